From an optimization exercise on the open Yosys and OpenROAD flow, aimed at small area and a short achievable clock period; shortcuts taken in it are not production practice. Where RTL was checked, it was by simulation tests only, not by an equivalence proof against the original. Runs are listed by start time; runs that overlapped did not see each other's results, and the first one shown may already differ from the original design. Some runs may be left out. An edit can pass the tests and still lose a function that they never use. No functional check of the RTL was part of runs 2, 3, 7, 11 and 12. No driver is modelled on the clock port, so clocking that relies on it looks cheaper here than on a real chip.

$ cat config.mk
export PLATFORM = sky130hd
export DESIGN_NAME = alu_top
export DESIGN_NICKNAME = alu_top
export VERILOG_FILES = /design/flow/design.v
export SDC_FILE = /design/flow/constraint.sdc
export NUM_CORES = 4
export LEC_CHECK = 0
export CAP_MARGIN = 20
export CORE_MARGIN = 2
export CORE_UTILIZATION = 30
export PLACE_DENSITY = 0.5
export SLEW_MARGIN = 20
$ cat constraint.sdc
create_clock -name core_clock -period 7.0 [get_ports {clk}]
set_input_delay 1.4000 -clock core_clock [delete_from_list [all_inputs] [get_ports {clk}]]
set_output_delay 1.4000 -clock core_clock [all_outputs]
set_load 0.01 [all_outputs]
$ cat design.v
module alu_top (clk, A, B, sel, Cin, Y, Zero);
	input clk;
	input [31:0] A, B;
	input [3:0] sel;
	input Cin;
	output [31:0] Y;
	output Zero;
	reg [31:0] a_q, b_q;
	reg [3:0]  sel_q;
	reg        cin_q;
	reg [31:0] y_q;
	reg        zero_q;
	wire [31:0] y_d;
	wire        zero_d;
	ALU u_alu (.A(a_q), .B(b_q), .sel(sel_q), .Cin(cin_q), .Y(y_d), .Zero(zero_d));
	always @(posedge clk) begin
		a_q    <= A;
		b_q    <= B;
		sel_q  <= sel;
		cin_q  <= Cin;
		y_q    <= y_d;
		zero_q <= zero_d;
	end
	assign Y    = y_q;
	assign Zero = zero_q;
endmodule

module ALU (A, B, sel, Cin, Y, Zero);
	input [32 - 1 : 0] A, B;
	input [3 : 0] sel;
	input Cin;
	output reg[32 - 1 : 0] Y;
	output reg Zero;
	wire out_add,out_or,out_not,out_xor,out_xnor,out_nor;
	wire[32-1:0] out_dec;
	wire[5-1:0]  out_arb;
	AND  a1(.a(A[0]),.b(B[0]),.c(out_add));
	OR   a2(.a(A[0]),.b(B[0]),.c(out_or));
	NOT  a3(.a(A[0]),.b(out_not));
	XOR  a4(.a(A[0]),.b(B[0]),.c(out_xor));
	XNOR a5(.a(A[0]),.b(B[0]),.c(out_xnor));
	NOR  a6(.a(A[0]),.b(B[0]),.c(out_nor));
	Decoder a7(.a(A[5-1:0]),.b(out_dec[32-1:0]));
	Arbiter a8(.r(A[5-1:0]),.g(out_arb[5-1:0]));
	always@(*)begin
		case(sel)
			4'b0000:begin
				Y = {31'b0,out_add};
				if(out_add == 0)
					Zero = 1;
				else
					Zero = 0;
			end
			4'b0001:begin
				Y = {31'b0,out_or};
				if(out_or == 0)
					Zero = 1;
				else
					Zero = 0;
			end
			4'b0010:begin
				Y = {31'b0,out_not};
                if(out_not == 0)
                    Zero = 1;
                else
                    Zero = 0;
			end
			4'b0011:begin
				Y = {31'b0,out_xor};
                if(out_xor == 0)
                    Zero = 1;
                else
                    Zero = 0;
			end
			4'b0100:begin
				Y = {31'b0,out_xnor};
                if(out_xnor == 0)
                    Zero = 1;
                else
                    Zero = 0;
			end
			4'b0101:begin
				Y = {31'b0,out_nor};
                if(out_nor == 0)
                    Zero = 1;
                else
                    Zero = 0;
			end
			4'b0110:begin
				Y = A + B + Cin;
				if(Y == 0)
					Zero = 1;
				else
					Zero = 0;
			end
			4'b0111:begin
				Y = A - B;
				if(Y == 0)
					Zero = 1;
				else
					Zero = 0;
			end
			4'b1000:begin
				if(A > B)
					Y = A - B;
				else
					Y = B - A;
				if(Y == 0)
					Zero = 1;
				else
					Zero = 0;
			end
			4'b1001:begin
				Y = A[15:0]*B[15:0];
				if(Y == 0)
					Zero = 1;
				else
					Zero = 0;
			end
			4'b1010:begin
				Y = A << 1'b1;
				if(Y == 0)
					Zero = 1;
				else
					Zero = 0;
			end
			4'b1011:begin
				Y = $signed(A) <<< 1'b1;
				if(Y == 0)
					Zero = 1;
				else
					Zero = 0;
			end
			4'b1100:begin
				Y = A >> 1'b1;
				if(Y == 0)
					Zero = 1;
				else
					Zero = 0;
			end
			4'b1101:begin
				Y = $signed(A) >>> 1'b1;
				if(Y == 0)
					Zero = 1;
				else
					Zero = 0;
			end
			4'b1110:begin
				Y = out_dec;
				Zero = 1'b0;
			end
			4'b1111:begin
				Y = out_arb;
				Zero = 1'b0;
			end
		endcase
	end
endmodule 
module Arbiter(r, g);  
	input [5 - 1 : 0] r;
	output[5 - 1 : 0] g;
	reg [5 - 1 : 0] g;
	always@(*)begin
		casex(r)
			5'b00000: g = 5'b00000; 
			5'bxxxx1: g = 5'b00001; 
			5'bxxx10: g = 5'b00010; 
			5'bxx100: g = 5'b00100; 
			5'bx1000: g = 5'b01000;  
			5'b10000: g = 5'b10000; 
			 default: g = 5'hx;
		endcase
	end
endmodule
module Decoder(a, b);  
	input [5 - 1 : 0] a;
	output[32- 1 : 0] b;
	wire[32 - 1 : 0]b = 1 << a;
endmodule
module AND (a, b, c);
	input  a, b;
	output c;
	wire and1;
	nand nand_to_and1(and1,a,b);
	nand nand_to_and2(c,and1,and1);
endmodule
module OR (a, b, c);
	input  a, b;
	output c;
	wire or1,or2;
	nand nand_to_or1(or1,a,a);
	nand nand_to_or2(or2,b,b);
	nand nand_to_or3(c,or1,or2);
endmodule
module NOT (a, b);
	input  a;
	output b;
	nand nand_to_not(b,a,a);
endmodule
module NOR (a, b, c);
	input  a, b;
	output c;
	wire nor1,nor2,nor3;
	nand nand_to_nor1(nor1,a,a);
	nand nand_to_nor2(nor2,b,b);
	nand nand_to_nor3(nor3,nor1,nor2);
	nand nand_to_nor4(c,nor3,nor3);
endmodule
module XNOR (a, b, c);
	input  a, b;
	output c;
	wire xnor1,xnor2,xnor3,xnor4;
	nand nand_to_xnor1(xnor1,a,b);
	nand nand_to_xnor2(xnor2,xnor1,a);
	nand nand_to_xnor3(xnor3,xnor1,b);
	nand nand_to_xnor4(xnor4,xnor3,xnor2);
	nand nand_to_xnor5(c,xnor4,xnor4);
endmodule
module XOR (a, b, c);
	input  a, b;
	output c;
	wire xor1,xor2,xor3;
	nand nand_to_xor1(xor1,a,b);
	nand nand_to_xor2(xor2,xor1,a);
	nand nand_to_xor3(xor3,xor1,b);
	nand nand_to_xor4(c,xor3,xor2);
endmodule
$ cat run.sh
#!/bin/bash
# synth_recipe.tcl (not shown) runs the flow's synth.tcl, then flattens the netlist and writes it again
# the make line also repeats each setting of config.mk as NAME=value (left out here)
make -C /OpenROAD-flow-scripts/flow DESIGN_CONFIG=/design/flow/config.mk WORK_HOME=/design/flow/orfs CLKGATE_MAP_FILE= SYNTH_SCRIPT=/design/flow/synth_recipe.tcl finish
==> results of run 1 <==
## sequential cells by signal (all words and copies together), names as in the netlist
register,cells
y_q,32
b_q,32
cin_q,1
sel_q,4
zero_q,1
a_q,32
## layout make-up
type	instances	share of cell area, %
Multi-Input combinational cell	1850	68.4
Sequential cell	102	9.33
Inverter	339	5.78
Timing Repair Buffer	258	10.2
Antenna cell	2	0.0226
Clock inverter	7	0.470
Clock buffer	9	1.02
Tap cell	846	4.79
## worst min path at each step
stage / startpoint / to / slack, ns / cells after the start
6_report: sel_q[1]$_DFF_P_ / y_q[0]$_DFF_P_ / 0.73 / 3
2_1_floorplan: a_q[7]$_DFF_P_ / y_q[6]$_DFF_P_ / 0.57 / 2
3_3_place_gp: sel_q[1]$_DFF_P_ / y_q[0]$_DFF_P_ / 0.69 / 3
3_5_place_dp: sel_q[1]$_DFF_P_ / y_q[0]$_DFF_P_ / 0.69 / 3
4_1_cts: sel_q[1]$_DFF_P_ / y_q[0]$_DFF_P_ / 0.73 / 3
5_1_grt: sel_q[1]$_DFF_P_ / y_q[0]$_DFF_P_ / 0.75 / 3
## cell families (layout without fill, tap and decap cells)
kind of cell / Yosys count / after routing / share of synthesized area [%]
xor gates and xnor gates: 104 / 104 / 4.82
muxes: 21 / 21 / 1.13
and+or+nand+nor: 741 / 741 / 18.5
other: 0 / 2 / 0
buffers and inverters: 468 / 613 / 9.76
adders and majority gates: 397 / 397 / 34.1
AOI/OAI and AO/OA: 587 / 587 / 20.9
DFF: 102 / 102 / 10.8
## Yosys cell counts (9+ instances only)
cell and count:
mux2i_1 18, o21bai_1 16, nor2_1 236, nand2_1 243
o21ai_0 101, o2111ai_1 11, a211oi_1 17, o21a_1 18
a21o_1 35, xnor2_1 81, nor4_1 22, a22oi_1 12
fa_1 198, clkbuf_1 86, nand4_1 27, dfxtp_1 102
nand2b_1 16, buf_2 15, a221oi_1 13, a221o_1 12
ha_1 199, a21oi_1 163, and2_1 10, a311oi_1 9
xor2_1 23, and3_1 15, o211ai_1 21, inv_1 329
or3_1 17, buf_1 16, nor2b_1 19, o221ai_1 12
or2_2 9, a31oi_1 22, nand3_1 39, nor3_1 41
a222oi_1 20, o31ai_1 16
## worst max-delay path, delay by kind of cell, from the launching register on
kind | cells | cell delay (ns)
adder cells (fa/ha/maj) | 7 | 3.19
buffers and inverters | 8 | 1.02
AND/OR/NAND/NOR | 6 | 0.99
AO/OA/AOI/OAI | 5 | 0.92
flip-flops | 1 | 0.41
XOR/XNOR | 1 | 0.17
## per-layer routing
metal	GRT usage, %	wire (um)	vias up
met4	7.65	2580	6
met2	41.0	37600	884
met3	4.75	6870	144
li1	-	-	8540
met5	0	40	-
met1	37.9	38800	9502
## per-stage QoR
| stage | setup slack [ns] | setup TNS [ns] | utilization, % |
|---|---|---|---|
| floorplan | 0.574 | 0 | - |
| finish | 0.225 | 0 | 35.2 |
| global route | -0.0770 | -0.0770 | 35.2 |
| CTS | 0.0722 | 0 | 34.9 |
| detailed placement | -0.0825 | -0.0825 | 34.4 |
| global placement | -0.00779 | -0.00779 | 34.4 |
## timing repair
item                       CTS  global route
buffers inserted             0             6
gates cloned                 0             0
setup endpoints to repair    1             7
resized for setup            2            33
pin swaps                    0             3
==> reports/metrics.yaml, run 1 <==
synthDominantCellAreaShare_pct: 21.0
clock-root-buffer: "clkbuf_16"
dr_total_vias: 19100
netlist_instances: 2420
clk_path_buf_depth: 2
drtIter0Drc: 2349
synth_area_leaders: "fa_1, ha_1, dfxtp_1, inv_1, nand2_1"
fin_crit_sh_pct: 96.8
nNetsFinal: 3027
final_cells: 3413
synth-seq-area-share_pct: 10.8
path_class: "reg2reg"
netlist_area_um2: 18900
hold-worst-slack_ns: 0.727
synthToLayoutAreaGrowth_pct: 16.8
syn_area_per_cell_um2: 7.82
crit_required_ns: 7.34
finalCriticalPeriod_ns: 6.78
cp.arrival_ns: 7.11
multi_input_area_um2: 15100
postRouteAntennaNets: 0
async_reset_ff_share_pct: 0
layout_common_cells: "inv_1, nand2_1, nor2_1"
drv_slew: 0
slowest_delay_ns: 0.52
post-route-drc-count: 0
final_common_cell: "inv_1"
status: "no timing/DRC/antenna violations"
seq_area_um2: 2060
slew_headroom_pct: 27.6
startpoint_type: "flop"
cts_tree: "done"
worstSetupStartpoint: "a_q[10]$_DFF_P_"
wl_per_cell_um: 25.2
globalplace.congestion: 0.972
grt_max_degree: 32
drive_gt1_share_pct: 9.32
synth_edf_count: 0
grt_pass1_vias: 19000
clkSlewWorstSetupHoldPaths_ns: 0.08
start_util_pct: 30.2
die_height_um: 255
rows: 92
reg2reg_depth: 27
cts_hold_buf: 0
cpMostUsedCell: "fa_1"
synth_top_area_cell: "fa_1"
clock_sinks: 102
crit_slowest_cell: "fa_1"
ys_seq_elements: 102
path_max_fanout: 6
grt_usage_pct: 26.6
viasPerCell: 5.59
final_area_um2: 22100
synth.distinct_cells: 91
yosysWarnings: 3
cts_buffers: 9
r2r_setup_slack_ns: 0.22
grt.overflow.total: 0
placed_cells: 3389
max_freq_mhz: 148
grt_first_pass_wirelength_um: 127000
cp-endpoint: "zero_q$_DFF_P_"
coreArea_um2: 62700
dp_hpwl_um: 71300
drt_first_pass_iters: 8
ioPinCount: 103
htreeDepth: 3
hp-class: "reg2reg"
clk_latency_ns: 0.42
drt_wl_total_um: 85900
r2r_start: "a_q[10]$_DFF_P_"
end_kind: "flop"
die_w_um: 255
hold_viol_final: 0
placed_area_um2: 21600
fin_worst_skew_ns: 0.0277
antenna_found_initial: 4
cap_violations: 0
die-area_um2: 65100
nFillCells: 6611
worstMarginPinSlew_ns: 1.08
setup_violations: 0
io_buffer_count: 102
synth_flop_cell: "dfxtp_1"
rr_endpoint: "zero_q$_DFF_P_"
Power of run 1 is not shown: the default activity estimate is doubtful for this run.
==> run 2: changes to the inputs <==
==> design.v (replaced) <==
module alu_top (clk, A, B, sel, Cin, Y, Zero);
	input clk;
	input [31:0] A, B;
	input [3:0] sel;
	input Cin;
	output [31:0] Y;
	output Zero;
	reg [31:0] a_q, b_q;
	reg [3:0]  sel_q;
	reg        cin_q;
	reg [31:0] y_q;
	reg        zero_q;
	wire [31:0] y_d;
	wire        zero_d;
	ALU u_alu (.A(a_q), .B(b_q), .sel(sel_q), .Cin(cin_q), .Y(y_d), .Zero(zero_d));
	always @(posedge clk) begin
		a_q    <= A;
		b_q    <= B;
		sel_q  <= sel;
		cin_q  <= Cin;
		y_q    <= y_d;
		zero_q <= zero_d;
	end
	assign Y    = y_q;
	assign Zero = zero_q;
endmodule

module ALU (A, B, sel, Cin, Y, Zero);
	input [31:0] A, B;
	input [3:0] sel;
	input Cin;
	output reg [31:0] Y;
	output Zero;
	wire is6 = (sel == 4'd6);
	wire is7 = (sel == 4'd7);
	wire is8 = (sel == 4'd8);
	wire sub = is7 | is8;
	wire [15:0] Am = A[15:0];
	wire one1 = B[0] ^ 1'b0;
	wire two2 = (B[1] & ~B[0] & ~1'b0) | (~B[1] & B[0] & 1'b0);
	wire neg3 = B[1];
	wire pp4 = ((one1 & Am[0])) ^ neg3;
	wire pp5 = ((one1 & Am[1]) | (two2 & Am[0])) ^ neg3;
	wire pp6 = ((one1 & Am[2]) | (two2 & Am[1])) ^ neg3;
	wire pp7 = ((one1 & Am[3]) | (two2 & Am[2])) ^ neg3;
	wire pp8 = ((one1 & Am[4]) | (two2 & Am[3])) ^ neg3;
	wire pp9 = ((one1 & Am[5]) | (two2 & Am[4])) ^ neg3;
	wire pp10 = ((one1 & Am[6]) | (two2 & Am[5])) ^ neg3;
	wire pp11 = ((one1 & Am[7]) | (two2 & Am[6])) ^ neg3;
	wire pp12 = ((one1 & Am[8]) | (two2 & Am[7])) ^ neg3;
	wire pp13 = ((one1 & Am[9]) | (two2 & Am[8])) ^ neg3;
	wire pp14 = ((one1 & Am[10]) | (two2 & Am[9])) ^ neg3;
	wire pp15 = ((one1 & Am[11]) | (two2 & Am[10])) ^ neg3;
	wire pp16 = ((one1 & Am[12]) | (two2 & Am[11])) ^ neg3;
	wire pp17 = ((one1 & Am[13]) | (two2 & Am[12])) ^ neg3;
	wire pp18 = ((one1 & Am[14]) | (two2 & Am[13])) ^ neg3;
	wire pp19 = ((one1 & Am[15]) | (two2 & Am[14])) ^ neg3;
	wire pp20 = ((two2 & Am[15])) ^ neg3;
	wire sn21 = ~neg3;
	wire one22 = B[2] ^ B[1];
	wire two23 = (B[3] & ~B[2] & ~B[1]) | (~B[3] & B[2] & B[1]);
	wire neg24 = B[3];
	wire pp25 = ((one22 & Am[0])) ^ neg24;
	wire pp26 = ((one22 & Am[1]) | (two23 & Am[0])) ^ neg24;
	wire pp27 = ((one22 & Am[2]) | (two23 & Am[1])) ^ neg24;
	wire pp28 = ((one22 & Am[3]) | (two23 & Am[2])) ^ neg24;
	wire pp29 = ((one22 & Am[4]) | (two23 & Am[3])) ^ neg24;
	wire pp30 = ((one22 & Am[5]) | (two23 & Am[4])) ^ neg24;
	wire pp31 = ((one22 & Am[6]) | (two23 & Am[5])) ^ neg24;
	wire pp32 = ((one22 & Am[7]) | (two23 & Am[6])) ^ neg24;
	wire pp33 = ((one22 & Am[8]) | (two23 & Am[7])) ^ neg24;
	wire pp34 = ((one22 & Am[9]) | (two23 & Am[8])) ^ neg24;
	wire pp35 = ((one22 & Am[10]) | (two23 & Am[9])) ^ neg24;
	wire pp36 = ((one22 & Am[11]) | (two23 & Am[10])) ^ neg24;
	wire pp37 = ((one22 & Am[12]) | (two23 & Am[11])) ^ neg24;
	wire pp38 = ((one22 & Am[13]) | (two23 & Am[12])) ^ neg24;
	wire pp39 = ((one22 & Am[14]) | (two23 & Am[13])) ^ neg24;
	wire pp40 = ((one22 & Am[15]) | (two23 & Am[14])) ^ neg24;
	wire pp41 = ((two23 & Am[15])) ^ neg24;
	wire sn42 = ~neg24;
	wire one43 = B[4] ^ B[3];
	wire two44 = (B[5] & ~B[4] & ~B[3]) | (~B[5] & B[4] & B[3]);
	wire neg45 = B[5];
	wire pp46 = ((one43 & Am[0])) ^ neg45;
	wire pp47 = ((one43 & Am[1]) | (two44 & Am[0])) ^ neg45;
	wire pp48 = ((one43 & Am[2]) | (two44 & Am[1])) ^ neg45;
	wire pp49 = ((one43 & Am[3]) | (two44 & Am[2])) ^ neg45;
	wire pp50 = ((one43 & Am[4]) | (two44 & Am[3])) ^ neg45;
	wire pp51 = ((one43 & Am[5]) | (two44 & Am[4])) ^ neg45;
	wire pp52 = ((one43 & Am[6]) | (two44 & Am[5])) ^ neg45;
	wire pp53 = ((one43 & Am[7]) | (two44 & Am[6])) ^ neg45;
	wire pp54 = ((one43 & Am[8]) | (two44 & Am[7])) ^ neg45;
	wire pp55 = ((one43 & Am[9]) | (two44 & Am[8])) ^ neg45;
	wire pp56 = ((one43 & Am[10]) | (two44 & Am[9])) ^ neg45;
	wire pp57 = ((one43 & Am[11]) | (two44 & Am[10])) ^ neg45;
	wire pp58 = ((one43 & Am[12]) | (two44 & Am[11])) ^ neg45;
	wire pp59 = ((one43 & Am[13]) | (two44 & Am[12])) ^ neg45;
	wire pp60 = ((one43 & Am[14]) | (two44 & Am[13])) ^ neg45;
	wire pp61 = ((one43 & Am[15]) | (two44 & Am[14])) ^ neg45;
	wire pp62 = ((two44 & Am[15])) ^ neg45;
	wire sn63 = ~neg45;
	wire one64 = B[6] ^ B[5];
	wire two65 = (B[7] & ~B[6] & ~B[5]) | (~B[7] & B[6] & B[5]);
	wire neg66 = B[7];
	wire pp67 = ((one64 & Am[0])) ^ neg66;
	wire pp68 = ((one64 & Am[1]) | (two65 & Am[0])) ^ neg66;
	wire pp69 = ((one64 & Am[2]) | (two65 & Am[1])) ^ neg66;
	wire pp70 = ((one64 & Am[3]) | (two65 & Am[2])) ^ neg66;
	wire pp71 = ((one64 & Am[4]) | (two65 & Am[3])) ^ neg66;
	wire pp72 = ((one64 & Am[5]) | (two65 & Am[4])) ^ neg66;
	wire pp73 = ((one64 & Am[6]) | (two65 & Am[5])) ^ neg66;
	wire pp74 = ((one64 & Am[7]) | (two65 & Am[6])) ^ neg66;
	wire pp75 = ((one64 & Am[8]) | (two65 & Am[7])) ^ neg66;
	wire pp76 = ((one64 & Am[9]) | (two65 & Am[8])) ^ neg66;
	wire pp77 = ((one64 & Am[10]) | (two65 & Am[9])) ^ neg66;
	wire pp78 = ((one64 & Am[11]) | (two65 & Am[10])) ^ neg66;
	wire pp79 = ((one64 & Am[12]) | (two65 & Am[11])) ^ neg66;
	wire pp80 = ((one64 & Am[13]) | (two65 & Am[12])) ^ neg66;
	wire pp81 = ((one64 & Am[14]) | (two65 & Am[13])) ^ neg66;
	wire pp82 = ((one64 & Am[15]) | (two65 & Am[14])) ^ neg66;
	wire pp83 = ((two65 & Am[15])) ^ neg66;
	wire sn84 = ~neg66;
	wire one85 = B[8] ^ B[7];
	wire two86 = (B[9] & ~B[8] & ~B[7]) | (~B[9] & B[8] & B[7]);
	wire neg87 = B[9];
	wire pp88 = ((one85 & Am[0])) ^ neg87;
	wire pp89 = ((one85 & Am[1]) | (two86 & Am[0])) ^ neg87;
	wire pp90 = ((one85 & Am[2]) | (two86 & Am[1])) ^ neg87;
	wire pp91 = ((one85 & Am[3]) | (two86 & Am[2])) ^ neg87;
	wire pp92 = ((one85 & Am[4]) | (two86 & Am[3])) ^ neg87;
	wire pp93 = ((one85 & Am[5]) | (two86 & Am[4])) ^ neg87;
	wire pp94 = ((one85 & Am[6]) | (two86 & Am[5])) ^ neg87;
	wire pp95 = ((one85 & Am[7]) | (two86 & Am[6])) ^ neg87;
	wire pp96 = ((one85 & Am[8]) | (two86 & Am[7])) ^ neg87;
	wire pp97 = ((one85 & Am[9]) | (two86 & Am[8])) ^ neg87;
	wire pp98 = ((one85 & Am[10]) | (two86 & Am[9])) ^ neg87;
	wire pp99 = ((one85 & Am[11]) | (two86 & Am[10])) ^ neg87;
	wire pp100 = ((one85 & Am[12]) | (two86 & Am[11])) ^ neg87;
	wire pp101 = ((one85 & Am[13]) | (two86 & Am[12])) ^ neg87;
	wire pp102 = ((one85 & Am[14]) | (two86 & Am[13])) ^ neg87;
	wire pp103 = ((one85 & Am[15]) | (two86 & Am[14])) ^ neg87;
	wire pp104 = ((two86 & Am[15])) ^ neg87;
	wire sn105 = ~neg87;
	wire one106 = B[10] ^ B[9];
	wire two107 = (B[11] & ~B[10] & ~B[9]) | (~B[11] & B[10] & B[9]);
	wire neg108 = B[11];
	wire pp109 = ((one106 & Am[0])) ^ neg108;
	wire pp110 = ((one106 & Am[1]) | (two107 & Am[0])) ^ neg108;
	wire pp111 = ((one106 & Am[2]) | (two107 & Am[1])) ^ neg108;
	wire pp112 = ((one106 & Am[3]) | (two107 & Am[2])) ^ neg108;
	wire pp113 = ((one106 & Am[4]) | (two107 & Am[3])) ^ neg108;
	wire pp114 = ((one106 & Am[5]) | (two107 & Am[4])) ^ neg108;
	wire pp115 = ((one106 & Am[6]) | (two107 & Am[5])) ^ neg108;
	wire pp116 = ((one106 & Am[7]) | (two107 & Am[6])) ^ neg108;
	wire pp117 = ((one106 & Am[8]) | (two107 & Am[7])) ^ neg108;
	wire pp118 = ((one106 & Am[9]) | (two107 & Am[8])) ^ neg108;
	wire pp119 = ((one106 & Am[10]) | (two107 & Am[9])) ^ neg108;
	wire pp120 = ((one106 & Am[11]) | (two107 & Am[10])) ^ neg108;
	wire pp121 = ((one106 & Am[12]) | (two107 & Am[11])) ^ neg108;
	wire pp122 = ((one106 & Am[13]) | (two107 & Am[12])) ^ neg108;
	wire pp123 = ((one106 & Am[14]) | (two107 & Am[13])) ^ neg108;
	wire pp124 = ((one106 & Am[15]) | (two107 & Am[14])) ^ neg108;
	wire pp125 = ((two107 & Am[15])) ^ neg108;
	wire sn126 = ~neg108;
	wire one127 = B[12] ^ B[11];
	wire two128 = (B[13] & ~B[12] & ~B[11]) | (~B[13] & B[12] & B[11]);
	wire neg129 = B[13];
	wire pp130 = ((one127 & Am[0])) ^ neg129;
	wire pp131 = ((one127 & Am[1]) | (two128 & Am[0])) ^ neg129;
	wire pp132 = ((one127 & Am[2]) | (two128 & Am[1])) ^ neg129;
	wire pp133 = ((one127 & Am[3]) | (two128 & Am[2])) ^ neg129;
	wire pp134 = ((one127 & Am[4]) | (two128 & Am[3])) ^ neg129;
	wire pp135 = ((one127 & Am[5]) | (two128 & Am[4])) ^ neg129;
	wire pp136 = ((one127 & Am[6]) | (two128 & Am[5])) ^ neg129;
	wire pp137 = ((one127 & Am[7]) | (two128 & Am[6])) ^ neg129;
	wire pp138 = ((one127 & Am[8]) | (two128 & Am[7])) ^ neg129;
	wire pp139 = ((one127 & Am[9]) | (two128 & Am[8])) ^ neg129;
	wire pp140 = ((one127 & Am[10]) | (two128 & Am[9])) ^ neg129;
	wire pp141 = ((one127 & Am[11]) | (two128 & Am[10])) ^ neg129;
	wire pp142 = ((one127 & Am[12]) | (two128 & Am[11])) ^ neg129;
	wire pp143 = ((one127 & Am[13]) | (two128 & Am[12])) ^ neg129;
	wire pp144 = ((one127 & Am[14]) | (two128 & Am[13])) ^ neg129;
	wire pp145 = ((one127 & Am[15]) | (two128 & Am[14])) ^ neg129;
	wire pp146 = ((two128 & Am[15])) ^ neg129;
	wire sn147 = ~neg129;
	wire one148 = B[14] ^ B[13];
	wire two149 = (B[15] & ~B[14] & ~B[13]) | (~B[15] & B[14] & B[13]);
	wire neg150 = B[15];
	wire pp151 = ((one148 & Am[0])) ^ neg150;
	wire pp152 = ((one148 & Am[1]) | (two149 & Am[0])) ^ neg150;
	wire pp153 = ((one148 & Am[2]) | (two149 & Am[1])) ^ neg150;
	wire pp154 = ((one148 & Am[3]) | (two149 & Am[2])) ^ neg150;
	wire pp155 = ((one148 & Am[4]) | (two149 & Am[3])) ^ neg150;
	wire pp156 = ((one148 & Am[5]) | (two149 & Am[4])) ^ neg150;
	wire pp157 = ((one148 & Am[6]) | (two149 & Am[5])) ^ neg150;
	wire pp158 = ((one148 & Am[7]) | (two149 & Am[6])) ^ neg150;
	wire pp159 = ((one148 & Am[8]) | (two149 & Am[7])) ^ neg150;
	wire pp160 = ((one148 & Am[9]) | (two149 & Am[8])) ^ neg150;
	wire pp161 = ((one148 & Am[10]) | (two149 & Am[9])) ^ neg150;
	wire pp162 = ((one148 & Am[11]) | (two149 & Am[10])) ^ neg150;
	wire pp163 = ((one148 & Am[12]) | (two149 & Am[11])) ^ neg150;
	wire pp164 = ((one148 & Am[13]) | (two149 & Am[12])) ^ neg150;
	wire pp165 = ((one148 & Am[14]) | (two149 & Am[13])) ^ neg150;
	wire pp166 = ((one148 & Am[15]) | (two149 & Am[14])) ^ neg150;
	wire pp167 = ((two149 & Am[15])) ^ neg150;
	wire sn168 = ~neg150;
	wire pp169 = Am[0] & B[15];
	wire pp170 = Am[1] & B[15];
	wire pp171 = Am[2] & B[15];
	wire pp172 = Am[3] & B[15];
	wire pp173 = Am[4] & B[15];
	wire pp174 = Am[5] & B[15];
	wire pp175 = Am[6] & B[15];
	wire pp176 = Am[7] & B[15];
	wire pp177 = Am[8] & B[15];
	wire pp178 = Am[9] & B[15];
	wire pp179 = Am[10] & B[15];
	wire pp180 = Am[11] & B[15];
	wire pp181 = Am[12] & B[15];
	wire pp182 = Am[13] & B[15];
	wire pp183 = Am[14] & B[15];
	wire pp184 = Am[15] & B[15];
	wire s185 = pp14 ^ pp33;
	wire c186 = pp14 & pp33;
	wire s187 = pp15 ^ pp34;
	wire c188 = pp15 & pp34;
	wire s189 = pp16 ^ pp35 ^ pp54;
	wire c190 = (pp16 & pp35) | (pp16 & pp54) | (pp35 & pp54);
	wire s191 = pp73 ^ pp92;
	wire c192 = pp73 & pp92;
	wire s193 = pp17 ^ pp36 ^ pp55;
	wire c194 = (pp17 & pp36) | (pp17 & pp55) | (pp36 & pp55);
	wire s195 = pp74 ^ pp93;
	wire c196 = pp74 & pp93;
	wire s197 = pp18 ^ pp37 ^ pp56;
	wire c198 = (pp18 & pp37) | (pp18 & pp56) | (pp37 & pp56);
	wire s199 = pp75 ^ pp94 ^ pp113;
	wire c200 = (pp75 & pp94) | (pp75 & pp113) | (pp94 & pp113);
	wire s201 = pp132 ^ pp151;
	wire c202 = pp132 & pp151;
	wire s203 = pp19 ^ pp38 ^ pp57;
	wire c204 = (pp19 & pp38) | (pp19 & pp57) | (pp38 & pp57);
	wire s205 = pp76 ^ pp95 ^ pp114;
	wire c206 = (pp76 & pp95) | (pp76 & pp114) | (pp95 & pp114);
	wire s207 = pp133 ^ pp152;
	wire c208 = pp133 & pp152;
	wire s209 = pp20 ^ pp39 ^ pp58;
	wire c210 = (pp20 & pp39) | (pp20 & pp58) | (pp39 & pp58);
	wire s211 = pp77 ^ pp96 ^ pp115;
	wire c212 = (pp77 & pp96) | (pp77 & pp115) | (pp96 & pp115);
	wire s213 = pp134 ^ pp153 ^ pp169;
	wire c214 = (pp134 & pp153) | (pp134 & pp169) | (pp153 & pp169);
	wire s215 = neg3 ^ pp40 ^ pp59;
	wire c216 = (neg3 & pp40) | (neg3 & pp59) | (pp40 & pp59);
	wire s217 = pp78 ^ pp97 ^ pp116;
	wire c218 = (pp78 & pp97) | (pp78 & pp116) | (pp97 & pp116);
	wire s219 = pp135 ^ pp154 ^ pp170;
	wire c220 = (pp135 & pp154) | (pp135 & pp170) | (pp154 & pp170);
	wire s221 = neg3 ^ pp41 ^ pp60;
	wire c222 = (neg3 & pp41) | (neg3 & pp60) | (pp41 & pp60);
	wire s223 = pp79 ^ pp98 ^ pp117;
	wire c224 = (pp79 & pp98) | (pp79 & pp117) | (pp98 & pp117);
	wire s225 = pp136 ^ pp155 ^ pp171;
	wire c226 = (pp136 & pp155) | (pp136 & pp171) | (pp155 & pp171);
	wire s227 = sn21 ^ sn42 ^ pp61;
	wire c228 = (sn21 & sn42) | (sn21 & pp61) | (sn42 & pp61);
	wire s229 = pp80 ^ pp99 ^ pp118;
	wire c230 = (pp80 & pp99) | (pp80 & pp118) | (pp99 & pp118);
	wire s231 = pp137 ^ pp156 ^ pp172;
	wire c232 = (pp137 & pp156) | (pp137 & pp172) | (pp156 & pp172);
	wire s233 = pp62 ^ pp81 ^ pp100;
	wire c234 = (pp62 & pp81) | (pp62 & pp100) | (pp81 & pp100);
	wire s235 = pp119 ^ pp138 ^ pp157;
	wire c236 = (pp119 & pp138) | (pp119 & pp157) | (pp138 & pp157);
	wire s237 = pp173 ^ 1'b1;
	wire c238 = pp173 & 1'b1;
	wire s239 = sn63 ^ pp82 ^ pp101;
	wire c240 = (sn63 & pp82) | (sn63 & pp101) | (pp82 & pp101);
	wire s241 = pp120 ^ pp139 ^ pp158;
	wire c242 = (pp120 & pp139) | (pp120 & pp158) | (pp139 & pp158);
	wire s243 = pp83 ^ pp102 ^ pp121;
	wire c244 = (pp83 & pp102) | (pp83 & pp121) | (pp102 & pp121);
	wire s245 = pp140 ^ pp159;
	wire c246 = pp140 & pp159;
	wire s247 = sn84 ^ pp103 ^ pp122;
	wire c248 = (sn84 & pp103) | (sn84 & pp122) | (pp103 & pp122);
	wire s249 = pp104 ^ pp123;
	wire c250 = pp104 & pp123;
	wire s251 = pp10 ^ pp29;
	wire c252 = pp10 & pp29;
	wire s253 = pp11 ^ pp30;
	wire c254 = pp11 & pp30;
	wire s255 = pp12 ^ pp31 ^ pp50;
	wire c256 = (pp12 & pp31) | (pp12 & pp50) | (pp31 & pp50);
	wire s257 = pp69 ^ pp88;
	wire c258 = pp69 & pp88;
	wire s259 = pp13 ^ pp32 ^ pp51;
	wire c260 = (pp13 & pp32) | (pp13 & pp51) | (pp32 & pp51);
	wire s261 = pp70 ^ pp89;
	wire c262 = pp70 & pp89;
	wire s263 = pp52 ^ pp71 ^ pp90;
	wire c264 = (pp52 & pp71) | (pp52 & pp90) | (pp71 & pp90);
	wire s265 = pp109 ^ neg108 ^ s185;
	wire c266 = (pp109 & neg108) | (pp109 & s185) | (neg108 & s185);
	wire s267 = pp53 ^ pp72 ^ pp91;
	wire c268 = (pp53 & pp72) | (pp53 & pp91) | (pp72 & pp91);
	wire s269 = pp110 ^ s187 ^ c186;
	wire c270 = (pp110 & s187) | (pp110 & c186) | (s187 & c186);
	wire s271 = pp111 ^ pp130 ^ neg129;
	wire c272 = (pp111 & pp130) | (pp111 & neg129) | (pp130 & neg129);
	wire s273 = s189 ^ s191 ^ c188;
	wire c274 = (s189 & s191) | (s189 & c188) | (s191 & c188);
	wire s275 = pp112 ^ pp131 ^ s193;
	wire c276 = (pp112 & pp131) | (pp112 & s193) | (pp131 & s193);
	wire s277 = s195 ^ c190 ^ c192;
	wire c278 = (s195 & c190) | (s195 & c192) | (c190 & c192);
	wire s279 = neg150 ^ s197 ^ s199;
	wire c280 = (neg150 & s197) | (neg150 & s199) | (s197 & s199);
	wire s281 = s201 ^ c194 ^ c196;
	wire c282 = (s201 & c194) | (s201 & c196) | (c194 & c196);
	wire s283 = s203 ^ s205 ^ s207;
	wire c284 = (s203 & s205) | (s203 & s207) | (s205 & s207);
	wire s285 = c198 ^ c200 ^ c202;
	wire c286 = (c198 & c200) | (c198 & c202) | (c200 & c202);
	wire s287 = s209 ^ s211 ^ s213;
	wire c288 = (s209 & s211) | (s209 & s213) | (s211 & s213);
	wire s289 = c204 ^ c206 ^ c208;
	wire c290 = (c204 & c206) | (c204 & c208) | (c206 & c208);
	wire s291 = s215 ^ s217 ^ s219;
	wire c292 = (s215 & s217) | (s215 & s219) | (s217 & s219);
	wire s293 = c210 ^ c212 ^ c214;
	wire c294 = (c210 & c212) | (c210 & c214) | (c212 & c214);
	wire s295 = s221 ^ s223 ^ s225;
	wire c296 = (s221 & s223) | (s221 & s225) | (s223 & s225);
	wire s297 = c216 ^ c218 ^ c220;
	wire c298 = (c216 & c218) | (c216 & c220) | (c218 & c220);
	wire s299 = s227 ^ s229 ^ s231;
	wire c300 = (s227 & s229) | (s227 & s231) | (s229 & s231);
	wire s301 = c222 ^ c224 ^ c226;
	wire c302 = (c222 & c224) | (c222 & c226) | (c224 & c226);
	wire s303 = s233 ^ s235 ^ s237;
	wire c304 = (s233 & s235) | (s233 & s237) | (s235 & s237);
	wire s305 = c228 ^ c230 ^ c232;
	wire c306 = (c228 & c230) | (c228 & c232) | (c230 & c232);
	wire s307 = pp174 ^ s239 ^ s241;
	wire c308 = (pp174 & s239) | (pp174 & s241) | (s239 & s241);
	wire s309 = c234 ^ c236 ^ c238;
	wire c310 = (c234 & c236) | (c234 & c238) | (c236 & c238);
	wire s311 = pp175 ^ 1'b1 ^ s243;
	wire c312 = (pp175 & 1'b1) | (pp175 & s243) | (1'b1 & s243);
	wire s313 = s245 ^ c240 ^ c242;
	wire c314 = (s245 & c240) | (s245 & c242) | (c240 & c242);
	wire s315 = pp141 ^ pp160 ^ pp176;
	wire c316 = (pp141 & pp160) | (pp141 & pp176) | (pp160 & pp176);
	wire s317 = s247 ^ c244 ^ c246;
	wire c318 = (s247 & c244) | (s247 & c246) | (c244 & c246);
	wire s319 = pp142 ^ pp161 ^ pp177;
	wire c320 = (pp142 & pp161) | (pp142 & pp177) | (pp161 & pp177);
	wire s321 = 1'b1 ^ s249 ^ c248;
	wire c322 = (1'b1 & s249) | (1'b1 & c248) | (s249 & c248);
	wire s323 = sn105 ^ pp124 ^ pp143;
	wire c324 = (sn105 & pp124) | (sn105 & pp143) | (pp124 & pp143);
	wire s325 = pp162 ^ pp178 ^ c250;
	wire c326 = (pp162 & pp178) | (pp162 & c250) | (pp178 & c250);
	wire s327 = pp125 ^ pp144 ^ pp163;
	wire c328 = (pp125 & pp144) | (pp125 & pp163) | (pp144 & pp163);
	wire s329 = pp179 ^ 1'b1;
	wire c330 = pp179 & 1'b1;
	wire s331 = sn126 ^ pp145 ^ pp164;
	wire c332 = (sn126 & pp145) | (sn126 & pp164) | (pp145 & pp164);
	wire s333 = pp146 ^ pp165;
	wire c334 = pp146 & pp165;
	wire s335 = pp8 ^ pp27;
	wire c336 = pp8 & pp27;
	wire s337 = pp9 ^ pp28;
	wire c338 = pp9 & pp28;
	wire s339 = pp48 ^ pp67 ^ neg66;
	wire c340 = (pp48 & pp67) | (pp48 & neg66) | (pp67 & neg66);
	wire s341 = pp49 ^ pp68 ^ s253;
	wire c342 = (pp49 & pp68) | (pp49 & s253) | (pp68 & s253);
	wire s343 = neg87 ^ s255 ^ s257;
	wire c344 = (neg87 & s255) | (neg87 & s257) | (s255 & s257);
	wire s345 = s259 ^ s261 ^ c256;
	wire c346 = (s259 & s261) | (s259 & c256) | (s261 & c256);
	wire s347 = s263 ^ s265 ^ c260;
	wire c348 = (s263 & s265) | (s263 & c260) | (s265 & c260);
	wire s349 = s267 ^ s269 ^ c264;
	wire c350 = (s267 & s269) | (s267 & c264) | (s269 & c264);
	wire s351 = s271 ^ s273 ^ c268;
	wire c352 = (s271 & s273) | (s271 & c268) | (s273 & c268);
	wire s353 = s275 ^ s277 ^ c272;
	wire c354 = (s275 & s277) | (s275 & c272) | (s277 & c272);
	wire s355 = s279 ^ s281 ^ c276;
	wire c356 = (s279 & s281) | (s279 & c276) | (s281 & c276);
	wire s357 = s283 ^ s285 ^ c280;
	wire c358 = (s283 & s285) | (s283 & c280) | (s285 & c280);
	wire s359 = s287 ^ s289 ^ c284;
	wire c360 = (s287 & s289) | (s287 & c284) | (s289 & c284);
	wire s361 = s291 ^ s293 ^ c288;
	wire c362 = (s291 & s293) | (s291 & c288) | (s293 & c288);
	wire s363 = s295 ^ s297 ^ c292;
	wire c364 = (s295 & s297) | (s295 & c292) | (s297 & c292);
	wire s365 = s299 ^ s301 ^ c296;
	wire c366 = (s299 & s301) | (s299 & c296) | (s301 & c296);
	wire s367 = s303 ^ s305 ^ c300;
	wire c368 = (s303 & s305) | (s303 & c300) | (s305 & c300);
	wire s369 = s307 ^ s309 ^ c304;
	wire c370 = (s307 & s309) | (s307 & c304) | (s309 & c304);
	wire s371 = s311 ^ s313 ^ c308;
	wire c372 = (s311 & s313) | (s311 & c308) | (s313 & c308);
	wire s373 = s315 ^ s317 ^ c312;
	wire c374 = (s315 & s317) | (s315 & c312) | (s317 & c312);
	wire s375 = s319 ^ s321 ^ c316;
	wire c376 = (s319 & s321) | (s319 & c316) | (s321 & c316);
	wire s377 = s323 ^ s325 ^ c320;
	wire c378 = (s323 & s325) | (s323 & c320) | (s325 & c320);
	wire s379 = s327 ^ s329 ^ c324;
	wire c380 = (s327 & s329) | (s327 & c324) | (s329 & c324);
	wire s381 = pp180 ^ s331 ^ c328;
	wire c382 = (pp180 & s331) | (pp180 & c328) | (s331 & c328);
	wire s383 = pp181 ^ 1'b1 ^ s333;
	wire c384 = (pp181 & 1'b1) | (pp181 & s333) | (1'b1 & s333);
	wire s385 = sn147 ^ pp166 ^ pp182;
	wire c386 = (sn147 & pp166) | (sn147 & pp182) | (pp166 & pp182);
	wire s387 = pp167 ^ pp183;
	wire c388 = pp167 & pp183;
	wire s389 = pp6 ^ pp25;
	wire c390 = pp6 & pp25;
	wire s391 = pp7 ^ pp26;
	wire c392 = pp7 & pp26;
	wire s393 = pp46 ^ neg45 ^ s335;
	wire c394 = (pp46 & neg45) | (pp46 & s335) | (neg45 & s335);
	wire s395 = pp47 ^ s337 ^ c336;
	wire c396 = (pp47 & s337) | (pp47 & c336) | (s337 & c336);
	wire s397 = s251 ^ s339 ^ c338;
	wire c398 = (s251 & s339) | (s251 & c338) | (s339 & c338);
	wire s399 = c252 ^ s341 ^ c340;
	wire c400 = (c252 & s341) | (c252 & c340) | (s341 & c340);
	wire s401 = c254 ^ s343 ^ c342;
	wire c402 = (c254 & s343) | (c254 & c342) | (s343 & c342);
	wire s403 = c258 ^ s345 ^ c344;
	wire c404 = (c258 & s345) | (c258 & c344) | (s345 & c344);
	wire s405 = c262 ^ s347 ^ c346;
	wire c406 = (c262 & s347) | (c262 & c346) | (s347 & c346);
	wire s407 = c266 ^ s349 ^ c348;
	wire c408 = (c266 & s349) | (c266 & c348) | (s349 & c348);
	wire s409 = c270 ^ s351 ^ c350;
	wire c410 = (c270 & s351) | (c270 & c350) | (s351 & c350);
	wire s411 = c274 ^ s353 ^ c352;
	wire c412 = (c274 & s353) | (c274 & c352) | (s353 & c352);
	wire s413 = c278 ^ s355 ^ c354;
	wire c414 = (c278 & s355) | (c278 & c354) | (s355 & c354);
	wire s415 = c282 ^ s357 ^ c356;
	wire c416 = (c282 & s357) | (c282 & c356) | (s357 & c356);
	wire s417 = c286 ^ s359 ^ c358;
	wire c418 = (c286 & s359) | (c286 & c358) | (s359 & c358);
	wire s419 = c290 ^ s361 ^ c360;
	wire c420 = (c290 & s361) | (c290 & c360) | (s361 & c360);
	wire s421 = c294 ^ s363 ^ c362;
	wire c422 = (c294 & s363) | (c294 & c362) | (s363 & c362);
	wire s423 = c298 ^ s365 ^ c364;
	wire c424 = (c298 & s365) | (c298 & c364) | (s365 & c364);
	wire s425 = c302 ^ s367 ^ c366;
	wire c426 = (c302 & s367) | (c302 & c366) | (s367 & c366);
	wire s427 = c306 ^ s369 ^ c368;
	wire c428 = (c306 & s369) | (c306 & c368) | (s369 & c368);
	wire s429 = c310 ^ s371 ^ c370;
	wire c430 = (c310 & s371) | (c310 & c370) | (s371 & c370);
	wire s431 = c314 ^ s373 ^ c372;
	wire c432 = (c314 & s373) | (c314 & c372) | (s373 & c372);
	wire s433 = c318 ^ s375 ^ c374;
	wire c434 = (c318 & s375) | (c318 & c374) | (s375 & c374);
	wire s435 = c322 ^ s377 ^ c376;
	wire c436 = (c322 & s377) | (c322 & c376) | (s377 & c376);
	wire s437 = c326 ^ s379 ^ c378;
	wire c438 = (c326 & s379) | (c326 & c378) | (s379 & c378);
	wire s439 = c330 ^ s381 ^ c380;
	wire c440 = (c330 & s381) | (c330 & c380) | (s381 & c380);
	wire s441 = c332 ^ s383 ^ c382;
	wire c442 = (c332 & s383) | (c332 & c382) | (s383 & c382);
	wire s443 = c334 ^ s385 ^ c384;
	wire c444 = (c334 & s385) | (c334 & c384) | (s385 & c384);
	wire s445 = 1'b1 ^ s387 ^ c386;
	wire c446 = (1'b1 & s387) | (1'b1 & c386) | (s387 & c386);
	wire s447 = sn168 ^ pp184 ^ c388;
	wire c448 = (sn168 & pp184) | (sn168 & c388) | (pp184 & c388);
	wire [31:0] mx = {s447, s445, s443, s441, s439, s437, s435, s433, s431, s429, s427, s425, s423, s421, s419, s417, s415, s413, s411, s409, s407, s405, s403, s401, s399, s397, s395, s393, s391, neg24, pp5, pp4};
	wire [31:0] my = {c446, c444, c442, c440, c438, c436, c434, c432, c430, c428, c426, c424, c422, c420, c418, c416, c414, c412, c410, c408, c406, c404, c402, c400, c398, c396, c394, c392, c390, s389, 1'b0, neg3};
	wire mg449 = (mx[0] & my[0]);
	wire mg450 = (mx[1] & my[1]);
	wire mg451 = (mx[2] & my[2]);
	wire mg452 = (mx[3] & my[3]);
	wire mg453 = (mx[4] & my[4]);
	wire mg454 = (mx[5] & my[5]);
	wire mg455 = (mx[6] & my[6]);
	wire mg456 = (mx[7] & my[7]);
	wire mg457 = (mx[8] & my[8]);
	wire mg458 = (mx[9] & my[9]);
	wire mg459 = (mx[10] & my[10]);
	wire mg460 = (mx[11] & my[11]);
	wire mg461 = (mx[12] & my[12]);
	wire mg462 = (mx[13] & my[13]);
	wire mg463 = (mx[14] & my[14]);
	wire mg464 = (mx[15] & my[15]);
	wire mg465 = (mx[16] & my[16]);
	wire mg466 = (mx[17] & my[17]);
	wire mg467 = (mx[18] & my[18]);
	wire mg468 = (mx[19] & my[19]);
	wire mg469 = (mx[20] & my[20]);
	wire mg470 = (mx[21] & my[21]);
	wire mg471 = (mx[22] & my[22]);
	wire mg472 = (mx[23] & my[23]);
	wire mg473 = (mx[24] & my[24]);
	wire mg474 = (mx[25] & my[25]);
	wire mg475 = (mx[26] & my[26]);
	wire mg476 = (mx[27] & my[27]);
	wire mg477 = (mx[28] & my[28]);
	wire mg478 = (mx[29] & my[29]);
	wire mg479 = (mx[30] & my[30]);
	wire mg480 = (mx[31] & my[31]);
	wire mp481 = (mx[0] ^ my[0]);
	wire mp482 = (mx[1] ^ my[1]);
	wire mp483 = (mx[2] ^ my[2]);
	wire mp484 = (mx[3] ^ my[3]);
	wire mp485 = (mx[4] ^ my[4]);
	wire mp486 = (mx[5] ^ my[5]);
	wire mp487 = (mx[6] ^ my[6]);
	wire mp488 = (mx[7] ^ my[7]);
	wire mp489 = (mx[8] ^ my[8]);
	wire mp490 = (mx[9] ^ my[9]);
	wire mp491 = (mx[10] ^ my[10]);
	wire mp492 = (mx[11] ^ my[11]);
	wire mp493 = (mx[12] ^ my[12]);
	wire mp494 = (mx[13] ^ my[13]);
	wire mp495 = (mx[14] ^ my[14]);
	wire mp496 = (mx[15] ^ my[15]);
	wire mp497 = (mx[16] ^ my[16]);
	wire mp498 = (mx[17] ^ my[17]);
	wire mp499 = (mx[18] ^ my[18]);
	wire mp500 = (mx[19] ^ my[19]);
	wire mp501 = (mx[20] ^ my[20]);
	wire mp502 = (mx[21] ^ my[21]);
	wire mp503 = (mx[22] ^ my[22]);
	wire mp504 = (mx[23] ^ my[23]);
	wire mp505 = (mx[24] ^ my[24]);
	wire mp506 = (mx[25] ^ my[25]);
	wire mp507 = (mx[26] ^ my[26]);
	wire mp508 = (mx[27] ^ my[27]);
	wire mp509 = (mx[28] ^ my[28]);
	wire mp510 = (mx[29] ^ my[29]);
	wire mp511 = (mx[30] ^ my[30]);
	wire mp512 = (mx[31] ^ my[31]);
	wire mh513 = mx[0] ^ my[0];
	wire mh514 = mx[1] ^ my[1];
	wire mh515 = mx[2] ^ my[2];
	wire mh516 = mx[3] ^ my[3];
	wire mh517 = mx[4] ^ my[4];
	wire mh518 = mx[5] ^ my[5];
	wire mh519 = mx[6] ^ my[6];
	wire mh520 = mx[7] ^ my[7];
	wire mh521 = mx[8] ^ my[8];
	wire mh522 = mx[9] ^ my[9];
	wire mh523 = mx[10] ^ my[10];
	wire mh524 = mx[11] ^ my[11];
	wire mh525 = mx[12] ^ my[12];
	wire mh526 = mx[13] ^ my[13];
	wire mh527 = mx[14] ^ my[14];
	wire mh528 = mx[15] ^ my[15];
	wire mh529 = mx[16] ^ my[16];
	wire mh530 = mx[17] ^ my[17];
	wire mh531 = mx[18] ^ my[18];
	wire mh532 = mx[19] ^ my[19];
	wire mh533 = mx[20] ^ my[20];
	wire mh534 = mx[21] ^ my[21];
	wire mh535 = mx[22] ^ my[22];
	wire mh536 = mx[23] ^ my[23];
	wire mh537 = mx[24] ^ my[24];
	wire mh538 = mx[25] ^ my[25];
	wire mh539 = mx[26] ^ my[26];
	wire mh540 = mx[27] ^ my[27];
	wire mh541 = mx[28] ^ my[28];
	wire mh542 = mx[29] ^ my[29];
	wire mh543 = mx[30] ^ my[30];
	wire mh544 = mx[31] ^ my[31];
	wire mg545 = mg450 | (mp482 & mg449);
	wire mp546 = mp482 & mp481;
	wire mg547 = mg451 | (mp483 & mg450);
	wire mp548 = mp483 & mp482;
	wire mg549 = mg452 | (mp484 & mg451);
	wire mp550 = mp484 & mp483;
	wire mg551 = mg453 | (mp485 & mg452);
	wire mp552 = mp485 & mp484;
	wire mg553 = mg454 | (mp486 & mg453);
	wire mp554 = mp486 & mp485;
	wire mg555 = mg455 | (mp487 & mg454);
	wire mp556 = mp487 & mp486;
	wire mg557 = mg456 | (mp488 & mg455);
	wire mp558 = mp488 & mp487;
	wire mg559 = mg457 | (mp489 & mg456);
	wire mp560 = mp489 & mp488;
	wire mg561 = mg458 | (mp490 & mg457);
	wire mp562 = mp490 & mp489;
	wire mg563 = mg459 | (mp491 & mg458);
	wire mp564 = mp491 & mp490;
	wire mg565 = mg460 | (mp492 & mg459);
	wire mp566 = mp492 & mp491;
	wire mg567 = mg461 | (mp493 & mg460);
	wire mp568 = mp493 & mp492;
	wire mg569 = mg462 | (mp494 & mg461);
	wire mp570 = mp494 & mp493;
	wire mg571 = mg463 | (mp495 & mg462);
	wire mp572 = mp495 & mp494;
	wire mg573 = mg464 | (mp496 & mg463);
	wire mp574 = mp496 & mp495;
	wire mg575 = mg465 | (mp497 & mg464);
	wire mp576 = mp497 & mp496;
	wire mg577 = mg466 | (mp498 & mg465);
	wire mp578 = mp498 & mp497;
	wire mg579 = mg467 | (mp499 & mg466);
	wire mp580 = mp499 & mp498;
	wire mg581 = mg468 | (mp500 & mg467);
	wire mp582 = mp500 & mp499;
	wire mg583 = mg469 | (mp501 & mg468);
	wire mp584 = mp501 & mp500;
	wire mg585 = mg470 | (mp502 & mg469);
	wire mp586 = mp502 & mp501;
	wire mg587 = mg471 | (mp503 & mg470);
	wire mp588 = mp503 & mp502;
	wire mg589 = mg472 | (mp504 & mg471);
	wire mp590 = mp504 & mp503;
	wire mg591 = mg473 | (mp505 & mg472);
	wire mp592 = mp505 & mp504;
	wire mg593 = mg474 | (mp506 & mg473);
	wire mp594 = mp506 & mp505;
	wire mg595 = mg475 | (mp507 & mg474);
	wire mp596 = mp507 & mp506;
	wire mg597 = mg476 | (mp508 & mg475);
	wire mp598 = mp508 & mp507;
	wire mg599 = mg477 | (mp509 & mg476);
	wire mp600 = mp509 & mp508;
	wire mg601 = mg478 | (mp510 & mg477);
	wire mp602 = mp510 & mp509;
	wire mg603 = mg479 | (mp511 & mg478);
	wire mp604 = mp511 & mp510;
	wire mg605 = mg480 | (mp512 & mg479);
	wire mp606 = mp512 & mp511;
	wire mg607 = mg547 | (mp548 & mg449);
	wire mp608 = mp548 & mp481;
	wire mg609 = mg549 | (mp550 & mg545);
	wire mp610 = mp550 & mp546;
	wire mg611 = mg551 | (mp552 & mg547);
	wire mp612 = mp552 & mp548;
	wire mg613 = mg553 | (mp554 & mg549);
	wire mp614 = mp554 & mp550;
	wire mg615 = mg555 | (mp556 & mg551);
	wire mp616 = mp556 & mp552;
	wire mg617 = mg557 | (mp558 & mg553);
	wire mp618 = mp558 & mp554;
	wire mg619 = mg559 | (mp560 & mg555);
	wire mp620 = mp560 & mp556;
	wire mg621 = mg561 | (mp562 & mg557);
	wire mp622 = mp562 & mp558;
	wire mg623 = mg563 | (mp564 & mg559);
	wire mp624 = mp564 & mp560;
	wire mg625 = mg565 | (mp566 & mg561);
	wire mp626 = mp566 & mp562;
	wire mg627 = mg567 | (mp568 & mg563);
	wire mp628 = mp568 & mp564;
	wire mg629 = mg569 | (mp570 & mg565);
	wire mp630 = mp570 & mp566;
	wire mg631 = mg571 | (mp572 & mg567);
	wire mp632 = mp572 & mp568;
	wire mg633 = mg573 | (mp574 & mg569);
	wire mp634 = mp574 & mp570;
	wire mg635 = mg575 | (mp576 & mg571);
	wire mp636 = mp576 & mp572;
	wire mg637 = mg577 | (mp578 & mg573);
	wire mp638 = mp578 & mp574;
	wire mg639 = mg579 | (mp580 & mg575);
	wire mp640 = mp580 & mp576;
	wire mg641 = mg581 | (mp582 & mg577);
	wire mp642 = mp582 & mp578;
	wire mg643 = mg583 | (mp584 & mg579);
	wire mp644 = mp584 & mp580;
	wire mg645 = mg585 | (mp586 & mg581);
	wire mp646 = mp586 & mp582;
	wire mg647 = mg587 | (mp588 & mg583);
	wire mp648 = mp588 & mp584;
	wire mg649 = mg589 | (mp590 & mg585);
	wire mp650 = mp590 & mp586;
	wire mg651 = mg591 | (mp592 & mg587);
	wire mp652 = mp592 & mp588;
	wire mg653 = mg593 | (mp594 & mg589);
	wire mp654 = mp594 & mp590;
	wire mg655 = mg595 | (mp596 & mg591);
	wire mp656 = mp596 & mp592;
	wire mg657 = mg597 | (mp598 & mg593);
	wire mp658 = mp598 & mp594;
	wire mg659 = mg599 | (mp600 & mg595);
	wire mp660 = mp600 & mp596;
	wire mg661 = mg601 | (mp602 & mg597);
	wire mp662 = mp602 & mp598;
	wire mg663 = mg603 | (mp604 & mg599);
	wire mp664 = mp604 & mp600;
	wire mg665 = mg605 | (mp606 & mg601);
	wire mp666 = mp606 & mp602;
	wire mg667 = mg611 | (mp612 & mg449);
	wire mp668 = mp612 & mp481;
	wire mg669 = mg613 | (mp614 & mg545);
	wire mp670 = mp614 & mp546;
	wire mg671 = mg615 | (mp616 & mg607);
	wire mp672 = mp616 & mp608;
	wire mg673 = mg617 | (mp618 & mg609);
	wire mp674 = mp618 & mp610;
	wire mg675 = mg619 | (mp620 & mg611);
	wire mp676 = mp620 & mp612;
	wire mg677 = mg621 | (mp622 & mg613);
	wire mp678 = mp622 & mp614;
	wire mg679 = mg623 | (mp624 & mg615);
	wire mp680 = mp624 & mp616;
	wire mg681 = mg625 | (mp626 & mg617);
	wire mp682 = mp626 & mp618;
	wire mg683 = mg627 | (mp628 & mg619);
	wire mp684 = mp628 & mp620;
	wire mg685 = mg629 | (mp630 & mg621);
	wire mp686 = mp630 & mp622;
	wire mg687 = mg631 | (mp632 & mg623);
	wire mp688 = mp632 & mp624;
	wire mg689 = mg633 | (mp634 & mg625);
	wire mp690 = mp634 & mp626;
	wire mg691 = mg635 | (mp636 & mg627);
	wire mp692 = mp636 & mp628;
	wire mg693 = mg637 | (mp638 & mg629);
	wire mp694 = mp638 & mp630;
	wire mg695 = mg639 | (mp640 & mg631);
	wire mp696 = mp640 & mp632;
	wire mg697 = mg641 | (mp642 & mg633);
	wire mp698 = mp642 & mp634;
	wire mg699 = mg643 | (mp644 & mg635);
	wire mp700 = mp644 & mp636;
	wire mg701 = mg645 | (mp646 & mg637);
	wire mp702 = mp646 & mp638;
	wire mg703 = mg647 | (mp648 & mg639);
	wire mp704 = mp648 & mp640;
	wire mg705 = mg649 | (mp650 & mg641);
	wire mp706 = mp650 & mp642;
	wire mg707 = mg651 | (mp652 & mg643);
	wire mp708 = mp652 & mp644;
	wire mg709 = mg653 | (mp654 & mg645);
	wire mp710 = mp654 & mp646;
	wire mg711 = mg655 | (mp656 & mg647);
	wire mp712 = mp656 & mp648;
	wire mg713 = mg657 | (mp658 & mg649);
	wire mp714 = mp658 & mp650;
	wire mg715 = mg659 | (mp660 & mg651);
	wire mp716 = mp660 & mp652;
	wire mg717 = mg661 | (mp662 & mg653);
	wire mp718 = mp662 & mp654;
	wire mg719 = mg663 | (mp664 & mg655);
	wire mp720 = mp664 & mp656;
	wire mg721 = mg665 | (mp666 & mg657);
	wire mp722 = mp666 & mp658;
	wire mg723 = mg675 | (mp676 & mg449);
	wire mp724 = mp676 & mp481;
	wire mg725 = mg677 | (mp678 & mg545);
	wire mp726 = mp678 & mp546;
	wire mg727 = mg679 | (mp680 & mg607);
	wire mp728 = mp680 & mp608;
	wire mg729 = mg681 | (mp682 & mg609);
	wire mp730 = mp682 & mp610;
	wire mg731 = mg683 | (mp684 & mg667);
	wire mp732 = mp684 & mp668;
	wire mg733 = mg685 | (mp686 & mg669);
	wire mp734 = mp686 & mp670;
	wire mg735 = mg687 | (mp688 & mg671);
	wire mp736 = mp688 & mp672;
	wire mg737 = mg689 | (mp690 & mg673);
	wire mp738 = mp690 & mp674;
	wire mg739 = mg691 | (mp692 & mg675);
	wire mp740 = mp692 & mp676;
	wire mg741 = mg693 | (mp694 & mg677);
	wire mp742 = mp694 & mp678;
	wire mg743 = mg695 | (mp696 & mg679);
	wire mp744 = mp696 & mp680;
	wire mg745 = mg697 | (mp698 & mg681);
	wire mp746 = mp698 & mp682;
	wire mg747 = mg699 | (mp700 & mg683);
	wire mp748 = mp700 & mp684;
	wire mg749 = mg701 | (mp702 & mg685);
	wire mp750 = mp702 & mp686;
	wire mg751 = mg703 | (mp704 & mg687);
	wire mp752 = mp704 & mp688;
	wire mg753 = mg705 | (mp706 & mg689);
	wire mp754 = mp706 & mp690;
	wire mg755 = mg707 | (mp708 & mg691);
	wire mp756 = mp708 & mp692;
	wire mg757 = mg709 | (mp710 & mg693);
	wire mp758 = mp710 & mp694;
	wire mg759 = mg711 | (mp712 & mg695);
	wire mp760 = mp712 & mp696;
	wire mg761 = mg713 | (mp714 & mg697);
	wire mp762 = mp714 & mp698;
	wire mg763 = mg715 | (mp716 & mg699);
	wire mp764 = mp716 & mp700;
	wire mg765 = mg717 | (mp718 & mg701);
	wire mp766 = mp718 & mp702;
	wire mg767 = mg719 | (mp720 & mg703);
	wire mp768 = mp720 & mp704;
	wire mg769 = mg721 | (mp722 & mg705);
	wire mp770 = mp722 & mp706;
	wire mg771 = mg739 | (mp740 & mg449);
	wire mp772 = mp740 & mp481;
	wire mg773 = mg741 | (mp742 & mg545);
	wire mp774 = mp742 & mp546;
	wire mg775 = mg743 | (mp744 & mg607);
	wire mp776 = mp744 & mp608;
	wire mg777 = mg745 | (mp746 & mg609);
	wire mp778 = mp746 & mp610;
	wire mg779 = mg747 | (mp748 & mg667);
	wire mp780 = mp748 & mp668;
	wire mg781 = mg749 | (mp750 & mg669);
	wire mp782 = mp750 & mp670;
	wire mg783 = mg751 | (mp752 & mg671);
	wire mp784 = mp752 & mp672;
	wire mg785 = mg753 | (mp754 & mg673);
	wire mp786 = mp754 & mp674;
	wire mg787 = mg755 | (mp756 & mg723);
	wire mp788 = mp756 & mp724;
	wire mg789 = mg757 | (mp758 & mg725);
	wire mp790 = mp758 & mp726;
	wire mg791 = mg759 | (mp760 & mg727);
	wire mp792 = mp760 & mp728;
	wire mg793 = mg761 | (mp762 & mg729);
	wire mp794 = mp762 & mp730;
	wire mg795 = mg763 | (mp764 & mg731);
	wire mp796 = mp764 & mp732;
	wire mg797 = mg765 | (mp766 & mg733);
	wire mp798 = mp766 & mp734;
	wire mg799 = mg767 | (mp768 & mg735);
	wire mp800 = mp768 & mp736;
	wire mg801 = mg769 | (mp770 & mg737);
	wire mp802 = mp770 & mp738;
	wire [31:0] prod = {(mh544 ^ mg799), (mh543 ^ mg797), (mh542 ^ mg795), (mh541 ^ mg793), (mh540 ^ mg791), (mh539 ^ mg789), (mh538 ^ mg787), (mh537 ^ mg785), (mh536 ^ mg783), (mh535 ^ mg781), (mh534 ^ mg779), (mh533 ^ mg777), (mh532 ^ mg775), (mh531 ^ mg773), (mh530 ^ mg771), (mh529 ^ mg737), (mh528 ^ mg735), (mh527 ^ mg733), (mh526 ^ mg731), (mh525 ^ mg729), (mh524 ^ mg727), (mh523 ^ mg725), (mh522 ^ mg723), (mh521 ^ mg673), (mh520 ^ mg671), (mh519 ^ mg669), (mh518 ^ mg667), (mh517 ^ mg609), (mh516 ^ mg607), (mh515 ^ mg545), (mh514 ^ mg449), (mh513)};
	wire [31:0] Zb = B ^ {32{sub}};
	wire ag803 = (A[0] & Zb[0]);
	wire ag804 = (A[1] & Zb[1]);
	wire ag805 = (A[2] & Zb[2]);
	wire ag806 = (A[3] & Zb[3]);
	wire ag807 = (A[4] & Zb[4]);
	wire ag808 = (A[5] & Zb[5]);
	wire ag809 = (A[6] & Zb[6]);
	wire ag810 = (A[7] & Zb[7]);
	wire ag811 = (A[8] & Zb[8]);
	wire ag812 = (A[9] & Zb[9]);
	wire ag813 = (A[10] & Zb[10]);
	wire ag814 = (A[11] & Zb[11]);
	wire ag815 = (A[12] & Zb[12]);
	wire ag816 = (A[13] & Zb[13]);
	wire ag817 = (A[14] & Zb[14]);
	wire ag818 = (A[15] & Zb[15]);
	wire ag819 = (A[16] & Zb[16]);
	wire ag820 = (A[17] & Zb[17]);
	wire ag821 = (A[18] & Zb[18]);
	wire ag822 = (A[19] & Zb[19]);
	wire ag823 = (A[20] & Zb[20]);
	wire ag824 = (A[21] & Zb[21]);
	wire ag825 = (A[22] & Zb[22]);
	wire ag826 = (A[23] & Zb[23]);
	wire ag827 = (A[24] & Zb[24]);
	wire ag828 = (A[25] & Zb[25]);
	wire ag829 = (A[26] & Zb[26]);
	wire ag830 = (A[27] & Zb[27]);
	wire ag831 = (A[28] & Zb[28]);
	wire ag832 = (A[29] & Zb[29]);
	wire ag833 = (A[30] & Zb[30]);
	wire ag834 = (A[31] & Zb[31]);
	wire ap835 = (A[0] ^ Zb[0]);
	wire ap836 = (A[1] ^ Zb[1]);
	wire ap837 = (A[2] ^ Zb[2]);
	wire ap838 = (A[3] ^ Zb[3]);
	wire ap839 = (A[4] ^ Zb[4]);
	wire ap840 = (A[5] ^ Zb[5]);
	wire ap841 = (A[6] ^ Zb[6]);
	wire ap842 = (A[7] ^ Zb[7]);
	wire ap843 = (A[8] ^ Zb[8]);
	wire ap844 = (A[9] ^ Zb[9]);
	wire ap845 = (A[10] ^ Zb[10]);
	wire ap846 = (A[11] ^ Zb[11]);
	wire ap847 = (A[12] ^ Zb[12]);
	wire ap848 = (A[13] ^ Zb[13]);
	wire ap849 = (A[14] ^ Zb[14]);
	wire ap850 = (A[15] ^ Zb[15]);
	wire ap851 = (A[16] ^ Zb[16]);
	wire ap852 = (A[17] ^ Zb[17]);
	wire ap853 = (A[18] ^ Zb[18]);
	wire ap854 = (A[19] ^ Zb[19]);
	wire ap855 = (A[20] ^ Zb[20]);
	wire ap856 = (A[21] ^ Zb[21]);
	wire ap857 = (A[22] ^ Zb[22]);
	wire ap858 = (A[23] ^ Zb[23]);
	wire ap859 = (A[24] ^ Zb[24]);
	wire ap860 = (A[25] ^ Zb[25]);
	wire ap861 = (A[26] ^ Zb[26]);
	wire ap862 = (A[27] ^ Zb[27]);
	wire ap863 = (A[28] ^ Zb[28]);
	wire ap864 = (A[29] ^ Zb[29]);
	wire ap865 = (A[30] ^ Zb[30]);
	wire ap866 = (A[31] ^ Zb[31]);
	wire ah867 = A[0] ^ Zb[0];
	wire ah868 = A[1] ^ Zb[1];
	wire ah869 = A[2] ^ Zb[2];
	wire ah870 = A[3] ^ Zb[3];
	wire ah871 = A[4] ^ Zb[4];
	wire ah872 = A[5] ^ Zb[5];
	wire ah873 = A[6] ^ Zb[6];
	wire ah874 = A[7] ^ Zb[7];
	wire ah875 = A[8] ^ Zb[8];
	wire ah876 = A[9] ^ Zb[9];
	wire ah877 = A[10] ^ Zb[10];
	wire ah878 = A[11] ^ Zb[11];
	wire ah879 = A[12] ^ Zb[12];
	wire ah880 = A[13] ^ Zb[13];
	wire ah881 = A[14] ^ Zb[14];
	wire ah882 = A[15] ^ Zb[15];
	wire ah883 = A[16] ^ Zb[16];
	wire ah884 = A[17] ^ Zb[17];
	wire ah885 = A[18] ^ Zb[18];
	wire ah886 = A[19] ^ Zb[19];
	wire ah887 = A[20] ^ Zb[20];
	wire ah888 = A[21] ^ Zb[21];
	wire ah889 = A[22] ^ Zb[22];
	wire ah890 = A[23] ^ Zb[23];
	wire ah891 = A[24] ^ Zb[24];
	wire ah892 = A[25] ^ Zb[25];
	wire ah893 = A[26] ^ Zb[26];
	wire ah894 = A[27] ^ Zb[27];
	wire ah895 = A[28] ^ Zb[28];
	wire ah896 = A[29] ^ Zb[29];
	wire ah897 = A[30] ^ Zb[30];
	wire ah898 = A[31] ^ Zb[31];
	wire ag899 = ag804 | (ap836 & ag803);
	wire ap900 = ap836 & ap835;
	wire ag901 = ag805 | (ap837 & ag804);
	wire ap902 = ap837 & ap836;
	wire ag903 = ag806 | (ap838 & ag805);
	wire ap904 = ap838 & ap837;
	wire ag905 = ag807 | (ap839 & ag806);
	wire ap906 = ap839 & ap838;
	wire ag907 = ag808 | (ap840 & ag807);
	wire ap908 = ap840 & ap839;
	wire ag909 = ag809 | (ap841 & ag808);
	wire ap910 = ap841 & ap840;
	wire ag911 = ag810 | (ap842 & ag809);
	wire ap912 = ap842 & ap841;
	wire ag913 = ag811 | (ap843 & ag810);
	wire ap914 = ap843 & ap842;
	wire ag915 = ag812 | (ap844 & ag811);
	wire ap916 = ap844 & ap843;
	wire ag917 = ag813 | (ap845 & ag812);
	wire ap918 = ap845 & ap844;
	wire ag919 = ag814 | (ap846 & ag813);
	wire ap920 = ap846 & ap845;
	wire ag921 = ag815 | (ap847 & ag814);
	wire ap922 = ap847 & ap846;
	wire ag923 = ag816 | (ap848 & ag815);
	wire ap924 = ap848 & ap847;
	wire ag925 = ag817 | (ap849 & ag816);
	wire ap926 = ap849 & ap848;
	wire ag927 = ag818 | (ap850 & ag817);
	wire ap928 = ap850 & ap849;
	wire ag929 = ag819 | (ap851 & ag818);
	wire ap930 = ap851 & ap850;
	wire ag931 = ag820 | (ap852 & ag819);
	wire ap932 = ap852 & ap851;
	wire ag933 = ag821 | (ap853 & ag820);
	wire ap934 = ap853 & ap852;
	wire ag935 = ag822 | (ap854 & ag821);
	wire ap936 = ap854 & ap853;
	wire ag937 = ag823 | (ap855 & ag822);
	wire ap938 = ap855 & ap854;
	wire ag939 = ag824 | (ap856 & ag823);
	wire ap940 = ap856 & ap855;
	wire ag941 = ag825 | (ap857 & ag824);
	wire ap942 = ap857 & ap856;
	wire ag943 = ag826 | (ap858 & ag825);
	wire ap944 = ap858 & ap857;
	wire ag945 = ag827 | (ap859 & ag826);
	wire ap946 = ap859 & ap858;
	wire ag947 = ag828 | (ap860 & ag827);
	wire ap948 = ap860 & ap859;
	wire ag949 = ag829 | (ap861 & ag828);
	wire ap950 = ap861 & ap860;
	wire ag951 = ag830 | (ap862 & ag829);
	wire ap952 = ap862 & ap861;
	wire ag953 = ag831 | (ap863 & ag830);
	wire ap954 = ap863 & ap862;
	wire ag955 = ag832 | (ap864 & ag831);
	wire ap956 = ap864 & ap863;
	wire ag957 = ag833 | (ap865 & ag832);
	wire ap958 = ap865 & ap864;
	wire ag959 = ag834 | (ap866 & ag833);
	wire ap960 = ap866 & ap865;
	wire ag961 = ag901 | (ap902 & ag803);
	wire ap962 = ap902 & ap835;
	wire ag963 = ag903 | (ap904 & ag899);
	wire ap964 = ap904 & ap900;
	wire ag965 = ag905 | (ap906 & ag901);
	wire ap966 = ap906 & ap902;
	wire ag967 = ag907 | (ap908 & ag903);
	wire ap968 = ap908 & ap904;
	wire ag969 = ag909 | (ap910 & ag905);
	wire ap970 = ap910 & ap906;
	wire ag971 = ag911 | (ap912 & ag907);
	wire ap972 = ap912 & ap908;
	wire ag973 = ag913 | (ap914 & ag909);
	wire ap974 = ap914 & ap910;
	wire ag975 = ag915 | (ap916 & ag911);
	wire ap976 = ap916 & ap912;
	wire ag977 = ag917 | (ap918 & ag913);
	wire ap978 = ap918 & ap914;
	wire ag979 = ag919 | (ap920 & ag915);
	wire ap980 = ap920 & ap916;
	wire ag981 = ag921 | (ap922 & ag917);
	wire ap982 = ap922 & ap918;
	wire ag983 = ag923 | (ap924 & ag919);
	wire ap984 = ap924 & ap920;
	wire ag985 = ag925 | (ap926 & ag921);
	wire ap986 = ap926 & ap922;
	wire ag987 = ag927 | (ap928 & ag923);
	wire ap988 = ap928 & ap924;
	wire ag989 = ag929 | (ap930 & ag925);
	wire ap990 = ap930 & ap926;
	wire ag991 = ag931 | (ap932 & ag927);
	wire ap992 = ap932 & ap928;
	wire ag993 = ag933 | (ap934 & ag929);
	wire ap994 = ap934 & ap930;
	wire ag995 = ag935 | (ap936 & ag931);
	wire ap996 = ap936 & ap932;
	wire ag997 = ag937 | (ap938 & ag933);
	wire ap998 = ap938 & ap934;
	wire ag999 = ag939 | (ap940 & ag935);
	wire ap1000 = ap940 & ap936;
	wire ag1001 = ag941 | (ap942 & ag937);
	wire ap1002 = ap942 & ap938;
	wire ag1003 = ag943 | (ap944 & ag939);
	wire ap1004 = ap944 & ap940;
	wire ag1005 = ag945 | (ap946 & ag941);
	wire ap1006 = ap946 & ap942;
	wire ag1007 = ag947 | (ap948 & ag943);
	wire ap1008 = ap948 & ap944;
	wire ag1009 = ag949 | (ap950 & ag945);
	wire ap1010 = ap950 & ap946;
	wire ag1011 = ag951 | (ap952 & ag947);
	wire ap1012 = ap952 & ap948;
	wire ag1013 = ag953 | (ap954 & ag949);
	wire ap1014 = ap954 & ap950;
	wire ag1015 = ag955 | (ap956 & ag951);
	wire ap1016 = ap956 & ap952;
	wire ag1017 = ag957 | (ap958 & ag953);
	wire ap1018 = ap958 & ap954;
	wire ag1019 = ag959 | (ap960 & ag955);
	wire ap1020 = ap960 & ap956;
	wire ag1021 = ag965 | (ap966 & ag803);
	wire ap1022 = ap966 & ap835;
	wire ag1023 = ag967 | (ap968 & ag899);
	wire ap1024 = ap968 & ap900;
	wire ag1025 = ag969 | (ap970 & ag961);
	wire ap1026 = ap970 & ap962;
	wire ag1027 = ag971 | (ap972 & ag963);
	wire ap1028 = ap972 & ap964;
	wire ag1029 = ag973 | (ap974 & ag965);
	wire ap1030 = ap974 & ap966;
	wire ag1031 = ag975 | (ap976 & ag967);
	wire ap1032 = ap976 & ap968;
	wire ag1033 = ag977 | (ap978 & ag969);
	wire ap1034 = ap978 & ap970;
	wire ag1035 = ag979 | (ap980 & ag971);
	wire ap1036 = ap980 & ap972;
	wire ag1037 = ag981 | (ap982 & ag973);
	wire ap1038 = ap982 & ap974;
	wire ag1039 = ag983 | (ap984 & ag975);
	wire ap1040 = ap984 & ap976;
	wire ag1041 = ag985 | (ap986 & ag977);
	wire ap1042 = ap986 & ap978;
	wire ag1043 = ag987 | (ap988 & ag979);
	wire ap1044 = ap988 & ap980;
	wire ag1045 = ag989 | (ap990 & ag981);
	wire ap1046 = ap990 & ap982;
	wire ag1047 = ag991 | (ap992 & ag983);
	wire ap1048 = ap992 & ap984;
	wire ag1049 = ag993 | (ap994 & ag985);
	wire ap1050 = ap994 & ap986;
	wire ag1051 = ag995 | (ap996 & ag987);
	wire ap1052 = ap996 & ap988;
	wire ag1053 = ag997 | (ap998 & ag989);
	wire ap1054 = ap998 & ap990;
	wire ag1055 = ag999 | (ap1000 & ag991);
	wire ap1056 = ap1000 & ap992;
	wire ag1057 = ag1001 | (ap1002 & ag993);
	wire ap1058 = ap1002 & ap994;
	wire ag1059 = ag1003 | (ap1004 & ag995);
	wire ap1060 = ap1004 & ap996;
	wire ag1061 = ag1005 | (ap1006 & ag997);
	wire ap1062 = ap1006 & ap998;
	wire ag1063 = ag1007 | (ap1008 & ag999);
	wire ap1064 = ap1008 & ap1000;
	wire ag1065 = ag1009 | (ap1010 & ag1001);
	wire ap1066 = ap1010 & ap1002;
	wire ag1067 = ag1011 | (ap1012 & ag1003);
	wire ap1068 = ap1012 & ap1004;
	wire ag1069 = ag1013 | (ap1014 & ag1005);
	wire ap1070 = ap1014 & ap1006;
	wire ag1071 = ag1015 | (ap1016 & ag1007);
	wire ap1072 = ap1016 & ap1008;
	wire ag1073 = ag1017 | (ap1018 & ag1009);
	wire ap1074 = ap1018 & ap1010;
	wire ag1075 = ag1019 | (ap1020 & ag1011);
	wire ap1076 = ap1020 & ap1012;
	wire ag1077 = ag1029 | (ap1030 & ag803);
	wire ap1078 = ap1030 & ap835;
	wire ag1079 = ag1031 | (ap1032 & ag899);
	wire ap1080 = ap1032 & ap900;
	wire ag1081 = ag1033 | (ap1034 & ag961);
	wire ap1082 = ap1034 & ap962;
	wire ag1083 = ag1035 | (ap1036 & ag963);
	wire ap1084 = ap1036 & ap964;
	wire ag1085 = ag1037 | (ap1038 & ag1021);
	wire ap1086 = ap1038 & ap1022;
	wire ag1087 = ag1039 | (ap1040 & ag1023);
	wire ap1088 = ap1040 & ap1024;
	wire ag1089 = ag1041 | (ap1042 & ag1025);
	wire ap1090 = ap1042 & ap1026;
	wire ag1091 = ag1043 | (ap1044 & ag1027);
	wire ap1092 = ap1044 & ap1028;
	wire ag1093 = ag1045 | (ap1046 & ag1029);
	wire ap1094 = ap1046 & ap1030;
	wire ag1095 = ag1047 | (ap1048 & ag1031);
	wire ap1096 = ap1048 & ap1032;
	wire ag1097 = ag1049 | (ap1050 & ag1033);
	wire ap1098 = ap1050 & ap1034;
	wire ag1099 = ag1051 | (ap1052 & ag1035);
	wire ap1100 = ap1052 & ap1036;
	wire ag1101 = ag1053 | (ap1054 & ag1037);
	wire ap1102 = ap1054 & ap1038;
	wire ag1103 = ag1055 | (ap1056 & ag1039);
	wire ap1104 = ap1056 & ap1040;
	wire ag1105 = ag1057 | (ap1058 & ag1041);
	wire ap1106 = ap1058 & ap1042;
	wire ag1107 = ag1059 | (ap1060 & ag1043);
	wire ap1108 = ap1060 & ap1044;
	wire ag1109 = ag1061 | (ap1062 & ag1045);
	wire ap1110 = ap1062 & ap1046;
	wire ag1111 = ag1063 | (ap1064 & ag1047);
	wire ap1112 = ap1064 & ap1048;
	wire ag1113 = ag1065 | (ap1066 & ag1049);
	wire ap1114 = ap1066 & ap1050;
	wire ag1115 = ag1067 | (ap1068 & ag1051);
	wire ap1116 = ap1068 & ap1052;
	wire ag1117 = ag1069 | (ap1070 & ag1053);
	wire ap1118 = ap1070 & ap1054;
	wire ag1119 = ag1071 | (ap1072 & ag1055);
	wire ap1120 = ap1072 & ap1056;
	wire ag1121 = ag1073 | (ap1074 & ag1057);
	wire ap1122 = ap1074 & ap1058;
	wire ag1123 = ag1075 | (ap1076 & ag1059);
	wire ap1124 = ap1076 & ap1060;
	wire ag1125 = ag1093 | (ap1094 & ag803);
	wire ap1126 = ap1094 & ap835;
	wire ag1127 = ag1095 | (ap1096 & ag899);
	wire ap1128 = ap1096 & ap900;
	wire ag1129 = ag1097 | (ap1098 & ag961);
	wire ap1130 = ap1098 & ap962;
	wire ag1131 = ag1099 | (ap1100 & ag963);
	wire ap1132 = ap1100 & ap964;
	wire ag1133 = ag1101 | (ap1102 & ag1021);
	wire ap1134 = ap1102 & ap1022;
	wire ag1135 = ag1103 | (ap1104 & ag1023);
	wire ap1136 = ap1104 & ap1024;
	wire ag1137 = ag1105 | (ap1106 & ag1025);
	wire ap1138 = ap1106 & ap1026;
	wire ag1139 = ag1107 | (ap1108 & ag1027);
	wire ap1140 = ap1108 & ap1028;
	wire ag1141 = ag1109 | (ap1110 & ag1077);
	wire ap1142 = ap1110 & ap1078;
	wire ag1143 = ag1111 | (ap1112 & ag1079);
	wire ap1144 = ap1112 & ap1080;
	wire ag1145 = ag1113 | (ap1114 & ag1081);
	wire ap1146 = ap1114 & ap1082;
	wire ag1147 = ag1115 | (ap1116 & ag1083);
	wire ap1148 = ap1116 & ap1084;
	wire ag1149 = ag1117 | (ap1118 & ag1085);
	wire ap1150 = ap1118 & ap1086;
	wire ag1151 = ag1119 | (ap1120 & ag1087);
	wire ap1152 = ap1120 & ap1088;
	wire ag1153 = ag1121 | (ap1122 & ag1089);
	wire ap1154 = ap1122 & ap1090;
	wire ag1155 = ag1123 | (ap1124 & ag1091);
	wire ap1156 = ap1124 & ap1092;
	wire cout0 = ag1155;
	wire cin_eff = is6 ? Cin : (is7 ? 1'b1 : cout0);
	wire inv = is8 & ~cout0;
	wire [31:0] asum = {(ah898 ^ (ag1153 | (ap1154 & cin_eff)) ^ inv), (ah897 ^ (ag1151 | (ap1152 & cin_eff)) ^ inv), (ah896 ^ (ag1149 | (ap1150 & cin_eff)) ^ inv), (ah895 ^ (ag1147 | (ap1148 & cin_eff)) ^ inv), (ah894 ^ (ag1145 | (ap1146 & cin_eff)) ^ inv), (ah893 ^ (ag1143 | (ap1144 & cin_eff)) ^ inv), (ah892 ^ (ag1141 | (ap1142 & cin_eff)) ^ inv), (ah891 ^ (ag1139 | (ap1140 & cin_eff)) ^ inv), (ah890 ^ (ag1137 | (ap1138 & cin_eff)) ^ inv), (ah889 ^ (ag1135 | (ap1136 & cin_eff)) ^ inv), (ah888 ^ (ag1133 | (ap1134 & cin_eff)) ^ inv), (ah887 ^ (ag1131 | (ap1132 & cin_eff)) ^ inv), (ah886 ^ (ag1129 | (ap1130 & cin_eff)) ^ inv), (ah885 ^ (ag1127 | (ap1128 & cin_eff)) ^ inv), (ah884 ^ (ag1125 | (ap1126 & cin_eff)) ^ inv), (ah883 ^ (ag1091 | (ap1092 & cin_eff)) ^ inv), (ah882 ^ (ag1089 | (ap1090 & cin_eff)) ^ inv), (ah881 ^ (ag1087 | (ap1088 & cin_eff)) ^ inv), (ah880 ^ (ag1085 | (ap1086 & cin_eff)) ^ inv), (ah879 ^ (ag1083 | (ap1084 & cin_eff)) ^ inv), (ah878 ^ (ag1081 | (ap1082 & cin_eff)) ^ inv), (ah877 ^ (ag1079 | (ap1080 & cin_eff)) ^ inv), (ah876 ^ (ag1077 | (ap1078 & cin_eff)) ^ inv), (ah875 ^ (ag1027 | (ap1028 & cin_eff)) ^ inv), (ah874 ^ (ag1025 | (ap1026 & cin_eff)) ^ inv), (ah873 ^ (ag1023 | (ap1024 & cin_eff)) ^ inv), (ah872 ^ (ag1021 | (ap1022 & cin_eff)) ^ inv), (ah871 ^ (ag963 | (ap964 & cin_eff)) ^ inv), (ah870 ^ (ag961 | (ap962 & cin_eff)) ^ inv), (ah869 ^ (ag899 | (ap900 & cin_eff)) ^ inv), (ah868 ^ (ag803 | (ap835 & cin_eff)) ^ inv), (ah867 ^ cin_eff ^ inv)};
	wire [31:0] dec = 32'h1 << A[4:0];
	wire [4:0] arb = A[4:0] & (~A[4:0] + 5'd1);
	always @(*) begin
		case (sel)
			4'd0: Y = {31'b0, A[0] & B[0]};
			4'd1: Y = {31'b0, A[0] | B[0]};
			4'd2: Y = {31'b0, ~A[0]};
			4'd3: Y = {31'b0, A[0] ^ B[0]};
			4'd4: Y = {31'b0, ~(A[0] ^ B[0])};
			4'd5: Y = {31'b0, ~(A[0] | B[0])};
			4'd6, 4'd7, 4'd8: Y = asum;
			4'd9: Y = prod;
			4'd10, 4'd11: Y = {A[30:0], 1'b0};
			4'd12: Y = {1'b0, A[31:1]};
			4'd13: Y = {A[31], A[31:1]};
			4'd14: Y = dec;
			default: Y = {27'b0, arb};
		endcase
	end
	wire eq = (A == B);
	wire [31:0] zp = A ^ B;
	wire [31:0] zk = {A[30:0] | B[30:0], Cin};
	wire addz = &(zp ~^ zk);
	wire mulz = ~|A[15:0] | ~|B[15:0];
	reg zr;
	always @(*) begin
		case (sel)
			4'd0: zr = ~(A[0] & B[0]);
			4'd1: zr = ~(A[0] | B[0]);
			4'd2: zr = A[0];
			4'd3: zr = ~(A[0] ^ B[0]);
			4'd4: zr = A[0] ^ B[0];
			4'd5: zr = A[0] | B[0];
			4'd6: zr = addz;
			4'd7, 4'd8: zr = eq;
			4'd9: zr = mulz;
			4'd10, 4'd11: zr = ~|A[30:0];
			4'd12: zr = ~|A[31:1];
			4'd13: zr = ~|A[31:1];
			default: zr = 1'b0;
		endcase
	end
	assign Zero = zr;
endmodule
==> run 2 against run 1 <==
Still clean on timing, DRC and antenna. Largest cell class unchanged. Utilization down 0.41 points. First-iteration DRC count down 9.5%. Register-to-register slack about the same. Flip-flop and latch count unchanged. Via count down 13%. Clock skew up 0.0048 ns.
==> reports/metrics.yaml, run 2 <==
status: "no timing/DRC/antenna violations"
cts_tree: "done"
setup_ws_ns: 0.222  # -0.00341 ns
clkSlewWorstSetupHoldPaths_ns: 0.12  # +0.04 ns
antenna_found_initial: 0  # -4
fin_crit_sh_pct: 96.8  # about the same
async_reset_ff_share_pct: 0  # unchanged
netlist_area_um2: 15700  # -17%
rsz0062_at_grt: "no"
crit_slowest_cell: "fa_1"
drv_slew: 0  # unchanged
reg.largest.list: "a_q (32), b_q (32), y_q (32)"
multi_input_area_um2: 12300  # -18%
dr_total_vias: 16700  # -13%
post-route-drc-count: 0  # unchanged
die_w_um: 233  # -8.7%
cp_cell_sequence: "buf_4 > nor2_2 > buf_4 > a211oi_1 > nor2_1 > a221oi_1 > fa_1 > fa_1 > fa_1 > fa_1 > ha_1 > a21oi_1 > o221ai_1 > nor2b_1 > o2111a_1 > o31a_1 > o21bai_1 > a21o_1 > a21oi_1 > mux2i_1 > or4_1"
finalCriticalPeriod_ns: 6.78  # +0.00341 ns
antennaDiodeCount: 0  # -2
cap_violations: 0  # unchanged
drt_first_pass_iters: 8  # unchanged
die-area_um2: 54300  # -17%
final_common_cell: "a21oi_1"
die_height_um: 233  # -8.7%
synth_flop_cell: "dfxtp_1"
whs_endpoint: "y_q[30]$_DFF_P_"
synthDominantCellAreaShare_pct: 13.2  # -7.7 points
rr_endpoint: "y_q[31]$_DFF_P_"
path_max_fanout: 19  # +13
dp_hpwl_um: 54700  # -23%
cts_buffers: 9  # unchanged
seq_area_um2: 2050  # -0.67%
worstMarginPinSlew_ns: 1.25  # +0.176 ns
clk_path_buf_depth: 2  # unchanged
synth-seq-area-share_pct: 13.0  # +2.2 points
finalSetupTns_ns: 0  # unchanged
synth_fa_ha_area_share_pct: 22.9  # -11 points
coreArea_um2: 51600  # -18%
synthToLayoutAreaGrowth_pct: 14.3
cp.arrival_ns: 7.05  # -0.06 ns
clk_latency_ns: 0.43  # about the same
io_buffer_count: 102  # unchanged
grt.overflow.total: 0  # unchanged
drt_wl_total_um: 71100  # -17%
use_met2_pct: 40.4  # -0.60 points
reg2reg_depth: 21  # -22%
clock_sinks: 102  # unchanged
grt_usage_pct: 26.0  # -0.59 points
postRouteAntennaNets: 0  # unchanged
dpl_worst_slack_ns: 0.313  # +0.396 ns
setup_violations: 0  # unchanged
grt_use_met1_pct: 35.2  # -2.6 points
grt_first_pass_wirelength_um: 105000  # -17%
end_kind: "flop"
r2r_setup_slack_ns: 0.22  # about the same
clock-root-buffer: "clkbuf_16"
start_util_pct: 30.5  # +0.32 points
slowest_delay_ns: 0.58  # +0.06 ns
hp-class: "reg2reg"
grt_pass1_vias: 15900  # -16%
hold_depth: 2  # -1
hp-start: "a_q[31]$_DFF_P_"
path_class: "reg2reg"
nNetsFinal: 2398  # -21%
synth_edf_count: 0  # unchanged
hold_viol_final: 0  # unchanged
crit_required_ns: 7.28  # -0.06 ns
fin_worst_skew_ns: 0.0325  # +0.00475 ns
slew_headroom_pct: 15.9  # -12 points
htreeDepth: 3  # unchanged
post-cts-setup-buffers: 0  # unchanged
synth_top_area_cell: "fa_1"
netlist_instances: 2103  # -13%
wl_per_cell_um: 25.5  # +1.3%
r2r_start: "b_q[1]$_DFF_P_"
viasPerCell: 5.98  # +7.0%
yosysMostFrequentCell: "a21oi_1"
synth_mux_area_share_pct: 1.42  # +0.29 points
synth_area_leaders: "fa_1, dfxtp_1, ha_1, a21oi_1, xnor2_1"
startpoint_type: "flop"
cpMostUsedCell: "fa_1"
synthTopCellsByCount: "a21oi_1, nor2_1, clkbuf_1"
drtIter0Drc: 2127  # -9.5%
ys_seq_elements: 102  # unchanged
layout_common_cells: "a21oi_1, nor2_1, inv_1"
grt_max_degree: 94  # +190%
ioPinCount: 103  # unchanged
grtUsageMet3_pct: 4.09  # -0.66 points
synth_top_family_by_area: "compound AO/OA/AOI/OAI gates"
nFillCells: 5444  # -18%
synth_xor_area_share_pct: 9.24  # +4.4 points
synthSimpleGateAreaFrac_pct: 13.5  # -5.0 points
syn_area_per_cell_um2: 7.48  # -4.3%
synth.distinct_cells: 73  # -20%
finish.utilization_pct: 34.8  # -0.41 points
rows: 83  # -9.8%
top_usage_layer: "met2"
yosysWarnings: 2  # -1
drive_gt1_share_pct: 6.82  # -2.5 points
globalplace.congestion: 0.999  # +2.7%
synth_compound_area_share_pct: 31.2  # +10 points
max_freq_mhz: 148  # about the same
==> run 2: cell types whose count changed in the layout (fill, tap and decap cells not counted), sizes merged, moves of 27 or more <==
cell / delta
a211oi: +30
a21oi: +114
a221oi: +44
buf: -62
fa: -94
ha: -81
inv: -175
nand2: -101
nor2: -55
o22ai: +37
xnor2: +27
xor2: +35
==> run 2: metrics by stage <==
step / area [um^2] / hold slack, ns / cells
6_report: 18000 / 0.763 / 2791
5_1_grt: 18000 / 0.776 / 2791
4_1_cts: 17900 / 0.749 / 2791
3_5_place_dp: 17600 / 0.720 / 2775
3_3_place_gp: 17600 / 0.730 / 2774
2_1_floorplan: 15700 / 0.516 / 2103
==> run 2: cell type report <==
cell class	count	area share (%)
multi-input cells	1635	68.7
flip-flops and latches	102	11.4
repair buffers	196	10.0
well taps	680	4.73
inverters	162	3.40
clock buffers	9	1.25
clock inverters	7	0.480
==> run 2: worst max path at each step <==
stage,from,endpoint,slack (ns),depth (start not counted)
after CTS,b_q[1]$_DFF_P_,y_q[31]$_DFF_P_,0.28,21
final,b_q[1]$_DFF_P_,y_q[31]$_DFF_P_,0.22,21
after floorplan,b_q[1]$_DFF_P_,y_q[31]$_DFF_P_,0.84,21
after global routing,b_q[14]$_DFF_P_,y_q[31]$_DFF_P_,0.03,22
after global placement,b_q[12]$_DFF_P_,y_q[31]$_DFF_P_,0.39,19
after detailed placement,b_q[12]$_DFF_P_,y_q[31]$_DFF_P_,0.31,19
==> run 2: logic make-up (layout without fill, tap and decap cells) <==
| kind of cell | count (synthesis) | after routing |
|---|---|---|
| AO/OA/AOI/OAI | 750 | 750 |
| XOR/XNOR | 166 | 166 |
| adder cells (fa/ha/maj) | 226 | 226 |
| buffers and inverters | 366 | 374 |
| flip-flops | 102 | 102 |
| multiplexers | 22 | 22 |
| AND/OR/NAND/NOR | 471 | 471 |
==> run 2: timing repair <==
| item | CTS | global route |
|---|---|---|
| gates resized for setup | 0 | 4 |
| setup endpoints to repair | 0 | 1 |
| hold buffers | 0 | 0 |
==> run 2: critical path, delay by kind of cell (launching register included) <==
kind | cells | cell delay [ns]
adders and majority gates | 5 | 2.51
AOI/OAI and AO/OA | 9 | 2.15
and+or+nand+nor | 4 | 0.87
DFF | 1 | 0.49
buffers and inverters | 2 | 0.49
muxes | 1 | 0.09
==> run 2: metal layers <==
metal  part of all wire [%]  vias to the layer above  wire [um]
li1                       -                     7580          -
met1                     43                     8024      30300
met2                     44                      917      31600
met3                    8.2                      164       5840
met4                    4.9                        0       3450
met5                      0                        -          0
Power of run 2 is not shown: the default activity estimate is doubtful for this run.
## Run 3: large edit since run 2, in outline
design.v: 1246 -> 1474 lines; modules unchanged: 1
  ALU: edited, 1219 -> 1447 lines, shown in part
==> module ALU as of run 3, first 67 of 1447 lines <==
module ALU (A, B, sel, Cin, Y, Zero);
	input [31:0] A, B;
	input [3:0] sel;
	input Cin;
	output reg [31:0] Y;
	output Zero;
	wire is6 = (sel == 4'd6);
	wire is7 = (sel == 4'd7);
	wire is8 = (sel == 4'd8);
	wire sub = is7 | is8;
	wire [15:0] Am = A[15:0];
	wire pp1 = Am[0] & B[0];
	wire pp2 = Am[0] & B[1];
	wire pp3 = Am[0] & B[2];
	wire pp4 = Am[0] & B[3];
	wire pp5 = Am[0] & B[4];
	wire pp6 = Am[0] & B[5];
	wire pp7 = Am[0] & B[6];
	wire pp8 = Am[0] & B[7];
	wire pp9 = Am[0] & B[8];
	wire pp10 = Am[0] & B[9];
	wire pp11 = Am[0] & B[10];
	wire pp12 = Am[0] & B[11];
	wire pp13 = Am[0] & B[12];
	wire pp14 = Am[0] & B[13];
	wire pp15 = Am[0] & B[14];
	wire pp16 = Am[0] & B[15];
	wire pp17 = Am[1] & B[0];
	wire pp18 = Am[1] & B[1];
	wire pp19 = Am[1] & B[2];
	wire pp20 = Am[1] & B[3];
	wire pp21 = Am[1] & B[4];
	wire pp22 = Am[1] & B[5];
	wire pp23 = Am[1] & B[6];
	wire pp24 = Am[1] & B[7];
	wire pp25 = Am[1] & B[8];
	wire pp26 = Am[1] & B[9];
	wire pp27 = Am[1] & B[10];
	wire pp28 = Am[1] & B[11];
	wire pp29 = Am[1] & B[12];
	wire pp30 = Am[1] & B[13];
	wire pp31 = Am[1] & B[14];
	wire pp32 = Am[1] & B[15];
	wire pp33 = Am[2] & B[0];
	wire pp34 = Am[2] & B[1];
	wire pp35 = Am[2] & B[2];
	wire pp36 = Am[2] & B[3];
	wire pp37 = Am[2] & B[4];
	wire pp38 = Am[2] & B[5];
	wire pp39 = Am[2] & B[6];
	wire pp40 = Am[2] & B[7];
	wire pp41 = Am[2] & B[8];
	wire pp42 = Am[2] & B[9];
	wire pp43 = Am[2] & B[10];
	wire pp44 = Am[2] & B[11];
	wire pp45 = Am[2] & B[12];
	wire pp46 = Am[2] & B[13];
	wire pp47 = Am[2] & B[14];
	wire pp48 = Am[2] & B[15];
	wire pp49 = Am[3] & B[0];
	wire pp50 = Am[3] & B[1];
	wire pp51 = Am[3] & B[2];
	wire pp52 = Am[3] & B[3];
	wire pp53 = Am[3] & B[4];
	wire pp54 = Am[3] & B[5];
	wire pp55 = Am[3] & B[6];
	wire pp56 = Am[3] & B[7];
==> run 3 against run 2 <==
Global-route usage is 2.0 points lower. Still clean. Register-to-register slack better by 0.14 ns. Sequential share of layout area is 0.73 points higher. Utilization is 0.47 points higher. Highest routed layer unchanged. Clock-buffer cell count is 1 higher. Flip-flop and latch count stayed put. Fmax is 2.0% higher. Area after synthesis is 7.7% lower. Non-clock buffer count is 28 lower. Synthesized cell count is 20% lower. Final area is 6.2% lower. First-iteration DRC count is 40% lower.
==> reports/metrics.yaml, run 3 <==
finish.utilization_pct: 35.3  # +0.47 points
clk_path_buf_depth: 2  # unchanged
antennaDiodeCount: 0  # unchanged
hold_depth: 2  # unchanged
nNetsFinal: 2182  # -9.0%
cts_buffers: 9  # unchanged
die-area_um2: 50200  # -7.6%
viasPerCell: 5.32  # -11%
max_freq_mhz: 151  # +2.0%
grt_usage_pct: 24.0  # -2.0 points
wl_per_cell_um: 24.5  # -4.1%
grt_pass1_vias: 13500  # -16%
drt_first_pass_iters: 8  # unchanged
worstMarginPinSlew_ns: 1.08  # -0.173 ns
rr_endpoint: "y_q[31]$_DFF_P_"
drt_wl_total_um: 59000  # -17%
netlist_area_um2: 14500  # -7.7%
end_kind: "flop"
setup_ws_ns: 0.358  # +0.136 ns
htreeDepth: 3  # unchanged
whs_endpoint: "y_q[21]$_DFF_P_"
seq_area_um2: 2040  # -0.24%
yosysWarnings: 2  # unchanged
nFillCells: 4888  # -10%
synth.distinct_cells: 84  # +15%
die_w_um: 224  # -3.9%
post-route-drc-count: 0  # unchanged
final_common_cell: "inv_1"
syn_area_per_cell_um2: 8.60  # +15%
path_class: "reg2reg"
synth-seq-area-share_pct: 14.1  # +1.1 points
cap_violations: 0  # unchanged
crit_required_ns: 7.29  # about the same
dr_total_vias: 12800  # -23%
dpl_worst_slack_ns: 0.335  # +0.0214 ns
async_reset_ff_share_pct: 0  # unchanged
synthTopCellsByCount: "inv_1, nor2_1, fa_1"
postRouteAntennaNets: 0  # unchanged
synthToLayoutAreaGrowth_pct: 16.1
ioPinCount: 103  # unchanged
synth_top_area_cell: "fa_1"
grt.overflow.total: 0  # unchanged
clock-root-buffer: "clkbuf_16"
layout_common_cells: "inv_1, nor2_1, fa_1"
yosysMostFrequentCell: "inv_1"
coreArea_um2: 47700  # -7.5%
fin_worst_skew_ns: 0.0202  # -0.0123 ns
setup_violations: 0  # unchanged
clk_latency_ns: 0.40  # -0.03 ns
synth_edf_count: 0  # unchanged
reg2reg_depth: 16  # -24%
start_util_pct: 30.4  # -0.071 points
cts_tree: "done"
netlist_instances: 1688  # -20%
synth_area_leaders: "fa_1, dfxtp_1, ha_1, inv_1, xnor2_1"
dp_hpwl_um: 48400  # -12%
startpoint_type: "flop"
finalCriticalPeriod_ns: 6.64  # -0.136 ns
globalplace.congestion: 0.989  # -0.98%
die_height_um: 224  # -3.9%
clkSlewWorstSetupHoldPaths_ns: 0.08  # -0.04 ns
drtIter0Drc: 1281  # -40%
r2r_start: "b_q[12]$_DFF_P_"
rows: 80  # -3.6%
fin_crit_sh_pct: 94.9  # -1.9 points
path_max_fanout: 8  # -11
rsz0062_at_grt: "no"
ys_seq_elements: 102  # unchanged
cp.arrival_ns: 6.93  # -0.12 ns
antenna_found_initial: 1  # +1
finalSetupTns_ns: 0  # unchanged
drv_slew: 0  # unchanged
worstSetupStartpoint: "b_q[12]$_DFF_P_"
multi_input_area_um2: 11200  # -9.2%
clock_sinks: 102  # unchanged
hold_viol_final: 0  # unchanged
synth_flop_cell: "dfxtp_1"
synthDominantCellAreaShare_pct: 27.2  # +14 points
r2r_setup_slack_ns: 0.36  # +0.14 ns
hp-class: "reg2reg"
status: "no timing/DRC/antenna violations"
reg.largest.list: "a_q (32), b_q (32), y_q (32)"
drive_gt1_share_pct: 6.57  # -0.25 points
grt_first_pass_wirelength_um: 87900  # -16%
grt_max_degree: 32  # -66%
io_buffer_count: 102  # unchanged
slew_headroom_pct: 27.8  # +12 points
hp-start: "a_q[22]$_DFF_P_"
==> run 3: cell count changes after synthesis, sizes merged, moves of 34 or more <==
cell	delta
a21oi	-206
inv	+108
a221oi	-52
clkbuf	-101
o21ai	-44
o22ai	-43
nor2	+34
a211oi	-41
fa	+93
a22oi	-35
==> run 3: kinds of logic after synthesis <==
logic type	synth area share (%)
simple gates	15.1
fa+ha+maj	37.9
buf+inv	8.99
mux	0.715
flops	14.1
compound gates	14.7
xor+xnor	8.56
==> run 3: timing repair <==
item / in CTS / in global routing
endpoints found under the setup margin: 0 / 1
gates resized for setup: 0 / 1
setup buffers: 0 / 0
hold buffers: 0 / 0
==> run 3: worst max path at each step <==
stage and end:
2_1_floorplan y_q[31]$_DFF_P_, 3_3_place_gp y_q[31]$_DFF_P_, 3_5_place_dp y_q[31]$_DFF_P_, 4_1_cts y_q[31]$_DFF_P_, 5_1_grt y_q[31]$_DFF_P_, 6_report y_q[31]$_DFF_P_
==> run 3: area by class of cell <==
cell class | instances | area share, %
multi-input cells | 1246 | 66.6
flip-flops and latches | 102 | 12.1
repair buffers | 168 | 9.00
inverters | 264 | 5.88
well taps | 615 | 4.57
clock buffers | 10 | 1.42
clock inverters | 6 | 0.453
==> run 3: metrics by stage <==
stage / area (um^2) / std cells / hold WS, ns
after floorplan: 14500 / 1688 / 0.509
after global placement: 16500 / 2394 / 0.701
after detailed placement: 16500 / 2395 / 0.708
after CTS: 16800 / 2411 / 0.733
after global routing: 16900 / 2411 / 0.746
final: 16900 / 2411 / 0.745
==> run 3: routing by layer <==
layer	vias up	global-route usage, %	routed length, um
li1	5773	-	-
met1	6406	29.7	23800
met2	533	42.1	28900
met3	114	3.19	3860
met4	0	9.66	2420
met5	-	0	0
==> run 3: critical path: stages, from the launching register on <==
cell	delay, ns
dfxtp_1	0.70
inv_1	0.35
nor2_1	0.24
fa_1	0.43
fa_1	0.50
fa_1	0.58
fa_1	0.45
fa_1	0.58
fa_1	0.43
ha_1	0.42
a21oi_1	0.17
o21ai_0	0.22
o31ai_2	0.44
o21ai_1	0.19
a22o_1	0.23
o41a_1	0.37
a211o_1	0.22
Power of run 3 is not shown: the default activity estimate is doubtful for this run.
==> run 4: changes to the inputs <==
--- a/design.v
+++ b/design.v
@@ -294,424 +294,424 @@
 	wire pp256 = Am[15] & B[15];
-	wire s257 = pp14 ^ pp29;
-	wire c258 = pp14 & pp29;
-	wire s259 = pp15 ^ pp30 ^ pp45;
-	wire c260 = (pp15 & pp30) | (pp15 & pp45) | (pp30 & pp45);
-	wire s261 = pp60 ^ pp75;
-	wire c262 = pp60 & pp75;
-	wire s263 = pp16 ^ pp31 ^ pp46;
-	wire c264 = (pp16 & pp31) | (pp16 & pp46) | (pp31 & pp46);
-	wire s265 = pp61 ^ pp76 ^ pp91;
-	wire c266 = (pp61 & pp76) | (pp61 & pp91) | (pp76 & pp91);
-	wire s267 = pp106 ^ pp121;
-	wire c268 = pp106 & pp121;
-	wire s269 = pp32 ^ pp47 ^ pp62;
-	wire c270 = (pp32 & pp47) | (pp32 & pp62) | (pp47 & pp62);
-	wire s271 = pp77 ^ pp92 ^ pp107;
-	wire c272 = (pp77 & pp92) | (pp77 & pp107) | (pp92 & pp107);
-	wire s273 = pp122 ^ pp137;
-	wire c274 = pp122 & pp137;
-	wire s275 = pp48 ^ pp63 ^ pp78;
-	wire c276 = (pp48 & pp63) | (pp48 & pp78) | (pp63 & pp78);
-	wire s277 = pp93 ^ pp108 ^ pp123;
-	wire c278 = (pp93 & pp108) | (pp93 & pp123) | (pp108 & pp123);
-	wire s279 = pp64 ^ pp79 ^ pp94;
-	wire c280 = (pp64 & pp79) | (pp64 & pp94) | (pp79 & pp94);
-	wire s281 = pp10 ^ pp25;
-	wire c282 = pp10 & pp25;
-	wire s283 = pp11 ^ pp26 ^ pp41;
-	wire c284 = (pp11 & pp26) | (pp11 & pp41) | (pp26 & pp41);
-	wire s285 = pp56 ^ pp71;
-	wire c286 = pp56 & pp71;
-	wire s287 = pp12 ^ pp27 ^ pp42;
-	wire c288 = (pp12 & pp27) | (pp12 & pp42) | (pp27 & pp42);
-	wire s289 = pp57 ^ pp72 ^ pp87;
-	wire c290 = (pp57 & pp72) | (pp57 & pp87) | (pp72 & pp87);
-	wire s291 = pp102 ^ pp117;
-	wire c292 = pp102 & pp117;
-	wire s293 = pp13 ^ pp28 ^ pp43;
-	wire c294 = (pp13 & pp28) | (pp13 & pp43) | (pp28 & pp43);
-	wire s295 = pp58 ^ pp73 ^ pp88;
-	wire c296 = (pp58 & pp73) | (pp58 & pp88) | (pp73 & pp88);
-	wire s297 = pp103 ^ pp118 ^ pp133;
-	wire c298 = (pp103 & pp118) | (pp103 & pp133) | (pp118 & pp133);
-	wire s299 = pp148 ^ pp163;
-	wire c300 = pp148 & pp163;
-	wire s301 = pp44 ^ pp59 ^ pp74;
-	wire c302 = (pp44 & pp59) | (pp44 & pp74) | (pp59 & pp74);
-	wire s303 = pp89 ^ pp104 ^ pp119;
-	wire c304 = (pp89 & pp104) | (pp89 & pp119) | (pp104 & pp119);
-	wire s305 = pp134 ^ pp149 ^ pp164;
-	wire c306 = (pp134 & pp149) | (pp134 & pp164) | (pp149 & pp164);
-	wire s307 = pp179 ^ pp194 ^ pp209;
-	wire c308 = (pp179 & pp194) | (pp179 & pp209) | (pp194 & pp209);
-	wire s309 = pp90 ^ pp105 ^ pp120;
-	wire c310 = (pp90 & pp105) | (pp90 & pp120) | (pp105 & pp120);
-	wire s311 = pp135 ^ pp150 ^ pp165;
-	wire c312 = (pp135 & pp150) | (pp135 & pp165) | (pp150 & pp165);
-	wire s313 = pp180 ^ pp195 ^ pp210;
-	wire c314 = (pp180 & pp195) | (pp180 & pp210) | (pp195 & pp210);
-	wire s315 = pp225 ^ s259 ^ s261;
-	wire c316 = (pp225 & s259) | (pp225 & s261) | (s259 & s261);
-	wire s317 = pp136 ^ pp151 ^ pp166;
-	wire c318 = (pp136 & pp151) | (pp136 & pp166) | (pp151 & pp166);
-	wire s319 = pp181 ^ pp196 ^ pp211;
-	wire c320 = (pp181 & pp196) | (pp181 & pp211) | (pp196 & pp211);
-	wire s321 = pp226 ^ pp241 ^ s263;
-	wire c322 = (pp226 & pp241) | (pp226 & s263) | (pp241 & s263);
-	wire s323 = s265 ^ s267 ^ c260;
-	wire c324 = (s265 & s267) | (s265 & c260) | (s267 & c260);
-	wire s325 = pp152 ^ pp167 ^ pp182;
-	wire c326 = (pp152 & pp167) | (pp152 & pp182) | (pp167 & pp182);
-	wire s327 = pp197 ^ pp212 ^ pp227;
-	wire c328 = (pp197 & pp212) | (pp197 & pp227) | (pp212 & pp227);
-	wire s329 = pp242 ^ s269 ^ s271;
-	wire c330 = (pp242 & s269) | (pp242 & s271) | (s269 & s271);
-	wire s331 = s273 ^ c264 ^ c266;
-	wire c332 = (s273 & c264) | (s273 & c266) | (c264 & c266);
-	wire s333 = pp138 ^ pp153 ^ pp168;
-	wire c334 = (pp138 & pp153) | (pp138 & pp168) | (pp153 & pp168);
-	wire s335 = pp183 ^ pp198 ^ pp213;
-	wire c336 = (pp183 & pp198) | (pp183 & pp213) | (pp198 & pp213);
-	wire s337 = pp228 ^ pp243 ^ s275;
-	wire c338 = (pp228 & pp243) | (pp228 & s275) | (pp243 & s275);
-	wire s339 = s277 ^ c270 ^ c272;
-	wire c340 = (s277 & c270) | (s277 & c272) | (c270 & c272);
-	wire s341 = pp109 ^ pp124 ^ pp139;
-	wire c342 = (pp109 & pp124) | (pp109 & pp139) | (pp124 & pp139);
-	wire s343 = pp154 ^ pp169 ^ pp184;
-	wire c344 = (pp154 & pp169) | (pp154 & pp184) | (pp169 & pp184);
-	wire s345 = pp199 ^ pp214 ^ pp229;
-	wire c346 = (pp199 & pp214) | (pp199 & pp229) | (pp214 & pp229);
-	wire s347 = pp244 ^ s279 ^ c276;
-	wire c348 = (pp244 & s279) | (pp244 & c276) | (s279 & c276);
-	wire s349 = pp80 ^ pp95 ^ pp110;
-	wire c350 = (pp80 & pp95) | (pp80 & pp110) | (pp95 & pp110);
-	wire s351 = pp125 ^ pp140 ^ pp155;
-	wire c352 = (pp125 & pp140) | (pp125 & pp155) | (pp140 & pp155);
-	wire s353 = pp170 ^ pp185 ^ pp200;
-	wire c354 = (pp170 & pp185) | (pp170 & pp200) | (pp185 & pp200);
-	wire s355 = pp215 ^ pp230 ^ pp245;
-	wire c356 = (pp215 & pp230) | (pp215 & pp245) | (pp230 & pp245);
-	wire s357 = pp96 ^ pp111 ^ pp126;
-	wire c358 = (pp96 & pp111) | (pp96 & pp126) | (pp111 & pp126);
-	wire s359 = pp141 ^ pp156 ^ pp171;
-	wire c360 = (pp141 & pp156) | (pp141 & pp171) | (pp156 & pp171);
-	wire s361 = pp186 ^ pp201 ^ pp216;
-	wire c362 = (pp186 & pp201) | (pp186 & pp216) | (pp201 & pp216);
-	wire s363 = pp112 ^ pp127 ^ pp142;
-	wire c364 = (pp112 & pp127) | (pp112 & pp142) | (pp127 & pp142);
-	wire s365 = pp157 ^ pp172 ^ pp187;
-	wire c366 = (pp157 & pp172) | (pp157 & pp187) | (pp172 & pp187);
-	wire s367 = pp128 ^ pp143 ^ pp158;
-	wire c368 = (pp128 & pp143) | (pp128 & pp158) | (pp143 & pp158);
-	wire s369 = pp7 ^ pp22;
-	wire c370 = pp7 & pp22;
-	wire s371 = pp8 ^ pp23 ^ pp38;
-	wire c372 = (pp8 & pp23) | (pp8 & pp38) | (pp23 & pp38);
-	wire s373 = pp53 ^ pp68;
-	wire c374 = pp53 & pp68;
-	wire s375 = pp9 ^ pp24 ^ pp39;
-	wire c376 = (pp9 & pp24) | (pp9 & pp39) | (pp24 & pp39);
-	wire s377 = pp54 ^ pp69 ^ pp84;
-	wire c378 = (pp54 & pp69) | (pp54 & pp84) | (pp69 & pp84);
-	wire s379 = pp99 ^ pp114;
-	wire c380 = pp99 & pp114;
-	wire s381 = pp40 ^ pp55 ^ pp70;
-	wire c382 = (pp40 & pp55) | (pp40 & pp70) | (pp55 & pp70);
-	wire s383 = pp85 ^ pp100 ^ pp115;
-	wire c384 = (pp85 & pp100) | (pp85 & pp115) | (pp100 & pp115);
-	wire s385 = pp130 ^ pp145 ^ s281;
-	wire c386 = (pp130 & pp145) | (pp130 & s281) | (pp145 & s281);
-	wire s387 = pp86 ^ pp101 ^ pp116;
-	wire c388 = (pp86 & pp101) | (pp86 & pp116) | (pp101 & pp116);
-	wire s389 = pp131 ^ pp146 ^ pp161;
-	wire c390 = (pp131 & pp146) | (pp131 & pp161) | (pp146 & pp161);
-	wire s391 = s283 ^ s285 ^ c282;
-	wire c392 = (s283 & s285) | (s283 & c282) | (s285 & c282);
-	wire s393 = pp132 ^ pp147 ^ pp162;
-	wire c394 = (pp132 & pp147) | (pp132 & pp162) | (pp147 & pp162);
-	wire s395 = pp177 ^ s287 ^ s289;
-	wire c396 = (pp177 & s287) | (pp177 & s289) | (s287 & s289);
-	wire s397 = s291 ^ c284 ^ c286;
-	wire c398 = (s291 & c284) | (s291 & c286) | (c284 & c286);
-	wire s399 = pp178 ^ pp193 ^ s293;
-	wire c400 = (pp178 & pp193) | (pp178 & s293) | (pp193 & s293);
-	wire s401 = s295 ^ s297 ^ s299;
-	wire c402 = (s295 & s297) | (s295 & s299) | (s297 & s299);
-	wire s403 = c288 ^ c290 ^ c292;
-	wire c404 = (c288 & c290) | (c288 & c292) | (c290 & c292);
-	wire s405 = s257 ^ s301 ^ s303;
-	wire c406 = (s257 & s301) | (s257 & s303) | (s301 & s303);
-	wire s407 = s305 ^ s307 ^ c294;
-	wire c408 = (s305 & s307) | (s305 & c294) | (s307 & c294);
-	wire s409 = c296 ^ c298 ^ c300;
-	wire c410 = (c296 & c298) | (c296 & c300) | (c298 & c300);
-	wire s411 = c258 ^ s309 ^ s311;
-	wire c412 = (c258 & s309) | (c258 & s311) | (s309 & s311);
-	wire s413 = s313 ^ s315 ^ c302;
-	wire c414 = (s313 & s315) | (s313 & c302) | (s315 & c302);
-	wire s415 = c304 ^ c306 ^ c308;
-	wire c416 = (c304 & c306) | (c304 & c308) | (c306 & c308);
-	wire s417 = c262 ^ s317 ^ s319;
-	wire c418 = (c262 & s317) | (c262 & s319) | (s317 & s319);
-	wire s419 = s321 ^ s323 ^ c310;
-	wire c420 = (s321 & s323) | (s321 & c310) | (s323 & c310);
-	wire s421 = c312 ^ c314 ^ c316;
-	wire c422 = (c312 & c314) | (c312 & c316) | (c314 & c316);
-	wire s423 = c268 ^ s325 ^ s327;
-	wire c424 = (c268 & s325) | (c268 & s327) | (s325 & s327);
-	wire s425 = s329 ^ s331 ^ c318;
-	wire c426 = (s329 & s331) | (s329 & c318) | (s331 & c318);
-	wire s427 = c320 ^ c322 ^ c324;
-	wire c428 = (c320 & c322) | (c320 & c324) | (c322 & c324);
-	wire s429 = c274 ^ s333 ^ s335;
-	wire c430 = (c274 & s333) | (c274 & s335) | (s333 & s335);
-	wire s431 = s337 ^ s339 ^ c326;
-	wire c432 = (s337 & s339) | (s337 & c326) | (s339 & c326);
-	wire s433 = c328 ^ c330 ^ c332;
-	wire c434 = (c328 & c330) | (c328 & c332) | (c330 & c332);
-	wire s435 = c278 ^ s341 ^ s343;
-	wire c436 = (c278 & s341) | (c278 & s343) | (s341 & s343);
-	wire s437 = s345 ^ s347 ^ c334;
-	wire c438 = (s345 & s347) | (s345 & c334) | (s347 & c334);
-	wire s439 = c336 ^ c338 ^ c340;
-	wire c440 = (c336 & c338) | (c336 & c340) | (c338 & c340);
-	wire s441 = c280 ^ s349 ^ s351;
-	wire c442 = (c280 & s349) | (c280 & s351) | (s349 & s351);
-	wire s443 = s353 ^ s355 ^ c342;
-	wire c444 = (s353 & s355) | (s353 & c342) | (s355 & c342);
-	wire s445 = c344 ^ c346 ^ c348;
-	wire c446 = (c344 & c346) | (c344 & c348) | (c346 & c348);
-	wire s447 = pp231 ^ pp246 ^ s357;
-	wire c448 = (pp231 & pp246) | (pp231 & s357) | (pp246 & s357);
-	wire s449 = s359 ^ s361 ^ c350;
-	wire c450 = (s359 & s361) | (s359 & c350) | (s361 & c350);
-	wire s451 = c352 ^ c354 ^ c356;
-	wire c452 = (c352 & c354) | (c352 & c356) | (c354 & c356);
-	wire s453 = pp202 ^ pp217 ^ pp232;
-	wire c454 = (pp202 & pp217) | (pp202 & pp232) | (pp217 & pp232);
-	wire s455 = pp247 ^ s363 ^ s365;
-	wire c456 = (pp247 & s363) | (pp247 & s365) | (s363 & s365);
-	wire s457 = c358 ^ c360 ^ c362;
-	wire c458 = (c358 & c360) | (c358 & c362) | (c360 & c362);
-	wire s459 = pp173 ^ pp188 ^ pp203;
-	wire c460 = (pp173 & pp188) | (pp173 & pp203) | (pp188 & pp203);
-	wire s461 = pp218 ^ pp233 ^ pp248;
-	wire c462 = (pp218 & pp233) | (pp218 & pp248) | (pp233 & pp248);
-	wire s463 = s367 ^ c364 ^ c366;
-	wire c464 = (s367 & c364) | (s367 & c366) | (c364 & c366);
-	wire s465 = pp144 ^ pp159 ^ pp174;
-	wire c466 = (pp144 & pp159) | (pp144 & pp174) | (pp159 & pp174);
-	wire s467 = pp189 ^ pp204 ^ pp219;
-	wire c468 = (pp189 & pp204) | (pp189 & pp219) | (pp204 & pp219);
-	wire s469 = pp234 ^ pp249 ^ c368;
-	wire c470 = (pp234 & pp249) | (pp234 & c368) | (pp249 & c368);
-	wire s471 = pp160 ^ pp175 ^ pp190;
-	wire c472 = (pp160 & pp175) | (pp160 & pp190) | (pp175 & pp190);
-	wire s473 = pp205 ^ pp220 ^ pp235;
-	wire c474 = (pp205 & pp220) | (pp205 & pp235) | (pp220 & pp235);
-	wire s475 = pp176 ^ pp191 ^ pp206;
-	wire c476 = (pp176 & pp191) | (pp176 & pp206) | (pp191 & pp206);
-	wire s477 = pp5 ^ pp20;
-	wire c478 = pp5 & pp20;
-	wire s479 = pp6 ^ pp21 ^ pp36;
-	wire c480 = (pp6 & pp21) | (pp6 & pp36) | (pp21 & pp36);
-	wire s481 = pp51 ^ pp66;
-	wire c482 = pp51 & pp66;
-	wire s483 = pp37 ^ pp52 ^ pp67;
-	wire c484 = (pp37 & pp52) | (pp37 & pp67) | (pp52 & pp67);
-	wire s485 = pp82 ^ pp97 ^ s369;
-	wire c486 = (pp82 & pp97) | (pp82 & s369) | (pp97 & s369);
-	wire s487 = pp83 ^ pp98 ^ pp113;
-	wire c488 = (pp83 & pp98) | (pp83 & pp113) | (pp98 & pp113);
-	wire s489 = s371 ^ s373 ^ c370;
-	wire c490 = (s371 & s373) | (s371 & c370) | (s373 & c370);
-	wire s491 = pp129 ^ s375 ^ s377;
-	wire c492 = (pp129 & s375) | (pp129 & s377) | (s375 & s377);
-	wire s493 = s379 ^ c372 ^ c374;
-	wire c494 = (s379 & c372) | (s379 & c374) | (c372 & c374);
-	wire s495 = s381 ^ s383 ^ s385;
-	wire c496 = (s381 & s383) | (s381 & s385) | (s383 & s385);
-	wire s497 = c376 ^ c378 ^ c380;
-	wire c498 = (c376 & c378) | (c376 & c380) | (c378 & c380);
-	wire s499 = s387 ^ s389 ^ s391;
-	wire c500 = (s387 & s389) | (s387 & s391) | (s389 & s391);
-	wire s501 = c382 ^ c384 ^ c386;
-	wire c502 = (c382 & c384) | (c382 & c386) | (c384 & c386);
-	wire s503 = s393 ^ s395 ^ s397;
-	wire c504 = (s393 & s395) | (s393 & s397) | (s395 & s397);
-	wire s505 = c388 ^ c390 ^ c392;
-	wire c506 = (c388 & c390) | (c388 & c392) | (c390 & c392);
-	wire s507 = s399 ^ s401 ^ s403;
-	wire c508 = (s399 & s401) | (s399 & s403) | (s401 & s403);
-	wire s509 = c394 ^ c396 ^ c398;
-	wire c510 = (c394 & c396) | (c394 & c398) | (c396 & c398);
-	wire s511 = s405 ^ s407 ^ s409;
-	wire c512 = (s405 & s407) | (s405 & s409) | (s407 & s409);
-	wire s513 = c400 ^ c402 ^ c404;
-	wire c514 = (c400 & c402) | (c400 & c404) | (c402 & c404);
-	wire s515 = s411 ^ s413 ^ s415;
-	wire c516 = (s411 & s413) | (s411 & s415) | (s413 & s415);
-	wire s517 = c406 ^ c408 ^ c410;
-	wire c518 = (c406 & c408) | (c406 & c410) | (c408 & c410);
-	wire s519 = s417 ^ s419 ^ s421;
-	wire c520 = (s417 & s419) | (s417 & s421) | (s419 & s421);
-	wire s521 = c412 ^ c414 ^ c416;
-	wire c522 = (c412 & c414) | (c412 & c416) | (c414 & c416);
-	wire s523 = s423 ^ s425 ^ s427;
-	wire c524 = (s423 & s425) | (s423 & s427) | (s425 & s427);
-	wire s525 = c418 ^ c420 ^ c422;
-	wire c526 = (c418 & c420) | (c418 & c422) | (c420 & c422);
-	wire s527 = s429 ^ s431 ^ s433;
-	wire c528 = (s429 & s431) | (s429 & s433) | (s431 & s433);
-	wire s529 = c424 ^ c426 ^ c428;
-	wire c530 = (c424 & c426) | (c424 & c428) | (c426 & c428);
-	wire s531 = s435 ^ s437 ^ s439;
-	wire c532 = (s435 & s437) | (s435 & s439) | (s437 & s439);
-	wire s533 = c430 ^ c432 ^ c434;
-	wire c534 = (c430 & c432) | (c430 & c434) | (c432 & c434);
-	wire s535 = s441 ^ s443 ^ s445;
-	wire c536 = (s441 & s443) | (s441 & s445) | (s443 & s445);
-	wire s537 = c436 ^ c438 ^ c440;
-	wire c538 = (c436 & c438) | (c436 & c440) | (c438 & c440);
-	wire s539 = s447 ^ s449 ^ s451;
-	wire c540 = (s447 & s449) | (s447 & s451) | (s449 & s451);
-	wire s541 = c442 ^ c444 ^ c446;
-	wire c542 = (c442 & c444) | (c442 & c446) | (c444 & c446);
-	wire s543 = s453 ^ s455 ^ s457;
-	wire c544 = (s453 & s455) | (s453 & s457) | (s455 & s457);
-	wire s545 = c448 ^ c450 ^ c452;
-	wire c546 = (c448 & c450) | (c448 & c452) | (c450 & c452);
-	wire s547 = s459 ^ s461 ^ s463;
-	wire c548 = (s459 & s461) | (s459 & s463) | (s461 & s463);
-	wire s549 = c454 ^ c456 ^ c458;
-	wire c550 = (c454 & c456) | (c454 & c458) | (c456 & c458);
-	wire s551 = s465 ^ s467 ^ s469;
-	wire c552 = (s465 & s467) | (s465 & s469) | (s467 & s469);
-	wire s553 = c460 ^ c462 ^ c464;
-	wire c554 = (c460 & c462) | (c460 & c464) | (c462 & c464);
-	wire s555 = pp250 ^ s471 ^ s473;
-	wire c556 = (pp250 & s471) | (pp250 & s473) | (s471 & s473);
-	wire s557 = c466 ^ c468 ^ c470;
-	wire c558 = (c466 & c468) | (c466 & c470) | (c468 & c470);
-	wire s559 = pp221 ^ pp236 ^ pp251;
-	wire c560 = (pp221 & pp236) | (pp221 & pp251) | (pp236 & pp251);
-	wire s561 = s475 ^ c472 ^ c474;
-	wire c562 = (s475 & c472) | (s475 & c474) | (c472 & c474);
-	wire s563 = pp192 ^ pp207 ^ pp222;
-	wire c564 = (pp192 & pp207) | (pp192 & pp222) | (pp207 & pp222);
-	wire s565 = pp237 ^ pp252 ^ c476;
-	wire c566 = (pp237 & pp252) | (pp237 & c476) | (pp252 & c476);
-	wire s567 = pp208 ^ pp223 ^ pp238;
-	wire c568 = (pp208 & pp223) | (pp208 & pp238) | (pp223 & pp238);
-	wire s569 = pp4 ^ pp19;
-	wire c570 = pp4 & pp19;
-	wire s571 = pp35 ^ pp50 ^ pp65;
-	wire c572 = (pp35 & pp50) | (pp35 & pp65) | (pp50 & pp65);
-	wire s573 = pp81 ^ s479 ^ s481;
-	wire c574 = (pp81 & s479) | (pp81 & s481) | (s479 & s481);
-	wire s575 = s483 ^ s485 ^ c480;
-	wire c576 = (s483 & s485) | (s483 & c480) | (s485 & c480);
-	wire s577 = s487 ^ s489 ^ c484;
-	wire c578 = (s487 & s489) | (s487 & c484) | (s489 & c484);
-	wire s579 = s491 ^ s493 ^ c488;
-	wire c580 = (s491 & s493) | (s491 & c488) | (s493 & c488);
-	wire s581 = s495 ^ s497 ^ c492;
-	wire c582 = (s495 & s497) | (s495 & c492) | (s497 & c492);
-	wire s583 = s499 ^ s501 ^ c496;
-	wire c584 = (s499 & s501) | (s499 & c496) | (s501 & c496);
-	wire s585 = s503 ^ s505 ^ c500;
-	wire c586 = (s503 & s505) | (s503 & c500) | (s505 & c500);
-	wire s587 = s507 ^ s509 ^ c504;
-	wire c588 = (s507 & s509) | (s507 & c504) | (s509 & c504);
-	wire s589 = s511 ^ s513 ^ c508;
-	wire c590 = (s511 & s513) | (s511 & c508) | (s513 & c508);
-	wire s591 = s515 ^ s517 ^ c512;
-	wire c592 = (s515 & s517) | (s515 & c512) | (s517 & c512);
-	wire s593 = s519 ^ s521 ^ c516;
-	wire c594 = (s519 & s521) | (s519 & c516) | (s521 & c516);
-	wire s595 = s523 ^ s525 ^ c520;
-	wire c596 = (s523 & s525) | (s523 & c520) | (s525 & c520);
-	wire s597 = s527 ^ s529 ^ c524;
-	wire c598 = (s527 & s529) | (s527 & c524) | (s529 & c524);
-	wire s599 = s531 ^ s533 ^ c528;
-	wire c600 = (s531 & s533) | (s531 & c528) | (s533 & c528);
-	wire s601 = s535 ^ s537 ^ c532;
-	wire c602 = (s535 & s537) | (s535 & c532) | (s537 & c532);
-	wire s603 = s539 ^ s541 ^ c536;
-	wire c604 = (s539 & s541) | (s539 & c536) | (s541 & c536);
-	wire s605 = s543 ^ s545 ^ c540;
-	wire c606 = (s543 & s545) | (s543 & c540) | (s545 & c540);
-	wire s607 = s547 ^ s549 ^ c544;
-	wire c608 = (s547 & s549) | (s547 & c544) | (s549 & c544);
-	wire s609 = s551 ^ s553 ^ c548;
-	wire c610 = (s551 & s553) | (s551 & c548) | (s553 & c548);
-	wire s611 = s555 ^ s557 ^ c552;
-	wire c612 = (s555 & s557) | (s555 & c552) | (s557 & c552);
-	wire s613 = s559 ^ s561 ^ c556;
-	wire c614 = (s559 & s561) | (s559 & c556) | (s561 & c556);
-	wire s615 = s563 ^ s565 ^ c560;
-	wire c616 = (s563 & s565) | (s563 & c560) | (s565 & c560);
-	wire s617 = pp253 ^ s567 ^ c564;
-	wire c618 = (pp253 & s567) | (pp253 & c564) | (s567 & c564);
-	wire s619 = pp224 ^ pp239 ^ pp254;
-	wire c620 = (pp224 & pp239) | (pp224 & pp254) | (pp239 & pp254);
-	wire s621 = pp3 ^ pp18;
-	wire c622 = pp3 & pp18;
-	wire s623 = pp34 ^ pp49 ^ s569;
-	wire c624 = (pp34 & pp49) | (pp34 & s569) | (pp49 & s569);
-	wire s625 = s477 ^ s571 ^ c570;
-	wire c626 = (s477 & s571) | (s477 & c570) | (s571 & c570);
-	wire s627 = c478 ^ s573 ^ c572;
-	wire c628 = (c478 & s573) | (c478 & c572) | (s573 & c572);
-	wire s629 = c482 ^ s575 ^ c574;
-	wire c630 = (c482 & s575) | (c482 & c574) | (s575 & c574);
-	wire s631 = c486 ^ s577 ^ c576;
-	wire c632 = (c486 & s577) | (c486 & c576) | (s577 & c576);
-	wire s633 = c490 ^ s579 ^ c578;
-	wire c634 = (c490 & s579) | (c490 & c578) | (s579 & c578);
-	wire s635 = c494 ^ s581 ^ c580;
-	wire c636 = (c494 & s581) | (c494 & c580) | (s581 & c580);
-	wire s637 = c498 ^ s583 ^ c582;
-	wire c638 = (c498 & s583) | (c498 & c582) | (s583 & c582);
-	wire s639 = c502 ^ s585 ^ c584;
-	wire c640 = (c502 & s585) | (c502 & c584) | (s585 & c584);
-	wire s641 = c506 ^ s587 ^ c586;
-	wire c642 = (c506 & s587) | (c506 & c586) | (s587 & c586);
-	wire s643 = c510 ^ s589 ^ c588;
-	wire c644 = (c510 & s589) | (c510 & c588) | (s589 & c588);
-	wire s645 = c514 ^ s591 ^ c590;
-	wire c646 = (c514 & s591) | (c514 & c590) | (s591 & c590);
-	wire s647 = c518 ^ s593 ^ c592;
-	wire c648 = (c518 & s593) | (c518 & c592) | (s593 & c592);
-	wire s649 = c522 ^ s595 ^ c594;
-	wire c650 = (c522 & s595) | (c522 & c594) | (s595 & c594);
-	wire s651 = c526 ^ s597 ^ c596;
-	wire c652 = (c526 & s597) | (c526 & c596) | (s597 & c596);
-	wire s653 = c530 ^ s599 ^ c598;
-	wire c654 = (c530 & s599) | (c530 & c598) | (s599 & c598);
-	wire s655 = c534 ^ s601 ^ c600;
-	wire c656 = (c534 & s601) | (c534 & c600) | (s601 & c600);
-	wire s657 = c538 ^ s603 ^ c602;
-	wire c658 = (c538 & s603) | (c538 & c602) | (s603 & c602);
-	wire s659 = c542 ^ s605 ^ c604;
-	wire c660 = (c542 & s605) | (c542 & c604) | (s605 & c604);
-	wire s661 = c546 ^ s607 ^ c606;
-	wire c662 = (c546 & s607) | (c546 & c606) | (s607 & c606);
-	wire s663 = c550 ^ s609 ^ c608;
-	wire c664 = (c550 & s609) | (c550 & c608) | (s609 & c608);
-	wire s665 = c554 ^ s611 ^ c610;
-	wire c666 = (c554 & s611) | (c554 & c610) | (s611 & c610);
-	wire s667 = c558 ^ s613 ^ c612;
-	wire c668 = (c558 & s613) | (c558 & c612) | (s613 & c612);
-	wire s669 = c562 ^ s615 ^ c614;
-	wire c670 = (c562 & s615) | (c562 & c614) | (s615 & c614);
-	wire s671 = c566 ^ s617 ^ c616;
-	wire c672 = (c566 & s617) | (c566 & c616) | (s617 & c616);
-	wire s673 = c568 ^ s619 ^ c618;
-	wire c674 = (c568 & s619) | (c568 & c618) | (s619 & c618);
-	wire s675 = pp240 ^ pp255 ^ c620;
-	wire c676 = (pp240 & pp255) | (pp240 & c620) | (pp255 & c620);
-	wire [31:0] mx = {1'b0, pp256, s675, s673, s671, s669, s667, s665, s663, s661, s659, s657, s655, s653, s651, s649, s647, s645, s643, s641, s639, s637, s635, s633, s631, s629, s627, s625, s623, pp33, pp2, pp1};
-	wire [31:0] my = {1'b0, c676, c674, c672, c670, c668, c666, c664, c662, c660, c658, c656, c654, c652, c650, c648, c646, c644, c642, c640, c638, c636, c634, c632, c630, c628, c626, c624, c622, s621, pp17, 1'b0};
+	wire s257 = pp3 ^ pp18;
+	wire c258 = pp3 & pp18;
+	wire s259 = pp4 ^ pp19 ^ pp34;
+	wire c260 = (pp4 & pp19) | (pp4 & pp34) | (pp19 & pp34);
+	wire s261 = pp49 ^ c258;
+	wire c262 = pp49 & c258;
+	wire s263 = pp5 ^ pp20 ^ pp35;
+	wire c264 = (pp5 & pp20) | (pp5 & pp35) | (pp20 & pp35);
+	wire s265 = pp50 ^ pp65 ^ c260;
+	wire c266 = (pp50 & pp65) | (pp50 & c260) | (pp65 & c260);
+	wire s267 = c262 ^ s263;
+	wire c268 = c262 & s263;
+	wire s269 = pp6 ^ pp21 ^ pp36;
+	wire c270 = (pp6 & pp21) | (pp6 & pp36) | (pp21 & pp36);
+	wire s271 = pp51 ^ pp66 ^ pp81;
+	wire c272 = (pp51 & pp66) | (pp51 & pp81) | (pp66 & pp81);
+	wire s273 = c264 ^ s269 ^ s271;
+	wire c274 = (c264 & s269) | (c264 & s271) | (s269 & s271);
+	wire s275 = c268 ^ c266;
+	wire c276 = c268 & c266;
+	wire s277 = pp7 ^ pp22 ^ pp37;
+	wire c278 = (pp7 & pp22) | (pp7 & pp37) | (pp22 & pp37);
+	wire s279 = pp52 ^ pp67 ^ pp82;
+	wire c280 = (pp52 & pp67) | (pp52 & pp82) | (pp67 & pp82);
+	wire s281 = pp97 ^ c270 ^ c272;
+	wire c282 = (pp97 & c270) | (pp97 & c272) | (c270 & c272);
+	wire s283 = s277 ^ s279 ^ c274;
+	wire c284 = (s277 & s279) | (s277 & c274) | (s279 & c274);
+	wire s285 = s281 ^ c276;
+	wire c286 = s281 & c276;
+	wire s287 = pp8 ^ pp23 ^ pp38;
+	wire c288 = (pp8 & pp23) | (pp8 & pp38) | (pp23 & pp38);
+	wire s289 = pp53 ^ pp68 ^ pp83;
+	wire c290 = (pp53 & pp68) | (pp53 & pp83) | (pp68 & pp83);
+	wire s291 = pp98 ^ pp113 ^ c278;
+	wire c292 = (pp98 & pp113) | (pp98 & c278) | (pp113 & c278);
+	wire s293 = c280 ^ s287 ^ s289;
+	wire c294 = (c280 & s287) | (c280 & s289) | (s287 & s289);
+	wire s295 = c282 ^ s291 ^ s293;
+	wire c296 = (c282 & s291) | (c282 & s293) | (s291 & s293);
+	wire s297 = c286 ^ c284;
+	wire c298 = c286 & c284;
+	wire s299 = pp9 ^ pp24 ^ pp39;
+	wire c300 = (pp9 & pp24) | (pp9 & pp39) | (pp24 & pp39);
+	wire s301 = pp54 ^ pp69 ^ pp84;
+	wire c302 = (pp54 & pp69) | (pp54 & pp84) | (pp69 & pp84);
+	wire s303 = pp99 ^ pp114 ^ pp129;
+	wire c304 = (pp99 & pp114) | (pp99 & pp129) | (pp114 & pp129);
+	wire s305 = c288 ^ c290 ^ s299;
+	wire c306 = (c288 & c290) | (c288 & s299) | (c290 & s299);
+	wire s307 = s301 ^ s303 ^ c292;
+	wire c308 = (s301 & s303) | (s301 & c292) | (s303 & c292);
+	wire s309 = c294 ^ s305 ^ s307;
+	wire c310 = (c294 & s305) | (c294 & s307) | (s305 & s307);
+	wire s311 = c296 ^ c298;
+	wire c312 = c296 & c298;
+	wire s313 = pp10 ^ pp25 ^ pp40;
+	wire c314 = (pp10 & pp25) | (pp10 & pp40) | (pp25 & pp40);
+	wire s315 = pp55 ^ pp70 ^ pp85;
+	wire c316 = (pp55 & pp70) | (pp55 & pp85) | (pp70 & pp85);
+	wire s317 = pp100 ^ pp115 ^ pp130;
+	wire c318 = (pp100 & pp115) | (pp100 & pp130) | (pp115 & pp130);
+	wire s319 = pp145 ^ c300 ^ c302;
+	wire c320 = (pp145 & c300) | (pp145 & c302) | (c300 & c302);
+	wire s321 = c304 ^ s313 ^ s315;
+	wire c322 = (c304 & s313) | (c304 & s315) | (s313 & s315);
+	wire s323 = s317 ^ c306 ^ s319;
+	wire c324 = (s317 & c306) | (s317 & s319) | (c306 & s319);
+	wire s325 = s321 ^ c308 ^ s323;
+	wire c326 = (s321 & c308) | (s321 & s323) | (c308 & s323);
+	wire s327 = c310 ^ c312;
+	wire c328 = c310 & c312;
+	wire s329 = pp11 ^ pp26 ^ pp41;
+	wire c330 = (pp11 & pp26) | (pp11 & pp41) | (pp26 & pp41);
+	wire s331 = pp56 ^ pp71 ^ pp86;
+	wire c332 = (pp56 & pp71) | (pp56 & pp86) | (pp71 & pp86);
+	wire s333 = pp101 ^ pp116 ^ pp131;
+	wire c334 = (pp101 & pp116) | (pp101 & pp131) | (pp116 & pp131);
+	wire s335 = pp146 ^ pp161 ^ c314;
+	wire c336 = (pp146 & pp161) | (pp146 & c314) | (pp161 & c314);
+	wire s337 = c316 ^ c318 ^ s329;
+	wire c338 = (c316 & c318) | (c316 & s329) | (c318 & s329);
+	wire s339 = s331 ^ s333 ^ c320;
+	wire c340 = (s331 & s333) | (s331 & c320) | (s333 & c320);
+	wire s341 = c322 ^ s335 ^ s337;
+	wire c342 = (c322 & s335) | (c322 & s337) | (s335 & s337);
+	wire s343 = c324 ^ s339 ^ s341;
+	wire c344 = (c324 & s339) | (c324 & s341) | (s339 & s341);
+	wire s345 = c326 ^ s343;
+	wire c346 = c326 & s343;
+	wire s347 = pp12 ^ pp27 ^ pp42;
+	wire c348 = (pp12 & pp27) | (pp12 & pp42) | (pp27 & pp42);
+	wire s349 = pp57 ^ pp72 ^ pp87;
+	wire c350 = (pp57 & pp72) | (pp57 & pp87) | (pp72 & pp87);
+	wire s351 = pp102 ^ pp117 ^ pp132;
+	wire c352 = (pp102 & pp117) | (pp102 & pp132) | (pp117 & pp132);
+	wire s353 = pp147 ^ pp162 ^ pp177;
+	wire c354 = (pp147 & pp162) | (pp147 & pp177) | (pp162 & pp177);
+	wire s355 = c330 ^ c332 ^ c334;
+	wire c356 = (c330 & c332) | (c330 & c334) | (c332 & c334);
+	wire s357 = s347 ^ s349 ^ s351;
+	wire c358 = (s347 & s349) | (s347 & s351) | (s349 & s351);
+	wire s359 = s353 ^ c336 ^ c338;
+	wire c360 = (s353 & c336) | (s353 & c338) | (c336 & c338);
+	wire s361 = s355 ^ s357 ^ c340;
+	wire c362 = (s355 & s357) | (s355 & c340) | (s357 & c340);
+	wire s363 = c342 ^ s359 ^ s361;
+	wire c364 = (c342 & s359) | (c342 & s361) | (s359 & s361);
+	wire s365 = c344 ^ c346;
+	wire c366 = c344 & c346;
+	wire s367 = pp13 ^ pp28 ^ pp43;
+	wire c368 = (pp13 & pp28) | (pp13 & pp43) | (pp28 & pp43);
+	wire s369 = pp58 ^ pp73 ^ pp88;
+	wire c370 = (pp58 & pp73) | (pp58 & pp88) | (pp73 & pp88);
+	wire s371 = pp103 ^ pp118 ^ pp133;
+	wire c372 = (pp103 & pp118) | (pp103 & pp133) | (pp118 & pp133);
+	wire s373 = pp148 ^ pp163 ^ pp178;
+	wire c374 = (pp148 & pp163) | (pp148 & pp178) | (pp163 & pp178);
+	wire s375 = pp193 ^ c348 ^ c350;
+	wire c376 = (pp193 & c348) | (pp193 & c350) | (c348 & c350);
+	wire s377 = c352 ^ c354 ^ s367;
+	wire c378 = (c352 & c354) | (c352 & s367) | (c354 & s367);
+	wire s379 = s369 ^ s371 ^ s373;
+	wire c380 = (s369 & s371) | (s369 & s373) | (s371 & s373);
+	wire s381 = c356 ^ c358 ^ s375;
+	wire c382 = (c356 & c358) | (c356 & s375) | (c358 & s375);
+	wire s383 = s377 ^ s379 ^ c360;
+	wire c384 = (s377 & s379) | (s377 & c360) | (s379 & c360);
+	wire s385 = s381 ^ c362 ^ s383;
+	wire c386 = (s381 & c362) | (s381 & s383) | (c362 & s383);
+	wire s387 = c364 ^ s385;
+	wire c388 = c364 & s385;
+	wire s389 = pp14 ^ pp29 ^ pp44;
+	wire c390 = (pp14 & pp29) | (pp14 & pp44) | (pp29 & pp44);
+	wire s391 = pp59 ^ pp74 ^ pp89;
+	wire c392 = (pp59 & pp74) | (pp59 & pp89) | (pp74 & pp89);
+	wire s393 = pp104 ^ pp119 ^ pp134;
+	wire c394 = (pp104 & pp119) | (pp104 & pp134) | (pp119 & pp134);
+	wire s395 = pp149 ^ pp164 ^ pp179;
+	wire c396 = (pp149 & pp164) | (pp149 & pp179) | (pp164 & pp179);
+	wire s397 = pp194 ^ pp209 ^ c368;
+	wire c398 = (pp194 & pp209) | (pp194 & c368) | (pp209 & c368);
+	wire s399 = c370 ^ c372 ^ c374;
+	wire c400 = (c370 & c372) | (c370 & c374) | (c372 & c374);
+	wire s401 = s389 ^ s391 ^ s393;
+	wire c402 = (s389 & s391) | (s389 & s393) | (s391 & s393);
+	wire s403 = s395 ^ c376 ^ c378;
+	wire c404 = (s395 & c376) | (s395 & c378) | (c376 & c378);
+	wire s405 = c380 ^ s397 ^ s399;
+	wire c406 = (c380 & s397) | (c380 & s399) | (s397 & s399);
+	wire s407 = s401 ^ c382 ^ s403;
+	wire c408 = (s401 & c382) | (s401 & s403) | (c382 & s403);
+	wire s409 = s405 ^ c384 ^ s407;
+	wire c410 = (s405 & c384) | (s405 & s407) | (c384 & s407);
+	wire s411 = c386 ^ s409;
+	wire c412 = c386 & s409;
+	wire s413 = pp15 ^ pp30 ^ pp45;
+	wire c414 = (pp15 & pp30) | (pp15 & pp45) | (pp30 & pp45);
+	wire s415 = pp60 ^ pp75 ^ pp90;
+	wire c416 = (pp60 & pp75) | (pp60 & pp90) | (pp75 & pp90);
+	wire s417 = pp105 ^ pp120 ^ pp135;
+	wire c418 = (pp105 & pp120) | (pp105 & pp135) | (pp120 & pp135);
+	wire s419 = pp150 ^ pp165 ^ pp180;
+	wire c420 = (pp150 & pp165) | (pp150 & pp180) | (pp165 & pp180);
+	wire s421 = pp195 ^ pp210 ^ pp225;
+	wire c422 = (pp195 & pp210) | (pp195 & pp225) | (pp210 & pp225);
+	wire s423 = c390 ^ c392 ^ c394;
+	wire c424 = (c390 & c392) | (c390 & c394) | (c392 & c394);
+	wire s425 = c396 ^ s413 ^ s415;
+	wire c426 = (c396 & s413) | (c396 & s415) | (s413 & s415);
+	wire s427 = s417 ^ s419 ^ s421;
+	wire c428 = (s417 & s419) | (s417 & s421) | (s419 & s421);
+	wire s429 = c398 ^ c400 ^ c402;
+	wire c430 = (c398 & c400) | (c398 & c402) | (c400 & c402);
+	wire s431 = s423 ^ s425 ^ s427;
+	wire c432 = (s423 & s425) | (s423 & s427) | (s425 & s427);
+	wire s433 = c404 ^ c406 ^ s429;
+	wire c434 = (c404 & c406) | (c404 & s429) | (c406 & s429);
+	wire s435 = s431 ^ c408 ^ s433;
+	wire c436 = (s431 & c408) | (s431 & s433) | (c408 & s433);
+	wire s437 = c410 ^ s435;
+	wire c438 = c410 & s435;
+	wire s439 = pp16 ^ pp31 ^ pp46;
+	wire c440 = (pp16 & pp31) | (pp16 & pp46) | (pp31 & pp46);
+	wire s441 = pp61 ^ pp76 ^ pp91;
+	wire c442 = (pp61 & pp76) | (pp61 & pp91) | (pp76 & pp91);
+	wire s443 = pp106 ^ pp121 ^ pp136;
+	wire c444 = (pp106 & pp121) | (pp106 & pp136) | (pp121 & pp136);
+	wire s445 = pp151 ^ pp166 ^ pp181;
+	wire c446 = (pp151 & pp166) | (pp151 & pp181) | (pp166 & pp181);
+	wire s447 = pp196 ^ pp211 ^ pp226;
+	wire c448 = (pp196 & pp211) | (pp196 & pp226) | (pp211 & pp226);
+	wire s449 = pp241 ^ c414 ^ c416;
+	wire c450 = (pp241 & c414) | (pp241 & c416) | (c414 & c416);
+	wire s451 = c418 ^ c420 ^ c422;
+	wire c452 = (c418 & c420) | (c418 & c422) | (c420 & c422);
+	wire s453 = s439 ^ s441 ^ s443;
+	wire c454 = (s439 & s441) | (s439 & s443) | (s441 & s443);
+	wire s455 = s445 ^ s447 ^ c424;
+	wire c456 = (s445 & s447) | (s445 & c424) | (s447 & c424);
+	wire s457 = c426 ^ c428 ^ s449;
+	wire c458 = (c426 & c428) | (c426 & s449) | (c428 & s449);
+	wire s459 = s451 ^ s453 ^ c430;
+	wire c460 = (s451 & s453) | (s451 & c430) | (s453 & c430);
+	wire s461 = s455 ^ c432 ^ s457;
+	wire c462 = (s455 & c432) | (s455 & s457) | (c432 & s457);
+	wire s463 = s459 ^ c434 ^ s461;
+	wire c464 = (s459 & c434) | (s459 & s461) | (c434 & s461);
+	wire s465 = c436 ^ s463;
+	wire c466 = c436 & s463;
+	wire s467 = pp32 ^ pp47 ^ pp62;
+	wire c468 = (pp32 & pp47) | (pp32 & pp62) | (pp47 & pp62);
+	wire s469 = pp77 ^ pp92 ^ pp107;
+	wire c470 = (pp77 & pp92) | (pp77 & pp107) | (pp92 & pp107);
+	wire s471 = pp122 ^ pp137 ^ pp152;
+	wire c472 = (pp122 & pp137) | (pp122 & pp152) | (pp137 & pp152);
+	wire s473 = pp167 ^ pp182 ^ pp197;
+	wire c474 = (pp167 & pp182) | (pp167 & pp197) | (pp182 & pp197);
+	wire s475 = pp212 ^ pp227 ^ pp242;
+	wire c476 = (pp212 & pp227) | (pp212 & pp242) | (pp227 & pp242);
+	wire s477 = c440 ^ c442 ^ c444;
+	wire c478 = (c440 & c442) | (c440 & c444) | (c442 & c444);
+	wire s479 = c446 ^ c448 ^ s467;
+	wire c480 = (c446 & c448) | (c446 & s467) | (c448 & s467);
+	wire s481 = s469 ^ s471 ^ s473;
+	wire c482 = (s469 & s471) | (s469 & s473) | (s471 & s473);
+	wire s483 = s475 ^ c450 ^ c452;
+	wire c484 = (s475 & c450) | (s475 & c452) | (c450 & c452);
+	wire s485 = c454 ^ s477 ^ s479;
+	wire c486 = (c454 & s477) | (c454 & s479) | (s477 & s479);
+	wire s487 = s481 ^ c456 ^ c458;
+	wire c488 = (s481 & c456) | (s481 & c458) | (c456 & c458);
+	wire s489 = s483 ^ s485 ^ c460;
+	wire c490 = (s483 & s485) | (s483 & c460) | (s485 & c460);
+	wire s491 = s487 ^ c462 ^ s489;
+	wire c492 = (s487 & c462) | (s487 & s489) | (c462 & s489);
+	wire s493 = c464 ^ c466;
+	wire c494 = c464 & c466;
+	wire s495 = pp48 ^ pp63 ^ pp78;
+	wire c496 = (pp48 & pp63) | (pp48 & pp78) | (pp63 & pp78);
+	wire s497 = pp93 ^ pp108 ^ pp123;
+	wire c498 = (pp93 & pp108) | (pp93 & pp123) | (pp108 & pp123);
+	wire s499 = pp138 ^ pp153 ^ pp168;
+	wire c500 = (pp138 & pp153) | (pp138 & pp168) | (pp153 & pp168);
+	wire s501 = pp183 ^ pp198 ^ pp213;
+	wire c502 = (pp183 & pp198) | (pp183 & pp213) | (pp198 & pp213);
+	wire s503 = pp228 ^ pp243 ^ c468;
+	wire c504 = (pp228 & pp243) | (pp228 & c468) | (pp243 & c468);
+	wire s505 = c470 ^ c472 ^ c474;
+	wire c506 = (c470 & c472) | (c470 & c474) | (c472 & c474);
+	wire s507 = c476 ^ s495 ^ s497;
+	wire c508 = (c476 & s495) | (c476 & s497) | (s495 & s497);
+	wire s509 = s499 ^ s501 ^ c478;
+	wire c510 = (s499 & s501) | (s499 & c478) | (s501 & c478);
+	wire s511 = c480 ^ c482 ^ s503;
+	wire c512 = (c480 & c482) | (c480 & s503) | (c482 & s503);
+	wire s513 = s505 ^ s507 ^ c484;
+	wire c514 = (s505 & s507) | (s505 & c484) | (s507 & c484);
+	wire s515 = s509 ^ c486 ^ s511;
+	wire c516 = (s509 & c486) | (s509 & s511) | (c486 & s511);
+	wire s517 = c488 ^ s513 ^ s515;
+	wire c518 = (c488 & s513) | (c488 & s515) | (s513 & s515);
+	wire s519 = c490 ^ s517 ^ c492;
+	wire c520 = (c490 & s517) | (c490 & c492) | (s517 & c492);
+	wire s521 = pp64 ^ pp79 ^ pp94;
+	wire c522 = (pp64 & pp79) | (pp64 & pp94) | (pp79 & pp94);
+	wire s523 = pp109 ^ pp124 ^ pp139;
+	wire c524 = (pp109 & pp124) | (pp109 & pp139) | (pp124 & pp139);
+	wire s525 = pp154 ^ pp169 ^ pp184;
+	wire c526 = (pp154 & pp169) | (pp154 & pp184) | (pp169 & pp184);
+	wire s527 = pp199 ^ pp214 ^ pp229;
+	wire c528 = (pp199 & pp214) | (pp199 & pp229) | (pp214 & pp229);
+	wire s529 = pp244 ^ c496 ^ c498;
+	wire c530 = (pp244 & c496) | (pp244 & c498) | (c496 & c498);
+	wire s531 = c500 ^ c502 ^ s521;
+	wire c532 = (c500 & c502) | (c500 & s521) | (c502 & s521);
+	wire s533 = s523 ^ s525 ^ s527;
+	wire c534 = (s523 & s525) | (s523 & s527) | (s525 & s527);
+	wire s535 = c504 ^ c506 ^ c508;
+	wire c536 = (c504 & c506) | (c504 & c508) | (c506 & c508);
+	wire s537 = s529 ^ s531 ^ s533;
+	wire c538 = (s529 & s531) | (s529 & s533) | (s531 & s533);
+	wire s539 = c510 ^ c512 ^ s535;
+	wire c540 = (c510 & c512) | (c510 & s535) | (c512 & s535);
+	wire s541 = s537 ^ c514 ^ c516;
+	wire c542 = (s537 & c514) | (s537 & c516) | (c514 & c516);
+	wire s543 = s539 ^ c518 ^ s541;
+	wire c544 = (s539 & c518) | (s539 & s541) | (c518 & s541);
+	wire s545 = pp80 ^ pp95 ^ pp110;
+	wire c546 = (pp80 & pp95) | (pp80 & pp110) | (pp95 & pp110);
+	wire s547 = pp125 ^ pp140 ^ pp155;
+	wire c548 = (pp125 & pp140) | (pp125 & pp155) | (pp140 & pp155);
+	wire s549 = pp170 ^ pp185 ^ pp200;
+	wire c550 = (pp170 & pp185) | (pp170 & pp200) | (pp185 & pp200);
+	wire s551 = pp215 ^ pp230 ^ pp245;
+	wire c552 = (pp215 & pp230) | (pp215 & pp245) | (pp230 & pp245);
+	wire s553 = c522 ^ c524 ^ c526;
+	wire c554 = (c522 & c524) | (c522 & c526) | (c524 & c526);
+	wire s555 = c528 ^ s545 ^ s547;
+	wire c556 = (c528 & s545) | (c528 & s547) | (s545 & s547);
+	wire s557 = s549 ^ s551 ^ c530;
+	wire c558 = (s549 & s551) | (s549 & c530) | (s551 & c530);
+	wire s559 = c532 ^ c534 ^ s553;
+	wire c560 = (c532 & c534) | (c532 & s553) | (c534 & s553);
+	wire s561 = s555 ^ c536 ^ s557;
+	wire c562 = (s555 & c536) | (s555 & s557) | (c536 & s557);
+	wire s563 = c538 ^ s559 ^ s561;
+	wire c564 = (c538 & s559) | (c538 & s561) | (s559 & s561);
+	wire s565 = c540 ^ c542 ^ s563;
+	wire c566 = (c540 & c542) | (c540 & s563) | (c542 & s563);
+	wire s567 = pp96 ^ pp111 ^ pp126;
+	wire c568 = (pp96 & pp111) | (pp96 & pp126) | (pp111 & pp126);
+	wire s569 = pp141 ^ pp156 ^ pp171;
+	wire c570 = (pp141 & pp156) | (pp141 & pp171) | (pp156 & pp171);
+	wire s571 = pp186 ^ pp201 ^ pp216;
+	wire c572 = (pp186 & pp201) | (pp186 & pp216) | (pp201 & pp216);
+	wire s573 = pp231 ^ pp246 ^ c546;
+	wire c574 = (pp231 & pp246) | (pp231 & c546) | (pp246 & c546);
+	wire s575 = c548 ^ c550 ^ c552;
+	wire c576 = (c548 & c550) | (c548 & c552) | (c550 & c552);
+	wire s577 = s567 ^ s569 ^ s571;
+	wire c578 = (s567 & s569) | (s567 & s571) | (s569 & s571);
+	wire s579 = c554 ^ c556 ^ s573;
+	wire c580 = (c554 & c556) | (c554 & s573) | (c556 & s573);
+	wire s581 = s575 ^ s577 ^ c558;
+	wire c582 = (s575 & s577) | (s575 & c558) | (s577 & c558);
+	wire s583 = c560 ^ s579 ^ c562;
+	wire c584 = (c560 & s579) | (c560 & c562) | (s579 & c562);
+	wire s585 = s581 ^ c564 ^ s583;
+	wire c586 = (s581 & c564) | (s581 & s583) | (c564 & s583);
+	wire s587 = pp112 ^ pp127 ^ pp142;
+	wire c588 = (pp112 & pp127) | (pp112 & pp142) | (pp127 & pp142);
+	wire s589 = pp157 ^ pp172 ^ pp187;
+	wire c590 = (pp157 & pp172) | (pp157 & pp187) | (pp172 & pp187);
+	wire s591 = pp202 ^ pp217 ^ pp232;
+	wire c592 = (pp202 & pp217) | (pp202 & pp232) | (pp217 & pp232);
+	wire s593 = pp247 ^ c568 ^ c570;
+	wire c594 = (pp247 & c568) | (pp247 & c570) | (c568 & c570);
+	wire s595 = c572 ^ s587 ^ s589;
+	wire c596 = (c572 & s587) | (c572 & s589) | (s587 & s589);
+	wire s597 = s591 ^ c574 ^ c576;
+	wire c598 = (s591 & c574) | (s591 & c576) | (c574 & c576);
+	wire s599 = c578 ^ s593 ^ s595;
+	wire c600 = (c578 & s593) | (c578 & s595) | (s593 & s595);
+	wire s601 = c580 ^ s597 ^ s599;
+	wire c602 = (c580 & s597) | (c580 & s599) | (s597 & s599);
+	wire s603 = c582 ^ s601 ^ c584;
+	wire c604 = (c582 & s601) | (c582 & c584) | (s601 & c584);
+	wire s605 = pp128 ^ pp143 ^ pp158;
+	wire c606 = (pp128 & pp143) | (pp128 & pp158) | (pp143 & pp158);
+	wire s607 = pp173 ^ pp188 ^ pp203;
+	wire c608 = (pp173 & pp188) | (pp173 & pp203) | (pp188 & pp203);
+	wire s609 = pp218 ^ pp233 ^ pp248;
+	wire c610 = (pp218 & pp233) | (pp218 & pp248) | (pp233 & pp248);
+	wire s611 = c588 ^ c590 ^ c592;
+	wire c612 = (c588 & c590) | (c588 & c592) | (c590 & c592);
+	wire s613 = s605 ^ s607 ^ s609;
+	wire c614 = (s605 & s607) | (s605 & s609) | (s607 & s609);
+	wire s615 = c594 ^ c596 ^ s611;
+	wire c616 = (c594 & c596) | (c594 & s611) | (c596 & s611);
+	wire s617 = s613 ^ c598 ^ c600;
+	wire c618 = (s613 & c598) | (s613 & c600) | (c598 & c600);
+	wire s619 = s615 ^ c602 ^ s617;
+	wire c620 = (s615 & c602) | (s615 & s617) | (c602 & s617);
+	wire s621 = pp144 ^ pp159 ^ pp174;
+	wire c622 = (pp144 & pp159) | (pp144 & pp174) | (pp159 & pp174);
+	wire s623 = pp189 ^ pp204 ^ pp219;
+	wire c624 = (pp189 & pp204) | (pp189 & pp219) | (pp204 & pp219);
+	wire s625 = pp234 ^ pp249 ^ c606;
+	wire c626 = (pp234 & pp249) | (pp234 & c606) | (pp249 & c606);
+	wire s627 = c608 ^ c610 ^ s621;
+	wire c628 = (c608 & c610) | (c608 & s621) | (c610 & s621);
+	wire s629 = s623 ^ c612 ^ c614;
+	wire c630 = (s623 & c612) | (s623 & c614) | (c612 & c614);
+	wire s631 = s625 ^ s627 ^ c616;
+	wire c632 = (s625 & s627) | (s625 & c616) | (s627 & c616);
+	wire s633 = s629 ^ s631 ^ c618;
+	wire c634 = (s629 & s631) | (s629 & c618) | (s631 & c618);
+	wire s635 = pp160 ^ pp175 ^ pp190;
+	wire c636 = (pp160 & pp175) | (pp160 & pp190) | (pp175 & pp190);
+	wire s637 = pp205 ^ pp220 ^ pp235;
+	wire c638 = (pp205 & pp220) | (pp205 & pp235) | (pp220 & pp235);
+	wire s639 = pp250 ^ c622 ^ c624;
+	wire c640 = (pp250 & c622) | (pp250 & c624) | (c622 & c624);
+	wire s641 = s635 ^ s637 ^ c626;
+	wire c642 = (s635 & s637) | (s635 & c626) | (s637 & c626);
+	wire s643 = c628 ^ s639 ^ c630;
+	wire c644 = (c628 & s639) | (c628 & c630) | (s639 & c630);
+	wire s645 = s641 ^ c632 ^ s643;
+	wire c646 = (s641 & c632) | (s641 & s643) | (c632 & s643);
+	wire s647 = pp176 ^ pp191 ^ pp206;
+	wire c648 = (pp176 & pp191) | (pp176 & pp206) | (pp191 & pp206);
+	wire s649 = pp221 ^ pp236 ^ pp251;
+	wire c650 = (pp221 & pp236) | (pp221 & pp251) | (pp236 & pp251);
+	wire s651 = c636 ^ c638 ^ s647;
+	wire c652 = (c636 & c638) | (c636 & s647) | (c638 & s647);
+	wire s653 = s649 ^ c640 ^ s651;
+	wire c654 = (s649 & c640) | (s649 & s651) | (c640 & s651);
+	wire s655 = c642 ^ s653 ^ c644;
+	wire c656 = (c642 & s653) | (c642 & c644) | (s653 & c644);
+	wire s657 = pp192 ^ pp207 ^ pp222;
+	wire c658 = (pp192 & pp207) | (pp192 & pp222) | (pp207 & pp222);
+	wire s659 = pp237 ^ pp252 ^ c648;
+	wire c660 = (pp237 & pp252) | (pp237 & c648) | (pp252 & c648);
+	wire s661 = c650 ^ s657 ^ c652;
+	wire c662 = (c650 & s657) | (c650 & c652) | (s657 & c652);
+	wire s663 = s659 ^ c654 ^ s661;
+	wire c664 = (s659 & c654) | (s659 & s661) | (c654 & s661);
+	wire s665 = pp208 ^ pp223 ^ pp238;
+	wire c666 = (pp208 & pp223) | (pp208 & pp238) | (pp223 & pp238);
+	wire s667 = pp253 ^ c658 ^ s665;
+	wire c668 = (pp253 & c658) | (pp253 & s665) | (c658 & s665);
+	wire s669 = c660 ^ s667 ^ c662;
+	wire c670 = (c660 & s667) | (c660 & c662) | (s667 & c662);
+	wire s671 = pp224 ^ pp239 ^ pp254;
+	wire c672 = (pp224 & pp239) | (pp224 & pp254) | (pp239 & pp254);
+	wire s673 = c666 ^ s671 ^ c668;
+	wire c674 = (c666 & s671) | (c666 & c668) | (s671 & c668);
+	wire s675 = pp240 ^ pp255 ^ c672;
+	wire c676 = (pp240 & pp255) | (pp240 & c672) | (pp255 & c672);
+	wire [31:0] mx = {1'b0, pp256, s675, s673, s669, s663, c646, c634, c620, s619, c586, c566, c544, s543, c494, s491, c438, c412, c388, c366, s363, c328, s325, s309, s295, s283, s273, s267, s259, pp33, pp2, pp1};
+	wire [31:0] my = {1'b0, c676, c674, c670, c664, c656, s655, s645, s633, c604, s603, s585, s565, c520, s519, s493, s465, s437, s411, s387, s365, s345, s327, s311, s297, s285, s275, s265, s261, s257, pp17, 1'b0};
 	wire mg677 = (mx[0] & my[0]);
--- a/config.mk
+++ b/config.mk
@@ -11,2 +11,3 @@
 export PLACE_DENSITY = 0.5
+export SETUP_SLACK_MARGIN = 2.5
 export SLEW_MARGIN = 20
==> run 4 against run 3 <==
Still clean on timing, DRC and antenna. Clock-buffer cell count decreased by 1. Cell count up 3.5%. Utilization rose by 3.7 points. Global-route usage is 0.22 points lower. First-iteration DRC count down 2.6%. Largest cell class unchanged.
==> reports/metrics.yaml, run 4 <==
path_delay_family: "adder cells"
max_freq_mhz: 179  # +19%
status: "no timing/DRC/antenna violations"
worstMarginPinSlew_ns: 1.12  # +0.0406 ns
setup_violations: 0  # unchanged
final_common_cell: "inv_1"
clock-root-buffer: "clkbuf_16"
top_usage_layer: "met2"
postRouteAntennaNets: 0  # unchanged
cts_buffers: 9  # unchanged
antennaDiodeCount: 0  # unchanged
fin_worst_skew_ns: 0.0158  # -0.00437 ns
post-route-drc-count: 0  # unchanged
htreeDepth: 3  # unchanged
dpl_worst_slack_ns: 0.581  # +0.247 ns
crit_required_ns: 7.35  # +0.06 ns
grt_first_pass_wirelength_um: 86800  # -1.3%
syn_area_per_cell_um2: 8.50  # -1.2%
rsz0062_at_grt: "yes"
synth-seq-area-share_pct: 14.2  # +0.13 points
wl_per_cell_um: 23.3  # -4.7%
use_met2_pct: 38.7  # -3.4 points
die_height_um: 223  # -0.46%
cp_cell_sequence: "buf_4 > clkinv_2 > nor2_1 > fa_1 > inv_1 > fa_1 > inv_1 > fa_1 > fa_1 > fa_1 > ha_4 > and3_4 > and2_1 > nand2b_1 > o211ai_1 > buf_4 > a211oi_2 > or4_1 > o211ai_1 > or3b_1"
startpoint_type: "flop"
grt_usage_pct: 23.8  # -0.22 points
slowest_delay_ns: 0.54  # -0.16 ns
hp-class: "reg2reg"
clock_sinks: 102  # unchanged
yosysWarnings: 2  # unchanged
path_max_fanout: 14  # +6
coreArea_um2: 47500  # -0.42%
fin_crit_sh_pct: 79.8  # -15 points
drive_gt1_share_pct: 20.4  # +14 points
drv_slew: 0  # unchanged
rows: 80  # unchanged
hold_viol_final: 0  # unchanged
cts_hold_buf: 0  # unchanged
synthDominantCellAreaShare_pct: 27.4  # +0.26 points
grt_use_met1_pct: 30.8  # +1.1 points
cap_violations: 0  # unchanged
clkSlewWorstSetupHoldPaths_ns: 0.08  # about the same
drt_first_pass_iters: 7  # -1
synthToLayoutAreaGrowth_pct: 28.9
cts_tree: "done"
finalSetupTns_ns: 0  # unchanged
netlist_instances: 1692  # +0.24%
cpMostUsedCell: "fa_1"
synth.distinct_cells: 77  # -8.3%
dr_total_vias: 13200  # +2.8%
globalplace.congestion: 0.959  # -3.1%
dp_hpwl_um: 43900  # -9.2%
drt_wl_total_um: 58200  # -1.4%
cp.arrival_ns: 5.93  # -1.00 ns
reg.largest.list: "a_q (32), b_q (32), y_q (32)"
ys_seq_elements: 102  # unchanged
layout_common_cells: "inv_1, fa_1, nor2_1"
synth_area_leaders: "fa_1, dfxtp_1, ha_1, inv_1, xnor2_1"
finalCriticalPeriod_ns: 5.58  # -1.06 ns
viasPerCell: 5.28  # -0.68%
synth_flop_cell: "dfxtp_1"
grt_max_degree: 32  # unchanged
netlist_area_um2: 14400  # -0.93%
async_reset_ff_share_pct: 0  # unchanged
antenna_found_initial: 0  # -1
nNetsFinal: 2266  # +3.8%
start_util_pct: 30.2  # -0.16 points
grt_pass1_vias: 13800  # +2.3%
yosysMostFrequentCell: "inv_1"
slew_headroom_pct: 25.0  # -2.8 points
cp_num_buf_inv: 5  # +4
synth_edf_count: 0  # unchanged
die_w_um: 223  # -0.46%
grtUsageMet3_pct: 4.56  # +1.4 points
synth_top_area_cell: "fa_1"
drtIter0Drc: 1248  # -2.6%
clk_path_buf_depth: 2  # unchanged
end_kind: "flop"
ioPinCount: 103  # unchanged
path_class: "reg2reg"
grt.overflow.total: 0  # unchanged
clk_latency_ns: 0.41  # about the same
nFillCells: 4757  # -2.7%
io_buffer_count: 102  # unchanged
crit_slowest_cell: "fa_1"
setup_ws_ns: 1.42  # +1.06 ns
die-area_um2: 49700  # -0.91%
synthTopCellsByCount: "inv_1, fa_1, nor2_1"
==> run 4: cell types whose count changed after synthesis, sizes merged, moves of 6 or more <==
cell,change
a21o,+6
o21a,-9
nand2,+34
clkinv,+7
nor2,-22
xnor2,+6
==> run 4: worst min-delay path, stage by stage, from the launching register on <==
cell	delay [ns]
dfxtp_1	0.44
a222oi_1	0.12
o221ai_2	0.09
==> run 4: logic make-up (layout without fill, tap and decap cells) <==
| logic type | Yosys count | after routing | share of synthesized area [%] |
|---|---|---|---|
| AO/OA/AOI/OAI | 280 | 280 | 13.7 |
| AND/OR/NAND/NOR | 496 | 496 | 15.4 |
| flip-flops | 102 | 102 | 14.2 |
| adder cells (fa/ha/maj) | 321 | 321 | 38.2 |
| buffers and inverters | 343 | 531 | 9.20 |
| multiplexers | 7 | 7 | 0.487 |
| XOR/XNOR | 143 | 143 | 8.81 |
==> run 4: routing by layer <==
layer	wire (um)	vias up
met5	0	-
met4	2550	0
met3	4110	90
met2	27000	560
met1	24500	6604
li1	-	5928
==> run 4: final timing paths <==
check,start,endpoint,slack (ns),cells past startpoint
min reg2reg,a_q[18]$_DFF_P_,y_q[17]$_DFF_P_,0.70,2
max reg2reg,a_q[15]$_DFF_P_,y_q[29]$_DFF_P_,1.42,20
min,a_q[18]$_DFF_P_,y_q[17]$_DFF_P_,0.70,2
max,a_q[15]$_DFF_P_,y_q[29]$_DFF_P_,1.42,20
==> run 4: final cells by class <==
type	count	area (um^2)	area share [%]
tap	615	769	4.15
sequential	102	2130	11.5
inverter	267	1120	6.04
clock buffer	9	225	1.21
multi-input combinational	1247	11900	64.1
clock inverter	7	90.1	0.486
timing repair buffer	248	2320	12.5
==> run 4: through the flow <==
step / hold WS [ns] / instances / utilization [%] / cell area (um^2)
CTS: 0.696 / 2478 / 38.3 / 18200
global route: 0.737 / 2495 / 39.0 / 18500
detailed placement: 0.681 / 2370 / 34.4 / 16400
finish: 0.701 / 2495 / 39.0 / 18500
global placement: 0.673 / 2370 / 34.4 / 16400
floorplan: 0.531 / 1692 / - / 14800
==> run 4: repair_timing <==
action	4_1_cts	5_1_grt
pin swaps	60	38
gates resized for setup	213	45
hold endpoints to repair	0	0
buffers inserted	92	17
setup endpoints to repair	32	29
Power of run 4 is not shown: the default activity estimate is doubtful for this run.
==> run 5: changes to the inputs <==
--- a/design.v
+++ b/design.v
@@ -296,420 +296,420 @@
 	wire c258 = pp3 & pp18;
-	wire s259 = pp4 ^ pp19 ^ pp34;
-	wire c260 = (pp4 & pp19) | (pp4 & pp34) | (pp19 & pp34);
+	wire s259 = ~(~pp4 ^ pp19 ^ pp34);
+	wire c260 = ~((~pp4 & ~pp19) | (~pp4 & ~pp34) | (~pp19 & ~pp34));
 	wire s261 = pp49 ^ c258;
 	wire c262 = pp49 & c258;
-	wire s263 = pp5 ^ pp20 ^ pp35;
-	wire c264 = (pp5 & pp20) | (pp5 & pp35) | (pp20 & pp35);
-	wire s265 = pp50 ^ pp65 ^ c260;
-	wire c266 = (pp50 & pp65) | (pp50 & c260) | (pp65 & c260);
+	wire s263 = ~(~pp5 ^ pp20 ^ pp35);
+	wire c264 = ~((~pp5 & ~pp20) | (~pp5 & ~pp35) | (~pp20 & ~pp35));
+	wire s265 = ~(~pp50 ^ pp65 ^ c260);
+	wire c266 = ~((~pp50 & ~pp65) | (~pp50 & ~c260) | (~pp65 & ~c260));
 	wire s267 = c262 ^ s263;
 	wire c268 = c262 & s263;
-	wire s269 = pp6 ^ pp21 ^ pp36;
-	wire c270 = (pp6 & pp21) | (pp6 & pp36) | (pp21 & pp36);
-	wire s271 = pp51 ^ pp66 ^ pp81;
-	wire c272 = (pp51 & pp66) | (pp51 & pp81) | (pp66 & pp81);
-	wire s273 = c264 ^ s269 ^ s271;
-	wire c274 = (c264 & s269) | (c264 & s271) | (s269 & s271);
+	wire s269 = ~(~pp6 ^ pp21 ^ pp36);
+	wire c270 = ~((~pp6 & ~pp21) | (~pp6 & ~pp36) | (~pp21 & ~pp36));
+	wire s271 = ~(~pp51 ^ pp66 ^ pp81);
+	wire c272 = ~((~pp51 & ~pp66) | (~pp51 & ~pp81) | (~pp66 & ~pp81));
+	wire s273 = ~(~c264 ^ s269 ^ s271);
+	wire c274 = ~((~c264 & ~s269) | (~c264 & ~s271) | (~s269 & ~s271));
 	wire s275 = c268 ^ c266;
 	wire c276 = c268 & c266;
-	wire s277 = pp7 ^ pp22 ^ pp37;
-	wire c278 = (pp7 & pp22) | (pp7 & pp37) | (pp22 & pp37);
-	wire s279 = pp52 ^ pp67 ^ pp82;
-	wire c280 = (pp52 & pp67) | (pp52 & pp82) | (pp67 & pp82);
-	wire s281 = pp97 ^ c270 ^ c272;
-	wire c282 = (pp97 & c270) | (pp97 & c272) | (c270 & c272);
-	wire s283 = s277 ^ s279 ^ c274;
-	wire c284 = (s277 & s279) | (s277 & c274) | (s279 & c274);
+	wire s277 = ~(~pp7 ^ pp22 ^ pp37);
+	wire c278 = ~((~pp7 & ~pp22) | (~pp7 & ~pp37) | (~pp22 & ~pp37));
+	wire s279 = ~(~pp52 ^ pp67 ^ pp82);
+	wire c280 = ~((~pp52 & ~pp67) | (~pp52 & ~pp82) | (~pp67 & ~pp82));
+	wire s281 = ~(~pp97 ^ c270 ^ c272);
+	wire c282 = ~((~pp97 & ~c270) | (~pp97 & ~c272) | (~c270 & ~c272));
+	wire s283 = ~(~s277 ^ s279 ^ c274);
+	wire c284 = ~((~s277 & ~s279) | (~s277 & ~c274) | (~s279 & ~c274));
 	wire s285 = s281 ^ c276;
 	wire c286 = s281 & c276;
-	wire s287 = pp8 ^ pp23 ^ pp38;
-	wire c288 = (pp8 & pp23) | (pp8 & pp38) | (pp23 & pp38);
-	wire s289 = pp53 ^ pp68 ^ pp83;
-	wire c290 = (pp53 & pp68) | (pp53 & pp83) | (pp68 & pp83);
-	wire s291 = pp98 ^ pp113 ^ c278;
-	wire c292 = (pp98 & pp113) | (pp98 & c278) | (pp113 & c278);
-	wire s293 = c280 ^ s287 ^ s289;
-	wire c294 = (c280 & s287) | (c280 & s289) | (s287 & s289);
-	wire s295 = c282 ^ s291 ^ s293;
-	wire c296 = (c282 & s291) | (c282 & s293) | (s291 & s293);
+	wire s287 = ~(~pp8 ^ pp23 ^ pp38);
+	wire c288 = ~((~pp8 & ~pp23) | (~pp8 & ~pp38) | (~pp23 & ~pp38));
+	wire s289 = ~(~pp53 ^ pp68 ^ pp83);
+	wire c290 = ~((~pp53 & ~pp68) | (~pp53 & ~pp83) | (~pp68 & ~pp83));
+	wire s291 = ~(~pp98 ^ pp113 ^ c278);
+	wire c292 = ~((~pp98 & ~pp113) | (~pp98 & ~c278) | (~pp113 & ~c278));
+	wire s293 = ~(~c280 ^ s287 ^ s289);
+	wire c294 = ~((~c280 & ~s287) | (~c280 & ~s289) | (~s287 & ~s289));
+	wire s295 = ~(~c282 ^ s291 ^ s293);
+	wire c296 = ~((~c282 & ~s291) | (~c282 & ~s293) | (~s291 & ~s293));
 	wire s297 = c286 ^ c284;
 	wire c298 = c286 & c284;
-	wire s299 = pp9 ^ pp24 ^ pp39;
-	wire c300 = (pp9 & pp24) | (pp9 & pp39) | (pp24 & pp39);
-	wire s301 = pp54 ^ pp69 ^ pp84;
-	wire c302 = (pp54 & pp69) | (pp54 & pp84) | (pp69 & pp84);
-	wire s303 = pp99 ^ pp114 ^ pp129;
-	wire c304 = (pp99 & pp114) | (pp99 & pp129) | (pp114 & pp129);
-	wire s305 = c288 ^ c290 ^ s299;
-	wire c306 = (c288 & c290) | (c288 & s299) | (c290 & s299);
-	wire s307 = s301 ^ s303 ^ c292;
-	wire c308 = (s301 & s303) | (s301 & c292) | (s303 & c292);
-	wire s309 = c294 ^ s305 ^ s307;
-	wire c310 = (c294 & s305) | (c294 & s307) | (s305 & s307);
+	wire s299 = ~(~pp9 ^ pp24 ^ pp39);
+	wire c300 = ~((~pp9 & ~pp24) | (~pp9 & ~pp39) | (~pp24 & ~pp39));
+	wire s301 = ~(~pp54 ^ pp69 ^ pp84);
+	wire c302 = ~((~pp54 & ~pp69) | (~pp54 & ~pp84) | (~pp69 & ~pp84));
+	wire s303 = ~(~pp99 ^ pp114 ^ pp129);
+	wire c304 = ~((~pp99 & ~pp114) | (~pp99 & ~pp129) | (~pp114 & ~pp129));
+	wire s305 = ~(~c288 ^ c290 ^ s299);
+	wire c306 = ~((~c288 & ~c290) | (~c288 & ~s299) | (~c290 & ~s299));
+	wire s307 = ~(~s301 ^ s303 ^ c292);
+	wire c308 = ~((~s301 & ~s303) | (~s301 & ~c292) | (~s303 & ~c292));
+	wire s309 = ~(~c294 ^ s305 ^ s307);
+	wire c310 = ~((~c294 & ~s305) | (~c294 & ~s307) | (~s305 & ~s307));
 	wire s311 = c296 ^ c298;
 	wire c312 = c296 & c298;
-	wire s313 = pp10 ^ pp25 ^ pp40;
-	wire c314 = (pp10 & pp25) | (pp10 & pp40) | (pp25 & pp40);
-	wire s315 = pp55 ^ pp70 ^ pp85;
-	wire c316 = (pp55 & pp70) | (pp55 & pp85) | (pp70 & pp85);
-	wire s317 = pp100 ^ pp115 ^ pp130;
-	wire c318 = (pp100 & pp115) | (pp100 & pp130) | (pp115 & pp130);
-	wire s319 = pp145 ^ c300 ^ c302;
-	wire c320 = (pp145 & c300) | (pp145 & c302) | (c300 & c302);
-	wire s321 = c304 ^ s313 ^ s315;
-	wire c322 = (c304 & s313) | (c304 & s315) | (s313 & s315);
-	wire s323 = s317 ^ c306 ^ s319;
-	wire c324 = (s317 & c306) | (s317 & s319) | (c306 & s319);
-	wire s325 = s321 ^ c308 ^ s323;
-	wire c326 = (s321 & c308) | (s321 & s323) | (c308 & s323);
+	wire s313 = ~(~pp10 ^ pp25 ^ pp40);
+	wire c314 = ~((~pp10 & ~pp25) | (~pp10 & ~pp40) | (~pp25 & ~pp40));
+	wire s315 = ~(~pp55 ^ pp70 ^ pp85);
+	wire c316 = ~((~pp55 & ~pp70) | (~pp55 & ~pp85) | (~pp70 & ~pp85));
+	wire s317 = ~(~pp100 ^ pp115 ^ pp130);
+	wire c318 = ~((~pp100 & ~pp115) | (~pp100 & ~pp130) | (~pp115 & ~pp130));
+	wire s319 = ~(~pp145 ^ c300 ^ c302);
+	wire c320 = ~((~pp145 & ~c300) | (~pp145 & ~c302) | (~c300 & ~c302));
+	wire s321 = ~(~c304 ^ s313 ^ s315);
+	wire c322 = ~((~c304 & ~s313) | (~c304 & ~s315) | (~s313 & ~s315));
+	wire s323 = ~(~s317 ^ c306 ^ s319);
+	wire c324 = ~((~s317 & ~c306) | (~s317 & ~s319) | (~c306 & ~s319));
+	wire s325 = ~(~s321 ^ c308 ^ s323);
+	wire c326 = ~((~s321 & ~c308) | (~s321 & ~s323) | (~c308 & ~s323));
 	wire s327 = c310 ^ c312;
 	wire c328 = c310 & c312;
-	wire s329 = pp11 ^ pp26 ^ pp41;
-	wire c330 = (pp11 & pp26) | (pp11 & pp41) | (pp26 & pp41);
-	wire s331 = pp56 ^ pp71 ^ pp86;
-	wire c332 = (pp56 & pp71) | (pp56 & pp86) | (pp71 & pp86);
-	wire s333 = pp101 ^ pp116 ^ pp131;
-	wire c334 = (pp101 & pp116) | (pp101 & pp131) | (pp116 & pp131);
-	wire s335 = pp146 ^ pp161 ^ c314;
-	wire c336 = (pp146 & pp161) | (pp146 & c314) | (pp161 & c314);
-	wire s337 = c316 ^ c318 ^ s329;
-	wire c338 = (c316 & c318) | (c316 & s329) | (c318 & s329);
-	wire s339 = s331 ^ s333 ^ c320;
-	wire c340 = (s331 & s333) | (s331 & c320) | (s333 & c320);
-	wire s341 = c322 ^ s335 ^ s337;
-	wire c342 = (c322 & s335) | (c322 & s337) | (s335 & s337);
-	wire s343 = c324 ^ s339 ^ s341;
-	wire c344 = (c324 & s339) | (c324 & s341) | (s339 & s341);
+	wire s329 = ~(~pp11 ^ pp26 ^ pp41);
+	wire c330 = ~((~pp11 & ~pp26) | (~pp11 & ~pp41) | (~pp26 & ~pp41));
+	wire s331 = ~(~pp56 ^ pp71 ^ pp86);
+	wire c332 = ~((~pp56 & ~pp71) | (~pp56 & ~pp86) | (~pp71 & ~pp86));
+	wire s333 = ~(~pp101 ^ pp116 ^ pp131);
+	wire c334 = ~((~pp101 & ~pp116) | (~pp101 & ~pp131) | (~pp116 & ~pp131));
+	wire s335 = ~(~pp146 ^ pp161 ^ c314);
+	wire c336 = ~((~pp146 & ~pp161) | (~pp146 & ~c314) | (~pp161 & ~c314));
+	wire s337 = ~(~c316 ^ c318 ^ s329);
+	wire c338 = ~((~c316 & ~c318) | (~c316 & ~s329) | (~c318 & ~s329));
+	wire s339 = ~(~s331 ^ s333 ^ c320);
+	wire c340 = ~((~s331 & ~s333) | (~s331 & ~c320) | (~s333 & ~c320));
+	wire s341 = ~(~c322 ^ s335 ^ s337);
+	wire c342 = ~((~c322 & ~s335) | (~c322 & ~s337) | (~s335 & ~s337));
+	wire s343 = ~(~c324 ^ s339 ^ s341);
+	wire c344 = ~((~c324 & ~s339) | (~c324 & ~s341) | (~s339 & ~s341));
 	wire s345 = c326 ^ s343;
 	wire c346 = c326 & s343;
-	wire s347 = pp12 ^ pp27 ^ pp42;
-	wire c348 = (pp12 & pp27) | (pp12 & pp42) | (pp27 & pp42);
-	wire s349 = pp57 ^ pp72 ^ pp87;
-	wire c350 = (pp57 & pp72) | (pp57 & pp87) | (pp72 & pp87);
-	wire s351 = pp102 ^ pp117 ^ pp132;
-	wire c352 = (pp102 & pp117) | (pp102 & pp132) | (pp117 & pp132);
-	wire s353 = pp147 ^ pp162 ^ pp177;
-	wire c354 = (pp147 & pp162) | (pp147 & pp177) | (pp162 & pp177);
-	wire s355 = c330 ^ c332 ^ c334;
-	wire c356 = (c330 & c332) | (c330 & c334) | (c332 & c334);
-	wire s357 = s347 ^ s349 ^ s351;
-	wire c358 = (s347 & s349) | (s347 & s351) | (s349 & s351);
-	wire s359 = s353 ^ c336 ^ c338;
-	wire c360 = (s353 & c336) | (s353 & c338) | (c336 & c338);
-	wire s361 = s355 ^ s357 ^ c340;
-	wire c362 = (s355 & s357) | (s355 & c340) | (s357 & c340);
-	wire s363 = c342 ^ s359 ^ s361;
-	wire c364 = (c342 & s359) | (c342 & s361) | (s359 & s361);
+	wire s347 = ~(~pp12 ^ pp27 ^ pp42);
+	wire c348 = ~((~pp12 & ~pp27) | (~pp12 & ~pp42) | (~pp27 & ~pp42));
+	wire s349 = ~(~pp57 ^ pp72 ^ pp87);
+	wire c350 = ~((~pp57 & ~pp72) | (~pp57 & ~pp87) | (~pp72 & ~pp87));
+	wire s351 = ~(~pp102 ^ pp117 ^ pp132);
+	wire c352 = ~((~pp102 & ~pp117) | (~pp102 & ~pp132) | (~pp117 & ~pp132));
+	wire s353 = ~(~pp147 ^ pp162 ^ pp177);
+	wire c354 = ~((~pp147 & ~pp162) | (~pp147 & ~pp177) | (~pp162 & ~pp177));
+	wire s355 = ~(~c330 ^ c332 ^ c334);
+	wire c356 = ~((~c330 & ~c332) | (~c330 & ~c334) | (~c332 & ~c334));
+	wire s357 = ~(~s347 ^ s349 ^ s351);
+	wire c358 = ~((~s347 & ~s349) | (~s347 & ~s351) | (~s349 & ~s351));
+	wire s359 = ~(~s353 ^ c336 ^ c338);
+	wire c360 = ~((~s353 & ~c336) | (~s353 & ~c338) | (~c336 & ~c338));
+	wire s361 = ~(~s355 ^ s357 ^ c340);
+	wire c362 = ~((~s355 & ~s357) | (~s355 & ~c340) | (~s357 & ~c340));
+	wire s363 = ~(~c342 ^ s359 ^ s361);
+	wire c364 = ~((~c342 & ~s359) | (~c342 & ~s361) | (~s359 & ~s361));
 	wire s365 = c344 ^ c346;
 	wire c366 = c344 & c346;
-	wire s367 = pp13 ^ pp28 ^ pp43;
-	wire c368 = (pp13 & pp28) | (pp13 & pp43) | (pp28 & pp43);
-	wire s369 = pp58 ^ pp73 ^ pp88;
-	wire c370 = (pp58 & pp73) | (pp58 & pp88) | (pp73 & pp88);
-	wire s371 = pp103 ^ pp118 ^ pp133;
-	wire c372 = (pp103 & pp118) | (pp103 & pp133) | (pp118 & pp133);
-	wire s373 = pp148 ^ pp163 ^ pp178;
-	wire c374 = (pp148 & pp163) | (pp148 & pp178) | (pp163 & pp178);
-	wire s375 = pp193 ^ c348 ^ c350;
-	wire c376 = (pp193 & c348) | (pp193 & c350) | (c348 & c350);
-	wire s377 = c352 ^ c354 ^ s367;
-	wire c378 = (c352 & c354) | (c352 & s367) | (c354 & s367);
-	wire s379 = s369 ^ s371 ^ s373;
-	wire c380 = (s369 & s371) | (s369 & s373) | (s371 & s373);
-	wire s381 = c356 ^ c358 ^ s375;
-	wire c382 = (c356 & c358) | (c356 & s375) | (c358 & s375);
-	wire s383 = s377 ^ s379 ^ c360;
-	wire c384 = (s377 & s379) | (s377 & c360) | (s379 & c360);
-	wire s385 = s381 ^ c362 ^ s383;
-	wire c386 = (s381 & c362) | (s381 & s383) | (c362 & s383);
+	wire s367 = ~(~pp13 ^ pp28 ^ pp43);
+	wire c368 = ~((~pp13 & ~pp28) | (~pp13 & ~pp43) | (~pp28 & ~pp43));
+	wire s369 = ~(~pp58 ^ pp73 ^ pp88);
+	wire c370 = ~((~pp58 & ~pp73) | (~pp58 & ~pp88) | (~pp73 & ~pp88));
+	wire s371 = ~(~pp103 ^ pp118 ^ pp133);
+	wire c372 = ~((~pp103 & ~pp118) | (~pp103 & ~pp133) | (~pp118 & ~pp133));
+	wire s373 = ~(~pp148 ^ pp163 ^ pp178);
+	wire c374 = ~((~pp148 & ~pp163) | (~pp148 & ~pp178) | (~pp163 & ~pp178));
+	wire s375 = ~(~pp193 ^ c348 ^ c350);
+	wire c376 = ~((~pp193 & ~c348) | (~pp193 & ~c350) | (~c348 & ~c350));
+	wire s377 = ~(~c352 ^ c354 ^ s367);
+	wire c378 = ~((~c352 & ~c354) | (~c352 & ~s367) | (~c354 & ~s367));
+	wire s379 = ~(~s369 ^ s371 ^ s373);
+	wire c380 = ~((~s369 & ~s371) | (~s369 & ~s373) | (~s371 & ~s373));
+	wire s381 = ~(~c356 ^ c358 ^ s375);
+	wire c382 = ~((~c356 & ~c358) | (~c356 & ~s375) | (~c358 & ~s375));
+	wire s383 = ~(~s377 ^ s379 ^ c360);
+	wire c384 = ~((~s377 & ~s379) | (~s377 & ~c360) | (~s379 & ~c360));
+	wire s385 = ~(~s381 ^ c362 ^ s383);
+	wire c386 = ~((~s381 & ~c362) | (~s381 & ~s383) | (~c362 & ~s383));
 	wire s387 = c364 ^ s385;
 	wire c388 = c364 & s385;
-	wire s389 = pp14 ^ pp29 ^ pp44;
-	wire c390 = (pp14 & pp29) | (pp14 & pp44) | (pp29 & pp44);
-	wire s391 = pp59 ^ pp74 ^ pp89;
-	wire c392 = (pp59 & pp74) | (pp59 & pp89) | (pp74 & pp89);
-	wire s393 = pp104 ^ pp119 ^ pp134;
-	wire c394 = (pp104 & pp119) | (pp104 & pp134) | (pp119 & pp134);
-	wire s395 = pp149 ^ pp164 ^ pp179;
-	wire c396 = (pp149 & pp164) | (pp149 & pp179) | (pp164 & pp179);
-	wire s397 = pp194 ^ pp209 ^ c368;
-	wire c398 = (pp194 & pp209) | (pp194 & c368) | (pp209 & c368);
-	wire s399 = c370 ^ c372 ^ c374;
-	wire c400 = (c370 & c372) | (c370 & c374) | (c372 & c374);
-	wire s401 = s389 ^ s391 ^ s393;
-	wire c402 = (s389 & s391) | (s389 & s393) | (s391 & s393);
-	wire s403 = s395 ^ c376 ^ c378;
-	wire c404 = (s395 & c376) | (s395 & c378) | (c376 & c378);
-	wire s405 = c380 ^ s397 ^ s399;
-	wire c406 = (c380 & s397) | (c380 & s399) | (s397 & s399);
-	wire s407 = s401 ^ c382 ^ s403;
-	wire c408 = (s401 & c382) | (s401 & s403) | (c382 & s403);
-	wire s409 = s405 ^ c384 ^ s407;
-	wire c410 = (s405 & c384) | (s405 & s407) | (c384 & s407);
+	wire s389 = ~(~pp14 ^ pp29 ^ pp44);
+	wire c390 = ~((~pp14 & ~pp29) | (~pp14 & ~pp44) | (~pp29 & ~pp44));
+	wire s391 = ~(~pp59 ^ pp74 ^ pp89);
+	wire c392 = ~((~pp59 & ~pp74) | (~pp59 & ~pp89) | (~pp74 & ~pp89));
+	wire s393 = ~(~pp104 ^ pp119 ^ pp134);
+	wire c394 = ~((~pp104 & ~pp119) | (~pp104 & ~pp134) | (~pp119 & ~pp134));
+	wire s395 = ~(~pp149 ^ pp164 ^ pp179);
+	wire c396 = ~((~pp149 & ~pp164) | (~pp149 & ~pp179) | (~pp164 & ~pp179));
+	wire s397 = ~(~pp194 ^ pp209 ^ c368);
+	wire c398 = ~((~pp194 & ~pp209) | (~pp194 & ~c368) | (~pp209 & ~c368));
+	wire s399 = ~(~c370 ^ c372 ^ c374);
+	wire c400 = ~((~c370 & ~c372) | (~c370 & ~c374) | (~c372 & ~c374));
+	wire s401 = ~(~s389 ^ s391 ^ s393);
+	wire c402 = ~((~s389 & ~s391) | (~s389 & ~s393) | (~s391 & ~s393));
+	wire s403 = ~(~s395 ^ c376 ^ c378);
+	wire c404 = ~((~s395 & ~c376) | (~s395 & ~c378) | (~c376 & ~c378));
+	wire s405 = ~(~c380 ^ s397 ^ s399);
+	wire c406 = ~((~c380 & ~s397) | (~c380 & ~s399) | (~s397 & ~s399));
+	wire s407 = ~(~s401 ^ c382 ^ s403);
+	wire c408 = ~((~s401 & ~c382) | (~s401 & ~s403) | (~c382 & ~s403));
+	wire s409 = ~(~s405 ^ c384 ^ s407);
+	wire c410 = ~((~s405 & ~c384) | (~s405 & ~s407) | (~c384 & ~s407));
 	wire s411 = c386 ^ s409;
 	wire c412 = c386 & s409;
-	wire s413 = pp15 ^ pp30 ^ pp45;
-	wire c414 = (pp15 & pp30) | (pp15 & pp45) | (pp30 & pp45);
-	wire s415 = pp60 ^ pp75 ^ pp90;
-	wire c416 = (pp60 & pp75) | (pp60 & pp90) | (pp75 & pp90);
-	wire s417 = pp105 ^ pp120 ^ pp135;
-	wire c418 = (pp105 & pp120) | (pp105 & pp135) | (pp120 & pp135);
-	wire s419 = pp150 ^ pp165 ^ pp180;
-	wire c420 = (pp150 & pp165) | (pp150 & pp180) | (pp165 & pp180);
-	wire s421 = pp195 ^ pp210 ^ pp225;
-	wire c422 = (pp195 & pp210) | (pp195 & pp225) | (pp210 & pp225);
-	wire s423 = c390 ^ c392 ^ c394;
-	wire c424 = (c390 & c392) | (c390 & c394) | (c392 & c394);
-	wire s425 = c396 ^ s413 ^ s415;
-	wire c426 = (c396 & s413) | (c396 & s415) | (s413 & s415);
-	wire s427 = s417 ^ s419 ^ s421;
-	wire c428 = (s417 & s419) | (s417 & s421) | (s419 & s421);
-	wire s429 = c398 ^ c400 ^ c402;
-	wire c430 = (c398 & c400) | (c398 & c402) | (c400 & c402);
-	wire s431 = s423 ^ s425 ^ s427;
-	wire c432 = (s423 & s425) | (s423 & s427) | (s425 & s427);
-	wire s433 = c404 ^ c406 ^ s429;
-	wire c434 = (c404 & c406) | (c404 & s429) | (c406 & s429);
-	wire s435 = s431 ^ c408 ^ s433;
-	wire c436 = (s431 & c408) | (s431 & s433) | (c408 & s433);
+	wire s413 = ~(~pp15 ^ pp30 ^ pp45);
+	wire c414 = ~((~pp15 & ~pp30) | (~pp15 & ~pp45) | (~pp30 & ~pp45));
+	wire s415 = ~(~pp60 ^ pp75 ^ pp90);
+	wire c416 = ~((~pp60 & ~pp75) | (~pp60 & ~pp90) | (~pp75 & ~pp90));
+	wire s417 = ~(~pp105 ^ pp120 ^ pp135);
+	wire c418 = ~((~pp105 & ~pp120) | (~pp105 & ~pp135) | (~pp120 & ~pp135));
+	wire s419 = ~(~pp150 ^ pp165 ^ pp180);
+	wire c420 = ~((~pp150 & ~pp165) | (~pp150 & ~pp180) | (~pp165 & ~pp180));
+	wire s421 = ~(~pp195 ^ pp210 ^ pp225);
+	wire c422 = ~((~pp195 & ~pp210) | (~pp195 & ~pp225) | (~pp210 & ~pp225));
+	wire s423 = ~(~c390 ^ c392 ^ c394);
+	wire c424 = ~((~c390 & ~c392) | (~c390 & ~c394) | (~c392 & ~c394));
+	wire s425 = ~(~c396 ^ s413 ^ s415);
+	wire c426 = ~((~c396 & ~s413) | (~c396 & ~s415) | (~s413 & ~s415));
+	wire s427 = ~(~s417 ^ s419 ^ s421);
+	wire c428 = ~((~s417 & ~s419) | (~s417 & ~s421) | (~s419 & ~s421));
+	wire s429 = ~(~c398 ^ c400 ^ c402);
+	wire c430 = ~((~c398 & ~c400) | (~c398 & ~c402) | (~c400 & ~c402));
+	wire s431 = ~(~s423 ^ s425 ^ s427);
+	wire c432 = ~((~s423 & ~s425) | (~s423 & ~s427) | (~s425 & ~s427));
+	wire s433 = ~(~c404 ^ c406 ^ s429);
+	wire c434 = ~((~c404 & ~c406) | (~c404 & ~s429) | (~c406 & ~s429));
+	wire s435 = ~(~s431 ^ c408 ^ s433);
+	wire c436 = ~((~s431 & ~c408) | (~s431 & ~s433) | (~c408 & ~s433));
 	wire s437 = c410 ^ s435;
 	wire c438 = c410 & s435;
-	wire s439 = pp16 ^ pp31 ^ pp46;
-	wire c440 = (pp16 & pp31) | (pp16 & pp46) | (pp31 & pp46);
-	wire s441 = pp61 ^ pp76 ^ pp91;
-	wire c442 = (pp61 & pp76) | (pp61 & pp91) | (pp76 & pp91);
-	wire s443 = pp106 ^ pp121 ^ pp136;
-	wire c444 = (pp106 & pp121) | (pp106 & pp136) | (pp121 & pp136);
-	wire s445 = pp151 ^ pp166 ^ pp181;
-	wire c446 = (pp151 & pp166) | (pp151 & pp181) | (pp166 & pp181);
-	wire s447 = pp196 ^ pp211 ^ pp226;
-	wire c448 = (pp196 & pp211) | (pp196 & pp226) | (pp211 & pp226);
-	wire s449 = pp241 ^ c414 ^ c416;
-	wire c450 = (pp241 & c414) | (pp241 & c416) | (c414 & c416);
-	wire s451 = c418 ^ c420 ^ c422;
-	wire c452 = (c418 & c420) | (c418 & c422) | (c420 & c422);
-	wire s453 = s439 ^ s441 ^ s443;
-	wire c454 = (s439 & s441) | (s439 & s443) | (s441 & s443);
-	wire s455 = s445 ^ s447 ^ c424;
-	wire c456 = (s445 & s447) | (s445 & c424) | (s447 & c424);
-	wire s457 = c426 ^ c428 ^ s449;
-	wire c458 = (c426 & c428) | (c426 & s449) | (c428 & s449);
-	wire s459 = s451 ^ s453 ^ c430;
-	wire c460 = (s451 & s453) | (s451 & c430) | (s453 & c430);
-	wire s461 = s455 ^ c432 ^ s457;
-	wire c462 = (s455 & c432) | (s455 & s457) | (c432 & s457);
-	wire s463 = s459 ^ c434 ^ s461;
-	wire c464 = (s459 & c434) | (s459 & s461) | (c434 & s461);
+	wire s439 = ~(~pp16 ^ pp31 ^ pp46);
+	wire c440 = ~((~pp16 & ~pp31) | (~pp16 & ~pp46) | (~pp31 & ~pp46));
+	wire s441 = ~(~pp61 ^ pp76 ^ pp91);
+	wire c442 = ~((~pp61 & ~pp76) | (~pp61 & ~pp91) | (~pp76 & ~pp91));
+	wire s443 = ~(~pp106 ^ pp121 ^ pp136);
+	wire c444 = ~((~pp106 & ~pp121) | (~pp106 & ~pp136) | (~pp121 & ~pp136));
+	wire s445 = ~(~pp151 ^ pp166 ^ pp181);
+	wire c446 = ~((~pp151 & ~pp166) | (~pp151 & ~pp181) | (~pp166 & ~pp181));
+	wire s447 = ~(~pp196 ^ pp211 ^ pp226);
+	wire c448 = ~((~pp196 & ~pp211) | (~pp196 & ~pp226) | (~pp211 & ~pp226));
+	wire s449 = ~(~pp241 ^ c414 ^ c416);
+	wire c450 = ~((~pp241 & ~c414) | (~pp241 & ~c416) | (~c414 & ~c416));
+	wire s451 = ~(~c418 ^ c420 ^ c422);
+	wire c452 = ~((~c418 & ~c420) | (~c418 & ~c422) | (~c420 & ~c422));
+	wire s453 = ~(~s439 ^ s441 ^ s443);
+	wire c454 = ~((~s439 & ~s441) | (~s439 & ~s443) | (~s441 & ~s443));
+	wire s455 = ~(~s445 ^ s447 ^ c424);
+	wire c456 = ~((~s445 & ~s447) | (~s445 & ~c424) | (~s447 & ~c424));
+	wire s457 = ~(~c426 ^ c428 ^ s449);
+	wire c458 = ~((~c426 & ~c428) | (~c426 & ~s449) | (~c428 & ~s449));
+	wire s459 = ~(~s451 ^ s453 ^ c430);
+	wire c460 = ~((~s451 & ~s453) | (~s451 & ~c430) | (~s453 & ~c430));
+	wire s461 = ~(~s455 ^ c432 ^ s457);
+	wire c462 = ~((~s455 & ~c432) | (~s455 & ~s457) | (~c432 & ~s457));
+	wire s463 = ~(~s459 ^ c434 ^ s461);
+	wire c464 = ~((~s459 & ~c434) | (~s459 & ~s461) | (~c434 & ~s461));
 	wire s465 = c436 ^ s463;
 	wire c466 = c436 & s463;
-	wire s467 = pp32 ^ pp47 ^ pp62;
-	wire c468 = (pp32 & pp47) | (pp32 & pp62) | (pp47 & pp62);
-	wire s469 = pp77 ^ pp92 ^ pp107;
-	wire c470 = (pp77 & pp92) | (pp77 & pp107) | (pp92 & pp107);
-	wire s471 = pp122 ^ pp137 ^ pp152;
-	wire c472 = (pp122 & pp137) | (pp122 & pp152) | (pp137 & pp152);
-	wire s473 = pp167 ^ pp182 ^ pp197;
-	wire c474 = (pp167 & pp182) | (pp167 & pp197) | (pp182 & pp197);
-	wire s475 = pp212 ^ pp227 ^ pp242;
-	wire c476 = (pp212 & pp227) | (pp212 & pp242) | (pp227 & pp242);
-	wire s477 = c440 ^ c442 ^ c444;
-	wire c478 = (c440 & c442) | (c440 & c444) | (c442 & c444);
-	wire s479 = c446 ^ c448 ^ s467;
-	wire c480 = (c446 & c448) | (c446 & s467) | (c448 & s467);
-	wire s481 = s469 ^ s471 ^ s473;
-	wire c482 = (s469 & s471) | (s469 & s473) | (s471 & s473);
-	wire s483 = s475 ^ c450 ^ c452;
-	wire c484 = (s475 & c450) | (s475 & c452) | (c450 & c452);
-	wire s485 = c454 ^ s477 ^ s479;
-	wire c486 = (c454 & s477) | (c454 & s479) | (s477 & s479);
-	wire s487 = s481 ^ c456 ^ c458;
-	wire c488 = (s481 & c456) | (s481 & c458) | (c456 & c458);
-	wire s489 = s483 ^ s485 ^ c460;
-	wire c490 = (s483 & s485) | (s483 & c460) | (s485 & c460);
-	wire s491 = s487 ^ c462 ^ s489;
-	wire c492 = (s487 & c462) | (s487 & s489) | (c462 & s489);
+	wire s467 = ~(~pp32 ^ pp47 ^ pp62);
+	wire c468 = ~((~pp32 & ~pp47) | (~pp32 & ~pp62) | (~pp47 & ~pp62));
+	wire s469 = ~(~pp77 ^ pp92 ^ pp107);
+	wire c470 = ~((~pp77 & ~pp92) | (~pp77 & ~pp107) | (~pp92 & ~pp107));
+	wire s471 = ~(~pp122 ^ pp137 ^ pp152);
+	wire c472 = ~((~pp122 & ~pp137) | (~pp122 & ~pp152) | (~pp137 & ~pp152));
+	wire s473 = ~(~pp167 ^ pp182 ^ pp197);
+	wire c474 = ~((~pp167 & ~pp182) | (~pp167 & ~pp197) | (~pp182 & ~pp197));
+	wire s475 = ~(~pp212 ^ pp227 ^ pp242);
+	wire c476 = ~((~pp212 & ~pp227) | (~pp212 & ~pp242) | (~pp227 & ~pp242));
+	wire s477 = ~(~c440 ^ c442 ^ c444);
+	wire c478 = ~((~c440 & ~c442) | (~c440 & ~c444) | (~c442 & ~c444));
+	wire s479 = ~(~c446 ^ c448 ^ s467);
+	wire c480 = ~((~c446 & ~c448) | (~c446 & ~s467) | (~c448 & ~s467));
+	wire s481 = ~(~s469 ^ s471 ^ s473);
+	wire c482 = ~((~s469 & ~s471) | (~s469 & ~s473) | (~s471 & ~s473));
+	wire s483 = ~(~s475 ^ c450 ^ c452);
+	wire c484 = ~((~s475 & ~c450) | (~s475 & ~c452) | (~c450 & ~c452));
+	wire s485 = ~(~c454 ^ s477 ^ s479);
+	wire c486 = ~((~c454 & ~s477) | (~c454 & ~s479) | (~s477 & ~s479));
+	wire s487 = ~(~s481 ^ c456 ^ c458);
+	wire c488 = ~((~s481 & ~c456) | (~s481 & ~c458) | (~c456 & ~c458));
+	wire s489 = ~(~s483 ^ s485 ^ c460);
+	wire c490 = ~((~s483 & ~s485) | (~s483 & ~c460) | (~s485 & ~c460));
+	wire s491 = ~(~s487 ^ c462 ^ s489);
+	wire c492 = ~((~s487 & ~c462) | (~s487 & ~s489) | (~c462 & ~s489));
 	wire s493 = c464 ^ c466;
 	wire c494 = c464 & c466;
-	wire s495 = pp48 ^ pp63 ^ pp78;
-	wire c496 = (pp48 & pp63) | (pp48 & pp78) | (pp63 & pp78);
-	wire s497 = pp93 ^ pp108 ^ pp123;
-	wire c498 = (pp93 & pp108) | (pp93 & pp123) | (pp108 & pp123);
-	wire s499 = pp138 ^ pp153 ^ pp168;
-	wire c500 = (pp138 & pp153) | (pp138 & pp168) | (pp153 & pp168);
-	wire s501 = pp183 ^ pp198 ^ pp213;
-	wire c502 = (pp183 & pp198) | (pp183 & pp213) | (pp198 & pp213);
-	wire s503 = pp228 ^ pp243 ^ c468;
-	wire c504 = (pp228 & pp243) | (pp228 & c468) | (pp243 & c468);
-	wire s505 = c470 ^ c472 ^ c474;
-	wire c506 = (c470 & c472) | (c470 & c474) | (c472 & c474);
-	wire s507 = c476 ^ s495 ^ s497;
-	wire c508 = (c476 & s495) | (c476 & s497) | (s495 & s497);
-	wire s509 = s499 ^ s501 ^ c478;
-	wire c510 = (s499 & s501) | (s499 & c478) | (s501 & c478);
-	wire s511 = c480 ^ c482 ^ s503;
-	wire c512 = (c480 & c482) | (c480 & s503) | (c482 & s503);
-	wire s513 = s505 ^ s507 ^ c484;
-	wire c514 = (s505 & s507) | (s505 & c484) | (s507 & c484);
-	wire s515 = s509 ^ c486 ^ s511;
-	wire c516 = (s509 & c486) | (s509 & s511) | (c486 & s511);
-	wire s517 = c488 ^ s513 ^ s515;
-	wire c518 = (c488 & s513) | (c488 & s515) | (s513 & s515);
-	wire s519 = c490 ^ s517 ^ c492;
-	wire c520 = (c490 & s517) | (c490 & c492) | (s517 & c492);
-	wire s521 = pp64 ^ pp79 ^ pp94;
-	wire c522 = (pp64 & pp79) | (pp64 & pp94) | (pp79 & pp94);
-	wire s523 = pp109 ^ pp124 ^ pp139;
-	wire c524 = (pp109 & pp124) | (pp109 & pp139) | (pp124 & pp139);
-	wire s525 = pp154 ^ pp169 ^ pp184;
-	wire c526 = (pp154 & pp169) | (pp154 & pp184) | (pp169 & pp184);
-	wire s527 = pp199 ^ pp214 ^ pp229;
-	wire c528 = (pp199 & pp214) | (pp199 & pp229) | (pp214 & pp229);
-	wire s529 = pp244 ^ c496 ^ c498;
-	wire c530 = (pp244 & c496) | (pp244 & c498) | (c496 & c498);
-	wire s531 = c500 ^ c502 ^ s521;
-	wire c532 = (c500 & c502) | (c500 & s521) | (c502 & s521);
-	wire s533 = s523 ^ s525 ^ s527;
-	wire c534 = (s523 & s525) | (s523 & s527) | (s525 & s527);
-	wire s535 = c504 ^ c506 ^ c508;
-	wire c536 = (c504 & c506) | (c504 & c508) | (c506 & c508);
-	wire s537 = s529 ^ s531 ^ s533;
-	wire c538 = (s529 & s531) | (s529 & s533) | (s531 & s533);
-	wire s539 = c510 ^ c512 ^ s535;
-	wire c540 = (c510 & c512) | (c510 & s535) | (c512 & s535);
-	wire s541 = s537 ^ c514 ^ c516;
-	wire c542 = (s537 & c514) | (s537 & c516) | (c514 & c516);
-	wire s543 = s539 ^ c518 ^ s541;
-	wire c544 = (s539 & c518) | (s539 & s541) | (c518 & s541);
-	wire s545 = pp80 ^ pp95 ^ pp110;
-	wire c546 = (pp80 & pp95) | (pp80 & pp110) | (pp95 & pp110);
-	wire s547 = pp125 ^ pp140 ^ pp155;
-	wire c548 = (pp125 & pp140) | (pp125 & pp155) | (pp140 & pp155);
-	wire s549 = pp170 ^ pp185 ^ pp200;
-	wire c550 = (pp170 & pp185) | (pp170 & pp200) | (pp185 & pp200);
-	wire s551 = pp215 ^ pp230 ^ pp245;
-	wire c552 = (pp215 & pp230) | (pp215 & pp245) | (pp230 & pp245);
-	wire s553 = c522 ^ c524 ^ c526;
-	wire c554 = (c522 & c524) | (c522 & c526) | (c524 & c526);
-	wire s555 = c528 ^ s545 ^ s547;
-	wire c556 = (c528 & s545) | (c528 & s547) | (s545 & s547);
-	wire s557 = s549 ^ s551 ^ c530;
-	wire c558 = (s549 & s551) | (s549 & c530) | (s551 & c530);
-	wire s559 = c532 ^ c534 ^ s553;
-	wire c560 = (c532 & c534) | (c532 & s553) | (c534 & s553);
-	wire s561 = s555 ^ c536 ^ s557;
-	wire c562 = (s555 & c536) | (s555 & s557) | (c536 & s557);
-	wire s563 = c538 ^ s559 ^ s561;
-	wire c564 = (c538 & s559) | (c538 & s561) | (s559 & s561);
-	wire s565 = c540 ^ c542 ^ s563;
-	wire c566 = (c540 & c542) | (c540 & s563) | (c542 & s563);
-	wire s567 = pp96 ^ pp111 ^ pp126;
-	wire c568 = (pp96 & pp111) | (pp96 & pp126) | (pp111 & pp126);
-	wire s569 = pp141 ^ pp156 ^ pp171;
-	wire c570 = (pp141 & pp156) | (pp141 & pp171) | (pp156 & pp171);
-	wire s571 = pp186 ^ pp201 ^ pp216;
-	wire c572 = (pp186 & pp201) | (pp186 & pp216) | (pp201 & pp216);
-	wire s573 = pp231 ^ pp246 ^ c546;
-	wire c574 = (pp231 & pp246) | (pp231 & c546) | (pp246 & c546);
-	wire s575 = c548 ^ c550 ^ c552;
-	wire c576 = (c548 & c550) | (c548 & c552) | (c550 & c552);
-	wire s577 = s567 ^ s569 ^ s571;
-	wire c578 = (s567 & s569) | (s567 & s571) | (s569 & s571);
-	wire s579 = c554 ^ c556 ^ s573;
-	wire c580 = (c554 & c556) | (c554 & s573) | (c556 & s573);
-	wire s581 = s575 ^ s577 ^ c558;
-	wire c582 = (s575 & s577) | (s575 & c558) | (s577 & c558);
-	wire s583 = c560 ^ s579 ^ c562;
-	wire c584 = (c560 & s579) | (c560 & c562) | (s579 & c562);
-	wire s585 = s581 ^ c564 ^ s583;
-	wire c586 = (s581 & c564) | (s581 & s583) | (c564 & s583);
-	wire s587 = pp112 ^ pp127 ^ pp142;
-	wire c588 = (pp112 & pp127) | (pp112 & pp142) | (pp127 & pp142);
-	wire s589 = pp157 ^ pp172 ^ pp187;
-	wire c590 = (pp157 & pp172) | (pp157 & pp187) | (pp172 & pp187);
-	wire s591 = pp202 ^ pp217 ^ pp232;
-	wire c592 = (pp202 & pp217) | (pp202 & pp232) | (pp217 & pp232);
-	wire s593 = pp247 ^ c568 ^ c570;
-	wire c594 = (pp247 & c568) | (pp247 & c570) | (c568 & c570);
-	wire s595 = c572 ^ s587 ^ s589;
-	wire c596 = (c572 & s587) | (c572 & s589) | (s587 & s589);
-	wire s597 = s591 ^ c574 ^ c576;
-	wire c598 = (s591 & c574) | (s591 & c576) | (c574 & c576);
-	wire s599 = c578 ^ s593 ^ s595;
-	wire c600 = (c578 & s593) | (c578 & s595) | (s593 & s595);
-	wire s601 = c580 ^ s597 ^ s599;
-	wire c602 = (c580 & s597) | (c580 & s599) | (s597 & s599);
-	wire s603 = c582 ^ s601 ^ c584;
-	wire c604 = (c582 & s601) | (c582 & c584) | (s601 & c584);
-	wire s605 = pp128 ^ pp143 ^ pp158;
-	wire c606 = (pp128 & pp143) | (pp128 & pp158) | (pp143 & pp158);
-	wire s607 = pp173 ^ pp188 ^ pp203;
-	wire c608 = (pp173 & pp188) | (pp173 & pp203) | (pp188 & pp203);
-	wire s609 = pp218 ^ pp233 ^ pp248;
-	wire c610 = (pp218 & pp233) | (pp218 & pp248) | (pp233 & pp248);
-	wire s611 = c588 ^ c590 ^ c592;
-	wire c612 = (c588 & c590) | (c588 & c592) | (c590 & c592);
-	wire s613 = s605 ^ s607 ^ s609;
-	wire c614 = (s605 & s607) | (s605 & s609) | (s607 & s609);
-	wire s615 = c594 ^ c596 ^ s611;
-	wire c616 = (c594 & c596) | (c594 & s611) | (c596 & s611);
-	wire s617 = s613 ^ c598 ^ c600;
-	wire c618 = (s613 & c598) | (s613 & c600) | (c598 & c600);
-	wire s619 = s615 ^ c602 ^ s617;
-	wire c620 = (s615 & c602) | (s615 & s617) | (c602 & s617);
-	wire s621 = pp144 ^ pp159 ^ pp174;
-	wire c622 = (pp144 & pp159) | (pp144 & pp174) | (pp159 & pp174);
-	wire s623 = pp189 ^ pp204 ^ pp219;
-	wire c624 = (pp189 & pp204) | (pp189 & pp219) | (pp204 & pp219);
-	wire s625 = pp234 ^ pp249 ^ c606;
-	wire c626 = (pp234 & pp249) | (pp234 & c606) | (pp249 & c606);
-	wire s627 = c608 ^ c610 ^ s621;
-	wire c628 = (c608 & c610) | (c608 & s621) | (c610 & s621);
-	wire s629 = s623 ^ c612 ^ c614;
-	wire c630 = (s623 & c612) | (s623 & c614) | (c612 & c614);
-	wire s631 = s625 ^ s627 ^ c616;
-	wire c632 = (s625 & s627) | (s625 & c616) | (s627 & c616);
-	wire s633 = s629 ^ s631 ^ c618;
-	wire c634 = (s629 & s631) | (s629 & c618) | (s631 & c618);
-	wire s635 = pp160 ^ pp175 ^ pp190;
-	wire c636 = (pp160 & pp175) | (pp160 & pp190) | (pp175 & pp190);
-	wire s637 = pp205 ^ pp220 ^ pp235;
-	wire c638 = (pp205 & pp220) | (pp205 & pp235) | (pp220 & pp235);
-	wire s639 = pp250 ^ c622 ^ c624;
-	wire c640 = (pp250 & c622) | (pp250 & c624) | (c622 & c624);
-	wire s641 = s635 ^ s637 ^ c626;
-	wire c642 = (s635 & s637) | (s635 & c626) | (s637 & c626);
-	wire s643 = c628 ^ s639 ^ c630;
-	wire c644 = (c628 & s639) | (c628 & c630) | (s639 & c630);
-	wire s645 = s641 ^ c632 ^ s643;
-	wire c646 = (s641 & c632) | (s641 & s643) | (c632 & s643);
-	wire s647 = pp176 ^ pp191 ^ pp206;
-	wire c648 = (pp176 & pp191) | (pp176 & pp206) | (pp191 & pp206);
-	wire s649 = pp221 ^ pp236 ^ pp251;
-	wire c650 = (pp221 & pp236) | (pp221 & pp251) | (pp236 & pp251);
-	wire s651 = c636 ^ c638 ^ s647;
-	wire c652 = (c636 & c638) | (c636 & s647) | (c638 & s647);
-	wire s653 = s649 ^ c640 ^ s651;
-	wire c654 = (s649 & c640) | (s649 & s651) | (c640 & s651);
-	wire s655 = c642 ^ s653 ^ c644;
-	wire c656 = (c642 & s653) | (c642 & c644) | (s653 & c644);
-	wire s657 = pp192 ^ pp207 ^ pp222;
-	wire c658 = (pp192 & pp207) | (pp192 & pp222) | (pp207 & pp222);
-	wire s659 = pp237 ^ pp252 ^ c648;
-	wire c660 = (pp237 & pp252) | (pp237 & c648) | (pp252 & c648);
-	wire s661 = c650 ^ s657 ^ c652;
-	wire c662 = (c650 & s657) | (c650 & c652) | (s657 & c652);
-	wire s663 = s659 ^ c654 ^ s661;
-	wire c664 = (s659 & c654) | (s659 & s661) | (c654 & s661);
-	wire s665 = pp208 ^ pp223 ^ pp238;
-	wire c666 = (pp208 & pp223) | (pp208 & pp238) | (pp223 & pp238);
-	wire s667 = pp253 ^ c658 ^ s665;
-	wire c668 = (pp253 & c658) | (pp253 & s665) | (c658 & s665);
-	wire s669 = c660 ^ s667 ^ c662;
-	wire c670 = (c660 & s667) | (c660 & c662) | (s667 & c662);
-	wire s671 = pp224 ^ pp239 ^ pp254;
-	wire c672 = (pp224 & pp239) | (pp224 & pp254) | (pp239 & pp254);
-	wire s673 = c666 ^ s671 ^ c668;
-	wire c674 = (c666 & s671) | (c666 & c668) | (s671 & c668);
-	wire s675 = pp240 ^ pp255 ^ c672;
-	wire c676 = (pp240 & pp255) | (pp240 & c672) | (pp255 & c672);
+	wire s495 = ~(~pp48 ^ pp63 ^ pp78);
+	wire c496 = ~((~pp48 & ~pp63) | (~pp48 & ~pp78) | (~pp63 & ~pp78));
+	wire s497 = ~(~pp93 ^ pp108 ^ pp123);
+	wire c498 = ~((~pp93 & ~pp108) | (~pp93 & ~pp123) | (~pp108 & ~pp123));
+	wire s499 = ~(~pp138 ^ pp153 ^ pp168);
+	wire c500 = ~((~pp138 & ~pp153) | (~pp138 & ~pp168) | (~pp153 & ~pp168));
+	wire s501 = ~(~pp183 ^ pp198 ^ pp213);
+	wire c502 = ~((~pp183 & ~pp198) | (~pp183 & ~pp213) | (~pp198 & ~pp213));
+	wire s503 = ~(~pp228 ^ pp243 ^ c468);
+	wire c504 = ~((~pp228 & ~pp243) | (~pp228 & ~c468) | (~pp243 & ~c468));
+	wire s505 = ~(~c470 ^ c472 ^ c474);
+	wire c506 = ~((~c470 & ~c472) | (~c470 & ~c474) | (~c472 & ~c474));
+	wire s507 = ~(~c476 ^ s495 ^ s497);
+	wire c508 = ~((~c476 & ~s495) | (~c476 & ~s497) | (~s495 & ~s497));
+	wire s509 = ~(~s499 ^ s501 ^ c478);
+	wire c510 = ~((~s499 & ~s501) | (~s499 & ~c478) | (~s501 & ~c478));
+	wire s511 = ~(~c480 ^ c482 ^ s503);
+	wire c512 = ~((~c480 & ~c482) | (~c480 & ~s503) | (~c482 & ~s503));
+	wire s513 = ~(~s505 ^ s507 ^ c484);
+	wire c514 = ~((~s505 & ~s507) | (~s505 & ~c484) | (~s507 & ~c484));
+	wire s515 = ~(~s509 ^ c486 ^ s511);
+	wire c516 = ~((~s509 & ~c486) | (~s509 & ~s511) | (~c486 & ~s511));
+	wire s517 = ~(~c488 ^ s513 ^ s515);
+	wire c518 = ~((~c488 & ~s513) | (~c488 & ~s515) | (~s513 & ~s515));
+	wire s519 = ~(~c490 ^ s517 ^ c492);
+	wire c520 = ~((~c490 & ~s517) | (~c490 & ~c492) | (~s517 & ~c492));
+	wire s521 = ~(~pp64 ^ pp79 ^ pp94);
+	wire c522 = ~((~pp64 & ~pp79) | (~pp64 & ~pp94) | (~pp79 & ~pp94));
+	wire s523 = ~(~pp109 ^ pp124 ^ pp139);
+	wire c524 = ~((~pp109 & ~pp124) | (~pp109 & ~pp139) | (~pp124 & ~pp139));
+	wire s525 = ~(~pp154 ^ pp169 ^ pp184);
+	wire c526 = ~((~pp154 & ~pp169) | (~pp154 & ~pp184) | (~pp169 & ~pp184));
+	wire s527 = ~(~pp199 ^ pp214 ^ pp229);
+	wire c528 = ~((~pp199 & ~pp214) | (~pp199 & ~pp229) | (~pp214 & ~pp229));
+	wire s529 = ~(~pp244 ^ c496 ^ c498);
+	wire c530 = ~((~pp244 & ~c496) | (~pp244 & ~c498) | (~c496 & ~c498));
+	wire s531 = ~(~c500 ^ c502 ^ s521);
+	wire c532 = ~((~c500 & ~c502) | (~c500 & ~s521) | (~c502 & ~s521));
+	wire s533 = ~(~s523 ^ s525 ^ s527);
+	wire c534 = ~((~s523 & ~s525) | (~s523 & ~s527) | (~s525 & ~s527));
+	wire s535 = ~(~c504 ^ c506 ^ c508);
+	wire c536 = ~((~c504 & ~c506) | (~c504 & ~c508) | (~c506 & ~c508));
+	wire s537 = ~(~s529 ^ s531 ^ s533);
+	wire c538 = ~((~s529 & ~s531) | (~s529 & ~s533) | (~s531 & ~s533));
+	wire s539 = ~(~c510 ^ c512 ^ s535);
+	wire c540 = ~((~c510 & ~c512) | (~c510 & ~s535) | (~c512 & ~s535));
+	wire s541 = ~(~s537 ^ c514 ^ c516);
+	wire c542 = ~((~s537 & ~c514) | (~s537 & ~c516) | (~c514 & ~c516));
+	wire s543 = ~(~s539 ^ c518 ^ s541);
+	wire c544 = ~((~s539 & ~c518) | (~s539 & ~s541) | (~c518 & ~s541));
+	wire s545 = ~(~pp80 ^ pp95 ^ pp110);
+	wire c546 = ~((~pp80 & ~pp95) | (~pp80 & ~pp110) | (~pp95 & ~pp110));
+	wire s547 = ~(~pp125 ^ pp140 ^ pp155);
+	wire c548 = ~((~pp125 & ~pp140) | (~pp125 & ~pp155) | (~pp140 & ~pp155));
+	wire s549 = ~(~pp170 ^ pp185 ^ pp200);
+	wire c550 = ~((~pp170 & ~pp185) | (~pp170 & ~pp200) | (~pp185 & ~pp200));
+	wire s551 = ~(~pp215 ^ pp230 ^ pp245);
+	wire c552 = ~((~pp215 & ~pp230) | (~pp215 & ~pp245) | (~pp230 & ~pp245));
+	wire s553 = ~(~c522 ^ c524 ^ c526);
+	wire c554 = ~((~c522 & ~c524) | (~c522 & ~c526) | (~c524 & ~c526));
+	wire s555 = ~(~c528 ^ s545 ^ s547);
+	wire c556 = ~((~c528 & ~s545) | (~c528 & ~s547) | (~s545 & ~s547));
+	wire s557 = ~(~s549 ^ s551 ^ c530);
+	wire c558 = ~((~s549 & ~s551) | (~s549 & ~c530) | (~s551 & ~c530));
+	wire s559 = ~(~c532 ^ c534 ^ s553);
+	wire c560 = ~((~c532 & ~c534) | (~c532 & ~s553) | (~c534 & ~s553));
+	wire s561 = ~(~s555 ^ c536 ^ s557);
+	wire c562 = ~((~s555 & ~c536) | (~s555 & ~s557) | (~c536 & ~s557));
+	wire s563 = ~(~c538 ^ s559 ^ s561);
+	wire c564 = ~((~c538 & ~s559) | (~c538 & ~s561) | (~s559 & ~s561));
+	wire s565 = ~(~c540 ^ c542 ^ s563);
+	wire c566 = ~((~c540 & ~c542) | (~c540 & ~s563) | (~c542 & ~s563));
+	wire s567 = ~(~pp96 ^ pp111 ^ pp126);
+	wire c568 = ~((~pp96 & ~pp111) | (~pp96 & ~pp126) | (~pp111 & ~pp126));
+	wire s569 = ~(~pp141 ^ pp156 ^ pp171);
+	wire c570 = ~((~pp141 & ~pp156) | (~pp141 & ~pp171) | (~pp156 & ~pp171));
+	wire s571 = ~(~pp186 ^ pp201 ^ pp216);
+	wire c572 = ~((~pp186 & ~pp201) | (~pp186 & ~pp216) | (~pp201 & ~pp216));
+	wire s573 = ~(~pp231 ^ pp246 ^ c546);
+	wire c574 = ~((~pp231 & ~pp246) | (~pp231 & ~c546) | (~pp246 & ~c546));
+	wire s575 = ~(~c548 ^ c550 ^ c552);
+	wire c576 = ~((~c548 & ~c550) | (~c548 & ~c552) | (~c550 & ~c552));
+	wire s577 = ~(~s567 ^ s569 ^ s571);
+	wire c578 = ~((~s567 & ~s569) | (~s567 & ~s571) | (~s569 & ~s571));
+	wire s579 = ~(~c554 ^ c556 ^ s573);
+	wire c580 = ~((~c554 & ~c556) | (~c554 & ~s573) | (~c556 & ~s573));
+	wire s581 = ~(~s575 ^ s577 ^ c558);
+	wire c582 = ~((~s575 & ~s577) | (~s575 & ~c558) | (~s577 & ~c558));
+	wire s583 = ~(~c560 ^ s579 ^ c562);
+	wire c584 = ~((~c560 & ~s579) | (~c560 & ~c562) | (~s579 & ~c562));
+	wire s585 = ~(~s581 ^ c564 ^ s583);
+	wire c586 = ~((~s581 & ~c564) | (~s581 & ~s583) | (~c564 & ~s583));
+	wire s587 = ~(~pp112 ^ pp127 ^ pp142);
+	wire c588 = ~((~pp112 & ~pp127) | (~pp112 & ~pp142) | (~pp127 & ~pp142));
+	wire s589 = ~(~pp157 ^ pp172 ^ pp187);
+	wire c590 = ~((~pp157 & ~pp172) | (~pp157 & ~pp187) | (~pp172 & ~pp187));
+	wire s591 = ~(~pp202 ^ pp217 ^ pp232);
+	wire c592 = ~((~pp202 & ~pp217) | (~pp202 & ~pp232) | (~pp217 & ~pp232));
+	wire s593 = ~(~pp247 ^ c568 ^ c570);
+	wire c594 = ~((~pp247 & ~c568) | (~pp247 & ~c570) | (~c568 & ~c570));
+	wire s595 = ~(~c572 ^ s587 ^ s589);
+	wire c596 = ~((~c572 & ~s587) | (~c572 & ~s589) | (~s587 & ~s589));
+	wire s597 = ~(~s591 ^ c574 ^ c576);
+	wire c598 = ~((~s591 & ~c574) | (~s591 & ~c576) | (~c574 & ~c576));
+	wire s599 = ~(~c578 ^ s593 ^ s595);
+	wire c600 = ~((~c578 & ~s593) | (~c578 & ~s595) | (~s593 & ~s595));
+	wire s601 = ~(~c580 ^ s597 ^ s599);
+	wire c602 = ~((~c580 & ~s597) | (~c580 & ~s599) | (~s597 & ~s599));
+	wire s603 = ~(~c582 ^ s601 ^ c584);
+	wire c604 = ~((~c582 & ~s601) | (~c582 & ~c584) | (~s601 & ~c584));
+	wire s605 = ~(~pp128 ^ pp143 ^ pp158);
+	wire c606 = ~((~pp128 & ~pp143) | (~pp128 & ~pp158) | (~pp143 & ~pp158));
+	wire s607 = ~(~pp173 ^ pp188 ^ pp203);
+	wire c608 = ~((~pp173 & ~pp188) | (~pp173 & ~pp203) | (~pp188 & ~pp203));
+	wire s609 = ~(~pp218 ^ pp233 ^ pp248);
+	wire c610 = ~((~pp218 & ~pp233) | (~pp218 & ~pp248) | (~pp233 & ~pp248));
+	wire s611 = ~(~c588 ^ c590 ^ c592);
+	wire c612 = ~((~c588 & ~c590) | (~c588 & ~c592) | (~c590 & ~c592));
+	wire s613 = ~(~s605 ^ s607 ^ s609);
+	wire c614 = ~((~s605 & ~s607) | (~s605 & ~s609) | (~s607 & ~s609));
+	wire s615 = ~(~c594 ^ c596 ^ s611);
+	wire c616 = ~((~c594 & ~c596) | (~c594 & ~s611) | (~c596 & ~s611));
+	wire s617 = ~(~s613 ^ c598 ^ c600);
+	wire c618 = ~((~s613 & ~c598) | (~s613 & ~c600) | (~c598 & ~c600));
+	wire s619 = ~(~s615 ^ c602 ^ s617);
+	wire c620 = ~((~s615 & ~c602) | (~s615 & ~s617) | (~c602 & ~s617));
+	wire s621 = ~(~pp144 ^ pp159 ^ pp174);
+	wire c622 = ~((~pp144 & ~pp159) | (~pp144 & ~pp174) | (~pp159 & ~pp174));
+	wire s623 = ~(~pp189 ^ pp204 ^ pp219);
+	wire c624 = ~((~pp189 & ~pp204) | (~pp189 & ~pp219) | (~pp204 & ~pp219));
+	wire s625 = ~(~pp234 ^ pp249 ^ c606);
+	wire c626 = ~((~pp234 & ~pp249) | (~pp234 & ~c606) | (~pp249 & ~c606));
+	wire s627 = ~(~c608 ^ c610 ^ s621);
+	wire c628 = ~((~c608 & ~c610) | (~c608 & ~s621) | (~c610 & ~s621));
+	wire s629 = ~(~s623 ^ c612 ^ c614);
+	wire c630 = ~((~s623 & ~c612) | (~s623 & ~c614) | (~c612 & ~c614));
+	wire s631 = ~(~s625 ^ s627 ^ c616);
+	wire c632 = ~((~s625 & ~s627) | (~s625 & ~c616) | (~s627 & ~c616));
+	wire s633 = ~(~s629 ^ s631 ^ c618);
+	wire c634 = ~((~s629 & ~s631) | (~s629 & ~c618) | (~s631 & ~c618));
+	wire s635 = ~(~pp160 ^ pp175 ^ pp190);
+	wire c636 = ~((~pp160 & ~pp175) | (~pp160 & ~pp190) | (~pp175 & ~pp190));
+	wire s637 = ~(~pp205 ^ pp220 ^ pp235);
+	wire c638 = ~((~pp205 & ~pp220) | (~pp205 & ~pp235) | (~pp220 & ~pp235));
+	wire s639 = ~(~pp250 ^ c622 ^ c624);
+	wire c640 = ~((~pp250 & ~c622) | (~pp250 & ~c624) | (~c622 & ~c624));
+	wire s641 = ~(~s635 ^ s637 ^ c626);
+	wire c642 = ~((~s635 & ~s637) | (~s635 & ~c626) | (~s637 & ~c626));
+	wire s643 = ~(~c628 ^ s639 ^ c630);
+	wire c644 = ~((~c628 & ~s639) | (~c628 & ~c630) | (~s639 & ~c630));
+	wire s645 = ~(~s641 ^ c632 ^ s643);
+	wire c646 = ~((~s641 & ~c632) | (~s641 & ~s643) | (~c632 & ~s643));
+	wire s647 = ~(~pp176 ^ pp191 ^ pp206);
+	wire c648 = ~((~pp176 & ~pp191) | (~pp176 & ~pp206) | (~pp191 & ~pp206));
+	wire s649 = ~(~pp221 ^ pp236 ^ pp251);
+	wire c650 = ~((~pp221 & ~pp236) | (~pp221 & ~pp251) | (~pp236 & ~pp251));
+	wire s651 = ~(~c636 ^ c638 ^ s647);
+	wire c652 = ~((~c636 & ~c638) | (~c636 & ~s647) | (~c638 & ~s647));
+	wire s653 = ~(~s649 ^ c640 ^ s651);
+	wire c654 = ~((~s649 & ~c640) | (~s649 & ~s651) | (~c640 & ~s651));
+	wire s655 = ~(~c642 ^ s653 ^ c644);
+	wire c656 = ~((~c642 & ~s653) | (~c642 & ~c644) | (~s653 & ~c644));
+	wire s657 = ~(~pp192 ^ pp207 ^ pp222);
+	wire c658 = ~((~pp192 & ~pp207) | (~pp192 & ~pp222) | (~pp207 & ~pp222));
+	wire s659 = ~(~pp237 ^ pp252 ^ c648);
+	wire c660 = ~((~pp237 & ~pp252) | (~pp237 & ~c648) | (~pp252 & ~c648));
+	wire s661 = ~(~c650 ^ s657 ^ c652);
+	wire c662 = ~((~c650 & ~s657) | (~c650 & ~c652) | (~s657 & ~c652));
+	wire s663 = ~(~s659 ^ c654 ^ s661);
+	wire c664 = ~((~s659 & ~c654) | (~s659 & ~s661) | (~c654 & ~s661));
+	wire s665 = ~(~pp208 ^ pp223 ^ pp238);
+	wire c666 = ~((~pp208 & ~pp223) | (~pp208 & ~pp238) | (~pp223 & ~pp238));
+	wire s667 = ~(~pp253 ^ c658 ^ s665);
+	wire c668 = ~((~pp253 & ~c658) | (~pp253 & ~s665) | (~c658 & ~s665));
+	wire s669 = ~(~c660 ^ s667 ^ c662);
+	wire c670 = ~((~c660 & ~s667) | (~c660 & ~c662) | (~s667 & ~c662));
+	wire s671 = ~(~pp224 ^ pp239 ^ pp254);
+	wire c672 = ~((~pp224 & ~pp239) | (~pp224 & ~pp254) | (~pp239 & ~pp254));
+	wire s673 = ~(~c666 ^ s671 ^ c668);
+	wire c674 = ~((~c666 & ~s671) | (~c666 & ~c668) | (~s671 & ~c668));
+	wire s675 = ~(~pp240 ^ pp255 ^ c672);
+	wire c676 = ~((~pp240 & ~pp255) | (~pp240 & ~c672) | (~pp255 & ~c672));
 	wire [31:0] mx = {1'b0, pp256, s675, s673, s669, s663, c646, c634, c620, s619, c586, c566, c544, s543, c494, s491, c438, c412, c388, c366, s363, c328, s325, s309, s295, s283, s273, s267, s259, pp33, pp2, pp1};
@@ -1432,19 +1432,22 @@
 	wire [4:0] arb = A[4:0] & (~A[4:0] + 5'd1);
+	reg [31:0] yo;
 	always @(*) begin
 		case (sel)
-			4'd0: Y = {31'b0, A[0] & B[0]};
-			4'd1: Y = {31'b0, A[0] | B[0]};
-			4'd2: Y = {31'b0, ~A[0]};
-			4'd3: Y = {31'b0, A[0] ^ B[0]};
-			4'd4: Y = {31'b0, ~(A[0] ^ B[0])};
-			4'd5: Y = {31'b0, ~(A[0] | B[0])};
-			4'd6, 4'd7, 4'd8: Y = asum;
-			4'd9: Y = prod;
-			4'd10, 4'd11: Y = {A[30:0], 1'b0};
-			4'd12: Y = {1'b0, A[31:1]};
-			4'd13: Y = {A[31], A[31:1]};
-			4'd14: Y = dec;
-			default: Y = {27'b0, arb};
+			4'd0: yo = {31'b0, A[0] & B[0]};
+			4'd1: yo = {31'b0, A[0] | B[0]};
+			4'd2: yo = {31'b0, ~A[0]};
+			4'd3: yo = {31'b0, A[0] ^ B[0]};
+			4'd4: yo = {31'b0, ~(A[0] ^ B[0])};
+			4'd5: yo = {31'b0, ~(A[0] | B[0])};
+			4'd6, 4'd7, 4'd8: yo = asum;
+			4'd10, 4'd11: yo = {A[30:0], 1'b0};
+			4'd12: yo = {1'b0, A[31:1]};
+			4'd13: yo = {A[31], A[31:1]};
+			4'd14: yo = dec;
+			4'd15: yo = {27'b0, arb};
+			default: yo = 32'b0;
 		endcase
 	end
+	wire is9 = (sel == 4'd9);
+	always @(*) Y = ({32{is9}} & prod) | yo;
 	wire eq = (A == B);
==> run 5 against run 4 <==
Critical path type unchanged. Cell count shrank 5.6%. Via count shrank 3.5%. Highest routed layer unchanged. Sequential share of layout area grew 0.15 points. Critical path depth is the same. Utilization grew 1.7 points. Still clean on timing, DRC and antenna. Flip-flop and latch count is the same. Global-route usage shrank 0.65 points. First-iteration DRC count shrank 4.8%. Register-to-register slack lost 0.09 ns.
==> reports/metrics.yaml, run 5 <==
grt_pass1_vias: 12900  # -6.0%
fin_crit_sh_pct: 81.1  # +1.3 points
post-route-drc-count: 0  # unchanged
synth_area_leaders: "fa_1, dfxtp_1, ha_1, nor2_1, xnor2_1"
drv_slew: 0  # unchanged
grt_first_pass_wirelength_um: 81300  # -6.3%
synth_flop_cell: "dfxtp_1"
drt_first_pass_iters: 6  # -1
cap_violations: 0  # unchanged
async_reset_ff_share_pct: 0  # unchanged
clk_latency_ns: 0.41  # about the same
reg2reg_depth: 20  # unchanged
setup_violations: 0  # unchanged
wl_per_cell_um: 23.4  # +0.20%
finish.utilization_pct: 40.7  # +1.7 points
max_freq_mhz: 176  # -1.6%
clk_path_buf_depth: 2  # unchanged
die-area_um2: 47600  # -4.2%
slew_headroom_pct: 27.0  # +2.0 points
clkSlewWorstSetupHoldPaths_ns: 0.09  # about the same
dpl_worst_slack_ns: 0.757  # +0.176 ns
finalCriticalPeriod_ns: 5.68  # +0.0934 ns
rsz0062_at_grt: "yes"
path_delay_family: "adder cells"
path_max_fanout: 5  # -9
grt.overflow.total: 0  # unchanged
synth_top_area_cell: "fa_1"
clock_sinks: 102  # unchanged
worstMarginPinSlew_ns: 1.09  # -0.0324 ns
htreeDepth: 3  # unchanged
drtIter0Drc: 1188  # -4.8%
grt_usage_pct: 23.2  # -0.65 points
drive_gt1_share_pct: 26.1  # +5.7 points
fin_worst_skew_ns: 0.0160  # +0.000180 ns
synth-seq-area-share_pct: 14.8  # +0.64 points
startpoint_type: "flop"
cts_tree: "done"
crit_slowest_cell: "fa_2"
path_class: "reg2reg"
cp_num_buf_inv: 2  # -3
postRouteAntennaNets: 0  # unchanged
synth_edf_count: 0  # unchanged
start_util_pct: 30.4  # +0.14 points
cts_hold_buf: 0  # unchanged
coreArea_um2: 45300  # -4.8%
cp_cell_sequence: "clkinvlp_4 > buf_6 > nor2_1 > fa_1 > fa_1 > fa_2 > fa_1 > fa_1 > ha_1 > ha_2 > nand4_1 > nor2_4 > nand4_1 > o21ai_2 > a31oi_4 > nor3b_4 > o21a_1 > nor2_1 > xor2_1 > a32oi_1"
netlist_instances: 1545  # -8.7%
antennaDiodeCount: 0  # unchanged
drt_wl_total_um: 55000  # -5.4%
hold_depth: 2  # unchanged
syn_area_per_cell_um2: 8.91  # +4.8%
ioPinCount: 103  # unchanged
synthTopCellsByCount: "nor2_1, fa_1, inv_1"
dr_total_vias: 12700  # -3.5%
dp_hpwl_um: 41000  # -6.7%
netlist_area_um2: 13800  # -4.3%
nFillCells: 4546  # -4.4%
ys_seq_elements: 102  # unchanged
yosysMostFrequentCell: "nor2_1"
setup_ws_ns: 1.32  # -0.0934 ns
io_buffer_count: 102  # unchanged
crit_required_ns: 7.28  # -0.07 ns
cp.arrival_ns: 5.96  # +0.03 ns
synthDominantCellAreaShare_pct: 28.7  # +1.2 points
finalSetupTns_ns: 0  # unchanged
slowest_delay_ns: 0.54  # about the same
die_w_um: 218  # -2.1%
antenna_found_initial: 1  # +1
layout_common_cells: "nor2_1, fa_1, buf_4"
yosysWarnings: 2  # unchanged
final_common_cell: "nor2_1"
cts_buffers: 9  # unchanged
viasPerCell: 5.40  # +2.2%
die_height_um: 218  # -2.1%
clock-root-buffer: "clkbuf_16"
hp-class: "reg2reg"
globalplace.congestion: 0.918  # -4.3%
end_kind: "flop"
synthToLayoutAreaGrowth_pct: 34.1
rows: 78  # -2.5%
cp.depth: 20  # unchanged
status: "no timing/DRC/antenna violations"
cpMostUsedCell: "fa_1"
hold_viol_final: 0  # unchanged
nNetsFinal: 2141  # -5.5%
reg.largest.list: "a_q (32), b_q (32), y_q (32)"
synth.distinct_cells: 71  # -7.8%
grt_max_degree: 30  # -6.3%
[run 5: cell count changes in the layout (fill, tap and decap cells not counted), moves of 12 or more]
cell | before | now
fa_1 | 175 | 157
xnor2_1 | 94 | 82
buf_4 | 112 | 127
fa_2 | 22 | 40
nand2_1 | 153 | 68
nor2_2 | 15 | 28
nor2_1 | 172 | 215
xor2_1 | 39 | 51
inv_1 | 230 | 125
[run 5: logic make-up (layout without fill, tap and decap cells)]
logic type / count (synthesis) / count (layout) / synth area share [%]
muxes: 5 / 5 / 0.382
and+or+nand+nor: 460 / 461 / 14.8
adders and majority gates: 321 / 321 / 39.9
buffers and inverters: 231 / 440 / 6.44
xor gates and xnor gates: 148 / 148 / 9.42
DFF: 102 / 102 / 14.8
AOI/OAI and AO/OA: 278 / 278 / 14.2
[run 5: final cells by class]
cell class	instances	area [um^2]	share of cell area (%)
tap	600	751	4.07
multi-input combinational	1213	12000	64.9
sequential	102	2150	11.7
timing repair buffer	261	2400	13.0
clock inverter	7	93.8	0.509
inverter	163	843	4.57
clock buffer	9	225	1.22
[run 5: timing repair]
item	in CTS	in global routing
gates cloned	1	0
gates resized for setup	186	137
buffers inserted	69	68
pin swaps	62	94
setup endpoints to repair	32	29
[run 5: worst paths after layout]
path / slack [ns] / startpoint / to
max reg2reg: 1.32 / b_q[10]$_DFF_P_ / y_q[25]$_DFF_P_
min reg2reg: 0.64 / a_q[20]$_DFF_P_ / y_q[21]$_DFF_P_
min: 0.64 / a_q[20]$_DFF_P_ / y_q[21]$_DFF_P_
max: 1.32 / b_q[10]$_DFF_P_ / y_q[25]$_DFF_P_
[run 5: layer usage]
layer	routed length [um]	GRT usage, %
met1	23400	31.4
met2	25500	37.1
met3	3970	3.45
met4	2110	8.91
met5	0	0
[run 5: metrics by stage]
stage                     cells  area [um^2]  hold WS, ns
after global placement     2201        15700        0.659
after floorplan            1545        14300        0.509
after CTS                  2287        17400        0.641
after global routing       2355        18400        0.643
final                      2355        18400        0.636
after detailed placement   2201        15700        0.632
[run 5: worst min-delay path, cell delays in order (launching register included)]
cell and delay, ns:
dfxtp_1 0.42, a222oi_1 0.10, o221ai_2 0.08
Power of run 5 is not shown: the default activity estimate is doubtful for this run.
==> run 6: changes to the inputs <==
==> flow/run.sh (new file) <==
#!/bin/bash
# Standard ORFS flow (standard.sh) with three hooks:
#  - ports.tcl: port buffers with chosen cells (DONT_BUFFER_PORTS skips ORFS's own call)
#  - skew.tcl: output registers clocked from a delayed clock branch (before CTS)
#  - CTS without latency balancing, so that the branch keeps its delay
set -e
F=$PWD/flow
export FLOW_SKEW_NDLY=${FLOW_SKEW_NDLY:-2}
export FLOW_SKEW_CELL=${FLOW_SKEW_CELL:-sky130_fd_sc_hd__clkdlybuf4s50_1}
export FLOW_INBUF=${FLOW_INBUF:-sky130_fd_sc_hd__buf_1}
export FLOW_OUTBUF=${FLOW_OUTBUF:-sky130_fd_sc_hd__buf_4}
bash standard.sh DONT_BUFFER_PORTS=1 PRE_GLOBAL_PLACE_TCL=$F/ports.tcl PRE_CTS_TCL=$F/skew.tcl \
  "CTS_ARGS=-sink_clustering_enable -repair_clock_nets -no_insertion_delay" finish > standard.log 2>&1
==> flow/ports.tcl (new file) <==
# Buffer every input and output port, as the standard flow does, with smaller cells.
buffer_ports -inputs -buffer_cell $::env(FLOW_INBUF)
buffer_ports -outputs -buffer_cell $::env(FLOW_OUTBUF)
==> flow/skew.tcl (new file) <==
# Useful skew for the register-to-register paths: the output registers (y_q*, zero_q)
# take their clock from a delayed copy of the clock, so the ALU paths from the input
# registers get more time. Runs before CTS; CTS then builds a tree on each clock net.
proc my_insert_skew {ndly dlycell} {
  set block [ord::get_db_block]
  set clknet [$block findNet clk]
  set ys {}
  set sx 0; set sy 0
  foreach inst [$block getInsts] {
    set n [$inst getName]
    if {[string match "y_q*" $n] || [string match "zero_q*" $n]} {
      lappend ys $inst
      set loc [$inst getLocation]
      set sx [expr {$sx + [lindex $loc 0]}]; set sy [expr {$sy + [lindex $loc 1]}]
    }
  }
  set cx [expr {int($sx / [llength $ys])}]; set cy [expr {int($sy / [llength $ys])}]
  set master [[ord::get_db] findMaster $dlycell]
  set prev $clknet
  for {set i 0} {$i < $ndly} {incr i} {
    set inst [odb::dbInst_create $block $master "skewdly_$i"]
    $inst setLocation $cx $cy
    $inst setPlacementStatus PLACED
    set out [odb::dbNet_create $block "clk_skew_$i"]
    $out setSigType CLOCK
    [$inst findITerm A] connect $prev
    [$inst findITerm X] connect $out
    set prev $out
  }
  foreach inst $ys {
    set it [$inst findITerm CLK]
    $it disconnect
    $it connect $prev
  }
  puts "my_insert_skew: [llength $ys] registers behind $ndly x $dlycell at $cx $cy"
}
my_insert_skew $::env(FLOW_SKEW_NDLY) $::env(FLOW_SKEW_CELL)
==> standard.sh (new file) <==
#!/bin/bash
# synth_recipe.tcl (not shown) runs the flow's synth.tcl, then flattens the netlist and writes it again
# the make line also repeats each setting of config.mk as NAME=value (left out here)
make -C /OpenROAD-flow-scripts/flow DESIGN_CONFIG=/design/flow/config.mk WORK_HOME=/design/flow/orfs CLKGATE_MAP_FILE= SYNTH_SCRIPT=/design/flow/synth_recipe.tcl "${@:-finish}"
--- a/config.mk
+++ b/config.mk
@@ -11,3 +11,3 @@
 export PLACE_DENSITY = 0.5
-export SETUP_SLACK_MARGIN = 2.5
+export SETUP_SLACK_MARGIN = 3.5
 export SLEW_MARGIN = 20
removed: run.sh
==> run 6 against run 5 <==
Flip-flop and latch count stayed put. Area after synthesis stayed put. Fmax grew 38%. Sequential share of layout area is 0.59 points higher. Setup slack improved by 1.6 ns. Register-to-register slack gained 1.6 ns. Wire length grew 2.7%. Final area down 2.5%. Global-route usage rose by 1.2 points. Via count increased by 1.1%. Critical path depth grew 2. Highest routed layer is now met5.
==> reports/metrics.yaml, run 6 <==
status: "no timing/DRC/antenna violations"
reg.largest.list: "a_q (32), b_q (32), y_q (32)"
antenna_found_initial: 1  # unchanged
setup_ws_ns: 2.89  # +1.56 ns
fin_worst_skew_ns: 1.39  # +1.37 ns
yosysWarnings: 2  # unchanged
post-route-drc-count: 0  # unchanged
top_usage_layer: "met2"
syn_area_per_cell_um2: 8.91  # unchanged
die_w_um: 218  # unchanged
synthDominantCellAreaShare_pct: 28.7  # unchanged
max_freq_mhz: 243  # +38%
end_kind: "flop"
antennaDiodeCount: 0  # unchanged
synth_fa_ha_area_share_pct: 39.9  # unchanged
synth_area_leaders: "fa_1, dfxtp_1, ha_1, nor2_1, xnor2_1"
path_delay_family: "adder cells"
start_util_pct: 30.4  # unchanged
cp_cell_sequence: "inv_6 > nor2_2 > fa_1 > fa_2 > fa_2 > fa_2 > fa_1 > inv_1 > fa_2 > inv_2 > fa_1 > ha_4 > nor3_2 > nor2_1 > a32oi_1 > o21ai_2 > a31oi_4 > nor3b_4 > o21a_1 > nor2_2 > xor2_2 > a32oi_1"
placed_cells: 2091  # -5.0%
grt.overflow.total: 0  # unchanged
die_height_um: 218  # unchanged
postRouteAntennaNets: 0  # unchanged
fin_crit_sh_pct: 58.8  # -22 points
synth_mux_area_share_pct: 0.382  # unchanged
synth.distinct_cells: 71  # unchanged
slew_headroom_pct: 23.1  # -3.9 points
cts_tree: "done"
grt_max_degree: 34  # +13%
grt_use_met1_pct: 31.7  # +0.34 points
whs_endpoint: "y_q[15]$_DFF_P_"
cpMostUsedCell: "fa_2"
placed_area_um2: 15000  # -4.9%
drtIter0Drc: 1293  # +8.8%
synthSimpleGateAreaFrac_pct: 14.8  # unchanged
viasPerCell: 5.57  # +3.1%
coreArea_um2: 45300  # unchanged
nNetsFinal: 2091  # -2.3%
setup_violations: 0  # unchanged
synth_xor_area_share_pct: 9.42  # unchanged
path_max_fanout: 16  # +11
cp.arrival_ns: 5.76  # -0.20 ns
reg2reg_depth: 22  # +10%
drt_wl_total_um: 56500  # +2.7%
path_class: "reg2reg"
die-area_um2: 47600  # unchanged
clkSlewWorstSetupHoldPaths_ns: 0.07  # -0.02 ns
grt_usage_pct: 24.3  # +1.2 points
cap_violations: 0  # unchanged
io_buffer_count: 102  # unchanged
grt_pass1_vias: 13300  # +3.0%
final_common_cell: "nor2_1"
clk_latency_ns: 1.77  # +1.36 ns
dp_hpwl_um: 39700  # -3.1%
netlist_area_um2: 13800  # unchanged
rsz0062_at_grt: "yes"
yosysMostFrequentCell: "nor2_1"
r2r_setup_slack_ns: 2.89  # +1.56 ns
grtUsageMet3_pct: 6.39  # +2.9 points
startpoint_type: "flop"
crit_slowest_cell: "fa_1"
drive_gt1_share_pct: 23.3  # -2.8 points
async_reset_ff_share_pct: 0  # unchanged
rows: 78  # unchanged
grt_first_pass_wirelength_um: 84700  # +4.2%
final_cells: 2308  # -2.0%
synth_compound_area_share_pct: 14.2  # unchanged
drt_first_pass_iters: 8  # +2
synth-seq-area-share_pct: 14.8  # unchanged
hp-class: "reg2reg"
ys_seq_elements: 102  # unchanged
ioPinCount: 103  # unchanged
synth_edf_count: 0  # unchanged
synth_top_area_cell: "fa_1"
slowest_delay_ns: 0.49  # -0.05 ns
drv_slew: 0  # unchanged
hold_viol_final: 0  # unchanged
use_met2_pct: 38.5  # +1.3 points
final_area_um2: 18000  # -2.5%
synthToLayoutAreaGrowth_pct: 30.7
finalCriticalPeriod_ns: 4.11  # -1.56 ns
layout_common_cells: "nor2_1, fa_1, inv_1"
crit_required_ns: 8.65  # +1.37 ns
nFillCells: 4540  # -0.13%
rr_endpoint: "y_q[25]$_DFF_P_"
finalSetupTns_ns: 0  # unchanged
globalplace.congestion: 0.929  # +1.2%
dpl_worst_slack_ns: 0.867  # +0.110 ns
multi_input_area_um2: 11800  # -1.4%
r2r_start: "a_q[7]$_DFF_P_"
seq_area_um2: 2200  # +2.4%
synth_flop_cell: "dfxtp_1"
cp_num_buf_inv: 3  # +1
synth_top_family_by_area: "adder cells"
hp-start: "a_q[16]$_DFF_P_"
worstMarginPinSlew_ns: 1.14  # +0.0575 ns
dr_total_vias: 12900  # +1.1%
synthTopCellsByCount: "nor2_1, fa_1, inv_1"
hold_depth: 3  # +1
netlist_instances: 1545  # unchanged
wl_per_cell_um: 24.5  # +4.8%
## run 6: cell counts after synthesis
No cell type changed its count.
## run 6: how the worst max path moves through the flow
stage / from / end / slack, ns / cells past startpoint
after global routing: a_q[4]$_DFF_P_ / y_q[31]$_DFF_P_ / 2.72 / 21
final: a_q[7]$_DFF_P_ / y_q[25]$_DFF_P_ / 2.89 / 22
after global placement: a_q[1]$_DFF_P_ / y_q[27]$_DFF_P_ / 0.91 / 21
after detailed placement: a_q[1]$_DFF_P_ / y_q[31]$_DFF_P_ / 0.87 / 21
after CTS: a_q[4]$_DFF_P_ / y_q[25]$_DFF_P_ / 2.86 / 20
after floorplan: b_q[5]$_DFF_P_ / y_q[31]$_DFF_P_ / 1.74 / 23
## run 6: cells by family after synthesis
family / Yosys count
simple gates: 460
fa+ha+maj: 321
compound gates: 278
buf+inv: 231
xor+xnor: 148
flops: 102
mux: 5
## run 6: timing repair
item                                    in CTS  in global routing
hold buffers                               119                  0
pin swaps                                   25                 26
endpoints found under the hold margin       33                  0
cloned                                       0                  1
resized for setup                          160                 70
endpoints found under the setup margin      65                 65
buffers inserted                            50                 21
## run 6: layout make-up, clock buffers not listed
type / instances / area share, %
buffer: 2 / 0.111
multi-input combinational: 1213 / 65.7
inverter: 163 / 4.58
tap: 600 / 4.17
sequential: 102 / 12.3
timing repair buffer: 204 / 10.7
clock inverter: 9 / 0.501
## run 6: worst register-to-register path, cell delays in order (launching register included)
cell and delay [ns]:
dfxtp_4 0.38, inv_6 0.20, nor2_2 0.08, fa_1 0.49
fa_2 0.41, fa_2 0.35, fa_2 0.35, fa_1 0.48
inv_1 0.05, fa_2 0.33, inv_2 0.06, fa_1 0.45
ha_4 0.27, nor3_2 0.18, nor2_1 0.07, a32oi_1 0.20
o21ai_2 0.14, a31oi_4 0.23, nor3b_4 0.08, o21a_1 0.18
nor2_2 0.12, xor2_2 0.22, a32oi_1 0.07
## run 6: layer usage
layer,up-vias,routed length [um]
li1,5536,-
met1,6534,23300
met2,632,25900
met3,146,5190
met4,2,2150
met5,-,11
## run 6: through the flow
step / utilization (%) / hold WS (ns)
after floorplan: - / 0.509
after global placement: 33.1 / 0.659
after detailed placement: 33.1 / 0.653
after CTS: 38.7 / 0.0101
after global routing: 39.7 / 0.0468
final: 39.7 / 0.0318
Power of run 6 is not shown: the default activity estimate is doubtful for this run.
==> run 7: too many edits to list; what changed since run 6 <==
design.v: 1477 -> 1126 lines; modules unchanged: 1
  ALU: edited, 1450 -> 1099 lines, shown in part
==> module ALU as of run 7, first 65 of 1099 lines <==
module ALU (A, B, sel, Cin, Y, Zero);
	input [31:0] A, B;
	input [3:0] sel;
	input Cin;
	output reg [31:0] Y;
	output Zero;
	wire is6 = (sel == 4'd6);
	wire is7 = (sel == 4'd7);
	wire is8 = (sel == 4'd8);
	wire sub = is7 | is8;
	wire is9 = (sel == 4'd9);
	wire [15:0] Bm = B[15:0] & {16{is9}};
	wire [15:0] Am = A[15:0];
	wire pp1 = Am[0] & Bm[0];
	wire pp2 = Am[0] & Bm[1];
	wire pp3 = Am[0] & Bm[2];
	wire pp4 = Am[0] & Bm[3];
	wire pp5 = Am[0] & Bm[4];
	wire pp6 = Am[0] & Bm[5];
	wire pp7 = Am[0] & Bm[6];
	wire pp8 = Am[0] & Bm[7];
	wire pp9 = Am[0] & Bm[8];
	wire pp10 = Am[0] & Bm[9];
	wire pp11 = Am[0] & Bm[10];
	wire pp12 = Am[0] & Bm[11];
	wire pp13 = Am[0] & Bm[12];
	wire pp14 = Am[0] & Bm[13];
	wire pp15 = Am[0] & Bm[14];
	wire pp16 = Am[0] & Bm[15];
	wire pp17 = Am[1] & Bm[0];
	wire pp18 = Am[1] & Bm[1];
	wire pp19 = Am[1] & Bm[2];
	wire pp20 = Am[1] & Bm[3];
	wire pp21 = Am[1] & Bm[4];
	wire pp22 = Am[1] & Bm[5];
	wire pp23 = Am[1] & Bm[6];
	wire pp24 = Am[1] & Bm[7];
	wire pp25 = Am[1] & Bm[8];
	wire pp26 = Am[1] & Bm[9];
	wire pp27 = Am[1] & Bm[10];
	wire pp28 = Am[1] & Bm[11];
	wire pp29 = Am[1] & Bm[12];
	wire pp30 = Am[1] & Bm[13];
	wire pp31 = Am[1] & Bm[14];
	wire pp32 = Am[1] & Bm[15];
	wire pp33 = Am[2] & Bm[0];
	wire pp34 = Am[2] & Bm[1];
	wire pp35 = Am[2] & Bm[2];
	wire pp36 = Am[2] & Bm[3];
	wire pp37 = Am[2] & Bm[4];
	wire pp38 = Am[2] & Bm[5];
	wire pp39 = Am[2] & Bm[6];
	wire pp40 = Am[2] & Bm[7];
	wire pp41 = Am[2] & Bm[8];
	wire pp42 = Am[2] & Bm[9];
	wire pp43 = Am[2] & Bm[10];
	wire pp44 = Am[2] & Bm[11];
	wire pp45 = Am[2] & Bm[12];
	wire pp46 = Am[2] & Bm[13];
	wire pp47 = Am[2] & Bm[14];
	wire pp48 = Am[2] & Bm[15];
	wire pp49 = Am[3] & Bm[0];
	wire pp50 = Am[3] & Bm[1];
	wire pp51 = Am[3] & Bm[2];
	wire pp52 = Am[3] & Bm[3];
--- a/flow/run.sh
+++ b/flow/run.sh
@@ -7,4 +7,3 @@
 F=$PWD/flow
-export FLOW_SKEW_NDLY=${FLOW_SKEW_NDLY:-2}
-export FLOW_SKEW_CELL=${FLOW_SKEW_CELL:-sky130_fd_sc_hd__clkdlybuf4s50_1}
+export FLOW_SKEW_CELLS=${FLOW_SKEW_CELLS:-"sky130_fd_sc_hd__clkdlybuf4s50_1 sky130_fd_sc_hd__clkdlybuf4s50_1 sky130_fd_sc_hd__clkdlybuf4s25_1"}
 export FLOW_INBUF=${FLOW_INBUF:-sky130_fd_sc_hd__buf_1}
--- a/flow/skew.tcl
+++ b/flow/skew.tcl
@@ -3,3 +3,3 @@
 # registers get more time. Runs before CTS; CTS then builds a tree on each clock net.
-proc my_insert_skew {ndly dlycell} {
+proc my_insert_skew {cells} {
   set block [ord::get_db_block]
@@ -17,5 +17,6 @@
   set cx [expr {int($sx / [llength $ys])}]; set cy [expr {int($sy / [llength $ys])}]
-  set master [[ord::get_db] findMaster $dlycell]
   set prev $clknet
-  for {set i 0} {$i < $ndly} {incr i} {
+  set i 0
+  foreach dlycell $cells {
+    set master [[ord::get_db] findMaster $dlycell]
     set inst [odb::dbInst_create $block $master "skewdly_$i"]
@@ -28,2 +29,3 @@
     set prev $out
+    incr i
   }
@@ -34,4 +36,4 @@
   }
-  puts "my_insert_skew: [llength $ys] registers behind $ndly x $dlycell at $cx $cy"
+  puts "my_insert_skew: [llength $ys] registers behind $cells at $cx $cy"
 }
-my_insert_skew $::env(FLOW_SKEW_NDLY) $::env(FLOW_SKEW_CELL)
+my_insert_skew $::env(FLOW_SKEW_CELLS)
==> run 7 against run 6 <==
Largest cell class unchanged. Die area decreased by 1.6%. Final area rose by 3.4%. Highest routed layer unchanged. Hold slack lost 0.11 ns. The layout now fails its checks (hold timing). Fmax decreased by 5.5%.
==> reports/metrics.yaml, run 7 <==
status: "finished with violations"
so_faults: "hold timing"
yosysMostFrequentCell: "nor3_1"
grt_usage_pct: 25.4  # +1.1 points
fin_crit_sh_pct: 62.2  # +3.4 points
syn_area_per_cell_um2: 8.84  # -0.70%
drt_wl_total_um: 60100  # +6.3%
synthDominantCellAreaShare_pct: 29.1  # +0.47 points
cts_tree: "done"
hold-worst-slack_ns: -0.0781  # -0.110 ns
synthSimpleGateAreaFrac_pct: 16.3  # +1.5 points
coreArea_um2: 44400  # -1.9%
yosysWarnings: 2  # unchanged
finalCriticalPeriod_ns: 4.35  # +0.238 ns
hold_viol_final: 2  # +2
grt_max_degree: 70  # +110%
synth_fa_ha_area_share_pct: 39.2  # -0.74 points
synth_top_family_by_area: "adder cells"
cp_cell_sequence: "nor3b_4 > buf_8 > buf_6 > nand2_8 > buf_4 > nor3_1 > fa_1 > fa_1 > fa_1 > fa_1 > inv_1 > fa_1 > o21ai_1 > ha_1 > and2_1 > a22o_1 > nor3_4 > o21ai_1 > a211oi_2 > xnor2_1 > o221ai_2"
grt_pass1_vias: 13500  # +1.4%
antenna_found_initial: 7  # +6
crit_slowest_cell: "fa_1"
cap_violations: 0  # unchanged
viasPerCell: 5.70  # +2.3%
synth-seq-area-share_pct: 15.1  # +0.24 points
grt_first_pass_wirelength_um: 87800  # +3.6%
globalplace.congestion: 0.951  # +2.4%
start_util_pct: 30.5  # +0.099 points
synth_edf_count: 0  # unchanged
die_height_um: 216  # -0.79%
layout_common_cells: "fa_1, inv_1, nor3_1"
startpoint_type: "flop"
nNetsFinal: 2095  # +0.19%
nFillCells: 4261  # -6.1%
cpMostUsedCell: "fa_1"
ioPinCount: 103  # unchanged
drt_first_pass_iters: 10  # +2
grt.overflow.total: 0  # unchanged
postRouteAntennaNets: 0  # unchanged
netlist_instances: 1531  # -0.91%
final_common_cell: "fa_1"
io_buffer_count: 102  # unchanged
drtIter0Drc: 1544  # +19%
synth_area_leaders: "fa_1, dfxtp_1, ha_1, nor3_1, xnor2_1"
dr_total_vias: 13200  # +3.0%
path_max_fanout: 8  # -8
hp-class: "reg2reg"
drive_gt1_share_pct: 25.4  # +2.1 points
async_reset_ff_share_pct: 0  # unchanged
clk_latency_ns: 2.02  # +0.25 ns
synth_top_area_cell: "fa_1"
path_class: "reg2reg"
netlist_area_um2: 13500  # -1.6%
drv_slew: 0  # unchanged
wl_per_cell_um: 25.9  # +5.6%
fin_worst_skew_ns: 1.64  # +0.252 ns
synthTopCellsByCount: "nor3_1, fa_1, inv_1"
die-area_um2: 46900  # -1.6%
post-route-drc-count: 0  # unchanged
crit_required_ns: 8.89  # +0.24 ns
clkSlewWorstSetupHoldPaths_ns: 0.09  # +0.02 ns
max_freq_mhz: 230  # -5.5%
synth.distinct_cells: 67  # -5.6%
rows: 77  # -1.3%
end_kind: "flop"
rsz0062_at_grt: "yes"
setup_violations: 0  # unchanged
die_w_um: 216  # -0.79%
slew_headroom_pct: 32.5  # +9.4 points
slowest_delay_ns: 0.58  # +0.09 ns
synth_xor_area_share_pct: 8.21  # -1.2 points
ys_seq_elements: 102  # unchanged
finalSetupTns_ns: 0  # unchanged
synth_compound_area_share_pct: 12.5  # -1.6 points
reg.largest.list: "a_q (32), b_q (32), y_q (32)"
synthToLayoutAreaGrowth_pct: 37.4
cp.arrival_ns: 6.24  # +0.48 ns
synth_flop_cell: "dfxtp_1"
worstMarginPinSlew_ns: 1.00  # -0.141 ns
dp_hpwl_um: 40100  # +1.1%
synth_mux_area_share_pct: 0.0739  # -0.31 points
-- run 7: critical path, delay by kind of cell, from the launching register on --
kind	cells	cell delay, ns
fa+ha+maj	6	2.94
simple gates	5	0.94
compound gates	5	0.86
buf+inv	4	0.58
flops	1	0.35
xor+xnor	1	0.17
-- run 7: routing by layer --
metal	track usage [%]	up-vias	part of all wire, %
met5	0	-	0.060
met1	34.0	6601	41
met4	10.2	6	4.8
met3	5.43	205	8.9
met2	39.9	832	45
li1	-	5586	-
-- run 7: what timing repair did --
item / CTS / global route
setup buffers: 31 / 36
gates cloned: 6 / 5
hold buffers: 143 / 6
setup endpoints to repair: 56 / 63
pin swaps: 51 / 62
hold endpoints to repair: 33 / 7
gates resized for setup: 173 / 136
-- run 7: final cells by class, clock buffers not listed --
class	count	area [um^2]	share of cell area [%]
Multi-Input combinational cell	1132	11700	62.9
Timing Repair Buffer	268	2700	14.5
Sequential cell	102	2130	11.4
Inverter	198	831	4.47
Tap cell	592	741	3.98
Clock inverter	9	86.3	0.464
Buffer	3	30.0	0.161
Antenna cell	4	10.0	0.0538
-- run 7: stage by stage --
| step | hold WS [ns] | cells | setup WS (ns) | cell area (um^2) | utilization, % |
|---|---|---|---|---|---|
| finish | -0.0781 | 2323 | 2.65 | 18600 | 41.9 |
| detailed placement | 0.634 | 2065 | 0.380 | 14600 | 33.0 |
| global placement | 0.621 | 2065 | 0.415 | 14600 | 33.0 |
| floorplan | 0.507 | 1531 | 1.12 | 14200 | - |
| global route | 0.0409 | 2320 | 2.45 | 18600 | 41.9 |
| CTS | -0.193 | 2272 | 2.74 | 17600 | 39.6 |
-- run 7: worst paths after layout --
check | start | depth (start not counted) | endpoint | slack [ns]
hold reg to reg | a_q[29]$_DFF_P_ | 7 | y_q[30]$_DFF_P_ | -0.08
setup reg to reg | sel_q[2]$_DFF_P_ | 21 | y_q[30]$_DFF_P_ | 2.65
hold / removal | a_q[29]$_DFF_P_ | 7 | y_q[30]$_DFF_P_ | -0.08
setup / recovery | sel_q[2]$_DFF_P_ | 21 | y_q[30]$_DFF_P_ | 2.65
-- run 7: cell families (layout without fill, tap and decap cells) --
logic type / count (synthesis) / after routing
other cells: 0 / 4
mux: 1 / 1
fa+ha+maj: 306 / 306
simple gates: 439 / 443
flops: 102 / 102
xor+xnor: 126 / 126
buf+inv: 301 / 493
compound gates: 256 / 256
Power of run 7 is not shown: the default activity estimate is doubtful for this run.
==> run 8: changes to the inputs <==
==> design.v: back to that of run 5 <==
==> flow/run.sh (replaced) <==
#!/bin/bash
# Standard ORFS flow (standard.sh) with three hooks:
#  - ports.tcl: port buffers with chosen cells (DONT_BUFFER_PORTS skips ORFS's own call)
#  - skew.tcl: output registers clocked from taps of a delayed clock branch (before CTS)
#  - CTS without latency balancing, so that the branch keeps its delay
# standard.sh writes the full ORFS logs under orfs/logs; its console output goes to standard.log.
set -e
F=$PWD/flow
source $F/params.sh
bash standard.sh DONT_BUFFER_PORTS=1 PRE_GLOBAL_PLACE_TCL=$F/ports.tcl PRE_CTS_TCL=$F/skew.tcl \
  "CTS_ARGS=-sink_clustering_enable -repair_clock_nets -no_insertion_delay" finish > standard.log 2>&1
==> flow/params.sh (new file) <==
export FLOW_SKEW_CELLS="sky130_fd_sc_hd__clkdlybuf4s50_1 sky130_fd_sc_hd__clkdlybuf4s50_1 sky130_fd_sc_hd__clkdlybuf4s25_1"
export FLOW_SKEW_GROUPS='{^zero_q 1} {{^y_q\\?\[([0-9]|1[01])\\?\]} 2} {^y_q 3}'
export FLOW_INBUF=sky130_fd_sc_hd__buf_1
export FLOW_OUTBUF=sky130_fd_sc_hd__buf_4
==> flow/skew.tcl (replaced) <==
proc my_insert_skew {cells groups} {
  set block [ord::get_db_block]
  set clknet [$block findNet clk]
  set members [dict create]
  foreach inst [$block getInsts] {
    set n [$inst getName]
    foreach g $groups {
      lassign $g re tap
      if {[regexp $re $n]} {
        if {$tap > 0} { dict lappend members $tap $inst }
        break
      }
    }
  }
  # place the chain at the centroid of all moved registers
  set sx 0; set sy 0; set cnt 0
  dict for {tap insts} $members {
    foreach inst $insts {
      set loc [$inst getLocation]
      set sx [expr {$sx + [lindex $loc 0]}]; set sy [expr {$sy + [lindex $loc 1]}]; incr cnt
    }
  }
  set cx [expr {int($sx / $cnt)}]; set cy [expr {int($sy / $cnt)}]
  set taps [list $clknet]
  set prev $clknet
  set i 0
  foreach dlycell $cells {
    set master [[ord::get_db] findMaster $dlycell]
    set inst [odb::dbInst_create $block $master "skewdly_$i"]
    $inst setLocation $cx $cy
    $inst setPlacementStatus PLACED
    set out [odb::dbNet_create $block "clk_skew_$i"]
    $out setSigType CLOCK
    [$inst findITerm A] connect $prev
    [$inst findITerm X] connect $out
    set prev $out
    lappend taps $out
    incr i
  }
  dict for {tap insts} $members {
    set net [lindex $taps $tap]
    foreach inst $insts {
      set it [$inst findITerm CLK]
      $it disconnect
      $it connect $net
    }
    puts "my_insert_skew: [llength $insts] registers on tap $tap ([$net getName])"
  }
}
my_insert_skew $::env(FLOW_SKEW_CELLS) $::env(FLOW_SKEW_GROUPS)
==> run 8 against run 7 <==
The layout still fails its checks (hold timing). Wire length is 4.4% higher. Sequential share of layout area decreased by 0.26 points. Critical path depth decreased by 21. Setup slack worse by 0.35 ns. First-iteration DRC count up 15%. Utilization is 0.53 points higher. Cell count is 6.2% higher. Via count grew 6.3%. Global-route usage grew 0.20 points. Critical endpoint is now Y[21]. Highest routed layer unchanged.
==> reports/metrics.yaml, run 8 <==
finalSetupTns_ns: 0  # unchanged
die_height_um: 218  # +0.79%
synth_compound_area_share_pct: 14.2  # +1.6 points
reg2reg_depth: 21  # unchanged
clkSlewWorstSetupHoldPaths_ns: 0.10  # about the same
rsz0062_at_grt: "yes"
finalCriticalPeriod_ns: 4.70  # +0.351 ns
synth-seq-area-share_pct: 14.8  # -0.24 points
grt.overflow.total: 0  # unchanged
drt_wl_total_um: 62700  # +4.4%
synth_xor_area_share_pct: 9.42  # +1.2 points
fin_worst_skew_ns: 2.53  # +0.888 ns
crit_required_ns: 5.60  # -3.29 ns
yosysWarnings: 2  # unchanged
drt_first_pass_iters: 6  # -4
worstMarginPinSlew_ns: 1.27  # +0.270 ns
path_max_fanout: 1  # -7
viasPerCell: 5.70  # about the same
netlist_instances: 1545  # +0.91%
synth_flop_cell: "dfxtp_1"
drv_slew: 0  # unchanged
async_reset_ff_share_pct: 0  # unchanged
synth_top_area_cell: "fa_1"
reg.largest.list: "a_q (32), b_q (32), y_q (32)"
rows: 78  # +1.3%
io_buffer_count: 102  # unchanged
synthSimpleGateAreaFrac_pct: 14.8  # -1.5 points
drtIter0Drc: 1781  # +15%
die_w_um: 218  # +0.79%
layout_common_cells: "dlygate4sd3_1, nor2_1, fa_1"
yosysMostFrequentCell: "nor2_1"
r2r_setup_slack_ns: 2.41  # -0.24 ns
nNetsFinal: 2250  # +7.4%
so_faults: "hold timing"
netlist_area_um2: 13800  # +1.6%
synth_top_family_by_area: "adder cells"
slew_headroom_pct: 14.3  # -18 points
ioPinCount: 103  # unchanged
setup_ws_ns: 2.30  # -0.351 ns
hp-class: "reg2reg"
wl_per_cell_um: 25.4  # -1.8%
die-area_um2: 47600  # +1.6%
drive_gt1_share_pct: 17.9  # -7.5 points
grt_usage_pct: 25.6  # +0.20 points
grt_max_degree: 34  # -51%
synth.distinct_cells: 71  # +6.0%
hold_depth: 10  # +3
antenna_found_initial: 1  # -6
start_util_pct: 30.4  # -0.099 points
cts_tree: "done"
hold-worst-slack_ns: -0.356  # -0.278 ns
placed_cells: 2091  # +1.3%
grt_pass1_vias: 13800  # +2.4%
max_freq_mhz: 213  # -7.5%
hold_viol_final: 18  # +16
cp.arrival_ns: 3.30  # -2.94 ns
synth_fa_ha_area_share_pct: 39.9  # +0.74 points
synthToLayoutAreaGrowth_pct: 39.6
syn_area_per_cell_um2: 8.91  # +0.71%
dr_total_vias: 14100  # +6.3%
grt_first_pass_wirelength_um: 88600  # +0.93%
status: "finished with violations"
synthDominantCellAreaShare_pct: 28.7  # -0.47 points
end_kind: "output pin"
synthTopCellsByCount: "nor2_1, fa_1, inv_1"
startpoint_type: "flop"
final_cells: 2468  # +6.2%
postRouteAntennaNets: 0  # unchanged
post-route-drc-count: 0  # unchanged
ys_seq_elements: 102  # unchanged
path_class: "reg2out"
fin_crit_sh_pct: 67.2  # +5.0 points
globalplace.congestion: 0.929  # -2.4%
cap_violations: 0  # unchanged
setup_violations: 0  # unchanged
synth_mux_area_share_pct: 0.382  # +0.31 points
clk_latency_ns: 2.91  # +0.89 ns
dp_hpwl_um: 39700  # -1.1%
synth_area_leaders: "fa_1, dfxtp_1, ha_1, nor2_1, xnor2_1"
final_common_cell: "dlygate4sd3_1"
synth_edf_count: 0  # unchanged
cp.depth: 0  # -100%
coreArea_um2: 45300  # +2.0%
dpl_worst_slack_ns: 0.867  # +0.488 ns
nFillCells: 4436  # +4.1%
[run 8: cell types whose count changed in the layout (fill, tap and decap cells not counted), sizes merged, moves of 15 or more]
cell	previous run	this run
xor2	30	57
o21ai	90	47
nand2	47	79
dlygate4sd3	138	282
ha	109	124
a21oi	51	72
nor3	255	18
clkbuf	20	44
inv	180	155
buf	115	45
nor2	44	259
[run 8: path summary, 6_finish.rpt]
kind              startpoint               to
min           b_q[5]$_DFF_P_  y_q[12]$_DFF_P_
min reg2reg   b_q[5]$_DFF_P_  y_q[12]$_DFF_P_
max          y_q[21]$_DFF_P_            Y[21]
max reg2reg   a_q[0]$_DFF_P_  y_q[27]$_DFF_P_
[run 8: final cells by class, clock buffers not listed]
class | instances | area, um^2 | area share (%)
Multi-Input combinational cell | 1213 | 11500 | 60.0
Timing Repair Buffer | 358 | 3430 | 17.9
Sequential cell | 102 | 2150 | 11.2
Tap cell | 600 | 751 | 3.91
Inverter | 163 | 742 | 3.86
Clock inverter | 8 | 110 | 0.573
Buffer | 3 | 30.0 | 0.156
Antenna cell | 1 | 2.50 | 0.0130
[run 8: logic make-up (layout without fill, tap and decap cells)]
| logic type | Yosys count | after routing |
|---|---|---|
| flops | 102 | 102 |
| other cells | 0 | 1 |
| mux | 5 | 5 |
| xor+xnor | 148 | 148 |
| buf+inv | 231 | 552 |
| compound gates | 278 | 278 |
| fa+ha+maj | 321 | 321 |
| simple gates | 460 | 461 |
[run 8: repair_timing]
action,4_1_cts,5_1_grt
pin swaps,0,9
cloned,0,1
resized for setup,48,228
endpoints found under the setup margin,43,64
endpoints found under the hold margin,32,33
buffers inserted,2,21
hold buffers,236,85
[run 8: routing by layer]
metal / vias up / routed length [um] / GRT usage, %
li1: 5866 / - / -
met1: 6984 / 24400 / 33.0
met2: 953 / 27700 / 40.0
met3: 256 / 7080 / 7.17
met4: 2 / 3470 / 11.0
met5: - / 11 / 0
[run 8: per-stage QoR]
| stage | hold slack (ns) | area [um^2] | utilization (%) |
|---|---|---|---|
| 6_report | -0.356 | 19200 | 42.4 |
| 2_1_floorplan | 0.509 | 14700 | - |
| 5_1_grt | -0.336 | 19200 | 42.4 |
| 3_3_place_gp | 0.659 | 15000 | 33.1 |
| 3_5_place_dp | 0.653 | 15000 | 33.1 |
| 4_1_cts | -1.25 | 18000 | 39.8 |
Power of run 8 is not shown: the default activity estimate is doubtful for this run.
==> run 9: changes to the inputs <==
==> flow/run.sh (replaced) <==
#!/bin/bash
# Standard ORFS flow (standard.sh) with three hooks:
#  - ports.tcl: port buffers with chosen cells (DONT_BUFFER_PORTS skips ORFS's own call)
#  - skew.tcl: output registers clocked from a delayed clock branch (before CTS)
#  - CTS without latency balancing, so that the branch keeps its delay
set -e
F=$PWD/flow
export FLOW_SKEW_CELLS=${FLOW_SKEW_CELLS:-"sky130_fd_sc_hd__clkdlybuf4s50_1 sky130_fd_sc_hd__clkdlybuf4s50_1 sky130_fd_sc_hd__clkdlybuf4s25_1"}
export FLOW_INBUF=${FLOW_INBUF:-sky130_fd_sc_hd__buf_1}
export FLOW_OUTBUF=${FLOW_OUTBUF:-sky130_fd_sc_hd__buf_4}
bash standard.sh DONT_BUFFER_PORTS=1 PRE_GLOBAL_PLACE_TCL=$F/ports.tcl PRE_CTS_TCL=$F/skew.tcl \
  "CTS_ARGS=-sink_clustering_enable -repair_clock_nets -no_insertion_delay" finish > standard.log 2>&1
==> flow/skew.tcl (replaced) <==
# Useful skew for the register-to-register paths: the output registers (y_q*, zero_q)
# take their clock from a delayed copy of the clock, so the ALU paths from the input
# registers get more time. Runs before CTS; CTS then builds a tree on each clock net.
proc my_insert_skew {cells} {
  set block [ord::get_db_block]
  set clknet [$block findNet clk]
  set ys {}
  set sx 0; set sy 0
  foreach inst [$block getInsts] {
    set n [$inst getName]
    if {[string match "y_q*" $n] || [string match "zero_q*" $n]} {
      lappend ys $inst
      set loc [$inst getLocation]
      set sx [expr {$sx + [lindex $loc 0]}]; set sy [expr {$sy + [lindex $loc 1]}]
    }
  }
  set cx [expr {int($sx / [llength $ys])}]; set cy [expr {int($sy / [llength $ys])}]
  set prev $clknet
  set i 0
  foreach dlycell $cells {
    set master [[ord::get_db] findMaster $dlycell]
    set inst [odb::dbInst_create $block $master "skewdly_$i"]
    $inst setLocation $cx $cy
    $inst setPlacementStatus PLACED
    set out [odb::dbNet_create $block "clk_skew_$i"]
    $out setSigType CLOCK
    [$inst findITerm A] connect $prev
    [$inst findITerm X] connect $out
    set prev $out
    incr i
  }
  foreach inst $ys {
    set it [$inst findITerm CLK]
    $it disconnect
    $it connect $prev
  }
  puts "my_insert_skew: [llength $ys] registers behind $cells at $cx $cy"
}
my_insert_skew $::env(FLOW_SKEW_CELLS)
--- a/config.mk
+++ b/config.mk
@@ -11,3 +11,3 @@
 export PLACE_DENSITY = 0.5
-export SETUP_SLACK_MARGIN = 3.5
+export SETUP_SLACK_MARGIN = 4.5
 export SLEW_MARGIN = 20
removed: flow/params.sh
==> run 9 against run 8 <==
Still fails the layout checks on hold timing. Area after synthesis did not move. First-iteration DRC count fell by 20%. Via count shrank 2.1%. Clock skew is 0.87 ns lower. Critical path depth rose by 19. Fmax is 22% higher. Die area stayed put. Flip-flop and latch count unchanged.
==> reports/metrics.yaml, run 9 <==
status: "finished with violations"
so_faults: "hold timing"
finalCriticalPeriod_ns: 3.85  # -0.856 ns
synth_top_area_cell: "fa_1"
synth_area_leaders: "fa_1, dfxtp_1, ha_1, nor2_1, xnor2_1"
drv_slew: 0  # unchanged
synthTopCellsByCount: "nor2_1, fa_1, inv_1"
synth_top_family_by_area: "adder cells"
antenna_found_initial: 1  # unchanged
r2r_start: "b_q[13]$_DFF_P_"
path_class: "reg2reg"
synthSimpleGateAreaFrac_pct: 14.8  # unchanged
synth_flop_cell: "dfxtp_1"
coreArea_um2: 45300  # unchanged
nFillCells: 4273  # -3.7%
wl_per_cell_um: 24.6  # -3.2%
path_max_fanout: 15  # +14
rows: 78  # unchanged
hold-worst-slack_ns: -0.0479  # +0.308 ns
synth.distinct_cells: 71  # unchanged
drt_first_pass_iters: 10  # +4
clkSlewWorstSetupHoldPaths_ns: 0.08  # -0.02 ns
synth_xor_area_share_pct: 9.42  # unchanged
drtIter0Drc: 1430  # -20%
grt_usage_pct: 25.3  # -0.28 points
synth_mux_area_share_pct: 0.382  # unchanged
antennaDiodeCount: 0  # -1
globalplace.congestion: 0.929  # unchanged
rsz0062_at_grt: "yes"
slew_headroom_pct: 11.1  # -3.1 points
worstSetupStartpoint: "b_q[13]$_DFF_P_"
layout_common_cells: "nor2_1, dlygate4sd3_1, fa_1"
cp.arrival_ns: 5.77  # +2.47 ns
netlist_instances: 1545  # unchanged
async_reset_ff_share_pct: 0  # unchanged
syn_area_per_cell_um2: 8.91  # unchanged
grt_max_degree: 28  # -18%
grt_first_pass_wirelength_um: 88500  # -0.14%
dr_total_vias: 13800  # -2.1%
post-route-drc-count: 0  # unchanged
synthDominantCellAreaShare_pct: 28.7  # unchanged
synth_edf_count: 0  # unchanged
max_freq_mhz: 260  # +22%
hp-start: "sel_q[3]$_DFF_P_"
worstMarginPinSlew_ns: 1.32  # +0.0503 ns
postRouteAntennaNets: 0  # unchanged
dp_hpwl_um: 39700  # unchanged
drt_wl_total_um: 60600  # -3.3%
ys_seq_elements: 102  # unchanged
start_util_pct: 30.4  # unchanged
startpoint_type: "flop"
fin_worst_skew_ns: 1.66  # -0.869 ns
hold_viol_final: 4  # -14
viasPerCell: 5.59  # -2.0%
synth-seq-area-share_pct: 14.8  # unchanged
drive_gt1_share_pct: 29.9  # +12 points
grt.overflow.total: 0  # unchanged
yosysMostFrequentCell: "nor2_1"
cap_violations: 0  # unchanged
die-area_um2: 47600  # unchanged
die_w_um: 218  # unchanged
synth_compound_area_share_pct: 14.2  # unchanged
netlist_area_um2: 13800  # unchanged
grt_pass1_vias: 14000  # +1.3%
io_buffer_count: 102  # unchanged
finalSetupTns_ns: 0  # unchanged
synthToLayoutAreaGrowth_pct: 46.8
cts_tree: "done"
crit_required_ns: 8.92  # +3.32 ns
final_common_cell: "nor2_1"
yosysWarnings: 2  # unchanged
end_kind: "flop"
setup_violations: 0  # unchanged
nNetsFinal: 2248  # -0.089%
synth_fa_ha_area_share_pct: 39.9  # unchanged
clk_latency_ns: 2.04  # -0.87 ns
fin_crit_sh_pct: 54.9  # -12 points
hp-class: "reg2reg"
die_height_um: 218  # unchanged
ioPinCount: 103  # unchanged
reg.largest.list: "a_q (32), b_q (32), y_q (32)"
[run 9: cell counts after synthesis]
Identical to the previous run, type by type.
[run 9: path summary, 6_finish.rpt]
path,slack (ns),end,cells past startpoint
worst min register to register,-0.05,y_q[2]$_DFF_P_,9
worst max-delay path,3.15,y_q[31]$_DFF_P_,19
worst max register to register,3.15,y_q[31]$_DFF_P_,19
worst min-delay path,-0.05,y_q[2]$_DFF_P_,9
[run 9: cell families after synthesis]
group	Yosys count
DFF	102
AOI/OAI and AO/OA	278
xor gates and xnor gates	148
adders and majority gates	321
muxes	5
and+or+nand+nor	460
buffers and inverters	231
[run 9: per-layer routing]
| metal | routed length (um) | global-route usage [%] | vias up |
|---|---|---|---|
| li1 | - | - | 5858 |
| met1 | 23900 | 32.7 | 6839 |
| met2 | 27600 | 40.2 | 845 |
| met3 | 6270 | 6.86 | 226 |
| met4 | 2810 | 10.0 | 2 |
| met5 | 11 | 0 | - |
[run 9: per-stage QoR]
stage | cells | area (um^2) | setup slack, ns | hold slack (ns) | utilization (%)
global placement | 2091 | 15000 | 0.905 | 0.659 | 33.1
global route | 2465 | 20200 | 2.92 | 0.0245 | 44.6
finish | 2465 | 20200 | 3.15 | -0.0479 | 44.6
floorplan | 1545 | 14700 | 1.74 | 0.509 | -
detailed placement | 2091 | 15000 | 0.867 | 0.653 | 33.1
CTS | 2370 | 18700 | 3.13 | -0.327 | 41.3
[run 9: area by class of cell, clock buffers not listed]
| cell class | count | area [um^2] | area share [%] |
|---|---|---|---|
| clock inverters | 9 | 90.1 | 0.446 |
| plain buffers | 3 | 30.0 | 0.149 |
| inverters | 163 | 841 | 4.16 |
| repair buffers | 358 | 3450 | 17.1 |
| flip-flops and latches | 102 | 2210 | 10.9 |
| well taps | 600 | 751 | 3.72 |
| multi-input cells | 1215 | 12500 | 61.7 |
[run 9: worst max-delay path, stage by stage, from the launching register on]
cell      delay [ns]
dfxtp_4         0.40
inv_6           0.19
nor2_2          0.07
fa_1            0.55
fa_2            0.48
fa_2            0.41
fa_2            0.55
fa_2            0.44
fa_1            0.57
ha_4            0.23
nor3_2          0.18
nor2_1          0.07
a32oi_1         0.20
o21ai_2         0.13
a31oi_4         0.20
nor3b_4         0.08
o21ai_2         0.23
o21ai_1         0.11
a211oi_1        0.23
a21oi_1         0.06
[run 9: repair_timing]
action | 4_1_cts | 5_1_grt
buffers inserted | 93 | 58
hold buffers | 156 | 37
gates resized for setup | 246 | 161
setup endpoints to repair | 65 | 66
pin swaps | 82 | 115
hold endpoints to repair | 33 | 29
cloned | 3 | 0
Power of run 9 is not shown: the default activity estimate is doubtful for this run.
==> run 10: changes to the inputs <==
--- a/flow/run.sh
+++ b/flow/run.sh
@@ -10,3 +10,3 @@
 export FLOW_OUTBUF=${FLOW_OUTBUF:-sky130_fd_sc_hd__buf_4}
-bash standard.sh DONT_BUFFER_PORTS=1 PRE_GLOBAL_PLACE_TCL=$F/ports.tcl PRE_CTS_TCL=$F/skew.tcl \
+bash standard.sh RECOVER_POWER=100 DONT_BUFFER_PORTS=1 PRE_GLOBAL_PLACE_TCL=$F/ports.tcl PRE_CTS_TCL=$F/skew.tcl \
   "CTS_ARGS=-sink_clustering_enable -repair_clock_nets -no_insertion_delay" finish > standard.log 2>&1
--- a/config.mk
+++ b/config.mk
@@ -11,3 +11,3 @@
 export PLACE_DENSITY = 0.5
-export SETUP_SLACK_MARGIN = 4.5
+export SETUP_SLACK_MARGIN = 3.0
 export SLEW_MARGIN = 20
==> run 10 against run 9 <==
Still fails the layout checks on hold timing. Critical path depth is 3 lower. Cell count fell by 5.3%. Via count down 6.5%. Register-to-register slack got worse by 1.2 ns. Hold slack improved by 0.0060 ns. Highest routed layer unchanged. Final area fell by 13%. Utilization decreased by 5.6 points. Synthesized cell count unchanged. Sequential share of layout area grew 1.0 points. Area after synthesis unchanged. Fmax down 24%. Critical endpoint is now y_q[30]$_DFF_P_. Die area stayed put.
==> reports/metrics.yaml, run 10 <==
grt_pass1_vias: 13400  # -4.7%
hold-worst-slack_ns: -0.0419  # +0.00598 ns
path_class: "reg2reg"
setup_violations: 0  # unchanged
crit_required_ns: 8.94  # +0.02 ns
synthDominantCellAreaShare_pct: 28.7  # unchanged
rsz0062_at_grt: "yes"
rows: 78  # unchanged
antenna_found_initial: 5  # +4
viasPerCell: 5.51  # -1.3%
synthTopCellsByCount: "nor2_1, fa_1, inv_1"
synth-seq-area-share_pct: 14.8  # unchanged
finalCriticalPeriod_ns: 5.08  # +1.24 ns
synth_flop_cell: "dfxtp_1"
fin_worst_skew_ns: 1.67  # +0.0136 ns
max_freq_mhz: 197  # -24%
postRouteAntennaNets: 0  # unchanged
finalSetupTns_ns: 0  # unchanged
die-area_um2: 47600  # unchanged
clk_latency_ns: 2.05  # about the same
hp-class: "reg2reg"
start_util_pct: 30.4  # unchanged
netlist_instances: 1545  # unchanged
final_common_cell: "nor2_1"
reg.largest.list: "a_q (32), b_q (32), y_q (32)"
end_kind: "flop"
ioPinCount: 103  # unchanged
io_buffer_count: 102  # unchanged
wl_per_cell_um: 23.8  # -3.3%
final_cells: 2334  # -5.3%
synthToLayoutAreaGrowth_pct: 28.3
status: "finished with violations"
yosysMostFrequentCell: "nor2_1"
hold_viol_final: 2  # -2
startpoint_type: "flop"
nFillCells: 4598  # +7.6%
grt_max_degree: 34  # +21%
synth_area_leaders: "fa_1, dfxtp_1, ha_1, nor2_1, xnor2_1"
slew_headroom_pct: 6.15  # -5.0 points
globalplace.congestion: 0.924  # -0.51%
cp.arrival_ns: 7.03  # +1.26 ns
drtIter0Drc: 1426  # -0.28%
worstMarginPinSlew_ns: 1.40  # +0.0817 ns
yosysWarnings: 2  # unchanged
coreArea_um2: 45300  # unchanged
grt_usage_pct: 23.8  # -1.5 points
drt_first_pass_iters: 6  # -4
drive_gt1_share_pct: 14.7  # -15 points
multi_input_area_um2: 11300  # -9.2%
so_faults: "hold timing"
synth_edf_count: 0  # unchanged
dr_total_vias: 12900  # -6.5%
clkSlewWorstSetupHoldPaths_ns: 0.08  # about the same
post-route-drc-count: 0  # unchanged
netlist_area_um2: 13800  # unchanged
die_w_um: 218  # unchanged
fin_crit_sh_pct: 72.6  # +18 points
ys_seq_elements: 102  # unchanged
drt_wl_total_um: 55500  # -8.5%
setup_ws_ns: 1.92  # -1.24 ns
placed_cells: 2095  # +0.19%
synth_top_area_cell: "fa_1"
drv_slew: 0  # unchanged
die_height_um: 218  # unchanged
path_max_fanout: 23  # +8
cap_violations: 0  # unchanged
syn_area_per_cell_um2: 8.91  # unchanged
layout_common_cells: "nor2_1, dlygate4sd3_1, fa_1"
synth.distinct_cells: 71  # unchanged
dp_hpwl_um: 40500  # +2.0%
nNetsFinal: 2115  # -5.9%
seq_area_um2: 2110  # -4.5%
dpl_worst_slack_ns: 0.932  # +0.0647 ns
grt_first_pass_wirelength_um: 83500  # -5.6%
grt.overflow.total: 0  # unchanged
cts_tree: "done"
async_reset_ff_share_pct: 0  # unchanged
run 10: worst paths after layout:
kind	cells after the start	slack [ns]	endpoint	startpoint
worst min register to register	9	-0.04	y_q[31]$_DFF_P_	b_q[12]$_DFF_P_
worst max register to register	16	1.92	y_q[30]$_DFF_P_	sel_q[0]$_DFF_P_
worst max-delay path	16	1.92	y_q[30]$_DFF_P_	sel_q[0]$_DFF_P_
worst min-delay path	9	-0.04	y_q[31]$_DFF_P_	b_q[12]$_DFF_P_
run 10: kinds of logic (layout without fill, tap and decap cells):
family / count (synthesis) / after routing / synth area share, %
AOI/OAI and AO/OA: 278 / 278 / 14.2
xor gates and xnor gates: 148 / 148 / 9.42
adders and majority gates: 321 / 321 / 39.9
buffers and inverters: 231 / 418 / 6.44
DFF: 102 / 102 / 14.8
muxes: 5 / 5 / 0.382
other: 0 / 2 / 0
and+or+nand+nor: 460 / 460 / 14.8
run 10: timing repair:
action,CTS,global route
hold buffers,169,1
gates resized for setup,63,37
setup buffers,19,20
endpoints found under the setup margin,14,23
pin swaps,7,20
endpoints found under the hold margin,33,1
run 10: through the flow:
step | hold WS (ns) | cell area [um^2] | utilization (%)
after global routing | 0.00182 | 17700 | 39.0
after CTS | 0.00408 | 17400 | 38.4
after global placement | 0.671 | 14800 | 32.8
after floorplan | 0.509 | 14400 | -
final | -0.0419 | 17700 | 39.0
after detailed placement | 0.685 | 14800 | 32.8
run 10: layout make-up, clock buffers not listed:
type | count | area share (%)
Antenna cell | 2 | 0.0283
Buffer | 3 | 0.170
Tap cell | 600 | 4.25
Timing Repair Buffer | 228 | 12.5
Clock inverter | 9 | 0.496
Inverter | 163 | 4.44
Sequential cell | 102 | 12.0
Multi-Input combinational cell | 1212 | 64.2
run 10: metal layers:
metal	global-route usage, %	routed length [um]
met1	31.3	23200
met2	37.5	25600
met3	6.12	4910
met4	8.55	1710
met5	0	41
run 10: critical path: stages, from the launching register on:
cell	delay, ns
dfxtp_1	0.30
dlygate4sd3_1	0.53
buf_4	0.26
nand3b_1	0.17
nand2_1	0.82
xnor2_1	0.51
ha_1	0.38
a21o_1	0.23
a21o_1	0.18
a221oi_1	0.48
o21ai_0	0.44
nor3_1	0.85
o21ai_0	0.40
a31o_4	0.37
a21oi_1	0.26
mux2i_1	0.15
a211o_1	0.28
Power of run 10 is not shown: the default activity estimate is doubtful for this run.
## Run 11: large edit since run 10, in outline
design.v: 1477 -> 1456 lines; modules unchanged: 1
  ALU: edited, 1450 -> 1429 lines, shown in part
==> module ALU as of run 11, first 67 of 1429 lines <==
module ALU (A, B, sel, Cin, Y, Zero);
	input [31:0] A, B;
	input [3:0] sel;
	input Cin;
	output reg [31:0] Y;
	output Zero;
	wire is6 = (sel == 4'd6);
	wire is7 = (sel == 4'd7);
	wire is8 = (sel == 4'd8);
	wire sub = is7 | is8;
	wire is9 = (sel == 4'd9);
	wire [15:0] Am = A[15:0];
	wire pp1 = Am[0] & B[0];
	wire pp2 = Am[0] & B[1];
	wire pp3 = Am[0] & B[2];
	wire pp4 = Am[0] & B[3];
	wire pp5 = Am[0] & B[4];
	wire pp6 = Am[0] & B[5];
	wire pp7 = Am[0] & B[6];
	wire pp8 = Am[0] & B[7];
	wire pp9 = Am[0] & B[8];
	wire pp10 = Am[0] & B[9];
	wire pp11 = Am[0] & B[10];
	wire pp12 = Am[0] & B[11];
	wire pp13 = Am[0] & B[12];
	wire pp14 = Am[0] & B[13];
	wire pp15 = Am[0] & B[14];
	wire pp16 = Am[0] & B[15];
	wire pp17 = Am[1] & B[0];
	wire pp18 = Am[1] & B[1];
	wire pp19 = Am[1] & B[2];
	wire pp20 = Am[1] & B[3];
	wire pp21 = Am[1] & B[4];
	wire pp22 = Am[1] & B[5];
	wire pp23 = Am[1] & B[6];
	wire pp24 = Am[1] & B[7];
	wire pp25 = Am[1] & B[8];
	wire pp26 = Am[1] & B[9];
	wire pp27 = Am[1] & B[10];
	wire pp28 = Am[1] & B[11];
	wire pp29 = Am[1] & B[12];
	wire pp30 = Am[1] & B[13];
	wire pp31 = Am[1] & B[14];
	wire pp32 = Am[1] & B[15];
	wire pp33 = Am[2] & B[0];
	wire pp34 = Am[2] & B[1];
	wire pp35 = Am[2] & B[2];
	wire pp36 = Am[2] & B[3];
	wire pp37 = Am[2] & B[4];
	wire pp38 = Am[2] & B[5];
	wire pp39 = Am[2] & B[6];
	wire pp40 = Am[2] & B[7];
	wire pp41 = Am[2] & B[8];
	wire pp42 = Am[2] & B[9];
	wire pp43 = Am[2] & B[10];
	wire pp44 = Am[2] & B[11];
	wire pp45 = Am[2] & B[12];
	wire pp46 = Am[2] & B[13];
	wire pp47 = Am[2] & B[14];
	wire pp48 = Am[2] & B[15];
	wire pp49 = Am[3] & B[0];
	wire pp50 = Am[3] & B[1];
	wire pp51 = Am[3] & B[2];
	wire pp52 = Am[3] & B[3];
	wire pp53 = Am[3] & B[4];
	wire pp54 = Am[3] & B[5];
	wire pp55 = Am[3] & B[6];
==> flow/run.sh (replaced) <==
#!/bin/bash
# Standard ORFS flow (standard.sh) with these changes:
#  - netopt.py: after synthesis, two local rewrites of the gate netlist (registers
#    untouched): and2 cells on widely shared signals become nor2 cells on shared
#    inverted copies, and full adders are used in inverted form where that removes
#    inverters between them (a full adder is self-dual)
#  - ports.tcl: port buffers with chosen cells (DONT_BUFFER_PORTS skips ORFS's own call)
#  - skew.tcl: output registers clocked from taps of a delayed clock branch (before CTS)
#  - CTS without latency balancing, so that the branch keeps its delay
# standard.sh writes the full ORFS logs under orfs/logs; console output goes to *.log here.
set -e
F=$PWD/flow
R=$PWD/orfs/results/sky130hd/alu_top/base
source $F/params.sh
ARGS=(DONT_BUFFER_PORTS=1 PRE_GLOBAL_PLACE_TCL=$F/ports.tcl PRE_CTS_TCL=$F/skew.tcl
  "CTS_ARGS=-sink_clustering_enable -repair_clock_nets -no_insertion_delay")
bash standard.sh "${ARGS[@]}" $R/1_2_yosys.v > synth.log 2>&1
if [[ "${FLOW_NETOPT:-1}" == 1 ]]; then
  python3 $F/netopt.py $R/1_2_yosys.v $R/1_2_yosys.flip.v > netopt.log 2>&1
  cp $R/1_2_yosys.v $R/1_2_yosys.orig.v
  mv $R/1_2_yosys.flip.v $R/1_2_yosys.v
fi
bash standard.sh "${ARGS[@]}" finish > standard.log 2>&1
==> flow/netopt.py (new file) <==
#!/usr/bin/env python3
"""Remove inverters around full-adder cells in a Yosys gate netlist.

A full adder is self-dual: FA(~a, ~b, ~c) = (~sum, ~cout). Yosys's extract_fa often
maps adders with inverted inputs and outputs, leaving inverters between adder cells.
This picks, for each fa cell, whether to use it in inverted form, so that as few
inverters as possible are needed, then rewrites the netlist: inverters on adder
nets are rebuilt (at most one per signal), everything else is left as it is.
usage: faflip.py in.v out.v
"""
import re, sys, collections, random, os

src = open(sys.argv[1]).read()
# split module body into statements ending with ';'
m = re.search(r'\bmodule\b.*?;\n', src, re.S)
head_end = m.end()
end_idx = src.rindex('endmodule')
body = src[head_end:end_idx]
stmts = [s for s in re.split(r';\s*\n', body) if s.strip()]

INV = re.compile(r'sky130_fd_sc_hd__(clk)?inv_\d+$')
cells = []   # dict(type, name, pins: {pin: net}, text)
other = []
for s in stmts:
    t = s.strip()
    mm = re.match(r'(sky130_fd_sc_hd__\w+)\s+(\S+)\s*\((.*)\)\s*$', t, re.S)
    if mm:
        pins = dict((p, n.strip()) for p, n in re.findall(r'\.(\w+)\(([^()]*)\)', mm.group(3)))
        cells.append(dict(type=mm.group(1), name=mm.group(2), pins=pins))
    else:
        other.append(t)


# Pass 1: and2 cells on signals that feed several and2 cells become nor2 cells on
# inverted copies of those signals (one inverter per signal, shared).
if os.environ.get('NETOPT_AND2', '1') == '1':
    AND2 = re.compile(r'sky130_fd_sc_hd__and2_\d+$')
    BUF = re.compile(r'sky130_fd_sc_hd__(clk)?buf_\d+$')
    bufdrv = {}
    for c in cells:
        if BUF.match(c['type']):
            bufdrv[c['pins']['X']] = c['pins']['A']
    def root(n):
        seen = 0
        while n in bufdrv and seen < 10:
            n = bufdrv[n]; seen += 1
        return n
    use = collections.Counter()
    for c in cells:
        if AND2.match(c['type']):
            c['pins']['A'] = root(c['pins']['A']); c['pins']['B'] = root(c['pins']['B'])
            use[c['pins']['A']] += 1; use[c['pins']['B']] += 1
    inv_have = {}
    for c in cells:
        if INV.match(c['type']):
            inv_have.setdefault(c['pins']['A'], c['pins']['Y'])
    ports_in = set()
    for t in other:
        mm = re.match(r'input\s+(\[\d+:\d+\]\s*)?(\S+)', t)
        if mm: ports_in.add(mm.group(2))
    made = 0; conv = 0
    extra = []
    for c in list(cells):
        if not AND2.match(c['type']):
            continue
        a, b = c['pins']['A'], c['pins']['B']
        if use[a] < 2 or use[b] < 2:
            continue
        for sgl in (a, b):
            if sgl not in inv_have:
                made += 1
                nn = f"_netopt_n{made}_"
                extra.append(dict(type='sky130_fd_sc_hd__inv_1', name=f"_netopt_i{made}_", pins={'A': sgl, 'Y': nn}))
                inv_have[sgl] = nn
        c['type'] = 'sky130_fd_sc_hd__nor2_1'
        c['pins'] = {'A': inv_have[a], 'B': inv_have[b], 'Y': c['pins']['X']}
        conv += 1
    cells.extend(extra)
    # drop buffers left without loads
    while True:
        used = set()
        for c in cells:
            for p, n in c['pins'].items():
                if p not in ('X', 'Y', 'Q', 'SUM', 'COUT', 'Q_N', 'HI', 'LO'):
                    used.add(n)
        for t in other:
            if re.match(r'(assign|output)\b', t):
                for n in re.findall(r'(\\\S+|[A-Za-z_][\w$]*(?:\[\d+\])?)', t):
                    used.add(n)
        dead = [i for i, c in enumerate(cells) if BUF.match(c['type']) and c['pins']['X'] not in used]
        if not dead:
            break
        for i in reversed(dead):
            del cells[i]
    print(f"netopt: {len(cells)} cells after buffer cleanup", file=sys.stderr)
    NEWWIRES = [e['pins']['Y'] for e in extra]
    print(f"netopt: {conv} and2 -> nor2, {made} inverters added", file=sys.stderr)
else:
    NEWWIRES = []

OUTPINS = {'X', 'Y', 'Q', 'SUM', 'COUT', 'Q_N', 'HI', 'LO'}
driver = {}
loads = collections.defaultdict(list)
for i, c in enumerate(cells):
    for p, n in c['pins'].items():
        if p in OUTPINS:
            driver[n] = (i, p)
        else:
            loads[n].append((i, p))
# nets used by assigns/ports are treated as fixed loads
fixed_nets = set()
for t in other:
    if not re.match(r'(assign|input|output)\b', t):
        continue
    for n in re.findall(r'(\\\S+|[A-Za-z_][\w$]*(?:\[\d+\])?)', t):
        fixed_nets.add(n)

def is_inv(i): return bool(INV.match(cells[i]['type']))
def is_fa(i): return cells[i]['type'].startswith('sky130_fd_sc_hd__fa_')

# signals: nets driven by a non-inverter cell output (or undriven = input)
# For each such signal S: level-1 loads (pol 0) and loads through one inverter (pol 1).
inv_of = collections.defaultdict(list)   # S -> inverter cell indices fed by S
for i, c in enumerate(cells):
    if is_inv(i):
        inv_of[c['pins']['A']].append(i)

def src_of(net):
    """signal and polarity that a net carries: through at most one inverter."""
    d = driver.get(net)
    if d is not None and is_inv(d[0]):
        a = cells[d[0]]['pins']['A']
        da = driver.get(a)
        if da is None or not is_inv(da[0]):
            return a, 1
    return net, 0

fa_idx = [i for i in range(len(cells)) if is_fa(i)]
# signals touched by adders
sigs = set()
for i in fa_idx:
    for p in ('A', 'B', 'CIN'):
        sigs.add(src_of(cells[i]['pins'][p])[0])
    for p in ('SUM', 'COUT'):
        sigs.add(cells[i]['pins'][p])

# for each signal: list of (load cell, pin, pol) reached directly or via its inverters;
# a signal is rebuildable if all its inverters have only cell loads (no fixed nets)
info = {}
for S in sigs:
    d = driver.get(S)
    if d is not None and is_inv(d[0]):
        continue
    ok = S not in fixed_nets or True
    ls = [(i, p, 0) for (i, p) in loads[S] if not is_inv(i)]
    invs = []
    for iv in inv_of.get(S, []):
        y = cells[iv]['pins']['Y']
        if y in fixed_nets:
            ok = False
        for (i, p) in loads[y]:
            ls.append((i, p, 1))
        invs.append(iv)
    # direct inverter loads that feed further inverters are fine (they become pol-1 loads)
    info[S] = dict(loads=ls, invs=invs, ok=ok, drv=d)

flip = {i: 0 for i in fa_idx}
def delivered(S):
    d = info[S]['drv']
    if d is not None and d[0] in flip and d[1] in ('SUM', 'COUT'):
        return flip[d[0]]
    return 0
def need(S, l):
    i, p, pol = l
    if i in flip and p in ('A', 'B', 'CIN'):
        return pol ^ flip[i]
    return pol
def cost(S):
    if not info[S]['ok']:
        return 0
    dv = delivered(S)
    return 1 if any(need(S, l) != dv for l in info[S]['loads']) else 0

touch = collections.defaultdict(set)
for S in info:
    d = info[S]['drv']
    if d is not None and d[0] in flip:
        touch[d[0]].add(S)
    for (i, p, pol) in info[S]['loads']:
        if i in flip:
            touch[i].add(S)
total0 = sum(cost(S) for S in info)
random.seed(1)
improved = True
while improved:
    improved = False
    for i in fa_idx:
        before = sum(cost(S) for S in touch[i])
        flip[i] ^= 1
        after = sum(cost(S) for S in touch[i])
        if after < before:
            improved = True
        else:
            flip[i] ^= 1
total1 = sum(cost(S) for S in info)
old_invs = sum(len(info[S]['invs']) for S in info if info[S]['ok'])
print(f"faflip: {sum(flip.values())} of {len(fa_idx)} adders flipped; inverters on adder signals {old_invs} -> {total1} (cost before {total0})", file=sys.stderr)

# rewrite
removed = set()
newcells = []
k = 0
for S, inf in info.items():
    if not inf['ok']:
        continue
    dv = delivered(S)
    for iv in inf['invs']:
        removed.add(iv)
    need_inv = [l for l in inf['loads'] if need(S, l) != dv]
    same = [l for l in inf['loads'] if need(S, l) == dv]
    for (i, p, pol) in same:
        cells[i]['pins'][p] = S
    if need_inv:
        k += 1
        nn = f"_faflip_n{k}_"
        newcells.append(dict(type='sky130_fd_sc_hd__inv_1', name=f"_faflip_i{k}_", pins={'A': S, 'Y': nn}, new=True))
        for (i, p, pol) in need_inv:
            cells[i]['pins'][p] = nn

out = [src[:head_end]]
for k2 in range(1, k + 1):
    out.append(f"  wire _faflip_n{k2}_;\n")
for w in NEWWIRES:
    out.append(f"  wire {w};\n")
for t in other:
    out.append("  " + t + " ;\n")
for i, c in enumerate(cells + newcells):
    if i in removed and i < len(cells):
        continue
    pins = ",\n    ".join(f".{p}({n}{' ' if n.startswith(chr(92)) else ''})" for p, n in c['pins'].items())
    out.append(f" {c['type']} {c['name']} ({pins});\n")
out.append("endmodule\n")
open(sys.argv[2], 'w').write("".join(out))
==> flow/params.sh (new file) <==
export FLOW_SKEW_CELLS="sky130_fd_sc_hd__clkdlybuf4s50_1 sky130_fd_sc_hd__clkdlybuf4s50_1 sky130_fd_sc_hd__clkdlybuf4s25_1"
export FLOW_SKEW_GROUPS='{^y_q 3} {^zero_q 3}'
export FLOW_INBUF=sky130_fd_sc_hd__buf_1
export FLOW_OUTBUF=sky130_fd_sc_hd__buf_4
==> flow/skew.tcl (replaced) <==
proc my_insert_skew {cells groups} {
  set block [ord::get_db_block]
  set clknet [$block findNet clk]
  set members [dict create]
  foreach inst [$block getInsts] {
    set n [$inst getName]
    foreach g $groups {
      lassign $g re tap
      if {[regexp $re $n]} {
        if {$tap > 0} { dict lappend members $tap $inst }
        break
      }
    }
  }
  # place the chain at the centroid of all moved registers
  set sx 0; set sy 0; set cnt 0
  dict for {tap insts} $members {
    foreach inst $insts {
      set loc [$inst getLocation]
      set sx [expr {$sx + [lindex $loc 0]}]; set sy [expr {$sy + [lindex $loc 1]}]; incr cnt
    }
  }
  set cx [expr {int($sx / $cnt)}]; set cy [expr {int($sy / $cnt)}]
  set taps [list $clknet]
  set prev $clknet
  set i 0
  foreach dlycell $cells {
    set master [[ord::get_db] findMaster $dlycell]
    set inst [odb::dbInst_create $block $master "skewdly_$i"]
    $inst setLocation $cx $cy
    $inst setPlacementStatus PLACED
    set out [odb::dbNet_create $block "clk_skew_$i"]
    $out setSigType CLOCK
    [$inst findITerm A] connect $prev
    [$inst findITerm X] connect $out
    set prev $out
    lappend taps $out
    incr i
  }
  dict for {tap insts} $members {
    set net [lindex $taps $tap]
    foreach inst $insts {
      set it [$inst findITerm CLK]
      $it disconnect
      $it connect $net
    }
    puts "my_insert_skew: [llength $insts] registers on tap $tap ([$net getName])"
  }
}
my_insert_skew $::env(FLOW_SKEW_CELLS) $::env(FLOW_SKEW_GROUPS)
==> run 11 against run 10 <==
The layout still fails its checks (hold timing). Fmax is 28% higher. First-iteration DRC count is 15% lower. Global-route usage hardly changed. Via count is 3.5% lower. Highest routed layer unchanged. Critical path depth is 6 higher. Hold slack worse by 0.013 ns. Cell count is 3.0% lower.
==> reports/metrics.yaml, run 11 <==
die_height_um: 212  # -2.7%
nNetsFinal: 2014  # -4.8%
cap_violations: 0  # unchanged
crit_required_ns: 8.93  # about the same
drt_wl_total_um: 52300  # -5.8%
antenna_found_initial: 5  # unchanged
clkSlewWorstSetupHoldPaths_ns: 0.08  # about the same
grt_usage_pct: 23.8  # about the same
ioPinCount: 103  # unchanged
finalCriticalPeriod_ns: 3.97  # -1.12 ns
hold-worst-slack_ns: -0.0551  # -0.0132 ns
drv_slew: 0  # unchanged
startpoint_type: "flop"
post-route-drc-count: 0  # unchanged
grt_pass1_vias: 13000  # -2.8%
setup_violations: 0  # unchanged
coreArea_um2: 43000  # -5.1%
grt.overflow.total: 0  # unchanged
drtIter0Drc: 1217  # -15%
netlist_instances: 1457  # -5.7%
io_buffer_count: 102  # unchanged
so_faults: "hold timing"
postRouteAntennaNets: 0  # unchanged
grt_max_degree: 32  # -5.9%
die-area_um2: 45100  # -5.3%
placed_area_um2: 13900  # -6.0%
globalplace.congestion: 0.894  # -3.2%
hp-class: "reg2reg"
hold_depth: 9  # unchanged
drt_first_pass_iters: 9  # +3
fin_worst_skew_ns: 1.69  # +0.0140 ns
netlist_area_um2: 13000  # -5.4%
nFillCells: 4331  # -5.8%
fin_crit_sh_pct: 56.6  # -16 points
dr_total_vias: 12400  # -3.5%
syn_area_per_cell_um2: 8.93  # +0.27%
yosysWarnings: 2  # unchanged
end_kind: "flop"
grt_first_pass_wirelength_um: 78800  # -5.7%
path_max_fanout: 5  # -78%
wl_per_cell_um: 23.1  # -2.9%
slew_headroom_pct: 33.9  # +28 points
path_class: "reg2reg"
viasPerCell: 5.48  # -0.55%
start_util_pct: 30.3  # -0.11 points
cts_tree: "done"
layout_common_cells: "nor2_1, fa_1, dlygate4sd3_1"
final_common_cell: "nor2_1"
finalSetupTns_ns: 0  # unchanged
reg2reg_depth: 22  # +6
status: "finished with violations"
die_w_um: 212  # -2.7%
drive_gt1_share_pct: 20.5  # +5.8 points
reg.largest.list: "a_q (32), b_q (32), y_q (32)"
hold_viol_final: 1  # -1
clk_latency_ns: 2.06  # about the same
worstMarginPinSlew_ns: 0.990  # -0.415 ns
dp_hpwl_um: 37000  # -8.8%
rows: 76  # -2.6%
synthToLayoutAreaGrowth_pct: 34.2
final_area_um2: 17500  # -1.1%
max_freq_mhz: 252  # +28%
rsz0062_at_grt: "yes"
cp.arrival_ns: 5.90  # -1.13 ns
==> run 11: path summary, 6_finish.rpt <==
| path | from | end | slack [ns] |
|---|---|---|---|
| setup / recovery | a_q[0]$_DFF_P_ | y_q[21]$_DFF_P_ | 3.03 |
| hold reg to reg | b_q[14]$_DFF_P_ | y_q[28]$_DFF_P_ | -0.06 |
| hold / removal | b_q[14]$_DFF_P_ | y_q[28]$_DFF_P_ | -0.06 |
| setup reg to reg | a_q[0]$_DFF_P_ | y_q[21]$_DFF_P_ | 3.03 |
==> run 11: layout make-up, clock buffers not listed <==
type                       instances  area, um^2  area share, %
antenna                            3        7.51         0.0430
tap                              585         732           4.19
clock inverter                     8        57.6          0.330
sequential                       102        2120           12.1
inverter                          65         343           1.96
timing repair buffer             286        2660           15.3
buffer                             3        30.0          0.172
multi-input combinational       1193       11100           63.7
timing repair inverter             3        17.5          0.100
==> run 11: per-stage QoR <==
step | instances | utilization [%] | worst slack [ns]
after floorplan | 1457 | - | 1.82
after global placement | 1972 | 32.4 | 0.164
after detailed placement | 1972 | 32.4 | 0.188
after CTS | 2232 | 39.1 | 3.01
after global routing | 2262 | 40.6 | 2.90
final | 2264 | 40.6 | 3.03
==> run 11: per-layer routing <==
metal | routed length (um) | GRT usage (%) | vias to the layer above
met4 | 1770 | 8.61 | 6
met3 | 4440 | 5.88 | 113
met2 | 23600 | 37.8 | 609
li1 | - | - | 5439
met1 | 22400 | 31.3 | 6248
met5 | 34 | 0 | -
==> run 11: worst max-delay path, stage by stage, from the launching register on <==
cell and delay (ns):
dfxtp_4 0.37, clkinvlp_4 0.23, buf_4 0.22, buf_6 0.11, buf_4 0.14, nor2_2 0.13
fa_1 0.46, fa_2 0.36, fa_2 0.55, fa_1 0.44, fa_2 0.37, xor2_1 0.18
xnor2_1 0.26, ha_4 0.26, buf_6 0.12, nand2_4 0.06, nor2_2 0.04, a211o_1 0.29
a21o_1 0.19, a211oi_2 0.28, nand2b_4 0.18, nand3_2 0.07, o211ai_1 0.21
==> run 11: repair_timing <==
| item | 4_1_cts | 5_1_grt |
|---|---|---|
| gates cloned | 3 | 0 |
| gates resized for setup | 79 | 97 |
| hold buffers | 159 | 5 |
| pin swaps | 8 | 75 |
| setup buffers | 71 | 24 |
| endpoints found under the setup margin | 19 | 14 |
| endpoints found under the hold margin | 33 | 3 |
Power of run 11 is not shown: the default activity estimate is doubtful for this run.
==> run 12: too many edits to list; what changed since run 11 <==
design.v: 1456 -> 1275 lines; modules unchanged: 1
  ALU: edited, 1429 -> 718 lines, shown in part
  ALU_fin: new, 263 lines
  ALU_add: new, 267 lines, not shown
==> module ALU as of run 12, first 67 of 718 lines <==
module ALU (A, B, sel, Cin, Y, Zero);
	input [31:0] A, B;
	input [3:0] sel;
	input Cin;
	output reg [31:0] Y;
	output Zero;
	wire is6 = (sel == 4'd6);
	wire is7 = (sel == 4'd7);
	wire is8 = (sel == 4'd8);
	wire sub = is7 | is8;
	wire is9 = (sel == 4'd9);
	wire [15:0] Am = A[15:0];
	wire pp1 = Am[0] & B[0];
	wire pp2 = Am[0] & B[1];
	wire pp3 = Am[0] & B[2];
	wire pp4 = Am[0] & B[3];
	wire pp5 = Am[0] & B[4];
	wire pp6 = Am[0] & B[5];
	wire pp7 = Am[0] & B[6];
	wire pp8 = Am[0] & B[7];
	wire pp9 = Am[0] & B[8];
	wire pp10 = Am[0] & B[9];
	wire pp11 = Am[0] & B[10];
	wire pp12 = Am[0] & B[11];
	wire pp13 = Am[0] & B[12];
	wire pp14 = Am[0] & B[13];
	wire pp15 = Am[0] & B[14];
	wire pp16 = Am[0] & B[15];
	wire pp17 = Am[1] & B[0];
	wire pp18 = Am[1] & B[1];
	wire pp19 = Am[1] & B[2];
	wire pp20 = Am[1] & B[3];
	wire pp21 = Am[1] & B[4];
	wire pp22 = Am[1] & B[5];
	wire pp23 = Am[1] & B[6];
	wire pp24 = Am[1] & B[7];
	wire pp25 = Am[1] & B[8];
	wire pp26 = Am[1] & B[9];
	wire pp27 = Am[1] & B[10];
	wire pp28 = Am[1] & B[11];
	wire pp29 = Am[1] & B[12];
	wire pp30 = Am[1] & B[13];
	wire pp31 = Am[1] & B[14];
	wire pp32 = Am[1] & B[15];
	wire pp33 = Am[2] & B[0];
	wire pp34 = Am[2] & B[1];
	wire pp35 = Am[2] & B[2];
	wire pp36 = Am[2] & B[3];
	wire pp37 = Am[2] & B[4];
	wire pp38 = Am[2] & B[5];
	wire pp39 = Am[2] & B[6];
	wire pp40 = Am[2] & B[7];
	wire pp41 = Am[2] & B[8];
	wire pp42 = Am[2] & B[9];
	wire pp43 = Am[2] & B[10];
	wire pp44 = Am[2] & B[11];
	wire pp45 = Am[2] & B[12];
	wire pp46 = Am[2] & B[13];
	wire pp47 = Am[2] & B[14];
	wire pp48 = Am[2] & B[15];
	wire pp49 = Am[3] & B[0];
	wire pp50 = Am[3] & B[1];
	wire pp51 = Am[3] & B[2];
	wire pp52 = Am[3] & B[3];
	wire pp53 = Am[3] & B[4];
	wire pp54 = Am[3] & B[5];
	wire pp55 = Am[3] & B[6];
==> module ALU_fin as of run 12 <==
module ALU_fin (mx, my, is9, yo, Y);
	input [31:0] mx, my, yo;
	input is9;
	output [31:0] Y;
	wire mg677 = (mx[0] & my[0]);
	wire mg678 = (mx[1] & my[1]);
	wire mg679 = (mx[2] & my[2]);
	wire mg680 = (mx[3] & my[3]);
	wire mg681 = (mx[4] & my[4]);
	wire mg682 = (mx[5] & my[5]);
	wire mg683 = (mx[6] & my[6]);
	wire mg684 = (mx[7] & my[7]);
	wire mg685 = (mx[8] & my[8]);
	wire mg686 = (mx[9] & my[9]);
	wire mg687 = (mx[10] & my[10]);
	wire mg688 = (mx[11] & my[11]);
	wire mg689 = (mx[12] & my[12]);
	wire mg690 = (mx[13] & my[13]);
	wire mg691 = (mx[14] & my[14]);
	wire mg692 = (mx[15] & my[15]);
	wire mg693 = (mx[16] & my[16]);
	wire mg694 = (mx[17] & my[17]);
	wire mg695 = (mx[18] & my[18]);
	wire mg696 = (mx[19] & my[19]);
	wire mg697 = (mx[20] & my[20]);
	wire mg698 = (mx[21] & my[21]);
	wire mg699 = (mx[22] & my[22]);
	wire mg700 = (mx[23] & my[23]);
	wire mg701 = (mx[24] & my[24]);
	wire mg702 = (mx[25] & my[25]);
	wire mg703 = (mx[26] & my[26]);
	wire mg704 = (mx[27] & my[27]);
	wire mg705 = (mx[28] & my[28]);
	wire mg706 = (mx[29] & my[29]);
	wire mg707 = (mx[30] & my[30]);
	wire mg708 = (mx[31] & my[31]);
	wire mp709 = (mx[0] ^ my[0]);
	wire mp710 = (mx[1] ^ my[1]);
	wire mp711 = (mx[2] ^ my[2]);
	wire mp712 = (mx[3] ^ my[3]);
	wire mp713 = (mx[4] ^ my[4]);
	wire mp714 = (mx[5] ^ my[5]);
	wire mp715 = (mx[6] ^ my[6]);
	wire mp716 = (mx[7] ^ my[7]);
	wire mp717 = (mx[8] ^ my[8]);
	wire mp718 = (mx[9] ^ my[9]);
	wire mp719 = (mx[10] ^ my[10]);
	wire mp720 = (mx[11] ^ my[11]);
	wire mp721 = (mx[12] ^ my[12]);
	wire mp722 = (mx[13] ^ my[13]);
	wire mp723 = (mx[14] ^ my[14]);
	wire mp724 = (mx[15] ^ my[15]);
	wire mp725 = (mx[16] ^ my[16]);
	wire mp726 = (mx[17] ^ my[17]);
	wire mp727 = (mx[18] ^ my[18]);
	wire mp728 = (mx[19] ^ my[19]);
	wire mp729 = (mx[20] ^ my[20]);
	wire mp730 = (mx[21] ^ my[21]);
	wire mp731 = (mx[22] ^ my[22]);
	wire mp732 = (mx[23] ^ my[23]);
	wire mp733 = (mx[24] ^ my[24]);
	wire mp734 = (mx[25] ^ my[25]);
	wire mp735 = (mx[26] ^ my[26]);
	wire mp736 = (mx[27] ^ my[27]);
	wire mp737 = (mx[28] ^ my[28]);
	wire mp738 = (mx[29] ^ my[29]);
	wire mp739 = (mx[30] ^ my[30]);
	wire mp740 = (mx[31] ^ my[31]);
	wire mh741 = mx[0] ^ my[0];
	wire mh742 = mx[1] ^ my[1];
	wire mh743 = mx[2] ^ my[2];
	wire mh744 = mx[3] ^ my[3];
	wire mh745 = mx[4] ^ my[4];
	wire mh746 = mx[5] ^ my[5];
	wire mh747 = mx[6] ^ my[6];
	wire mh748 = mx[7] ^ my[7];
	wire mh749 = mx[8] ^ my[8];
	wire mh750 = mx[9] ^ my[9];
	wire mh751 = mx[10] ^ my[10];
	wire mh752 = mx[11] ^ my[11];
	wire mh753 = mx[12] ^ my[12];
	wire mh754 = mx[13] ^ my[13];
	wire mh755 = mx[14] ^ my[14];
	wire mh756 = mx[15] ^ my[15];
	wire mh757 = mx[16] ^ my[16];
	wire mh758 = mx[17] ^ my[17];
	wire mh759 = mx[18] ^ my[18];
	wire mh760 = mx[19] ^ my[19];
	wire mh761 = mx[20] ^ my[20];
	wire mh762 = mx[21] ^ my[21];
	wire mh763 = mx[22] ^ my[22];
	wire mh764 = mx[23] ^ my[23];
	wire mh765 = mx[24] ^ my[24];
	wire mh766 = mx[25] ^ my[25];
	wire mh767 = mx[26] ^ my[26];
	wire mh768 = mx[27] ^ my[27];
	wire mh769 = mx[28] ^ my[28];
	wire mh770 = mx[29] ^ my[29];
	wire mh771 = mx[30] ^ my[30];
	wire mh772 = mx[31] ^ my[31];
	wire mg773 = mg678 | (mp710 & mg677);
	wire mp774 = mp710 & mp709;
	wire mg775 = mg680 | (mp712 & mg679);
	wire mp776 = mp712 & mp711;
	wire mg777 = mg682 | (mp714 & mg681);
	wire mp778 = mp714 & mp713;
	wire mg779 = mg684 | (mp716 & mg683);
	wire mp780 = mp716 & mp715;
	wire mg781 = mg686 | (mp718 & mg685);
	wire mp782 = mp718 & mp717;
	wire mg783 = mg688 | (mp720 & mg687);
	wire mp784 = mp720 & mp719;
	wire mg785 = mg690 | (mp722 & mg689);
	wire mp786 = mp722 & mp721;
	wire mg787 = mg692 | (mp724 & mg691);
	wire mp788 = mp724 & mp723;
	wire mg789 = mg694 | (mp726 & mg693);
	wire mp790 = mp726 & mp725;
	wire mg791 = mg696 | (mp728 & mg695);
	wire mp792 = mp728 & mp727;
	wire mg793 = mg698 | (mp730 & mg697);
	wire mp794 = mp730 & mp729;
	wire mg795 = mg700 | (mp732 & mg699);
	wire mp796 = mp732 & mp731;
	wire mg797 = mg702 | (mp734 & mg701);
	wire mp798 = mp734 & mp733;
	wire mg799 = mg704 | (mp736 & mg703);
	wire mp800 = mp736 & mp735;
	wire mg801 = mg706 | (mp738 & mg705);
	wire mp802 = mp738 & mp737;
	wire mg803 = mg708 | (mp740 & mg707);
	wire mp804 = mp740 & mp739;
	wire mg805 = mg679 | (mp711 & mg773);
	wire mp806 = mp711 & mp774;
	wire mg807 = mg775 | (mp776 & mg773);
	wire mp808 = mp776 & mp774;
	wire mg809 = mg683 | (mp715 & mg777);
	wire mp810 = mp715 & mp778;
	wire mg811 = mg779 | (mp780 & mg777);
	wire mp812 = mp780 & mp778;
	wire mg813 = mg687 | (mp719 & mg781);
	wire mp814 = mp719 & mp782;
	wire mg815 = mg783 | (mp784 & mg781);
	wire mp816 = mp784 & mp782;
	wire mg817 = mg691 | (mp723 & mg785);
	wire mp818 = mp723 & mp786;
	wire mg819 = mg787 | (mp788 & mg785);
	wire mp820 = mp788 & mp786;
	wire mg821 = mg695 | (mp727 & mg789);
	wire mp822 = mp727 & mp790;
	wire mg823 = mg791 | (mp792 & mg789);
	wire mp824 = mp792 & mp790;
	wire mg825 = mg699 | (mp731 & mg793);
	wire mp826 = mp731 & mp794;
	wire mg827 = mg795 | (mp796 & mg793);
	wire mp828 = mp796 & mp794;
	wire mg829 = mg703 | (mp735 & mg797);
	wire mp830 = mp735 & mp798;
	wire mg831 = mg799 | (mp800 & mg797);
	wire mp832 = mp800 & mp798;
	wire mg833 = mg707 | (mp739 & mg801);
	wire mp834 = mp739 & mp802;
	wire mg835 = mg803 | (mp804 & mg801);
	wire mp836 = mp804 & mp802;
	wire mg837 = mg681 | (mp713 & mg807);
	wire mp838 = mp713 & mp808;
	wire mg839 = mg777 | (mp778 & mg807);
	wire mp840 = mp778 & mp808;
	wire mg841 = mg809 | (mp810 & mg807);
	wire mp842 = mp810 & mp808;
	wire mg843 = mg811 | (mp812 & mg807);
	wire mp844 = mp812 & mp808;
	wire mg845 = mg689 | (mp721 & mg815);
	wire mp846 = mp721 & mp816;
	wire mg847 = mg785 | (mp786 & mg815);
	wire mp848 = mp786 & mp816;
	wire mg849 = mg817 | (mp818 & mg815);
	wire mp850 = mp818 & mp816;
	wire mg851 = mg819 | (mp820 & mg815);
	wire mp852 = mp820 & mp816;
	wire mg853 = mg697 | (mp729 & mg823);
	wire mp854 = mp729 & mp824;
	wire mg855 = mg793 | (mp794 & mg823);
	wire mp856 = mp794 & mp824;
	wire mg857 = mg825 | (mp826 & mg823);
	wire mp858 = mp826 & mp824;
	wire mg859 = mg827 | (mp828 & mg823);
	wire mp860 = mp828 & mp824;
	wire mg861 = mg705 | (mp737 & mg831);
	wire mp862 = mp737 & mp832;
	wire mg863 = mg801 | (mp802 & mg831);
	wire mp864 = mp802 & mp832;
	wire mg865 = mg833 | (mp834 & mg831);
	wire mp866 = mp834 & mp832;
	wire mg867 = mg835 | (mp836 & mg831);
	wire mp868 = mp836 & mp832;
	wire mg869 = mg685 | (mp717 & mg843);
	wire mp870 = mp717 & mp844;
	wire mg871 = mg781 | (mp782 & mg843);
	wire mp872 = mp782 & mp844;
	wire mg873 = mg813 | (mp814 & mg843);
	wire mp874 = mp814 & mp844;
	wire mg875 = mg815 | (mp816 & mg843);
	wire mp876 = mp816 & mp844;
	wire mg877 = mg845 | (mp846 & mg843);
	wire mp878 = mp846 & mp844;
	wire mg879 = mg847 | (mp848 & mg843);
	wire mp880 = mp848 & mp844;
	wire mg881 = mg849 | (mp850 & mg843);
	wire mp882 = mp850 & mp844;
	wire mg883 = mg851 | (mp852 & mg843);
	wire mp884 = mp852 & mp844;
	wire mg885 = mg701 | (mp733 & mg859);
	wire mp886 = mp733 & mp860;
	wire mg887 = mg797 | (mp798 & mg859);
	wire mp888 = mp798 & mp860;
	wire mg889 = mg829 | (mp830 & mg859);
	wire mp890 = mp830 & mp860;
	wire mg891 = mg831 | (mp832 & mg859);
	wire mp892 = mp832 & mp860;
	wire mg893 = mg861 | (mp862 & mg859);
	wire mp894 = mp862 & mp860;
	wire mg895 = mg863 | (mp864 & mg859);
	wire mp896 = mp864 & mp860;
	wire mg897 = mg865 | (mp866 & mg859);
	wire mp898 = mp866 & mp860;
	wire mg899 = mg867 | (mp868 & mg859);
	wire mp900 = mp868 & mp860;
	wire mg901 = mg693 | (mp725 & mg883);
	wire mp902 = mp725 & mp884;
	wire mg903 = mg789 | (mp790 & mg883);
	wire mp904 = mp790 & mp884;
	wire mg905 = mg821 | (mp822 & mg883);
	wire mp906 = mp822 & mp884;
	wire mg907 = mg823 | (mp824 & mg883);
	wire mp908 = mp824 & mp884;
	wire mg909 = mg853 | (mp854 & mg883);
	wire mp910 = mp854 & mp884;
	wire mg911 = mg855 | (mp856 & mg883);
	wire mp912 = mp856 & mp884;
	wire mg913 = mg857 | (mp858 & mg883);
	wire mp914 = mp858 & mp884;
	wire mg915 = mg859 | (mp860 & mg883);
	wire mp916 = mp860 & mp884;
	wire mg917 = mg885 | (mp886 & mg883);
	wire mp918 = mp886 & mp884;
	wire mg919 = mg887 | (mp888 & mg883);
	wire mp920 = mp888 & mp884;
	wire mg921 = mg889 | (mp890 & mg883);
	wire mp922 = mp890 & mp884;
	wire mg923 = mg891 | (mp892 & mg883);
	wire mp924 = mp892 & mp884;
	wire mg925 = mg893 | (mp894 & mg883);
	wire mp926 = mp894 & mp884;
	wire mg927 = mg895 | (mp896 & mg883);
	wire mp928 = mp896 & mp884;
	wire mg929 = mg897 | (mp898 & mg883);
	wire mp930 = mp898 & mp884;
	wire mg931 = mg899 | (mp900 & mg883);
	wire mp932 = mp900 & mp884;
	wire [31:0] prod = {(mh772 ^ mg929), (mh771 ^ mg927), (mh770 ^ mg925), (mh769 ^ mg923), (mh768 ^ mg921), (mh767 ^ mg919), (mh766 ^ mg917), (mh765 ^ mg915), (mh764 ^ mg913), (mh763 ^ mg911), (mh762 ^ mg909), (mh761 ^ mg907), (mh760 ^ mg905), (mh759 ^ mg903), (mh758 ^ mg901), (mh757 ^ mg883), (mh756 ^ mg881), (mh755 ^ mg879), (mh754 ^ mg877), (mh753 ^ mg875), (mh752 ^ mg873), (mh751 ^ mg871), (mh750 ^ mg869), (mh749 ^ mg843), (mh748 ^ mg841), (mh747 ^ mg839), (mh746 ^ mg837), (mh745 ^ mg807), (mh744 ^ mg805), (mh743 ^ mg773), (mh742 ^ mg677), (mh741)};
	assign Y = ({32{is9}} & prod) | yo;
endmodule
--- a/config.mk
+++ b/config.mk
@@ -10,2 +10,3 @@
 export CORE_UTILIZATION = 30
+export HOLD_SLACK_MARGIN = 0.05
 export PLACE_DENSITY = 0.5
@@ -13 +14,3 @@
 export SLEW_MARGIN = 20
+export SYNTH_HIERARCHICAL = 1
+export SYNTH_MINIMUM_KEEP_SIZE = 0
==> run 12 against run 11 <==
Final area fell by 2.1%. Via count shrank 3.9%. Clock skew rose by 0.013 ns. First-iteration DRC count decreased by 21%. Sequential share of layout area rose by 0.27 points. Setup slack better by 0.0049 ns. Critical endpoint is now y_q[27]$_DFF_P_. Highest routed layer unchanged. Synthesized cell count is 1.9% lower. Now clean on timing, DRC and antenna. Area after synthesis increased by 0.36%. Die area rose by 0.35%. Hold slack improved by 0.13 ns.
==> reports/metrics.yaml, run 12 <==
worstMarginPinSlew_ns: 1.16  # +0.167 ns
end_kind: "flop"
drt_first_pass_iters: 5  # -4
dr_total_vias: 11900  # -3.9%
cp.arrival_ns: 5.90  # about the same
grt_first_pass_wirelength_um: 77500  # -1.6%
nNetsFinal: 2010  # -0.20%
final_area_um2: 17100  # -2.1%
slew_headroom_pct: 21.8  # -12 points
syn_area_per_cell_um2: 9.13  # +2.3%
viasPerCell: 5.28  # -3.7%
coreArea_um2: 43000  # unchanged
drv_slew: 0  # unchanged
dp_hpwl_um: 38000  # +2.7%
startpoint_type: "flop"
clkSlewWorstSetupHoldPaths_ns: 0.07  # about the same
path_max_fanout: 8  # +3
grt_max_degree: 33  # +3.1%
setup_violations: 0  # unchanged
ioPinCount: 103  # unchanged
grt_pass1_vias: 12400  # -4.7%
die_height_um: 213  # +0.17%
start_util_pct: 30.4  # +0.11 points
grt_usage_pct: 23.7  # -0.064 points
globalplace.congestion: 0.917  # +2.6%
layout_common_cells: "nor2_1, fa_1, dlygate4sd3_1"
finalCriticalPeriod_ns: 3.96  # -0.00488 ns
grt.overflow.total: 0  # unchanged
netlist_instances: 1430  # -1.9%
postRouteAntennaNets: 0  # unchanged
path_delay_family: "adder cells"
path_class: "reg2reg"
hp-class: "reg2reg"
crit_required_ns: 8.94  # about the same
post-route-drc-count: 0  # unchanged
fin_worst_skew_ns: 1.70  # +0.0127 ns
clk_latency_ns: 2.05  # about the same
placed_area_um2: 13900  # -0.63%
drtIter0Drc: 964  # -21%
netlist_area_um2: 13100  # +0.36%
rsz0062_at_grt: "yes"
crit_slowest_cell: "fa_1"
max_freq_mhz: 253  # +0.12%
io_buffer_count: 102  # unchanged
fin_crit_sh_pct: 56.6  # -0.070 points
rows: 76  # unchanged
cpMostUsedCell: "fa_2"
die_w_um: 213  # +0.17%
die-area_um2: 45200  # +0.35%
hold_viol_final: 0  # -1
status: "no timing/DRC/antenna violations"
nFillCells: 4460  # +3.0%
finalSetupTns_ns: 0  # unchanged
antenna_found_initial: 12  # +7
final_common_cell: "nor2_1"
drt_wl_total_um: 51500  # -1.5%
wl_per_cell_um: 22.8  # -1.4%
drive_gt1_share_pct: 17.3  # -3.2 points
synthToLayoutAreaGrowth_pct: 30.9
cp_cell_sequence: "clkinvlp_4 > nor2_4 > fa_1 > fa_2 > fa_2 > fa_2 > fa_1 > fa_2 > fa_1 > ha_4 > a21o_1 > a221o_2 > a21o_4 > a221oi_4 > a211oi_2 > a311o_1"
cp_num_buf_inv: 1  # -4
cap_violations: 0  # unchanged
reg.largest.list: "a_q (32), b_q (32), y_q (32)"
slowest_delay_ns: 0.55  # about the same
yosysWarnings: 8  # +6
cts_tree: "done"
[run 12: stage by stage]
| step | std cells | setup slack, ns | utilization, % | hold WS, ns |
|---|---|---|---|---|
| after floorplan | 1432 | 1.47 | - | 0.655 |
| after global placement | 1963 | 0.906 | 32.2 | 0.849 |
| after detailed placement | 1963 | 0.830 | 32.2 | 0.871 |
| after CTS | 2207 | 3.00 | 38.4 | 0.0537 |
| after global routing | 2256 | 2.92 | 39.7 | 0.109 |
| final | 2260 | 3.04 | 39.8 | 0.0730 |
[run 12: final timing paths]
| path | from | slack (ns) | end | depth (start not counted) |
|---|---|---|---|---|
| min reg2reg | a_q[2]$_DFF_P_ | 0.07 | zero_q$_DFF_P_ | 7 |
| min | a_q[2]$_DFF_P_ | 0.07 | zero_q$_DFF_P_ | 7 |
| max | a_q[7]$_DFF_P_ | 3.04 | y_q[27]$_DFF_P_ | 16 |
| max reg2reg | a_q[7]$_DFF_P_ | 3.04 | y_q[27]$_DFF_P_ | 16 |
[run 12: layer usage]
layer	wire [um]	global-route usage (%)
met1	22000	31.2
met3	4390	6.13
met5	56	0
met4	1670	8.17
met2	23400	37.7
[run 12: worst reg2reg max path: stages (launching register included)]
cell        delay [ns]
dfxtp_4           0.38
clkinvlp_4        0.20
nor2_4            0.17
fa_1              0.45
fa_2              0.41
fa_2              0.34
fa_2              0.35
fa_1              0.49
fa_2              0.36
fa_1              0.55
ha_4              0.21
a21o_1            0.18
a221o_2           0.42
a21o_4            0.26
a221oi_4          0.32
a211oi_2          0.11
a311o_1           0.34
[run 12: final cells by class, clock buffers not listed]
type                       count  area [um^2]  area share (%)
multi-input combinational   1119        10500            61.7
timing repair buffer         289         2650            15.5
sequential                   102         2120            12.4
tap                          585          732            4.28
inverter                     130          584            3.42
clock inverter                 9         58.8           0.344
buffer                         3         30.0           0.176
antenna                        7         17.5           0.102
timing repair inverter         1         5.00          0.0293
[run 12: what timing repair did]
| action | CTS | global route |
|---|---|---|
| buffers inserted | 44 | 45 |
| hold buffers | 173 | 0 |
| endpoints found under the hold margin | 33 | 0 |
| cloned | 0 | 1 |
| setup endpoints to repair | 12 | 27 |
| pin swaps | 5 | 23 |
| gates resized for setup | 51 | 57 |
Power of run 12 is not shown: the default activity estimate is doubtful for this run.
==> run 13: too many edits to list; what changed since run 12 <==
design.v: 1275 -> 1275 lines; modules unchanged: 3
  ALU: edited, 718 -> 718 lines, shown in part
==> module ALU as of run 13, first 67 of 718 lines <==
module ALU (A, B, sel, Cin, Y, Zero);
	input [31:0] A, B;
	input [3:0] sel;
	input Cin;
	output reg [31:0] Y;
	output Zero;
	wire is6 = (sel == 4'd6);
	wire is7 = (sel == 4'd7);
	wire is8 = (sel == 4'd8);
	wire sub = is7 | is8;
	wire is9 = (sel == 4'd9);
	wire [15:0] Am = A[15:0];
	wire pp1 = Am[0] & B[0];
	wire pp2 = Am[0] & B[1];
	wire pp3 = Am[0] & B[2];
	wire pp4 = Am[0] & B[3];
	wire pp5 = Am[0] & B[4];
	wire pp6 = Am[0] & B[5];
	wire pp7 = Am[0] & B[6];
	wire pp8 = Am[0] & B[7];
	wire pp9 = Am[0] & B[8];
	wire pp10 = Am[0] & B[9];
	wire pp11 = Am[0] & B[10];
	wire pp12 = Am[0] & B[11];
	wire pp13 = Am[0] & B[12];
	wire pp14 = Am[0] & B[13];
	wire pp15 = Am[0] & B[14];
	wire pp16 = Am[0] & B[15];
	wire pp17 = Am[1] & B[0];
	wire pp18 = Am[1] & B[1];
	wire pp19 = Am[1] & B[2];
	wire pp20 = Am[1] & B[3];
	wire pp21 = Am[1] & B[4];
	wire pp22 = Am[1] & B[5];
	wire pp23 = Am[1] & B[6];
	wire pp24 = Am[1] & B[7];
	wire pp25 = Am[1] & B[8];
	wire pp26 = Am[1] & B[9];
	wire pp27 = Am[1] & B[10];
	wire pp28 = Am[1] & B[11];
	wire pp29 = Am[1] & B[12];
	wire pp30 = Am[1] & B[13];
	wire pp31 = Am[1] & B[14];
	wire pp32 = Am[1] & B[15];
	wire pp33 = Am[2] & B[0];
	wire pp34 = Am[2] & B[1];
	wire pp35 = Am[2] & B[2];
	wire pp36 = Am[2] & B[3];
	wire pp37 = Am[2] & B[4];
	wire pp38 = Am[2] & B[5];
	wire pp39 = Am[2] & B[6];
	wire pp40 = Am[2] & B[7];
	wire pp41 = Am[2] & B[8];
	wire pp42 = Am[2] & B[9];
	wire pp43 = Am[2] & B[10];
	wire pp44 = Am[2] & B[11];
	wire pp45 = Am[2] & B[12];
	wire pp46 = Am[2] & B[13];
	wire pp47 = Am[2] & B[14];
	wire pp48 = Am[2] & B[15];
	wire pp49 = Am[3] & B[0];
	wire pp50 = Am[3] & B[1];
	wire pp51 = Am[3] & B[2];
	wire pp52 = Am[3] & B[3];
	wire pp53 = Am[3] & B[4];
	wire pp54 = Am[3] & B[5];
	wire pp55 = Am[3] & B[6];
--- a/config.mk
+++ b/config.mk
@@ -10,3 +10,3 @@
 export CORE_UTILIZATION = 30
-export HOLD_SLACK_MARGIN = 0.05
+export HOLD_SLACK_MARGIN = 0.1
 export PLACE_DENSITY = 0.5
==> run 13 against run 12 <==
Critical path depth down 2. Still clean on timing, DRC and antenna. Final area decreased by 1.5%. Global-route usage is 0.84 points lower. Cell count decreased by 3.5%. Synthesized cell count shrank 1.2%. Highest routed layer unchanged. Hold slack got worse by 0.029 ns. Setup slack improved by 0.041 ns. Flip-flop and latch count stayed put. Critical endpoint is now y_q[30]$_DFF_P_.
==> reports/metrics.yaml, run 13 <==
path_max_fanout: 11  # +3
grtUsageMet3_pct: 6.59  # +0.46 points
netlist_area_um2: 12900  # -1.2%
antenna_found_initial: 9  # -3
dp_hpwl_um: 35800  # -5.8%
die_height_um: 211  # -0.60%
cts_tree: "done"
setup_violations: 0  # unchanged
rsz0062_at_grt: "yes"
clk_latency_ns: 2.04  # about the same
cap_violations: 0  # unchanged
grt_pass1_vias: 12300  # -0.81%
rows: 75  # -1.3%
use_met2_pct: 34.6  # -3.1 points
grt_use_met1_pct: 29.9  # -1.3 points
setup_ws_ns: 3.08  # +0.0408 ns
io_buffer_count: 102  # unchanged
grt_first_pass_wirelength_um: 74900  # -3.4%
drtIter0Drc: 1021  # +5.9%
slew_headroom_pct: 33.7  # +12 points
fin_worst_skew_ns: 1.68  # -0.0170 ns
drt_wl_total_um: 49000  # -4.8%
cp-endpoint: "y_q[30]$_DFF_P_"
hp-start: "sel_q[1]$_DFF_P_"
yosysWarnings: 8  # unchanged
layout_common_cells: "dlygate4sd3_1, nor2_1, fa_1"
grt_usage_pct: 22.9  # -0.84 points
max_freq_mhz: 255  # +1.0%
start_util_pct: 30.5  # +0.17 points
r2r_start: "b_q[13]$_DFF_P_"
path_class: "reg2reg"
cp.arrival_ns: 5.87  # -0.03 ns
reg2reg_depth: 14  # -2
top_usage_layer: "met2"
r2r_setup_slack_ns: 3.08  # +0.04 ns
final_common_cell: "dlygate4sd3_1"
nFillCells: 4261  # -4.5%
placed_area_um2: 13700  # -1.4%
drt_first_pass_iters: 6  # +1
fin_crit_sh_pct: 56.0  # -0.58 points
die-area_um2: 44700  # -1.2%
end_kind: "flop"
startpoint_type: "flop"
synthToLayoutAreaGrowth_pct: 30.5
crit_required_ns: 8.95  # about the same
netlist_instances: 1413  # -1.2%
nNetsFinal: 1980  # -1.5%
worstSetupStartpoint: "b_q[13]$_DFF_P_"
grt.overflow.total: 0  # unchanged
finalSetupTns_ns: 0  # unchanged
drive_gt1_share_pct: 12.6  # -4.7 points
postRouteAntennaNets: 0  # unchanged
status: "no timing/DRC/antenna violations"
finalCriticalPeriod_ns: 3.92  # -0.0408 ns
dr_total_vias: 11700  # -1.6%
hold_viol_final: 0  # unchanged
drv_slew: 0  # unchanged
hp-class: "reg2reg"
coreArea_um2: 42200  # -1.8%
syn_area_per_cell_um2: 9.13  # about the same
wl_per_cell_um: 22.5  # -1.3%
globalplace.congestion: 0.902  # -1.7%
clkSlewWorstSetupHoldPaths_ns: 0.07  # about the same
reg.largest.list: "a_q (32), b_q (32), y_q (32)"
dpl_worst_slack_ns: 0.830  # +0.000154 ns
worstMarginPinSlew_ns: 0.994  # -0.163 ns
ioPinCount: 103  # unchanged
final_area_um2: 16800  # -1.5%
grt_max_degree: 32  # -3.0%
die_w_um: 211  # -0.60%
post-route-drc-count: 0  # unchanged
viasPerCell: 5.39  # +2.0%
rr_endpoint: "y_q[30]$_DFF_P_"
==> run 13: per-stage QoR <==
step	util, %	std cells	hold slack (ns)
after detailed placement	32.4	1895	0.799
after global routing	39.9	2179	0.112
after global placement	32.4	1895	0.798
after CTS	39.2	2155	0.101
after floorplan	-	1415	0.581
final	39.9	2180	0.0438
==> run 13: final cells by class, clock buffers not listed <==
type / count / area (um^2) / area share [%]
Antenna cell: 4 / 10.0 / 0.0594
Sequential cell: 102 / 2100 / 12.5
Buffer: 3 / 30.0 / 0.178
Multi-Input combinational cell: 1113 / 10400 / 61.7
Tap cell: 539 / 674 / 4.01
Timing Repair Buffer: 274 / 2640 / 15.7
Clock inverter: 5 / 62.6 / 0.372
Timing Repair inverter: 1 / 5.00 / 0.0297
Inverter: 121 / 528 / 3.14
==> run 13: worst max-delay path, stage by stage (launching register included) <==
cell and delay (ns):
dfxtp_4 0.38, inv_4 0.14, dlygate4sd3_1 0.61, nor2_1 0.05, dlygate4sd3_1 0.59, fa_1 0.44
dlygate4sd3_1 0.59, fa_1 0.52, dlygate4sd3_1 0.62, ha_4 0.24, or3_1 0.34, o211ai_1 0.13
nand3_1 0.10, dlygate4sd3_1 0.58, o211ai_1 0.17
==> run 13: worst min-delay path by stage <==
stage	to	slack, ns	cells past startpoint
after floorplan	y_q[23]$_DFF_P_	0.58	3
after global placement	y_q[0]$_DFF_P_	0.80	3
after detailed placement	y_q[0]$_DFF_P_	0.80	3
after CTS	zero_q$_DFF_P_	0.10	7
after global routing	zero_q$_DFF_P_	0.11	9
final	zero_q$_DFF_P_	0.04	10
==> run 13: what timing repair did <==
action | 4_1_cts | 5_1_grt
gates resized for setup | 31 | 33
buffers inserted | 24 | 19
hold buffers | 209 | 2
hold endpoints to repair | 33 | 1
endpoints found under the setup margin | 12 | 20
cloned | 1 | 0
pin swaps | 2 | 11
==> run 13: layer usage <==
metal,vias to the layer above,routed length (um)
met5,-,36
met4,6,2050
met3,107,4130
met2,528,21700
met1,5880,21100
li1,5219,-
Power of run 13 is not shown: the default activity estimate is doubtful for this run.
==> run 14: changes to the inputs <==
--- a/flow/netopt.py
+++ b/flow/netopt.py
@@ -193,2 +193,11 @@
 random.seed(1)
+# adders driving a net that an assign statement or a port reads keep their polarity
+frozen = set(i for i in fa_idx if cells[i]['pins']['SUM'] in fixed_nets or cells[i]['pins']['COUT'] in fixed_nets)
+# and so do adders with a pin on a signal that is not rebuilt
+for i in fa_idx:
+    for p in ('A', 'B', 'CIN', 'SUM', 'COUT'):
+        S = src_of(cells[i]['pins'][p])[0] if p in ('A', 'B', 'CIN') else cells[i]['pins'][p]
+        if S not in info or not info[S]['ok']:
+            frozen.add(i)
+print(f"faflip: {len(frozen)} adders frozen (outputs used by assigns/ports)", file=sys.stderr)
 improved = True
@@ -197,2 +206,4 @@
     for i in fa_idx:
+        if i in frozen:
+            continue
         before = sum(cost(S) for S in touch[i])
==> run 14 against run 13 <==
Synthesized cell count is 0.28% higher. Flip-flop and latch count stayed put. Register-to-register slack worse by 0.05 ns. Highest routed layer unchanged. Clock skew is 0.037 ns lower. Hold slack better by 0.044 ns. Die area is 0.11% higher. Utilization is 0.15 points lower. Via count is 2.1% higher.
==> reports/metrics.yaml, run 14 <==
die-area_um2: 44700  # +0.11%
nNetsFinal: 2001  # +1.1%
layout_common_cells: "dlygate4sd3_1, nor2_1, fa_1"
final_area_um2: 17000  # +0.94%
start_util_pct: 30.2  # -0.37 points
wl_per_cell_um: 23.2  # +3.1%
dp_hpwl_um: 36200  # +1.2%
viasPerCell: 5.42  # +0.68%
drt_first_pass_iters: 6  # unchanged
drt_wl_total_um: 51200  # +4.5%
max_freq_mhz: 252  # -1.2%
grt.overflow.total: 0  # unchanged
finalCriticalPeriod_ns: 3.97  # +0.0492 ns
globalplace.congestion: 0.901  # -0.12%
hp-class: "reg2reg"
coreArea_um2: 42800  # +1.3%
slew_headroom_pct: 29.8  # -3.8 points
post-route-drc-count: 0  # unchanged
final_common_cell: "dlygate4sd3_1"
startpoint_type: "flop"
grt_first_pass_wirelength_um: 77400  # +3.3%
nFillCells: 4278  # +0.40%
cap_violations: 0  # unchanged
io_buffer_count: 102  # unchanged
clkSlewWorstSetupHoldPaths_ns: 0.06  # about the same
rows: 76  # +1.3%
dr_total_vias: 12000  # +2.1%
placed_area_um2: 13600  # -0.19%
die_height_um: 211  # about the same
rsz0062_at_grt: "yes"
worstMarginPinSlew_ns: 1.05  # +0.0574 ns
path_class: "reg2reg"
hp-start: "sel_q[3]$_DFF_P_"
drive_gt1_share_pct: 15.2  # +2.5 points
cts_tree: "done"
hold_depth: 4  # -6
path_max_fanout: 11  # unchanged
finish.utilization_pct: 39.7  # -0.15 points
r2r_start: "a_q[11]$_DFF_P_"
yosysWarnings: 8  # unchanged
grt_pass1_vias: 12600  # +2.3%
syn_area_per_cell_um2: 9.11  # -0.17%
ioPinCount: 103  # unchanged
cp.arrival_ns: 5.85  # -0.02 ns
fin_crit_sh_pct: 56.7  # +0.70 points
synthToLayoutAreaGrowth_pct: 31.6
grt_max_degree: 32  # unchanged
clk_latency_ns: 2.01  # -0.03 ns
end_kind: "flop"
drv_slew: 0  # unchanged
netlist_area_um2: 12900  # +0.12%
grt_usage_pct: 23.7  # +0.80 points
hold_viol_final: 0  # unchanged
drtIter0Drc: 985  # -3.5%
netlist_instances: 1417  # +0.28%
status: "no timing/DRC/antenna violations"
crit_required_ns: 8.88  # -0.07 ns
reg.largest.list: "a_q (32), b_q (32), y_q (32)"
postRouteAntennaNets: 0  # unchanged
antenna_found_initial: 8  # -1
reg2reg_depth: 15  # +1
worstSetupStartpoint: "a_q[11]$_DFF_P_"
setup_violations: 0  # unchanged
finalSetupTns_ns: 0  # unchanged
fin_worst_skew_ns: 1.64  # -0.0369 ns
die_w_um: 211  # about the same
hold-worst-slack_ns: 0.0880  # +0.0441 ns
-- run 14: final cells by class, clock buffers not listed --
class / count / area, um^2 / share of cell area (%)
timing repair inverter: 1 / 5.00 / 0.0294
antenna: 5 / 12.5 / 0.0736
clock inverter: 7 / 51.3 / 0.302
sequential: 102 / 2120 / 12.5
timing repair buffer: 291 / 2710 / 15.9
multi-input combinational: 1113 / 10400 / 61.3
inverter: 125 / 577 / 3.39
buffer: 3 / 30.0 / 0.177
tap: 546 / 683 / 4.02
-- run 14: final timing paths --
kind | endpoint | slack, ns
worst min register to register | y_q[22]$_DFF_P_ | 0.09
worst min-delay path | y_q[22]$_DFF_P_ | 0.09
worst max-delay path | y_q[27]$_DFF_P_ | 3.03
worst max register to register | y_q[27]$_DFF_P_ | 3.03
-- run 14: routing by layer --
layer	routed length (um)	part of all wire [%]	global-route usage, %
met5	8	0.016	0
met4	2040	4.0	10.8
met3	4140	8.1	5.46
met2	23400	46	37.4
met1	21600	42	30.8
-- run 14: what timing repair did --
item / in CTS / in global routing
buffers inserted: 43 / 31
gates resized for setup: 43 / 49
endpoints found under the hold margin: 33 / 1
setup endpoints to repair: 14 / 17
hold buffers: 200 / 2
gates cloned: 0 / 1
pin swaps: 2 / 18
-- run 14: worst max-delay path: stages (launching register included) --
cell,delay [ns]
dfxtp_1,0.31
buf_4,0.21
clkinvlp_4,0.32
nor2_1,0.23
fa_1,0.47
fa_1,0.56
fa_1,0.45
fa_1,0.57
fa_1,0.45
ha_4,0.25
and2_4,0.17
a221o_2,0.44
a21o_4,0.29
a221oi_2,0.30
a211oi_1,0.12
a311o_1,0.33
-- run 14: through the flow --
| stage | setup WS (ns) | cells |
|---|---|---|
| detailed placement | 0.905 | 1901 |
| finish | 3.03 | 2210 |
| global placement | 0.939 | 1901 |
| global route | 2.96 | 2210 |
| CTS | 2.96 | 2171 |
| floorplan | 1.79 | 1419 |
Power of run 14 is not shown: the default activity estimate is doubtful for this run.
==> run 15: changes to the inputs <==
--- a/design.v
+++ b/design.v
@@ -685,34 +685,41 @@
 	wire c646 = ~((~s517 & ~c590) | (~s517 & ~s591) | (~c590 & ~s591));
-	wire s647 = ~(~c592 ^ s521 ^ s593);
-	wire c648 = ~((~c592 & ~s521) | (~c592 & ~s593) | (~s521 & ~s593));
-	wire s649 = ~(~s525 ^ c594 ^ s595);
-	wire c650 = ~((~s525 & ~c594) | (~s525 & ~s595) | (~c594 & ~s595));
-	wire s651 = ~(~s529 ^ c596 ^ s597);
-	wire c652 = ~((~s529 & ~c596) | (~s529 & ~s597) | (~c596 & ~s597));
-	wire s653 = ~(~c530 ^ c598 ^ s599);
-	wire c654 = ~((~c530 & ~c598) | (~c530 & ~s599) | (~c598 & ~s599));
-	wire s655 = ~(~c534 ^ s601 ^ c600);
-	wire c656 = ~((~c534 & ~s601) | (~c534 & ~c600) | (~s601 & ~c600));
-	wire s657 = ~(~s541 ^ s603 ^ c602);
-	wire c658 = ~((~s541 & ~s603) | (~s541 & ~c602) | (~s603 & ~c602));
-	wire s659 = ~(~c542 ^ s605 ^ c604);
-	wire c660 = ~((~c542 & ~s605) | (~c542 & ~c604) | (~s605 & ~c604));
-	wire s661 = ~(~s549 ^ s607 ^ c606);
-	wire c662 = ~((~s549 & ~s607) | (~s549 & ~c606) | (~s607 & ~c606));
-	wire s663 = ~(~c550 ^ c608 ^ s609);
-	wire c664 = ~((~c550 & ~c608) | (~c550 & ~s609) | (~c608 & ~s609));
-	wire s665 = ~(~c554 ^ s611 ^ c610);
-	wire c666 = ~((~c554 & ~s611) | (~c554 & ~c610) | (~s611 & ~c610));
-	wire s667 = ~(~c558 ^ s613 ^ c612);
-	wire c668 = ~((~c558 & ~s613) | (~c558 & ~c612) | (~s613 & ~c612));
-	wire s669 = ~(~c562 ^ s615 ^ c614);
-	wire c670 = ~((~c562 & ~s615) | (~c562 & ~c614) | (~s615 & ~c614));
-	wire s671 = ~(~c566 ^ s617 ^ c616);
-	wire c672 = ~((~c566 & ~s617) | (~c566 & ~c616) | (~s617 & ~c616));
-	wire s673 = ~(~c568 ^ s619 ^ c618);
-	wire c674 = ~((~c568 & ~s619) | (~c568 & ~c618) | (~s619 & ~c618));
-	wire s675 = ~(~pp240 ^ pp255 ^ c620);
-	wire c676 = ~((~pp240 & ~pp255) | (~pp240 & ~c620) | (~pp255 & ~c620));
-	wire [31:0] mx = {1'b0, pp256, s675, s673, s671, s669, s667, s665, s663, s661, s659, s657, s655, s653, s651, s649, s647, s645, s643, s641, s639, s637, s635, s633, s631, s629, s627, s625, s623, pp33, pp2, pp1};
-	wire [31:0] my = {1'b0, c676, c674, c672, c670, c668, c666, c664, c662, c660, c658, c656, c654, c652, c650, c648, c646, c644, c642, c640, c638, c636, c634, c632, c630, c628, c626, c624, c622, s621, pp17, 1'b0};
+	wire t647 = c592 ^ s521;
+	wire s648 = t647 ^ s593;
+	wire c649 = t647 ? s593 : c592;
+	wire t650 = s525 ^ c594;
+	wire s651 = t650 ^ s595;
+	wire c652 = t650 ? s595 : s525;
+	wire t653 = s529 ^ c596;
+	wire s654 = t653 ^ s597;
+	wire c655 = t653 ? s597 : s529;
+	wire t656 = c530 ^ c598;
+	wire s657 = t656 ^ s599;
+	wire c658 = t656 ? s599 : c530;
+	wire t659 = c534 ^ s601;
+	wire s660 = t659 ^ c600;
+	wire c661 = t659 ? c600 : c534;
+	wire t662 = s541 ^ s603;
+	wire s663 = t662 ^ c602;
+	wire c664 = t662 ? c602 : s541;
+	wire t665 = c542 ^ s605;
+	wire s666 = t665 ^ c604;
+	wire c667 = t665 ? c604 : c542;
+	wire s668 = ~(~s549 ^ s607 ^ c606);
+	wire c669 = ~((~s549 & ~s607) | (~s549 & ~c606) | (~s607 & ~c606));
+	wire s670 = ~(~c550 ^ c608 ^ s609);
+	wire c671 = ~((~c550 & ~c608) | (~c550 & ~s609) | (~c608 & ~s609));
+	wire s672 = ~(~c554 ^ s611 ^ c610);
+	wire c673 = ~((~c554 & ~s611) | (~c554 & ~c610) | (~s611 & ~c610));
+	wire s674 = ~(~c558 ^ s613 ^ c612);
+	wire c675 = ~((~c558 & ~s613) | (~c558 & ~c612) | (~s613 & ~c612));
+	wire s676 = ~(~c562 ^ s615 ^ c614);
+	wire c677 = ~((~c562 & ~s615) | (~c562 & ~c614) | (~s615 & ~c614));
+	wire s678 = ~(~c566 ^ s617 ^ c616);
+	wire c679 = ~((~c566 & ~s617) | (~c566 & ~c616) | (~s617 & ~c616));
+	wire s680 = ~(~c568 ^ s619 ^ c618);
+	wire c681 = ~((~c568 & ~s619) | (~c568 & ~c618) | (~s619 & ~c618));
+	wire s682 = ~(~pp240 ^ pp255 ^ c620);
+	wire c683 = ~((~pp240 & ~pp255) | (~pp240 & ~c620) | (~pp255 & ~c620));
+	wire [31:0] mx = {1'b0, pp256, s682, s680, s678, s676, s674, s672, s670, s668, s666, s663, s660, s657, s654, s651, s648, s645, s643, s641, s639, s637, s635, s633, s631, s629, s627, s625, s623, pp33, pp2, pp1};
+	wire [31:0] my = {1'b0, c683, c681, c679, c677, c675, c673, c671, c669, c667, c664, c661, c658, c655, c652, c649, c646, c644, c642, c640, c638, c636, c634, c632, c630, c628, c626, c624, c622, s621, pp17, 1'b0};
 	wire [31:0] asum;
@@ -749,259 +756,259 @@
 	output [31:0] Y;
-	wire mg677 = (mx[0] & my[0]);
-	wire mg678 = (mx[1] & my[1]);
-	wire mg679 = (mx[2] & my[2]);
-	wire mg680 = (mx[3] & my[3]);
-	wire mg681 = (mx[4] & my[4]);
-	wire mg682 = (mx[5] & my[5]);
-	wire mg683 = (mx[6] & my[6]);
-	wire mg684 = (mx[7] & my[7]);
-	wire mg685 = (mx[8] & my[8]);
-	wire mg686 = (mx[9] & my[9]);
-	wire mg687 = (mx[10] & my[10]);
-	wire mg688 = (mx[11] & my[11]);
-	wire mg689 = (mx[12] & my[12]);
-	wire mg690 = (mx[13] & my[13]);
-	wire mg691 = (mx[14] & my[14]);
-	wire mg692 = (mx[15] & my[15]);
-	wire mg693 = (mx[16] & my[16]);
-	wire mg694 = (mx[17] & my[17]);
-	wire mg695 = (mx[18] & my[18]);
-	wire mg696 = (mx[19] & my[19]);
-	wire mg697 = (mx[20] & my[20]);
-	wire mg698 = (mx[21] & my[21]);
-	wire mg699 = (mx[22] & my[22]);
-	wire mg700 = (mx[23] & my[23]);
-	wire mg701 = (mx[24] & my[24]);
-	wire mg702 = (mx[25] & my[25]);
-	wire mg703 = (mx[26] & my[26]);
-	wire mg704 = (mx[27] & my[27]);
-	wire mg705 = (mx[28] & my[28]);
-	wire mg706 = (mx[29] & my[29]);
-	wire mg707 = (mx[30] & my[30]);
-	wire mg708 = (mx[31] & my[31]);
-	wire mp709 = (mx[0] ^ my[0]);
-	wire mp710 = (mx[1] ^ my[1]);
-	wire mp711 = (mx[2] ^ my[2]);
-	wire mp712 = (mx[3] ^ my[3]);
-	wire mp713 = (mx[4] ^ my[4]);
-	wire mp714 = (mx[5] ^ my[5]);
-	wire mp715 = (mx[6] ^ my[6]);
-	wire mp716 = (mx[7] ^ my[7]);
-	wire mp717 = (mx[8] ^ my[8]);
-	wire mp718 = (mx[9] ^ my[9]);
-	wire mp719 = (mx[10] ^ my[10]);
-	wire mp720 = (mx[11] ^ my[11]);
-	wire mp721 = (mx[12] ^ my[12]);
-	wire mp722 = (mx[13] ^ my[13]);
-	wire mp723 = (mx[14] ^ my[14]);
-	wire mp724 = (mx[15] ^ my[15]);
-	wire mp725 = (mx[16] ^ my[16]);
-	wire mp726 = (mx[17] ^ my[17]);
-	wire mp727 = (mx[18] ^ my[18]);
-	wire mp728 = (mx[19] ^ my[19]);
-	wire mp729 = (mx[20] ^ my[20]);
-	wire mp730 = (mx[21] ^ my[21]);
-	wire mp731 = (mx[22] ^ my[22]);
-	wire mp732 = (mx[23] ^ my[23]);
-	wire mp733 = (mx[24] ^ my[24]);
-	wire mp734 = (mx[25] ^ my[25]);
-	wire mp735 = (mx[26] ^ my[26]);
-	wire mp736 = (mx[27] ^ my[27]);
-	wire mp737 = (mx[28] ^ my[28]);
-	wire mp738 = (mx[29] ^ my[29]);
-	wire mp739 = (mx[30] ^ my[30]);
-	wire mp740 = (mx[31] ^ my[31]);
-	wire mh741 = mx[0] ^ my[0];
-	wire mh742 = mx[1] ^ my[1];
-	wire mh743 = mx[2] ^ my[2];
-	wire mh744 = mx[3] ^ my[3];
-	wire mh745 = mx[4] ^ my[4];
-	wire mh746 = mx[5] ^ my[5];
-	wire mh747 = mx[6] ^ my[6];
-	wire mh748 = mx[7] ^ my[7];
-	wire mh749 = mx[8] ^ my[8];
-	wire mh750 = mx[9] ^ my[9];
-	wire mh751 = mx[10] ^ my[10];
-	wire mh752 = mx[11] ^ my[11];
-	wire mh753 = mx[12] ^ my[12];
-	wire mh754 = mx[13] ^ my[13];
-	wire mh755 = mx[14] ^ my[14];
-	wire mh756 = mx[15] ^ my[15];
-	wire mh757 = mx[16] ^ my[16];
-	wire mh758 = mx[17] ^ my[17];
-	wire mh759 = mx[18] ^ my[18];
-	wire mh760 = mx[19] ^ my[19];
-	wire mh761 = mx[20] ^ my[20];
-	wire mh762 = mx[21] ^ my[21];
-	wire mh763 = mx[22] ^ my[22];
-	wire mh764 = mx[23] ^ my[23];
-	wire mh765 = mx[24] ^ my[24];
-	wire mh766 = mx[25] ^ my[25];
-	wire mh767 = mx[26] ^ my[26];
-	wire mh768 = mx[27] ^ my[27];
-	wire mh769 = mx[28] ^ my[28];
-	wire mh770 = mx[29] ^ my[29];
-	wire mh771 = mx[30] ^ my[30];
-	wire mh772 = mx[31] ^ my[31];
-	wire mg773 = mg678 | (mp710 & mg677);
-	wire mp774 = mp710 & mp709;
-	wire mg775 = mg680 | (mp712 & mg679);
-	wire mp776 = mp712 & mp711;
-	wire mg777 = mg682 | (mp714 & mg681);
-	wire mp778 = mp714 & mp713;
-	wire mg779 = mg684 | (mp716 & mg683);
-	wire mp780 = mp716 & mp715;
-	wire mg781 = mg686 | (mp718 & mg685);
-	wire mp782 = mp718 & mp717;
-	wire mg783 = mg688 | (mp720 & mg687);
-	wire mp784 = mp720 & mp719;
-	wire mg785 = mg690 | (mp722 & mg689);
-	wire mp786 = mp722 & mp721;
-	wire mg787 = mg692 | (mp724 & mg691);
-	wire mp788 = mp724 & mp723;
-	wire mg789 = mg694 | (mp726 & mg693);
-	wire mp790 = mp726 & mp725;
-	wire mg791 = mg696 | (mp728 & mg695);
-	wire mp792 = mp728 & mp727;
-	wire mg793 = mg698 | (mp730 & mg697);
-	wire mp794 = mp730 & mp729;
-	wire mg795 = mg700 | (mp732 & mg699);
-	wire mp796 = mp732 & mp731;
-	wire mg797 = mg702 | (mp734 & mg701);
-	wire mp798 = mp734 & mp733;
-	wire mg799 = mg704 | (mp736 & mg703);
-	wire mp800 = mp736 & mp735;
-	wire mg801 = mg706 | (mp738 & mg705);
-	wire mp802 = mp738 & mp737;
-	wire mg803 = mg708 | (mp740 & mg707);
-	wire mp804 = mp740 & mp739;
-	wire mg805 = mg679 | (mp711 & mg773);
-	wire mp806 = mp711 & mp774;
-	wire mg807 = mg775 | (mp776 & mg773);
-	wire mp808 = mp776 & mp774;
-	wire mg809 = mg683 | (mp715 & mg777);
-	wire mp810 = mp715 & mp778;
-	wire mg811 = mg779 | (mp780 & mg777);
-	wire mp812 = mp780 & mp778;
-	wire mg813 = mg687 | (mp719 & mg781);
-	wire mp814 = mp719 & mp782;
-	wire mg815 = mg783 | (mp784 & mg781);
-	wire mp816 = mp784 & mp782;
-	wire mg817 = mg691 | (mp723 & mg785);
-	wire mp818 = mp723 & mp786;
-	wire mg819 = mg787 | (mp788 & mg785);
-	wire mp820 = mp788 & mp786;
-	wire mg821 = mg695 | (mp727 & mg789);
-	wire mp822 = mp727 & mp790;
-	wire mg823 = mg791 | (mp792 & mg789);
-	wire mp824 = mp792 & mp790;
-	wire mg825 = mg699 | (mp731 & mg793);
-	wire mp826 = mp731 & mp794;
-	wire mg827 = mg795 | (mp796 & mg793);
-	wire mp828 = mp796 & mp794;
-	wire mg829 = mg703 | (mp735 & mg797);
-	wire mp830 = mp735 & mp798;
-	wire mg831 = mg799 | (mp800 & mg797);
-	wire mp832 = mp800 & mp798;
-	wire mg833 = mg707 | (mp739 & mg801);
-	wire mp834 = mp739 & mp802;
-	wire mg835 = mg803 | (mp804 & mg801);
-	wire mp836 = mp804 & mp802;
-	wire mg837 = mg681 | (mp713 & mg807);
-	wire mp838 = mp713 & mp808;
-	wire mg839 = mg777 | (mp778 & mg807);
-	wire mp840 = mp778 & mp808;
-	wire mg841 = mg809 | (mp810 & mg807);
-	wire mp842 = mp810 & mp808;
-	wire mg843 = mg811 | (mp812 & mg807);
-	wire mp844 = mp812 & mp808;
-	wire mg845 = mg689 | (mp721 & mg815);
-	wire mp846 = mp721 & mp816;
-	wire mg847 = mg785 | (mp786 & mg815);
-	wire mp848 = mp786 & mp816;
-	wire mg849 = mg817 | (mp818 & mg815);
-	wire mp850 = mp818 & mp816;
-	wire mg851 = mg819 | (mp820 & mg815);
-	wire mp852 = mp820 & mp816;
-	wire mg853 = mg697 | (mp729 & mg823);
-	wire mp854 = mp729 & mp824;
-	wire mg855 = mg793 | (mp794 & mg823);
-	wire mp856 = mp794 & mp824;
-	wire mg857 = mg825 | (mp826 & mg823);
-	wire mp858 = mp826 & mp824;
-	wire mg859 = mg827 | (mp828 & mg823);
-	wire mp860 = mp828 & mp824;
-	wire mg861 = mg705 | (mp737 & mg831);
-	wire mp862 = mp737 & mp832;
-	wire mg863 = mg801 | (mp802 & mg831);
-	wire mp864 = mp802 & mp832;
-	wire mg865 = mg833 | (mp834 & mg831);
-	wire mp866 = mp834 & mp832;
-	wire mg867 = mg835 | (mp836 & mg831);
-	wire mp868 = mp836 & mp832;
-	wire mg869 = mg685 | (mp717 & mg843);
-	wire mp870 = mp717 & mp844;
-	wire mg871 = mg781 | (mp782 & mg843);
-	wire mp872 = mp782 & mp844;
-	wire mg873 = mg813 | (mp814 & mg843);
-	wire mp874 = mp814 & mp844;
-	wire mg875 = mg815 | (mp816 & mg843);
-	wire mp876 = mp816 & mp844;
-	wire mg877 = mg845 | (mp846 & mg843);
-	wire mp878 = mp846 & mp844;
-	wire mg879 = mg847 | (mp848 & mg843);
-	wire mp880 = mp848 & mp844;
-	wire mg881 = mg849 | (mp850 & mg843);
-	wire mp882 = mp850 & mp844;
-	wire mg883 = mg851 | (mp852 & mg843);
-	wire mp884 = mp852 & mp844;
-	wire mg885 = mg701 | (mp733 & mg859);
-	wire mp886 = mp733 & mp860;
-	wire mg887 = mg797 | (mp798 & mg859);
-	wire mp888 = mp798 & mp860;
-	wire mg889 = mg829 | (mp830 & mg859);
-	wire mp890 = mp830 & mp860;
-	wire mg891 = mg831 | (mp832 & mg859);
-	wire mp892 = mp832 & mp860;
-	wire mg893 = mg861 | (mp862 & mg859);
-	wire mp894 = mp862 & mp860;
-	wire mg895 = mg863 | (mp864 & mg859);
-	wire mp896 = mp864 & mp860;
-	wire mg897 = mg865 | (mp866 & mg859);
-	wire mp898 = mp866 & mp860;
-	wire mg899 = mg867 | (mp868 & mg859);
-	wire mp900 = mp868 & mp860;
-	wire mg901 = mg693 | (mp725 & mg883);
-	wire mp902 = mp725 & mp884;
-	wire mg903 = mg789 | (mp790 & mg883);
-	wire mp904 = mp790 & mp884;
-	wire mg905 = mg821 | (mp822 & mg883);
-	wire mp906 = mp822 & mp884;
-	wire mg907 = mg823 | (mp824 & mg883);
-	wire mp908 = mp824 & mp884;
-	wire mg909 = mg853 | (mp854 & mg883);
-	wire mp910 = mp854 & mp884;
-	wire mg911 = mg855 | (mp856 & mg883);
-	wire mp912 = mp856 & mp884;
-	wire mg913 = mg857 | (mp858 & mg883);
-	wire mp914 = mp858 & mp884;
-	wire mg915 = mg859 | (mp860 & mg883);
-	wire mp916 = mp860 & mp884;
-	wire mg917 = mg885 | (mp886 & mg883);
-	wire mp918 = mp886 & mp884;
-	wire mg919 = mg887 | (mp888 & mg883);
-	wire mp920 = mp888 & mp884;
-	wire mg921 = mg889 | (mp890 & mg883);
-	wire mp922 = mp890 & mp884;
-	wire mg923 = mg891 | (mp892 & mg883);
-	wire mp924 = mp892 & mp884;
-	wire mg925 = mg893 | (mp894 & mg883);
-	wire mp926 = mp894 & mp884;
-	wire mg927 = mg895 | (mp896 & mg883);
-	wire mp928 = mp896 & mp884;
-	wire mg929 = mg897 | (mp898 & mg883);
-	wire mp930 = mp898 & mp884;
-	wire mg931 = mg899 | (mp900 & mg883);
-	wire mp932 = mp900 & mp884;
-	wire [31:0] prod = {(mh772 ^ mg929), (mh771 ^ mg927), (mh770 ^ mg925), (mh769 ^ mg923), (mh768 ^ mg921), (mh767 ^ mg919), (mh766 ^ mg917), (mh765 ^ mg915), (mh764 ^ mg913), (mh763 ^ mg911), (mh762 ^ mg909), (mh761 ^ mg907), (mh760 ^ mg905), (mh759 ^ mg903), (mh758 ^ mg901), (mh757 ^ mg883), (mh756 ^ mg881), (mh755 ^ mg879), (mh754 ^ mg877), (mh753 ^ mg875), (mh752 ^ mg873), (mh751 ^ mg871), (mh750 ^ mg869), (mh749 ^ mg843), (mh748 ^ mg841), (mh747 ^ mg839), (mh746 ^ mg837), (mh745 ^ mg807), (mh744 ^ mg805), (mh743 ^ mg773), (mh742 ^ mg677), (mh741)};
+	wire mg684 = (mx[0] & my[0]);
+	wire mg685 = (mx[1] & my[1]);
+	wire mg686 = (mx[2] & my[2]);
+	wire mg687 = (mx[3] & my[3]);
+	wire mg688 = (mx[4] & my[4]);
+	wire mg689 = (mx[5] & my[5]);
+	wire mg690 = (mx[6] & my[6]);
+	wire mg691 = (mx[7] & my[7]);
+	wire mg692 = (mx[8] & my[8]);
+	wire mg693 = (mx[9] & my[9]);
+	wire mg694 = (mx[10] & my[10]);
+	wire mg695 = (mx[11] & my[11]);
+	wire mg696 = (mx[12] & my[12]);
+	wire mg697 = (mx[13] & my[13]);
+	wire mg698 = (mx[14] & my[14]);
+	wire mg699 = (mx[15] & my[15]);
+	wire mg700 = (mx[16] & my[16]);
+	wire mg701 = (mx[17] & my[17]);
+	wire mg702 = (mx[18] & my[18]);
+	wire mg703 = (mx[19] & my[19]);
+	wire mg704 = (mx[20] & my[20]);
+	wire mg705 = (mx[21] & my[21]);
+	wire mg706 = (mx[22] & my[22]);
+	wire mg707 = (mx[23] & my[23]);
+	wire mg708 = (mx[24] & my[24]);
+	wire mg709 = (mx[25] & my[25]);
+	wire mg710 = (mx[26] & my[26]);
+	wire mg711 = (mx[27] & my[27]);
+	wire mg712 = (mx[28] & my[28]);
+	wire mg713 = (mx[29] & my[29]);
+	wire mg714 = (mx[30] & my[30]);
+	wire mg715 = (mx[31] & my[31]);
+	wire mp716 = (mx[0] ^ my[0]);
+	wire mp717 = (mx[1] ^ my[1]);
+	wire mp718 = (mx[2] ^ my[2]);
+	wire mp719 = (mx[3] ^ my[3]);
+	wire mp720 = (mx[4] ^ my[4]);
+	wire mp721 = (mx[5] ^ my[5]);
+	wire mp722 = (mx[6] ^ my[6]);
+	wire mp723 = (mx[7] ^ my[7]);
+	wire mp724 = (mx[8] ^ my[8]);
+	wire mp725 = (mx[9] ^ my[9]);
+	wire mp726 = (mx[10] ^ my[10]);
+	wire mp727 = (mx[11] ^ my[11]);
+	wire mp728 = (mx[12] ^ my[12]);
+	wire mp729 = (mx[13] ^ my[13]);
+	wire mp730 = (mx[14] ^ my[14]);
+	wire mp731 = (mx[15] ^ my[15]);
+	wire mp732 = (mx[16] ^ my[16]);
+	wire mp733 = (mx[17] ^ my[17]);
+	wire mp734 = (mx[18] ^ my[18]);
+	wire mp735 = (mx[19] ^ my[19]);
+	wire mp736 = (mx[20] ^ my[20]);
+	wire mp737 = (mx[21] ^ my[21]);
+	wire mp738 = (mx[22] ^ my[22]);
+	wire mp739 = (mx[23] ^ my[23]);
+	wire mp740 = (mx[24] ^ my[24]);
+	wire mp741 = (mx[25] ^ my[25]);
+	wire mp742 = (mx[26] ^ my[26]);
+	wire mp743 = (mx[27] ^ my[27]);
+	wire mp744 = (mx[28] ^ my[28]);
+	wire mp745 = (mx[29] ^ my[29]);
+	wire mp746 = (mx[30] ^ my[30]);
+	wire mp747 = (mx[31] ^ my[31]);
+	wire mh748 = mx[0] ^ my[0];
+	wire mh749 = mx[1] ^ my[1];
+	wire mh750 = mx[2] ^ my[2];
+	wire mh751 = mx[3] ^ my[3];
+	wire mh752 = mx[4] ^ my[4];
+	wire mh753 = mx[5] ^ my[5];
+	wire mh754 = mx[6] ^ my[6];
+	wire mh755 = mx[7] ^ my[7];
+	wire mh756 = mx[8] ^ my[8];
+	wire mh757 = mx[9] ^ my[9];
+	wire mh758 = mx[10] ^ my[10];
+	wire mh759 = mx[11] ^ my[11];
+	wire mh760 = mx[12] ^ my[12];
+	wire mh761 = mx[13] ^ my[13];
+	wire mh762 = mx[14] ^ my[14];
+	wire mh763 = mx[15] ^ my[15];
+	wire mh764 = mx[16] ^ my[16];
+	wire mh765 = mx[17] ^ my[17];
+	wire mh766 = mx[18] ^ my[18];
+	wire mh767 = mx[19] ^ my[19];
+	wire mh768 = mx[20] ^ my[20];
+	wire mh769 = mx[21] ^ my[21];
+	wire mh770 = mx[22] ^ my[22];
+	wire mh771 = mx[23] ^ my[23];
+	wire mh772 = mx[24] ^ my[24];
+	wire mh773 = mx[25] ^ my[25];
+	wire mh774 = mx[26] ^ my[26];
+	wire mh775 = mx[27] ^ my[27];
+	wire mh776 = mx[28] ^ my[28];
+	wire mh777 = mx[29] ^ my[29];
+	wire mh778 = mx[30] ^ my[30];
+	wire mh779 = mx[31] ^ my[31];
+	wire mg780 = mg685 | (mp717 & mg684);
+	wire mp781 = mp717 & mp716;
+	wire mg782 = mg687 | (mp719 & mg686);
+	wire mp783 = mp719 & mp718;
+	wire mg784 = mg689 | (mp721 & mg688);
+	wire mp785 = mp721 & mp720;
+	wire mg786 = mg691 | (mp723 & mg690);
+	wire mp787 = mp723 & mp722;
+	wire mg788 = mg693 | (mp725 & mg692);
+	wire mp789 = mp725 & mp724;
+	wire mg790 = mg695 | (mp727 & mg694);
+	wire mp791 = mp727 & mp726;
+	wire mg792 = mg697 | (mp729 & mg696);
+	wire mp793 = mp729 & mp728;
+	wire mg794 = mg699 | (mp731 & mg698);
+	wire mp795 = mp731 & mp730;
+	wire mg796 = mg701 | (mp733 & mg700);
+	wire mp797 = mp733 & mp732;
+	wire mg798 = mg703 | (mp735 & mg702);
+	wire mp799 = mp735 & mp734;
+	wire mg800 = mg705 | (mp737 & mg704);
+	wire mp801 = mp737 & mp736;
+	wire mg802 = mg707 | (mp739 & mg706);
+	wire mp803 = mp739 & mp738;
+	wire mg804 = mg709 | (mp741 & mg708);
+	wire mp805 = mp741 & mp740;
+	wire mg806 = mg711 | (mp743 & mg710);
+	wire mp807 = mp743 & mp742;
+	wire mg808 = mg713 | (mp745 & mg712);
+	wire mp809 = mp745 & mp744;
+	wire mg810 = mg715 | (mp747 & mg714);
+	wire mp811 = mp747 & mp746;
+	wire mg812 = mg686 | (mp718 & mg780);
+	wire mp813 = mp718 & mp781;
+	wire mg814 = mg782 | (mp783 & mg780);
+	wire mp815 = mp783 & mp781;
+	wire mg816 = mg690 | (mp722 & mg784);
+	wire mp817 = mp722 & mp785;
+	wire mg818 = mg786 | (mp787 & mg784);
+	wire mp819 = mp787 & mp785;
+	wire mg820 = mg694 | (mp726 & mg788);
+	wire mp821 = mp726 & mp789;
+	wire mg822 = mg790 | (mp791 & mg788);
+	wire mp823 = mp791 & mp789;
+	wire mg824 = mg698 | (mp730 & mg792);
+	wire mp825 = mp730 & mp793;
+	wire mg826 = mg794 | (mp795 & mg792);
+	wire mp827 = mp795 & mp793;
+	wire mg828 = mg702 | (mp734 & mg796);
+	wire mp829 = mp734 & mp797;
+	wire mg830 = mg798 | (mp799 & mg796);
+	wire mp831 = mp799 & mp797;
+	wire mg832 = mg706 | (mp738 & mg800);
+	wire mp833 = mp738 & mp801;
+	wire mg834 = mg802 | (mp803 & mg800);
+	wire mp835 = mp803 & mp801;
+	wire mg836 = mg710 | (mp742 & mg804);
+	wire mp837 = mp742 & mp805;
+	wire mg838 = mg806 | (mp807 & mg804);
+	wire mp839 = mp807 & mp805;
+	wire mg840 = mg714 | (mp746 & mg808);
+	wire mp841 = mp746 & mp809;
+	wire mg842 = mg810 | (mp811 & mg808);
+	wire mp843 = mp811 & mp809;
+	wire mg844 = mg688 | (mp720 & mg814);
+	wire mp845 = mp720 & mp815;
+	wire mg846 = mg784 | (mp785 & mg814);
+	wire mp847 = mp785 & mp815;
+	wire mg848 = mg816 | (mp817 & mg814);
+	wire mp849 = mp817 & mp815;
+	wire mg850 = mg818 | (mp819 & mg814);
+	wire mp851 = mp819 & mp815;
+	wire mg852 = mg696 | (mp728 & mg822);
+	wire mp853 = mp728 & mp823;
+	wire mg854 = mg792 | (mp793 & mg822);
+	wire mp855 = mp793 & mp823;
+	wire mg856 = mg824 | (mp825 & mg822);
+	wire mp857 = mp825 & mp823;
+	wire mg858 = mg826 | (mp827 & mg822);
+	wire mp859 = mp827 & mp823;
+	wire mg860 = mg704 | (mp736 & mg830);
+	wire mp861 = mp736 & mp831;
+	wire mg862 = mg800 | (mp801 & mg830);
+	wire mp863 = mp801 & mp831;
+	wire mg864 = mg832 | (mp833 & mg830);
+	wire mp865 = mp833 & mp831;
+	wire mg866 = mg834 | (mp835 & mg830);
+	wire mp867 = mp835 & mp831;
+	wire mg868 = mg712 | (mp744 & mg838);
+	wire mp869 = mp744 & mp839;
+	wire mg870 = mg808 | (mp809 & mg838);
+	wire mp871 = mp809 & mp839;
+	wire mg872 = mg840 | (mp841 & mg838);
+	wire mp873 = mp841 & mp839;
+	wire mg874 = mg842 | (mp843 & mg838);
+	wire mp875 = mp843 & mp839;
+	wire mg876 = mg692 | (mp724 & mg850);
+	wire mp877 = mp724 & mp851;
+	wire mg878 = mg788 | (mp789 & mg850);
+	wire mp879 = mp789 & mp851;
+	wire mg880 = mg820 | (mp821 & mg850);
+	wire mp881 = mp821 & mp851;
+	wire mg882 = mg822 | (mp823 & mg850);
+	wire mp883 = mp823 & mp851;
+	wire mg884 = mg852 | (mp853 & mg850);
+	wire mp885 = mp853 & mp851;
+	wire mg886 = mg854 | (mp855 & mg850);
+	wire mp887 = mp855 & mp851;
+	wire mg888 = mg856 | (mp857 & mg850);
+	wire mp889 = mp857 & mp851;
+	wire mg890 = mg858 | (mp859 & mg850);
+	wire mp891 = mp859 & mp851;
+	wire mg892 = mg708 | (mp740 & mg866);
+	wire mp893 = mp740 & mp867;
+	wire mg894 = mg804 | (mp805 & mg866);
+	wire mp895 = mp805 & mp867;
+	wire mg896 = mg836 | (mp837 & mg866);
+	wire mp897 = mp837 & mp867;
+	wire mg898 = mg838 | (mp839 & mg866);
+	wire mp899 = mp839 & mp867;
+	wire mg900 = mg868 | (mp869 & mg866);
+	wire mp901 = mp869 & mp867;
+	wire mg902 = mg870 | (mp871 & mg866);
+	wire mp903 = mp871 & mp867;
+	wire mg904 = mg872 | (mp873 & mg866);
+	wire mp905 = mp873 & mp867;
+	wire mg906 = mg874 | (mp875 & mg866);
+	wire mp907 = mp875 & mp867;
+	wire mg908 = mg700 | (mp732 & mg890);
+	wire mp909 = mp732 & mp891;
+	wire mg910 = mg796 | (mp797 & mg890);
+	wire mp911 = mp797 & mp891;
+	wire mg912 = mg828 | (mp829 & mg890);
+	wire mp913 = mp829 & mp891;
+	wire mg914 = mg830 | (mp831 & mg890);
+	wire mp915 = mp831 & mp891;
+	wire mg916 = mg860 | (mp861 & mg890);
+	wire mp917 = mp861 & mp891;
+	wire mg918 = mg862 | (mp863 & mg890);
+	wire mp919 = mp863 & mp891;
+	wire mg920 = mg864 | (mp865 & mg890);
+	wire mp921 = mp865 & mp891;
+	wire mg922 = mg866 | (mp867 & mg890);
+	wire mp923 = mp867 & mp891;
+	wire mg924 = mg892 | (mp893 & mg890);
+	wire mp925 = mp893 & mp891;
+	wire mg926 = mg894 | (mp895 & mg890);
+	wire mp927 = mp895 & mp891;
+	wire mg928 = mg896 | (mp897 & mg890);
+	wire mp929 = mp897 & mp891;
+	wire mg930 = mg898 | (mp899 & mg890);
+	wire mp931 = mp899 & mp891;
+	wire mg932 = mg900 | (mp901 & mg890);
+	wire mp933 = mp901 & mp891;
+	wire mg934 = mg902 | (mp903 & mg890);
+	wire mp935 = mp903 & mp891;
+	wire mg936 = mg904 | (mp905 & mg890);
+	wire mp937 = mp905 & mp891;
+	wire mg938 = mg906 | (mp907 & mg890);
+	wire mp939 = mp907 & mp891;
+	wire [31:0] prod = {(mh779 ^ mg936), (mh778 ^ mg934), (mh777 ^ mg932), (mh776 ^ mg930), (mh775 ^ mg928), (mh774 ^ mg926), (mh773 ^ mg924), (mh772 ^ mg922), (mh771 ^ mg920), (mh770 ^ mg918), (mh769 ^ mg916), (mh768 ^ mg914), (mh767 ^ mg912), (mh766 ^ mg910), (mh765 ^ mg908), (mh764 ^ mg890), (mh763 ^ mg888), (mh762 ^ mg886), (mh761 ^ mg884), (mh760 ^ mg882), (mh759 ^ mg880), (mh758 ^ mg878), (mh757 ^ mg876), (mh756 ^ mg850), (mh755 ^ mg848), (mh754 ^ mg846), (mh753 ^ mg844), (mh752 ^ mg814), (mh751 ^ mg812), (mh750 ^ mg780), (mh749 ^ mg684), (mh748)};
 	assign Y = ({32{is9}} & prod) | yo;
@@ -1014,262 +1021,262 @@
 	wire [31:0] Zb = B ^ {32{sub}};
-	wire ag933 = (A[0] & Zb[0]);
-	wire ag934 = (A[1] & Zb[1]);
-	wire ag935 = (A[2] & Zb[2]);
-	wire ag936 = (A[3] & Zb[3]);
-	wire ag937 = (A[4] & Zb[4]);
-	wire ag938 = (A[5] & Zb[5]);
-	wire ag939 = (A[6] & Zb[6]);
-	wire ag940 = (A[7] & Zb[7]);
-	wire ag941 = (A[8] & Zb[8]);
-	wire ag942 = (A[9] & Zb[9]);
-	wire ag943 = (A[10] & Zb[10]);
-	wire ag944 = (A[11] & Zb[11]);
-	wire ag945 = (A[12] & Zb[12]);
-	wire ag946 = (A[13] & Zb[13]);
-	wire ag947 = (A[14] & Zb[14]);
-	wire ag948 = (A[15] & Zb[15]);
-	wire ag949 = (A[16] & Zb[16]);
-	wire ag950 = (A[17] & Zb[17]);
-	wire ag951 = (A[18] & Zb[18]);
-	wire ag952 = (A[19] & Zb[19]);
-	wire ag953 = (A[20] & Zb[20]);
-	wire ag954 = (A[21] & Zb[21]);
-	wire ag955 = (A[22] & Zb[22]);
-	wire ag956 = (A[23] & Zb[23]);
-	wire ag957 = (A[24] & Zb[24]);
-	wire ag958 = (A[25] & Zb[25]);
-	wire ag959 = (A[26] & Zb[26]);
-	wire ag960 = (A[27] & Zb[27]);
-	wire ag961 = (A[28] & Zb[28]);
-	wire ag962 = (A[29] & Zb[29]);
-	wire ag963 = (A[30] & Zb[30]);
-	wire ag964 = (A[31] & Zb[31]);
-	wire ap965 = (A[0] ^ Zb[0]);
-	wire ap966 = (A[1] ^ Zb[1]);
-	wire ap967 = (A[2] ^ Zb[2]);
-	wire ap968 = (A[3] ^ Zb[3]);
-	wire ap969 = (A[4] ^ Zb[4]);
-	wire ap970 = (A[5] ^ Zb[5]);
-	wire ap971 = (A[6] ^ Zb[6]);
-	wire ap972 = (A[7] ^ Zb[7]);
-	wire ap973 = (A[8] ^ Zb[8]);
-	wire ap974 = (A[9] ^ Zb[9]);
-	wire ap975 = (A[10] ^ Zb[10]);
-	wire ap976 = (A[11] ^ Zb[11]);
-	wire ap977 = (A[12] ^ Zb[12]);
-	wire ap978 = (A[13] ^ Zb[13]);
-	wire ap979 = (A[14] ^ Zb[14]);
-	wire ap980 = (A[15] ^ Zb[15]);
-	wire ap981 = (A[16] ^ Zb[16]);
-	wire ap982 = (A[17] ^ Zb[17]);
-	wire ap983 = (A[18] ^ Zb[18]);
-	wire ap984 = (A[19] ^ Zb[19]);
-	wire ap985 = (A[20] ^ Zb[20]);
-	wire ap986 = (A[21] ^ Zb[21]);
-	wire ap987 = (A[22] ^ Zb[22]);
-	wire ap988 = (A[23] ^ Zb[23]);
-	wire ap989 = (A[24] ^ Zb[24]);
-	wire ap990 = (A[25] ^ Zb[25]);
-	wire ap991 = (A[26] ^ Zb[26]);
-	wire ap992 = (A[27] ^ Zb[27]);
-	wire ap993 = (A[28] ^ Zb[28]);
-	wire ap994 = (A[29] ^ Zb[29]);
-	wire ap995 = (A[30] ^ Zb[30]);
-	wire ap996 = (A[31] ^ Zb[31]);
-	wire ah997 = A[0] ^ Zb[0];
-	wire ah998 = A[1] ^ Zb[1];
-	wire ah999 = A[2] ^ Zb[2];
-	wire ah1000 = A[3] ^ Zb[3];
-	wire ah1001 = A[4] ^ Zb[4];
-	wire ah1002 = A[5] ^ Zb[5];
-	wire ah1003 = A[6] ^ Zb[6];
-	wire ah1004 = A[7] ^ Zb[7];
-	wire ah1005 = A[8] ^ Zb[8];
-	wire ah1006 = A[9] ^ Zb[9];
-	wire ah1007 = A[10] ^ Zb[10];
-	wire ah1008 = A[11] ^ Zb[11];
-	wire ah1009 = A[12] ^ Zb[12];
-	wire ah1010 = A[13] ^ Zb[13];
-	wire ah1011 = A[14] ^ Zb[14];
-	wire ah1012 = A[15] ^ Zb[15];
-	wire ah1013 = A[16] ^ Zb[16];
-	wire ah1014 = A[17] ^ Zb[17];
-	wire ah1015 = A[18] ^ Zb[18];
-	wire ah1016 = A[19] ^ Zb[19];
-	wire ah1017 = A[20] ^ Zb[20];
-	wire ah1018 = A[21] ^ Zb[21];
-	wire ah1019 = A[22] ^ Zb[22];
-	wire ah1020 = A[23] ^ Zb[23];
-	wire ah1021 = A[24] ^ Zb[24];
-	wire ah1022 = A[25] ^ Zb[25];
-	wire ah1023 = A[26] ^ Zb[26];
-	wire ah1024 = A[27] ^ Zb[27];
-	wire ah1025 = A[28] ^ Zb[28];
-	wire ah1026 = A[29] ^ Zb[29];
-	wire ah1027 = A[30] ^ Zb[30];
-	wire ah1028 = A[31] ^ Zb[31];
-	wire ag1029 = ag934 | (ap966 & ag933);
-	wire ap1030 = ap966 & ap965;
-	wire ag1031 = ag936 | (ap968 & ag935);
-	wire ap1032 = ap968 & ap967;
-	wire ag1033 = ag938 | (ap970 & ag937);
-	wire ap1034 = ap970 & ap969;
-	wire ag1035 = ag940 | (ap972 & ag939);
-	wire ap1036 = ap972 & ap971;
-	wire ag1037 = ag942 | (ap974 & ag941);
-	wire ap1038 = ap974 & ap973;
-	wire ag1039 = ag944 | (ap976 & ag943);
-	wire ap1040 = ap976 & ap975;
-	wire ag1041 = ag946 | (ap978 & ag945);
-	wire ap1042 = ap978 & ap977;
-	wire ag1043 = ag948 | (ap980 & ag947);
-	wire ap1044 = ap980 & ap979;
-	wire ag1045 = ag950 | (ap982 & ag949);
-	wire ap1046 = ap982 & ap981;
-	wire ag1047 = ag952 | (ap984 & ag951);
-	wire ap1048 = ap984 & ap983;
-	wire ag1049 = ag954 | (ap986 & ag953);
-	wire ap1050 = ap986 & ap985;
-	wire ag1051 = ag956 | (ap988 & ag955);
-	wire ap1052 = ap988 & ap987;
-	wire ag1053 = ag958 | (ap990 & ag957);
-	wire ap1054 = ap990 & ap989;
-	wire ag1055 = ag960 | (ap992 & ag959);
-	wire ap1056 = ap992 & ap991;
-	wire ag1057 = ag962 | (ap994 & ag961);
-	wire ap1058 = ap994 & ap993;
-	wire ag1059 = ag964 | (ap996 & ag963);
-	wire ap1060 = ap996 & ap995;
-	wire ag1061 = ag935 | (ap967 & ag1029);
-	wire ap1062 = ap967 & ap1030;
-	wire ag1063 = ag1031 | (ap1032 & ag1029);
-	wire ap1064 = ap1032 & ap1030;
-	wire ag1065 = ag939 | (ap971 & ag1033);
-	wire ap1066 = ap971 & ap1034;
-	wire ag1067 = ag1035 | (ap1036 & ag1033);
-	wire ap1068 = ap1036 & ap1034;
-	wire ag1069 = ag943 | (ap975 & ag1037);
-	wire ap1070 = ap975 & ap1038;
-	wire ag1071 = ag1039 | (ap1040 & ag1037);
-	wire ap1072 = ap1040 & ap1038;
-	wire ag1073 = ag947 | (ap979 & ag1041);
-	wire ap1074 = ap979 & ap1042;
-	wire ag1075 = ag1043 | (ap1044 & ag1041);
-	wire ap1076 = ap1044 & ap1042;
-	wire ag1077 = ag951 | (ap983 & ag1045);
-	wire ap1078 = ap983 & ap1046;
-	wire ag1079 = ag1047 | (ap1048 & ag1045);
-	wire ap1080 = ap1048 & ap1046;
-	wire ag1081 = ag955 | (ap987 & ag1049);
-	wire ap1082 = ap987 & ap1050;
-	wire ag1083 = ag1051 | (ap1052 & ag1049);
-	wire ap1084 = ap1052 & ap1050;
-	wire ag1085 = ag959 | (ap991 & ag1053);
-	wire ap1086 = ap991 & ap1054;
-	wire ag1087 = ag1055 | (ap1056 & ag1053);
-	wire ap1088 = ap1056 & ap1054;
-	wire ag1089 = ag963 | (ap995 & ag1057);
-	wire ap1090 = ap995 & ap1058;
-	wire ag1091 = ag1059 | (ap1060 & ag1057);
-	wire ap1092 = ap1060 & ap1058;
-	wire ag1093 = ag937 | (ap969 & ag1063);
-	wire ap1094 = ap969 & ap1064;
-	wire ag1095 = ag1033 | (ap1034 & ag1063);
-	wire ap1096 = ap1034 & ap1064;
-	wire ag1097 = ag1065 | (ap1066 & ag1063);
-	wire ap1098 = ap1066 & ap1064;
-	wire ag1099 = ag1067 | (ap1068 & ag1063);
-	wire ap1100 = ap1068 & ap1064;
-	wire ag1101 = ag945 | (ap977 & ag1071);
-	wire ap1102 = ap977 & ap1072;
-	wire ag1103 = ag1041 | (ap1042 & ag1071);
-	wire ap1104 = ap1042 & ap1072;
-	wire ag1105 = ag1073 | (ap1074 & ag1071);
-	wire ap1106 = ap1074 & ap1072;
-	wire ag1107 = ag1075 | (ap1076 & ag1071);
-	wire ap1108 = ap1076 & ap1072;
-	wire ag1109 = ag953 | (ap985 & ag1079);
-	wire ap1110 = ap985 & ap1080;
-	wire ag1111 = ag1049 | (ap1050 & ag1079);
-	wire ap1112 = ap1050 & ap1080;
-	wire ag1113 = ag1081 | (ap1082 & ag1079);
-	wire ap1114 = ap1082 & ap1080;
-	wire ag1115 = ag1083 | (ap1084 & ag1079);
-	wire ap1116 = ap1084 & ap1080;
-	wire ag1117 = ag961 | (ap993 & ag1087);
-	wire ap1118 = ap993 & ap1088;
-	wire ag1119 = ag1057 | (ap1058 & ag1087);
-	wire ap1120 = ap1058 & ap1088;
-	wire ag1121 = ag1089 | (ap1090 & ag1087);
-	wire ap1122 = ap1090 & ap1088;
-	wire ag1123 = ag1091 | (ap1092 & ag1087);
-	wire ap1124 = ap1092 & ap1088;
-	wire ag1125 = ag941 | (ap973 & ag1099);
-	wire ap1126 = ap973 & ap1100;
-	wire ag1127 = ag1037 | (ap1038 & ag1099);
-	wire ap1128 = ap1038 & ap1100;
-	wire ag1129 = ag1069 | (ap1070 & ag1099);
-	wire ap1130 = ap1070 & ap1100;
-	wire ag1131 = ag1071 | (ap1072 & ag1099);
-	wire ap1132 = ap1072 & ap1100;
-	wire ag1133 = ag1101 | (ap1102 & ag1099);
-	wire ap1134 = ap1102 & ap1100;
-	wire ag1135 = ag1103 | (ap1104 & ag1099);
-	wire ap1136 = ap1104 & ap1100;
-	wire ag1137 = ag1105 | (ap1106 & ag1099);
-	wire ap1138 = ap1106 & ap1100;
-	wire ag1139 = ag1107 | (ap1108 & ag1099);
-	wire ap1140 = ap1108 & ap1100;
-	wire ag1141 = ag957 | (ap989 & ag1115);
-	wire ap1142 = ap989 & ap1116;
-	wire ag1143 = ag1053 | (ap1054 & ag1115);
-	wire ap1144 = ap1054 & ap1116;
-	wire ag1145 = ag1085 | (ap1086 & ag1115);
-	wire ap1146 = ap1086 & ap1116;
-	wire ag1147 = ag1087 | (ap1088 & ag1115);
-	wire ap1148 = ap1088 & ap1116;
-	wire ag1149 = ag1117 | (ap1118 & ag1115);
-	wire ap1150 = ap1118 & ap1116;
-	wire ag1151 = ag1119 | (ap1120 & ag1115);
-	wire ap1152 = ap1120 & ap1116;
-	wire ag1153 = ag1121 | (ap1122 & ag1115);
-	wire ap1154 = ap1122 & ap1116;
-	wire ag1155 = ag1123 | (ap1124 & ag1115);
-	wire ap1156 = ap1124 & ap1116;
-	wire ag1157 = ag949 | (ap981 & ag1139);
-	wire ap1158 = ap981 & ap1140;
-	wire ag1159 = ag1045 | (ap1046 & ag1139);
-	wire ap1160 = ap1046 & ap1140;
-	wire ag1161 = ag1077 | (ap1078 & ag1139);
-	wire ap1162 = ap1078 & ap1140;
-	wire ag1163 = ag1079 | (ap1080 & ag1139);
-	wire ap1164 = ap1080 & ap1140;
-	wire ag1165 = ag1109 | (ap1110 & ag1139);
-	wire ap1166 = ap1110 & ap1140;
-	wire ag1167 = ag1111 | (ap1112 & ag1139);
-	wire ap1168 = ap1112 & ap1140;
-	wire ag1169 = ag1113 | (ap1114 & ag1139);
-	wire ap1170 = ap1114 & ap1140;
-	wire ag1171 = ag1115 | (ap1116 & ag1139);
-	wire ap1172 = ap1116 & ap1140;
-	wire ag1173 = ag1141 | (ap1142 & ag1139);
-	wire ap1174 = ap1142 & ap1140;
-	wire ag1175 = ag1143 | (ap1144 & ag1139);
-	wire ap1176 = ap1144 & ap1140;
-	wire ag1177 = ag1145 | (ap1146 & ag1139);
-	wire ap1178 = ap1146 & ap1140;
-	wire ag1179 = ag1147 | (ap1148 & ag1139);
-	wire ap1180 = ap1148 & ap1140;
-	wire ag1181 = ag1149 | (ap1150 & ag1139);
-	wire ap1182 = ap1150 & ap1140;
-	wire ag1183 = ag1151 | (ap1152 & ag1139);
-	wire ap1184 = ap1152 & ap1140;
-	wire ag1185 = ag1153 | (ap1154 & ag1139);
-	wire ap1186 = ap1154 & ap1140;
-	wire ag1187 = ag1155 | (ap1156 & ag1139);
-	wire ap1188 = ap1156 & ap1140;
-	wire cout0 = ag1187;
+	wire ag940 = (A[0] & Zb[0]);
+	wire ag941 = (A[1] & Zb[1]);
+	wire ag942 = (A[2] & Zb[2]);
+	wire ag943 = (A[3] & Zb[3]);
+	wire ag944 = (A[4] & Zb[4]);
+	wire ag945 = (A[5] & Zb[5]);
+	wire ag946 = (A[6] & Zb[6]);
+	wire ag947 = (A[7] & Zb[7]);
+	wire ag948 = (A[8] & Zb[8]);
+	wire ag949 = (A[9] & Zb[9]);
+	wire ag950 = (A[10] & Zb[10]);
+	wire ag951 = (A[11] & Zb[11]);
+	wire ag952 = (A[12] & Zb[12]);
+	wire ag953 = (A[13] & Zb[13]);
+	wire ag954 = (A[14] & Zb[14]);
+	wire ag955 = (A[15] & Zb[15]);
+	wire ag956 = (A[16] & Zb[16]);
+	wire ag957 = (A[17] & Zb[17]);
+	wire ag958 = (A[18] & Zb[18]);
+	wire ag959 = (A[19] & Zb[19]);
+	wire ag960 = (A[20] & Zb[20]);
+	wire ag961 = (A[21] & Zb[21]);
+	wire ag962 = (A[22] & Zb[22]);
+	wire ag963 = (A[23] & Zb[23]);
+	wire ag964 = (A[24] & Zb[24]);
+	wire ag965 = (A[25] & Zb[25]);
+	wire ag966 = (A[26] & Zb[26]);
+	wire ag967 = (A[27] & Zb[27]);
+	wire ag968 = (A[28] & Zb[28]);
+	wire ag969 = (A[29] & Zb[29]);
+	wire ag970 = (A[30] & Zb[30]);
+	wire ag971 = (A[31] & Zb[31]);
+	wire ap972 = (A[0] ^ Zb[0]);
+	wire ap973 = (A[1] ^ Zb[1]);
+	wire ap974 = (A[2] ^ Zb[2]);
+	wire ap975 = (A[3] ^ Zb[3]);
+	wire ap976 = (A[4] ^ Zb[4]);
+	wire ap977 = (A[5] ^ Zb[5]);
+	wire ap978 = (A[6] ^ Zb[6]);
+	wire ap979 = (A[7] ^ Zb[7]);
+	wire ap980 = (A[8] ^ Zb[8]);
+	wire ap981 = (A[9] ^ Zb[9]);
+	wire ap982 = (A[10] ^ Zb[10]);
+	wire ap983 = (A[11] ^ Zb[11]);
+	wire ap984 = (A[12] ^ Zb[12]);
+	wire ap985 = (A[13] ^ Zb[13]);
+	wire ap986 = (A[14] ^ Zb[14]);
+	wire ap987 = (A[15] ^ Zb[15]);
+	wire ap988 = (A[16] ^ Zb[16]);
+	wire ap989 = (A[17] ^ Zb[17]);
+	wire ap990 = (A[18] ^ Zb[18]);
+	wire ap991 = (A[19] ^ Zb[19]);
+	wire ap992 = (A[20] ^ Zb[20]);
+	wire ap993 = (A[21] ^ Zb[21]);
+	wire ap994 = (A[22] ^ Zb[22]);
+	wire ap995 = (A[23] ^ Zb[23]);
+	wire ap996 = (A[24] ^ Zb[24]);
+	wire ap997 = (A[25] ^ Zb[25]);
+	wire ap998 = (A[26] ^ Zb[26]);
+	wire ap999 = (A[27] ^ Zb[27]);
+	wire ap1000 = (A[28] ^ Zb[28]);
+	wire ap1001 = (A[29] ^ Zb[29]);
+	wire ap1002 = (A[30] ^ Zb[30]);
+	wire ap1003 = (A[31] ^ Zb[31]);
+	wire ah1004 = A[0] ^ Zb[0];
+	wire ah1005 = A[1] ^ Zb[1];
+	wire ah1006 = A[2] ^ Zb[2];
+	wire ah1007 = A[3] ^ Zb[3];
+	wire ah1008 = A[4] ^ Zb[4];
+	wire ah1009 = A[5] ^ Zb[5];
+	wire ah1010 = A[6] ^ Zb[6];
+	wire ah1011 = A[7] ^ Zb[7];
+	wire ah1012 = A[8] ^ Zb[8];
+	wire ah1013 = A[9] ^ Zb[9];
+	wire ah1014 = A[10] ^ Zb[10];
+	wire ah1015 = A[11] ^ Zb[11];
+	wire ah1016 = A[12] ^ Zb[12];
+	wire ah1017 = A[13] ^ Zb[13];
+	wire ah1018 = A[14] ^ Zb[14];
+	wire ah1019 = A[15] ^ Zb[15];
+	wire ah1020 = A[16] ^ Zb[16];
+	wire ah1021 = A[17] ^ Zb[17];
+	wire ah1022 = A[18] ^ Zb[18];
+	wire ah1023 = A[19] ^ Zb[19];
+	wire ah1024 = A[20] ^ Zb[20];
+	wire ah1025 = A[21] ^ Zb[21];
+	wire ah1026 = A[22] ^ Zb[22];
+	wire ah1027 = A[23] ^ Zb[23];
+	wire ah1028 = A[24] ^ Zb[24];
+	wire ah1029 = A[25] ^ Zb[25];
+	wire ah1030 = A[26] ^ Zb[26];
+	wire ah1031 = A[27] ^ Zb[27];
+	wire ah1032 = A[28] ^ Zb[28];
+	wire ah1033 = A[29] ^ Zb[29];
+	wire ah1034 = A[30] ^ Zb[30];
+	wire ah1035 = A[31] ^ Zb[31];
+	wire ag1036 = ag941 | (ap973 & ag940);
+	wire ap1037 = ap973 & ap972;
+	wire ag1038 = ag943 | (ap975 & ag942);
+	wire ap1039 = ap975 & ap974;
+	wire ag1040 = ag945 | (ap977 & ag944);
+	wire ap1041 = ap977 & ap976;
+	wire ag1042 = ag947 | (ap979 & ag946);
+	wire ap1043 = ap979 & ap978;
+	wire ag1044 = ag949 | (ap981 & ag948);
+	wire ap1045 = ap981 & ap980;
+	wire ag1046 = ag951 | (ap983 & ag950);
+	wire ap1047 = ap983 & ap982;
+	wire ag1048 = ag953 | (ap985 & ag952);
+	wire ap1049 = ap985 & ap984;
+	wire ag1050 = ag955 | (ap987 & ag954);
+	wire ap1051 = ap987 & ap986;
+	wire ag1052 = ag957 | (ap989 & ag956);
+	wire ap1053 = ap989 & ap988;
+	wire ag1054 = ag959 | (ap991 & ag958);
+	wire ap1055 = ap991 & ap990;
+	wire ag1056 = ag961 | (ap993 & ag960);
+	wire ap1057 = ap993 & ap992;
+	wire ag1058 = ag963 | (ap995 & ag962);
+	wire ap1059 = ap995 & ap994;
+	wire ag1060 = ag965 | (ap997 & ag964);
+	wire ap1061 = ap997 & ap996;
+	wire ag1062 = ag967 | (ap999 & ag966);
+	wire ap1063 = ap999 & ap998;
+	wire ag1064 = ag969 | (ap1001 & ag968);
+	wire ap1065 = ap1001 & ap1000;
+	wire ag1066 = ag971 | (ap1003 & ag970);
+	wire ap1067 = ap1003 & ap1002;
+	wire ag1068 = ag942 | (ap974 & ag1036);
+	wire ap1069 = ap974 & ap1037;
+	wire ag1070 = ag1038 | (ap1039 & ag1036);
+	wire ap1071 = ap1039 & ap1037;
+	wire ag1072 = ag946 | (ap978 & ag1040);
+	wire ap1073 = ap978 & ap1041;
+	wire ag1074 = ag1042 | (ap1043 & ag1040);
+	wire ap1075 = ap1043 & ap1041;
+	wire ag1076 = ag950 | (ap982 & ag1044);
+	wire ap1077 = ap982 & ap1045;
+	wire ag1078 = ag1046 | (ap1047 & ag1044);
+	wire ap1079 = ap1047 & ap1045;
+	wire ag1080 = ag954 | (ap986 & ag1048);
+	wire ap1081 = ap986 & ap1049;
+	wire ag1082 = ag1050 | (ap1051 & ag1048);
+	wire ap1083 = ap1051 & ap1049;
+	wire ag1084 = ag958 | (ap990 & ag1052);
+	wire ap1085 = ap990 & ap1053;
+	wire ag1086 = ag1054 | (ap1055 & ag1052);
+	wire ap1087 = ap1055 & ap1053;
+	wire ag1088 = ag962 | (ap994 & ag1056);
+	wire ap1089 = ap994 & ap1057;
+	wire ag1090 = ag1058 | (ap1059 & ag1056);
+	wire ap1091 = ap1059 & ap1057;
+	wire ag1092 = ag966 | (ap998 & ag1060);
+	wire ap1093 = ap998 & ap1061;
+	wire ag1094 = ag1062 | (ap1063 & ag1060);
+	wire ap1095 = ap1063 & ap1061;
+	wire ag1096 = ag970 | (ap1002 & ag1064);
+	wire ap1097 = ap1002 & ap1065;
+	wire ag1098 = ag1066 | (ap1067 & ag1064);
+	wire ap1099 = ap1067 & ap1065;
+	wire ag1100 = ag944 | (ap976 & ag1070);
+	wire ap1101 = ap976 & ap1071;
+	wire ag1102 = ag1040 | (ap1041 & ag1070);
+	wire ap1103 = ap1041 & ap1071;
+	wire ag1104 = ag1072 | (ap1073 & ag1070);
+	wire ap1105 = ap1073 & ap1071;
+	wire ag1106 = ag1074 | (ap1075 & ag1070);
+	wire ap1107 = ap1075 & ap1071;
+	wire ag1108 = ag952 | (ap984 & ag1078);
+	wire ap1109 = ap984 & ap1079;
+	wire ag1110 = ag1048 | (ap1049 & ag1078);
+	wire ap1111 = ap1049 & ap1079;
+	wire ag1112 = ag1080 | (ap1081 & ag1078);
+	wire ap1113 = ap1081 & ap1079;
+	wire ag1114 = ag1082 | (ap1083 & ag1078);
+	wire ap1115 = ap1083 & ap1079;
+	wire ag1116 = ag960 | (ap992 & ag1086);
+	wire ap1117 = ap992 & ap1087;
+	wire ag1118 = ag1056 | (ap1057 & ag1086);
+	wire ap1119 = ap1057 & ap1087;
+	wire ag1120 = ag1088 | (ap1089 & ag1086);
+	wire ap1121 = ap1089 & ap1087;
+	wire ag1122 = ag1090 | (ap1091 & ag1086);
+	wire ap1123 = ap1091 & ap1087;
+	wire ag1124 = ag968 | (ap1000 & ag1094);
+	wire ap1125 = ap1000 & ap1095;
+	wire ag1126 = ag1064 | (ap1065 & ag1094);
+	wire ap1127 = ap1065 & ap1095;
+	wire ag1128 = ag1096 | (ap1097 & ag1094);
+	wire ap1129 = ap1097 & ap1095;
+	wire ag1130 = ag1098 | (ap1099 & ag1094);
+	wire ap1131 = ap1099 & ap1095;
+	wire ag1132 = ag948 | (ap980 & ag1106);
+	wire ap1133 = ap980 & ap1107;
+	wire ag1134 = ag1044 | (ap1045 & ag1106);
+	wire ap1135 = ap1045 & ap1107;
+	wire ag1136 = ag1076 | (ap1077 & ag1106);
+	wire ap1137 = ap1077 & ap1107;
+	wire ag1138 = ag1078 | (ap1079 & ag1106);
+	wire ap1139 = ap1079 & ap1107;
+	wire ag1140 = ag1108 | (ap1109 & ag1106);
+	wire ap1141 = ap1109 & ap1107;
+	wire ag1142 = ag1110 | (ap1111 & ag1106);
+	wire ap1143 = ap1111 & ap1107;
+	wire ag1144 = ag1112 | (ap1113 & ag1106);
+	wire ap1145 = ap1113 & ap1107;
+	wire ag1146 = ag1114 | (ap1115 & ag1106);
+	wire ap1147 = ap1115 & ap1107;
+	wire ag1148 = ag964 | (ap996 & ag1122);
+	wire ap1149 = ap996 & ap1123;
+	wire ag1150 = ag1060 | (ap1061 & ag1122);
+	wire ap1151 = ap1061 & ap1123;
+	wire ag1152 = ag1092 | (ap1093 & ag1122);
+	wire ap1153 = ap1093 & ap1123;
+	wire ag1154 = ag1094 | (ap1095 & ag1122);
+	wire ap1155 = ap1095 & ap1123;
+	wire ag1156 = ag1124 | (ap1125 & ag1122);
+	wire ap1157 = ap1125 & ap1123;
+	wire ag1158 = ag1126 | (ap1127 & ag1122);
+	wire ap1159 = ap1127 & ap1123;
+	wire ag1160 = ag1128 | (ap1129 & ag1122);
+	wire ap1161 = ap1129 & ap1123;
+	wire ag1162 = ag1130 | (ap1131 & ag1122);
+	wire ap1163 = ap1131 & ap1123;
+	wire ag1164 = ag956 | (ap988 & ag1146);
+	wire ap1165 = ap988 & ap1147;
+	wire ag1166 = ag1052 | (ap1053 & ag1146);
+	wire ap1167 = ap1053 & ap1147;
+	wire ag1168 = ag1084 | (ap1085 & ag1146);
+	wire ap1169 = ap1085 & ap1147;
+	wire ag1170 = ag1086 | (ap1087 & ag1146);
+	wire ap1171 = ap1087 & ap1147;
+	wire ag1172 = ag1116 | (ap1117 & ag1146);
+	wire ap1173 = ap1117 & ap1147;
+	wire ag1174 = ag1118 | (ap1119 & ag1146);
+	wire ap1175 = ap1119 & ap1147;
+	wire ag1176 = ag1120 | (ap1121 & ag1146);
+	wire ap1177 = ap1121 & ap1147;
+	wire ag1178 = ag1122 | (ap1123 & ag1146);
+	wire ap1179 = ap1123 & ap1147;
+	wire ag1180 = ag1148 | (ap1149 & ag1146);
+	wire ap1181 = ap1149 & ap1147;
+	wire ag1182 = ag1150 | (ap1151 & ag1146);
+	wire ap1183 = ap1151 & ap1147;
+	wire ag1184 = ag1152 | (ap1153 & ag1146);
+	wire ap1185 = ap1153 & ap1147;
+	wire ag1186 = ag1154 | (ap1155 & ag1146);
+	wire ap1187 = ap1155 & ap1147;
+	wire ag1188 = ag1156 | (ap1157 & ag1146);
+	wire ap1189 = ap1157 & ap1147;
+	wire ag1190 = ag1158 | (ap1159 & ag1146);
+	wire ap1191 = ap1159 & ap1147;
+	wire ag1192 = ag1160 | (ap1161 & ag1146);
+	wire ap1193 = ap1161 & ap1147;
+	wire ag1194 = ag1162 | (ap1163 & ag1146);
+	wire ap1195 = ap1163 & ap1147;
+	wire cout0 = ag1194;
 	wire cin_eff = is6 ? Cin : (is7 ? 1'b1 : cout0);
 	wire inv = is8 & ~cout0;
-	assign asum = {(ah1028 ^ (ag1185 | (ap1186 & cin_eff)) ^ inv), (ah1027 ^ (ag1183 | (ap1184 & cin_eff)) ^ inv), (ah1026 ^ (ag1181 | (ap1182 & cin_eff)) ^ inv), (ah1025 ^ (ag1179 | (ap1180 & cin_eff)) ^ inv), (ah1024 ^ (ag1177 | (ap1178 & cin_eff)) ^ inv), (ah1023 ^ (ag1175 | (ap1176 & cin_eff)) ^ inv), (ah1022 ^ (ag1173 | (ap1174 & cin_eff)) ^ inv), (ah1021 ^ (ag1171 | (ap1172 & cin_eff)) ^ inv), (ah1020 ^ (ag1169 | (ap1170 & cin_eff)) ^ inv), (ah1019 ^ (ag1167 | (ap1168 & cin_eff)) ^ inv), (ah1018 ^ (ag1165 | (ap1166 & cin_eff)) ^ inv), (ah1017 ^ (ag1163 | (ap1164 & cin_eff)) ^ inv), (ah1016 ^ (ag1161 | (ap1162 & cin_eff)) ^ inv), (ah1015 ^ (ag1159 | (ap1160 & cin_eff)) ^ inv), (ah1014 ^ (ag1157 | (ap1158 & cin_eff)) ^ inv), (ah1013 ^ (ag1139 | (ap1140 & cin_eff)) ^ inv), (ah1012 ^ (ag1137 | (ap1138 & cin_eff)) ^ inv), (ah1011 ^ (ag1135 | (ap1136 & cin_eff)) ^ inv), (ah1010 ^ (ag1133 | (ap1134 & cin_eff)) ^ inv), (ah1009 ^ (ag1131 | (ap1132 & cin_eff)) ^ inv), (ah1008 ^ (ag1129 | (ap1130 & cin_eff)) ^ inv), (ah1007 ^ (ag1127 | (ap1128 & cin_eff)) ^ inv), (ah1006 ^ (ag1125 | (ap1126 & cin_eff)) ^ inv), (ah1005 ^ (ag1099 | (ap1100 & cin_eff)) ^ inv), (ah1004 ^ (ag1097 | (ap1098 & cin_eff)) ^ inv), (ah1003 ^ (ag1095 | (ap1096 & cin_eff)) ^ inv), (ah1002 ^ (ag1093 | (ap1094 & cin_eff)) ^ inv), (ah1001 ^ (ag1063 | (ap1064 & cin_eff)) ^ inv), (ah1000 ^ (ag1061 | (ap1062 & cin_eff)) ^ inv), (ah999 ^ (ag1029 | (ap1030 & cin_eff)) ^ inv), (ah998 ^ (ag933 | (ap965 & cin_eff)) ^ inv), (ah997 ^ cin_eff ^ inv)};
+	assign asum = {(ah1035 ^ (ag1192 | (ap1193 & cin_eff)) ^ inv), (ah1034 ^ (ag1190 | (ap1191 & cin_eff)) ^ inv), (ah1033 ^ (ag1188 | (ap1189 & cin_eff)) ^ inv), (ah1032 ^ (ag1186 | (ap1187 & cin_eff)) ^ inv), (ah1031 ^ (ag1184 | (ap1185 & cin_eff)) ^ inv), (ah1030 ^ (ag1182 | (ap1183 & cin_eff)) ^ inv), (ah1029 ^ (ag1180 | (ap1181 & cin_eff)) ^ inv), (ah1028 ^ (ag1178 | (ap1179 & cin_eff)) ^ inv), (ah1027 ^ (ag1176 | (ap1177 & cin_eff)) ^ inv), (ah1026 ^ (ag1174 | (ap1175 & cin_eff)) ^ inv), (ah1025 ^ (ag1172 | (ap1173 & cin_eff)) ^ inv), (ah1024 ^ (ag1170 | (ap1171 & cin_eff)) ^ inv), (ah1023 ^ (ag1168 | (ap1169 & cin_eff)) ^ inv), (ah1022 ^ (ag1166 | (ap1167 & cin_eff)) ^ inv), (ah1021 ^ (ag1164 | (ap1165 & cin_eff)) ^ inv), (ah1020 ^ (ag1146 | (ap1147 & cin_eff)) ^ inv), (ah1019 ^ (ag1144 | (ap1145 & cin_eff)) ^ inv), (ah1018 ^ (ag1142 | (ap1143 & cin_eff)) ^ inv), (ah1017 ^ (ag1140 | (ap1141 & cin_eff)) ^ inv), (ah1016 ^ (ag1138 | (ap1139 & cin_eff)) ^ inv), (ah1015 ^ (ag1136 | (ap1137 & cin_eff)) ^ inv), (ah1014 ^ (ag1134 | (ap1135 & cin_eff)) ^ inv), (ah1013 ^ (ag1132 | (ap1133 & cin_eff)) ^ inv), (ah1012 ^ (ag1106 | (ap1107 & cin_eff)) ^ inv), (ah1011 ^ (ag1104 | (ap1105 & cin_eff)) ^ inv), (ah1010 ^ (ag1102 | (ap1103 & cin_eff)) ^ inv), (ah1009 ^ (ag1100 | (ap1101 & cin_eff)) ^ inv), (ah1008 ^ (ag1070 | (ap1071 & cin_eff)) ^ inv), (ah1007 ^ (ag1068 | (ap1069 & cin_eff)) ^ inv), (ah1006 ^ (ag1036 | (ap1037 & cin_eff)) ^ inv), (ah1005 ^ (ag940 | (ap972 & cin_eff)) ^ inv), (ah1004 ^ cin_eff ^ inv)};
 endmodule
==> run 15 against run 14 <==
Still clean on timing, DRC and antenna. Setup slack better by 0.039 ns. Clock skew increased by 0.029 ns. Area after synthesis is essentially flat. Critical path type unchanged. Critical endpoint unchanged.
==> reports/metrics.yaml, run 15 <==
drive_gt1_share_pct: 14.1  # -1.1 points
grt_pass1_vias: 12300  # -1.8%
finalCriticalPeriod_ns: 3.93  # -0.0393 ns
syn_area_per_cell_um2: 9.02  # -1.1%
post-route-drc-count: 0  # unchanged
die-area_um2: 44700  # about the same
antenna_found_initial: 8  # unchanged
globalplace.congestion: 0.887  # -1.6%
postRouteAntennaNets: 0  # unchanged
setup_violations: 0  # unchanged
whs_endpoint: "zero_q$_DFF_P_"
cp_cell_sequence: "inv_1 > nor2_1 > fa_1 > fa_1 > fa_1 > fa_1 > xor2_1 > xnor2_2 > ha_4 > a21o_1 > a221o_2 > a21o_4 > a221oi_4 > a211oi_1 > a311o_1"
drtIter0Drc: 1174  # +19%
worstSetupStartpoint: "b_q[6]$_DFF_P_"
clk_latency_ns: 2.04  # +0.03 ns
crit_slowest_cell: "dfxtp_2"
grt_usage_pct: 23.1  # -0.59 points
netlist_area_um2: 12900  # about the same
die_w_um: 212  # about the same
yosysWarnings: 8  # unchanged
drt_first_pass_iters: 7  # +1
rows: 76  # unchanged
reg.largest.list: "a_q (32), b_q (32), y_q (32)"
netlist_instances: 1433  # +1.1%
dpl_worst_slack_ns: 0.706  # -0.199 ns
reg2reg_depth: 15  # unchanged
coreArea_um2: 42800  # unchanged
hold_depth: 8  # +4
max_freq_mhz: 254  # +1.0%
ioPinCount: 103  # unchanged
fin_crit_sh_pct: 56.1  # -0.56 points
worstMarginPinSlew_ns: 1.13  # +0.0755 ns
status: "no timing/DRC/antenna violations"
drv_slew: 0  # unchanged
clkSlewWorstSetupHoldPaths_ns: 0.07  # about the same
io_buffer_count: 102  # unchanged
fin_worst_skew_ns: 1.67  # +0.0288 ns
final_common_cell: "nor2_1"
slew_headroom_pct: 24.7  # -5.1 points
synthToLayoutAreaGrowth_pct: 27.3
end_kind: "flop"
rsz0062_at_grt: "yes"
cap_violations: 0  # unchanged
path_class: "reg2reg"
r2r_start: "b_q[6]$_DFF_P_"
grt_first_pass_wirelength_um: 75700  # -2.2%
dr_total_vias: 11700  # -2.4%
path_max_fanout: 11  # unchanged
start_util_pct: 30.2  # about the same
r2r_setup_slack_ns: 3.07  # +0.04 ns
cts_tree: "done"
viasPerCell: 5.40  # -0.46%
drt_wl_total_um: 50000  # -2.4%
nNetsFinal: 1954  # -2.3%
path_delay_family: "adder cells"
cp_num_buf_inv: 1  # -1
hold_viol_final: 0  # unchanged
grt_max_degree: 32  # unchanged
finalSetupTns_ns: 0  # unchanged
hp-class: "reg2reg"
layout_common_cells: "nor2_1, fa_1, dlygate4sd3_1"
crit_required_ns: 8.88  # about the same
cp.arrival_ns: 5.81  # -0.04 ns
startpoint_type: "flop"
cpMostUsedCell: "fa_1"
hp-start: "b_q[17]$_DFF_P_"
slowest_delay_ns: 0.53  # -0.04 ns
die_height_um: 212  # about the same
dp_hpwl_um: 35800  # -1.1%
wl_per_cell_um: 23.0  # -0.53%
grt.overflow.total: 0  # unchanged
rr_endpoint: "y_q[27]$_DFF_P_"
setup_ws_ns: 3.07  # +0.0393 ns
## run 15: changes by cell type in the layout (fill, tap and decap cells not counted), sizes merged, moves of 10 or more
cell | before | now
a221o | 30 | 15
nor2 | 202 | 217
a222oi | 1 | 11
buf | 88 | 74
nand3b | 16 | 0
xnor2 | 88 | 98
and3 | 17 | 7
dlygate4sd3 | 200 | 161
## run 15: worst reg2reg max path: stages (launching register included)
cell and delay, ns:
dfxtp_2 0.53, inv_1 0.32, nor2_1 0.24, fa_1 0.46, fa_1 0.52, fa_1 0.47
fa_1 0.54, xor2_1 0.23, xnor2_2 0.18, ha_4 0.25, a21o_1 0.22, a221o_2 0.45
a21o_4 0.27, a221oi_4 0.29, a211oi_1 0.11, a311o_1 0.36
## run 15: what timing repair did
action,CTS,global route
hold buffers,151,11
cloned,0,0
buffers inserted,45,19
pin swaps,1,5
hold endpoints to repair,33,4
resized for setup,56,18
setup endpoints to repair,11,25
## run 15: worst max-delay path by stage
stage	to	slack (ns)	cells past startpoint
after floorplan	y_q[27]$_DFF_P_	1.86	16
after global placement	y_q[27]$_DFF_P_	0.73	16
after detailed placement	y_q[27]$_DFF_P_	0.71	16
after CTS	y_q[27]$_DFF_P_	3.00	15
after global routing	zero_q$_DFF_P_	2.92	19
final	y_q[27]$_DFF_P_	3.07	15
## run 15: through the flow
stage	hold WS, ns	utilization (%)	cell area (um^2)	instances
3_3_place_gp	0.846	31.8	13600	1912
2_1_floorplan	0.582	-	13300	1435
5_1_grt	0.102	38.4	16400	2166
4_1_cts	-0.746	37.6	16100	2135
3_5_place_dp	0.852	31.8	13600	1912
6_report	0.0332	38.4	16400	2168
## run 15: metal layers
layer / track usage, % / share of wire [%]
met3: 5.93 / 8.4
met1: 30.4 / 43
met2: 36.1 / 45
met4: 9.20 / 3.6
met5: 0 / 0
## run 15: area by class of cell, clock buffers not listed
| cell class | instances | area, um^2 |
|---|---|---|
| Antenna cell | 3 | 7.51 |
| Buffer | 3 | 30.0 |
| Clock inverter | 10 | 126 |
| Fill cell | 4331 | 26300 |
| Inverter | 122 | 552 |
| Multi-Input combinational cell | 1132 | 10400 |
| Sequential cell | 102 | 2110 |
| Tap cell | 546 | 683 |
| Timing Repair Buffer | 236 | 2190 |
Power of run 15 is not shown: the default activity estimate is doubtful for this run.
==> run 16: changes to the inputs <==
--- a/config.mk
+++ b/config.mk
@@ -9,5 +9,5 @@
 export CORE_MARGIN = 2
-export CORE_UTILIZATION = 30
+export CORE_UTILIZATION = 40
 export HOLD_SLACK_MARGIN = 0.1
-export PLACE_DENSITY = 0.5
+export PLACE_DENSITY = 0.55
 export SETUP_SLACK_MARGIN = 3.0
==> run 16 against run 15 <==
Cell count down 4.6%. Wire length is 0.17% lower. Fmax increased by 0.55%. The layout now fails its checks (hold timing). Synthesized cell count is the same. Flip-flop and latch count unchanged. Via count grew 5.1%. Critical path depth grew 2. Setup slack improved by 0.022 ns. Highest routed layer is now met5. Register-to-register slack improved by 0.02 ns. Utilization is 14 points higher. Hold slack got worse by 0.75 ns. Die area shrank 25%.
==> reports/metrics.yaml, run 16 <==
fin_crit_sh_pct: 55.8  # -0.31 points
drive_gt1_share_pct: 15.5  # +1.4 points
netlist_instances: 1433  # unchanged
setup_violations: 0  # unchanged
globalplace.congestion: 0.980  # +11%
clk_latency_ns: 2.06  # +0.02 ns
io_buffer_count: 102  # unchanged
final_area_um2: 16700  # +1.6%
status: "finished with violations"
max_freq_mhz: 256  # +0.55%
start_util_pct: 40.7  # +11 points
synthToLayoutAreaGrowth_pct: 29.3
ioPinCount: 103  # unchanged
placed_area_um2: 13400  # -1.2%
end_kind: "flop"
grt_usage_pct: 30.4  # +7.4 points
so_faults: "hold timing"
dp_hpwl_um: 34600  # -3.3%
drt_first_pass_iters: 6  # -1
cap_violations: 0  # unchanged
nFillCells: 2924  # -32%
syn_area_per_cell_um2: 9.02  # unchanged
wl_per_cell_um: 24.1  # +4.6%
hold_viol_final: 2  # +2
finalSetupTns_ns: 0  # unchanged
antenna_found_initial: 7  # -1
path_max_fanout: 9  # -2
coreArea_um2: 31700  # -26%
nNetsFinal: 1998  # +2.3%
fin_worst_skew_ns: 1.72  # +0.0474 ns
dr_total_vias: 12300  # +5.1%
path_class: "reg2reg"
die-area_um2: 33800  # -25%
drtIter0Drc: 1478  # +26%
layout_common_cells: "nor2_1, fa_1, dlygate4sd3_1"
rows: 65  # -14%
drv_slew: 0  # unchanged
hold-worst-slack_ns: -0.713  # -0.746 ns
hp-class: "reg2reg"
netlist_area_um2: 12900  # unchanged
grt_pass1_vias: 12600  # +2.0%
drt_wl_total_um: 49900  # -0.17%
cp.arrival_ns: 5.85  # +0.04 ns
grt_max_degree: 32  # unchanged
die_w_um: 184  # -13%
post-route-drc-count: 0  # unchanged
slew_headroom_pct: 25.8  # +1.1 points
cts_tree: "done"
reg.largest.list: "a_q (32), b_q (32), y_q (32)"
postRouteAntennaNets: 0  # unchanged
worstMarginPinSlew_ns: 1.11  # -0.0181 ns
die_height_um: 184  # -13%
clkSlewWorstSetupHoldPaths_ns: 0.08  # about the same
finalCriticalPeriod_ns: 3.91  # -0.0216 ns
rsz0062_at_grt: "yes"
viasPerCell: 5.94  # +10%
crit_required_ns: 8.94  # +0.06 ns
final_common_cell: "nor2_1"
startpoint_type: "flop"
grt_first_pass_wirelength_um: 75900  # +0.29%
grt.overflow.total: 0  # unchanged
yosysWarnings: 8  # unchanged
==> run 16: critical path: stages, from the launching register on <==
cell and delay [ns]:
dfxtp_4 0.43, inv_4 0.09, nor2_1 0.14, fa_1 0.46, fa_1 0.53, fa_1 0.44
fa_1 0.40, fa_1 0.53, xor2_2 0.22, xnor2_2 0.22, ha_4 0.24, a21o_1 0.20
a221o_2 0.46, nand3_1 0.11, nand2_1 0.10, a21o_1 0.21, or3_1 0.37, a31o_1 0.29
==> run 16: per-stage QoR <==
step                      cells  util, %  setup slack, ns
after floorplan            1435        -             1.86
after global placement     1770     42.4            0.729
after detailed placement   1770     42.4            0.769
after CTS                  2018     51.1             3.00
after global routing       2066     52.6             2.97
final                      2069     52.7             3.09
==> run 16: layout make-up, clock buffers not listed <==
| cell class | count | area, um^2 | share of cell area, % |
|---|---|---|---|
| antenna | 4 | 10.0 | 0.0599 |
| buffer | 3 | 30.0 | 0.180 |
| sequential | 102 | 2120 | 12.7 |
| tap | 402 | 503 | 3.01 |
| inverter | 122 | 571 | 3.42 |
| clock inverter | 7 | 116 | 0.697 |
| timing repair buffer | 280 | 2580 | 15.4 |
| multi-input combinational | 1132 | 10400 | 62.2 |
==> run 16: final timing paths <==
kind                    start              end  slack [ns]  depth (start not counted)
max           b_q[14]$_DFF_P_  y_q[23]$_DFF_P_        3.09                         17
min          sel_q[1]$_DFF_P_   y_q[1]$_DFF_P_       -0.71                          3
max reg2reg   b_q[14]$_DFF_P_  y_q[23]$_DFF_P_        3.09                         17
min reg2reg  sel_q[1]$_DFF_P_   y_q[1]$_DFF_P_       -0.71                          3
==> run 16: repair_timing <==
action	4_1_cts	5_1_grt
cloned	0	0
resized for setup	58	32
endpoints found under the setup margin	11	25
setup buffers	46	37
pin swaps	3	11
hold endpoints to repair	33	5
hold buffers	175	10
==> run 16: layer usage <==
| layer | global-route usage, % | vias up | wire (um) |
|---|---|---|---|
| met2 | 47.5 | 758 | 22100 |
| met5 | 0 | - | 25 |
| met3 | 9.51 | 195 | 5440 |
| li1 | - | 5269 | - |
| met4 | 12.3 | 4 | 2370 |
| met1 | 39.3 | 6070 | 20000 |
Power of run 16 is not shown: the default activity estimate is doubtful for this run.
==> run 17: changes to the inputs <==
--- a/config.mk
+++ b/config.mk
@@ -9,6 +9,6 @@
 export CORE_MARGIN = 2
-export CORE_UTILIZATION = 40
+export CORE_UTILIZATION = 30
 export HOLD_SLACK_MARGIN = 0.1
-export PLACE_DENSITY = 0.55
-export SETUP_SLACK_MARGIN = 3.0
+export PLACE_DENSITY = 0.5
+export SETUP_SLACK_MARGIN = 3.3
 export SLEW_MARGIN = 20
==> run 17 against run 16 <==
The layout still fails its checks (hold timing). Area after synthesis stayed put. Flip-flop and latch count unchanged. Wire length increased by 4.6%. Fmax grew 2.6%. Via count decreased by 0.31%. Hold slack improved by 0.055 ns. Cell count is 8.7% higher. Register-to-register slack better by 0.13 ns. Synthesized cell count unchanged. Sequential share of layout area down 0.21 points. First-iteration DRC count decreased by 17%. Critical endpoint is now Zero. Largest cell class unchanged. Highest routed layer is now met4.
==> reports/metrics.yaml, run 17 <==
status: "finished with violations"
so_faults: "hold timing"
grt_first_pass_wirelength_um: 79100  # +4.3%
fin_worst_skew_ns: 1.65  # -0.0729 ns
grt_pass1_vias: 12600  # +0.095%
dp_hpwl_um: 35600  # +2.8%
clkSlewWorstSetupHoldPaths_ns: 0.08  # about the same
hold_viol_final: 2  # unchanged
dr_total_vias: 12300  # -0.31%
hold-worst-slack_ns: -0.658  # +0.0548 ns
antenna_found_initial: 8  # +1
reg.largest.list: "a_q (32), b_q (32), y_q (32)"
rsz0062_at_grt: "yes"
netlist_instances: 1433  # unchanged
post-route-drc-count: 0  # unchanged
setup_violations: 0  # unchanged
cp.arrival_ns: 2.41  # -3.44 ns
rows: 76  # +17%
netlist_area_um2: 12900  # unchanged
crit_required_ns: 5.60  # -3.34 ns
die_w_um: 212  # +15%
drt_wl_total_um: 52200  # +4.6%
grt_usage_pct: 24.2  # -6.2 points
path_max_fanout: 1  # -8
clk_latency_ns: 2.01  # -0.05 ns
finalSetupTns_ns: 0  # unchanged
start_util_pct: 30.2  # -11 points
nNetsFinal: 2034  # +1.8%
drt_first_pass_iters: 6  # unchanged
syn_area_per_cell_um2: 9.02  # unchanged
seq_area_um2: 2200  # +3.7%
drv_slew: 0  # unchanged
end_kind: "output pin"
die-area_um2: 44700  # +33%
ioPinCount: 103  # unchanged
die_height_um: 212  # +15%
r2r_setup_slack_ns: 3.22  # +0.13 ns
layout_common_cells: "nor2_1, fa_1, dlygate4sd3_1"
max_freq_mhz: 262  # +2.6%
yosysWarnings: 8  # unchanged
finalCriticalPeriod_ns: 3.81  # -0.0977 ns
grt_max_degree: 32  # unchanged
synthToLayoutAreaGrowth_pct: 36.3
hp-class: "reg2reg"
drive_gt1_share_pct: 23.6  # +8.1 points
io_buffer_count: 102  # unchanged
path_class: "reg2out"
wl_per_cell_um: 23.2  # -3.7%
cap_violations: 0  # unchanged
slew_headroom_pct: 30.4  # +4.6 points
nFillCells: 4206  # +44%
viasPerCell: 5.45  # -8.2%
drtIter0Drc: 1225  # -17%
grt.overflow.total: 0  # unchanged
postRouteAntennaNets: 0  # unchanged
coreArea_um2: 42800  # +35%
globalplace.congestion: 0.886  # -9.6%
final_common_cell: "nor2_1"
fin_crit_sh_pct: 54.4  # -1.4 points
cts_tree: "done"
worstMarginPinSlew_ns: 1.04  # -0.0662 ns
startpoint_type: "flop"
multi_input_area_um2: 10700  # +3.4%
[run 17: cell count changes in the layout (fill, tap and decap cells not counted), moves of 14 or more]
| cell | before | now |
|---|---|---|
| nor2_1 | 213 | 193 |
| dfxtp_4 | 16 | 31 |
| buf_4 | 94 | 126 |
| dfxtp_1 | 68 | 36 |
| dfxtp_2 | 18 | 35 |
| nor2_2 | 3 | 17 |
[run 17: what timing repair did]
action	CTS	global route
pin swaps	26	49
buffers inserted	97	36
endpoints found under the setup margin	54	57
hold endpoints to repair	33	3
gates resized for setup	153	74
hold buffers	175	1
[run 17: layout make-up, clock buffers not listed]
cell class,count,area share [%]
multi-input combinational,1132,61.0
timing repair buffer,316,16.5
sequential,102,12.5
tap,546,3.88
inverter,122,3.39
clock inverter,9,0.490
buffer,3,0.171
antenna,3,0.0426
[run 17: worst paths after layout]
path | from | to | cells past startpoint
worst max-delay path | zero_q$_DFF_P_ | Zero | 0
worst min-delay path | sel_q[1]$_DFF_P_ | y_q[1]$_DFF_P_ | 2
worst max register to register | a_q[7]$_DFF_P_ | y_q[27]$_DFF_P_ | 17
worst min register to register | sel_q[1]$_DFF_P_ | y_q[1]$_DFF_P_ | 2
[run 17: routing by layer]
metal	wire, um	up-vias	global-route usage [%]	part of all wire (%)
met3	4590	156	6.26	8.8
met2	23000	670	37.1	44
met1	21900	6091	31.7	42
li1	-	5341	-	-
met5	0	-	0	0
met4	2730	0	12.0	5.2
[run 17: through the flow]
step / instances / worst slack (ns) / hold WS, ns / cell area, um^2 / utilization [%]
6_report: 2248 / 3.19 / -0.658 / 17600 / 41.2
2_1_floorplan: 1435 / 1.86 / 0.582 / 13400 / -
5_1_grt: 2248 / 3.10 / -0.750 / 17600 / 41.2
3_5_place_dp: 1909 / 0.646 / 0.854 / 13600 / 31.9
4_1_cts: 2208 / 3.15 / -0.672 / 17000 / 39.8
3_3_place_gp: 1909 / 0.689 / 0.848 / 13600 / 31.9
[run 17: worst reg2reg max path: stages (launching register included)]
cell and delay [ns]:
dfxtp_4 0.37, clkinvlp_4 0.14, buf_6 0.16, nor2_4 0.07, ha_1 0.25, fa_1 0.50
fa_1 0.53, fa_2 0.38, fa_2 0.58, xor2_2 0.18, xnor2_2 0.17, ha_4 0.24
a21o_4 0.21, a221o_2 0.43, a21o_4 0.24, a221oi_4 0.34, a211oi_2 0.11, a311o_1 0.41
Power of run 17 is not shown: the default activity estimate is doubtful for this run.
==> run 18: changes to the inputs <==
--- a/config.mk
+++ b/config.mk
@@ -10,5 +10,6 @@
 export CORE_UTILIZATION = 30
+export CTS_BUF_LIST = sky130_fd_sc_hd__clkbuf_8
 export HOLD_SLACK_MARGIN = 0.1
 export PLACE_DENSITY = 0.5
-export SETUP_SLACK_MARGIN = 3.3
+export SETUP_SLACK_MARGIN = 3.0
 export SLEW_MARGIN = 20
==> run 18 against run 17 <==
Still fails the layout checks on hold timing. Setup slack lost 0.11 ns. Critical path depth is the same. Synthesized cell count is the same. Area after synthesis is the same. Clock skew grew 0.027 ns. Die area is the same. Global-route usage shrank 1.2 points.
==> reports/metrics.yaml, run 18 <==
globalplace.congestion: 0.917  # +3.5%
rsz0062_at_grt: "yes"
wl_met2_um: 21900  # -4.7%
path_class: "reg2out"
finalCriticalPeriod_ns: 3.92  # +0.112 ns
max_freq_mhz: 255  # -2.9%
cts_tree: "done"
rows: 76  # unchanged
whs_endpoint: "y_q[1]$_DFF_P_"
hold_viol_final: 3  # +1
grt_pass1_vias: 11900  # -5.2%
reg.largest.list: "a_q (32), b_q (32), y_q (32)"
end_kind: "output pin"
drt_wl_total_um: 49500  # -5.1%
drv_slew: 0  # unchanged
so_faults: "hold timing"
yosysWarnings: 8  # unchanged
io_buffer_count: 102  # unchanged
hold-worst-slack_ns: -0.704  # -0.0461 ns
startpoint_type: "flop"
postRouteAntennaNets: 0  # unchanged
die_height_um: 212  # unchanged
nNetsFinal: 1944  # -4.4%
top_layer: "met5"
netlist_instances: 1433  # unchanged
die_w_um: 212  # unchanged
dr_total_vias: 11700  # -4.3%
synthToLayoutAreaGrowth_pct: 26.4
dp_hpwl_um: 36200  # +1.7%
ioPinCount: 103  # unchanged
slew_headroom_pct: 27.2  # -3.2 points
cp.arrival_ns: 2.52  # +0.11 ns
coreArea_um2: 42800  # unchanged
start_util_pct: 30.2  # unchanged
final_common_cell: "nor2_1"
post-route-drc-count: 0  # unchanged
crit_required_ns: 5.60  # about the same
path_max_fanout: 1  # unchanged
netlist_area_um2: 12900  # unchanged
hp-class: "reg2reg"
antenna_found_initial: 13  # +5
layout_common_cells: "nor2_1, fa_1, dlygate4sd3_1"
drtIter0Drc: 1327  # +8.3%
fin_worst_skew_ns: 1.67  # +0.0270 ns
rr_endpoint: "y_q[27]$_DFF_P_"
clkSlewWorstSetupHoldPaths_ns: 0.08  # about the same
r2r_setup_slack_ns: 3.14  # -0.08 ns
status: "finished with violations"
finalSetupTns_ns: 0  # unchanged
fin_crit_sh_pct: 56.0  # +1.6 points
die-area_um2: 44700  # unchanged
drive_gt1_share_pct: 13.9  # -9.7 points
syn_area_per_cell_um2: 9.02  # unchanged
wl_per_cell_um: 22.9  # -1.4%
grt.overflow.total: 0  # unchanged
viasPerCell: 5.42  # -0.54%
grt_first_pass_wirelength_um: 75200  # -4.9%
met1_length_um: 21000  # -3.9%
reg2reg_depth: 16  # -1
grt_max_degree: 32  # unchanged
setup_violations: 0  # unchanged
cap_violations: 0  # unchanged
grt_usage_pct: 23.0  # -1.2 points
r2r_start: "b_q[10]$_DFF_P_"
drt_first_pass_iters: 6  # unchanged
hold_depth: 2  # unchanged
worstMarginPinSlew_ns: 1.09  # +0.0475 ns
hp-start: "sel_q[1]$_DFF_P_"
wl_met3_um: 4620  # +0.57%
clk_latency_ns: 2.03  # +0.02 ns
-- run 18: repair_timing --
action                                  in CTS  in global routing
gates cloned                                 0                  0
gates resized for setup                     28                 50
pin swaps                                    0                  6
endpoints found under the setup margin       4                 19
buffers inserted                            19                 39
hold endpoints to repair                    33                  7
hold buffers                               148                  8
-- run 18: how the worst max path moves through the flow --
| stage | startpoint | end | slack, ns | cells past startpoint |
|---|---|---|---|---|
| 2_1_floorplan | a_q[0]$_DFF_P_ | y_q[27]$_DFF_P_ | 1.86 | 16 |
| 3_3_place_gp | sel_q[2]$_DFF_P_ | zero_q$_DFF_P_ | 1.10 | 18 |
| 3_5_place_dp | sel_q[2]$_DFF_P_ | zero_q$_DFF_P_ | 1.10 | 18 |
| 4_1_cts | a_q[2]$_DFF_P_ | y_q[27]$_DFF_P_ | 2.99 | 15 |
| 5_1_grt | b_q[9]$_DFF_P_ | y_q[27]$_DFF_P_ | 2.99 | 16 |
| 6_report | zero_q$_DFF_P_ | Zero | 3.08 | 0 |
-- run 18: cell type report, clock buffers not listed --
cell class,count,area [um^2]
inverter,122,553
sequential,102,2100
buffer,3,30.0
clock inverter,8,51.3
fill,4348,26500
antenna,8,20.0
multi-input combinational,1132,10400
timing repair buffer,226,2130
tap,546,683
-- run 18: per-layer routing --
metal	vias up	global-route usage [%]
met3	132	6.39
met4	6	10.2
met1	5808	30.6
met2	612	35.0
li1	5173	-
met5	-	0
-- run 18: per-stage QoR --
| stage | area, um^2 | worst slack (ns) | utilization [%] | instances |
|---|---|---|---|---|
| global placement | 13600 | 1.10 | 31.8 | 1913 |
| finish | 16300 | 3.08 | 38.2 | 2163 |
| global route | 16300 | 2.99 | 38.2 | 2161 |
| detailed placement | 13600 | 1.10 | 31.8 | 1913 |
| CTS | 15800 | 2.99 | 36.8 | 2107 |
| floorplan | 13300 | 1.86 | - | 1435 |
Power of run 18 is not shown: the default activity estimate is doubtful for this run.
==> run 19: changes to the inputs <==
--- a/flow/run.sh
+++ b/flow/run.sh
@@ -9,2 +9,3 @@
 #  - CTS without latency balancing, so that the branch keeps its delay
+#  - holdfix.tcl: a hold repair after CTS that is not held back by the setup margin
 # standard.sh writes the full ORFS logs under orfs/logs; console output goes to *.log here.
@@ -14,3 +15,3 @@
 source $F/params.sh
-ARGS=(DONT_BUFFER_PORTS=1 PRE_GLOBAL_PLACE_TCL=$F/ports.tcl PRE_CTS_TCL=$F/skew.tcl
+ARGS=(DONT_BUFFER_PORTS=1 PRE_GLOBAL_PLACE_TCL=$F/ports.tcl PRE_CTS_TCL=$F/skew.tcl POST_CTS_TCL=$F/holdfix.tcl
   "CTS_ARGS=-sink_clustering_enable -repair_clock_nets -no_insertion_delay")
==> flow/holdfix.tcl (new file) <==
# After CTS's own repair: one more hold repair without the setup margin. With
# SETUP_SLACK_MARGIN set, repair_timing will not put a hold buffer on a path whose
# setup slack is below that margin, and can leave hold violations; here setup only
# has to stay met.
estimate_parasitics -placement
repair_timing -hold -hold_margin $::env(HOLD_SLACK_MARGIN) -verbose
detailed_placement
check_placement -verbose
==> run 19 against run 18 <==
Now clean on timing, DRC and antenna. Synthesized cell count stayed put. Clock skew is 0.0023 ns higher. Wire length is 4.4% higher. Via count is 4.1% higher. Setup slack worse by 0.056 ns. Sequential share of layout area is 0.70 points lower. Die area stayed put. Fmax is 1.4% lower.
==> reports/metrics.yaml, run 19 <==
placed_cells: 1908  # -0.26%
die-area_um2: 44700  # unchanged
drv_slew: 0  # unchanged
final_cells: 2240  # +3.6%
clkSlewWorstSetupHoldPaths_ns: 0.07  # about the same
dr_total_vias: 12200  # +4.1%
wl_met3_um: 4730  # +2.5%
globalplace.congestion: 0.897  # -2.2%
worstSetupStartpoint: "sel_q[2]$_DFF_P_"
layout_common_cells: "nor2_1, fa_1, dlygate4sd3_1"
setup_violations: 0  # unchanged
grt_pass1_vias: 12400  # +3.6%
grt.overflow.total: 0  # unchanged
finalCriticalPeriod_ns: 3.98  # +0.0565 ns
netlist_instances: 1433  # unchanged
postRouteAntennaNets: 0  # unchanged
startpoint_type: "flop"
drtIter0Drc: 1360  # +2.5%
die_w_um: 212  # unchanged
yosysWarnings: 8  # unchanged
worstMarginPinSlew_ns: 0.942  # -0.148 ns
synthToLayoutAreaGrowth_pct: 35.1
final_common_cell: "nor2_1"
cts_tree: "done"
path_class: "reg2reg"
status: "no timing/DRC/antenna violations"
hp-class: "reg2reg"
start_util_pct: 30.2  # unchanged
finalSetupTns_ns: 0  # unchanged
grt_usage_pct: 23.1  # +0.10 points
nNetsFinal: 2024  # +4.1%
rows: 76  # unchanged
crit_required_ns: 8.99  # +3.39 ns
dp_hpwl_um: 35800  # -1.1%
slew_headroom_pct: 36.6  # +9.4 points
ioPinCount: 103  # unchanged
path_max_fanout: 8  # +7
viasPerCell: 5.45  # +0.48%
finish.utilization_pct: 40.8  # +2.6 points
drive_gt1_share_pct: 20.7  # +6.8 points
hp-start: "b_q[9]$_DFF_P_"
cap_violations: 0  # unchanged
netlist_area_um2: 12900  # unchanged
nFillCells: 4226  # -2.8%
coreArea_um2: 42800  # unchanged
drt_wl_total_um: 51700  # +4.4%
drt_first_pass_iters: 8  # +2
r2r_start: "sel_q[2]$_DFF_P_"
fin_crit_sh_pct: 56.8  # +0.81 points
clk_latency_ns: 2.04  # about the same
max_freq_mhz: 251  # -1.4%
grt_max_degree: 32  # unchanged
post-route-drc-count: 0  # unchanged
reg.largest.list: "a_q (32), b_q (32), y_q (32)"
grt_first_pass_wirelength_um: 76000  # +1.0%
end_kind: "flop"
syn_area_per_cell_um2: 9.02  # unchanged
io_buffer_count: 102  # unchanged
rsz0062_at_grt: "yes"
fin_worst_skew_ns: 1.68  # +0.00232 ns
top_layer: "met4"
wl_per_cell_um: 23.1  # +0.82%
wl_met2_um: 23600  # +7.8%
hold_viol_final: 0  # -3
cp.arrival_ns: 5.96  # +3.44 ns
met1_length_um: 21400  # +1.6%
antenna_found_initial: 6  # -7
die_height_um: 212  # unchanged
run 19: final timing paths:
kind                          end  slack [ns]  depth (start not counted)
setup reg to reg   zero_q$_DFF_P_        3.02                         20
hold / removal    y_q[28]$_DFF_P_        0.07                          8
hold reg to reg   y_q[28]$_DFF_P_        0.07                          8
setup / recovery   zero_q$_DFF_P_        3.02                         20
run 19: stage by stage:
stage | hold slack, ns | worst slack (ns) | cell area, um^2
after global routing | 0.130 | 2.86 | 17400
after floorplan | 0.582 | 1.86 | 13300
after detailed placement | 0.856 | 0.785 | 13600
after global placement | 0.855 | 0.762 | 13600
final | 0.0680 | 3.02 | 17500
run 19: critical path, cell delays in order (launching register included):
cell and delay (ns):
dfxtp_4 0.38, nor4b_4 0.39, nor2_4 0.15, buf_12 0.19, xnor2_2 0.18, ha_4 0.25, a21o_1 0.16, a21o_1 0.21
a211o_1 0.35, o221ai_4 0.23, buf_4 0.18, a211oi_1 0.07, or3b_4 0.41, a21oi_1 0.19, xnor2_1 0.13, a22oi_1 0.26
dlygate4sd3_1 0.61, o211ai_1 0.13, nor4b_2 0.37, a41o_1 0.22, dlygate4sd3_1 0.54
run 19: area by class of cell, clock buffers not listed:
cell class	count	area (um^2)	share of cell area (%)
multi-input combinational	1132	10700	61.5
sequential	102	2130	12.2
buffer	3	30.0	0.172
tap	546	683	3.91
clock inverter	9	61.3	0.351
inverter	122	578	3.31
timing repair buffer	306	2870	16.5
antenna	5	12.5	0.0717
run 19: metal layers:
metal | GRT usage [%] | vias to the layer above
met2 | 36.1 | 636
met4 | 9.88 | 0
met5 | 0 | -
met1 | 30.1 | 6098
met3 | 6.38 | 132
li1 | - | 5341
Power of run 19 is not shown: the default activity estimate is doubtful for this run.
==> run 20: changes to the inputs <==
--- a/config.mk
+++ b/config.mk
@@ -10,3 +10,3 @@
 export CORE_UTILIZATION = 30
-export CTS_BUF_LIST = sky130_fd_sc_hd__clkbuf_8
+export CTS_BUF_LIST = sky130_fd_sc_hd__clkbuf_4
 export HOLD_SLACK_MARGIN = 0.1
==> run 20 against run 19 <==
Still clean on timing, DRC and antenna. Die area stayed put. Wire length is 0.75% higher. Sequential share of layout area hardly changed. Setup slack worse by 0.042 ns. Critical path type unchanged.
==> reports/metrics.yaml, run 20 <==
synthToLayoutAreaGrowth_pct: 35.7
die_height_um: 212  # unchanged
startpoint_type: "flop"
fin_worst_skew_ns: 1.65  # -0.0229 ns
grt_first_pass_wirelength_um: 77900  # +2.5%
drt_first_pass_iters: 9  # +1
netlist_area_um2: 12900  # unchanged
syn_area_per_cell_um2: 9.02  # unchanged
rsz0062_at_grt: "yes"
antenna_found_initial: 6  # unchanged
drive_gt1_share_pct: 20.1  # -0.63 points
clkSlewWorstSetupHoldPaths_ns: 0.07  # about the same
die-area_um2: 44700  # unchanged
r2r_start: "sel_q[1]$_DFF_P_"
hold-worst-slack_ns: 0.117  # +0.0494 ns
clk_latency_ns: 2.01  # -0.03 ns
viasPerCell: 5.43  # -0.28%
hp-class: "reg2reg"
crit_required_ns: 8.95  # -0.04 ns
slew_headroom_pct: 29.2  # -7.4 points
hold_viol_final: 0  # unchanged
status: "no timing/DRC/antenna violations"
path_max_fanout: 7  # -1
finalCriticalPeriod_ns: 4.02  # +0.0419 ns
die_w_um: 212  # unchanged
grt.overflow.total: 0  # unchanged
drv_slew: 0  # unchanged
end_kind: "flop"
wl_per_cell_um: 23.2  # +0.44%
drtIter0Drc: 1179  # -13%
worstMarginPinSlew_ns: 1.06  # +0.118 ns
final_common_cell: "nor2_1"
dr_total_vias: 12200  # +0.033%
cts_tree: "done"
max_freq_mhz: 249  # -1.0%
drt_wl_total_um: 52100  # +0.75%
worstSetupStartpoint: "sel_q[1]$_DFF_P_"
rows: 76  # unchanged
post-route-drc-count: 0  # unchanged
grt_max_degree: 32  # unchanged
grt_usage_pct: 23.7  # +0.53 points
grt_pass1_vias: 12500  # +1.1%
nNetsFinal: 2032  # +0.40%
setup_violations: 0  # unchanged
cp.arrival_ns: 5.97  # about the same
dp_hpwl_um: 35800  # +0.15%
coreArea_um2: 42800  # unchanged
hp-start: "sel_q[0]$_DFF_P_"
postRouteAntennaNets: 0  # unchanged
io_buffer_count: 102  # unchanged
finalSetupTns_ns: 0  # unchanged
reg.largest.list: "a_q (32), b_q (32), y_q (32)"
cap_violations: 0  # unchanged
start_util_pct: 30.2  # unchanged
globalplace.congestion: 0.875  # -2.4%
fin_crit_sh_pct: 57.4  # +0.60 points
ioPinCount: 103  # unchanged
layout_common_cells: "nor2_1, fa_1, dlygate4sd3_1"
yosysWarnings: 8  # unchanged
path_class: "reg2reg"
netlist_instances: 1433  # unchanged
run 20: layer usage:
layer | part of all wire [%] | global-route usage, % | vias up
li1 | - | - | 5342
met2 | 45 | 36.7 | 653
met5 | 0 | 0 | -
met4 | 3.9 | 10.5 | 0
met1 | 42 | 31.2 | 6095
met3 | 8.8 | 5.84 | 121
run 20: per-stage QoR:
step / std cells / cell area, um^2 / setup slack, ns / utilization [%]
detailed placement: 1910 / 13600 / 0.740 / 31.7
global route: 2246 / 17500 / 2.96 / 41.0
finish: 2247 / 17500 / 2.98 / 41.0
floorplan: 1435 / 13300 / 1.86 / -
global placement: 1910 / 13600 / 0.692 / 31.7
run 20: worst paths after layout:
check | slack, ns | end | cells after the start
setup / recovery | 2.98 | zero_q$_DFF_P_ | 21
hold / removal | 0.12 | y_q[19]$_DFF_P_ | 6
setup reg to reg | 2.98 | zero_q$_DFF_P_ | 21
hold reg to reg | 0.12 | y_q[19]$_DFF_P_ | 6
run 20: final cells by class, clock buffers not listed:
class                   count  area (um^2)
plain buffers               3         30.0
diodes                      4         10.0
repair buffers            314         2930
clock inverters            10          121
inverters                 122          562
fillers                  4230        25300
multi-input cells        1132        10700
flip-flops and latches    102         2130
well taps                 546          683
run 20: worst max-delay path, stage by stage (launching register included):
cell and delay [ns]:
dfxtp_4 0.37, nor4b_4 0.38, nor2_4 0.15, buf_4 0.17
buf_4 0.13, xnor2_2 0.12, ha_1 0.35, nand4_1 0.18
buf_4 0.13, nor2_1 0.04, a22oi_2 0.33, a31oi_4 0.15
buf_4 0.19, o311ai_1 0.30, nand2_1 0.08, dlygate4sd3_1 0.58
xnor2_1 0.13, a222oi_1 0.30, nand2_1 0.22, nor4b_1 0.52
a41o_1 0.25, dlygate4sd3_1 0.55
Power of run 20 is not shown: the default activity estimate is doubtful for this run.

## re-timing with driven ports
No port has a modelled driver above. Below, the same layouts with a new extraction and two added sets of constraints.
Step 1, drivers: a clkbuf_16 drives clk and a buf_2 each remaining input, both assumed.
Step 2, shift: input delay + t, output delay - t, t = (earliest + latest rising clock arrival at the registers) / 2. This alone moves slack from input paths to output paths.
Slacks: no drivers / after step 1 / after step 2; pairs: no drivers / after step 1.
run	shift t [ns]	setup WS [ns]	hold slack, ns	latest minus earliest clock arrival (ns)	worst data-port slew with drivers (ns)
run 1	0.463	0.225 / 0.225 / 0.225	0.727 / 0.727 / 0.727	0.028 / 0.028	0.05
run 2	0.470	0.222 / 0.222 / 0.222	0.763 / 0.763 / 0.763	0.032 / 0.033	0.06
run 3	0.452	0.358 / 0.358 / 0.358	0.745 / 0.745 / 0.745	0.021 / 0.020	0.04
run 4	0.459	1.416 / 1.416 / 1.416	0.701 / 0.701 / 0.701	0.016 / 0.016	0.05
run 5	0.452	1.322 / 1.322 / 1.322	0.636 / 0.636 / 0.636	0.016 / 0.016	0.05
run 6	1.123	2.887 / 2.887 / 2.887	0.032 / 0.032 / 0.032	1.386 / 1.386	0.09
run 7	1.260	2.649 / 2.649 / 2.649	-0.078 / -0.078 / -0.078	1.639 / 1.639	0.11
run 8	1.692	2.298 / 2.250 / 2.406	-0.356 / -0.356 / -0.356	2.527 / 2.527	0.09
run 9	1.260	3.154 / 3.130 / 3.154	-0.048 / -0.048 / -0.048	1.657 / 1.658	0.08
run 10	1.263	1.916 / 1.916 / 1.916	-0.042 / -0.042 / -0.042	1.671 / 1.672	0.12
run 11	1.261	3.035 / 3.024 / 3.035	-0.055 / -0.055 / -0.055	1.685 / 1.686	0.10
run 12	1.245	3.040 / 3.040 / 3.040	0.073 / 0.073 / 0.073	1.698 / 1.698	0.11
run 13	1.245	3.081 / 3.076 / 3.081	0.044 / 0.044 / 0.044	1.681 / 1.681	0.11
run 14	1.244	3.031 / 3.031 / 3.031	0.088 / 0.088 / 0.088	1.644 / 1.644	0.10
run 15	1.252	3.071 / 3.068 / 3.071	0.033 / 0.033 / 0.033	1.673 / 1.673	0.10
run 16	1.242	3.092 / 3.073 / 3.092	-0.713 / -0.713 / -0.713	1.721 / 1.720	0.09
run 17	1.241	3.190 / 3.132 / 3.221	-0.658 / -0.658 / -0.658	1.647 / 1.648	0.09
run 18	1.246	3.078 / 3.028 / 3.140	-0.704 / -0.704 / -0.704	1.674 / 1.674	0.13
run 19	1.253	3.021 / 3.021 / 3.021	0.068 / 0.068 / 0.068	1.677 / 1.677	0.10
run 20	1.233	2.979 / 2.979 / 2.979	0.117 / 0.117 / 0.117	1.654 / 1.654	0.09
In 15 of these runs the clock reaches the registers at very different times; t lies between them, and the last value is a rough guide only.
